This design comes from an exercise in tuning for small area and a short achievable clock period on the open sky130 flow, not from production work.
At most, simulation tests tie the RTL to the original design; equivalence was not proved.
Runs are listed by start time; runs that overlapped did not see each other's results, and the first one shown may already differ from the original design.
The series may have gaps, and a smaller design here may also do less where the tests do not look.
Only the layout flow was run in runs 5 to 7, 9, 10, 18 and 31; the RTL was not checked for function there.

<file path="constraint.sdc">
create_clock -name core_clock -period 21.0 [get_ports {clk}]
set_input_delay 4.2000 -clock core_clock [delete_from_list [all_inputs] [get_ports {clk}]]
set_output_delay 4.2000 -clock core_clock [all_outputs]
set_load 0.01 [all_outputs]
</file>
<file path="run.sh">
#!/bin/bash
# synth_recipe.tcl (not shown) runs the flow's synth.tcl, then flattens the netlist and writes it again
# the make line also repeats each setting of config.mk as NAME=value (left out here)
make -C /OpenROAD-flow-scripts/flow DESIGN_CONFIG=/design/flow/config.mk WORK_HOME=/design/flow/orfs CLKGATE_MAP_FILE= SYNTH_SCRIPT=/design/flow/synth_recipe.tcl finish
</file>
<file path="config.mk">
export PLATFORM = sky130hd
export DESIGN_NAME = izhneuron_verilog
export DESIGN_NICKNAME = izhneuron_verilog
export VERILOG_FILES = /design/flow/design.v
export SDC_FILE = /design/flow/constraint.sdc
export NUM_CORES = 4
export LEC_CHECK = 0
export CAP_MARGIN = 20
export CORE_MARGIN = 2
export CORE_UTILIZATION = 40
export SLEW_MARGIN = 20
</file>
<file path="design.v">
module RAM(clk, rst, we, syn_addr, AER_bus, syn_weight, weight_out);
	parameter N_NEURONS=4;				 
	input we, rst, clk;					 
	input [3:0] AER_bus, syn_addr;	 
	input [10:0] syn_weight;			 
	output reg [10:0] weight_out;			 
	reg [10:0] memory [N_NEURONS-1:0];
	integer i;
	always @ (posedge clk) begin
					if (rst) begin
							weight_out <= 11'b00000000000;
							for (i=0; i<N_NEURONS; i= i+1)begin				 
								memory[i] <= 11'b00000000000;
							end
					end
					else begin
						if(we) begin
							if(syn_addr < N_NEURONS)				 
								memory[syn_addr] <= syn_weight;
						end
						else
							weight_out <= (AER_bus < N_NEURONS) ? memory[AER_bus] : 11'b00000000000;	 
					end
	end
endmodule 
module input_align(clk, rst, en, synaptic_in, out, out_next);
input en, rst, clk;
input [10:0] synaptic_in;
output reg [10:0] out;
output reg [10:0] out_next;			 
reg [10:0] intermediate;
reg [10:0] sum;
always @(*) begin
	sum = intermediate + synaptic_in;
	if(rst)
		out_next = 11'b00000000000;
	else if(en)
		out_next = sum;  
	else
		out_next = out;
end
always @ (posedge clk) begin
	out <= out_next;
	if(rst || en)
		intermediate <= 11'b00000000000;
	else
		intermediate <= sum;
end
endmodule 
module store(clk, rst, in, out);
input clk, rst;
input [31:0] in;
output integer out;
always @ (posedge clk) begin
	out <= in;
end
endmodule
module neg_store(clk, rst, in, out);
input clk, rst;
input [31:0] in;
output integer out;
always @ (posedge clk) begin
	out <= in;
end
endmodule
module u_equation(rst, clk, v, u, spike, u_out);  
parameter d = 80;
input clk, rst;
input signed [31:0] v, u;
input wire spike;
output integer u_out;
integer intermediate;
always@(*) begin
	intermediate = (((v>>>2) - u)>>>6) + u;
	if(rst)
		u_out = d;
	else begin
		if(spike) 
			u_out = intermediate+d;
		else 
			u_out = intermediate;
	end
end
endmodule
module v_equation(clk, rst, v, u, I, u_next, I_next, v_out, spike);
parameter threshold = 300;
parameter c = -650;
input signed [31:0] v, u, u_next;
input signed [10:0] I, I_next;
input rst, clk;
output integer v_out;
output reg spike;
integer base;
integer intermediate;
integer intermediate_next;
always@(*) begin
	base = ((v*v)>>>8) + (v<<<1) + (v<<<2) + 1400;
	intermediate = base - u + I;
	if(rst)
		spike = 1'b0;
	else if(intermediate > threshold) 
		spike = 1'b1;
	else 
		spike = 1'b0;
	intermediate_next = base - u_next + I_next;
	if(rst)
		v_out = c;
	else if(intermediate_next > threshold)
		v_out = c;
	else
		v_out = intermediate_next;
end
endmodule
module izhneuron_verilog(
	clk,
	rst,
	en,
	WE,
	Addr,
	AER_BUS,
	Weight,
	spike_out
);
input wire	clk;
input wire	rst;
input wire	en;
input wire	WE;
input wire	[3:0] Addr;
input wire	[3:0] AER_BUS;
input wire	[10:0] Weight;
output wire	spike_out;
wire	SYNTHESIZED_WIRE_0;
wire	[31:0] SYNTHESIZED_WIRE_9;
wire	[31:0] SYNTHESIZED_WIRE_10;
wire	[31:0] SYNTHESIZED_WIRE_3;
wire	[31:0] SYNTHESIZED_WIRE_4;
wire	[10:0] SYNTHESIZED_WIRE_5;
wire	[10:0] SYNTHESIZED_WIRE_6;
wire	[10:0] SYNTHESIZED_WIRE_7;
assign	spike_out = SYNTHESIZED_WIRE_0;
u_equation	b2v_inst(
	.rst(rst),
	.clk(clk),
	.spike(SYNTHESIZED_WIRE_0),
	.u(SYNTHESIZED_WIRE_9),
	.v(SYNTHESIZED_WIRE_10),
	.u_out(SYNTHESIZED_WIRE_3));
	defparam	b2v_inst.d = 80;
store	b2v_inst2(
	.rst(rst),
	.clk(clk),
	.in(SYNTHESIZED_WIRE_3),
	.out(SYNTHESIZED_WIRE_9));
neg_store	b2v_inst3(
	.rst(rst),
	.clk(clk),
	.in(SYNTHESIZED_WIRE_4),
	.out(SYNTHESIZED_WIRE_10));
input_align	b2v_inst4(
	.clk(clk),
	.rst(rst),
	.en(en),
	.synaptic_in(SYNTHESIZED_WIRE_5),
	.out(SYNTHESIZED_WIRE_6),
	.out_next(SYNTHESIZED_WIRE_7));
RAM	b2v_inst5(
	.clk(clk),
	.rst(rst),
	.we(WE),
	.AER_bus(AER_BUS),
	.syn_addr(Addr),
	.syn_weight(Weight),
	.weight_out(SYNTHESIZED_WIRE_5));
	defparam	b2v_inst5.N_NEURONS = 4;
v_equation	b2v_inst6(
	.clk(clk),
	.rst(rst),
	.I(SYNTHESIZED_WIRE_6),
	.u(SYNTHESIZED_WIRE_9),
	.v(SYNTHESIZED_WIRE_10),
	.u_next(SYNTHESIZED_WIRE_3),
	.I_next(SYNTHESIZED_WIRE_7),
	.spike(SYNTHESIZED_WIRE_0),
	.v_out(SYNTHESIZED_WIRE_4));
	defparam	b2v_inst6.c = -650;
	defparam	b2v_inst6.threshold = 300;
endmodule
</file>
==> impl_metrics.env, run 1 <==
export IMPL_hold_path_class="flip-flop to flip-flop"
export IMPL_cts_resized=0
export IMPL_cts_tree="yes"
export IMPL_drc_errors=0
export IMPL_critical_path_required_ns=16.80
export IMPL_cts_clk_slew_worst_paths_ns=0.08
export IMPL_outcome="finished clean"
export IMPL_layout_drive_gt1_share_pct=5.74
export IMPL_ys_top_cells_by_count="inv_1 (638), fa_1 (451), ha_1 (363)"
export IMPL_vias=21700
export IMPL_ys_ff_latch=141
export IMPL_initial_utilization_pct=40.5
export IMPL_setup_tns_ns=0
export IMPL_port_buffers=23
export IMPL_maxCapViolCount=0
export IMPL_clock_skew_ns=0.0104
export IMPL_cts_setup_buffers=0
export IMPL_syn_area_um2=29600
export IMPL_dieArea_um2=76100
export IMPL_area_growth_pct=6.71
export IMPL_synth_top_area_cell="fa_1"
export IMPL_path_common_cell="fa_1"
export IMPL_setup_viol=0
export IMPL_startpoint="b2v_inst3.out[2]$_SDFF_PP1_"
export IMPL_synth_most_common_cell="inv_1"
export IMPL_min_period_over_period_pct=96.0
export IMPL_endpoint_kind="output port"
export IMPL_antenna_found_initial=0
export IMPL_grt_max_degree=57
export IMPL_final_area_um2=31600
export IMPL_worstPathMaxFanout=12
export IMPL_grtUsageTotal_pct=20.8
export IMPL_die_w_um=276
export IMPL_dp_cells=4148
export IMPL_worst_path_buf_inv=6
export IMPL_drt_antenna_violating_nets=0
export IMPL_root_buffer="clkbuf_16"
export IMPL_num_nets_final=4045
export IMPL_grt_pass1_vias=22800
export IMPL_cts_htree_levels=4
export IMPL_cp_start_kind="flip-flop"
export IMPL_netlist_instances=3210
export IMPL_async_flop_share_pct=0
export IMPL_cp_slowest_cell="a211oi_1"
export IMPL_n_antenna_cell=0
export IMPL_rsz0062_at_grt="false"
export IMPL_cts_sinks=141
export IMPL_routed_wl_um=76000
export IMPL_yosysWarnings=6
export IMPL_seq_area_frac_synth_pct=11.0
export IMPL_ios=24
export IMPL_gp_congestion=0.906
export IMPL_finalHoldViolCount=0
export IMPL_fin_hold_ws_ns=0.530
export IMPL_firstDrtPassIters=5
export IMPL_arrival_ns=15.96
export IMPL_seqCellArea_um2=3260
export IMPL_hold_buffers=0
export IMPL_timing_worst_setup_path_type="flip-flop to output port"
export IMPL_instances_no_fill=4180
export IMPL_clkLatencyLatePin_ns=0.46
export IMPL_core_area_um2=73100
export IMPL_cp_depth=53
export IMPL_dpl_cell_area_um2=30900
export IMPL_syn_area_per_cell_um2=9.21
export IMPL_worstMarginPinSlew_ns=0.948
export IMPL_synth_nets=4047
export IMPL_r2r_start="b2v_inst3.out[2]$_SDFF_PP1_"
export IMPL_fill_cells=7285
export IMPL_slew_headroom_pct=36.7
export IMPL_reg2reg_depth=69
export IMPL_first_iter_violations=1143
export IMPL_grt_pass1_wl_um=124000
export IMPL_yosysUniqueCellTypes=105
export IMPL_viasPerCell=5.19
export IMPL_synth_edf_count=44
export IMPL_hold_start="b2v_inst5.weight_out[9]$_SDFFE_PP0N_"
export IMPL_synth_top_cells_by_area="fa_1 (31%), ha_1 (15%), inv_1 (8.1%), dfxtp_1 (6.6%), edfxtp_1 (4.5%)"
export IMPL_die_height_um=276
export IMPL_critPathMaxStageDelay_ns=0.61
export IMPL_yosysTopAreaCellShare_pct=30.5
export IMPL_wl_per_cell_um=18.2
export IMPL_fmax_mhz=49.6
export IMPL_num_rows=99
export IMPL_holdPathStages=2
export IMPL_period_minus_slack_ns=20.16
export IMPL_cts_buffers=17
export IMPL_critical_path_top_delay_family="adder cells"
export IMPL_multi_input_area_um2=23600
export IMPL_finalMaxSlewViolations=0
export IMPL_hpwl_um=64000
export IMPL_grt_ovfl_total=0
export IMPL_clockBufferDepth=2
export IMPL_ys_flop_type="dfxtp_1"
-- path summary, 6_finish.rpt --
kind / to / slack (ns)
max reg2reg: b2v_inst3.out[4]$_SDFF_PP1_ / 1.30
min reg2reg: b2v_inst5.weight_out[9]$_SDFFE_PP0N_ / 0.53
max: spike_out / 0.84
min: b2v_inst5.weight_out[9]$_SDFFE_PP0N_ / 0.53
-- layout make-up --
| class | instances | area share (%) |
|---|---|---|
| timing repair buffer | 56 | 1.50 |
| multi-input combinational | 2342 | 74.7 |
| clock inverter | 15 | 0.607 |
| inverter | 650 | 7.73 |
| sequential | 141 | 10.3 |
| tap | 959 | 3.80 |
| clock buffer | 17 | 1.35 |
-- sequential cells by signal, indices dropped and copies added (netlist names) --
name and count:
b2v_inst2.out 32, b2v_inst4.out 11, b2v_inst5.weight_out 11, b2v_inst5.memory 44, b2v_inst3.out 32, b2v_inst4.intermediate 11
-- per-stage QoR --
step           setup slack [ns]  util (%)
2_1_floorplan              3.73         -
3_3_place_gp               1.59      42.3
3_5_place_dp               1.38      42.3
4_1_cts                   0.820      43.2
5_1_grt                  0.0865      43.2
6_report                  0.839      43.2
-- cells in the final DEF, fill, tap and decap left out, drive strengths merged, types with 14 or more instances in the layout --
master         synthesis  layout
nand2b                18      18
buf                   20      34
and2                  94      94
dfxtp                 97      97
or2                   24      24
nand2                172     172
ha                   363     363
and3                  24      24
a21oi                145     145
edfxtp                44      44
a21o                  71      71
clkdlybuf4s50          0      22
inv                  643     655
xor2                  72      72
nor2b                 29      29
o211ai                34      34
o21ai                 82      82
nor3                  47      47
fa                   451     451
mux2i                 14      14
nand3                 29      29
xnor2                125     125
a211oi                23      23
nand4                 32      32
a31oi                 22      22
o21bai                21      21
nor2                 225     225
o21a                  33      33
clkbuf                57      17
-- worst reg2reg max path: cells and delay by family, from the launching register on --
| family | cells | cell delay [ns] |
|---|---|---|
| DFF | 1 | 0.33 |
| AOI/OAI and AO/OA | 24 | 6.77 |
| adders and majority gates | 16 | 6.57 |
| xor gates and xnor gates | 3 | 0.76 |
| and+or+nand+nor | 20 | 4.52 |
| buffers and inverters | 6 | 0.63 |
-- cell families (layout without fill, tap and decap cells) --
family                   Yosys count  after routing  share of synthesized area, %
other                              1              1                        0.0127
buffers and inverters            727            738                          9.36
multiplexers                      27             27                          1.39
XOR/XNOR                         202            202                          6.31
AO/OA/AOI/OAI                    537            537                          13.1
flip-flops                       141            141                          11.0
AND/OR/NAND/NOR                  761            761                          13.0
adder cells (fa/ha/maj)          814            814                          45.9
-- routing by layer --
layer | global-route usage, % | wire length (µm) | up-vias
met2 | 35.9 | 36600 | 412
met4 | 3.10 | 767 | 0
met3 | 1.84 | 3120 | 49
li1 | - | - | 10500
met5 | 0 | 0 | -
met1 | 29.0 | 35600 | 10800
Power of run 1 is left out: the tool's default activity adds up to more than one toggle a clock period on the data nets, which glitch-free logic cannot reach.
==> run 2: changes to the inputs <==
==> design.v (replaced) <==
module izhneuron_verilog(clk, rst, en, WE, Addr, AER_BUS, Weight, spike_out);
input wire clk;
input wire rst;
input wire en;
input wire WE;
input wire [3:0] Addr;
input wire [3:0] AER_BUS;
input wire [10:0] Weight;
output wire spike_out;
reg [10:0] mem0, mem1, mem2, mem3;
reg [10:0] wout, acc, I;
reg signed [13:0] u, v;
wire [10:0] sum = acc + wout;
wire [10:0] I_next = en ? sum : I;
reg [10:0] rd;
always @(*) begin
	case (AER_BUS[1:0])
		2'd0: rd = mem0;
		2'd1: rd = mem1;
		2'd2: rd = mem2;
		default: rd = mem3;
	endcase
end
wire signed [27:0] sq = v * v;
wire signed [17:0] sqh = sq[25:8];
wire signed [17:0] B = sqh + 18'sd6 * v + 18'sd1400;
wire signed [10:0] Is = I;
wire signed [10:0] Ins = I_next;
wire signed [17:0] W = B - u + Is;
wire spk = W > 18'sd300;
assign spike_out = !rst && spk;
wire signed [13:0] u0 = u + (((v >>> 2) - u) >>> 6);
wire signed [13:0] u_next = spk ? u0 + 14'sd80 : u0;
wire signed [17:0] Wn = B - u_next + Ins;
wire signed [13:0] v_next = (Wn > 18'sd300) ? -14'sd650 : Wn[13:0];
always @(posedge clk) begin
	if (rst) begin
		mem0 <= 0; mem1 <= 0; mem2 <= 0; mem3 <= 0;
		wout <= 0; acc <= 0; I <= 0;
		u <= 14'sd80; v <= -14'sd650;
	end else begin
		if (WE && Addr[3:2] == 2'b00) begin
			case (Addr[1:0])
				2'd0: mem0 <= Weight;
				2'd1: mem1 <= Weight;
				2'd2: mem2 <= Weight;
				default: mem3 <= Weight;
			endcase
		end
		if (!WE) wout <= (AER_BUS[3:2] == 2'b00) ? rd : 11'd0;
		acc <= en ? 11'd0 : sum;
		I <= I_next;
		u <= u_next;
		v <= v_next;
	end
end
endmodule
==> impl_metrics.env, run 2 <==
export IMPL_outcome="finished clean"
export IMPL_cts_clk_slew_worst_paths_ns=0.08
export IMPL_synth_nets=2126
export IMPL_critPathMaxStageDelay_ns=0.72
export IMPL_n_antenna_cell=0
export IMPL_area_growth_pct=6.97
export IMPL_final_cell_mix="inv_1 (294), fa_1 (202), ha_1 (194)"
export IMPL_setup_viol=0
export IMPL_grt_ovfl_total=0
export IMPL_num_nets_final=2129
export IMPL_setup_tns_ns=0
export IMPL_finalMaxSlewViolations=0
export IMPL_antenna_found_initial=0
export IMPL_netlist_instances=1707
export IMPL_clockBufferDepth=2
export IMPL_clkLatencyLatePin_ns=0.37
export IMPL_grtUsageMet1_pct=26.0
export IMPL_cp_slowest_cell="dfxtp_1"
export IMPL_cts_resized=0
export IMPL_synth_edf_count=0
export IMPL_clock_skew_ns=0.0132
export IMPL_num_rows=72
export IMPL_wl_per_cell_um=15.8
export IMPL_multi_input_area_um2=12300
export IMPL_root_buffer="clkbuf_16"
export IMPL_initial_utilization_pct=40.4
export IMPL_fmax_mhz=61.3
export IMPL_cts_sinks=105
export IMPL_synth_top_area_cell="fa_1"
export IMPL_rsz0062_at_grt="false"
export IMPL_ys_top_cells_by_count="inv_1 (294), fa_1 (202), ha_1 (194)"
export IMPL_ys_ff_latch=105
export IMPL_die_w_um=202
export IMPL_die_height_um=202
export IMPL_ios=24
export IMPL_routed_wl_um=35300
export IMPL_worstPathMaxFanout=17
export IMPL_layout_drive_gt1_share_pct=4.90
export IMPL_drt_antenna_violating_nets=0
export IMPL_final_common_cell="inv_1"
export IMPL_cp_start_kind="flip-flop"
export IMPL_first_iter_violations=619
export IMPL_yosysUniqueCellTypes=77
export IMPL_grt_pass1_wl_um=59500
export IMPL_hold_buffers=0
export IMPL_slew_headroom_pct=40.3
export IMPL_seqCellArea_um2=2100
export IMPL_syn_area_um2=15600
export IMPL_holdPathStages=2
export IMPL_hold_path_class="flip-flop to flip-flop"
export IMPL_endpoint_kind="output port"
export IMPL_grtUsageTotal_pct=18.1
export IMPL_critical_path_required_ns=16.80
export IMPL_cts_tree="yes"
export IMPL_fill_cells=3738
export IMPL_core_area_um2=38600
export IMPL_cp_depth=43
export IMPL_reg2reg_depth=53
export IMPL_grt_pass1_vias=11700
export IMPL_path_common_cell="inv_1"
export IMPL_hpwl_um=29500
export IMPL_period_minus_slack_ns=16.30
export IMPL_synth_most_common_cell="inv_1"
export IMPL_yosysTopAreaCellShare_pct=25.9
export IMPL_maxCapViolCount=0
export IMPL_critical_path_top_delay_family="adder cells"
export IMPL_drc_errors=0
export IMPL_vias=11400
export IMPL_arrival_ns=12.10
export IMPL_yosysWarnings=1
export IMPL_viasPerCell=5.12
export IMPL_rrSetupSlack_ns=5.58
export IMPL_timing_worst_setup_path_type="flip-flop to output port"
export IMPL_met3_usage_pct=1.90
export IMPL_seq_area_frac_synth_pct=13.4
export IMPL_min_period_over_period_pct=77.6
export IMPL_grt_max_degree=81
export IMPL_cts_setup_buffers=0
export IMPL_busiest_layer="met2"
export IMPL_largestRegisters="u: 14 flops, v: 14 flops"
export IMPL_grtUsageMet2_pct=29.8
export IMPL_firstDrtPassIters=5
export IMPL_ys_flop_type="dfxtp_1"
export IMPL_dieArea_um2=40700
export IMPL_cts_buffers=9
export IMPL_worst_path_buf_inv=9
export IMPL_cts_htree_levels=3
export IMPL_port_buffers=23
export IMPL_gp_congestion=0.887
export IMPL_synth_top_cells_by_area="fa_1 (26%), ha_1 (16%), dfxtp_1 (13%), inv_1 (7.1%), xnor2_1 (4.2%)"
export IMPL_syn_area_per_cell_um2=9.16
export IMPL_worstMarginPinSlew_ns=0.895
export IMPL_finalHoldViolCount=0
export IMPL_async_flop_share_pct=0
## run 2: through the flow
step | area (µm²) | utilization, % | setup slack, ns | instances | hold slack, ns
4_1_cts | 16700 | 43.3 | 4.71 | 2233 | 0.501
6_report | 16700 | 43.3 | 4.70 | 2233 | 0.495
3_3_place_gp | 16400 | 42.4 | 5.34 | 2216 | 0.468
2_1_floorplan | 15600 | - | 6.70 | 1707 | 0.455
3_5_place_dp | 16400 | 42.5 | 5.13 | 2217 | 0.482
5_1_grt | 16700 | 43.3 | 4.01 | 2233 | 0.526
## run 2: kinds of logic (layout without fill, tap and decap cells)
logic type / Yosys count / count (layout) / share of synthesized area, %
buf+inv: 335 / 343 / 8.20
flops: 105 / 105 / 13.4
mux: 74 / 74 / 5.75
other cells: 1 / 1 / 0.0240
simple gates: 407 / 407 / 12.4
xor+xnor: 109 / 109 / 6.38
fa+ha+maj: 396 / 396 / 41.4
compound gates: 280 / 280 / 12.4
## run 2: layout make-up
cell class,count,area share [%]
clock inverters,7,0.546
repair buffers,33,1.78
multi-input cells,1267,73.3
flip-flops and latches,105,12.6
clock buffers,9,1.35
well taps,518,3.88
inverters,294,6.60
## run 2: worst paths after layout
kind,end,start
setup / recovery,spike_out,v[4]$_SDFF_PP1_
hold / removal,mem0[10]$_SDFFE_PP0P_,mem0[10]$_SDFFE_PP0P_
setup reg to reg,v[2]$_SDFF_PP1_,v[4]$_SDFF_PP1_
hold reg to reg,mem0[10]$_SDFFE_PP0P_,mem0[10]$_SDFFE_PP0P_
## run 2: routing by layer
layer	vias to the layer above	part of all wire [%]
met5	-	0
met4	0	1.4
met3	27	4.2
met2	235	46
met1	5570	48
li1	5609	-
## run 2: worst register-to-register path, delay by kind of cell, from the launching register on
kind / cells / cell delay (ns)
DFF: 1 / 0.72
adders and majority gates: 14 / 5.93
buffers and inverters: 8 / 0.45
and+or+nand+nor: 10 / 3.64
AOI/OAI and AO/OA: 19 / 3.89
xor gates and xnor gates: 2 / 0.62
Power of run 2 is left out for the same reason.
==> run 3: changes to the inputs <==
==> design.v (replaced) <==
module izhneuron_verilog(clk, rst, en, WE, Addr, AER_BUS, Weight, spike_out);
input wire clk;
input wire rst;
input wire en;
input wire WE;
input wire [3:0] Addr;
input wire [3:0] AER_BUS;
input wire [10:0] Weight;
output wire spike_out;
reg [10:0] mem0, mem1, mem2, mem3;
reg [3:0] valid;                  
reg [10:0] wout, acc, I;
reg [13:0] u, t;
reg [10:0] rd;
reg rv;
always @(*) begin
	case (AER_BUS[1:0])
		2'd0: begin rd = mem0; rv = valid[0]; end
		2'd1: begin rd = mem1; rv = valid[1]; end
		2'd2: begin rd = mem2; rv = valid[2]; end
		default: begin rd = mem3; rv = valid[3]; end
	endcase
end
wire rsel = rv && (AER_BUS[3:2] == 2'b00);
wire [10:0] sum = acc + wout;
wire [10:0] I_next = en ? sum : I;
wire [13:0] dv = {{2{t[13]}}, t[13:2]} - 14'd192 - u;      
wire [13:0] u0 = u + {{6{dv[13]}}, dv[13:6]};
wire [13:0] G = {{3{I[10]}}, I} - u - 14'd1205;
wire [13:0] H = 14'd0 - 14'd136 - 14'd1024 - u0;
wire [10:0] In = {~I_next[10], I_next[9:0]};               
wire c0 = t[0] ^ t[13];
wire c1 = t[1] ^ t[13];
wire c2 = t[2] ^ t[13];
wire c3 = t[3] ^ t[13];
wire c4 = t[4] ^ t[13];
wire c5 = t[5] ^ t[13];
wire c6 = t[6] ^ t[13];
wire c7 = t[7] ^ t[13];
wire c8 = t[8] ^ t[13];
wire c9 = t[9] ^ t[13];
wire c10 = t[10] ^ t[13];
wire nq = t[13] & ~t[0];
wire m1 = t[13] & c1;
wire m2 = t[13] & c2;
wire m3 = t[13] & c3;
wire m4 = t[13] & c4;
wire m5 = t[13] & c5;
wire m6 = t[13] & c6;
wire m7 = t[13] & c7;
wire m8 = t[13] & c8;
wire m9 = t[13] & c9;
wire m10 = t[13] & c10;
wire p0_1 = c0 & c1;
wire p0_2 = c0 & c2;
wire p0_3 = c0 & c3;
wire p0_4 = c0 & c4;
wire p0_5 = c0 & c5;
wire p0_6 = c0 & c6;
wire p0_7 = c0 & c7;
wire p0_8 = c0 & c8;
wire p0_9 = c0 & c9;
wire p0_10 = c0 & c10;
wire p1_2 = c1 & c2;
wire p1_3 = c1 & c3;
wire p1_4 = c1 & c4;
wire p1_5 = c1 & c5;
wire p1_6 = c1 & c6;
wire p1_7 = c1 & c7;
wire p1_8 = c1 & c8;
wire p1_9 = c1 & c9;
wire p1_10 = c1 & c10;
wire p2_3 = c2 & c3;
wire p2_4 = c2 & c4;
wire p2_5 = c2 & c5;
wire p2_6 = c2 & c6;
wire p2_7 = c2 & c7;
wire p2_8 = c2 & c8;
wire p2_9 = c2 & c9;
wire p2_10 = c2 & c10;
wire p3_4 = c3 & c4;
wire p3_5 = c3 & c5;
wire p3_6 = c3 & c6;
wire p3_7 = c3 & c7;
wire p3_8 = c3 & c8;
wire p3_9 = c3 & c9;
wire p3_10 = c3 & c10;
wire p4_5 = c4 & c5;
wire p4_6 = c4 & c6;
wire p4_7 = c4 & c7;
wire p4_8 = c4 & c8;
wire p4_9 = c4 & c9;
wire p4_10 = c4 & c10;
wire p5_6 = c5 & c6;
wire p5_7 = c5 & c7;
wire p5_8 = c5 & c8;
wire p5_9 = c5 & c9;
wire p5_10 = c5 & c10;
wire p6_7 = c6 & c7;
wire p6_8 = c6 & c8;
wire p6_9 = c6 & c9;
wire p6_10 = c6 & c10;
wire p7_8 = c7 & c8;
wire p7_9 = c7 & c9;
wire p7_10 = c7 & c10;
wire p8_9 = c8 & c9;
wire p8_10 = c8 & c10;
wire p9_10 = c9 & c10;
wire qs0 = c1 ^ m1 ^ nq;
wire qc0 = (c1 & m1) | (c1 & nq) | (m1 & nq);
wire qs1 = m2 ^ p0_2 ^ qc0;
wire qc1 = (m2 & p0_2) | (m2 & qc0) | (p0_2 & qc0);
wire qs2 = c2 ^ m3 ^ p0_3;
wire qc2 = (c2 & m3) | (c2 & p0_3) | (m3 & p0_3);
wire qs3 = p1_2 ^ qs2 ^ qc1;
wire qc3 = (p1_2 & qs2) | (p1_2 & qc1) | (qs2 & qc1);
wire qs4 = m4 ^ p0_4 ^ p1_3;
wire qc4 = (m4 & p0_4) | (m4 & p1_3) | (p0_4 & p1_3);
wire qs5 = qc2 ^ qs4 ^ qc3;
wire qc5 = (qc2 & qs4) | (qc2 & qc3) | (qs4 & qc3);
wire qs6 = c3 ^ m5 ^ p0_5;
wire qc6 = (c3 & m5) | (c3 & p0_5) | (m5 & p0_5);
wire qs7 = p1_4 ^ p2_3 ^ qc4;
wire qc7 = (p1_4 & p2_3) | (p1_4 & qc4) | (p2_3 & qc4);
wire qs8 = qs6 ^ qs7 ^ qc5;
wire qc8 = (qs6 & qs7) | (qs6 & qc5) | (qs7 & qc5);
wire qs9 = m6 ^ p0_6 ^ p1_5;
wire qc9 = (m6 & p0_6) | (m6 & p1_5) | (p0_6 & p1_5);
wire qs10 = p2_4 ^ qc6 ^ qs9;
wire qc10 = (p2_4 & qc6) | (p2_4 & qs9) | (qc6 & qs9);
wire qs11 = qc7 ^ qs10 ^ qc8;
wire qc11 = (qc7 & qs10) | (qc7 & qc8) | (qs10 & qc8);
wire qs12 = c4 ^ m7 ^ p0_7;
wire qc12 = (c4 & m7) | (c4 & p0_7) | (m7 & p0_7);
wire qs13 = p1_6 ^ p2_5 ^ p3_4;
wire qc13 = (p1_6 & p2_5) | (p1_6 & p3_4) | (p2_5 & p3_4);
wire qs14 = qc9 ^ qs12 ^ qs13;
wire qc14 = (qc9 & qs12) | (qc9 & qs13) | (qs12 & qs13);
wire qs15 = qc10 ^ qs14 ^ qc11;
wire qc15 = (qc10 & qs14) | (qc10 & qc11) | (qs14 & qc11);
wire qs16 = m8 ^ p0_8 ^ p1_7;
wire qc16 = (m8 & p0_8) | (m8 & p1_7) | (p0_8 & p1_7);
wire qs17 = p2_6 ^ p3_5 ^ qc12;
wire qc17 = (p2_6 & p3_5) | (p2_6 & qc12) | (p3_5 & qc12);
wire qs18 = qc13 ^ qs16 ^ qc14;
wire qc18 = (qc13 & qs16) | (qc13 & qc14) | (qs16 & qc14);
wire qs19 = qs17 ^ qs18 ^ qc15;
wire qc19 = (qs17 & qs18) | (qs17 & qc15) | (qs18 & qc15);
wire qs20 = c5 ^ m9 ^ p0_9;
wire qc20 = (c5 & m9) | (c5 & p0_9) | (m9 & p0_9);
wire qs21 = p1_8 ^ p2_7 ^ p3_6;
wire qc21 = (p1_8 & p2_7) | (p1_8 & p3_6) | (p2_7 & p3_6);
wire qs22 = p4_5 ^ qc16 ^ qs20;
wire qc22 = (p4_5 & qc16) | (p4_5 & qs20) | (qc16 & qs20);
wire qs23 = qs21 ^ qc17 ^ qs22;
wire qc23 = (qs21 & qc17) | (qs21 & qs22) | (qc17 & qs22);
wire qs24 = qc18 ^ qs23 ^ qc19;
wire qc24 = (qc18 & qs23) | (qc18 & qc19) | (qs23 & qc19);
wire qs25 = m10 ^ p0_10 ^ p1_9;
wire qc25 = (m10 & p0_10) | (m10 & p1_9) | (p0_10 & p1_9);
wire qs26 = p2_8 ^ p3_7 ^ p4_6;
wire qc26 = (p2_8 & p3_7) | (p2_8 & p4_6) | (p3_7 & p4_6);
wire qs27 = qc20 ^ qc21 ^ qs25;
wire qc27 = (qc20 & qc21) | (qc20 & qs25) | (qc21 & qs25);
wire qs28 = qs26 ^ qc22 ^ qs27;
wire qc28 = (qs26 & qc22) | (qs26 & qs27) | (qc22 & qs27);
wire qs29 = qc23 ^ qs28 ^ qc24;
wire qc29 = (qc23 & qs28) | (qc23 & qc24) | (qs28 & qc24);
wire qs30 = c6 ^ p1_10 ^ p2_9;
wire qc30 = (c6 & p1_10) | (c6 & p2_9) | (p1_10 & p2_9);
wire qs31 = p3_8 ^ p4_7 ^ p5_6;
wire qc31 = (p3_8 & p4_7) | (p3_8 & p5_6) | (p4_7 & p5_6);
wire qs32 = qc25 ^ qc26 ^ qs30;
wire qc32 = (qc25 & qc26) | (qc25 & qs30) | (qc26 & qs30);
wire qs33 = qs31 ^ qc27 ^ qs32;
wire qc33 = (qs31 & qc27) | (qs31 & qs32) | (qc27 & qs32);
wire qs34 = qc28 ^ qs33 ^ qc29;
wire qc34 = (qc28 & qs33) | (qc28 & qc29) | (qs33 & qc29);
wire qs35 = p2_10 ^ p3_9 ^ p4_8;
wire qc35 = (p2_10 & p3_9) | (p2_10 & p4_8) | (p3_9 & p4_8);
wire qs36 = p5_7 ^ qc30 ^ qc31;
wire qc36 = (p5_7 & qc30) | (p5_7 & qc31) | (qc30 & qc31);
wire qs37 = qs35 ^ qc32 ^ qs36;
wire qc37 = (qs35 & qc32) | (qs35 & qs36) | (qc32 & qs36);
wire qs38 = qc33 ^ qs37 ^ qc34;
wire qc38 = (qc33 & qs37) | (qc33 & qc34) | (qs37 & qc34);
wire qs39 = c7 ^ p3_10 ^ p4_9;
wire qc39 = (c7 & p3_10) | (c7 & p4_9) | (p3_10 & p4_9);
wire qs40 = p5_8 ^ p6_7 ^ qc35;
wire qc40 = (p5_8 & p6_7) | (p5_8 & qc35) | (p6_7 & qc35);
wire qs41 = qs39 ^ qc36 ^ qs40;
wire qc41 = (qs39 & qc36) | (qs39 & qs40) | (qc36 & qs40);
wire qs42 = qc37 ^ qs41 ^ qc38;
wire qc42 = (qc37 & qs41) | (qc37 & qc38) | (qs41 & qc38);
wire qs43 = p4_10 ^ p5_9 ^ p6_8;
wire qc43 = (p4_10 & p5_9) | (p4_10 & p6_8) | (p5_9 & p6_8);
wire qs44 = qc39 ^ qs43 ^ qc40;
wire qc44 = (qc39 & qs43) | (qc39 & qc40) | (qs43 & qc40);
wire qs45 = qs44 ^ qc41 ^ qc42;
wire qc45 = (qs44 & qc41) | (qs44 & qc42) | (qc41 & qc42);
wire qs46 = c8 ^ p5_10 ^ p6_9;
wire qc46 = (c8 & p5_10) | (c8 & p6_9) | (p5_10 & p6_9);
wire qs47 = p7_8 ^ qc43 ^ qs46;
wire qc47 = (p7_8 & qc43) | (p7_8 & qs46) | (qc43 & qs46);
wire qs48 = qs47 ^ qc44 ^ qc45;
wire qc48 = (qs47 & qc44) | (qs47 & qc45) | (qc44 & qc45);
wire qs49 = p6_10 ^ p7_9 ^ qc46;
wire qc49 = (p6_10 & p7_9) | (p6_10 & qc46) | (p7_9 & qc46);
wire qs50 = qc47 ^ qs49 ^ qc48;
wire qc50 = (qc47 & qs49) | (qc47 & qc48) | (qs49 & qc48);
wire qs51 = c9 ^ p7_10 ^ p8_9;
wire qc51 = (c9 & p7_10) | (c9 & p8_9) | (p7_10 & p8_9);
wire qs52 = qs51 ^ qc49 ^ qc50;
wire qc52 = (qs51 & qc49) | (qs51 & qc50) | (qc49 & qc50);
wire qs53 = p8_10 ^ qc51 ^ qc52;
wire qc53 = (p8_10 & qc51) | (p8_10 & qc52) | (qc51 & qc52);
wire qs54 = c10 ^ p9_10 ^ qc53;
wire qc54 = (c10 & p9_10) | (c10 & qc53) | (p9_10 & qc53);
wire [21:0] sqa = {qc54, qs54, qs53, qs52, qs50, qs48, qs45, qs42, qs38, qs34, qs29, qs24, qs19, qs15, qs11, qs8, qs5, qs3, qs1, p0_1, 1'b0, t[0]};
wire [21:0] sqb = {1'b0, 1'b0, 1'b0, 1'b0, 1'b0, 1'b0, 1'b0, 1'b0, 1'b0, 1'b0, 1'b0, 1'b0, 1'b0, 1'b0, 1'b0, 1'b0, 1'b0, 1'b0, 1'b0, qs0, 1'b0, 1'b0};
wire [8:0] sqlo = sqa[7:0] + sqb[7:0];
wire lc8 = sqlo[8];
wire gs55 = G[0] ^ lc8 ^ qs15;
wire gc55 = (G[0] & lc8) | (G[0] & qs15) | (lc8 & qs15);
wire gs56 = G[1] ^ gc55 ^ qs19;
wire gc56 = (G[1] & gc55) | (G[1] & qs19) | (gc55 & qs19);
wire gs57 = G[2] ^ gc56 ^ qs24;
wire gc57 = (G[2] & gc56) | (G[2] & qs24) | (gc56 & qs24);
wire gs58 = G[3] ^ gc57 ^ qs29;
wire gc58 = (G[3] & gc57) | (G[3] & qs29) | (gc57 & qs29);
wire gs59 = G[4] ^ gc58 ^ qs34;
wire gc59 = (G[4] & gc58) | (G[4] & qs34) | (gc58 & qs34);
wire gs60 = G[5] ^ gc59 ^ qs38;
wire gc60 = (G[5] & gc59) | (G[5] & qs38) | (gc59 & qs38);
wire gs61 = G[6] ^ gc60 ^ qs42;
wire gc61 = (G[6] & gc60) | (G[6] & qs42) | (gc60 & qs42);
wire gs62 = G[7] ^ gc61 ^ qs45;
wire gc62 = (G[7] & gc61) | (G[7] & qs45) | (gc61 & qs45);
wire gs63 = G[8] ^ gc62 ^ qs48;
wire gc63 = (G[8] & gc62) | (G[8] & qs48) | (gc62 & qs48);
wire gs64 = G[9] ^ gc63 ^ qs50;
wire gc64 = (G[9] & gc63) | (G[9] & qs50) | (gc63 & qs50);
wire gs65 = G[10] ^ gc64 ^ qs52;
wire gc65 = (G[10] & gc64) | (G[10] & qs52) | (gc64 & qs52);
wire gs66 = G[11] ^ gc65 ^ qs53;
wire gc66 = (G[11] & gc65) | (G[11] & qs53) | (gc65 & qs53);
wire gs67 = G[12] ^ gc66 ^ qs54;
wire gc67 = (G[12] & gc66) | (G[12] & qs54) | (gc66 & qs54);
wire gs68 = G[13] ^ qc54 ^ gc67;
wire gc68 = (G[13] & qc54) | (G[13] & gc67) | (qc54 & gc67);
wire [13:0] wsa = {gs68, gs67, gs66, gs65, gs64, gs63, gs62, gs61, gs60, gs59, gs58, gs57, gs56, gs55};
wire [13:0] wsb = {1'b0, 1'b0, 1'b0, 1'b0, 1'b0, 1'b0, 1'b0, 1'b0, 1'b0, 1'b0, 1'b0, 1'b0, 1'b0, 1'b0};
wire hs69 = H[0] ^ lc8 ^ qs15;
wire hc69 = (H[0] & lc8) | (H[0] & qs15) | (lc8 & qs15);
wire hs70 = H[1] ^ hc69 ^ qs19;
wire hc70 = (H[1] & hc69) | (H[1] & qs19) | (hc69 & qs19);
wire hs71 = H[2] ^ In[2] ^ hc70;
wire hc71 = (H[2] & In[2]) | (H[2] & hc70) | (In[2] & hc70);
wire hs72 = H[3] ^ In[3] ^ hc71;
wire hc72 = (H[3] & In[3]) | (H[3] & hc71) | (In[3] & hc71);
wire hs73 = H[4] ^ In[4] ^ hc72;
wire hc73 = (H[4] & In[4]) | (H[4] & hc72) | (In[4] & hc72);
wire hs74 = H[5] ^ In[5] ^ hc73;
wire hc74 = (H[5] & In[5]) | (H[5] & hc73) | (In[5] & hc73);
wire hs75 = H[6] ^ In[6] ^ hc74;
wire hc75 = (H[6] & In[6]) | (H[6] & hc74) | (In[6] & hc74);
wire hs76 = H[7] ^ In[7] ^ hc75;
wire hc76 = (H[7] & In[7]) | (H[7] & hc75) | (In[7] & hc75);
wire hs77 = H[8] ^ In[8] ^ hc76;
wire hc77 = (H[8] & In[8]) | (H[8] & hc76) | (In[8] & hc76);
wire hs78 = H[9] ^ In[9] ^ hc77;
wire hc78 = (H[9] & In[9]) | (H[9] & hc77) | (In[9] & hc77);
wire hs79 = H[10] ^ In[10] ^ hc78;
wire hc79 = (H[10] & In[10]) | (H[10] & hc78) | (In[10] & hc78);
wire hs80 = H[11] ^ hc79 ^ qs53;
wire hc80 = (H[11] & hc79) | (H[11] & qs53) | (hc79 & qs53);
wire hs81 = H[12] ^ hc80 ^ qs54;
wire hc81 = (H[12] & hc80) | (H[12] & qs54) | (hc80 & qs54);
wire hs82 = H[13] ^ qc54 ^ hc81;
wire hc82 = (H[13] & qc54) | (H[13] & hc81) | (qc54 & hc81);
wire [13:0] wya = {hs82, hs81, hs80, qs52, qs50, qs48, qs45, qs42, qs38, qs34, qs29, qs24, In[1], hs69};
wire [13:0] wyb = {1'b0, 1'b0, 1'b0, hs79, hs78, hs77, hs76, hs75, hs74, hs73, hs72, hs71, hs70, In[0]};
wire [13:0] ws = wsa + wsb;            
wire [13:0] y0 = wya + wyb;            
wire signed [13:0] ts = t;
wire f = ts < -14'sd1285;               
wire spk = f | ~ws[13];
assign spike_out = ~rst & spk;
wire [13:0] y1 = y0 - 14'd80;
wire g0 = ~y0[13] & (y0[12:0] > 13'd1068);
wire g1 = ~y0[13] & (y0[12:0] > 13'd1148);
wire [13:0] u_next = spk ? u0 + 14'd80 : u0;
wire [13:0] t_next = (f | (spk ? g1 : g0)) ? 14'd118 : (spk ? y1 : y0);
always @(posedge clk) begin
	if (WE && Addr[3:2] == 2'b00) begin
		case (Addr[1:0])
			2'd0: mem0 <= Weight;
			2'd1: mem1 <= Weight;
			2'd2: mem2 <= Weight;
			default: mem3 <= Weight;
		endcase
	end
	if (rst) begin
		valid <= 4'b0000;
		wout <= 11'd0; acc <= 11'd0; I <= 11'd0;
		u <= 14'd80; t <= 14'd118;
	end else begin
		if (WE && Addr[3:2] == 2'b00) valid[Addr[1:0]] <= 1'b1;
		if (!WE) wout <= rsel ? rd : 11'd0;
		acc <= en ? 11'd0 : sum;
		I <= I_next;
		u <= u_next;
		t <= t_next;
	end
end
endmodule
==> impl_metrics.env, run 3 <==
export IMPL_outcome="finished clean"
export IMPL_setup_tns_ns=0
export IMPL_first_iter_violations=548
export IMPL_root_buffer="clkbuf_16"
export IMPL_setup_viol=0
export IMPL_slew_headroom_pct=40.3
export IMPL_cts_clk_slew_worst_paths_ns=0.09
export IMPL_ys_top_cells_by_count="inv_1 (143), nor2_1 (101), ha_1 (90)"
export IMPL_holdPathStages=2
export IMPL_fin_util_pct=44.1
export IMPL_cts_htree_levels=3
export IMPL_hpwl_um=18000
export IMPL_firstDrtPassIters=5
export IMPL_core_area_um2=24200
export IMPL_fill_cells=2334
export IMPL_seq_area_frac_synth_pct=26.7
export IMPL_clkLatencyLatePin_ns=0.36
export IMPL_cts_sinks=109
export IMPL_synth_most_common_cell="inv_1"
export IMPL_reg2reg_depth=37
export IMPL_gp_congestion=0.863
export IMPL_cts_buffers=9
export IMPL_num_rows=57
export IMPL_num_nets_final=1222
export IMPL_ios=24
export IMPL_synth_edf_count=44
export IMPL_clock_skew_ns=0.0198
export IMPL_finalHoldViolCount=0
export IMPL_n_antenna_cell=0
export IMPL_path_common_cell="fa_1"
export IMPL_grt_pass1_vias=7151
export IMPL_seqCellArea_um2=2620
export IMPL_min_period_over_period_pct=67.4
export IMPL_grt_max_degree=48
export IMPL_vias=7143
export IMPL_yosysTopAreaCellShare_pct=14.1
export IMPL_timing_worst_setup_path_type="flip-flop to output port"
export IMPL_die_height_um=161
export IMPL_largestRegisters="t: 14 flops, u: 14 flops"
export IMPL_port_buffers=23
export IMPL_drt_antenna_violating_nets=0
export IMPL_routed_wl_um=22400
export IMPL_worstPathMaxFanout=17
export IMPL_ys_flop_type="dfxtp_1"
export IMPL_area_growth_pct=8.70
export IMPL_final_common_cell="inv_1"
export IMPL_synth_top_area_cell="fa_1"
export IMPL_endpoint_kind="output port"
export IMPL_ys_ff_latch=109
export IMPL_yosysUniqueCellTypes=86
export IMPL_hold_start="valid[1]$_SDFFE_PP0P_"
export IMPL_maxCapViolCount=0
export IMPL_synth_top_cells_by_area="fa_1 (14%), edfxtp_1 (13%), dfxtp_1 (13%), ha_1 (11%), inv_1 (5.5%)"
export IMPL_startpoint="t[13]$_SDFF_PP0_"
export IMPL_critical_path_required_ns=16.80
export IMPL_r2r_start="t[13]$_SDFF_PP0_"
export IMPL_die_w_um=161
export IMPL_antenna_found_initial=0
export IMPL_cts_resized=0
export IMPL_grtUsageTotal_pct=18.4
export IMPL_final_cell_mix="inv_1 (143), nor2_1 (101), ha_1 (90)"
export IMPL_hold_path_class="flip-flop to flip-flop"
export IMPL_drc_errors=0
export IMPL_period_minus_slack_ns=14.14
export IMPL_arrival_ns=9.94
export IMPL_async_flop_share_pct=0
export IMPL_netlist_instances=1031
export IMPL_worstMarginPinSlew_ns=0.892
export IMPL_dieArea_um2=25800
export IMPL_syn_area_per_cell_um2=9.52
export IMPL_finalMaxSlewViolations=0
export IMPL_grt_pass1_wl_um=37600
export IMPL_clockBufferDepth=2
export IMPL_grt_ovfl_total=0
export IMPL_cp_slowest_cell="dfxtp_1"
export IMPL_viasPerCell=5.22
export IMPL_cts_setup_buffers=0
export IMPL_synth_nets=1213
export IMPL_multi_input_area_um2=6550
export IMPL_cp_start_kind="flip-flop"
export IMPL_hold_buffers=0
export IMPL_syn_area_um2=9810
export IMPL_wl_per_cell_um=16.4
export IMPL_initial_utilization_pct=40.6
export IMPL_fmax_mhz=70.7
export IMPL_yosysWarnings=1
export IMPL_critPathMaxStageDelay_ns=0.78
export IMPL_cts_tree="yes"
export IMPL_rsz0062_at_grt="false"
export IMPL_layout_drive_gt1_share_pct=8.80
==> run 3: cells by family (layout without fill, tap and decap cells) <==
kind of cell,count (synthesis),in the layout,synth area share [%]
AND/OR/NAND/NOR,308,308,16.4
AO/OA/AOI/OAI,190,190,13.7
buffers and inverters,170,184,6.99
adder cells (fa/ha/maj),161,161,25.8
multiplexers,26,26,4.25
XOR/XNOR,67,67,6.12
flip-flops,109,109,26.7
==> run 3: path summary, 6_finish.rpt <==
path	slack [ns]	to
worst min-delay path	0.48	valid[1]$_SDFFE_PP0P_
worst max register to register	10.73	t[5]$_SDFF_PP1_
worst min register to register	0.48	valid[1]$_SDFFE_PP0P_
worst max-delay path	6.86	spike_out
==> run 3: cell type report <==
cell class,count,share of cell area [%]
multi-input combinational,752,61.4
timing repair buffer,25,2.25
tap,324,3.80
clock buffer,9,2.11
clock inverter,7,0.809
inverter,143,5.03
sequential,109,24.6
==> run 3: routing by layer <==
metal | track usage, % | vias up | wire length (µm)
li1 | - | 3567 | -
met1 | 26.0 | 3426 | 10800
met2 | 29.9 | 129 | 10200
met3 | 2.27 | 21 | 872
met4 | 5.20 | 0 | 429
met5 | 0 | - | 0
==> run 3: critical path, delay by kind of cell (launching register included) <==
family	cells	cell delay [ns]
simple gates	3	0.93
buf+inv	6	0.88
fa+ha+maj	18	6.16
flops	1	0.78
compound gates	4	0.83
==> run 3: stage by stage <==
step	cells	cell area, µm²	hold WS [ns]	worst slack (ns)
2_1_floorplan	1031	9810	0.435	8.40
3_3_place_gp	1353	10300	0.453	7.47
3_5_place_dp	1353	10300	0.464	7.20
4_1_cts	1369	10700	0.483	6.81
5_1_grt	1369	10700	0.507	6.38
6_report	1369	10700	0.480	6.86
Power of run 3 is left out for the same reason.
==> run 4: changes to the inputs <==
==> design.v (replaced) <==
module izhneuron_verilog(clk, rst, en, WE, Addr, AER_BUS, Weight, spike_out);
input wire clk;
input wire rst;
input wire en;
input wire WE;
input wire [3:0] Addr;
input wire [3:0] AER_BUS;
input wire [10:0] Weight;
output wire spike_out;
reg [10:0] mem0, mem1, mem2, mem3;
reg [3:0] valid;                  
reg [10:0] wout, acc, I;
reg [13:0] u, t;
reg [10:0] rd;
reg rv;
always @(*) begin
	case (AER_BUS[1:0])
		2'd0: begin rd = mem0; rv = valid[0]; end
		2'd1: begin rd = mem1; rv = valid[1]; end
		2'd2: begin rd = mem2; rv = valid[2]; end
		default: begin rd = mem3; rv = valid[3]; end
	endcase
end
wire rsel = rv && (AER_BUS[3:2] == 2'b00);
wire [10:0] sum = acc + wout;
wire [10:0] I_next = en ? sum : I;
wire [13:0] dv = {{2{t[13]}}, t[13:2]} - 14'd192 - u;      
wire [13:0] u0 = u + {{6{dv[13]}}, dv[13:6]};
wire [13:0] G = {{3{I[10]}}, I} - u - 14'd1205;
wire [13:0] H = 14'd0 - 14'd136 - 14'd1024 - u0;
wire [10:0] In = {~I_next[10], I_next[9:0]};               
wire c0 = t[0] ^ t[13];
wire c1 = t[1] ^ t[13];
wire c2 = t[2] ^ t[13];
wire c3 = t[3] ^ t[13];
wire c4 = t[4] ^ t[13];
wire c5 = t[5] ^ t[13];
wire c6 = t[6] ^ t[13];
wire c7 = t[7] ^ t[13];
wire c8 = t[8] ^ t[13];
wire c9 = t[9] ^ t[13];
wire c10 = t[10] ^ t[13];
wire nq = t[13] & ~t[0];
wire m1 = t[13] & c1;
wire m2 = t[13] & c2;
wire m3 = t[13] & c3;
wire m4 = t[13] & c4;
wire m5 = t[13] & c5;
wire m6 = t[13] & c6;
wire m7 = t[13] & c7;
wire m8 = t[13] & c8;
wire m9 = t[13] & c9;
wire m10 = t[13] & c10;
wire p0_1 = c0 & c1;
wire p0_2 = c0 & c2;
wire p0_3 = c0 & c3;
wire p0_4 = c0 & c4;
wire p0_5 = c0 & c5;
wire p0_6 = c0 & c6;
wire p0_7 = c0 & c7;
wire p0_8 = c0 & c8;
wire p0_9 = c0 & c9;
wire p0_10 = c0 & c10;
wire p1_2 = c1 & c2;
wire p1_3 = c1 & c3;
wire p1_4 = c1 & c4;
wire p1_5 = c1 & c5;
wire p1_6 = c1 & c6;
wire p1_7 = c1 & c7;
wire p1_8 = c1 & c8;
wire p1_9 = c1 & c9;
wire p1_10 = c1 & c10;
wire p2_3 = c2 & c3;
wire p2_4 = c2 & c4;
wire p2_5 = c2 & c5;
wire p2_6 = c2 & c6;
wire p2_7 = c2 & c7;
wire p2_8 = c2 & c8;
wire p2_9 = c2 & c9;
wire p2_10 = c2 & c10;
wire p3_4 = c3 & c4;
wire p3_5 = c3 & c5;
wire p3_6 = c3 & c6;
wire p3_7 = c3 & c7;
wire p3_8 = c3 & c8;
wire p3_9 = c3 & c9;
wire p3_10 = c3 & c10;
wire p4_5 = c4 & c5;
wire p4_6 = c4 & c6;
wire p4_7 = c4 & c7;
wire p4_8 = c4 & c8;
wire p4_9 = c4 & c9;
wire p4_10 = c4 & c10;
wire p5_6 = c5 & c6;
wire p5_7 = c5 & c7;
wire p5_8 = c5 & c8;
wire p5_9 = c5 & c9;
wire p5_10 = c5 & c10;
wire p6_7 = c6 & c7;
wire p6_8 = c6 & c8;
wire p6_9 = c6 & c9;
wire p6_10 = c6 & c10;
wire p7_8 = c7 & c8;
wire p7_9 = c7 & c9;
wire p7_10 = c7 & c10;
wire p8_9 = c8 & c9;
wire p8_10 = c8 & c10;
wire p9_10 = c9 & c10;
wire s1 = c5 ^ m9;
wire k2 = c5 & m9;
wire s3 = m10 ^ p0_10;
wire k4 = m10 & p0_10;
wire s5 = c6 ^ p1_10;
wire k6 = c6 & p1_10;
wire s7 = c3 ^ m5;
wire k8 = c3 & m5;
wire s9 = m6 ^ p0_6;
wire k10 = m6 & p0_6;
wire s11 = c4 ^ m7 ^ p0_7;
wire k12 = (c4 & m7) | (c4 & p0_7) | (m7 & p0_7);
wire s13 = p1_6 ^ p2_5;
wire k14 = p1_6 & p2_5;
wire s15 = m8 ^ p0_8 ^ p1_7;
wire k16 = (m8 & p0_8) | (m8 & p1_7) | (p0_8 & p1_7);
wire s17 = p2_6 ^ p3_5;
wire k18 = p2_6 & p3_5;
wire s19 = p0_9 ^ p1_8 ^ p2_7;
wire k20 = (p0_9 & p1_8) | (p0_9 & p2_7) | (p1_8 & p2_7);
wire s21 = p3_6 ^ p4_5 ^ s1;
wire k22 = (p3_6 & p4_5) | (p3_6 & s1) | (p4_5 & s1);
wire s23 = p1_9 ^ p2_8 ^ p3_7;
wire k24 = (p1_9 & p2_8) | (p1_9 & p3_7) | (p2_8 & p3_7);
wire s25 = p4_6 ^ k2 ^ s3;
wire k26 = (p4_6 & k2) | (p4_6 & s3) | (k2 & s3);
wire s27 = p2_9 ^ p3_8 ^ p4_7;
wire k28 = (p2_9 & p3_8) | (p2_9 & p4_7) | (p3_8 & p4_7);
wire s29 = p5_6 ^ k4 ^ s5;
wire k30 = (p5_6 & k4) | (p5_6 & s5) | (k4 & s5);
wire s31 = p2_10 ^ p3_9 ^ p4_8;
wire k32 = (p2_10 & p3_9) | (p2_10 & p4_8) | (p3_9 & p4_8);
wire s33 = p5_7 ^ k6;
wire k34 = p5_7 & k6;
wire s35 = c7 ^ p3_10 ^ p4_9;
wire k36 = (c7 & p3_10) | (c7 & p4_9) | (p3_10 & p4_9);
wire s37 = p5_8 ^ p6_7;
wire k38 = p5_8 & p6_7;
wire s39 = p4_10 ^ p5_9;
wire k40 = p4_10 & p5_9;
wire s41 = c8 ^ p5_10;
wire k42 = c8 & p5_10;
wire s43 = c1 ^ m1;
wire k44 = c1 & m1;
wire s45 = c2 ^ m3;
wire k46 = c2 & m3;
wire s47 = m4 ^ p0_4;
wire k48 = m4 & p0_4;
wire s49 = p0_5 ^ p1_4 ^ p2_3;
wire k50 = (p0_5 & p1_4) | (p0_5 & p2_3) | (p1_4 & p2_3);
wire s51 = p1_5 ^ p2_4 ^ k8;
wire k52 = (p1_5 & p2_4) | (p1_5 & k8) | (p2_4 & k8);
wire s53 = p3_4 ^ k10 ^ s13;
wire k54 = (p3_4 & k10) | (p3_4 & s13) | (k10 & s13);
wire s55 = k14 ^ s17 ^ k12;
wire k56 = (k14 & s17) | (k14 & k12) | (s17 & k12);
wire s57 = k18 ^ k16 ^ s19;
wire k58 = (k18 & k16) | (k18 & s19) | (k16 & s19);
wire s59 = k20 ^ s23 ^ k22;
wire k60 = (k20 & s23) | (k20 & k22) | (s23 & k22);
wire s61 = k24 ^ s27 ^ k26;
wire k62 = (k24 & s27) | (k24 & k26) | (s27 & k26);
wire s63 = k28 ^ s31 ^ s33;
wire k64 = (k28 & s31) | (k28 & s33) | (s31 & s33);
wire s65 = s37 ^ k32 ^ s35;
wire k66 = (s37 & k32) | (s37 & s35) | (k32 & s35);
wire s67 = p6_8 ^ k38 ^ s39;
wire k68 = (p6_8 & k38) | (p6_8 & s39) | (k38 & s39);
wire s69 = p6_9 ^ p7_8 ^ k40;
wire k70 = (p6_9 & p7_8) | (p6_9 & k40) | (p7_8 & k40);
wire s71 = p6_10 ^ p7_9;
wire k72 = p6_10 & p7_9;
wire s73 = c9 ^ p7_10;
wire k74 = c9 & p7_10;
wire s75 = nq ^ p0_1;
wire k76 = nq & p0_1;
wire s77 = m2 ^ p0_2 ^ k44;
wire k78 = (m2 & p0_2) | (m2 & k44) | (p0_2 & k44);
wire s79 = p0_3 ^ p1_2 ^ s45;
wire k80 = (p0_3 & p1_2) | (p0_3 & s45) | (p1_2 & s45);
wire s81 = p1_3 ^ k46 ^ s47;
wire k82 = (p1_3 & k46) | (p1_3 & s47) | (k46 & s47);
wire s83 = k48 ^ s7 ^ s49;
wire k84 = (k48 & s7) | (k48 & s49) | (s7 & s49);
wire s85 = s9 ^ k50 ^ s51;
wire k86 = (s9 & k50) | (s9 & s51) | (k50 & s51);
wire s87 = s11 ^ k52 ^ s53;
wire k88 = (s11 & k52) | (s11 & s53) | (k52 & s53);
wire s89 = s15 ^ k54 ^ s55;
wire k90 = (s15 & k54) | (s15 & s55) | (k54 & s55);
wire s91 = s21 ^ k56 ^ s57;
wire k92 = (s21 & k56) | (s21 & s57) | (k56 & s57);
wire s93 = s25 ^ k58 ^ s59;
wire k94 = (s25 & k58) | (s25 & s59) | (k58 & s59);
wire s95 = s29 ^ k60 ^ s61;
wire k96 = (s29 & k60) | (s29 & s61) | (k60 & s61);
wire s97 = k30 ^ s63 ^ k62;
wire k98 = (k30 & s63) | (k30 & k62) | (s63 & k62);
wire s99 = k34 ^ s65 ^ k64;
wire k100 = (k34 & s65) | (k34 & k64) | (s65 & k64);
wire s101 = k36 ^ s67 ^ k66;
wire k102 = (k36 & s67) | (k36 & k66) | (s67 & k66);
wire s103 = s41 ^ k68 ^ s69;
wire k104 = (s41 & k68) | (s41 & s69) | (k68 & s69);
wire s105 = k42 ^ s71 ^ k70;
wire k106 = (k42 & s71) | (k42 & k70) | (s71 & k70);
wire s107 = p8_9 ^ k72 ^ s73;
wire k108 = (p8_9 & k72) | (p8_9 & s73) | (k72 & s73);
wire s109 = p8_10 ^ k74;
wire k110 = p8_10 & k74;
wire s111 = c10 ^ p9_10;
wire k112 = c10 & p9_10;
wire g113 = t[0] & 1'b0;
wire p114 = t[0] | 1'b0;
wire g115 = 1'b0 & 1'b0;
wire p116 = 1'b0 | 1'b0;
wire g117 = s43 & s75;
wire p118 = s43 | s75;
wire g119 = k76 & s77;
wire p120 = k76 | s77;
wire g121 = k78 & s79;
wire p122 = k78 | s79;
wire g123 = k80 & s81;
wire p124 = k80 | s81;
wire g125 = k82 & s83;
wire p126 = k82 | s83;
wire g127 = k84 & s85;
wire p128 = k84 | s85;
wire G129 = g115 | (p116 & g113);
wire P130 = p116 & p114;
wire G131 = g119 | (p120 & g117);
wire P132 = p120 & p118;
wire G133 = g123 | (p124 & g121);
wire P134 = p124 & p122;
wire G135 = g127 | (p128 & g125);
wire P136 = p128 & p126;
wire G137 = g117 | (p118 & G129);
wire P138 = p118 & P130;
wire G139 = G131 | (P132 & G129);
wire P140 = P132 & P130;
wire G141 = g125 | (p126 & G133);
wire P142 = p126 & P134;
wire G143 = G135 | (P136 & G133);
wire P144 = P136 & P134;
wire G145 = g121 | (p122 & G139);
wire P146 = p122 & P140;
wire G147 = G133 | (P134 & G139);
wire P148 = P134 & P140;
wire G149 = G141 | (P142 & G139);
wire P150 = P142 & P140;
wire G151 = G143 | (P144 & G139);
wire P152 = P144 & P140;
wire lc8 = G151;
wire s153 = G[0] ^ k86;
wire k154 = G[0] & k86;
wire s155 = G[1] ^ k88;
wire k156 = G[1] & k88;
wire s157 = G[2] ^ k90;
wire k158 = G[2] & k90;
wire s159 = G[3] ^ k92;
wire k160 = G[3] & k92;
wire s161 = G[4] ^ k94;
wire k162 = G[4] & k94;
wire s163 = G[5] ^ k96;
wire k164 = G[5] & k96;
wire s165 = G[6] ^ s99;
wire k166 = G[6] & s99;
wire s167 = G[7] ^ s101;
wire k168 = G[7] & s101;
wire s169 = G[8] ^ s103;
wire k170 = G[8] & s103;
wire s171 = G[9] ^ k104;
wire k172 = G[9] & k104;
wire s173 = s107 ^ G[10];
wire k174 = s107 & G[10];
wire s175 = s109 ^ k108;
wire k176 = s109 & k108;
wire s177 = s111 ^ k110;
wire k178 = s111 & k110;
wire s179 = s87 ^ s153;
wire k180 = s87 & s153;
wire s181 = s89 ^ k154 ^ s155;
wire k182 = (s89 & k154) | (s89 & s155) | (k154 & s155);
wire s183 = s91 ^ k156 ^ s157;
wire k184 = (s91 & k156) | (s91 & s157) | (k156 & s157);
wire s185 = k158 ^ s159 ^ s93;
wire k186 = (k158 & s159) | (k158 & s93) | (s159 & s93);
wire s187 = k160 ^ s95 ^ s161;
wire k188 = (k160 & s95) | (k160 & s161) | (s95 & s161);
wire s189 = s97 ^ k162 ^ s163;
wire k190 = (s97 & k162) | (s97 & s163) | (k162 & s163);
wire s191 = k98 ^ s165 ^ k164;
wire k192 = (k98 & s165) | (k98 & k164) | (s165 & k164);
wire s193 = k100 ^ s167 ^ k166;
wire k194 = (k100 & s167) | (k100 & k166) | (s167 & k166);
wire s195 = k102 ^ s169 ^ k168;
wire k196 = (k102 & s169) | (k102 & k168) | (s169 & k168);
wire s197 = s105 ^ s171 ^ k170;
wire k198 = (s105 & s171) | (s105 & k170) | (s171 & k170);
wire s199 = k106 ^ s173 ^ k172;
wire k200 = (k106 & s173) | (k106 & k172) | (s173 & k172);
wire s201 = G[11] ^ s175 ^ k174;
wire k202 = (G[11] & s175) | (G[11] & k174) | (s175 & k174);
wire s203 = G[12] ^ s177 ^ k176;
wire k204 = (G[12] & s177) | (G[12] & k176) | (s177 & k176);
wire s205 = k112 ^ G[13] ^ k178;
wire k206 = (k112 & G[13]) | (k112 & k178) | (G[13] & k178);
wire g207 = s179 & lc8;
wire x209 = s179 ^ lc8;
wire g210 = k180 & s181;
wire x212 = k180 ^ s181;
wire g213 = k182 & s183;
wire x215 = k182 ^ s183;
wire g216 = k184 & s185;
wire x218 = k184 ^ s185;
wire g219 = k186 & s187;
wire x221 = k186 ^ s187;
wire g222 = k188 & s189;
wire x224 = k188 ^ s189;
wire g225 = k190 & s191;
wire x227 = k190 ^ s191;
wire g228 = s193 & k192;
wire x230 = s193 ^ k192;
wire g231 = s195 & k194;
wire x233 = s195 ^ k194;
wire g234 = s197 & k196;
wire x236 = s197 ^ k196;
wire g237 = k198 & s199;
wire x239 = k198 ^ s199;
wire g240 = s201 & k200;
wire x242 = s201 ^ k200;
wire g243 = s203 & k202;
wire x245 = s203 ^ k202;
wire g246 = s205 & k204;
wire x248 = s205 ^ k204;
wire G249 = g210 | (x212 & g207);
wire P250 = x212 & x209;
wire G251 = g216 | (x218 & g213);
wire P252 = x218 & x215;
wire G253 = g222 | (x224 & g219);
wire P254 = x224 & x221;
wire G255 = g228 | (x230 & g225);
wire P256 = x230 & x227;
wire G257 = g234 | (x236 & g231);
wire P258 = x236 & x233;
wire G259 = g240 | (x242 & g237);
wire P260 = x242 & x239;
wire G261 = g213 | (x215 & G249);
wire P262 = x215 & P250;
wire G263 = G251 | (P252 & G249);
wire P264 = P252 & P250;
wire G265 = g225 | (x227 & G253);
wire P266 = x227 & P254;
wire G267 = G255 | (P256 & G253);
wire P268 = P256 & P254;
wire G269 = g237 | (x239 & G257);
wire P270 = x239 & P258;
wire G271 = G259 | (P260 & G257);
wire P272 = P260 & P258;
wire G273 = g219 | (x221 & G263);
wire P274 = x221 & P264;
wire G275 = G253 | (P254 & G263);
wire P276 = P254 & P264;
wire G277 = G265 | (P266 & G263);
wire P278 = P266 & P264;
wire G279 = G267 | (P268 & G263);
wire P280 = P268 & P264;
wire G281 = g243 | (x245 & G271);
wire P282 = x245 & P272;
wire G283 = g231 | (x233 & G279);
wire P284 = x233 & P280;
wire G285 = G257 | (P258 & G279);
wire P286 = P258 & P280;
wire G287 = G269 | (P270 & G279);
wire P288 = P270 & P280;
wire G289 = G271 | (P272 & G279);
wire P290 = P272 & P280;
wire G291 = G281 | (P282 & G279);
wire P292 = P282 & P280;
wire wsn = x248 ^ G291;
wire s293 = k86 ^ s87;
wire k294 = k86 & s87;
wire s295 = k88 ^ s89;
wire k296 = k88 & s89;
wire s297 = k90 ^ s91;
wire k298 = k90 & s91;
wire s299 = k92 ^ s93;
wire k300 = k92 & s93;
wire s301 = k94 ^ s95;
wire k302 = k94 & s95;
wire s303 = k96 ^ s97;
wire k304 = k96 & s97;
wire s305 = s99 ^ k98;
wire k306 = s99 & k98;
wire s307 = s101 ^ k100;
wire k308 = s101 & k100;
wire s309 = s103 ^ k102;
wire k310 = s103 & k102;
wire s311 = k104 ^ s105;
wire k312 = k104 & s105;
wire s313 = s107 ^ k106;
wire k314 = s107 & k106;
wire s315 = s293 ^ H[0];
wire k316 = s293 & H[0];
wire s317 = k294 ^ s295 ^ H[1];
wire k318 = (k294 & s295) | (k294 & H[1]) | (s295 & H[1]);
wire s319 = k296 ^ s297 ^ H[2];
wire k320 = (k296 & s297) | (k296 & H[2]) | (s297 & H[2]);
wire s321 = k298 ^ H[3] ^ s299;
wire k322 = (k298 & H[3]) | (k298 & s299) | (H[3] & s299);
wire s323 = H[4] ^ k300 ^ s301;
wire k324 = (H[4] & k300) | (H[4] & s301) | (k300 & s301);
wire s325 = H[5] ^ s303 ^ k302;
wire k326 = (H[5] & s303) | (H[5] & k302) | (s303 & k302);
wire s327 = H[6] ^ s305 ^ k304;
wire k328 = (H[6] & s305) | (H[6] & k304) | (s305 & k304);
wire s329 = s307 ^ H[7] ^ k306;
wire k330 = (s307 & H[7]) | (s307 & k306) | (H[7] & k306);
wire s331 = s309 ^ k308 ^ H[8];
wire k332 = (s309 & k308) | (s309 & H[8]) | (k308 & H[8]);
wire s333 = s311 ^ k310 ^ H[9];
wire k334 = (s311 & k310) | (s311 & H[9]) | (k310 & H[9]);
wire s335 = s313 ^ k312 ^ H[10];
wire k336 = (s313 & k312) | (s313 & H[10]) | (k312 & H[10]);
wire s337 = s109 ^ k108 ^ k314;
wire k338 = (s109 & k108) | (s109 & k314) | (k108 & k314);
wire s339 = s111 ^ k110;
wire k340 = s111 & k110;
wire s341 = s315 ^ lc8;
wire k342 = s315 & lc8;
wire s343 = k316 ^ s317 ^ In[1];
wire k344 = (k316 & s317) | (k316 & In[1]) | (s317 & In[1]);
wire s345 = k318 ^ s319 ^ In[2];
wire k346 = (k318 & s319) | (k318 & In[2]) | (s319 & In[2]);
wire s347 = k320 ^ s321 ^ In[3];
wire k348 = (k320 & s321) | (k320 & In[3]) | (s321 & In[3]);
wire s349 = k322 ^ s323 ^ In[4];
wire k350 = (k322 & s323) | (k322 & In[4]) | (s323 & In[4]);
wire s351 = k324 ^ s325 ^ In[5];
wire k352 = (k324 & s325) | (k324 & In[5]) | (s325 & In[5]);
wire s353 = s327 ^ k326 ^ In[6];
wire k354 = (s327 & k326) | (s327 & In[6]) | (k326 & In[6]);
wire s355 = k328 ^ s329 ^ In[7];
wire k356 = (k328 & s329) | (k328 & In[7]) | (s329 & In[7]);
wire s357 = k330 ^ s331 ^ In[8];
wire k358 = (k330 & s331) | (k330 & In[8]) | (s331 & In[8]);
wire s359 = k332 ^ s333 ^ In[9];
wire k360 = (k332 & s333) | (k332 & In[9]) | (s333 & In[9]);
wire s361 = k334 ^ s335 ^ In[10];
wire k362 = (k334 & s335) | (k334 & In[10]) | (s335 & In[10]);
wire s363 = H[11] ^ s337 ^ k336;
wire k364 = (H[11] & s337) | (H[11] & k336) | (s337 & k336);
wire s365 = s339 ^ H[12] ^ k338;
wire k366 = (s339 & H[12]) | (s339 & k338) | (H[12] & k338);
wire s367 = k112 ^ k340 ^ H[13];
wire k368 = (k112 & k340) | (k112 & H[13]) | (k340 & H[13]);
wire g369 = s341 & In[0];
wire x371 = s341 ^ In[0];
wire g372 = k342 & s343;
wire x374 = k342 ^ s343;
wire g375 = k344 & s345;
wire x377 = k344 ^ s345;
wire g378 = k346 & s347;
wire x380 = k346 ^ s347;
wire g381 = k348 & s349;
wire x383 = k348 ^ s349;
wire g384 = k350 & s351;
wire x386 = k350 ^ s351;
wire g387 = k352 & s353;
wire x389 = k352 ^ s353;
wire g390 = k354 & s355;
wire x392 = k354 ^ s355;
wire g393 = k356 & s357;
wire x395 = k356 ^ s357;
wire g396 = k358 & s359;
wire x398 = k358 ^ s359;
wire g399 = k360 & s361;
wire x401 = k360 ^ s361;
wire g402 = s363 & k362;
wire x404 = s363 ^ k362;
wire g405 = s365 & k364;
wire x407 = s365 ^ k364;
wire g408 = k366 & s367;
wire x410 = k366 ^ s367;
wire G411 = g372 | (x374 & g369);
wire P412 = x374 & x371;
wire G413 = g378 | (x380 & g375);
wire P414 = x380 & x377;
wire G415 = g384 | (x386 & g381);
wire P416 = x386 & x383;
wire G417 = g390 | (x392 & g387);
wire P418 = x392 & x389;
wire G419 = g396 | (x398 & g393);
wire P420 = x398 & x395;
wire G421 = g402 | (x404 & g399);
wire P422 = x404 & x401;
wire G423 = g408 | (x410 & g405);
wire P424 = x410 & x407;
wire G425 = g375 | (x377 & G411);
wire P426 = x377 & P412;
wire G427 = G413 | (P414 & G411);
wire P428 = P414 & P412;
wire G429 = g387 | (x389 & G415);
wire P430 = x389 & P416;
wire G431 = G417 | (P418 & G415);
wire P432 = P418 & P416;
wire G433 = g399 | (x401 & G419);
wire P434 = x401 & P420;
wire G435 = G421 | (P422 & G419);
wire P436 = P422 & P420;
wire G437 = g381 | (x383 & G427);
wire P438 = x383 & P428;
wire G439 = G415 | (P416 & G427);
wire P440 = P416 & P428;
wire G441 = G429 | (P430 & G427);
wire P442 = P430 & P428;
wire G443 = G431 | (P432 & G427);
wire P444 = P432 & P428;
wire G445 = g405 | (x407 & G435);
wire P446 = x407 & P436;
wire G447 = G423 | (P424 & G435);
wire P448 = P424 & P436;
wire G449 = g393 | (x395 & G443);
wire P450 = x395 & P444;
wire G451 = G419 | (P420 & G443);
wire P452 = P420 & P444;
wire G453 = G433 | (P434 & G443);
wire P454 = P434 & P444;
wire G455 = G435 | (P436 & G443);
wire P456 = P436 & P444;
wire G457 = G445 | (P446 & G443);
wire P458 = P446 & P444;
wire G459 = G447 | (P448 & G443);
wire P460 = P448 & P444;
wire [13:0] y0;
assign y0[0] = x371 ^ 1'b0;
assign y0[1] = x374 ^ g369;
assign y0[2] = x377 ^ G411;
assign y0[3] = x380 ^ G425;
assign y0[4] = x383 ^ G427;
assign y0[5] = x386 ^ G437;
assign y0[6] = x389 ^ G439;
assign y0[7] = x392 ^ G441;
assign y0[8] = x395 ^ G443;
assign y0[9] = x398 ^ G449;
assign y0[10] = x401 ^ G451;
assign y0[11] = x404 ^ G453;
assign y0[12] = x407 ^ G455;
assign y0[13] = x410 ^ G457;
wire signed [13:0] ts = t;
wire f = ts < -14'sd1285;               
wire spk = f | ~wsn;
assign spike_out = ~rst & spk;
wire [13:0] y1 = y0 - 14'd80;
wire g0 = ~y0[13] & (y0[12:0] > 13'd1068);
wire g1 = ~y0[13] & (y0[12:0] > 13'd1148);
wire [13:0] u_next = spk ? u0 + 14'd80 : u0;
wire [13:0] t_next = (f | (spk ? g1 : g0)) ? 14'd118 : (spk ? y1 : y0);
always @(posedge clk) begin
	if (WE && Addr[3:2] == 2'b00) begin
		case (Addr[1:0])
			2'd0: mem0 <= Weight;
			2'd1: mem1 <= Weight;
			2'd2: mem2 <= Weight;
			default: mem3 <= Weight;
		endcase
	end
	if (rst) begin
		valid <= 4'b0000;
		wout <= 11'd0; acc <= 11'd0; I <= 11'd0;
		u <= 14'd80; t <= 14'd118;
	end else begin
		if (WE && Addr[3:2] == 2'b00) valid[Addr[1:0]] <= 1'b1;
		if (!WE) wout <= rsel ? rd : 11'd0;
		acc <= en ? 11'd0 : sum;
		I <= I_next;
		u <= u_next;
		t <= t_next;
	end
end
endmodule
==> impl_metrics.env, run 4 <==
export IMPL_outcome="finished clean"
export IMPL_cts_htree_levels=3
export IMPL_port_buffers=23
export IMPL_core_area_um2=25900
export IMPL_seqCellArea_um2=2620
export IMPL_final_common_cell="inv_1"
export IMPL_hold_buffers=0
export IMPL_cts_setup_buffers=0
export IMPL_hpwl_um=19900
export IMPL_die_height_um=166
export IMPL_synth_edf_count=44
export IMPL_num_rows=59
export IMPL_antenna_found_initial=0
export IMPL_slew_headroom_pct=32.7
export IMPL_cts_sinks=109
export IMPL_fmax_mhz=93.3
export IMPL_cts_clk_slew_worst_paths_ns=0.07
export IMPL_min_period_over_period_pct=51.1
export IMPL_hold_path_class="flip-flop to flip-flop"
export IMPL_n_antenna_cell=0
export IMPL_gp_congestion=0.877
export IMPL_vias=7363
export IMPL_synth_top_area_cell="ha_1"
export IMPL_drt_antenna_violating_nets=0
export IMPL_fin_ws_ns=10.28
export IMPL_dieArea_um2=27500
export IMPL_arrival_ns=6.52
export IMPL_period_minus_slack_ns=10.72
export IMPL_fill_cells=2430
export IMPL_ys_top_cells_by_count="inv_1 (163), ha_1 (149), nor2_1 (133)"
export IMPL_num_nets_final=1340
export IMPL_grt_max_degree=45
export IMPL_layout_drive_gt1_share_pct=5.94
export IMPL_clkLatencyLatePin_ns=0.36
export IMPL_maxCapViolCount=0
export IMPL_yosysTopAreaCellShare_pct=17.8
export IMPL_synth_nets=1328
export IMPL_dp_slack_ns=10.74
export IMPL_viasPerCell=5.15
export IMPL_timing_worst_setup_path_type="flip-flop to output port"
export IMPL_rsz0062_at_grt="false"
export IMPL_critical_path_required_ns=16.80
export IMPL_area_growth_pct=8.52
export IMPL_routed_wl_um=23500
export IMPL_synth_top_cells_by_area="ha_1 (18%), fa_1 (15%), edfxtp_1 (13%), dfxtp_1 (12%), inv_1 (5.8%)"
export IMPL_syn_area_per_cell_um2=9.73
export IMPL_firstDrtPassIters=5
export IMPL_syn_area_um2=10500
export IMPL_root_buffer="clkbuf_16"
export IMPL_endpoint_kind="output port"
export IMPL_cts_tree="yes"
export IMPL_async_flop_share_pct=0
export IMPL_worstMarginPinSlew_ns=1.01
export IMPL_setup_tns_ns=0
export IMPL_finalMaxSlewViolations=0
export IMPL_ys_flop_type="dfxtp_1"
export IMPL_netlist_instances=1077
export IMPL_grtUsageTotal_pct=18.0
export IMPL_cp_start_kind="flip-flop"
export IMPL_finalHoldViolCount=0
export IMPL_first_iter_violations=395
export IMPL_fin_hold_ws_ns=0.473
export IMPL_synth_most_common_cell="inv_1"
export IMPL_grt_pass1_wl_um=39500
export IMPL_ios=24
export IMPL_cts_resized=0
export IMPL_grt_pass1_vias=7521
export IMPL_ys_ff_latch=109
export IMPL_final_cell_mix="inv_1 (163), ha_1 (149), nor2_1 (133)"
export IMPL_multi_input_area_um2=7170
export IMPL_clockBufferDepth=2
export IMPL_clock_skew_ns=0.0105
export IMPL_cts_buffers=9
export IMPL_initial_utilization_pct=40.5
export IMPL_largestRegisters="t: 14 flops, u: 14 flops"
export IMPL_seq_area_frac_synth_pct=25.0
export IMPL_drc_errors=0
export IMPL_grt_ovfl_total=0
export IMPL_worstPathMaxFanout=19
export IMPL_yosysUniqueCellTypes=75
export IMPL_wl_per_cell_um=16.4
export IMPL_yosysWarnings=1
export IMPL_fin_util_pct=43.9
export IMPL_die_w_um=166
export IMPL_setup_viol=0
## run 4: cell types whose count changed after synthesis, sizes merged, moves of 9 or more
cell,previous run,this run
inv,143,163
a21oi,49,40
fa,69,79
or2,32,8
and3,15,4
nor2,102,133
ha,90,149
xnor2,39,48
## run 4: kinds of logic after synthesis
kind of cell,synth area share [%]
adders and majority gates,32.9
buffers and inverters,6.88
and+or+nand+nor,13.7
DFF,25.0
AOI/OAI and AO/OA,10.5
muxes,3.96
xor gates and xnor gates,7.15
## run 4: layout make-up
class                   count  area share [%]
clock inverters             7           0.583
repair buffers             27            2.24
multi-input cells         779            63.1
inverters                 163            5.38
flip-flops and latches    109            23.1
well taps                 335            3.68
clock buffers               9            1.98
## run 4: worst max-delay path, stage by stage (launching register included)
cell and delay (ns):
dfxtp_1 0.68, ha_1 0.45, or2_2 0.35, fa_1 0.52, fa_1 0.52, inv_1 0.05, fa_1 0.39, ha_1 0.32
fa_1 0.38, ha_1 0.32, a21oi_1 0.13, o21ai_0 0.11, a41o_1 0.26, o31a_1 0.24, a211oi_1 0.33, mux2i_2 0.24
buf_4 0.28, nor2_1 0.07, clkdlybuf4s50_1 0.51
## run 4: final timing paths
kind / end / cells after the start / from / slack [ns]
hold reg to reg: valid[1]$_SDFFE_PP0P_ / 2 / valid[1]$_SDFFE_PP0P_ / 0.47
setup reg to reg: t[5]$_SDFF_PP1_ / 34 / u[6]$_SDFF_PP1_ / 12.32
hold / removal: valid[1]$_SDFFE_PP0P_ / 2 / valid[1]$_SDFFE_PP0P_ / 0.47
setup / recovery: spike_out / 18 / t[13]$_SDFF_PP0_ / 10.28
## run 4: through the flow
step                      cell area (µm²)  cells
after floorplan                     10500   1077
after global placement              11100   1413
after detailed placement            11100   1413
after CTS                           11400   1429
after global routing                11400   1429
final                               11400   1429
## run 4: per-layer routing
metal | global-route usage, % | part of all wire, % | vias to the layer above | wire length (µm)
li1 | - | - | 3654 | -
met1 | 25.1 | 48 | 3580 | 11300
met2 | 29.9 | 47 | 105 | 11100
met3 | 1.91 | 2.6 | 24 | 616
met4 | 4.91 | 2.1 | 0 | 483
met5 | 0 | 0 | - | 0
Power of run 4 is left out for the same reason.
==> run 5: changes to the inputs <==
--- a/design.v
+++ b/design.v
@@ -560,9 +560,8 @@
 wire spk = f | ~wsn;
 assign spike_out = ~rst & spk;
-wire [13:0] y1 = y0 - 14'd80;
-wire g0 = ~y0[13] & (y0[12:0] > 13'd1068);
-wire g1 = ~y0[13] & (y0[12:0] > 13'd1148);
-wire [13:0] u_next = spk ? u0 + 14'd80 : u0;
-wire [13:0] t_next = (f | (spk ? g1 : g0)) ? 14'd118 : (spk ? y1 : y0);
+wire [13:0] y = y0 + {spk, spk, spk, spk, spk, spk, spk, 1'b0, spk, spk, 4'b0000};    
+wire g = ~y[13] & (y[12:0] > 13'd1068);
+wire [13:0] u_next = u0 + {7'b0, spk, 1'b0, spk, 4'b0000};                           
+wire [13:0] t_next = (f | g) ? 14'd118 : y;
 always @(posedge clk) begin
 	if (WE && Addr[3:2] == 2'b00) begin
==> flow/run.sh (new file) <==
#!/bin/bash
cp standard.sh standard.sh.log
export SETUP_SLACK_MARGIN=${FLOW_SETUP_MARGIN:-11}
export BUFFER_PORTS_ARGS="-buffer_cell sky130_fd_sc_hd__buf_2"
bash standard.sh > standard.log 2>&1
==> standard.sh (new file) <==
#!/bin/bash
# synth_recipe.tcl (not shown) runs the flow's synth.tcl, then flattens the netlist and writes it again
# the make line also repeats each setting of config.mk as NAME=value (left out here)
make -C /OpenROAD-flow-scripts/flow DESIGN_CONFIG=/design/flow/config.mk WORK_HOME=/design/flow/orfs CLKGATE_MAP_FILE= SYNTH_SCRIPT=/design/flow/synth_recipe.tcl "${@:-finish}"
removed: run.sh
==> impl_metrics.env, run 5 <==
export IMPL_die_height_um=165
export IMPL_clockBufferDepth=2
export IMPL_root_buffer="clkbuf_16"
export IMPL_reg2reg_depth=37
export IMPL_final_common_cell="inv_1"
export IMPL_worstMarginPinSlew_ns=1.00
export IMPL_port_buffers=23
export IMPL_clock_skew_ns=0.0140
export IMPL_netlist_instances=1063
export IMPL_yosysWarnings=1
export IMPL_core_area_um2=25800
export IMPL_firstDrtPassIters=5
export IMPL_ys_top_cells_by_count="inv_1 (155), ha_1 (154), nor2_1 (120)"
export IMPL_finalMaxSlewViolations=0
export IMPL_drt_antenna_violating_nets=0
export IMPL_ys_ff_latch=109
export IMPL_endpoint_kind="output port"
export IMPL_final_cell_mix="inv_1 (153), ha_1 (140), nor2_1 (119)"
export IMPL_vias=7447
export IMPL_grt_pass1_wl_um=39800
export IMPL_maxCapViolCount=0
export IMPL_synth_top_area_cell="ha_1"
export IMPL_yosysTopAreaCellShare_pct=18.5
export IMPL_fill_cells=2459
export IMPL_async_flop_share_pct=0
export IMPL_rrSetupSlack_ns=11.56
export IMPL_num_rows=59
export IMPL_worstReg2RegEnd="t[1]$_SDFF_PP1_"
export IMPL_r2r_start="t[8]$_SDFF_PP0_"
export IMPL_rsz0062_at_grt="true"
export IMPL_finalHoldViolCount=0
export IMPL_hold_buffers=0
export IMPL_viasPerCell=5.23
export IMPL_period_minus_slack_ns=9.82
export IMPL_ios=24
export IMPL_seq_area_frac_synth_pct=25.2
export IMPL_timing_worst_setup_path_type="flip-flop to output port"
export IMPL_multi_input_area_um2=7340
export IMPL_yosysUniqueCellTypes=68
export IMPL_syn_area_um2=10400
export IMPL_critical_path_required_ns=16.80
export IMPL_grt_max_degree=46
export IMPL_routed_wl_um=24600
export IMPL_hold_path_class="flip-flop to flip-flop"
export IMPL_gp_congestion=0.916
export IMPL_min_period_over_period_pct=46.8
export IMPL_layout_drive_gt1_share_pct=11.7
export IMPL_wl_per_cell_um=17.2
export IMPL_fmax_mhz=102
export IMPL_holdPathStages=2
export IMPL_area_growth_pct=10.6
export IMPL_synth_edf_count=44
export IMPL_ys_flop_type="dfxtp_1"
export IMPL_slew_headroom_pct=33.1
export IMPL_n_antenna_cell=0
export IMPL_clkLatencyLatePin_ns=0.37
export IMPL_outcome="finished clean"
export IMPL_initial_utilization_pct=40.3
export IMPL_setup_tns_ns=0
export IMPL_largestRegisters="t: 14 flops, u: 14 flops"
export IMPL_die_w_um=165
export IMPL_startpoint="t[13]$_SDFF_PP0_"
export IMPL_cts_tree="yes"
export IMPL_num_nets_final=1342
export IMPL_first_iter_violations=430
export IMPL_synth_most_common_cell="inv_1"
export IMPL_drc_errors=0
export IMPL_cp_endpoint="spike_out"
export IMPL_cts_clk_slew_worst_paths_ns=0.08
export IMPL_cts_buffers=9
export IMPL_cts_htree_levels=3
export IMPL_arrival_ns=5.62
export IMPL_synth_top_cells_by_area="ha_1 (19%), fa_1 (15%), edfxtp_1 (13%), dfxtp_1 (12%), inv_1 (5.6%)"
export IMPL_syn_area_per_cell_um2=9.80
export IMPL_worstPathMaxFanout=9
export IMPL_grt_pass1_vias=7672
export IMPL_cp_start_kind="flip-flop"
export IMPL_setup_viol=0
export IMPL_hpwl_um=20200
export IMPL_antenna_found_initial=0
export IMPL_grt_ovfl_total=0
export IMPL_synth_nets=1320
export IMPL_cts_sinks=109
export IMPL_dieArea_um2=27300
export IMPL_grtUsageTotal_pct=18.9
export IMPL_seqCellArea_um2=2640
run 5: cell count changes after synthesis, moves of 7 or more:
cell     delta
nor2_1     -13
inv_1       -8
or2_2       +7
nor3_1      -8
a21oi_1    +10
xnor2_1    +12
run 5: timing repair:
item	CTS	global route
pin swaps	1	3
setup buffers	3	6
endpoints found under the setup margin	1	11
gates resized for setup	24	29
run 5: how the worst min path moves through the flow:
stage / from / slack [ns] / endpoint
after floorplan: valid[1]$_SDFFE_PP0P_ / 0.43 / valid[1]$_SDFFE_PP0P_
after global placement: valid[1]$_SDFFE_PP0P_ / 0.45 / valid[1]$_SDFFE_PP0P_
after detailed placement: valid[1]$_SDFFE_PP0P_ / 0.46 / valid[1]$_SDFFE_PP0P_
after CTS: valid[1]$_SDFFE_PP0P_ / 0.48 / valid[1]$_SDFFE_PP0P_
after global routing: valid[1]$_SDFFE_PP0P_ / 0.51 / valid[1]$_SDFFE_PP0P_
final: valid[0]$_SDFFE_PP0P_ / 0.49 / valid[0]$_SDFFE_PP0P_
run 5: logic make-up (layout without fill, tap and decap cells):
| logic type | Yosys count | in the layout | share of synthesized area [%] |
|---|---|---|---|
| AND/OR/NAND/NOR | 273 | 273 | 12.7 |
| adder cells (fa/ha/maj) | 235 | 235 | 34.0 |
| buffers and inverters | 180 | 207 | 6.50 |
| AO/OA/AOI/OAI | 161 | 161 | 10.7 |
| flip-flops | 109 | 109 | 25.2 |
| XOR/XNOR | 81 | 81 | 7.09 |
| multiplexers | 24 | 24 | 3.82 |
run 5: through the flow:
step / area [µm²] / hold WS (ns) / worst slack, ns / instances / util (%)
after detailed placement: 10900 / 0.461 / 10.87 / 1400 / 42.2
after global routing: 11500 / 0.512 / 10.95 / 1425 / 44.6
after global placement: 10900 / 0.448 / 10.97 / 1400 / 42.2
after floorplan: 10400 / 0.435 / 11.18 / 1063 / -
after CTS: 11300 / 0.480 / 11.02 / 1419 / 43.8
final: 11500 / 0.488 / 11.18 / 1425 / 44.6
run 5: worst max-delay path, stage by stage, from the launching register on:
cell and delay [ns]:
dfxtp_4 0.39, buf_8 0.16, ha_4 0.32, inv_1 0.10, fa_1 0.50, fa_1 0.39
fa_2 0.58, ha_1 0.26, fa_1 0.50, ha_1 0.34, nand4_1 0.14, nor2_1 0.07
a211o_1 0.27, a211o_1 0.26, or3_1 0.39, a21o_1 0.21, nand3_4 0.08, inv_1 0.07
nor2_1 0.08, buf_2 0.13
run 5: routing by layer:
| metal | up-vias | wire length [µm] | global-route usage [%] |
|---|---|---|---|
| met3 | 33 | 560 | 2.37 |
| li1 | 3662 | - | - |
| met4 | 0 | 567 | 5.21 |
| met2 | 101 | 12200 | 33.4 |
| met1 | 3651 | 11200 | 24.3 |
| met5 | - | 0 | 0 |
run 5: final cells by class:
type / instances / area share (%)
clock buffer: 9 / 1.96
clock inverter: 7 / 0.750
inverter: 155 / 5.05
multi-input combinational: 774 / 63.8
sequential: 109 / 22.9
tap: 335 / 3.64
timing repair buffer: 36 / 1.93
Power of run 5 is left out for the same reason.
==> run 6: changes to the inputs <==
==> flow/run.sh (replaced) <==
#!/bin/bash
cp standard.sh standard.sh.log
export SETUP_SLACK_MARGIN=${FLOW_SETUP_MARGIN:-13}
export BUFFER_PORTS_ARGS="-buffer_cell sky130_fd_sc_hd__buf_2"
bash standard.sh > standard.log 2>&1
==> impl_metrics.env, run 6 <==
export IMPL_grt_ovfl_total=0
export IMPL_ys_flop_type="dfxtp_1"
export IMPL_area_growth_pct=22.0
export IMPL_cp_endpoint="spike_out"
export IMPL_grtUsageMet1_pct=24.3
export IMPL_gp_congestion=0.905
export IMPL_ys_top_cells_by_count="inv_1 (155), ha_1 (154), nor2_1 (120)"
export IMPL_cts_clk_slew_worst_paths_ns=0.08
export IMPL_holdPathStages=2
export IMPL_final_cell_mix="inv_1 (145), ha_1 (124), nor2_1 (113)"
export IMPL_die_w_um=165
export IMPL_timing_worst_setup_path_type="flip-flop to output port"
export IMPL_firstDrtPassIters=5
export IMPL_r2r_start="t[8]$_SDFF_PP0_"
export IMPL_die_height_um=165
export IMPL_synth_top_cells_by_area="ha_1 (19%), fa_1 (15%), edfxtp_1 (13%), dfxtp_1 (12%), inv_1 (5.6%)"
export IMPL_cts_sinks=109
export IMPL_startpoint="t[13]$_SDFF_PP0_"
export IMPL_port_buffers=23
export IMPL_netlist_instances=1063
export IMPL_setup_tns_ns=0
export IMPL_syn_area_um2=10400
export IMPL_yosysTopAreaCellShare_pct=18.5
export IMPL_core_area_um2=25800
export IMPL_rsz0062_at_grt="true"
export IMPL_yosysWarnings=1
export IMPL_worstReg2RegEnd="t[4]$_SDFF_PP1_"
export IMPL_root_buffer="clkbuf_16"
export IMPL_seq_area_frac_synth_pct=25.2
export IMPL_n_antenna_cell=0
export IMPL_syn_area_per_cell_um2=9.80
export IMPL_cp_start_kind="flip-flop"
export IMPL_antenna_found_initial=0
export IMPL_initial_utilization_pct=40.3
export IMPL_viasPerCell=5.23
export IMPL_hpwl_um=20000
export IMPL_num_rows=59
export IMPL_async_flop_share_pct=0
export IMPL_layout_drive_gt1_share_pct=24.9
export IMPL_clock_skew_ns=0.0175
export IMPL_min_period_over_period_pct=46.4
export IMPL_hold_path_class="flip-flop to flip-flop"
export IMPL_yosysUniqueCellTypes=68
export IMPL_first_iter_violations=333
export IMPL_outcome="finished clean"
export IMPL_wl_per_cell_um=17.6
export IMPL_busiest_layer="met2"
export IMPL_vias=7777
export IMPL_ys_ff_latch=109
export IMPL_drt_antenna_violating_nets=0
export IMPL_finalHoldViolCount=0
export IMPL_maxCapViolCount=0
export IMPL_hold_buffers=0
export IMPL_setup_viol=0
export IMPL_cts_htree_levels=3
export IMPL_clockBufferDepth=2
export IMPL_fin_hold_ws_ns=0.480
export IMPL_cts_buffers=9
export IMPL_routed_wl_um=26100
export IMPL_cts_tree="yes"
export IMPL_clkLatencyLatePin_ns=0.37
export IMPL_num_nets_final=1404
export IMPL_synth_nets=1320
export IMPL_finalMaxSlewViolations=0
export IMPL_ios=24
export IMPL_worstMarginPinSlew_ns=1.11
export IMPL_reg2reg_depth=38
export IMPL_fmax_mhz=103
export IMPL_grt_pass1_wl_um=40600
export IMPL_period_minus_slack_ns=9.74
export IMPL_synth_most_common_cell="inv_1"
export IMPL_drc_errors=0
export IMPL_grtUsageMet2_pct=34.8
export IMPL_slew_headroom_pct=25.8
export IMPL_grt_max_degree=46
export IMPL_largestRegisters="t: 14 flops, u: 14 flops"
export IMPL_arrival_ns=5.54
export IMPL_endpoint_kind="output port"
export IMPL_met3_usage_pct=2.00
export IMPL_synth_top_area_cell="ha_1"
export IMPL_final_common_cell="inv_1"
export IMPL_critical_path_required_ns=16.80
export IMPL_synth_edf_count=44
export IMPL_grt_pass1_vias=7849
export IMPL_worstPathMaxFanout=8
export IMPL_dieArea_um2=27300
export IMPL_grtUsageTotal_pct=19.5
export IMPL_rrSetupSlack_ns=12.45
-- run 6: final cells by class --
type                            count  area, µm²
Multi-Input combinational cell    774       7990
Sequential cell                   109       2630
Clock buffer                        9        225
Timing Repair Buffer               98        752
Inverter                          155        587
Tap cell                          335        419
Clock inverter                      7       98.8
Fill cell                        2343      13100
-- run 6: how the worst min path moves through the flow --
stage | start | endpoint | slack (ns)
after detailed placement | valid[2]$_SDFFE_PP0P_ | valid[2]$_SDFFE_PP0P_ | 0.47
after global placement | valid[3]$_SDFFE_PP0P_ | valid[3]$_SDFFE_PP0P_ | 0.45
after CTS | valid[2]$_SDFFE_PP0P_ | valid[2]$_SDFFE_PP0P_ | 0.48
final | valid[2]$_SDFFE_PP0P_ | valid[2]$_SDFFE_PP0P_ | 0.48
after global routing | valid[3]$_SDFFE_PP0P_ | valid[3]$_SDFFE_PP0P_ | 0.51
after floorplan | valid[1]$_SDFFE_PP0P_ | valid[1]$_SDFFE_PP0P_ | 0.43
-- run 6: logic make-up after synthesis --
group	count (synthesis)	share of synthesized area, %
buffers and inverters	180	6.50
adders and majority gates	235	34.0
AOI/OAI and AO/OA	161	10.7
xor gates and xnor gates	81	7.09
DFF	109	25.2
and+or+nand+nor	273	12.7
muxes	24	3.82
-- run 6: per-layer routing --
layer,routed length [µm],up-vias
li1,-,3769
met1,11200,3815
met2,13300,149
met3,871,44
met4,751,0
met5,0,-
-- run 6: timing repair --
item                       CTS  global route
setup buffers               41            30
pin swaps                   53            64
resized for setup           78            89
setup endpoints to repair   15            15
-- run 6: worst max-delay path: stages (launching register included) --
cell	delay (ns)
dfxtp_4	0.40
buf_8	0.15
ha_4	0.36
nor2_4	0.05
fa_1	0.48
fa_1	0.57
fa_1	0.46
ha_1	0.31
fa_1	0.53
ha_4	0.22
nand4_1	0.11
nor2_1	0.06
a211o_1	0.26
a211o_1	0.31
or3_4	0.37
a21o_1	0.19
nand3_4	0.12
inv_4	0.05
nor2_4	0.07
buf_6	0.10
-- run 6: per-stage QoR --
step	cell area [µm²]	instances	worst slack (ns)	util [%]
6_report	12700	1487	11.26	49.2
5_1_grt	12700	1487	11.11	49.2
4_1_cts	12000	1457	11.23	46.6
3_5_place_dp	11000	1400	11.32	42.7
3_3_place_gp	11000	1400	11.37	42.7
2_1_floorplan	10600	1063	11.77	-
Power of run 6 is left out for the same reason.
==> run 7: changes to the inputs <==
==> flow/run.sh (replaced) <==
#!/bin/bash
cp standard.sh standard.sh.log
export SETUP_SLACK_MARGIN=${FLOW_SETUP_MARGIN:-12}
export BUFFER_PORTS_ARGS="-buffer_cell sky130_fd_sc_hd__buf_2"
bash standard.sh > standard.log 2>&1
==> impl_metrics.env, run 7 <==
export IMPL_endpoint_kind="output port"
export IMPL_cts_tree="yes"
export IMPL_syn_area_per_cell_um2=9.80
export IMPL_hold_path_class="flip-flop to flip-flop"
export IMPL_timing_worst_setup_path_type="flip-flop to output port"
export IMPL_vias=7670
export IMPL_final_cell_mix="inv_1 (145), ha_1 (129), nor2_1 (115)"
export IMPL_dieArea_um2=27300
export IMPL_final_common_cell="inv_1"
export IMPL_critical_path_top_delay_family="adder cells"
export IMPL_root_buffer="clkbuf_16"
export IMPL_worstPathMaxFanout=8
export IMPL_critPathMaxStageDelay_ns=0.53
export IMPL_min_period_over_period_pct=46.3
export IMPL_netlist_instances=1063
export IMPL_die_w_um=165
export IMPL_grtUsageTotal_pct=18.9
export IMPL_hpwl_um=19600
export IMPL_grt_max_degree=46
export IMPL_n_antenna_cell=0
export IMPL_ys_ff_latch=109
export IMPL_drt_antenna_violating_nets=0
export IMPL_rrSetupSlack_ns=12.24
export IMPL_outcome="finished clean"
export IMPL_rsz0062_at_grt="true"
export IMPL_drc_errors=0
export IMPL_finalHoldViolCount=0
export IMPL_grt_pass1_vias=7681
export IMPL_setup_tns_ns=0
export IMPL_grt_ovfl_total=0
export IMPL_clockBufferDepth=2
export IMPL_seq_area_frac_synth_pct=25.2
export IMPL_die_height_um=165
export IMPL_yosysTopAreaCellShare_pct=18.5
export IMPL_antenna_found_initial=0
export IMPL_cts_buffers=9
export IMPL_clock_skew_ns=0.0177
export IMPL_synth_nets=1320
export IMPL_wl_per_cell_um=17.0
export IMPL_hold_start="valid[1]$_SDFFE_PP0P_"
export IMPL_fmax_mhz=103
export IMPL_cp_slowest_cell="fa_1"
export IMPL_critical_path_required_ns=16.80
export IMPL_firstDrtPassIters=5
export IMPL_cts_htree_levels=3
export IMPL_synth_top_cells_by_area="ha_1 (19%), fa_1 (15%), edfxtp_1 (13%), dfxtp_1 (12%), inv_1 (5.6%)"
export IMPL_largestRegisters="t: 14 flops, u: 14 flops"
export IMPL_r2r_start="t[8]$_SDFF_PP0_"
export IMPL_reg2reg_depth=38
export IMPL_yosysUniqueCellTypes=68
export IMPL_cp_start_kind="flip-flop"
export IMPL_num_rows=59
export IMPL_worst_path_buf_inv=3
export IMPL_area_growth_pct=19.5
export IMPL_layout_drive_gt1_share_pct=22.3
export IMPL_crit_chain="buf_12, ha_4, nor2_2, fa_1, fa_1, fa_1, ha_1, fa_1, ha_4, a21oi_1, nand2_1, a211o_1, a211o_1, or3_4, a21o_1, nand3_4, inv_4, nor2_4, buf_6"
export IMPL_cts_clk_slew_worst_paths_ns=0.08
export IMPL_grt_pass1_wl_um=39800
export IMPL_synth_top_area_cell="ha_1"
export IMPL_ios=24
export IMPL_first_iter_violations=375
export IMPL_viasPerCell=5.21
export IMPL_worstReg2RegEnd="t[4]$_SDFF_PP1_"
export IMPL_ys_top_cells_by_count="inv_1 (155), ha_1 (154), nor2_1 (120)"
export IMPL_gp_congestion=0.906
export IMPL_arrival_ns=5.52
export IMPL_syn_area_um2=10400
export IMPL_finalMaxSlewViolations=0
export IMPL_core_area_um2=25800
export IMPL_holdPathStages=2
export IMPL_routed_wl_um=25100
export IMPL_slew_headroom_pct=47.0
export IMPL_maxCapViolCount=0
export IMPL_async_flop_share_pct=0
export IMPL_synth_most_common_cell="inv_1"
export IMPL_cts_sinks=109
export IMPL_path_common_cell="fa_1"
export IMPL_hold_end="valid[1]$_SDFFE_PP0P_"
export IMPL_setup_viol=0
export IMPL_initial_utilization_pct=40.3
export IMPL_worstMarginPinSlew_ns=0.788
export IMPL_clkLatencyLatePin_ns=0.37
export IMPL_num_nets_final=1389
export IMPL_port_buffers=23
export IMPL_synth_edf_count=44
export IMPL_ys_flop_type="dfxtp_1"
export IMPL_period_minus_slack_ns=9.72
export IMPL_yosysWarnings=1
-- run 7: cell counts after synthesis --
No cell type changed its count.
-- run 7: tightest hold or removal path, cell delays in order (launching register included) --
cell	delay [ns]
dfxtp_1	0.33
nor2_1	0.05
nor2_1	0.07
-- run 7: area by class of cell --
cell class / count / area [µm²]
Fill cell: 2374 / 13400
Clock buffer: 9 / 225
Inverter: 155 / 592
Clock inverter: 7 / 93.8
Tap cell: 335 / 419
Sequential cell: 109 / 2630
Timing Repair Buffer: 83 / 606
Multi-Input combinational cell: 774 / 7880
-- run 7: timing repair --
item | 4_1_cts | 5_1_grt
hold buffers | 0 | 0
gates resized for setup | 53 | 97
buffers inserted | 29 | 27
setup endpoints to repair | 15 | 15
pin swaps | 33 | 46
endpoints found under the hold margin | 0 | 0
-- run 7: how the worst max path moves through the flow --
| stage | from | end | slack, ns | cells after the start |
|---|---|---|---|---|
| 2_1_floorplan | t[8]$_SDFF_PP0_ | spike_out | 11.77 | 19 |
| 3_3_place_gp | t[8]$_SDFF_PP0_ | spike_out | 11.20 | 20 |
| 3_5_place_dp | t[8]$_SDFF_PP0_ | spike_out | 11.16 | 20 |
| 4_1_cts | t[13]$_SDFF_PP0_ | spike_out | 11.27 | 20 |
| 5_1_grt | t[13]$_SDFF_PP0_ | spike_out | 11.13 | 19 |
| 6_report | t[13]$_SDFF_PP0_ | spike_out | 11.28 | 19 |
-- run 7: per-stage QoR --
| step | area, µm² | utilization, % | hold slack, ns | setup slack [ns] | instances |
|---|---|---|---|---|---|
| 2_1_floorplan | 10600 | - | 0.435 | 11.77 | 1063 |
| 6_report | 12400 | 48.2 | 0.478 | 11.28 | 1472 |
| 4_1_cts | 11800 | 45.6 | 0.485 | 11.27 | 1445 |
| 3_3_place_gp | 11000 | 42.6 | 0.445 | 11.20 | 1400 |
| 5_1_grt | 12400 | 48.2 | 0.511 | 11.13 | 1472 |
| 3_5_place_dp | 11000 | 42.6 | 0.466 | 11.16 | 1400 |
-- run 7: layer usage --
metal	vias up	routed length [µm]	track usage, %
met3	36	539	1.70
met1	3777	11500	24.9
met5	-	0	0
li1	3752	-	-
met4	0	573	5.76
met2	105	12400	32.9
-- run 7: logic make-up after synthesis --
logic type,share of synthesized area (%)
AO/OA/AOI/OAI,10.7
XOR/XNOR,7.09
adder cells (fa/ha/maj),34.0
buffers and inverters,6.50
flip-flops,25.2
multiplexers,3.82
AND/OR/NAND/NOR,12.7
Power of run 7 is left out for the same reason.
==> run 8: changes to the inputs <==
==> design.v (replaced) <==
module izhneuron_verilog(clk, rst, en, WE, Addr, AER_BUS, Weight, spike_out);
input wire clk;
input wire rst;
input wire en;
input wire WE;
input wire [3:0] Addr;
input wire [3:0] AER_BUS;
input wire [10:0] Weight;
output wire spike_out;
reg [10:0] mem0, mem1, mem2, mem3;
reg [3:0] valid;                  
reg [10:0] wout, acc, I;
reg [13:0] U, t;              
reg [10:0] rd;
reg rv;
always @(*) begin
	case (AER_BUS[1:0])
		2'd0: begin rd = mem0; rv = valid[0]; end
		2'd1: begin rd = mem1; rv = valid[1]; end
		2'd2: begin rd = mem2; rv = valid[2]; end
		default: begin rd = mem3; rv = valid[3]; end
	endcase
end
wire rsel = rv && (AER_BUS[3:2] == 2'b00);
wire [10:0] sum = acc + wout;
wire [10:0] I_next = en ? sum : I;
wire [13:0] dv = {t[13], t[13], t[13:2]} + 14'd2036 - U;      
wire [13:0] U0 = U + {{6{dv[13]}}, dv[13:6]};
wire [10:0] In = {~I[10], I[9:0]};                              
wire [10:0] Inn = {~I_next[10], I_next[9:0]};
wire c0 = t[0] ^ t[13];
wire c1 = t[1] ^ t[13];
wire c2 = t[2] ^ t[13];
wire c3 = t[3] ^ t[13];
wire c4 = t[4] ^ t[13];
wire c5 = t[5] ^ t[13];
wire c6 = t[6] ^ t[13];
wire c7 = t[7] ^ t[13];
wire c8 = t[8] ^ t[13];
wire c9 = t[9] ^ t[13];
wire c10 = t[10] ^ t[13];
wire nq = t[13] & ~t[0];
wire m1 = t[13] & c1;
wire m2 = t[13] & c2;
wire m3 = t[13] & c3;
wire m4 = t[13] & c4;
wire m5 = t[13] & c5;
wire m6 = t[13] & c6;
wire m7 = t[13] & c7;
wire m8 = t[13] & c8;
wire m9 = t[13] & c9;
wire m10 = t[13] & c10;
wire p0_1 = c0 & c1;
wire p0_2 = c0 & c2;
wire p0_3 = c0 & c3;
wire p0_4 = c0 & c4;
wire p0_5 = c0 & c5;
wire p0_6 = c0 & c6;
wire p0_7 = c0 & c7;
wire p0_8 = c0 & c8;
wire p0_9 = c0 & c9;
wire p0_10 = c0 & c10;
wire p1_2 = c1 & c2;
wire p1_3 = c1 & c3;
wire p1_4 = c1 & c4;
wire p1_5 = c1 & c5;
wire p1_6 = c1 & c6;
wire p1_7 = c1 & c7;
wire p1_8 = c1 & c8;
wire p1_9 = c1 & c9;
wire p1_10 = c1 & c10;
wire p2_3 = c2 & c3;
wire p2_4 = c2 & c4;
wire p2_5 = c2 & c5;
wire p2_6 = c2 & c6;
wire p2_7 = c2 & c7;
wire p2_8 = c2 & c8;
wire p2_9 = c2 & c9;
wire p2_10 = c2 & c10;
wire p3_4 = c3 & c4;
wire p3_5 = c3 & c5;
wire p3_6 = c3 & c6;
wire p3_7 = c3 & c7;
wire p3_8 = c3 & c8;
wire p3_9 = c3 & c9;
wire p3_10 = c3 & c10;
wire p4_5 = c4 & c5;
wire p4_6 = c4 & c6;
wire p4_7 = c4 & c7;
wire p4_8 = c4 & c8;
wire p4_9 = c4 & c9;
wire p4_10 = c4 & c10;
wire p5_6 = c5 & c6;
wire p5_7 = c5 & c7;
wire p5_8 = c5 & c8;
wire p5_9 = c5 & c9;
wire p5_10 = c5 & c10;
wire p6_7 = c6 & c7;
wire p6_8 = c6 & c8;
wire p6_9 = c6 & c9;
wire p6_10 = c6 & c10;
wire p7_8 = c7 & c8;
wire p7_9 = c7 & c9;
wire p7_10 = c7 & c10;
wire p8_9 = c8 & c9;
wire p8_10 = c8 & c10;
wire p9_10 = c9 & c10;
wire s1 = c4 ^ ~U[0];
wire k2 = c4 & ~U[0];
wire s3 = ~U[1] ^ m8;
wire k4 = ~U[1] & m8;
wire s5 = c5 ^ ~U[2] ^ m9;
wire k6 = (c5 & ~U[2]) | (c5 & m9) | (~U[2] & m9);
wire s7 = p0_9 ^ p1_8;
wire k8 = p0_9 & p1_8;
wire s9 = ~U[3] ^ m10 ^ p0_10;
wire k10 = (~U[3] & m10) | (~U[3] & p0_10) | (m10 & p0_10);
wire s11 = p1_9 ^ p2_8;
wire k12 = p1_9 & p2_8;
wire s13 = c6 ^ ~U[4] ^ p1_10;
wire k14 = (c6 & ~U[4]) | (c6 & p1_10) | (~U[4] & p1_10);
wire s15 = p2_9 ^ p3_8;
wire k16 = p2_9 & p3_8;
wire s17 = ~U[5] ^ p2_10;
wire k18 = ~U[5] & p2_10;
wire s19 = c7 ^ ~U[6];
wire k20 = c7 & ~U[6];
wire s21 = c3 ^ m5;
wire k22 = c3 & m5;
wire s23 = m6 ^ p0_6;
wire k24 = m6 & p0_6;
wire s25 = m7 ^ p0_7 ^ p1_6;
wire k26 = (m7 & p0_7) | (m7 & p1_6) | (p0_7 & p1_6);
wire s27 = p2_5 ^ p3_4;
wire k28 = p2_5 & p3_4;
wire s29 = p0_8 ^ p1_7 ^ p2_6;
wire k30 = (p0_8 & p1_7) | (p0_8 & p2_6) | (p1_7 & p2_6);
wire s31 = p3_5 ^ k2 ^ s3;
wire k32 = (p3_5 & k2) | (p3_5 & s3) | (k2 & s3);
wire s33 = p2_7 ^ p3_6 ^ p4_5;
wire k34 = (p2_7 & p3_6) | (p2_7 & p4_5) | (p3_6 & p4_5);
wire s35 = k4 ^ s7 ^ s5;
wire k36 = (k4 & s7) | (k4 & s5) | (s7 & s5);
wire s37 = p3_7 ^ p4_6 ^ k8;
wire k38 = (p3_7 & p4_6) | (p3_7 & k8) | (p4_6 & k8);
wire s39 = s11 ^ k6 ^ s9;
wire k40 = (s11 & k6) | (s11 & s9) | (k6 & s9);
wire s41 = p4_7 ^ p5_6 ^ k12;
wire k42 = (p4_7 & p5_6) | (p4_7 & k12) | (p5_6 & k12);
wire s43 = s15 ^ k10 ^ s13;
wire k44 = (s15 & k10) | (s15 & s13) | (k10 & s13);
wire s45 = p3_9 ^ p4_8 ^ p5_7;
wire k46 = (p3_9 & p4_8) | (p3_9 & p5_7) | (p4_8 & p5_7);
wire s47 = k16 ^ s17 ^ k14;
wire k48 = (k16 & s17) | (k16 & k14) | (s17 & k14);
wire s49 = p3_10 ^ p4_9 ^ p5_8;
wire k50 = (p3_10 & p4_9) | (p3_10 & p5_8) | (p4_9 & p5_8);
wire s51 = p6_7 ^ s19 ^ k18;
wire k52 = (p6_7 & s19) | (p6_7 & k18) | (s19 & k18);
wire s53 = ~U[7] ^ p4_10 ^ p5_9;
wire k54 = (~U[7] & p4_10) | (~U[7] & p5_9) | (p4_10 & p5_9);
wire s55 = p6_8 ^ k20;
wire k56 = p6_8 & k20;
wire s57 = c8 ^ ~U[8] ^ p5_10;
wire k58 = (c8 & ~U[8]) | (c8 & p5_10) | (~U[8] & p5_10);
wire s59 = p6_9 ^ p7_8;
wire k60 = p6_9 & p7_8;
wire s61 = ~U[9] ^ p6_10;
wire k62 = ~U[9] & p6_10;
wire s63 = c9 ^ ~U[10];
wire k64 = c9 & ~U[10];
wire s65 = c1 ^ m1;
wire k66 = c1 & m1;
wire s67 = c2 ^ m3;
wire k68 = c2 & m3;
wire s69 = m4 ^ p0_4;
wire k70 = m4 & p0_4;
wire s71 = p0_5 ^ p1_4 ^ p2_3;
wire k72 = (p0_5 & p1_4) | (p0_5 & p2_3) | (p1_4 & p2_3);
wire s73 = p1_5 ^ p2_4 ^ k22;
wire k74 = (p1_5 & p2_4) | (p1_5 & k22) | (p2_4 & k22);
wire s75 = s1 ^ k24 ^ s27;
wire k76 = (s1 & k24) | (s1 & s27) | (k24 & s27);
wire s77 = k28 ^ k26 ^ s29;
wire k78 = (k28 & k26) | (k28 & s29) | (k26 & s29);
wire s79 = k30 ^ s33 ^ k32;
wire k80 = (k30 & s33) | (k30 & k32) | (s33 & k32);
wire s81 = k34 ^ s37 ^ k36;
wire k82 = (k34 & s37) | (k34 & k36) | (s37 & k36);
wire s83 = k38 ^ s41 ^ k40;
wire k84 = (k38 & s41) | (k38 & k40) | (s41 & k40);
wire s85 = s45 ^ k42 ^ k44;
wire k86 = (s45 & k42) | (s45 & k44) | (k42 & k44);
wire s87 = k46 ^ s49 ^ s51;
wire k88 = (k46 & s49) | (k46 & s51) | (s49 & s51);
wire s89 = s55 ^ k50 ^ s53;
wire k90 = (s55 & k50) | (s55 & s53) | (k50 & s53);
wire s91 = s59 ^ k56 ^ k54;
wire k92 = (s59 & k56) | (s59 & k54) | (k56 & k54);
wire s93 = p7_9 ^ k60 ^ s61;
wire k94 = (p7_9 & k60) | (p7_9 & s61) | (k60 & s61);
wire s95 = p7_10 ^ p8_9 ^ s63;
wire k96 = (p7_10 & p8_9) | (p7_10 & s63) | (p8_9 & s63);
wire s97 = ~U[11] ^ p8_10;
wire k98 = ~U[11] & p8_10;
wire s99 = c10 ^ ~U[12];
wire k100 = c10 & ~U[12];
wire s101 = nq ^ p0_1;
wire k102 = nq & p0_1;
wire s103 = m2 ^ p0_2 ^ k66;
wire k104 = (m2 & p0_2) | (m2 & k66) | (p0_2 & k66);
wire s105 = p0_3 ^ p1_2 ^ s67;
wire k106 = (p0_3 & p1_2) | (p0_3 & s67) | (p1_2 & s67);
wire s107 = p1_3 ^ k68 ^ s69;
wire k108 = (p1_3 & k68) | (p1_3 & s69) | (k68 & s69);
wire s109 = k70 ^ s21 ^ s71;
wire k110 = (k70 & s21) | (k70 & s71) | (s21 & s71);
wire s111 = s23 ^ k72 ^ s73;
wire k112 = (s23 & k72) | (s23 & s73) | (k72 & s73);
wire s113 = s25 ^ k74 ^ s75;
wire k114 = (s25 & k74) | (s25 & s75) | (k74 & s75);
wire s115 = k76 ^ s31 ^ s77;
wire k116 = (k76 & s31) | (k76 & s77) | (s31 & s77);
wire s117 = k78 ^ s35 ^ s79;
wire k118 = (k78 & s35) | (k78 & s79) | (s35 & s79);
wire s119 = s39 ^ k80 ^ s81;
wire k120 = (s39 & k80) | (s39 & s81) | (k80 & s81);
wire s121 = s43 ^ k82 ^ s83;
wire k122 = (s43 & k82) | (s43 & s83) | (k82 & s83);
wire s123 = s47 ^ k84 ^ s85;
wire k124 = (s47 & k84) | (s47 & s85) | (k84 & s85);
wire s125 = k48 ^ s87 ^ k86;
wire k126 = (k48 & s87) | (k48 & k86) | (s87 & k86);
wire s127 = k52 ^ s89 ^ k88;
wire k128 = (k52 & s89) | (k52 & k88) | (s89 & k88);
wire s129 = s57 ^ k90 ^ s91;
wire k130 = (s57 & k90) | (s57 & s91) | (k90 & s91);
wire s131 = k58 ^ s93 ^ k92;
wire k132 = (k58 & s93) | (k58 & k92) | (s93 & k92);
wire s133 = k62 ^ s95 ^ k94;
wire k134 = (k62 & s95) | (k62 & k94) | (s95 & k94);
wire s135 = k64 ^ s97 ^ k96;
wire k136 = (k64 & s97) | (k64 & k96) | (s97 & k96);
wire s137 = p9_10 ^ s99 ^ k98;
wire k138 = (p9_10 & s99) | (p9_10 & k98) | (s99 & k98);
wire s139 = ~U[13] ^ k100;
wire k140 = ~U[13] & k100;
wire g141 = t[0] & 1'b0;
wire p142 = t[0] | 1'b0;
wire g143 = 1'b0 & 1'b0;
wire p144 = 1'b0 | 1'b0;
wire g145 = s101 & s65;
wire p146 = s101 | s65;
wire g147 = k102 & s103;
wire p148 = k102 | s103;
wire g149 = k104 & s105;
wire p150 = k104 | s105;
wire g151 = k106 & s107;
wire p152 = k106 | s107;
wire g153 = k108 & s109;
wire p154 = k108 | s109;
wire g155 = k110 & s111;
wire p156 = k110 | s111;
wire G157 = g143 | (p144 & g141);
wire P158 = p144 & p142;
wire G159 = g147 | (p148 & g145);
wire P160 = p148 & p146;
wire G161 = g151 | (p152 & g149);
wire P162 = p152 & p150;
wire G163 = g155 | (p156 & g153);
wire P164 = p156 & p154;
wire G165 = g145 | (p146 & G157);
wire P166 = p146 & P158;
wire G167 = G159 | (P160 & G157);
wire P168 = P160 & P158;
wire G169 = g153 | (p154 & G161);
wire P170 = p154 & P162;
wire G171 = G163 | (P164 & G161);
wire P172 = P164 & P162;
wire G173 = g149 | (p150 & G167);
wire P174 = p150 & P168;
wire G175 = G161 | (P162 & G167);
wire P176 = P162 & P168;
wire G177 = G169 | (P170 & G167);
wire P178 = P170 & P168;
wire G179 = G171 | (P172 & G167);
wire P180 = P172 & P168;
wire lc8 = G179;
wire s181 = In[0] ^ k112;
wire k182 = In[0] & k112;
wire s183 = In[1] ^ k114;
wire k184 = In[1] & k114;
wire s185 = In[2] ^ k116;
wire k186 = In[2] & k116;
wire s187 = In[3] ^ k118;
wire k188 = In[3] & k118;
wire s189 = In[4] ^ k120;
wire k190 = In[4] & k120;
wire s191 = In[5] ^ k122;
wire k192 = In[5] & k122;
wire s193 = In[6] ^ k124;
wire k194 = In[6] & k124;
wire s195 = In[7] ^ s127;
wire k196 = In[7] & s127;
wire s197 = In[8] ^ s129;
wire k198 = In[8] & s129;
wire s199 = In[9] ^ s131;
wire k200 = In[9] & s131;
wire s201 = In[10] ^ s133;
wire k202 = In[10] & s133;
wire s203 = s113 ^ s181;
wire k204 = s113 & s181;
wire s205 = s115 ^ k182 ^ s183;
wire k206 = (s115 & k182) | (s115 & s183) | (k182 & s183);
wire s207 = k184 ^ s185 ^ s117;
wire k208 = (k184 & s185) | (k184 & s117) | (s185 & s117);
wire s209 = k186 ^ s119 ^ s187;
wire k210 = (k186 & s119) | (k186 & s187) | (s119 & s187);
wire s211 = s121 ^ k188 ^ s189;
wire k212 = (s121 & k188) | (s121 & s189) | (k188 & s189);
wire s213 = s123 ^ k190 ^ s191;
wire k214 = (s123 & k190) | (s123 & s191) | (k190 & s191);
wire s215 = s125 ^ k192 ^ s193;
wire k216 = (s125 & k192) | (s125 & s193) | (k192 & s193);
wire s217 = k126 ^ s195 ^ k194;
wire k218 = (k126 & s195) | (k126 & k194) | (s195 & k194);
wire s219 = k128 ^ s197 ^ k196;
wire k220 = (k128 & s197) | (k128 & k196) | (s197 & k196);
wire s221 = k130 ^ s199 ^ k198;
wire k222 = (k130 & s199) | (k130 & k198) | (s199 & k198);
wire s223 = k132 ^ s201 ^ k200;
wire k224 = (k132 & s201) | (k132 & k200) | (s201 & k200);
wire s225 = s135 ^ k134 ^ k202;
wire k226 = (s135 & k134) | (s135 & k202) | (k134 & k202);
wire s227 = s137 ^ k136;
wire k228 = s137 & k136;
wire s229 = s139 ^ k138;
wire k230 = s139 & k138;
wire g231 = s203 & lc8;
wire x233 = s203 ^ lc8;
wire g234 = k204 & s205;
wire x236 = k204 ^ s205;
wire g237 = k206 & s207;
wire x239 = k206 ^ s207;
wire g240 = k208 & s209;
wire x242 = k208 ^ s209;
wire g243 = k210 & s211;
wire x245 = k210 ^ s211;
wire g246 = k212 & s213;
wire x248 = k212 ^ s213;
wire g249 = k214 & s215;
wire x251 = k214 ^ s215;
wire g252 = k216 & s217;
wire x254 = k216 ^ s217;
wire g255 = s219 & k218;
wire x257 = s219 ^ k218;
wire g258 = s221 & k220;
wire x260 = s221 ^ k220;
wire g261 = s223 & k222;
wire x263 = s223 ^ k222;
wire g264 = s225 & k224;
wire x266 = s225 ^ k224;
wire g267 = s227 & k226;
wire x269 = s227 ^ k226;
wire g270 = s229 & k228;
wire x272 = s229 ^ k228;
wire G273 = g234 | (x236 & g231);
wire P274 = x236 & x233;
wire G275 = g240 | (x242 & g237);
wire P276 = x242 & x239;
wire G277 = g246 | (x248 & g243);
wire P278 = x248 & x245;
wire G279 = g252 | (x254 & g249);
wire P280 = x254 & x251;
wire G281 = g258 | (x260 & g255);
wire P282 = x260 & x257;
wire G283 = g264 | (x266 & g261);
wire P284 = x266 & x263;
wire G285 = g237 | (x239 & G273);
wire P286 = x239 & P274;
wire G287 = G275 | (P276 & G273);
wire P288 = P276 & P274;
wire G289 = g249 | (x251 & G277);
wire P290 = x251 & P278;
wire G291 = G279 | (P280 & G277);
wire P292 = P280 & P278;
wire G293 = g261 | (x263 & G281);
wire P294 = x263 & P282;
wire G295 = G283 | (P284 & G281);
wire P296 = P284 & P282;
wire G297 = g243 | (x245 & G287);
wire P298 = x245 & P288;
wire G299 = G277 | (P278 & G287);
wire P300 = P278 & P288;
wire G301 = G289 | (P290 & G287);
wire P302 = P290 & P288;
wire G303 = G291 | (P292 & G287);
wire P304 = P292 & P288;
wire G305 = g267 | (x269 & G295);
wire P306 = x269 & P296;
wire G307 = g255 | (x257 & G303);
wire P308 = x257 & P304;
wire G309 = G281 | (P282 & G303);
wire P310 = P282 & P304;
wire G311 = G293 | (P294 & G303);
wire P312 = P294 & P304;
wire G313 = G295 | (P296 & G303);
wire P314 = P296 & P304;
wire G315 = G305 | (P306 & G303);
wire P316 = P306 & P304;
wire wsn = x272 ^ G315;
wire s317 = k112 ^ s113;
wire k318 = k112 & s113;
wire s319 = 1'b1 ^ k114 ^ s115;
wire k320 = (1'b1 & k114) | (1'b1 & s115) | (k114 & s115);
wire s321 = 1'b1 ^ k116 ^ s117;
wire k322 = (1'b1 & k116) | (1'b1 & s117) | (k116 & s117);
wire s323 = 1'b1 ^ k118 ^ ~dv[9];
wire k324 = (1'b1 & k118) | (1'b1 & ~dv[9]) | (k118 & ~dv[9]);
wire s325 = 1'b1 ^ ~dv[10] ^ k120;
wire k326 = (1'b1 & ~dv[10]) | (1'b1 & k120) | (~dv[10] & k120);
wire s327 = s121 ^ Inn[4];
wire k328 = s121 & Inn[4];
wire s329 = ~dv[11] ^ k122 ^ s123;
wire k330 = (~dv[11] & k122) | (~dv[11] & s123) | (k122 & s123);
wire s331 = 1'b1 ^ ~dv[12] ^ k124;
wire k332 = (1'b1 & ~dv[12]) | (1'b1 & k124) | (~dv[12] & k124);
wire s333 = s125 ^ Inn[6];
wire k334 = s125 & Inn[6];
wire s335 = s127 ^ dv[13] ^ k126;
wire k336 = (s127 & dv[13]) | (s127 & k126) | (dv[13] & k126);
wire s337 = 1'b1 ^ s129;
wire k338 = 1'b1 & s129;
wire s339 = 1'b1 ^ s131;
wire k340 = 1'b1 & s131;
wire s341 = s317 ^ ~dv[6];
wire k342 = s317 & ~dv[6];
wire s343 = k318 ^ ~dv[7] ^ s319;
wire k344 = (k318 & ~dv[7]) | (k318 & s319) | (~dv[7] & s319);
wire s345 = ~dv[8] ^ k320 ^ s321;
wire k346 = (~dv[8] & k320) | (~dv[8] & s321) | (k320 & s321);
wire s347 = s119 ^ k322 ^ s323;
wire k348 = (s119 & k322) | (s119 & s323) | (k322 & s323);
wire s349 = k324 ^ s325 ^ ~spk;
wire k350 = (k324 & s325) | (k324 & ~spk) | (s325 & ~spk);
wire s351 = k326 ^ s329 ^ Inn[5];
wire k352 = (k326 & s329) | (k326 & Inn[5]) | (s329 & Inn[5]);
wire s353 = k330 ^ s331 ^ ~spk;
wire k354 = (k330 & s331) | (k330 & ~spk) | (s331 & ~spk);
wire s355 = k332 ^ s335 ^ Inn[7];
wire k356 = (k332 & s335) | (k332 & Inn[7]) | (s335 & Inn[7]);
wire s357 = k128 ^ s337 ^ k336;
wire k358 = (k128 & s337) | (k128 & k336) | (s337 & k336);
wire s359 = k130 ^ s339 ^ k338;
wire k360 = (k130 & s339) | (k130 & k338) | (s339 & k338);
wire s361 = s133 ^ k132 ^ k340;
wire k362 = (s133 & k132) | (s133 & k340) | (k132 & k340);
wire s363 = s341 ^ lc8;
wire k364 = s341 & lc8;
wire s365 = k342 ^ s343 ^ Inn[1];
wire k366 = (k342 & s343) | (k342 & Inn[1]) | (s343 & Inn[1]);
wire s367 = k344 ^ s345 ^ Inn[2];
wire k368 = (k344 & s345) | (k344 & Inn[2]) | (s345 & Inn[2]);
wire s369 = k346 ^ s347 ^ Inn[3];
wire k370 = (k346 & s347) | (k346 & Inn[3]) | (s347 & Inn[3]);
wire s371 = k348 ^ s327 ^ s349;
wire k372 = (k348 & s327) | (k348 & s349) | (s327 & s349);
wire s373 = k328 ^ s351 ^ k350;
wire k374 = (k328 & s351) | (k328 & k350) | (s351 & k350);
wire s375 = s333 ^ k352 ^ s353;
wire k376 = (s333 & k352) | (s333 & s353) | (k352 & s353);
wire s377 = k334 ^ s355 ^ k354;
wire k378 = (k334 & s355) | (k334 & k354) | (s355 & k354);
wire s379 = s357 ^ Inn[8] ^ k356;
wire k380 = (s357 & Inn[8]) | (s357 & k356) | (Inn[8] & k356);
wire s381 = s359 ^ k358 ^ Inn[9];
wire k382 = (s359 & k358) | (s359 & Inn[9]) | (k358 & Inn[9]);
wire s383 = s361 ^ k360 ^ Inn[10];
wire k384 = (s361 & k360) | (s361 & Inn[10]) | (k360 & Inn[10]);
wire s385 = s135 ^ k134 ^ k362;
wire k386 = (s135 & k134) | (s135 & k362) | (k134 & k362);
wire s387 = s137 ^ k136;
wire k388 = s137 & k136;
wire s389 = s139 ^ k138;
wire k390 = s139 & k138;
wire g391 = s363 & Inn[0];
wire x393 = s363 ^ Inn[0];
wire g394 = k364 & s365;
wire x396 = k364 ^ s365;
wire g397 = k366 & s367;
wire x399 = k366 ^ s367;
wire g400 = k368 & s369;
wire x402 = k368 ^ s369;
wire g403 = k370 & s371;
wire x405 = k370 ^ s371;
wire g406 = k372 & s373;
wire x408 = k372 ^ s373;
wire g409 = k374 & s375;
wire x411 = k374 ^ s375;
wire g412 = k376 & s377;
wire x414 = k376 ^ s377;
wire g415 = s379 & k378;
wire x417 = s379 ^ k378;
wire g418 = s381 & k380;
wire x420 = s381 ^ k380;
wire g421 = k382 & s383;
wire x423 = k382 ^ s383;
wire g424 = s385 & k384;
wire x426 = s385 ^ k384;
wire g427 = s387 & k386;
wire x429 = s387 ^ k386;
wire g430 = s389 & k388;
wire x432 = s389 ^ k388;
wire G433 = g394 | (x396 & g391);
wire P434 = x396 & x393;
wire G435 = g400 | (x402 & g397);
wire P436 = x402 & x399;
wire G437 = g406 | (x408 & g403);
wire P438 = x408 & x405;
wire G439 = g412 | (x414 & g409);
wire P440 = x414 & x411;
wire G441 = g418 | (x420 & g415);
wire P442 = x420 & x417;
wire G443 = g424 | (x426 & g421);
wire P444 = x426 & x423;
wire G445 = g430 | (x432 & g427);
wire P446 = x432 & x429;
wire G447 = g397 | (x399 & G433);
wire P448 = x399 & P434;
wire G449 = G435 | (P436 & G433);
wire P450 = P436 & P434;
wire G451 = g409 | (x411 & G437);
wire P452 = x411 & P438;
wire G453 = G439 | (P440 & G437);
wire P454 = P440 & P438;
wire G455 = g421 | (x423 & G441);
wire P456 = x423 & P442;
wire G457 = G443 | (P444 & G441);
wire P458 = P444 & P442;
wire G459 = g403 | (x405 & G449);
wire P460 = x405 & P450;
wire G461 = G437 | (P438 & G449);
wire P462 = P438 & P450;
wire G463 = G451 | (P452 & G449);
wire P464 = P452 & P450;
wire G465 = G453 | (P454 & G449);
wire P466 = P454 & P450;
wire G467 = g427 | (x429 & G457);
wire P468 = x429 & P458;
wire G469 = G445 | (P446 & G457);
wire P470 = P446 & P458;
wire G471 = g415 | (x417 & G465);
wire P472 = x417 & P466;
wire G473 = G441 | (P442 & G465);
wire P474 = P442 & P466;
wire G475 = G455 | (P456 & G465);
wire P476 = P456 & P466;
wire G477 = G457 | (P458 & G465);
wire P478 = P458 & P466;
wire G479 = G467 | (P468 & G465);
wire P480 = P468 & P466;
wire G481 = G469 | (P470 & G465);
wire P482 = P470 & P466;
wire [13:0] y;
assign y[0] = x393 ^ 1'b0;
assign y[1] = x396 ^ g391;
assign y[2] = x399 ^ G433;
assign y[3] = x402 ^ G447;
assign y[4] = x405 ^ G449;
assign y[5] = x408 ^ G459;
assign y[6] = x411 ^ G461;
assign y[7] = x414 ^ G463;
assign y[8] = x417 ^ G465;
assign y[9] = x420 ^ G471;
assign y[10] = x423 ^ G473;
assign y[11] = x426 ^ G475;
assign y[12] = x429 ^ G477;
assign y[13] = x432 ^ G479;
wire signed [13:0] ts = t;
wire f = ts < -14'sd1285;               
wire spk = f | ~wsn;
assign spike_out = ~rst & spk;
wire g = ~y[13] & (y[12:0] > 13'd1068);
wire [13:0] U_next = U0 + {7'b0, spk, 1'b0, spk, 4'b0000};    
wire [13:0] t_next = (f | g) ? 14'd118 : y;
always @(posedge clk) begin
	if (WE && Addr[3:2] == 2'b00) begin
		case (Addr[1:0])
			2'd0: mem0 <= Weight;
			2'd1: mem1 <= Weight;
			2'd2: mem2 <= Weight;
			default: mem3 <= Weight;
		endcase
	end
	if (rst) begin
		valid <= 4'b0000;
		wout <= 11'd0; acc <= 11'd0; I <= 11'd0;
		U <= 14'd2308; t <= 14'd118;
	end else begin
		if (WE && Addr[3:2] == 2'b00) valid[Addr[1:0]] <= 1'b1;
		if (!WE) wout <= rsel ? rd : 11'd0;
		acc <= en ? 11'd0 : sum;
		I <= I_next;
		U <= U_next;
		t <= t_next;
	end
end
endmodule
==> flow/run.sh (replaced) <==
#!/bin/bash
cp standard.sh standard.sh.log
export SETUP_SLACK_MARGIN=${FLOW_SETUP_MARGIN:-11}
export BUFFER_PORTS_ARGS="-buffer_cell sky130_fd_sc_hd__buf_2"
bash standard.sh > standard.log 2>&1
==> impl_metrics.env, run 8 <==
export IMPL_fin_util_pct=44.1
export IMPL_routed_wl_um=18600
export IMPL_rrSetupSlack_ns=12.17
export IMPL_reg2reg_depth=31
export IMPL_holdPathStages=2
export IMPL_multi_input_area_um2=6170
export IMPL_rsz0062_at_grt="false"
export IMPL_r2r_start="t[13]$_SDFF_PP0_"
export IMPL_grt_pass1_vias=6145
export IMPL_timing_worst_setup_path_type="flip-flop to output port"
export IMPL_hold_path_class="flip-flop to flip-flop"
export IMPL_clockBufferDepth=2
export IMPL_final_cell_mix="inv_1 (164), ha_1 (116), nor2_1 (112)"
export IMPL_startpoint="t[13]$_SDFF_PP0_"
export IMPL_firstDrtPassIters=5
export IMPL_drc_errors=0
export IMPL_grtUsageTotal_pct=16.2
export IMPL_final_common_cell="inv_1"
export IMPL_synth_top_cells_by_area="fa_1 (19%), ha_1 (17%), edfxtp_1 (14%), dfxtp_1 (14%), inv_1 (6.6%)"
export IMPL_arrival_ns=5.48
export IMPL_synth_top_area_cell="fa_1"
export IMPL_core_area_um2=23300
export IMPL_hold_buffers=0
export IMPL_worstPathMaxFanout=14
export IMPL_cts_tree="yes"
export IMPL_viasPerCell=4.88
export IMPL_grt_pass1_wl_um=30900
export IMPL_netlist_instances=920
export IMPL_worstReg2RegEnd="t[6]$_SDFF_PP1_"
export IMPL_die_height_um=157
export IMPL_port_buffers=23
export IMPL_dpl_cell_area_um2=9860
export IMPL_cts_htree_levels=3
export IMPL_critical_path_required_ns=16.80
export IMPL_yosysTopAreaCellShare_pct=19.4
export IMPL_synth_edf_count=44
export IMPL_synth_most_common_cell="inv_1"
export IMPL_vias=6130
export IMPL_grt_max_degree=48
export IMPL_setup_viol=0
export IMPL_setup_tns_ns=0
export IMPL_fmax_mhz=103
export IMPL_slew_headroom_pct=38.5
export IMPL_dieArea_um2=24700
export IMPL_ys_flop_type="dfxtp_1"
export IMPL_hpwl_um=15400
export IMPL_period_minus_slack_ns=9.68
export IMPL_syn_area_per_cell_um2=10.2
export IMPL_maxCapViolCount=0
export IMPL_synth_nets=1158
export IMPL_n_antenna_cell=0
export IMPL_ios=24
export IMPL_cp_start_kind="flip-flop"
export IMPL_seqCellArea_um2=2630
export IMPL_largestRegisters="U: 14 flops, t: 14 flops"
export IMPL_seq_area_frac_synth_pct=27.9
export IMPL_initial_utilization_pct=40.4
export IMPL_syn_area_um2=9400
export IMPL_cp_endpoint="spike_out"
export IMPL_area_growth_pct=9.16
export IMPL_cts_clk_slew_worst_paths_ns=0.09
export IMPL_antenna_found_initial=0
export IMPL_gp_congestion=0.843
export IMPL_wl_per_cell_um=14.8
export IMPL_num_nets_final=1169
export IMPL_ys_top_cells_by_count="inv_1 (164), ha_1 (124), nor2_1 (112)"
export IMPL_grt_ovfl_total=0
export IMPL_num_rows=56
export IMPL_layout_drive_gt1_share_pct=9.94
export IMPL_clock_skew_ns=0.0126
export IMPL_first_iter_violations=272
export IMPL_cts_sinks=109
export IMPL_outcome="finished clean"
export IMPL_clkLatencyLatePin_ns=0.37
export IMPL_final_area_um2=10300
export IMPL_cts_buffers=9
export IMPL_yosysWarnings=1
export IMPL_endpoint_kind="output port"
export IMPL_dp_slack_ns=11.37
export IMPL_ys_ff_latch=109
export IMPL_async_flop_share_pct=0
export IMPL_root_buffer="clkbuf_16"
export IMPL_finalMaxSlewViolations=0
export IMPL_worstMarginPinSlew_ns=0.918
export IMPL_drt_antenna_violating_nets=0
export IMPL_min_period_over_period_pct=46.1
export IMPL_fin_ws_ns=11.32
export IMPL_yosysUniqueCellTypes=57
export IMPL_finalHoldViolCount=0
export IMPL_fill_cells=2251
export IMPL_die_w_um=157
-- run 8: cell types whose count changed after synthesis, sizes merged, moves of 8 or more --
| cell | change |
|---|---|
| nor2b | -8 |
| xnor2 | -28 |
| fa | +11 |
| nand3 | -9 |
| a21oi | -19 |
| nor3 | -10 |
| nor2 | -8 |
| o21bai | -8 |
| inv | +9 |
| ha | -30 |
-- run 8: how the worst min path moves through the flow --
stage / from / end / slack [ns]
after floorplan: valid[2]$_SDFFE_PP0P_ / valid[2]$_SDFFE_PP0P_ / 0.43
after detailed placement: valid[2]$_SDFFE_PP0P_ / valid[2]$_SDFFE_PP0P_ / 0.46
after CTS: valid[2]$_SDFFE_PP0P_ / valid[2]$_SDFFE_PP0P_ / 0.48
after global placement: valid[1]$_SDFFE_PP0P_ / valid[1]$_SDFFE_PP0P_ / 0.45
final: valid[2]$_SDFFE_PP0P_ / valid[2]$_SDFFE_PP0P_ / 0.47
after global routing: valid[0]$_SDFFE_PP0P_ / valid[0]$_SDFFE_PP0P_ / 0.52
-- run 8: repair_timing --
| item | in CTS | in global routing |
|---|---|---|
| setup endpoints to repair | 1 | 1 |
| resized for setup | 1 | 15 |
| buffers inserted | 0 | 0 |
| hold endpoints to repair | 0 | 0 |
-- run 8: kinds of logic (layout without fill, tap and decap cells) --
family,after synthesis,in the layout,synth area share (%)
adders and majority gates,216,216,36.0
and+or+nand+nor,213,213,10.6
buffers and inverters,188,204,7.59
AOI/OAI and AO/OA,121,121,9.03
DFF,109,109,27.9
xor gates and xnor gates,51,51,4.83
muxes,22,22,4.06
-- run 8: per-layer routing --
| metal | part of all wire (%) | GRT usage (%) | up-vias |
|---|---|---|---|
| li1 | - | - | 3058 |
| met1 | 49 | 22.8 | 2977 |
| met2 | 47 | 26.9 | 81 |
| met3 | 2.7 | 1.62 | 14 |
| met4 | 1.1 | 4.03 | 0 |
| met5 | 0 | 0 | - |
-- run 8: layout make-up --
| class | count | area share (%) |
|---|---|---|
| Timing Repair Buffer | 24 | 1.20 |
| Multi-Input combinational cell | 623 | 60.2 |
| Inverter | 164 | 6.00 |
| Sequential cell | 109 | 25.6 |
| Clock buffer | 9 | 2.20 |
| Clock inverter | 7 | 0.891 |
| Tap cell | 319 | 3.89 |
-- run 8: stage by stage --
stage | hold WS (ns) | std cells
after global placement | 0.450 | 1239
final | 0.474 | 1255
after CTS | 0.478 | 1255
after global routing | 0.518 | 1255
after floorplan | 0.435 | 920
after detailed placement | 0.458 | 1239
-- run 8: critical path: stages (launching register included) --
cell and delay, ns:
dfxtp_4 0.44, ha_4 0.37, inv_1 0.09, fa_1 0.50, inv_1 0.05, fa_1 0.36, inv_1 0.08, fa_1 0.43
fa_1 0.56, inv_1 0.07, fa_1 0.50, inv_1 0.04, ha_1 0.30, a21oi_1 0.15, a21oi_1 0.08, nor3_1 0.18
o31ai_1 0.09, a31oi_1 0.19, xor2_1 0.34, o21ba_1 0.16, buf_2 0.12
Power of run 8 is left out for the same reason.
==> run 9: changes to the inputs <==
==> design.v (replaced) <==
module izhneuron_verilog(clk, rst, en, WE, Addr, AER_BUS, Weight, spike_out);
input wire clk;
input wire rst;
input wire en;
input wire WE;
input wire [3:0] Addr;
input wire [3:0] AER_BUS;
input wire [10:0] Weight;
output wire spike_out;
reg [10:0] mem0, mem1, mem2, mem3;
reg [3:0] valid;                  
reg [10:0] wout, acc, I;
reg [13:0] N, t;              
wire sel0 = valid[0] & (AER_BUS == 4'd0);
wire sel1 = valid[1] & (AER_BUS == 4'd1);
wire sel2 = valid[2] & (AER_BUS == 4'd2);
wire sel3 = valid[3] & (AER_BUS == 4'd3);
wire [10:0] rdg = ({11{sel0}} & mem0) | ({11{sel1}} & mem1) | ({11{sel2}} & mem2) | ({11{sel3}} & mem3);
wire sm0 = acc[0] ^ wout[0];
wire sc0 = acc[0] & wout[0];
wire sm1 = acc[1] ^ wout[1] ^ sc0;
wire sc1 = (acc[1] & wout[1]) | (acc[1] & sc0) | (wout[1] & sc0);
wire sm2 = acc[2] ^ wout[2] ^ sc1;
wire sc2 = (acc[2] & wout[2]) | (acc[2] & sc1) | (wout[2] & sc1);
wire sm3 = acc[3] ^ wout[3] ^ sc2;
wire sc3 = (acc[3] & wout[3]) | (acc[3] & sc2) | (wout[3] & sc2);
wire sm4 = acc[4] ^ wout[4] ^ sc3;
wire sc4 = (acc[4] & wout[4]) | (acc[4] & sc3) | (wout[4] & sc3);
wire sm5 = acc[5] ^ wout[5] ^ sc4;
wire sc5 = (acc[5] & wout[5]) | (acc[5] & sc4) | (wout[5] & sc4);
wire sm6 = acc[6] ^ wout[6] ^ sc5;
wire sc6 = (acc[6] & wout[6]) | (acc[6] & sc5) | (wout[6] & sc5);
wire sm7 = acc[7] ^ wout[7] ^ sc6;
wire sc7 = (acc[7] & wout[7]) | (acc[7] & sc6) | (wout[7] & sc6);
wire sm8 = acc[8] ^ wout[8] ^ sc7;
wire sc8 = (acc[8] & wout[8]) | (acc[8] & sc7) | (wout[8] & sc7);
wire sm9 = acc[9] ^ wout[9] ^ sc8;
wire sc9 = (acc[9] & wout[9]) | (acc[9] & sc8) | (wout[9] & sc8);
wire sm10 = acc[10] ^ wout[10] ^ sc9;
wire sc10 = (acc[10] & wout[10]) | (acc[10] & sc9) | (wout[10] & sc9);
wire [10:0] sum = {sm10, sm9, sm8, sm7, sm6, sm5, sm4, sm3, sm2, sm1, sm0};
wire [10:0] I_next = en ? sum : I;
wire [13:0] dv = {t[13], t[13], t[13:2]} + N + 14'd2021;      
wire [7:0] d = dv[13:6];                                        
wire [10:0] In = {~I[10], I[9:0]};                              
wire [10:0] Inn = {~I_next[10], I_next[9:0]};
wire p0_1 = t[0] & t[1];
wire p0_2 = t[0] & t[2];
wire p0_3 = t[0] & t[3];
wire p0_4 = t[0] & t[4];
wire p0_5 = t[0] & t[5];
wire p0_6 = t[0] & t[6];
wire p0_7 = t[0] & t[7];
wire p0_8 = t[0] & t[8];
wire p0_9 = t[0] & t[9];
wire p0_10 = t[0] & t[10];
wire p1_2 = t[1] & t[2];
wire p1_3 = t[1] & t[3];
wire p1_4 = t[1] & t[4];
wire p1_5 = t[1] & t[5];
wire p1_6 = t[1] & t[6];
wire p1_7 = t[1] & t[7];
wire p1_8 = t[1] & t[8];
wire p1_9 = t[1] & t[9];
wire p1_10 = t[1] & t[10];
wire p2_3 = t[2] & t[3];
wire p2_4 = t[2] & t[4];
wire p2_5 = t[2] & t[5];
wire p2_6 = t[2] & t[6];
wire p2_7 = t[2] & t[7];
wire p2_8 = t[2] & t[8];
wire p2_9 = t[2] & t[9];
wire p2_10 = t[2] & t[10];
wire p3_4 = t[3] & t[4];
wire p3_5 = t[3] & t[5];
wire p3_6 = t[3] & t[6];
wire p3_7 = t[3] & t[7];
wire p3_8 = t[3] & t[8];
wire p3_9 = t[3] & t[9];
wire p3_10 = t[3] & t[10];
wire p4_5 = t[4] & t[5];
wire p4_6 = t[4] & t[6];
wire p4_7 = t[4] & t[7];
wire p4_8 = t[4] & t[8];
wire p4_9 = t[4] & t[9];
wire p4_10 = t[4] & t[10];
wire p5_6 = t[5] & t[6];
wire p5_7 = t[5] & t[7];
wire p5_8 = t[5] & t[8];
wire p5_9 = t[5] & t[9];
wire p5_10 = t[5] & t[10];
wire p6_7 = t[6] & t[7];
wire p6_8 = t[6] & t[8];
wire p6_9 = t[6] & t[9];
wire p6_10 = t[6] & t[10];
wire p7_8 = t[7] & t[8];
wire p7_9 = t[7] & t[9];
wire p7_10 = t[7] & t[10];
wire p8_9 = t[8] & t[9];
wire p8_10 = t[8] & t[10];
wire p9_10 = t[9] & t[10];
wire n0 = ~(t[11] & t[0]);
wire n1 = ~(t[11] & t[1]);
wire n2 = ~(t[11] & t[2]);
wire n3 = ~(t[11] & t[3]);
wire n4 = ~(t[11] & t[4]);
wire n5 = ~(t[11] & t[5]);
wire n6 = ~(t[11] & t[6]);
wire n7 = ~(t[11] & t[7]);
wire n8 = ~(t[11] & t[8]);
wire n9 = ~(t[11] & t[9]);
wire s1 = In[0] ^ N[0];
wire k2 = In[0] & N[0];
wire s3 = In[1] ^ N[1];
wire k4 = In[1] & N[1];
wire s5 = In[2] ^ N[2] ^ t[5];
wire k6 = (In[2] & N[2]) | (In[2] & t[5]) | (N[2] & t[5]);
wire s7 = p0_9 ^ p1_8;
wire k8 = p0_9 & p1_8;
wire s9 = In[3] ^ N[3] ^ p0_10;
wire k10 = (In[3] & N[3]) | (In[3] & p0_10) | (N[3] & p0_10);
wire s11 = p1_9 ^ p2_8;
wire k12 = p1_9 & p2_8;
wire s13 = In[4] ^ N[4] ^ t[6];
wire k14 = (In[4] & N[4]) | (In[4] & t[6]) | (N[4] & t[6]);
wire s15 = n0 ^ p1_10 ^ p2_9;
wire k16 = (n0 & p1_10) | (n0 & p2_9) | (p1_10 & p2_9);
wire s17 = p3_8 ^ p4_7;
wire k18 = p3_8 & p4_7;
wire s19 = In[5] ^ N[5] ^ n1;
wire k20 = (In[5] & N[5]) | (In[5] & n1) | (N[5] & n1);
wire s21 = p2_10 ^ p3_9 ^ p4_8;
wire k22 = (p2_10 & p3_9) | (p2_10 & p4_8) | (p3_9 & p4_8);
wire s23 = In[6] ^ N[6] ^ t[7];
wire k24 = (In[6] & N[6]) | (In[6] & t[7]) | (N[6] & t[7]);
wire s25 = n2 ^ p3_10 ^ p4_9;
wire k26 = (n2 & p3_10) | (n2 & p4_9) | (p3_10 & p4_9);
wire s27 = In[7] ^ N[7] ^ n3;
wire k28 = (In[7] & N[7]) | (In[7] & n3) | (N[7] & n3);
wire s29 = In[8] ^ N[8] ^ t[8];
wire k30 = (In[8] & N[8]) | (In[8] & t[8]) | (N[8] & t[8]);
wire s31 = t[4] ^ p0_7 ^ p1_6;
wire k32 = (t[4] & p0_7) | (t[4] & p1_6) | (p0_7 & p1_6);
wire s33 = p0_8 ^ p1_7 ^ p2_6;
wire k34 = (p0_8 & p1_7) | (p0_8 & p2_6) | (p1_7 & p2_6);
wire s35 = p3_5 ^ k2;
wire k36 = p3_5 & k2;
wire s37 = p2_7 ^ p3_6 ^ p4_5;
wire k38 = (p2_7 & p3_6) | (p2_7 & p4_5) | (p3_6 & p4_5);
wire s39 = k4 ^ s5 ^ s7;
wire k40 = (k4 & s5) | (k4 & s7) | (s5 & s7);
wire s41 = p3_7 ^ p4_6 ^ k6;
wire k42 = (p3_7 & p4_6) | (p3_7 & k6) | (p4_6 & k6);
wire s43 = k8 ^ s11 ^ s9;
wire k44 = (k8 & s11) | (k8 & s9) | (s11 & s9);
wire s45 = p5_6 ^ k12 ^ s13;
wire k46 = (p5_6 & k12) | (p5_6 & s13) | (k12 & s13);
wire s47 = s17 ^ k10 ^ s15;
wire k48 = (s17 & k10) | (s17 & s15) | (k10 & s15);
wire s49 = p5_7 ^ k14 ^ k18;
wire k50 = (p5_7 & k14) | (p5_7 & k18) | (k14 & k18);
wire s51 = k16 ^ s19 ^ s21;
wire k52 = (k16 & s19) | (k16 & s21) | (s19 & s21);
wire s53 = p5_8 ^ p6_7 ^ s23;
wire k54 = (p5_8 & p6_7) | (p5_8 & s23) | (p6_7 & s23);
wire s55 = k20 ^ k22 ^ s25;
wire k56 = (k20 & k22) | (k20 & s25) | (k22 & s25);
wire s57 = p4_10 ^ p5_9 ^ p6_8;
wire k58 = (p4_10 & p5_9) | (p4_10 & p6_8) | (p5_9 & p6_8);
wire s59 = k24 ^ k26 ^ s27;
wire k60 = (k24 & k26) | (k24 & s27) | (k26 & s27);
wire s61 = n4 ^ p5_10 ^ p6_9;
wire k62 = (n4 & p5_10) | (n4 & p6_9) | (p5_10 & p6_9);
wire s63 = p7_8 ^ s29 ^ k28;
wire k64 = (p7_8 & s29) | (p7_8 & k28) | (s29 & k28);
wire s65 = In[9] ^ N[9] ^ n5;
wire k66 = (In[9] & N[9]) | (In[9] & n5) | (N[9] & n5);
wire s67 = p6_10 ^ p7_9 ^ k30;
wire k68 = (p6_10 & p7_9) | (p6_10 & k30) | (p7_9 & k30);
wire s69 = In[10] ^ N[10] ^ t[9];
wire k70 = (In[10] & N[10]) | (In[10] & t[9]) | (N[10] & t[9]);
wire s71 = n6 ^ p7_10 ^ p8_9;
wire k72 = (n6 & p7_10) | (n6 & p8_9) | (p7_10 & p8_9);
wire s73 = N[11] ^ n7;
wire k74 = N[11] & n7;
wire s75 = N[12] ^ t[10];
wire k76 = N[12] & t[10];
wire s77 = t[3] ^ p0_5;
wire k78 = t[3] & p0_5;
wire s79 = p0_6 ^ p1_5;
wire k80 = p0_6 & p1_5;
wire s81 = p2_5 ^ p3_4 ^ s1;
wire k82 = (p2_5 & p3_4) | (p2_5 & s1) | (p3_4 & s1);
wire s83 = s3 ^ s35 ^ k32;
wire k84 = (s3 & s35) | (s3 & k32) | (s35 & k32);
wire s85 = k36 ^ k34 ^ s37;
wire k86 = (k36 & k34) | (k36 & s37) | (k34 & s37);
wire s87 = k38 ^ k40 ^ s41;
wire k88 = (k38 & k40) | (k38 & s41) | (k40 & s41);
wire s89 = k42 ^ s45 ^ k44;
wire k90 = (k42 & s45) | (k42 & k44) | (s45 & k44);
wire s91 = k46 ^ s49 ^ k48;
wire k92 = (k46 & s49) | (k46 & k48) | (s49 & k48);
wire s93 = k50 ^ s53 ^ k52;
wire k94 = (k50 & s53) | (k50 & k52) | (s53 & k52);
wire s95 = s57 ^ k54 ^ k56;
wire k96 = (s57 & k54) | (s57 & k56) | (k54 & k56);
wire s97 = k58 ^ s61 ^ k60;
wire k98 = (k58 & s61) | (k58 & k60) | (s61 & k60);
wire s99 = k62 ^ s65 ^ s67;
wire k100 = (k62 & s65) | (k62 & s67) | (s65 & s67);
wire s101 = s69 ^ k66 ^ s71;
wire k102 = (s69 & k66) | (s69 & s71) | (k66 & s71);
wire s103 = p8_10 ^ k70 ^ s73;
wire k104 = (p8_10 & k70) | (p8_10 & s73) | (k70 & s73);
wire s105 = n8 ^ p9_10 ^ s75;
wire k106 = (n8 & p9_10) | (n8 & s75) | (p9_10 & s75);
wire s107 = N[13] ^ n9;
wire k108 = N[13] & n9;
wire s109 = t[2] ^ p0_3;
wire k110 = t[2] & p0_3;
wire s111 = p0_4 ^ p1_3;
wire k112 = p0_4 & p1_3;
wire s113 = p1_4 ^ p2_3 ^ s77;
wire k114 = (p1_4 & p2_3) | (p1_4 & s77) | (p2_3 & s77);
wire s115 = p2_4 ^ k78 ^ s79;
wire k116 = (p2_4 & k78) | (p2_4 & s79) | (k78 & s79);
wire s117 = k80 ^ s31 ^ s81;
wire k118 = (k80 & s31) | (k80 & s81) | (s31 & s81);
wire s119 = s33 ^ k82 ^ s83;
wire k120 = (s33 & k82) | (s33 & s83) | (k82 & s83);
wire s121 = s39 ^ k84 ^ s85;
wire k122 = (s39 & k84) | (s39 & s85) | (k84 & s85);
wire s123 = k86 ^ s43 ^ s87;
wire k124 = (k86 & s43) | (k86 & s87) | (s43 & s87);
wire s125 = s47 ^ k88 ^ s89;
wire k126 = (s47 & k88) | (s47 & s89) | (k88 & s89);
wire s127 = s51 ^ k90 ^ s91;
wire k128 = (s51 & k90) | (s51 & s91) | (k90 & s91);
wire s129 = s55 ^ k92 ^ s93;
wire k130 = (s55 & k92) | (s55 & s93) | (k92 & s93);
wire s131 = s59 ^ k94 ^ s95;
wire k132 = (s59 & k94) | (s59 & s95) | (k94 & s95);
wire s133 = s63 ^ k96 ^ s97;
wire k134 = (s63 & k96) | (s63 & s97) | (k96 & s97);
wire s135 = k64 ^ s99 ^ k98;
wire k136 = (k64 & s99) | (k64 & k98) | (s99 & k98);
wire s137 = k68 ^ s101 ^ k100;
wire k138 = (k68 & s101) | (k68 & k100) | (s101 & k100);
wire s139 = k72 ^ s103 ^ k102;
wire k140 = (k72 & s103) | (k72 & k102) | (s103 & k102);
wire s141 = k74 ^ s105 ^ k104;
wire k142 = (k74 & s105) | (k74 & k104) | (s105 & k104);
wire s143 = k76 ^ s107 ^ k106;
wire k144 = (k76 & s107) | (k76 & k106) | (s107 & k106);
wire g145 = t[0] & 1'b0;
wire p146 = t[0] | 1'b0;
wire g147 = 1'b0 & 1'b0;
wire p148 = 1'b0 | 1'b0;
wire g149 = t[1] & p0_1;
wire p150 = t[1] | p0_1;
wire g151 = p0_2 & 1'b0;
wire p152 = p0_2 | 1'b0;
wire g153 = p1_2 & s109;
wire p154 = p1_2 | s109;
wire g155 = k110 & s111;
wire p156 = k110 | s111;
wire g157 = k112 & s113;
wire p158 = k112 | s113;
wire g159 = k114 & s115;
wire p160 = k114 | s115;
wire G161 = g147 | (p148 & g145);
wire P162 = p148 & p146;
wire G163 = g151 | (p152 & g149);
wire P164 = p152 & p150;
wire G165 = g155 | (p156 & g153);
wire P166 = p156 & p154;
wire G167 = g159 | (p160 & g157);
wire P168 = p160 & p158;
wire G169 = g149 | (p150 & G161);
wire P170 = p150 & P162;
wire G171 = G163 | (P164 & G161);
wire P172 = P164 & P162;
wire G173 = g157 | (p158 & G165);
wire P174 = p158 & P166;
wire G175 = G167 | (P168 & G165);
wire P176 = P168 & P166;
wire G177 = g153 | (p154 & G171);
wire P178 = p154 & P172;
wire G179 = G165 | (P166 & G171);
wire P180 = P166 & P172;
wire G181 = G173 | (P174 & G171);
wire P182 = P174 & P172;
wire G183 = G175 | (P176 & G171);
wire P184 = P176 & P172;
wire lc8 = G183;
wire s185 = k116 ^ s117;
wire k186 = k116 & s117;
wire s187 = k118 ^ s119;
wire k188 = k118 & s119;
wire s189 = k120 ^ s121;
wire k190 = k120 & s121;
wire s191 = k122 ^ s123;
wire k192 = k122 & s123;
wire s193 = k124 ^ s125;
wire k194 = k124 & s125;
wire s195 = k126 ^ s127;
wire k196 = k126 & s127;
wire s197 = k128 ^ s129;
wire k198 = k128 & s129;
wire s199 = k130 ^ s131;
wire k200 = k130 & s131;
wire s201 = k132 ^ s133;
wire k202 = k132 & s133;
wire s203 = k134 ^ s135;
wire k204 = k134 & s135;
wire s205 = s137 ^ k136;
wire k206 = s137 & k136;
wire s207 = s139 ^ k138;
wire k208 = s139 & k138;
wire s209 = s141 ^ k140;
wire k210 = s141 & k140;
wire s211 = s143 ^ k142;
wire k212 = s143 & k142;
wire g213 = s185 & lc8;
wire x215 = s185 ^ lc8;
wire g216 = k186 & s187;
wire x218 = k186 ^ s187;
wire g219 = k188 & s189;
wire x221 = k188 ^ s189;
wire g222 = k190 & s191;
wire x224 = k190 ^ s191;
wire g225 = k192 & s193;
wire x227 = k192 ^ s193;
wire g228 = k194 & s195;
wire x230 = k194 ^ s195;
wire g231 = k196 & s197;
wire x233 = k196 ^ s197;
wire g234 = k198 & s199;
wire x236 = k198 ^ s199;
wire g237 = k200 & s201;
wire x239 = k200 ^ s201;
wire g240 = s203 & k202;
wire x242 = s203 ^ k202;
wire g243 = s205 & k204;
wire x245 = s205 ^ k204;
wire g246 = s207 & k206;
wire x248 = s207 ^ k206;
wire g249 = s209 & k208;
wire x251 = s209 ^ k208;
wire g252 = s211 & k210;
wire x254 = s211 ^ k210;
wire G255 = g216 | (x218 & g213);
wire P256 = x218 & x215;
wire G257 = g222 | (x224 & g219);
wire P258 = x224 & x221;
wire G259 = g228 | (x230 & g225);
wire P260 = x230 & x227;
wire G261 = g234 | (x236 & g231);
wire P262 = x236 & x233;
wire G263 = g240 | (x242 & g237);
wire P264 = x242 & x239;
wire G265 = g246 | (x248 & g243);
wire P266 = x248 & x245;
wire G267 = g219 | (x221 & G255);
wire P268 = x221 & P256;
wire G269 = G257 | (P258 & G255);
wire P270 = P258 & P256;
wire G271 = g231 | (x233 & G259);
wire P272 = x233 & P260;
wire G273 = G261 | (P262 & G259);
wire P274 = P262 & P260;
wire G275 = g243 | (x245 & G263);
wire P276 = x245 & P264;
wire G277 = G265 | (P266 & G263);
wire P278 = P266 & P264;
wire G279 = g225 | (x227 & G269);
wire P280 = x227 & P270;
wire G281 = G259 | (P260 & G269);
wire P282 = P260 & P270;
wire G283 = G271 | (P272 & G269);
wire P284 = P272 & P270;
wire G285 = G273 | (P274 & G269);
wire P286 = P274 & P270;
wire G287 = g249 | (x251 & G277);
wire P288 = x251 & P278;
wire G289 = g237 | (x239 & G285);
wire P290 = x239 & P286;
wire G291 = G263 | (P264 & G285);
wire P292 = P264 & P286;
wire G293 = G275 | (P276 & G285);
wire P294 = P276 & P286;
wire G295 = G277 | (P278 & G285);
wire P296 = P278 & P286;
wire G297 = G287 | (P288 & G285);
wire P298 = P288 & P286;
wire wsn = x254 ^ G297;
wire s299 = 1'b1 ^ ~In[0] ^ k116;
wire k300 = (1'b1 & ~In[0]) | (1'b1 & k116) | (~In[0] & k116);
wire s301 = 1'b1 ^ ~In[1] ^ k118;
wire k302 = (1'b1 & ~In[1]) | (1'b1 & k118) | (~In[1] & k118);
wire s303 = 1'b1 ^ ~In[2] ^ k120;
wire k304 = (1'b1 & ~In[2]) | (1'b1 & k120) | (~In[2] & k120);
wire s305 = 1'b1 ^ ~In[3] ^ k122;
wire k306 = (1'b1 & ~In[3]) | (1'b1 & k122) | (~In[3] & k122);
wire s307 = 1'b1 ^ ~In[4] ^ k124;
wire k308 = (1'b1 & ~In[4]) | (1'b1 & k124) | (~In[4] & k124);
wire s309 = ~In[5] ^ k126;
wire k310 = ~In[5] & k126;
wire s311 = 1'b1 ^ ~In[6] ^ k128;
wire k312 = (1'b1 & ~In[6]) | (1'b1 & k128) | (~In[6] & k128);
wire s313 = ~In[7] ^ k130;
wire k314 = ~In[7] & k130;
wire s315 = 1'b1 ^ ~In[8];
wire k316 = 1'b1 & ~In[8];
wire s317 = 1'b1 ^ ~In[9];
wire k318 = 1'b1 & ~In[9];
wire s319 = s117 ^ s299;
wire k320 = s117 & s299;
wire s321 = k300 ^ s119 ^ s301;
wire k322 = (k300 & s119) | (k300 & s301) | (s119 & s301);
wire s323 = k302 ^ s121 ^ s303;
wire k324 = (k302 & s121) | (k302 & s303) | (s121 & s303);
wire s325 = s123 ^ k304 ^ s305;
wire k326 = (s123 & k304) | (s123 & s305) | (k304 & s305);
wire s327 = k306 ^ s125 ^ ~dv[10];
wire k328 = (k306 & s125) | (k306 & ~dv[10]) | (s125 & ~dv[10]);
wire s329 = s127 ^ ~dv[11] ^ k308;
wire k330 = (s127 & ~dv[11]) | (s127 & k308) | (~dv[11] & k308);
wire s331 = s129 ^ ~dv[12] ^ k310;
wire k332 = (s129 & ~dv[12]) | (s129 & k310) | (~dv[12] & k310);
wire s333 = s131 ^ dv[13] ^ s313;
wire k334 = (s131 & dv[13]) | (s131 & s313) | (dv[13] & s313);
wire s335 = s315 ^ k132 ^ s133;
wire k336 = (s315 & k132) | (s315 & s133) | (k132 & s133);
wire s337 = k316 ^ s317 ^ k134;
wire k338 = (k316 & s317) | (k316 & k134) | (s317 & k134);
wire s339 = ~In[10] ^ k318 ^ s137;
wire k340 = (~In[10] & k318) | (~In[10] & s137) | (k318 & s137);
wire s341 = 1'b1 ^ s139;
wire k342 = 1'b1 & s139;
wire s343 = 1'b1 ^ s141;
wire k344 = 1'b1 & s141;
wire s345 = 1'b1 ^ s143;
wire k346 = 1'b1 & s143;
wire s347 = s319 ^ ~dv[6];
wire k348 = s319 & ~dv[6];
wire s349 = k320 ^ ~dv[7] ^ s321;
wire k350 = (k320 & ~dv[7]) | (k320 & s321) | (~dv[7] & s321);
wire s351 = k322 ^ ~dv[8] ^ s323;
wire k352 = (k322 & ~dv[8]) | (k322 & s323) | (~dv[8] & s323);
wire s353 = ~dv[9] ^ k324 ^ s325;
wire k354 = (~dv[9] & k324) | (~dv[9] & s325) | (k324 & s325);
wire s355 = s307 ^ k326 ^ s327;
wire k356 = (s307 & k326) | (s307 & s327) | (k326 & s327);
wire s357 = s309 ^ k328 ^ s329;
wire k358 = (s309 & k328) | (s309 & s329) | (k328 & s329);
wire s359 = s311 ^ k330 ^ s331;
wire k360 = (s311 & k330) | (s311 & s331) | (k330 & s331);
wire s361 = k312 ^ k332 ^ s333;
wire k362 = (k312 & k332) | (k312 & s333) | (k332 & s333);
wire s363 = k314 ^ s335 ^ k334;
wire k364 = (k314 & s335) | (k314 & k334) | (s335 & k334);
wire s365 = s135 ^ s337 ^ k336;
wire k366 = (s135 & s337) | (s135 & k336) | (s337 & k336);
wire s367 = k136 ^ s339 ^ k338;
wire k368 = (k136 & s339) | (k136 & k338) | (s339 & k338);
wire s369 = k138 ^ s341 ^ k340;
wire k370 = (k138 & s341) | (k138 & k340) | (s341 & k340);
wire s371 = k140 ^ s343 ^ k342;
wire k372 = (k140 & s343) | (k140 & k342) | (s343 & k342);
wire s373 = k142 ^ s345 ^ k344;
wire k374 = (k142 & s345) | (k142 & k344) | (s345 & k344);
wire s375 = k354 ^ s355;
wire k376 = k354 & s355;
wire s377 = k356 ^ s357;
wire k378 = k356 & s357;
wire s379 = k358 ^ s359 ^ Inn[6];
wire k380 = (k358 & s359) | (k358 & Inn[6]) | (s359 & Inn[6]);
wire s381 = k360 ^ s361;
wire k382 = k360 & s361;
wire s383 = k362 ^ s363;
wire k384 = k362 & s363;
wire s385 = s365 ^ k364;
wire k386 = s365 & k364;
wire s387 = s367 ^ k366;
wire k388 = s367 & k366;
wire s389 = s347 ^ lc8;
wire k390 = s347 & lc8;
wire s391 = k348 ^ s349 ^ Inn[1];
wire k392 = (k348 & s349) | (k348 & Inn[1]) | (s349 & Inn[1]);
wire s393 = k350 ^ s351 ^ Inn[2];
wire k394 = (k350 & s351) | (k350 & Inn[2]) | (s351 & Inn[2]);
wire s395 = k352 ^ s353 ^ Inn[3];
wire k396 = (k352 & s353) | (k352 & Inn[3]) | (s353 & Inn[3]);
wire s397 = s375 ^ Inn[4] ^ ~spk;
wire k398 = (s375 & Inn[4]) | (s375 & ~spk) | (Inn[4] & ~spk);
wire s399 = k376 ^ s377 ^ Inn[5];
wire k400 = (k376 & s377) | (k376 & Inn[5]) | (s377 & Inn[5]);
wire s401 = k378 ^ ~spk ^ s379;
wire k402 = (k378 & ~spk) | (k378 & s379) | (~spk & s379);
wire s403 = s381 ^ Inn[7] ^ k380;
wire k404 = (s381 & Inn[7]) | (s381 & k380) | (Inn[7] & k380);
wire s405 = s383 ^ k382 ^ Inn[8];
wire k406 = (s383 & k382) | (s383 & Inn[8]) | (k382 & Inn[8]);
wire s407 = s385 ^ k384 ^ Inn[9];
wire k408 = (s385 & k384) | (s385 & Inn[9]) | (k384 & Inn[9]);
wire s409 = s387 ^ k386 ^ Inn[10];
wire k410 = (s387 & k386) | (s387 & Inn[10]) | (k386 & Inn[10]);
wire s411 = s369 ^ k368 ^ k388;
wire k412 = (s369 & k368) | (s369 & k388) | (k368 & k388);
wire s413 = s371 ^ k370;
wire k414 = s371 & k370;
wire s415 = s373 ^ k372;
wire k416 = s373 & k372;
wire g417 = s389 & Inn[0];
wire x419 = s389 ^ Inn[0];
wire g420 = k390 & s391;
wire x422 = k390 ^ s391;
wire g423 = k392 & s393;
wire x425 = k392 ^ s393;
wire g426 = k394 & s395;
wire x428 = k394 ^ s395;
wire g429 = k396 & s397;
wire x431 = k396 ^ s397;
wire g432 = s399 & k398;
wire x434 = s399 ^ k398;
wire g435 = k400 & s401;
wire x437 = k400 ^ s401;
wire g438 = k402 & s403;
wire x440 = k402 ^ s403;
wire g441 = s405 & k404;
wire x443 = s405 ^ k404;
wire g444 = k406 & s407;
wire x446 = k406 ^ s407;
wire g447 = k408 & s409;
wire x449 = k408 ^ s409;
wire g450 = s411 & k410;
wire x452 = s411 ^ k410;
wire g453 = s413 & k412;
wire x455 = s413 ^ k412;
wire g456 = s415 & k414;
wire x458 = s415 ^ k414;
wire G459 = g420 | (x422 & g417);
wire P460 = x422 & x419;
wire G461 = g426 | (x428 & g423);
wire P462 = x428 & x425;
wire G463 = g432 | (x434 & g429);
wire P464 = x434 & x431;
wire G465 = g438 | (x440 & g435);
wire P466 = x440 & x437;
wire G467 = g444 | (x446 & g441);
wire P468 = x446 & x443;
wire G469 = g450 | (x452 & g447);
wire P470 = x452 & x449;
wire G471 = g456 | (x458 & g453);
wire P472 = x458 & x455;
wire G473 = g423 | (x425 & G459);
wire P474 = x425 & P460;
wire G475 = G461 | (P462 & G459);
wire P476 = P462 & P460;
wire G477 = g435 | (x437 & G463);
wire P478 = x437 & P464;
wire G479 = G465 | (P466 & G463);
wire P480 = P466 & P464;
wire G481 = g447 | (x449 & G467);
wire P482 = x449 & P468;
wire G483 = G469 | (P470 & G467);
wire P484 = P470 & P468;
wire G485 = g429 | (x431 & G475);
wire P486 = x431 & P476;
wire G487 = G463 | (P464 & G475);
wire P488 = P464 & P476;
wire G489 = G477 | (P478 & G475);
wire P490 = P478 & P476;
wire G491 = G479 | (P480 & G475);
wire P492 = P480 & P476;
wire G493 = g453 | (x455 & G483);
wire P494 = x455 & P484;
wire G495 = G471 | (P472 & G483);
wire P496 = P472 & P484;
wire G497 = g441 | (x443 & G491);
wire P498 = x443 & P492;
wire G499 = G467 | (P468 & G491);
wire P500 = P468 & P492;
wire G501 = G481 | (P482 & G491);
wire P502 = P482 & P492;
wire G503 = G483 | (P484 & G491);
wire P504 = P484 & P492;
wire G505 = G493 | (P494 & G491);
wire P506 = P494 & P492;
wire G507 = G495 | (P496 & G491);
wire P508 = P496 & P492;
wire [13:0] y;
assign y[0] = x419 ^ 1'b0;
assign y[1] = x422 ^ g417;
assign y[2] = x425 ^ G459;
assign y[3] = x428 ^ G473;
assign y[4] = x431 ^ G475;
assign y[5] = x434 ^ G485;
assign y[6] = x437 ^ G487;
assign y[7] = x440 ^ G489;
assign y[8] = x443 ^ G491;
assign y[9] = x446 ^ G497;
assign y[10] = x449 ^ G499;
assign y[11] = x452 ^ G501;
assign y[12] = x455 ^ G503;
assign y[13] = x458 ^ G505;
wire signed [13:0] ts = t;
wire f = ts < -14'sd1285;               
wire spk = f | ~wsn;
assign spike_out = ~rst & spk;
wire g = ~y[13] & (y[12:0] > 13'd1068);
wire [13:0] N_next = N - {{6{d[7]}}, d} - {7'b0, spk, 1'b0, spk, 4'b0000};    
wire [13:0] t_next = (f | g) ? 14'd118 : y;
always @(posedge clk) begin
	if (WE && Addr[3:2] == 2'b00) begin
		case (Addr[1:0])
			2'd0: mem0 <= Weight;
			2'd1: mem1 <= Weight;
			2'd2: mem2 <= Weight;
			default: mem3 <= Weight;
		endcase
	end
	if (rst) begin
		valid <= 4'b0000;
		wout <= 11'd0; acc <= 11'd0; I <= 11'd0;
		N <= 14'd14091; t <= 14'd118;
	end else begin
		if (WE && Addr[3:2] == 2'b00) valid[Addr[1:0]] <= 1'b1;
		if (!WE) wout <= rdg;
		acc <= en ? 11'd0 : sum;
		I <= I_next;
		N <= N_next;
		t <= t_next;
	end
end
endmodule
==> flow/run.sh (replaced) <==
#!/bin/bash
set -e
cp standard.sh standard.sh.log
export SETUP_SLACK_MARGIN=${FLOW_SETUP_MARGIN:-11.5}
export BUFFER_PORTS_ARGS="-buffer_cell sky130_fd_sc_hd__buf_2"
bash standard.sh synth > synth.log 2>&1
R=orfs/results/sky130hd/izhneuron_verilog/base
cp $R/1_2_yosys.v yosys_netlist_before_polar.v.log
python3 flow/polar.py $R/1_2_yosys.v $R/1_2_yosys.polar.v > polar.log 2>&1
mv $R/1_2_yosys.polar.v $R/1_2_yosys.v
rm -f $R/1_synth.odb
bash standard.sh > standard.log 2>&1
==> flow/polar.py (new file) <==
#!/usr/bin/env python3
"""Re-polarise full adders in a mapped sky130hd netlist to remove inverters.

A full adder is self-dual: FA(~a, ~b, ~c) = (~sum, ~cout). Flipping an adder
complements what its inputs must carry and what its outputs carry, so the
inverters around it can move or vanish. The netlist's function is unchanged.
usage: polar.py in.v out.v
"""
import re
import sys
import random
from collections import defaultdict

src = open(sys.argv[1]).read()
cell_re = re.compile(r'^(\s*)(sky130_fd_sc_hd__\w+)\s+(\\\S+\s|\S+)\s*\((.*?)\);\n', re.S | re.M)
pin_re = re.compile(r'\.(\w+)\(\s*([^()]*?)\s*\)')
OUTPINS = {'X', 'Y', 'SUM', 'COUT', 'Q', 'Q_N', 'HI', 'LO'}

cells = []
for m in cell_re.finditer(src):
    pins = [(p, n) for p, n in pin_re.findall(m.group(4))]
    cells.append({'span': m.span(), 'ind': m.group(1), 'type': m.group(2), 'name': m.group(3), 'pins': pins})

outports = set()
for m in re.finditer(r'^\s*output\s+(\[[^\]]*\]\s*)?([^;]+);', src, re.M):
    rng, names = m.group(1), m.group(2)
    for nm in names.split(','):
        nm = nm.strip()
        if rng:
            hi, lo = map(int, re.findall(r'-?\d+', rng))
            for i in range(min(hi, lo), max(hi, lo) + 1):
                outports.add(f"{nm}[{i}]")
        else:
            outports.add(nm)

def is_inv(c):
    return re.match(r'sky130_fd_sc_hd__(inv|clkinv)_\d+$', c['type']) is not None

def is_fa(c):
    return re.match(r'sky130_fd_sc_hd__fa_\d+$', c['type']) is not None

# inverters that can be dissolved: input and output both internal nets
inv_of = {}   # output net -> input net
dissolve = set()
for i, c in enumerate(cells):
    if is_inv(c):
        d = dict(c['pins'])
        if d['Y'] not in outports:
            inv_of[d['Y']] = d['A']
            dissolve.add(i)

def root(net):
    p = 0
    while net in inv_of:
        net = inv_of[net]
        p ^= 1
    return net, p

driver_fa = {}  # net -> fa index
for i, c in enumerate(cells):
    if is_fa(c):
        for p, n in c['pins']:
            if p in ('SUM', 'COUT'):
                driver_fa[n] = i

# consumers: (cell index, pin, root, parity wanted in original terms)
cons = []
for i, c in enumerate(cells):
    if i in dissolve:
        continue
    for p, n in c['pins']:
        if p in OUTPINS:
            continue
        r, par = root(n)
        cons.append((i, p, r, par))
# output ports driven through dissolved inverters need the driving literal too:
# none, since inverters on output ports are kept.

fas = [i for i, c in enumerate(cells) if is_fa(c)]
flip = {i: 0 for i in fas}

def phys(r):
    i = driver_fa.get(r)
    return flip[i] if i is not None else 0

def need(con):
    i, p, r, par = con
    want = par ^ (flip[i] if i in flip else 0)
    return r, want ^ phys(r)    # 1: consumer needs the complement of the physical net

def cost():
    s = set()
    for con in cons:
        r, w = need(con)
        if w:
            s.add(r)
    return len(s)

by_root = defaultdict(list)
for k, con in enumerate(cons):
    by_root[con[2]].append(k)
fa_roots = defaultdict(set)
for k, con in enumerate(cons):
    if con[0] in flip:
        fa_roots[con[0]].add(con[2])
for i in fas:
    for p, n in cells[i]['pins']:
        if p in ('SUM', 'COUT'):
            fa_roots[i].add(n)

def local(rs):
    t = 0
    for r in rs:
        if any(need(cons[k])[1] for k in by_root[r]):
            t += 1
    return t

best = cost()
start = best
random.seed(1)
for it in range(50):
    improved = False
    order = fas[:]
    random.shuffle(order)
    for i in order:
        rs = fa_roots[i]
        before = local(rs)
        flip[i] ^= 1
        after = local(rs)
        if after < before or (after == before and random.random() < 0.0):
            improved = True
        elif after > before or after == before:
            flip[i] ^= 1
    if not improved:
        break
final = cost()

# rewrite
inv_net = {}
new_cells = []
k = 0
def esc(n):
    return n + " " if n.startswith("\\") else n


def inverted(r):
    global k
    if r not in inv_net:
        k += 1
        inv_net[r] = f"_pol{k}_"
        new_cells.append(f"  sky130_fd_sc_hd__inv_1 _polinv{k}_ (\n    .A({esc(r)}),\n    .Y(_pol{k}_)\n  );\n")
    return inv_net[r]

newpins = defaultdict(dict)
for con in cons:
    i, p, r, par = con
    rr, w = need(con)
    newpins[i][p] = inverted(rr) if w else rr

out = []
pos = 0
for i, c in enumerate(cells):
    a, b = c['span']
    out.append(src[pos:a])
    pos = b
    if i in dissolve:
        continue
    pins = []
    for p, n in c['pins']:
        pins.append((p, newpins[i].get(p, n)))
    body = ",\n".join(f"    .{p}({esc(n)})" for p, n in pins)
    out.append(f"{c['ind']}{c['type']} {c['name']}{'' if c['name'].endswith(' ') else ' '}(\n{body}\n  );\n")
tail = src[pos:]
ei = tail.rindex('endmodule')
out.append(tail[:ei])
out.extend(new_cells)
out.append(tail[ei:])
res = "".join(out)
# declare the new nets after the module header's last wire declaration
decl = "".join(f"  wire _pol{j}_;\n" for j in range(1, k + 1))
m = list(re.finditer(r'^\s*wire [^;]*;\n', res, re.M))
p = m[-1].end()
res = res[:p] + decl + res[p:]
open(sys.argv[2], 'w').write(res)
sys.stderr.write(f"polar: {len(fas)} adders, {sum(flip.values())} flipped, "
                 f"{len(dissolve)} inverters removed, {k} added (cost {start} -> {final})\n")
==> impl_metrics.env, run 9 <==
export IMPL_worstPathMaxFanout=40
export IMPL_min_period_over_period_pct=44.3
export IMPL_hpwl_um=15800
export IMPL_hold_buffers=0
export IMPL_initial_utilization_pct=40.7
export IMPL_grt_pass1_wl_um=33300
export IMPL_vias=6002
export IMPL_grt_pass1_vias=6297
export IMPL_die_w_um=156
export IMPL_final_common_cell="inv_1"
export IMPL_syn_area_um2=9220
export IMPL_cts_sinks=109
export IMPL_endpoint_kind="output port"
export IMPL_yosysWarnings=1
export IMPL_ios=24
export IMPL_routed_wl_um=19600
export IMPL_timing_worst_setup_path_type="input pin to output port"
export IMPL_finalMaxSlewViolations=0
export IMPL_hold_path_class="flip-flop to flip-flop"
export IMPL_core_area_um2=22600
export IMPL_syn_area_per_cell_um2=10.5
export IMPL_grtUsageTotal_pct=17.6
export IMPL_cp_start_kind="input pin"
export IMPL_slew_headroom_pct=45.4
export IMPL_setup_viol=0
export IMPL_synth_nets=1128
export IMPL_final_cell_mix="inv_1 (121), ha_1 (115), fa_1 (108)"
export IMPL_finalHoldViolCount=0
export IMPL_firstDrtPassIters=4
export IMPL_num_rows=55
export IMPL_wl_per_cell_um=16.6
export IMPL_gp_congestion=0.837
export IMPL_outcome="finished clean"
export IMPL_cts_setup_buffers=0
export IMPL_clkLatencyLatePin_ns=0.36
export IMPL_n_antenna_cell=0
export IMPL_grt_max_degree=41
export IMPL_fmax_mhz=107
export IMPL_viasPerCell=5.07
export IMPL_cts_clk_slew_worst_paths_ns=0.08
export IMPL_area_growth_pct=8.20
export IMPL_layout_drive_gt1_share_pct=7.68
export IMPL_root_buffer="clkbuf_16"
export IMPL_antenna_found_initial=0
export IMPL_dieArea_um2=24300
export IMPL_rsz0062_at_grt="false"
export IMPL_maxCapViolCount=0
export IMPL_rrSetupSlack_ns=12.99
export IMPL_grt_ovfl_total=0
export IMPL_port_buffers=23
export IMPL_cts_htree_levels=3
export IMPL_period_minus_slack_ns=9.30
export IMPL_cts_tree="yes"
export IMPL_num_nets_final=1139
export IMPL_clock_skew_ns=0.0106
export IMPL_drt_antenna_violating_nets=0
export IMPL_worstMarginPinSlew_ns=0.819
export IMPL_first_iter_violations=315
export IMPL_netlist_instances=882
export IMPL_setup_tns_ns=0
export IMPL_arrival_ns=5.10
export IMPL_critical_path_required_ns=16.80
export IMPL_largestRegisters="N: 14 flops, t: 14 flops"
export IMPL_drc_errors=0
export IMPL_die_height_um=156
export IMPL_cts_buffers=9
export IMPL_clockBufferDepth=2
run 9: final timing paths:
check	depth (start not counted)	from	to
min reg2reg	2	valid[0]$_SDFFE_PP0P_	valid[0]$_SDFFE_PP0P_
max reg2reg	26	t[0]$_SDFF_PP0_	t[4]$_SDFF_PP1_
max	3	rst	spike_out
min	2	valid[0]$_SDFFE_PP0P_	valid[0]$_SDFFE_PP0P_
run 9: timing repair:
| action | 4_1_cts | 5_1_grt |
|---|---|---|
| setup endpoints to repair | 1 | 1 |
| pin swaps | 0 | 2 |
| resized for setup | 10 | 8 |
| endpoints found under the hold margin | 0 | 0 |
run 9: final cells by class:
type | count | area (µm²)
Fill cell | 2129 | 12700
Multi-Input combinational cell | 626 | 6090
Sequential cell | 109 | 2640
Inverter | 121 | 454
Tap cell | 285 | 357
Clock buffer | 9 | 225
Timing Repair Buffer | 26 | 138
Clock inverter | 7 | 73.8
run 9: through the flow:
stage / instances / setup WS (ns) / utilization (%) / hold WS, ns / instance area [µm²]
after floorplan: 882 / 11.97 / - / 0.431 / 9220
after global placement: 1167 / 11.63 / 42.5 / 0.450 / 9630
after detailed placement: 1167 / 11.67 / 42.5 / 0.458 / 9630
after CTS: 1183 / 11.52 / 43.9 / 0.477 / 9940
after global routing: 1183 / 11.48 / 44.1 / 0.490 / 9980
final: 1183 / 11.70 / 44.1 / 0.473 / 9980
run 9: worst max-delay path, cell delays in order:
cell and delay [ns]:
buf_2 0.62, a21oi_1 0.09, buf_2 0.18
run 9: routing by layer:
metal  wire (µm)  GRT usage [%]
met1        9710           25.7
met2        9160           28.0
met3         490           2.31
met4         255           3.67
met5           0              0
Power of run 9 is left out for the same reason.
==> run 10: changes to the inputs <==
--- a/flow/run.sh
+++ b/flow/run.sh
@@ -2,5 +2,5 @@
 set -e
 cp standard.sh standard.sh.log
-export SETUP_SLACK_MARGIN=${FLOW_SETUP_MARGIN:-11.5}
+export SETUP_SLACK_MARGIN=${FLOW_SETUP_MARGIN:-12}
 export BUFFER_PORTS_ARGS="-buffer_cell sky130_fd_sc_hd__buf_2"
 bash standard.sh synth > synth.log 2>&1
==> impl_metrics.env, run 10 <==
export IMPL_cts_htree_levels=3
export IMPL_worstPathMaxFanout=40
export IMPL_arrival_ns=4.78
export IMPL_firstDrtPassIters=4
export IMPL_num_rows=55
export IMPL_hold_path_class="flip-flop to flip-flop"
export IMPL_yosysWarnings=1
export IMPL_routed_wl_um=19600
export IMPL_cts_tree="yes"
export IMPL_endpoint_kind="output port"
export IMPL_hold_buffers=0
export IMPL_final_common_cell="inv_1"
export IMPL_area_growth_pct=11.4
export IMPL_dp_cells=1170
export IMPL_grt_ovfl_total=0
export IMPL_final_cell_mix="inv_1 (118), ha_1 (111), fa_1 (102)"
export IMPL_num_nets_final=1160
export IMPL_wl_per_cell_um=16.2
export IMPL_cts_clk_slew_worst_paths_ns=0.07
export IMPL_syn_area_per_cell_um2=10.5
export IMPL_grt_max_degree=41
export IMPL_outcome="finished clean"
export IMPL_path_common_cell="buf_2"
export IMPL_viasPerCell=5.07
export IMPL_antenna_found_initial=0
export IMPL_critical_path_top_delay_family="buffers and inverters"
export IMPL_first_iter_violations=319
export IMPL_n_antenna_cell=0
export IMPL_rsz0062_at_grt="true"
export IMPL_setup_viol=0
export IMPL_critical_path_required_ns=16.80
export IMPL_cp_slowest_cell="buf_8"
export IMPL_dieArea_um2=24300
export IMPL_finalHoldViolCount=0
export IMPL_instances_no_fill=1204
export IMPL_worstMarginPinSlew_ns=0.820
export IMPL_cp_start_kind="input pin"
export IMPL_largestRegisters="N: 14 flops, t: 14 flops"
export IMPL_fin_util_pct=45.4
export IMPL_period_minus_slack_ns=8.98
export IMPL_critPathMaxStageDelay_ns=0.18
export IMPL_ios=24
export IMPL_die_w_um=156
export IMPL_port_buffers=23
export IMPL_cts_sinks=109
export IMPL_gp_congestion=0.836
export IMPL_drt_antenna_violating_nets=0
export IMPL_cts_buffers=9
export IMPL_timing_worst_setup_path_type="input pin to output port"
export IMPL_fmax_mhz=111
export IMPL_grtUsageTotal_pct=17.5
export IMPL_slew_headroom_pct=44.5
export IMPL_syn_area_um2=9220
export IMPL_hpwl_um=15600
export IMPL_drc_errors=0
export IMPL_core_area_um2=22600
export IMPL_crit_chain="buf_2, buf_8, a21oi_2, buf_2"
export IMPL_clock_skew_ns=0.0114
export IMPL_finalMaxSlewViolations=0
export IMPL_die_height_um=156
export IMPL_grt_pass1_wl_um=32900
export IMPL_root_buffer="clkbuf_16"
export IMPL_grt_pass1_vias=6326
export IMPL_worst_path_buf_inv=3
export IMPL_initial_utilization_pct=40.7
export IMPL_min_period_over_period_pct=42.8
export IMPL_clkLatencyLatePin_ns=0.37
export IMPL_maxCapViolCount=0
export IMPL_synth_nets=1128
export IMPL_setup_tns_ns=0
export IMPL_clockBufferDepth=2
export IMPL_layout_drive_gt1_share_pct=12.1
export IMPL_vias=6102
export IMPL_netlist_instances=882
run 10: timing repair:
| action | in CTS | in global routing |
|---|---|---|
| buffers inserted | 16 | 2 |
| gates cloned | 0 | 0 |
| pin swaps | 12 | 14 |
| setup endpoints to repair | 1 | 1 |
| gates resized for setup | 37 | 18 |
run 10: worst paths after layout:
path | cells after the start | slack [ns] | from | endpoint
max | 4 | 12.02 | rst | spike_out
min | 2 | 0.47 | valid[1]$_SDFFE_PP0P_ | valid[1]$_SDFFE_PP0P_
max reg2reg | 26 | 13.17 | t[8]$_SDFF_PP0_ | t[4]$_SDFF_PP1_
min reg2reg | 2 | 0.47 | valid[1]$_SDFFE_PP0P_ | valid[1]$_SDFFE_PP0P_
run 10: layout make-up:
type | instances | area (µm²)
multi-input combinational | 626 | 6170
sequential | 109 | 2670
clock inverter | 7 | 91.3
clock buffer | 9 | 225
inverter | 121 | 454
tap | 285 | 357
fill | 2126 | 12400
timing repair buffer | 47 | 307
run 10: worst reg2reg max path, delay by kind of cell (launching register included):
family                   cells  cell delay (ns)
XOR/XNOR                     1             0.22
flip-flops                   1             0.35
buffers and inverters        3             0.47
adder cells (fa/ha/maj)      9             3.87
AO/OA/AOI/OAI                8             1.95
AND/OR/NAND/NOR              5             0.86
run 10: per-layer routing:
| layer | wire length (µm) | track usage [%] | part of all wire, % | vias to the layer above |
|---|---|---|---|---|
| met2 | 9090 | 28.3 | 46 | 74 |
| li1 | - | - | - | 3038 |
| met4 | 251 | 4.85 | 1.3 | 0 |
| met3 | 493 | 1.75 | 2.5 | 12 |
| met1 | 9720 | 25.1 | 50 | 2978 |
| met5 | 0 | 0 | 0 | - |
run 10: metrics by stage:
stage / setup WS [ns] / hold WS [ns] / instance area [µm²]
3_3_place_gp: 11.83 / 0.453 / 9650
3_5_place_dp: 11.83 / 0.456 / 9650
6_report: 12.02 / 0.468 / 10300
4_1_cts: 11.99 / 0.474 / 10200
2_1_floorplan: 12.04 / 0.431 / 9220
5_1_grt: 11.90 / 0.499 / 10300
Power of run 10 is left out for the same reason.
==> run 11: changes to the inputs <==
==> design.v (replaced) <==
module izhneuron_verilog(clk, rst, en, WE, Addr, AER_BUS, Weight, spike_out);
input wire clk;
input wire rst;
input wire en;
input wire WE;
input wire [3:0] Addr;
input wire [3:0] AER_BUS;
input wire [10:0] Weight;
output wire spike_out;
reg [10:0] mem0, mem1, mem2, mem3;
reg [3:0] valid;                  
reg [10:0] wout, acc, I;
reg [13:0] N, t;              
wire sel0 = valid[0] & (AER_BUS == 4'd0);
wire sel1 = valid[1] & (AER_BUS == 4'd1);
wire sel2 = valid[2] & (AER_BUS == 4'd2);
wire sel3 = valid[3] & (AER_BUS == 4'd3);
wire [10:0] rdg = ({11{sel0}} & mem0) | ({11{sel1}} & mem1) | ({11{sel2}} & mem2) | ({11{sel3}} & mem3);
wire sm0 = acc[0] ^ wout[0];
wire sc0 = acc[0] & wout[0];
wire sm1 = acc[1] ^ wout[1] ^ sc0;
wire sc1 = (acc[1] & wout[1]) | (acc[1] & sc0) | (wout[1] & sc0);
wire sm2 = acc[2] ^ wout[2] ^ sc1;
wire sc2 = (acc[2] & wout[2]) | (acc[2] & sc1) | (wout[2] & sc1);
wire sm3 = acc[3] ^ wout[3] ^ sc2;
wire sc3 = (acc[3] & wout[3]) | (acc[3] & sc2) | (wout[3] & sc2);
wire sm4 = acc[4] ^ wout[4] ^ sc3;
wire sc4 = (acc[4] & wout[4]) | (acc[4] & sc3) | (wout[4] & sc3);
wire sm5 = acc[5] ^ wout[5] ^ sc4;
wire sc5 = (acc[5] & wout[5]) | (acc[5] & sc4) | (wout[5] & sc4);
wire sm6 = acc[6] ^ wout[6] ^ sc5;
wire sc6 = (acc[6] & wout[6]) | (acc[6] & sc5) | (wout[6] & sc5);
wire sm7 = acc[7] ^ wout[7] ^ sc6;
wire sc7 = (acc[7] & wout[7]) | (acc[7] & sc6) | (wout[7] & sc6);
wire sm8 = acc[8] ^ wout[8] ^ sc7;
wire sc8 = (acc[8] & wout[8]) | (acc[8] & sc7) | (wout[8] & sc7);
wire sm9 = acc[9] ^ wout[9] ^ sc8;
wire sc9 = (acc[9] & wout[9]) | (acc[9] & sc8) | (wout[9] & sc8);
wire sm10 = acc[10] ^ wout[10] ^ sc9;
wire sc10 = (acc[10] & wout[10]) | (acc[10] & sc9) | (wout[10] & sc9);
wire [10:0] sum = {sm10, sm9, sm8, sm7, sm6, sm5, sm4, sm3, sm2, sm1, sm0};
wire [10:0] I_next = en ? sum : I;
wire [10:0] In = {~I[10], I[9:0]};                              
wire [10:0] Inn = {~I_next[10], I_next[9:0]};
wire g1 = N[0] & t[2];
wire p2 = N[0] | t[2];
wire g3 = N[1] & t[3];
wire p4 = N[1] | t[3];
wire g5 = N[2] & t[4];
wire p6 = N[2] | t[4];
wire g7 = N[3] & t[5];
wire p8 = N[3] | t[5];
wire g9 = N[4] & t[6];
wire p10 = N[4] | t[6];
wire g11 = N[5] & t[7];
wire p12 = N[5] | t[7];
wire G13 = g3 | (p4 & g1);
wire P14 = p4 & p2;
wire G15 = g7 | (p8 & g5);
wire P16 = p8 & p6;
wire G17 = g11 | (p12 & g9);
wire P18 = p12 & p10;
wire G19 = g5 | (p6 & G13);
wire P20 = p6 & P14;
wire G21 = G15 | (P16 & G13);
wire P22 = P16 & P14;
wire G23 = g9 | (p10 & G21);
wire P24 = p10 & P22;
wire G25 = G17 | (P18 & G21);
wire P26 = P18 & P22;
wire cdv6 = G25;
wire dvs0 = t[8] ^ N[6] ^ cdv6;
wire dvc0 = (t[8] & N[6]) | (t[8] & cdv6) | (N[6] & cdv6);
wire dvs1 = t[9] ^ N[7] ^ dvc0;
wire dvc1 = (t[9] & N[7]) | (t[9] & dvc0) | (N[7] & dvc0);
wire dvs2 = t[10] ^ N[8] ^ dvc1;
wire dvc2 = (t[10] & N[8]) | (t[10] & dvc1) | (N[8] & dvc1);
wire dvs3 = t[11] ^ N[9] ^ dvc2;
wire dvc3 = (t[11] & N[9]) | (t[11] & dvc2) | (N[9] & dvc2);
wire dvs4 = t[12] ^ N[10] ^ dvc3;
wire dvc4 = (t[12] & N[10]) | (t[12] & dvc3) | (N[10] & dvc3);
wire dvs5 = t[13] ^ N[11] ^ dvc4;
wire dvc5 = (t[13] & N[11]) | (t[13] & dvc4) | (N[11] & dvc4);
wire dvs6 = t[13] ^ N[12] ^ dvc5;
wire dvc6 = (t[13] & N[12]) | (t[13] & dvc5) | (N[12] & dvc5);
wire dvs7 = t[13] ^ N[13] ^ dvc6;
wire [7:0] d = {dvs7, dvs6, dvs5, dvs4, dvs3, dvs2, dvs1, dvs0};
wire nas0 = N[0] ^ ~d[0] ^ 1'b1;
wire nac0 = (N[0] & ~d[0]) | (N[0] & 1'b1) | (~d[0] & 1'b1);
wire nas1 = N[1] ^ ~d[1] ^ nac0;
wire nac1 = (N[1] & ~d[1]) | (N[1] & nac0) | (~d[1] & nac0);
wire nas2 = N[2] ^ ~d[2] ^ nac1;
wire nac2 = (N[2] & ~d[2]) | (N[2] & nac1) | (~d[2] & nac1);
wire nas3 = N[3] ^ ~d[3] ^ nac2;
wire nac3 = (N[3] & ~d[3]) | (N[3] & nac2) | (~d[3] & nac2);
wire nas4 = N[4] ^ ~d[4] ^ nac3;
wire nac4 = (N[4] & ~d[4]) | (N[4] & nac3) | (~d[4] & nac3);
wire nas5 = N[5] ^ ~d[5] ^ nac4;
wire nac5 = (N[5] & ~d[5]) | (N[5] & nac4) | (~d[5] & nac4);
wire nas6 = N[6] ^ ~d[6] ^ nac5;
wire nac6 = (N[6] & ~d[6]) | (N[6] & nac5) | (~d[6] & nac5);
wire nas7 = N[7] ^ ~d[7] ^ nac6;
wire nac7 = (N[7] & ~d[7]) | (N[7] & nac6) | (~d[7] & nac6);
wire nas8 = N[8] ^ ~d[7] ^ nac7;
wire nac8 = (N[8] & ~d[7]) | (N[8] & nac7) | (~d[7] & nac7);
wire nas9 = N[9] ^ ~d[7] ^ nac8;
wire nac9 = (N[9] & ~d[7]) | (N[9] & nac8) | (~d[7] & nac8);
wire nas10 = N[10] ^ ~d[7] ^ nac9;
wire nac10 = (N[10] & ~d[7]) | (N[10] & nac9) | (~d[7] & nac9);
wire nas11 = N[11] ^ ~d[7] ^ nac10;
wire nac11 = (N[11] & ~d[7]) | (N[11] & nac10) | (~d[7] & nac10);
wire nas12 = N[12] ^ ~d[7] ^ nac11;
wire nac12 = (N[12] & ~d[7]) | (N[12] & nac11) | (~d[7] & nac11);
wire nas13 = N[13] ^ ~d[7] ^ nac12;
wire nms0 = N[0] ^ 1'b1 ^ 1'b0;
wire nmc0 = (N[0] & 1'b1) | (N[0] & 1'b0) | (1'b1 & 1'b0);
wire nms1 = N[1] ^ 1'b0 ^ nmc0;
wire nmc1 = (N[1] & 1'b0) | (N[1] & nmc0) | (1'b0 & nmc0);
wire nms2 = N[2] ^ 1'b0 ^ nmc1;
wire nmc2 = (N[2] & 1'b0) | (N[2] & nmc1) | (1'b0 & nmc1);
wire nms3 = N[3] ^ 1'b0 ^ nmc2;
wire nmc3 = (N[3] & 1'b0) | (N[3] & nmc2) | (1'b0 & nmc2);
wire nms4 = N[4] ^ 1'b1 ^ nmc3;
wire nmc4 = (N[4] & 1'b1) | (N[4] & nmc3) | (1'b1 & nmc3);
wire nms5 = N[5] ^ 1'b1 ^ nmc4;
wire nmc5 = (N[5] & 1'b1) | (N[5] & nmc4) | (1'b1 & nmc4);
wire nms6 = N[6] ^ 1'b0 ^ nmc5;
wire nmc6 = (N[6] & 1'b0) | (N[6] & nmc5) | (1'b0 & nmc5);
wire nms7 = N[7] ^ 1'b1 ^ nmc6;
wire nmc7 = (N[7] & 1'b1) | (N[7] & nmc6) | (1'b1 & nmc6);
wire nms8 = N[8] ^ 1'b1 ^ nmc7;
wire nmc8 = (N[8] & 1'b1) | (N[8] & nmc7) | (1'b1 & nmc7);
wire nms9 = N[9] ^ 1'b1 ^ nmc8;
wire nmc9 = (N[9] & 1'b1) | (N[9] & nmc8) | (1'b1 & nmc8);
wire nms10 = N[10] ^ 1'b1 ^ nmc9;
wire nmc10 = (N[10] & 1'b1) | (N[10] & nmc9) | (1'b1 & nmc9);
wire nms11 = N[11] ^ 1'b1 ^ nmc10;
wire nmc11 = (N[11] & 1'b1) | (N[11] & nmc10) | (1'b1 & nmc10);
wire nms12 = N[12] ^ 1'b1 ^ nmc11;
wire nmc12 = (N[12] & 1'b1) | (N[12] & nmc11) | (1'b1 & nmc11);
wire nms13 = N[13] ^ 1'b1 ^ nmc12;
wire nbs0 = nms0 ^ ~d[0] ^ 1'b0;
wire nbc0 = (nms0 & ~d[0]) | (nms0 & 1'b0) | (~d[0] & 1'b0);
wire nbs1 = nms1 ^ ~d[1] ^ nbc0;
wire nbc1 = (nms1 & ~d[1]) | (nms1 & nbc0) | (~d[1] & nbc0);
wire nbs2 = nms2 ^ ~d[2] ^ nbc1;
wire nbc2 = (nms2 & ~d[2]) | (nms2 & nbc1) | (~d[2] & nbc1);
wire nbs3 = nms3 ^ ~d[3] ^ nbc2;
wire nbc3 = (nms3 & ~d[3]) | (nms3 & nbc2) | (~d[3] & nbc2);
wire nbs4 = nms4 ^ ~d[4] ^ nbc3;
wire nbc4 = (nms4 & ~d[4]) | (nms4 & nbc3) | (~d[4] & nbc3);
wire nbs5 = nms5 ^ ~d[5] ^ nbc4;
wire nbc5 = (nms5 & ~d[5]) | (nms5 & nbc4) | (~d[5] & nbc4);
wire nbs6 = nms6 ^ ~d[6] ^ nbc5;
wire nbc6 = (nms6 & ~d[6]) | (nms6 & nbc5) | (~d[6] & nbc5);
wire nbs7 = nms7 ^ ~d[7] ^ nbc6;
wire nbc7 = (nms7 & ~d[7]) | (nms7 & nbc6) | (~d[7] & nbc6);
wire nbs8 = nms8 ^ ~d[7] ^ nbc7;
wire nbc8 = (nms8 & ~d[7]) | (nms8 & nbc7) | (~d[7] & nbc7);
wire nbs9 = nms9 ^ ~d[7] ^ nbc8;
wire nbc9 = (nms9 & ~d[7]) | (nms9 & nbc8) | (~d[7] & nbc8);
wire nbs10 = nms10 ^ ~d[7] ^ nbc9;
wire nbc10 = (nms10 & ~d[7]) | (nms10 & nbc9) | (~d[7] & nbc9);
wire nbs11 = nms11 ^ ~d[7] ^ nbc10;
wire nbc11 = (nms11 & ~d[7]) | (nms11 & nbc10) | (~d[7] & nbc10);
wire nbs12 = nms12 ^ ~d[7] ^ nbc11;
wire nbc12 = (nms12 & ~d[7]) | (nms12 & nbc11) | (~d[7] & nbc11);
wire nbs13 = nms13 ^ ~d[7] ^ nbc12;
wire [13:0] N0a = {nas13, nas12, nas11, nas10, nas9, nas8, nas7, nas6, nas5, nas4, nas3, nas2, nas1, nas0};
wire [13:0] N0b = {nbs13, nbs12, nbs11, nbs10, nbs9, nbs8, nbs7, nbs6, nbs5, nbs4, nbs3, nbs2, nbs1, nbs0};
wire p0_1 = t[0] & t[1];
wire p0_2 = t[0] & t[2];
wire p0_3 = t[0] & t[3];
wire p0_4 = t[0] & t[4];
wire p0_5 = t[0] & t[5];
wire p0_6 = t[0] & t[6];
wire p0_7 = t[0] & t[7];
wire p0_8 = t[0] & t[8];
wire p0_9 = t[0] & t[9];
wire p0_10 = t[0] & t[10];
wire p1_2 = t[1] & t[2];
wire p1_3 = t[1] & t[3];
wire p1_4 = t[1] & t[4];
wire p1_5 = t[1] & t[5];
wire p1_6 = t[1] & t[6];
wire p1_7 = t[1] & t[7];
wire p1_8 = t[1] & t[8];
wire p1_9 = t[1] & t[9];
wire p1_10 = t[1] & t[10];
wire p2_3 = t[2] & t[3];
wire p2_4 = t[2] & t[4];
wire p2_5 = t[2] & t[5];
wire p2_6 = t[2] & t[6];
wire p2_7 = t[2] & t[7];
wire p2_8 = t[2] & t[8];
wire p2_9 = t[2] & t[9];
wire p2_10 = t[2] & t[10];
wire p3_4 = t[3] & t[4];
wire p3_5 = t[3] & t[5];
wire p3_6 = t[3] & t[6];
wire p3_7 = t[3] & t[7];
wire p3_8 = t[3] & t[8];
wire p3_9 = t[3] & t[9];
wire p3_10 = t[3] & t[10];
wire p4_5 = t[4] & t[5];
wire p4_6 = t[4] & t[6];
wire p4_7 = t[4] & t[7];
wire p4_8 = t[4] & t[8];
wire p4_9 = t[4] & t[9];
wire p4_10 = t[4] & t[10];
wire p5_6 = t[5] & t[6];
wire p5_7 = t[5] & t[7];
wire p5_8 = t[5] & t[8];
wire p5_9 = t[5] & t[9];
wire p5_10 = t[5] & t[10];
wire p6_7 = t[6] & t[7];
wire p6_8 = t[6] & t[8];
wire p6_9 = t[6] & t[9];
wire p6_10 = t[6] & t[10];
wire p7_8 = t[7] & t[8];
wire p7_9 = t[7] & t[9];
wire p7_10 = t[7] & t[10];
wire p8_9 = t[8] & t[9];
wire p8_10 = t[8] & t[10];
wire p9_10 = t[9] & t[10];
wire n0 = ~(t[11] & t[0]);
wire n1 = ~(t[11] & t[1]);
wire n2 = ~(t[11] & t[2]);
wire n3 = ~(t[11] & t[3]);
wire n4 = ~(t[11] & t[4]);
wire n5 = ~(t[11] & t[5]);
wire n6 = ~(t[11] & t[6]);
wire n7 = ~(t[11] & t[7]);
wire n8 = ~(t[11] & t[8]);
wire n9 = ~(t[11] & t[9]);
wire s27 = 1'b1 ^ In[4];
wire k28 = 1'b1 & In[4];
wire s29 = 1'b1 ^ In[0] ^ N[0];
wire k30 = (1'b1 & In[0]) | (1'b1 & N[0]) | (In[0] & N[0]);
wire s31 = 1'b1 ^ In[1] ^ N[1];
wire k32 = (1'b1 & In[1]) | (1'b1 & N[1]) | (In[1] & N[1]);
wire s33 = In[2] ^ N[2] ^ t[5];
wire k34 = (In[2] & N[2]) | (In[2] & t[5]) | (N[2] & t[5]);
wire s35 = p0_9 ^ p1_8;
wire k36 = p0_9 & p1_8;
wire s37 = 1'b1 ^ In[3] ^ N[3];
wire k38 = (1'b1 & In[3]) | (1'b1 & N[3]) | (In[3] & N[3]);
wire s39 = p0_10 ^ p1_9 ^ p2_8;
wire k40 = (p0_10 & p1_9) | (p0_10 & p2_8) | (p1_9 & p2_8);
wire s41 = N[4] ^ t[6] ^ n0;
wire k42 = (N[4] & t[6]) | (N[4] & n0) | (t[6] & n0);
wire s43 = p1_10 ^ p2_9 ^ p3_8;
wire k44 = (p1_10 & p2_9) | (p1_10 & p3_8) | (p2_9 & p3_8);
wire s45 = p4_7 ^ p5_6;
wire k46 = p4_7 & p5_6;
wire s47 = In[5] ^ N[5] ^ n1;
wire k48 = (In[5] & N[5]) | (In[5] & n1) | (N[5] & n1);
wire s49 = p2_10 ^ p3_9 ^ p4_8;
wire k50 = (p2_10 & p3_9) | (p2_10 & p4_8) | (p3_9 & p4_8);
wire s51 = p5_7 ^ k28;
wire k52 = p5_7 & k28;
wire s53 = In[6] ^ N[6] ^ t[7];
wire k54 = (In[6] & N[6]) | (In[6] & t[7]) | (N[6] & t[7]);
wire s55 = n2 ^ p3_10 ^ p4_9;
wire k56 = (n2 & p3_10) | (n2 & p4_9) | (p3_10 & p4_9);
wire s57 = p5_8 ^ p6_7;
wire k58 = p5_8 & p6_7;
wire s59 = In[7] ^ N[7] ^ n3;
wire k60 = (In[7] & N[7]) | (In[7] & n3) | (N[7] & n3);
wire s61 = p4_10 ^ p5_9;
wire k62 = p4_10 & p5_9;
wire s63 = In[8] ^ N[8] ^ t[8];
wire k64 = (In[8] & N[8]) | (In[8] & t[8]) | (N[8] & t[8]);
wire s65 = n4 ^ p5_10;
wire k66 = n4 & p5_10;
wire s67 = In[9] ^ N[9];
wire k68 = In[9] & N[9];
wire s69 = In[10] ^ N[10];
wire k70 = In[10] & N[10];
wire s71 = t[4] ^ p0_7 ^ p1_6;
wire k72 = (t[4] & p0_7) | (t[4] & p1_6) | (p0_7 & p1_6);
wire s73 = p0_8 ^ p1_7 ^ p2_6;
wire k74 = (p0_8 & p1_7) | (p0_8 & p2_6) | (p1_7 & p2_6);
wire s75 = p3_5 ^ k30;
wire k76 = p3_5 & k30;
wire s77 = p2_7 ^ p3_6 ^ p4_5;
wire k78 = (p2_7 & p3_6) | (p2_7 & p4_5) | (p3_6 & p4_5);
wire s79 = k32 ^ s33 ^ s35;
wire k80 = (k32 & s33) | (k32 & s35) | (s33 & s35);
wire s81 = p3_7 ^ p4_6 ^ k34;
wire k82 = (p3_7 & p4_6) | (p3_7 & k34) | (p4_6 & k34);
wire s83 = k36 ^ s37 ^ s39;
wire k84 = (k36 & s37) | (k36 & s39) | (s37 & s39);
wire s85 = s27 ^ k38 ^ s45;
wire k86 = (s27 & k38) | (s27 & s45) | (k38 & s45);
wire s87 = k40 ^ s41 ^ s43;
wire k88 = (k40 & s41) | (k40 & s43) | (s41 & s43);
wire s89 = k46 ^ s51 ^ k42;
wire k90 = (k46 & s51) | (k46 & k42) | (s51 & k42);
wire s91 = k44 ^ s47 ^ s49;
wire k92 = (k44 & s47) | (k44 & s49) | (s47 & s49);
wire s93 = s53 ^ s57 ^ k52;
wire k94 = (s53 & s57) | (s53 & k52) | (s57 & k52);
wire s95 = k48 ^ k50 ^ s55;
wire k96 = (k48 & k50) | (k48 & s55) | (k50 & s55);
wire s97 = p6_8 ^ k54 ^ k58;
wire k98 = (p6_8 & k54) | (p6_8 & k58) | (k54 & k58);
wire s99 = s61 ^ k56 ^ s59;
wire k100 = (s61 & k56) | (s61 & s59) | (k56 & s59);
wire s101 = p6_9 ^ p7_8 ^ k62;
wire k102 = (p6_9 & p7_8) | (p6_9 & k62) | (p7_8 & k62);
wire s103 = s63 ^ s65 ^ k60;
wire k104 = (s63 & s65) | (s63 & k60) | (s65 & k60);
wire s105 = n5 ^ p6_10 ^ p7_9;
wire k106 = (n5 & p6_10) | (n5 & p7_9) | (p6_10 & p7_9);
wire s107 = s67 ^ k64 ^ k66;
wire k108 = (s67 & k64) | (s67 & k66) | (k64 & k66);
wire s109 = t[9] ^ n6 ^ p7_10;
wire k110 = (t[9] & n6) | (t[9] & p7_10) | (n6 & p7_10);
wire s111 = p8_9 ^ k68 ^ s69;
wire k112 = (p8_9 & k68) | (p8_9 & s69) | (k68 & s69);
wire s113 = 1'b1 ^ N[11] ^ n7;
wire k114 = (1'b1 & N[11]) | (1'b1 & n7) | (N[11] & n7);
wire s115 = p8_10 ^ k70;
wire k116 = p8_10 & k70;
wire s117 = 1'b1 ^ N[12] ^ t[10];
wire k118 = (1'b1 & N[12]) | (1'b1 & t[10]) | (N[12] & t[10]);
wire s119 = n8 ^ p9_10;
wire k120 = n8 & p9_10;
wire s121 = 1'b1 ^ N[13];
wire k122 = 1'b1 & N[13];
wire s123 = t[3] ^ p0_5;
wire k124 = t[3] & p0_5;
wire s125 = p0_6 ^ p1_5;
wire k126 = p0_6 & p1_5;
wire s127 = p2_5 ^ p3_4 ^ s29;
wire k128 = (p2_5 & p3_4) | (p2_5 & s29) | (p3_4 & s29);
wire s129 = s31 ^ k72 ^ s73;
wire k130 = (s31 & k72) | (s31 & s73) | (k72 & s73);
wire s131 = k74 ^ s77 ^ k76;
wire k132 = (k74 & s77) | (k74 & k76) | (s77 & k76);
wire s133 = k78 ^ k80 ^ s81;
wire k134 = (k78 & k80) | (k78 & s81) | (k80 & s81);
wire s135 = k82 ^ s85 ^ k84;
wire k136 = (k82 & s85) | (k82 & k84) | (s85 & k84);
wire s137 = k86 ^ k88 ^ s89;
wire k138 = (k86 & k88) | (k86 & s89) | (k88 & s89);
wire s139 = k90 ^ s93 ^ k92;
wire k140 = (k90 & s93) | (k90 & k92) | (s93 & k92);
wire s141 = s97 ^ k94 ^ k96;
wire k142 = (s97 & k94) | (s97 & k96) | (k94 & k96);
wire s143 = k98 ^ s101 ^ k100;
wire k144 = (k98 & s101) | (k98 & k100) | (s101 & k100);
wire s145 = s105 ^ k102 ^ s107;
wire k146 = (s105 & k102) | (s105 & s107) | (k102 & s107);
wire s147 = k106 ^ s109 ^ s111;
wire k148 = (k106 & s109) | (k106 & s111) | (s109 & s111);
wire s149 = s115 ^ k110 ^ s113;
wire k150 = (s115 & k110) | (s115 & s113) | (k110 & s113);
wire s151 = s117 ^ s119 ^ k116;
wire k152 = (s117 & s119) | (s117 & k116) | (s119 & k116);
wire s153 = n9 ^ s121 ^ k118;
wire k154 = (n9 & s121) | (n9 & k118) | (s121 & k118);
wire s155 = t[2] ^ p0_3;
wire k156 = t[2] & p0_3;
wire s157 = p0_4 ^ p1_3;
wire k158 = p0_4 & p1_3;
wire s159 = p1_4 ^ p2_3 ^ s123;
wire k160 = (p1_4 & p2_3) | (p1_4 & s123) | (p2_3 & s123);
wire s161 = p2_4 ^ k124 ^ s125;
wire k162 = (p2_4 & k124) | (p2_4 & s125) | (k124 & s125);
wire s163 = k126 ^ s71 ^ s127;
wire k164 = (k126 & s71) | (k126 & s127) | (s71 & s127);
wire s165 = s75 ^ k128 ^ s129;
wire k166 = (s75 & k128) | (s75 & s129) | (k128 & s129);
wire s167 = s79 ^ k130 ^ s131;
wire k168 = (s79 & k130) | (s79 & s131) | (k130 & s131);
wire s169 = k132 ^ s83 ^ s133;
wire k170 = (k132 & s83) | (k132 & s133) | (s83 & s133);
wire s171 = s87 ^ k134 ^ s135;
wire k172 = (s87 & k134) | (s87 & s135) | (k134 & s135);
wire s173 = s91 ^ k136 ^ s137;
wire k174 = (s91 & k136) | (s91 & s137) | (k136 & s137);
wire s175 = s95 ^ k138 ^ s139;
wire k176 = (s95 & k138) | (s95 & s139) | (k138 & s139);
wire s177 = s99 ^ k140 ^ s141;
wire k178 = (s99 & k140) | (s99 & s141) | (k140 & s141);
wire s179 = s103 ^ k142 ^ s143;
wire k180 = (s103 & k142) | (s103 & s143) | (k142 & s143);
wire s181 = k104 ^ s145 ^ k144;
wire k182 = (k104 & s145) | (k104 & k144) | (s145 & k144);
wire s183 = k108 ^ s147 ^ k146;
wire k184 = (k108 & s147) | (k108 & k146) | (s147 & k146);
wire s185 = k112 ^ s149 ^ k148;
wire k186 = (k112 & s149) | (k112 & k148) | (s149 & k148);
wire s187 = k114 ^ s151 ^ k150;
wire k188 = (k114 & s151) | (k114 & k150) | (s151 & k150);
wire s189 = k120 ^ s153 ^ k152;
wire k190 = (k120 & s153) | (k120 & k152) | (s153 & k152);
wire g191 = t[0] & 1'b0;
wire p192 = t[0] | 1'b0;
wire g193 = 1'b0 & 1'b0;
wire p194 = 1'b0 | 1'b0;
wire g195 = t[1] & p0_1;
wire p196 = t[1] | p0_1;
wire g197 = p0_2 & 1'b0;
wire p198 = p0_2 | 1'b0;
wire g199 = p1_2 & s155;
wire p200 = p1_2 | s155;
wire g201 = k156 & s157;
wire p202 = k156 | s157;
wire g203 = k158 & s159;
wire p204 = k158 | s159;
wire g205 = k160 & s161;
wire p206 = k160 | s161;
wire G207 = g193 | (p194 & g191);
wire P208 = p194 & p192;
wire G209 = g197 | (p198 & g195);
wire P210 = p198 & p196;
wire G211 = g201 | (p202 & g199);
wire P212 = p202 & p200;
wire G213 = g205 | (p206 & g203);
wire P214 = p206 & p204;
wire G215 = g195 | (p196 & G207);
wire P216 = p196 & P208;
wire G217 = G209 | (P210 & G207);
wire P218 = P210 & P208;
wire G219 = g203 | (p204 & G211);
wire P220 = p204 & P212;
wire G221 = G213 | (P214 & G211);
wire P222 = P214 & P212;
wire G223 = g199 | (p200 & G217);
wire P224 = p200 & P218;
wire G225 = G211 | (P212 & G217);
wire P226 = P212 & P218;
wire G227 = G219 | (P220 & G217);
wire P228 = P220 & P218;
wire G229 = G221 | (P222 & G217);
wire P230 = P222 & P218;
wire lc8 = G229;
wire s231 = k162 ^ s163;
wire k232 = k162 & s163;
wire s233 = k164 ^ s165;
wire k234 = k164 & s165;
wire s235 = k166 ^ s167;
wire k236 = k166 & s167;
wire s237 = k168 ^ s169;
wire k238 = k168 & s169;
wire s239 = k170 ^ s171;
wire k240 = k170 & s171;
wire s241 = k172 ^ s173;
wire k242 = k172 & s173;
wire s243 = k174 ^ s175;
wire k244 = k174 & s175;
wire s245 = k176 ^ s177;
wire k246 = k176 & s177;
wire s247 = k178 ^ s179;
wire k248 = k178 & s179;
wire s249 = k180 ^ s181;
wire k250 = k180 & s181;
wire s251 = s183 ^ k182;
wire k252 = s183 & k182;
wire s253 = s185 ^ k184;
wire k254 = s185 & k184;
wire s255 = s187 ^ k186;
wire k256 = s187 & k186;
wire s257 = s189 ^ k188;
wire k258 = s189 & k188;
wire g259 = s231 & lc8;
wire x261 = s231 ^ lc8;
wire g262 = k232 & s233;
wire x264 = k232 ^ s233;
wire g265 = k234 & s235;
wire x267 = k234 ^ s235;
wire g268 = k236 & s237;
wire x270 = k236 ^ s237;
wire g271 = k238 & s239;
wire x273 = k238 ^ s239;
wire g274 = k240 & s241;
wire x276 = k240 ^ s241;
wire g277 = k242 & s243;
wire x279 = k242 ^ s243;
wire g280 = k244 & s245;
wire x282 = k244 ^ s245;
wire g283 = k246 & s247;
wire x285 = k246 ^ s247;
wire g286 = s249 & k248;
wire x288 = s249 ^ k248;
wire g289 = s251 & k250;
wire x291 = s251 ^ k250;
wire g292 = s253 & k252;
wire x294 = s253 ^ k252;
wire g295 = s255 & k254;
wire x297 = s255 ^ k254;
wire g298 = s257 & k256;
wire x300 = s257 ^ k256;
wire G301 = g262 | (x264 & g259);
wire P302 = x264 & x261;
wire G303 = g268 | (x270 & g265);
wire P304 = x270 & x267;
wire G305 = g274 | (x276 & g271);
wire P306 = x276 & x273;
wire G307 = g280 | (x282 & g277);
wire P308 = x282 & x279;
wire G309 = g286 | (x288 & g283);
wire P310 = x288 & x285;
wire G311 = g292 | (x294 & g289);
wire P312 = x294 & x291;
wire G313 = g265 | (x267 & G301);
wire P314 = x267 & P302;
wire G315 = G303 | (P304 & G301);
wire P316 = P304 & P302;
wire G317 = g277 | (x279 & G305);
wire P318 = x279 & P306;
wire G319 = G307 | (P308 & G305);
wire P320 = P308 & P306;
wire G321 = g289 | (x291 & G309);
wire P322 = x291 & P310;
wire G323 = G311 | (P312 & G309);
wire P324 = P312 & P310;
wire G325 = g271 | (x273 & G315);
wire P326 = x273 & P316;
wire G327 = G305 | (P306 & G315);
wire P328 = P306 & P316;
wire G329 = G317 | (P318 & G315);
wire P330 = P318 & P316;
wire G331 = G319 | (P320 & G315);
wire P332 = P320 & P316;
wire G333 = g295 | (x297 & G323);
wire P334 = x297 & P324;
wire G335 = g283 | (x285 & G331);
wire P336 = x285 & P332;
wire G337 = G309 | (P310 & G331);
wire P338 = P310 & P332;
wire G339 = G321 | (P322 & G331);
wire P340 = P322 & P332;
wire G341 = G323 | (P324 & G331);
wire P342 = P324 & P332;
wire G343 = G333 | (P334 & G331);
wire P344 = P334 & P332;
wire wsn = x300 ^ G343;
wire s345 = 1'b1 ^ ~In[0];
wire k346 = 1'b1 & ~In[0];
wire s347 = 1'b1 ^ ~In[1];
wire k348 = 1'b1 & ~In[1];
wire s349 = 1'b1 ^ ~In[2];
wire k350 = 1'b1 & ~In[2];
wire s351 = 1'b1 ^ ~In[3];
wire k352 = 1'b1 & ~In[3];
wire s353 = 1'b1 ^ ~In[4];
wire k354 = 1'b1 & ~In[4];
wire s355 = s345 ^ k162;
wire k356 = s345 & k162;
wire s357 = k346 ^ s347 ^ k164;
wire k358 = (k346 & s347) | (k346 & k164) | (s347 & k164);
wire s359 = k348 ^ s349 ^ k166;
wire k360 = (k348 & s349) | (k348 & k166) | (s349 & k166);
wire s361 = k350 ^ s351 ^ k168;
wire k362 = (k350 & s351) | (k350 & k168) | (s351 & k168);
wire s363 = k352 ^ s353 ^ k170;
wire k364 = (k352 & s353) | (k352 & k170) | (s353 & k170);
wire s365 = ~In[5] ^ k354 ^ k172;
wire k366 = (~In[5] & k354) | (~In[5] & k172) | (k354 & k172);
wire s367 = 1'b1 ^ ~In[6] ^ k174;
wire k368 = (1'b1 & ~In[6]) | (1'b1 & k174) | (~In[6] & k174);
wire s369 = ~In[7] ^ k176;
wire k370 = ~In[7] & k176;
wire s371 = 1'b1 ^ ~In[8] ^ k178;
wire k372 = (1'b1 & ~In[8]) | (1'b1 & k178) | (~In[8] & k178);
wire s373 = 1'b1 ^ ~In[9] ^ k180;
wire k374 = (1'b1 & ~In[9]) | (1'b1 & k180) | (~In[9] & k180);
wire s375 = ~In[10] ^ s183;
wire k376 = ~In[10] & s183;
wire s377 = 1'b1 ^ s185;
wire k378 = 1'b1 & s185;
wire s379 = 1'b1 ^ s187;
wire k380 = 1'b1 & s187;
wire s381 = 1'b1 ^ s189;
wire k382 = 1'b1 & s189;
wire s383 = s355 ^ s163;
wire k384 = s355 & s163;
wire s385 = k356 ^ s165 ^ s357;
wire k386 = (k356 & s165) | (k356 & s357) | (s165 & s357);
wire s387 = s167 ^ k358 ^ s359;
wire k388 = (s167 & k358) | (s167 & s359) | (k358 & s359);
wire s389 = s169 ^ k360 ^ s361;
wire k390 = (s169 & k360) | (s169 & s361) | (k360 & s361);
wire s391 = k362 ^ s171 ^ s363;
wire k392 = (k362 & s171) | (k362 & s363) | (s171 & s363);
wire s393 = s173 ^ k364 ^ s365;
wire k394 = (s173 & k364) | (s173 & s365) | (k364 & s365);
wire s395 = s175 ^ k366 ^ s367;
wire k396 = (s175 & k366) | (s175 & s367) | (k366 & s367);
wire s397 = s177 ^ s369 ^ k368;
wire k398 = (s177 & s369) | (s177 & k368) | (s369 & k368);
wire s399 = s179 ^ k370 ^ s371;
wire k400 = (s179 & k370) | (s179 & s371) | (k370 & s371);
wire s401 = s181 ^ k372 ^ s373;
wire k402 = (s181 & k372) | (s181 & s373) | (k372 & s373);
wire s403 = k182 ^ s375 ^ k374;
wire k404 = (k182 & s375) | (k182 & k374) | (s375 & k374);
wire s405 = k184 ^ s377 ^ k376;
wire k406 = (k184 & s377) | (k184 & k376) | (s377 & k376);
wire s407 = k186 ^ s379 ^ k378;
wire k408 = (k186 & s379) | (k186 & k378) | (s379 & k378);
wire s409 = k188 ^ s381 ^ k380;
wire k410 = (k188 & s381) | (k188 & k380) | (s381 & k380);
wire s411 = k390 ^ s391;
wire k412 = k390 & s391;
wire s413 = k392 ^ s393;
wire k414 = k392 & s393;
wire s415 = k394 ^ s395 ^ ~d[6];
wire k416 = (k394 & s395) | (k394 & ~d[6]) | (s395 & ~d[6]);
wire s417 = k396 ^ s397;
wire k418 = k396 & s397;
wire s419 = s383 ^ lc8;
wire k420 = s383 & lc8;
wire s421 = k384 ^ s385 ^ ~d[1];
wire k422 = (k384 & s385) | (k384 & ~d[1]) | (s385 & ~d[1]);
wire s423 = k386 ^ s387 ^ ~d[2];
wire k424 = (k386 & s387) | (k386 & ~d[2]) | (s387 & ~d[2]);
wire s425 = k388 ^ s389 ^ ~d[3];
wire k426 = (k388 & s389) | (k388 & ~d[3]) | (s389 & ~d[3]);
wire s427 = s411 ^ ~d[4] ^ Inn[4];
wire k428 = (s411 & ~d[4]) | (s411 & Inn[4]) | (~d[4] & Inn[4]);
wire s429 = k412 ^ s413 ^ ~d[5];
wire k430 = (k412 & s413) | (k412 & ~d[5]) | (s413 & ~d[5]);
wire s431 = k414 ^ Inn[6] ^ s415;
wire k432 = (k414 & Inn[6]) | (k414 & s415) | (Inn[6] & s415);
wire s433 = s417 ^ d[7] ^ Inn[7];
wire k434 = (s417 & d[7]) | (s417 & Inn[7]) | (d[7] & Inn[7]);
wire s435 = k398 ^ s399 ^ k418;
wire k436 = (k398 & s399) | (k398 & k418) | (s399 & k418);
wire s437 = k400 ^ s401;
wire k438 = k400 & s401;
wire s439 = k402 ^ s403;
wire k440 = k402 & s403;
wire s441 = s419 ^ ~d[0];
wire k442 = s419 & ~d[0];
wire s443 = k420 ^ Inn[1] ^ s421;
wire k444 = (k420 & Inn[1]) | (k420 & s421) | (Inn[1] & s421);
wire s445 = Inn[2] ^ k422 ^ s423;
wire k446 = (Inn[2] & k422) | (Inn[2] & s423) | (k422 & s423);
wire s447 = Inn[3] ^ k424 ^ s425;
wire k448 = (Inn[3] & k424) | (Inn[3] & s425) | (k424 & s425);
wire s449 = k426 ^ ~spk ^ s427;
wire k450 = (k426 & ~spk) | (k426 & s427) | (~spk & s427);
wire s451 = Inn[5] ^ s429 ^ k428;
wire k452 = (Inn[5] & s429) | (Inn[5] & k428) | (s429 & k428);
wire s453 = k430 ^ ~spk ^ s431;
wire k454 = (k430 & ~spk) | (k430 & s431) | (~spk & s431);
wire s455 = k416 ^ s433 ^ k432;
wire k456 = (k416 & s433) | (k416 & k432) | (s433 & k432);
wire s457 = s435 ^ Inn[8] ^ k434;
wire k458 = (s435 & Inn[8]) | (s435 & k434) | (Inn[8] & k434);
wire s459 = s437 ^ k436 ^ Inn[9];
wire k460 = (s437 & k436) | (s437 & Inn[9]) | (k436 & Inn[9]);
wire s461 = s439 ^ k438 ^ Inn[10];
wire k462 = (s439 & k438) | (s439 & Inn[10]) | (k438 & Inn[10]);
wire s463 = s405 ^ k404 ^ k440;
wire k464 = (s405 & k404) | (s405 & k440) | (k404 & k440);
wire s465 = s407 ^ k406;
wire k466 = s407 & k406;
wire s467 = s409 ^ k408;
wire k468 = s409 & k408;
wire g469 = Inn[0] & s441;
wire x471 = Inn[0] ^ s441;
wire g472 = k442 & s443;
wire x474 = k442 ^ s443;
wire g475 = k444 & s445;
wire x477 = k444 ^ s445;
wire g478 = k446 & s447;
wire x480 = k446 ^ s447;
wire g481 = k448 & s449;
wire x483 = k448 ^ s449;
wire g484 = k450 & s451;
wire x486 = k450 ^ s451;
wire g487 = k452 & s453;
wire x489 = k452 ^ s453;
wire g490 = k454 & s455;
wire x492 = k454 ^ s455;
wire g493 = s457 & k456;
wire x495 = s457 ^ k456;
wire g496 = s459 & k458;
wire x498 = s459 ^ k458;
wire g499 = k460 & s461;
wire x501 = k460 ^ s461;
wire g502 = s463 & k462;
wire x504 = s463 ^ k462;
wire g505 = s465 & k464;
wire x507 = s465 ^ k464;
wire g508 = s467 & k466;
wire x510 = s467 ^ k466;
wire G511 = g472 | (x474 & g469);
wire P512 = x474 & x471;
wire G513 = g478 | (x480 & g475);
wire P514 = x480 & x477;
wire G515 = g484 | (x486 & g481);
wire P516 = x486 & x483;
wire G517 = g490 | (x492 & g487);
wire P518 = x492 & x489;
wire G519 = g496 | (x498 & g493);
wire P520 = x498 & x495;
wire G521 = g502 | (x504 & g499);
wire P522 = x504 & x501;
wire G523 = g508 | (x510 & g505);
wire P524 = x510 & x507;
wire G525 = g475 | (x477 & G511);
wire P526 = x477 & P512;
wire G527 = G513 | (P514 & G511);
wire P528 = P514 & P512;
wire G529 = g487 | (x489 & G515);
wire P530 = x489 & P516;
wire G531 = G517 | (P518 & G515);
wire P532 = P518 & P516;
wire G533 = g499 | (x501 & G519);
wire P534 = x501 & P520;
wire G535 = G521 | (P522 & G519);
wire P536 = P522 & P520;
wire G537 = g481 | (x483 & G527);
wire P538 = x483 & P528;
wire G539 = G515 | (P516 & G527);
wire P540 = P516 & P528;
wire G541 = G529 | (P530 & G527);
wire P542 = P530 & P528;
wire G543 = G531 | (P532 & G527);
wire P544 = P532 & P528;
wire G545 = g505 | (x507 & G535);
wire P546 = x507 & P536;
wire G547 = G523 | (P524 & G535);
wire P548 = P524 & P536;
wire G549 = g493 | (x495 & G543);
wire P550 = x495 & P544;
wire G551 = G519 | (P520 & G543);
wire P552 = P520 & P544;
wire G553 = G533 | (P534 & G543);
wire P554 = P534 & P544;
wire G555 = G535 | (P536 & G543);
wire P556 = P536 & P544;
wire G557 = G545 | (P546 & G543);
wire P558 = P546 & P544;
wire G559 = G547 | (P548 & G543);
wire P560 = P548 & P544;
wire [13:0] y;
assign y[0] = x471 ^ 1'b0;
assign y[1] = x474 ^ g469;
assign y[2] = x477 ^ G511;
assign y[3] = x480 ^ G525;
assign y[4] = x483 ^ G527;
assign y[5] = x486 ^ G537;
assign y[6] = x489 ^ G539;
assign y[7] = x492 ^ G541;
assign y[8] = x495 ^ G543;
assign y[9] = x498 ^ G549;
assign y[10] = x501 ^ G551;
assign y[11] = x504 ^ G553;
assign y[12] = x507 ^ G555;
assign y[13] = x510 ^ G557;
wire signed [13:0] ts = t;
wire f = ts < -14'sd1285;               
wire spk = f | ~wsn;
assign spike_out = ~rst & spk;
wire g = ~y[13] & (y[12:0] > 13'd1068);
wire [13:0] N_next = spk ? N0b : N0a;    
wire [13:0] t_next = (f | g) ? 14'd118 : y;
always @(posedge clk) begin
	if (WE && Addr[3:2] == 2'b00) begin
		case (Addr[1:0])
			2'd0: mem0 <= Weight;
			2'd1: mem1 <= Weight;
			2'd2: mem2 <= Weight;
			default: mem3 <= Weight;
		endcase
	end
	if (rst) begin
		valid <= 4'b0000;
		wout <= 11'd0; acc <= 11'd0; I <= 11'd0;
		N <= 14'd16112; t <= 14'd118;
	end else begin
		if (WE && Addr[3:2] == 2'b00) valid[Addr[1:0]] <= 1'b1;
		if (!WE) wout <= rdg;
		acc <= en ? 11'd0 : sum;
		I <= I_next;
		N <= N_next;
		t <= t_next;
	end
end
endmodule
==> impl_metrics.env, run 11 <==
export IMPL_final_common_cell="fa_1"
export IMPL_viasPerCell=5.08
export IMPL_startpoint="rst"
export IMPL_grt_pass1_vias=6272
export IMPL_worstPathMaxFanout=34
export IMPL_initial_utilization_pct=40.5
export IMPL_drc_errors=0
export IMPL_die_w_um=155
export IMPL_crit_chain="buf_2, buf_8, nor2_2, buf_2"
export IMPL_die_height_um=155
export IMPL_period_minus_slack_ns=8.95
export IMPL_routed_wl_um=19600
export IMPL_largestRegisters="N: 14 flops, t: 14 flops"
export IMPL_seqCellArea_um2=2670
export IMPL_cp_slowest_cell="buf_8"
export IMPL_cp_depth=4
export IMPL_critPathMaxStageDelay_ns=0.25
export IMPL_cts_buffers=9
export IMPL_maxCapViolCount=0
export IMPL_port_buffers=23
export IMPL_finalMaxSlewViolations=0
export IMPL_area_growth_pct=12.5
export IMPL_cts_htree_levels=3
export IMPL_dieArea_um2=23900
export IMPL_fill_cells=2088
export IMPL_fmax_mhz=112
export IMPL_setup_tns_ns=0
export IMPL_first_iter_violations=314
export IMPL_core_area_um2=22400
export IMPL_root_buffer="clkbuf_16"
export IMPL_antenna_found_initial=0
export IMPL_hold_buffers=0
export IMPL_drt_antenna_violating_nets=0
export IMPL_clkLatencyLatePin_ns=0.36
export IMPL_endpoint_kind="output port"
export IMPL_hpwl_um=15100
export IMPL_critical_path_required_ns=16.80
export IMPL_num_rows=55
export IMPL_syn_area_per_cell_um2=11.4
export IMPL_cts_sinks=109
export IMPL_firstDrtPassIters=5
export IMPL_rsz0062_at_grt="true"
export IMPL_clock_skew_ns=0.0100
export IMPL_grt_ovfl_total=0
export IMPL_critical_path_top_delay_family="buffers and inverters"
export IMPL_reg2reg_depth=28
export IMPL_yosysWarnings=1
export IMPL_vias=5739
export IMPL_n_antenna_cell=0
export IMPL_path_common_cell="buf_2"
export IMPL_outcome="finished clean"
export IMPL_netlist_instances=798
export IMPL_synth_nets=1049
export IMPL_worstMarginPinSlew_ns=0.804
export IMPL_slew_headroom_pct=45.3
export IMPL_multi_input_area_um2=6150
export IMPL_hold_start="valid[0]$_SDFFE_PP0P_"
export IMPL_final_cell_mix="fa_1 (132), inv_1 (94), ha_1 (82)"
export IMPL_holdPathStages=2
export IMPL_min_period_over_period_pct=42.6
export IMPL_layout_drive_gt1_share_pct=14.9
export IMPL_finalHoldViolCount=0
export IMPL_grt_max_degree=35
export IMPL_clockBufferDepth=2
export IMPL_wl_per_cell_um=17.3
export IMPL_num_nets_final=1090
export IMPL_cp_start_kind="input pin"
export IMPL_gp_congestion=0.793
export IMPL_cts_tree="yes"
export IMPL_timing_worst_setup_path_type="input pin to output port"
export IMPL_grtUsageTotal_pct=17.9
export IMPL_arrival_ns=4.75
export IMPL_worst_path_buf_inv=3
export IMPL_grt_pass1_wl_um=33200
export IMPL_hold_path_class="flip-flop to flip-flop"
export IMPL_r2r_start="t[3]$_SDFF_PP0_"
export IMPL_syn_area_um2=9080
export IMPL_ios=24
export IMPL_cts_clk_slew_worst_paths_ns=0.08
export IMPL_setup_viol=0
## run 11: changes by cell type in the layout (fill, tap and decap cells not counted), moves of 9 or more
| cell | delta |
|---|---|
| fa_1 | +30 |
| ha_1 | -29 |
| inv_1 | -24 |
| nor2_1 | -21 |
| o211ai_1 | +13 |
| a21oi_1 | -9 |
| buf_4 | +9 |
| xnor2_1 | -9 |
## run 11: cell type report
type | instances | share of cell area, %
Clock buffer | 9 | 2.21
Sequential cell | 109 | 26.1
Multi-Input combinational cell | 566 | 60.2
Inverter | 96 | 3.56
Clock inverter | 7 | 0.649
Tap cell | 285 | 3.49
Timing Repair Buffer | 57 | 3.77
## run 11: final timing paths
check	endpoint	slack, ns
max reg2reg	t[4]$_SDFF_PP1_	12.61
min	valid[0]$_SDFFE_PP0P_	0.46
max	spike_out	12.05
min reg2reg	valid[0]$_SDFFE_PP0P_	0.46
## run 11: tightest hold or removal path, stage by stage (launching register included)
cell,delay (ns)
dfxtp_1,0.32
nor2_1,0.04
nor2_1,0.07
## run 11: timing repair
item                                    in CTS  in global routing
pin swaps                                   23                  2
gates cloned                                 1                  0
buffers inserted                            25                  4
gates resized for setup                     52                  3
endpoints found under the setup margin       1                  8
## run 11: routing by layer
| metal | up-vias | global-route usage [%] | wire length [µm] |
|---|---|---|---|
| li1 | 2747 | - | - |
| met1 | 2897 | 25.0 | 9030 |
| met2 | 74 | 29.7 | 9600 |
| met3 | 21 | 2.35 | 563 |
| met4 | 0 | 4.85 | 357 |
| met5 | - | 0 | 0 |
## run 11: through the flow
stage | cells | util, % | cell area (µm²) | hold WS [ns] | setup slack, ns
after floorplan | 798 | - | 9100 | 0.431 | 12.00
after global placement | 1083 | 42.4 | 9500 | 0.445 | 11.39
after detailed placement | 1083 | 42.4 | 9500 | 0.451 | 11.16
after CTS | 1125 | 45.3 | 10200 | 0.469 | 12.00
after global routing | 1129 | 45.5 | 10200 | 0.495 | 11.90
final | 1129 | 45.5 | 10200 | 0.463 | 12.05
Power of run 11 is left out for the same reason.
==> run 12: changes to the inputs <==
--- a/design.v
+++ b/design.v
@@ -113,60 +113,5 @@
 wire nac12 = (N[12] & ~d[7]) | (N[12] & nac11) | (~d[7] & nac11);
 wire nas13 = N[13] ^ ~d[7] ^ nac12;
-wire nms0 = N[0] ^ 1'b1 ^ 1'b0;
-wire nmc0 = (N[0] & 1'b1) | (N[0] & 1'b0) | (1'b1 & 1'b0);
-wire nms1 = N[1] ^ 1'b0 ^ nmc0;
-wire nmc1 = (N[1] & 1'b0) | (N[1] & nmc0) | (1'b0 & nmc0);
-wire nms2 = N[2] ^ 1'b0 ^ nmc1;
-wire nmc2 = (N[2] & 1'b0) | (N[2] & nmc1) | (1'b0 & nmc1);
-wire nms3 = N[3] ^ 1'b0 ^ nmc2;
-wire nmc3 = (N[3] & 1'b0) | (N[3] & nmc2) | (1'b0 & nmc2);
-wire nms4 = N[4] ^ 1'b1 ^ nmc3;
-wire nmc4 = (N[4] & 1'b1) | (N[4] & nmc3) | (1'b1 & nmc3);
-wire nms5 = N[5] ^ 1'b1 ^ nmc4;
-wire nmc5 = (N[5] & 1'b1) | (N[5] & nmc4) | (1'b1 & nmc4);
-wire nms6 = N[6] ^ 1'b0 ^ nmc5;
-wire nmc6 = (N[6] & 1'b0) | (N[6] & nmc5) | (1'b0 & nmc5);
-wire nms7 = N[7] ^ 1'b1 ^ nmc6;
-wire nmc7 = (N[7] & 1'b1) | (N[7] & nmc6) | (1'b1 & nmc6);
-wire nms8 = N[8] ^ 1'b1 ^ nmc7;
-wire nmc8 = (N[8] & 1'b1) | (N[8] & nmc7) | (1'b1 & nmc7);
-wire nms9 = N[9] ^ 1'b1 ^ nmc8;
-wire nmc9 = (N[9] & 1'b1) | (N[9] & nmc8) | (1'b1 & nmc8);
-wire nms10 = N[10] ^ 1'b1 ^ nmc9;
-wire nmc10 = (N[10] & 1'b1) | (N[10] & nmc9) | (1'b1 & nmc9);
-wire nms11 = N[11] ^ 1'b1 ^ nmc10;
-wire nmc11 = (N[11] & 1'b1) | (N[11] & nmc10) | (1'b1 & nmc10);
-wire nms12 = N[12] ^ 1'b1 ^ nmc11;
-wire nmc12 = (N[12] & 1'b1) | (N[12] & nmc11) | (1'b1 & nmc11);
-wire nms13 = N[13] ^ 1'b1 ^ nmc12;
-wire nbs0 = nms0 ^ ~d[0] ^ 1'b0;
-wire nbc0 = (nms0 & ~d[0]) | (nms0 & 1'b0) | (~d[0] & 1'b0);
-wire nbs1 = nms1 ^ ~d[1] ^ nbc0;
-wire nbc1 = (nms1 & ~d[1]) | (nms1 & nbc0) | (~d[1] & nbc0);
-wire nbs2 = nms2 ^ ~d[2] ^ nbc1;
-wire nbc2 = (nms2 & ~d[2]) | (nms2 & nbc1) | (~d[2] & nbc1);
-wire nbs3 = nms3 ^ ~d[3] ^ nbc2;
-wire nbc3 = (nms3 & ~d[3]) | (nms3 & nbc2) | (~d[3] & nbc2);
-wire nbs4 = nms4 ^ ~d[4] ^ nbc3;
-wire nbc4 = (nms4 & ~d[4]) | (nms4 & nbc3) | (~d[4] & nbc3);
-wire nbs5 = nms5 ^ ~d[5] ^ nbc4;
-wire nbc5 = (nms5 & ~d[5]) | (nms5 & nbc4) | (~d[5] & nbc4);
-wire nbs6 = nms6 ^ ~d[6] ^ nbc5;
-wire nbc6 = (nms6 & ~d[6]) | (nms6 & nbc5) | (~d[6] & nbc5);
-wire nbs7 = nms7 ^ ~d[7] ^ nbc6;
-wire nbc7 = (nms7 & ~d[7]) | (nms7 & nbc6) | (~d[7] & nbc6);
-wire nbs8 = nms8 ^ ~d[7] ^ nbc7;
-wire nbc8 = (nms8 & ~d[7]) | (nms8 & nbc7) | (~d[7] & nbc7);
-wire nbs9 = nms9 ^ ~d[7] ^ nbc8;
-wire nbc9 = (nms9 & ~d[7]) | (nms9 & nbc8) | (~d[7] & nbc8);
-wire nbs10 = nms10 ^ ~d[7] ^ nbc9;
-wire nbc10 = (nms10 & ~d[7]) | (nms10 & nbc9) | (~d[7] & nbc9);
-wire nbs11 = nms11 ^ ~d[7] ^ nbc10;
-wire nbc11 = (nms11 & ~d[7]) | (nms11 & nbc10) | (~d[7] & nbc10);
-wire nbs12 = nms12 ^ ~d[7] ^ nbc11;
-wire nbc12 = (nms12 & ~d[7]) | (nms12 & nbc11) | (~d[7] & nbc11);
-wire nbs13 = nms13 ^ ~d[7] ^ nbc12;
 wire [13:0] N0a = {nas13, nas12, nas11, nas10, nas9, nas8, nas7, nas6, nas5, nas4, nas3, nas2, nas1, nas0};
-wire [13:0] N0b = {nbs13, nbs12, nbs11, nbs10, nbs9, nbs8, nbs7, nbs6, nbs5, nbs4, nbs3, nbs2, nbs1, nbs0};
 wire p0_1 = t[0] & t[1];
 wire p0_2 = t[0] & t[2];
@@ -495,266 +440,299 @@
 wire g298 = s257 & k256;
 wire x300 = s257 ^ k256;
-wire G301 = g262 | (x264 & g259);
-wire P302 = x264 & x261;
-wire G303 = g268 | (x270 & g265);
-wire P304 = x270 & x267;
-wire G305 = g274 | (x276 & g271);
-wire P306 = x276 & x273;
-wire G307 = g280 | (x282 & g277);
-wire P308 = x282 & x279;
-wire G309 = g286 | (x288 & g283);
-wire P310 = x288 & x285;
-wire G311 = g292 | (x294 & g289);
-wire P312 = x294 & x291;
-wire G313 = g265 | (x267 & G301);
-wire P314 = x267 & P302;
-wire G315 = G303 | (P304 & G301);
-wire P316 = P304 & P302;
-wire G317 = g277 | (x279 & G305);
-wire P318 = x279 & P306;
-wire G319 = G307 | (P308 & G305);
-wire P320 = P308 & P306;
-wire G321 = g289 | (x291 & G309);
-wire P322 = x291 & P310;
-wire G323 = G311 | (P312 & G309);
-wire P324 = P312 & P310;
-wire G325 = g271 | (x273 & G315);
-wire P326 = x273 & P316;
-wire G327 = G305 | (P306 & G315);
-wire P328 = P306 & P316;
-wire G329 = G317 | (P318 & G315);
-wire P330 = P318 & P316;
-wire G331 = G319 | (P320 & G315);
-wire P332 = P320 & P316;
-wire G333 = g295 | (x297 & G323);
-wire P334 = x297 & P324;
-wire G335 = g283 | (x285 & G331);
-wire P336 = x285 & P332;
-wire G337 = G309 | (P310 & G331);
-wire P338 = P310 & P332;
-wire G339 = G321 | (P322 & G331);
-wire P340 = P322 & P332;
-wire G341 = G323 | (P324 & G331);
-wire P342 = P324 & P332;
-wire G343 = G333 | (P334 & G331);
-wire P344 = P334 & P332;
-wire wsn = x300 ^ G343;
-wire s345 = 1'b1 ^ ~In[0];
-wire k346 = 1'b1 & ~In[0];
-wire s347 = 1'b1 ^ ~In[1];
-wire k348 = 1'b1 & ~In[1];
-wire s349 = 1'b1 ^ ~In[2];
-wire k350 = 1'b1 & ~In[2];
-wire s351 = 1'b1 ^ ~In[3];
-wire k352 = 1'b1 & ~In[3];
-wire s353 = 1'b1 ^ ~In[4];
-wire k354 = 1'b1 & ~In[4];
-wire s355 = s345 ^ k162;
-wire k356 = s345 & k162;
-wire s357 = k346 ^ s347 ^ k164;
-wire k358 = (k346 & s347) | (k346 & k164) | (s347 & k164);
-wire s359 = k348 ^ s349 ^ k166;
-wire k360 = (k348 & s349) | (k348 & k166) | (s349 & k166);
-wire s361 = k350 ^ s351 ^ k168;
-wire k362 = (k350 & s351) | (k350 & k168) | (s351 & k168);
-wire s363 = k352 ^ s353 ^ k170;
-wire k364 = (k352 & s353) | (k352 & k170) | (s353 & k170);
-wire s365 = ~In[5] ^ k354 ^ k172;
-wire k366 = (~In[5] & k354) | (~In[5] & k172) | (k354 & k172);
-wire s367 = 1'b1 ^ ~In[6] ^ k174;
-wire k368 = (1'b1 & ~In[6]) | (1'b1 & k174) | (~In[6] & k174);
-wire s369 = ~In[7] ^ k176;
-wire k370 = ~In[7] & k176;
-wire s371 = 1'b1 ^ ~In[8] ^ k178;
-wire k372 = (1'b1 & ~In[8]) | (1'b1 & k178) | (~In[8] & k178);
-wire s373 = 1'b1 ^ ~In[9] ^ k180;
-wire k374 = (1'b1 & ~In[9]) | (1'b1 & k180) | (~In[9] & k180);
-wire s375 = ~In[10] ^ s183;
-wire k376 = ~In[10] & s183;
-wire s377 = 1'b1 ^ s185;
-wire k378 = 1'b1 & s185;
-wire s379 = 1'b1 ^ s187;
-wire k380 = 1'b1 & s187;
-wire s381 = 1'b1 ^ s189;
-wire k382 = 1'b1 & s189;
-wire s383 = s355 ^ s163;
-wire k384 = s355 & s163;
-wire s385 = k356 ^ s165 ^ s357;
-wire k386 = (k356 & s165) | (k356 & s357) | (s165 & s357);
-wire s387 = s167 ^ k358 ^ s359;
-wire k388 = (s167 & k358) | (s167 & s359) | (k358 & s359);
-wire s389 = s169 ^ k360 ^ s361;
-wire k390 = (s169 & k360) | (s169 & s361) | (k360 & s361);
-wire s391 = k362 ^ s171 ^ s363;
-wire k392 = (k362 & s171) | (k362 & s363) | (s171 & s363);
-wire s393 = s173 ^ k364 ^ s365;
-wire k394 = (s173 & k364) | (s173 & s365) | (k364 & s365);
-wire s395 = s175 ^ k366 ^ s367;
-wire k396 = (s175 & k366) | (s175 & s367) | (k366 & s367);
-wire s397 = s177 ^ s369 ^ k368;
-wire k398 = (s177 & s369) | (s177 & k368) | (s369 & k368);
-wire s399 = s179 ^ k370 ^ s371;
-wire k400 = (s179 & k370) | (s179 & s371) | (k370 & s371);
-wire s401 = s181 ^ k372 ^ s373;
-wire k402 = (s181 & k372) | (s181 & s373) | (k372 & s373);
-wire s403 = k182 ^ s375 ^ k374;
-wire k404 = (k182 & s375) | (k182 & k374) | (s375 & k374);
-wire s405 = k184 ^ s377 ^ k376;
-wire k406 = (k184 & s377) | (k184 & k376) | (s377 & k376);
-wire s407 = k186 ^ s379 ^ k378;
-wire k408 = (k186 & s379) | (k186 & k378) | (s379 & k378);
-wire s409 = k188 ^ s381 ^ k380;
-wire k410 = (k188 & s381) | (k188 & k380) | (s381 & k380);
-wire s411 = k390 ^ s391;
-wire k412 = k390 & s391;
-wire s413 = k392 ^ s393;
-wire k414 = k392 & s393;
-wire s415 = k394 ^ s395 ^ ~d[6];
-wire k416 = (k394 & s395) | (k394 & ~d[6]) | (s395 & ~d[6]);
-wire s417 = k396 ^ s397;
-wire k418 = k396 & s397;
-wire s419 = s383 ^ lc8;
-wire k420 = s383 & lc8;
-wire s421 = k384 ^ s385 ^ ~d[1];
-wire k422 = (k384 & s385) | (k384 & ~d[1]) | (s385 & ~d[1]);
-wire s423 = k386 ^ s387 ^ ~d[2];
-wire k424 = (k386 & s387) | (k386 & ~d[2]) | (s387 & ~d[2]);
-wire s425 = k388 ^ s389 ^ ~d[3];
-wire k426 = (k388 & s389) | (k388 & ~d[3]) | (s389 & ~d[3]);
-wire s427 = s411 ^ ~d[4] ^ Inn[4];
-wire k428 = (s411 & ~d[4]) | (s411 & Inn[4]) | (~d[4] & Inn[4]);
-wire s429 = k412 ^ s413 ^ ~d[5];
-wire k430 = (k412 & s413) | (k412 & ~d[5]) | (s413 & ~d[5]);
-wire s431 = k414 ^ Inn[6] ^ s415;
-wire k432 = (k414 & Inn[6]) | (k414 & s415) | (Inn[6] & s415);
-wire s433 = s417 ^ d[7] ^ Inn[7];
-wire k434 = (s417 & d[7]) | (s417 & Inn[7]) | (d[7] & Inn[7]);
-wire s435 = k398 ^ s399 ^ k418;
-wire k436 = (k398 & s399) | (k398 & k418) | (s399 & k418);
-wire s437 = k400 ^ s401;
-wire k438 = k400 & s401;
-wire s439 = k402 ^ s403;
-wire k440 = k402 & s403;
-wire s441 = s419 ^ ~d[0];
-wire k442 = s419 & ~d[0];
-wire s443 = k420 ^ Inn[1] ^ s421;
-wire k444 = (k420 & Inn[1]) | (k420 & s421) | (Inn[1] & s421);
-wire s445 = Inn[2] ^ k422 ^ s423;
-wire k446 = (Inn[2] & k422) | (Inn[2] & s423) | (k422 & s423);
-wire s447 = Inn[3] ^ k424 ^ s425;
-wire k448 = (Inn[3] & k424) | (Inn[3] & s425) | (k424 & s425);
-wire s449 = k426 ^ ~spk ^ s427;
-wire k450 = (k426 & ~spk) | (k426 & s427) | (~spk & s427);
-wire s451 = Inn[5] ^ s429 ^ k428;
-wire k452 = (Inn[5] & s429) | (Inn[5] & k428) | (s429 & k428);
-wire s453 = k430 ^ ~spk ^ s431;
-wire k454 = (k430 & ~spk) | (k430 & s431) | (~spk & s431);
-wire s455 = k416 ^ s433 ^ k432;
-wire k456 = (k416 & s433) | (k416 & k432) | (s433 & k432);
-wire s457 = s435 ^ Inn[8] ^ k434;
-wire k458 = (s435 & Inn[8]) | (s435 & k434) | (Inn[8] & k434);
-wire s459 = s437 ^ k436 ^ Inn[9];
-wire k460 = (s437 & k436) | (s437 & Inn[9]) | (k436 & Inn[9]);
-wire s461 = s439 ^ k438 ^ Inn[10];
-wire k462 = (s439 & k438) | (s439 & Inn[10]) | (k438 & Inn[10]);
-wire s463 = s405 ^ k404 ^ k440;
-wire k464 = (s405 & k404) | (s405 & k440) | (k404 & k440);
-wire s465 = s407 ^ k406;
-wire k466 = s407 & k406;
-wire s467 = s409 ^ k408;
-wire k468 = s409 & k408;
-wire g469 = Inn[0] & s441;
-wire x471 = Inn[0] ^ s441;
-wire g472 = k442 & s443;
-wire x474 = k442 ^ s443;
-wire g475 = k444 & s445;
-wire x477 = k444 ^ s445;
-wire g478 = k446 & s447;
-wire x480 = k446 ^ s447;
-wire g481 = k448 & s449;
-wire x483 = k448 ^ s449;
-wire g484 = k450 & s451;
-wire x486 = k450 ^ s451;
-wire g487 = k452 & s453;
-wire x489 = k452 ^ s453;
-wire g490 = k454 & s455;
-wire x492 = k454 ^ s455;
-wire g493 = s457 & k456;
-wire x495 = s457 ^ k456;
-wire g496 = s459 & k458;
-wire x498 = s459 ^ k458;
-wire g499 = k460 & s461;
-wire x501 = k460 ^ s461;
-wire g502 = s463 & k462;
-wire x504 = s463 ^ k462;
-wire g505 = s465 & k464;
-wire x507 = s465 ^ k464;
-wire g508 = s467 & k466;
-wire x510 = s467 ^ k466;
-wire G511 = g472 | (x474 & g469);
-wire P512 = x474 & x471;
-wire G513 = g478 | (x480 & g475);
-wire P514 = x480 & x477;
-wire G515 = g484 | (x486 & g481);
-wire P516 = x486 & x483;
-wire G517 = g490 | (x492 & g487);
-wire P518 = x492 & x489;
-wire G519 = g496 | (x498 & g493);
-wire P520 = x498 & x495;
-wire G521 = g502 | (x504 & g499);
-wire P522 = x504 & x501;
-wire G523 = g508 | (x510 & g505);
-wire P524 = x510 & x507;
-wire G525 = g475 | (x477 & G511);
-wire P526 = x477 & P512;
-wire G527 = G513 | (P514 & G511);
-wire P528 = P514 & P512;
-wire G529 = g487 | (x489 & G515);
-wire P530 = x489 & P516;
-wire G531 = G517 | (P518 & G515);
-wire P532 = P518 & P516;
-wire G533 = g499 | (x501 & G519);
-wire P534 = x501 & P520;
-wire G535 = G521 | (P522 & G519);
-wire P536 = P522 & P520;
-wire G537 = g481 | (x483 & G527);
-wire P538 = x483 & P528;
-wire G539 = G515 | (P516 & G527);
-wire P540 = P516 & P528;
-wire G541 = G529 | (P530 & G527);
-wire P542 = P530 & P528;
-wire G543 = G531 | (P532 & G527);
-wire P544 = P532 & P528;
-wire G545 = g505 | (x507 & G535);
-wire P546 = x507 & P536;
-wire G547 = G523 | (P524 & G535);
-wire P548 = P524 & P536;
-wire G549 = g493 | (x495 & G543);
-wire P550 = x495 & P544;
-wire G551 = G519 | (P520 & G543);
-wire P552 = P520 & P544;
-wire G553 = G533 | (P534 & G543);
-wire P554 = P534 & P544;
-wire G555 = G535 | (P536 & G543);
-wire P556 = P536 & P544;
-wire G557 = G545 | (P546 & G543);
-wire P558 = P546 & P544;
-wire G559 = G547 | (P548 & G543);
-wire P560 = P548 & P544;
+wire o301 = s231 | lc8;
+wire o302 = k232 | s233;
+wire o303 = k234 | s235;
+wire o304 = k236 | s237;
+wire o305 = k238 | s239;
+wire o306 = k240 | s241;
+wire o307 = k242 | s243;
+wire o308 = k244 | s245;
+wire o309 = k246 | s247;
+wire o310 = s249 | k248;
+wire o311 = s251 | k250;
+wire o312 = s253 | k252;
+wire o313 = s255 | k254;
+wire G314 = g262 | (o302 & g259);
+wire P315 = o302 & o301;
+wire G316 = g268 | (o304 & g265);
+wire P317 = o304 & o303;
+wire G318 = g274 | (o306 & g271);
+wire P319 = o306 & o305;
+wire G320 = g280 | (o308 & g277);
+wire P321 = o308 & o307;
+wire G322 = g286 | (o310 & g283);
+wire P323 = o310 & o309;
+wire G324 = g292 | (o312 & g289);
+wire P325 = o312 & o311;
+wire G326 = g265 | (o303 & G314);
+wire P327 = o303 & P315;
+wire G328 = G316 | (P317 & G314);
+wire P329 = P317 & P315;
+wire G330 = g277 | (o307 & G318);
+wire P331 = o307 & P319;
+wire G332 = G320 | (P321 & G318);
+wire P333 = P321 & P319;
+wire G334 = g289 | (o311 & G322);
+wire P335 = o311 & P323;
+wire G336 = G324 | (P325 & G322);
+wire P337 = P325 & P323;
+wire G338 = g271 | (o305 & G328);
+wire P339 = o305 & P329;
+wire G340 = G318 | (P319 & G328);
+wire P341 = P319 & P329;
+wire G342 = G330 | (P331 & G328);
+wire P343 = P331 & P329;
+wire G344 = G332 | (P333 & G328);
+wire P345 = P333 & P329;
+wire G346 = g295 | (o313 & G336);
+wire P347 = o313 & P337;
+wire G348 = g283 | (o309 & G344);
+wire P349 = o309 & P345;
+wire G350 = G322 | (P323 & G344);
+wire P351 = P323 & P345;
+wire G352 = G334 | (P335 & G344);
+wire P353 = P335 & P345;
+wire G354 = G336 | (P337 & G344);
+wire P355 = P337 & P345;
+wire G356 = G346 | (P347 & G344);
+wire P357 = P347 & P345;
+wire wsn = x300 ^ G356;
+wire s358 = 1'b1 ^ ~In[0];
+wire k359 = 1'b1 & ~In[0];
+wire s360 = 1'b1 ^ ~In[1];
+wire k361 = 1'b1 & ~In[1];
+wire s362 = 1'b1 ^ ~In[2];
+wire k363 = 1'b1 & ~In[2];
+wire s364 = 1'b1 ^ ~In[3];
+wire k365 = 1'b1 & ~In[3];
+wire s366 = 1'b1 ^ ~In[4];
+wire k367 = 1'b1 & ~In[4];
+wire s368 = s358 ^ k162;
+wire k369 = s358 & k162;
+wire s370 = k359 ^ s360 ^ k164;
+wire k371 = (k359 & s360) | (k359 & k164) | (s360 & k164);
+wire s372 = k361 ^ s362 ^ k166;
+wire k373 = (k361 & s362) | (k361 & k166) | (s362 & k166);
+wire s374 = k363 ^ s364 ^ k168;
+wire k375 = (k363 & s364) | (k363 & k168) | (s364 & k168);
+wire s376 = k365 ^ s366 ^ k170;
+wire k377 = (k365 & s366) | (k365 & k170) | (s366 & k170);
+wire s378 = ~In[5] ^ k367 ^ k172;
+wire k379 = (~In[5] & k367) | (~In[5] & k172) | (k367 & k172);
+wire s380 = 1'b1 ^ ~In[6] ^ k174;
+wire k381 = (1'b1 & ~In[6]) | (1'b1 & k174) | (~In[6] & k174);
+wire s382 = ~In[7] ^ k176;
+wire k383 = ~In[7] & k176;
+wire s384 = 1'b1 ^ ~In[8] ^ k178;
+wire k385 = (1'b1 & ~In[8]) | (1'b1 & k178) | (~In[8] & k178);
+wire s386 = 1'b1 ^ ~In[9] ^ k180;
+wire k387 = (1'b1 & ~In[9]) | (1'b1 & k180) | (~In[9] & k180);
+wire s388 = ~In[10] ^ s183;
+wire k389 = ~In[10] & s183;
+wire s390 = 1'b1 ^ s185;
+wire k391 = 1'b1 & s185;
+wire s392 = 1'b1 ^ s187;
+wire k393 = 1'b1 & s187;
+wire s394 = 1'b1 ^ s189;
+wire k395 = 1'b1 & s189;
+wire s396 = s368 ^ s163;
+wire k397 = s368 & s163;
+wire s398 = k369 ^ s165 ^ s370;
+wire k399 = (k369 & s165) | (k369 & s370) | (s165 & s370);
+wire s400 = s167 ^ k371 ^ s372;
+wire k401 = (s167 & k371) | (s167 & s372) | (k371 & s372);
+wire s402 = s169 ^ k373 ^ s374;
+wire k403 = (s169 & k373) | (s169 & s374) | (k373 & s374);
+wire s404 = k375 ^ s171 ^ s376;
+wire k405 = (k375 & s171) | (k375 & s376) | (s171 & s376);
+wire s406 = s173 ^ k377 ^ s378;
+wire k407 = (s173 & k377) | (s173 & s378) | (k377 & s378);
+wire s408 = s175 ^ k379 ^ s380;
+wire k409 = (s175 & k379) | (s175 & s380) | (k379 & s380);
+wire s410 = s177 ^ s382 ^ k381;
+wire k411 = (s177 & s382) | (s177 & k381) | (s382 & k381);
+wire s412 = s179 ^ k383 ^ s384;
+wire k413 = (s179 & k383) | (s179 & s384) | (k383 & s384);
+wire s414 = s181 ^ k385 ^ s386;
+wire k415 = (s181 & k385) | (s181 & s386) | (k385 & s386);
+wire s416 = k182 ^ s388 ^ k387;
+wire k417 = (k182 & s388) | (k182 & k387) | (s388 & k387);
+wire s418 = k184 ^ s390 ^ k389;
+wire k419 = (k184 & s390) | (k184 & k389) | (s390 & k389);
+wire s420 = k186 ^ s392 ^ k391;
+wire k421 = (k186 & s392) | (k186 & k391) | (s392 & k391);
+wire s422 = k188 ^ s394 ^ k393;
+wire k423 = (k188 & s394) | (k188 & k393) | (s394 & k393);
+wire s424 = k403 ^ s404;
+wire k425 = k403 & s404;
+wire s426 = k405 ^ s406;
+wire k427 = k405 & s406;
+wire s428 = k407 ^ s408 ^ ~d[6];
+wire k429 = (k407 & s408) | (k407 & ~d[6]) | (s408 & ~d[6]);
+wire s430 = k409 ^ s410;
+wire k431 = k409 & s410;
+wire s432 = s396 ^ lc8;
+wire k433 = s396 & lc8;
+wire s434 = k397 ^ s398 ^ ~d[1];
+wire k435 = (k397 & s398) | (k397 & ~d[1]) | (s398 & ~d[1]);
+wire s436 = k399 ^ s400 ^ ~d[2];
+wire k437 = (k399 & s400) | (k399 & ~d[2]) | (s400 & ~d[2]);
+wire s438 = k401 ^ s402 ^ ~d[3];
+wire k439 = (k401 & s402) | (k401 & ~d[3]) | (s402 & ~d[3]);
+wire s440 = s424 ^ ~d[4] ^ Inn[4];
+wire k441 = (s424 & ~d[4]) | (s424 & Inn[4]) | (~d[4] & Inn[4]);
+wire s442 = k425 ^ s426 ^ ~d[5];
+wire k443 = (k425 & s426) | (k425 & ~d[5]) | (s426 & ~d[5]);
+wire s444 = k427 ^ Inn[6] ^ s428;
+wire k445 = (k427 & Inn[6]) | (k427 & s428) | (Inn[6] & s428);
+wire s446 = s430 ^ d[7] ^ Inn[7];
+wire k447 = (s430 & d[7]) | (s430 & Inn[7]) | (d[7] & Inn[7]);
+wire s448 = k411 ^ s412 ^ k431;
+wire k449 = (k411 & s412) | (k411 & k431) | (s412 & k431);
+wire s450 = k413 ^ s414;
+wire k451 = k413 & s414;
+wire s452 = k415 ^ s416;
+wire k453 = k415 & s416;
+wire s454 = s432 ^ ~d[0];
+wire k455 = s432 & ~d[0];
+wire s456 = k433 ^ Inn[1] ^ s434;
+wire k457 = (k433 & Inn[1]) | (k433 & s434) | (Inn[1] & s434);
+wire s458 = Inn[2] ^ k435 ^ s436;
+wire k459 = (Inn[2] & k435) | (Inn[2] & s436) | (k435 & s436);
+wire s460 = Inn[3] ^ k437 ^ s438;
+wire k461 = (Inn[3] & k437) | (Inn[3] & s438) | (k437 & s438);
+wire s462 = k439 ^ ~spk ^ s440;
+wire k463 = (k439 & ~spk) | (k439 & s440) | (~spk & s440);
+wire s464 = Inn[5] ^ s442 ^ k441;
+wire k465 = (Inn[5] & s442) | (Inn[5] & k441) | (s442 & k441);
+wire s466 = k443 ^ ~spk ^ s444;
+wire k467 = (k443 & ~spk) | (k443 & s444) | (~spk & s444);
+wire s468 = k429 ^ s446 ^ k445;
+wire k469 = (k429 & s446) | (k429 & k445) | (s446 & k445);
+wire s470 = s448 ^ Inn[8] ^ k447;
+wire k471 = (s448 & Inn[8]) | (s448 & k447) | (Inn[8] & k447);
+wire s472 = s450 ^ k449 ^ Inn[9];
+wire k473 = (s450 & k449) | (s450 & Inn[9]) | (k449 & Inn[9]);
+wire s474 = s452 ^ k451 ^ Inn[10];
+wire k475 = (s452 & k451) | (s452 & Inn[10]) | (k451 & Inn[10]);
+wire s476 = s418 ^ k417 ^ k453;
+wire k477 = (s418 & k417) | (s418 & k453) | (k417 & k453);
+wire s478 = s420 ^ k419;
+wire k479 = s420 & k419;
+wire s480 = s422 ^ k421;
+wire k481 = s422 & k421;
+wire g482 = Inn[0] & s454;
+wire x484 = Inn[0] ^ s454;
+wire g485 = k455 & s456;
+wire x487 = k455 ^ s456;
+wire g488 = k457 & s458;
+wire x490 = k457 ^ s458;
+wire g491 = k459 & s460;
+wire x493 = k459 ^ s460;
+wire g494 = k461 & s462;
+wire x496 = k461 ^ s462;
+wire g497 = k463 & s464;
+wire x499 = k463 ^ s464;
+wire g500 = k465 & s466;
+wire x502 = k465 ^ s466;
+wire g503 = k467 & s468;
+wire x505 = k467 ^ s468;
+wire g506 = s470 & k469;
+wire x508 = s470 ^ k469;
+wire g509 = s472 & k471;
+wire x511 = s472 ^ k471;
+wire g512 = k473 & s474;
+wire x514 = k473 ^ s474;
+wire g515 = s476 & k475;
+wire x517 = s476 ^ k475;
+wire g518 = s478 & k477;
+wire x520 = s478 ^ k477;
+wire g521 = s480 & k479;
+wire x523 = s480 ^ k479;
+wire G524 = g485 | (x487 & g482);
+wire P525 = x487 & x484;
+wire G526 = g491 | (x493 & g488);
+wire P527 = x493 & x490;
+wire G528 = g497 | (x499 & g494);
+wire P529 = x499 & x496;
+wire G530 = g503 | (x505 & g500);
+wire P531 = x505 & x502;
+wire G532 = g509 | (x511 & g506);
+wire P533 = x511 & x508;
+wire G534 = g515 | (x517 & g512);
+wire P535 = x517 & x514;
+wire G536 = g521 | (x523 & g518);
+wire P537 = x523 & x520;
+wire G538 = g488 | (x490 & G524);
+wire P539 = x490 & P525;
+wire G540 = G526 | (P527 & G524);
+wire P541 = P527 & P525;
+wire G542 = g500 | (x502 & G528);
+wire P543 = x502 & P529;
+wire G544 = G530 | (P531 & G528);
+wire P545 = P531 & P529;
+wire G546 = g512 | (x514 & G532);
+wire P547 = x514 & P533;
+wire G548 = G534 | (P535 & G532);
+wire P549 = P535 & P533;
+wire G550 = g494 | (x496 & G540);
+wire P551 = x496 & P541;
+wire G552 = G528 | (P529 & G540);
+wire P553 = P529 & P541;
+wire G554 = G542 | (P543 & G540);
+wire P555 = P543 & P541;
+wire G556 = G544 | (P545 & G540);
+wire P557 = P545 & P541;
+wire G558 = g518 | (x520 & G548);
+wire P559 = x520 & P549;
+wire G560 = G536 | (P537 & G548);
+wire P561 = P537 & P549;
+wire G562 = g506 | (x508 & G556);
+wire P563 = x508 & P557;
+wire G564 = G532 | (P533 & G556);
+wire P565 = P533 & P557;
+wire G566 = G546 | (P547 & G556);
+wire P567 = P547 & P557;
+wire G568 = G548 | (P549 & G556);
+wire P569 = P549 & P557;
+wire G570 = G558 | (P559 & G556);
+wire P571 = P559 & P557;
+wire G572 = G560 | (P561 & G556);
+wire P573 = P561 & P557;
 wire [13:0] y;
-assign y[0] = x471 ^ 1'b0;
-assign y[1] = x474 ^ g469;
-assign y[2] = x477 ^ G511;
-assign y[3] = x480 ^ G525;
-assign y[4] = x483 ^ G527;
-assign y[5] = x486 ^ G537;
-assign y[6] = x489 ^ G539;
-assign y[7] = x492 ^ G541;
-assign y[8] = x495 ^ G543;
-assign y[9] = x498 ^ G549;
-assign y[10] = x501 ^ G551;
-assign y[11] = x504 ^ G553;
-assign y[12] = x507 ^ G555;
-assign y[13] = x510 ^ G557;
+assign y[0] = x484 ^ 1'b0;
+assign y[1] = x487 ^ g482;
+assign y[2] = x490 ^ G524;
+assign y[3] = x493 ^ G538;
+assign y[4] = x496 ^ G540;
+assign y[5] = x499 ^ G550;
+assign y[6] = x502 ^ G552;
+assign y[7] = x505 ^ G554;
+assign y[8] = x508 ^ G556;
+assign y[9] = x511 ^ G562;
+assign y[10] = x514 ^ G564;
+assign y[11] = x517 ^ G566;
+assign y[12] = x520 ^ G568;
+assign y[13] = x523 ^ G570;
+wire nns0 = N0a[4] ^ spk ^ 1'b0;
+wire nnc0 = (N0a[4] & spk) | (N0a[4] & 1'b0) | (spk & 1'b0);
+wire nns1 = N0a[5] ^ spk ^ nnc0;
+wire nnc1 = (N0a[5] & spk) | (N0a[5] & nnc0) | (spk & nnc0);
+wire nns2 = N0a[6] ^ 1'b0 ^ nnc1;
+wire nnc2 = (N0a[6] & 1'b0) | (N0a[6] & nnc1) | (1'b0 & nnc1);
+wire nns3 = N0a[7] ^ spk ^ nnc2;
+wire nnc3 = (N0a[7] & spk) | (N0a[7] & nnc2) | (spk & nnc2);
+wire nns4 = N0a[8] ^ spk ^ nnc3;
+wire nnc4 = (N0a[8] & spk) | (N0a[8] & nnc3) | (spk & nnc3);
+wire nns5 = N0a[9] ^ spk ^ nnc4;
+wire nnc5 = (N0a[9] & spk) | (N0a[9] & nnc4) | (spk & nnc4);
+wire nns6 = N0a[10] ^ spk ^ nnc5;
+wire nnc6 = (N0a[10] & spk) | (N0a[10] & nnc5) | (spk & nnc5);
+wire nns7 = N0a[11] ^ spk ^ nnc6;
+wire nnc7 = (N0a[11] & spk) | (N0a[11] & nnc6) | (spk & nnc6);
+wire nns8 = N0a[12] ^ spk ^ nnc7;
+wire nnc8 = (N0a[12] & spk) | (N0a[12] & nnc7) | (spk & nnc7);
+wire nns9 = N0a[13] ^ spk ^ nnc8;
+wire [13:0] N_next = {nns9, nns8, nns7, nns6, nns5, nns4, nns3, nns2, nns1, nns0, N0a[3:0]};
 wire signed [13:0] ts = t;
 wire f = ts < -14'sd1285;               
@@ -762,5 +740,4 @@
 assign spike_out = ~rst & spk;
 wire g = ~y[13] & (y[12:0] > 13'd1068);
-wire [13:0] N_next = spk ? N0b : N0a;    
 wire [13:0] t_next = (f | g) ? 14'd118 : y;
 always @(posedge clk) begin
==> impl_metrics.env, run 12 <==
export IMPL_cts_clk_slew_worst_paths_ns=0.07
export IMPL_drt_antenna_violating_nets=0
export IMPL_ios=24
export IMPL_maxCapViolCount=0
export IMPL_hold_start="valid[2]$_SDFFE_PP0P_"
export IMPL_num_nets_final=997
export IMPL_crit_chain="buf_2, buf_12, nor2_2, buf_2"
export IMPL_endpoint_kind="output port"
export IMPL_period_minus_slack_ns=8.96
export IMPL_layout_drive_gt1_share_pct=12.9
export IMPL_wl_per_cell_um=17.3
export IMPL_syn_area_per_cell_um2=11.4
export IMPL_core_area_um2=21100
export IMPL_r2r_start="t[2]$_SDFF_PP1_"
export IMPL_grt_ovfl_total=0
export IMPL_gp_congestion=0.834
export IMPL_die_w_um=151
export IMPL_outcome="finished clean"
export IMPL_arrival_ns=4.76
export IMPL_fmax_mhz=112
export IMPL_grt_pass1_vias=5701
export IMPL_cts_tree="yes"
export IMPL_rsz0062_at_grt="false"
export IMPL_firstDrtPassIters=4
export IMPL_cp_start_kind="input pin"
export IMPL_critPathMaxStageDelay_ns=0.18
export IMPL_fill_cells=1967
export IMPL_worstPathMaxFanout=46
export IMPL_cp_endpoint="spike_out"
export IMPL_largestRegisters="N: 14 flops, t: 14 flops"
export IMPL_syn_area_um2=8600
export IMPL_vias=5316
export IMPL_rrSetupSlack_ns=12.37
export IMPL_cp_slowest_cell="buf_12"
export IMPL_drc_errors=0
export IMPL_yosysWarnings=1
export IMPL_port_buffers=23
export IMPL_startpoint="rst"
export IMPL_grtUsageMet1_pct=25.2
export IMPL_num_rows=53
export IMPL_initial_utilization_pct=40.8
export IMPL_dieArea_um2=22700
export IMPL_root_buffer="clkbuf_16"
export IMPL_n_antenna_cell=0
export IMPL_clockBufferDepth=2
export IMPL_grt_pass1_wl_um=30500
export IMPL_final_cell_mix="fa_1 (129), inv_1 (89), ha_1 (65)"
export IMPL_netlist_instances=752
export IMPL_slew_headroom_pct=57.2
export IMPL_die_height_um=151
export IMPL_setup_tns_ns=0
export IMPL_worstReg2RegEnd="N[13]$_SDFF_PP1_"
export IMPL_cts_htree_levels=3
export IMPL_setup_viol=0
export IMPL_critical_path_required_ns=16.80
export IMPL_worstMarginPinSlew_ns=0.643
export IMPL_cts_buffers=9
export IMPL_finalHoldViolCount=0
export IMPL_clkLatencyLatePin_ns=0.36
export IMPL_viasPerCell=5.05
export IMPL_cts_sinks=109
export IMPL_min_period_over_period_pct=42.7
export IMPL_area_growth_pct=10.7
export IMPL_first_iter_violations=290
export IMPL_grtUsageMet2_pct=29.1
export IMPL_busiest_layer="met2"
export IMPL_antenna_found_initial=0
export IMPL_grtUsageTotal_pct=17.8
export IMPL_final_common_cell="fa_1"
export IMPL_met3_usage_pct=3.24
export IMPL_grt_max_degree=47
export IMPL_hold_path_class="flip-flop to flip-flop"
export IMPL_worst_path_buf_inv=3
export IMPL_critical_path_top_delay_family="buffers and inverters"
export IMPL_finalMaxSlewViolations=0
export IMPL_cp_depth=4
export IMPL_timing_worst_setup_path_type="input pin to output port"
export IMPL_hpwl_um=14700
export IMPL_routed_wl_um=18200
export IMPL_synth_nets=976
export IMPL_reg2reg_depth=28
export IMPL_path_common_cell="buf_2"
export IMPL_clock_skew_ns=0.00788
run 12: worst min path at each step:
stage,endpoint,slack [ns],cells after the start
2_1_floorplan,valid[0]$_SDFFE_PP0P_,0.43,2
3_3_place_gp,valid[0]$_SDFFE_PP0P_,0.45,2
3_5_place_dp,valid[2]$_SDFFE_PP0P_,0.46,2
4_1_cts,valid[2]$_SDFFE_PP0P_,0.48,2
5_1_grt,valid[0]$_SDFFE_PP0P_,0.51,2
6_report,valid[2]$_SDFFE_PP0P_,0.47,2
run 12: final cells by class:
type                    instances  area (µm²)  area share, %
clock inverters                 4        55.1          0.578
repair buffers                 34         210           2.21
multi-input cells             529        5670           59.6
clock buffers                  12         236           2.48
inverters                      90         338           3.55
flip-flops and latches        109        2670           28.0
well taps                     275         344           3.61
run 12: timing repair:
item / in CTS / in global routing
pin swaps: 1 / 7
resized for setup: 28 / 19
hold buffers: 0 / 0
setup endpoints to repair: 12 / 10
setup buffers: 1 / 5
run 12: tightest hold or removal path: stages, from the launching register on:
cell and delay [ns]:
dfxtp_1 0.32, nor2_1 0.04, nor2_1 0.07
run 12: stage by stage:
stage / util [%] / setup slack, ns / hold WS [ns] / instance area [µm²] / instances
floorplan: - / 12.04 / 0.431 / 8600 / 752
global placement: 42.8 / 11.12 / 0.453 / 9020 / 1031
detailed placement: 42.8 / 11.21 / 0.459 / 9020 / 1031
CTS: 44.6 / 12.03 / 0.477 / 9400 / 1048
global route: 45.2 / 11.99 / 0.511 / 9520 / 1053
finish: 45.2 / 12.04 / 0.473 / 9520 / 1053
run 12: routing by layer:
layer	vias up	wire length, µm
met5	-	0
met4	0	176
met3	10	585
met2	88	8860
met1	2686	8550
li1	2532	-
Power of run 12 is left out for the same reason.
==> run 13: changes to the inputs <==
--- a/config.mk
+++ b/config.mk
@@ -9,3 +9,5 @@
 export CORE_MARGIN = 2
 export CORE_UTILIZATION = 40
+export CTS_BUF_LIST = sky130_fd_sc_hd__clkbuf_8
+export CTS_CLUSTER_SIZE = 10
 export SLEW_MARGIN = 20
==> impl_metrics.env, run 13 <==
export IMPL_outcome="finished clean"
export IMPL_largestRegisters="N: 14 flops, t: 14 flops"
export IMPL_gp_congestion=0.834
export IMPL_setup_tns_ns=0
export IMPL_grt_ovfl_total=0
export IMPL_antenna_found_initial=0
export IMPL_critical_path_required_ns=16.80
export IMPL_core_area_um2=21100
export IMPL_drc_errors=0
export IMPL_clkLatencyLatePin_ns=0.39
export IMPL_n_antenna_cell=0
export IMPL_path_common_cell="buf_2"
export IMPL_netlist_instances=752
export IMPL_critPathMaxStageDelay_ns=0.18
export IMPL_clock_skew_ns=0.0158
export IMPL_ios=24
export IMPL_viasPerCell=5.02
export IMPL_wl_per_cell_um=17.3
export IMPL_firstDrtPassIters=5
export IMPL_clockBufferDepth=2
export IMPL_worstPathMaxFanout=46
export IMPL_cts_clk_slew_worst_paths_ns=0.10
export IMPL_rsz0062_at_grt="false"
export IMPL_cp_start_kind="input pin"
export IMPL_final_common_cell="fa_1"
export IMPL_routed_wl_um=18400
export IMPL_cts_buffers=9
export IMPL_slew_headroom_pct=56.3
export IMPL_holdPathStages=2
export IMPL_crit_chain="buf_2, buf_12, nor2_2, buf_2"
export IMPL_reg2reg_depth=30
export IMPL_critical_path_top_delay_family="buffers and inverters"
export IMPL_maxCapViolCount=0
export IMPL_initial_utilization_pct=40.8
export IMPL_num_rows=53
export IMPL_final_cell_mix="fa_1 (128), inv_1 (92), ha_1 (66)"
export IMPL_drt_antenna_violating_nets=0
export IMPL_cts_sinks=109
export IMPL_port_buffers=23
export IMPL_hpwl_um=14700
export IMPL_finalMaxSlewViolations=0
export IMPL_synth_nets=976
export IMPL_grt_max_degree=47
export IMPL_area_growth_pct=10.7
export IMPL_num_nets_final=1007
export IMPL_worstReg2RegEnd="N[13]$_SDFF_PP1_"
export IMPL_root_buffer="clkbuf_8"
export IMPL_worst_path_buf_inv=3
export IMPL_worstMarginPinSlew_ns=0.656
export IMPL_hold_buffers=0
export IMPL_die_height_um=151
export IMPL_arrival_ns=4.76
export IMPL_hold_path_class="flip-flop to flip-flop"
export IMPL_yosysWarnings=1
export IMPL_period_minus_slack_ns=8.96
export IMPL_die_w_um=151
export IMPL_rrSetupSlack_ns=12.36
export IMPL_finalHoldViolCount=0
export IMPL_grt_pass1_wl_um=30400
export IMPL_multi_input_area_um2=5690
export IMPL_syn_area_per_cell_um2=11.4
export IMPL_cts_tree="yes"
export IMPL_min_period_over_period_pct=42.7
export IMPL_cts_htree_levels=3
export IMPL_cp_depth=4
export IMPL_vias=5331
export IMPL_r2r_start="t[2]$_SDFF_PP1_"
export IMPL_syn_area_um2=8600
export IMPL_fill_cells=1972
export IMPL_grt_pass1_vias=5686
export IMPL_seqCellArea_um2=2670
export IMPL_dieArea_um2=22700
export IMPL_setup_viol=0
export IMPL_fmax_mhz=112
export IMPL_first_iter_violations=254
export IMPL_cp_slowest_cell="buf_12"
export IMPL_hold_end="valid[2]$_SDFFE_PP0P_"
export IMPL_endpoint_kind="output port"
export IMPL_grtUsageTotal_pct=17.7
export IMPL_hold_start="valid[2]$_SDFFE_PP0P_"
export IMPL_timing_worst_setup_path_type="input pin to output port"
export IMPL_layout_drive_gt1_share_pct=14.5
## run 13: per-layer routing
layer  track usage [%]  part of all wire, %  wire length, µm
met5                 0                    0                0
met4              4.21                  1.4              255
met3              2.67                  2.3              416
met2              29.0                   49             8900
met1              25.0                   48             8780
## run 13: final cells by class
cell class	count	share of cell area, %
multi-input combinational	529	59.8
sequential	109	28.0
clock buffer	9	1.30
timing repair buffer	44	3.00
tap	275	3.62
clock inverter	7	0.697
inverter	90	3.55
## run 13: how the worst max path moves through the flow
stage / from / end / slack (ns)
after floorplan: rst / spike_out / 12.04
after global placement: t[4]$_SDFF_PP1_ / spike_out / 11.12
after detailed placement: t[4]$_SDFF_PP1_ / spike_out / 11.21
after CTS: t[6]$_SDFF_PP1_ / spike_out / 12.01
after global routing: t[2]$_SDFF_PP1_ / N[13]$_SDFF_PP1_ / 11.99
final: rst / spike_out / 12.04
## run 13: timing repair
item                                    CTS  global route
buffers inserted                          3            13
endpoints found under the setup margin   12            10
pin swaps                                 3             8
resized for setup                        31            22
hold endpoints to repair                  0             0
## run 13: tightest hold or removal path, stage by stage, from the launching register on
cell and delay, ns:
dfxtp_1 0.33, nor2_1 0.04, nor2_1 0.07
## run 13: metrics by stage
| step | area (µm²) | setup slack, ns | hold WS [ns] | utilization [%] | cells |
|---|---|---|---|---|---|
| final | 9510 | 12.04 | 0.477 | 45.1 | 1063 |
| after global routing | 9510 | 11.99 | 0.519 | 45.1 | 1063 |
| after global placement | 9020 | 11.12 | 0.453 | 42.8 | 1031 |
| after detailed placement | 9020 | 11.21 | 0.459 | 42.8 | 1031 |
| after floorplan | 8600 | 12.04 | 0.431 | - | 752 |
| after CTS | 9330 | 12.01 | 0.484 | 44.2 | 1050 |
Power of run 13 is left out for the same reason.
## Run 14: large edit since run 13, in outline
design.v: 765 -> 733 lines; modules unchanged: 0
  izhneuron_verilog: edited, 765 -> 733 lines, shown in part
==> module izhneuron_verilog as of run 14, first 41 of 733 lines <==
module izhneuron_verilog(clk, rst, en, WE, Addr, AER_BUS, Weight, spike_out);
input wire clk;
input wire rst;
input wire en;
input wire WE;
input wire [3:0] Addr;
input wire [3:0] AER_BUS;
input wire [10:0] Weight;
output wire spike_out;
reg [10:0] mem0, mem1, mem2, mem3;
reg [3:0] valid;                  
reg [10:0] wout, acc, I;
reg [13:0] N, t;              
wire sel0 = valid[0] & (AER_BUS == 4'd0);
wire sel1 = valid[1] & (AER_BUS == 4'd1);
wire sel2 = valid[2] & (AER_BUS == 4'd2);
wire sel3 = valid[3] & (AER_BUS == 4'd3);
wire [10:0] rdg = ({11{sel0}} & mem0) | ({11{sel1}} & mem1) | ({11{sel2}} & mem2) | ({11{sel3}} & mem3);
wire sm0 = acc[0] ^ wout[0];
wire sc0 = acc[0] & wout[0];
wire sm1 = acc[1] ^ wout[1] ^ sc0;
wire sc1 = (acc[1] & wout[1]) | (acc[1] & sc0) | (wout[1] & sc0);
wire sm2 = acc[2] ^ wout[2] ^ sc1;
wire sc2 = (acc[2] & wout[2]) | (acc[2] & sc1) | (wout[2] & sc1);
wire sm3 = acc[3] ^ wout[3] ^ sc2;
wire sc3 = (acc[3] & wout[3]) | (acc[3] & sc2) | (wout[3] & sc2);
wire sm4 = acc[4] ^ wout[4] ^ sc3;
wire sc4 = (acc[4] & wout[4]) | (acc[4] & sc3) | (wout[4] & sc3);
wire sm5 = acc[5] ^ wout[5] ^ sc4;
wire sc5 = (acc[5] & wout[5]) | (acc[5] & sc4) | (wout[5] & sc4);
wire sm6 = acc[6] ^ wout[6] ^ sc5;
wire sc6 = (acc[6] & wout[6]) | (acc[6] & sc5) | (wout[6] & sc5);
wire sm7 = acc[7] ^ wout[7] ^ sc6;
wire sc7 = (acc[7] & wout[7]) | (acc[7] & sc6) | (wout[7] & sc6);
wire sm8 = acc[8] ^ wout[8] ^ sc7;
wire sc8 = (acc[8] & wout[8]) | (acc[8] & sc7) | (wout[8] & sc7);
wire sm9 = acc[9] ^ wout[9] ^ sc8;
wire sc9 = (acc[9] & wout[9]) | (acc[9] & sc8) | (wout[9] & sc8);
wire sm10 = acc[10] ^ wout[10] ^ sc9;
wire sc10 = (acc[10] & wout[10]) | (acc[10] & sc9) | (wout[10] & sc9);
wire [10:0] sum = {sm10, sm9, sm8, sm7, sm6, sm5, sm4, sm3, sm2, sm1, sm0};
--- a/flow/polar.py
+++ b/flow/polar.py
@@ -4,5 +4,8 @@
 A full adder is self-dual: FA(~a, ~b, ~c) = (~sum, ~cout). Flipping an adder
 complements what its inputs must carry and what its outputs carry, so the
-inverters around it can move or vanish. The netlist's function is unchanged.
+inverters around it can move or vanish. Likewise a gate with a complementary
+cell (and2/nand2, or2/nor2, xor2/xnor2, ...) can be swapped for it with its
+output's polarity flipped. A simulated-annealing search picks the flips that
+leave the least inverter and gate area. The netlist's function is unchanged.
 usage: polar.py in.v out.v
 """
@@ -57,9 +60,29 @@
     return net, p
 
-driver_fa = {}  # net -> fa index
+COMP = {}
+for a, b in [('and2', 'nand2'), ('or2', 'nor2'), ('and3', 'nand3'), ('or3', 'nor3'),
+             ('and4', 'nand4'), ('or4', 'nor4'), ('xor2', 'xnor2')]:
+    for d in ('0', '1', '2', '4'):
+        COMP[f'sky130_fd_sc_hd__{a}_{d}'] = f'sky130_fd_sc_hd__{b}_{d}'
+        COMP[f'sky130_fd_sc_hd__{b}_{d}'] = f'sky130_fd_sc_hd__{a}_{d}'
+libsrc = open('/OpenROAD-flow-scripts/flow/platforms/sky130hd/lib/sky130_fd_sc_hd__tt_025C_1v80.lib').read() if len(sys.argv) < 4 else open(sys.argv[3]).read()
+AREA = {m.group(1): float(m.group(2)) for m in re.finditer(r'cell \("(sky130_fd_sc_hd__\w+)"\)\s*\{.*?\barea\s*:\s*([\d.]+)', libsrc, re.S)}
+OUTMAP = {}   # pin names of the complementary cell
+for k in list(COMP):
+    if k not in AREA or COMP[k] not in AREA:
+        del COMP[k]
+
+def is_gate_flip(c):
+    return c['type'] in COMP and all(p in ('A', 'B', 'C', 'D', 'X', 'Y') for p, _ in c['pins'])
+
+driver_fa = {}  # net -> flippable cell index
 for i, c in enumerate(cells):
     if is_fa(c):
         for p, n in c['pins']:
             if p in ('SUM', 'COUT'):
+                driver_fa[n] = i
+    elif is_gate_flip(c):
+        for p, n in c['pins']:
+            if p in ('X', 'Y'):
                 driver_fa[n] = i
 
@@ -78,5 +101,7 @@
 
 fas = [i for i, c in enumerate(cells) if is_fa(c)]
-flip = {i: 0 for i in fas}
+gates = [i for i, c in enumerate(cells) if is_gate_flip(c)]
+flip = {i: 0 for i in fas + gates}
+fa_set = set(fas)
 
 def phys(r):
@@ -86,6 +111,12 @@
 def need(con):
     i, p, r, par = con
-    want = par ^ (flip[i] if i in flip else 0)
+    want = par ^ (flip[i] if i in fa_set else 0)
     return r, want ^ phys(r)    # 1: consumer needs the complement of the physical net
+
+INV = AREA['sky130_fd_sc_hd__inv_1']
+
+def garea(i):
+    c = cells[i]
+    return AREA[COMP[c['type']]] if flip[i] else AREA[c['type']]
 
 def cost():
@@ -95,5 +126,5 @@
         if w:
             s.add(r)
-    return len(s)
+    return INV * len(s) + sum(garea(i) for i in gates)
 
 by_root = defaultdict(list)
@@ -104,14 +135,16 @@
     if con[0] in flip:
         fa_roots[con[0]].add(con[2])
-for i in fas:
+for i in fas + gates:
     for p, n in cells[i]['pins']:
-        if p in ('SUM', 'COUT'):
+        if p in ('SUM', 'COUT', 'X', 'Y'):
             fa_roots[i].add(n)
 
-def local(rs):
+def local(rs, i):
     t = 0
     for r in rs:
         if any(need(cons[k])[1] for k in by_root[r]):
-            t += 1
+            t += INV
+    if i in flip and i not in fa_set:
+        t += garea(i)
     return t
 
@@ -119,16 +152,35 @@
 start = best
 random.seed(1)
-for it in range(50):
+import math
+order = fas + gates
+cur = best
+best_flip = dict(flip)
+T0, T1, steps = 4.0, 0.05, 60000
+for step in range(steps):
+    T = T0 * (T1 / T0) ** (step / steps)
+    i = order[random.randrange(len(order))]
+    rs = fa_roots[i]
+    before = local(rs, i)
+    flip[i] ^= 1
+    after = local(rs, i)
+    dlt = after - before
+    if dlt <= 0 or random.random() < math.exp(-dlt / T):
+        cur += dlt
+        if cur < best - 1e-9:
+            best = cur
+            best_flip = dict(flip)
+    else:
+        flip[i] ^= 1
+flip.update(best_flip)
+# greedy polish
+while True:
     improved = False
-    order = fas[:]
-    random.shuffle(order)
     for i in order:
         rs = fa_roots[i]
-        before = local(rs)
+        before = local(rs, i)
         flip[i] ^= 1
-        after = local(rs)
-        if after < before or (after == before and random.random() < 0.0):
+        if local(rs, i) < before - 1e-9:
             improved = True
-        elif after > before or after == before:
+        else:
             flip[i] ^= 1
     if not improved:
@@ -166,9 +218,17 @@
     if i in dissolve:
         continue
+    ctype = COMP[c['type']] if (i in flip and i not in fa_set and flip[i]) else c['type']
     pins = []
+    outpin = None
+    if ctype != c['type']:
+        outpin = 'Y' if re.search(r'__(nand|nor|xnor)', ctype) else 'X'
     for p, n in c['pins']:
-        pins.append((p, newpins[i].get(p, n)))
+        if outpin and p in ('X', 'Y'):
+            p2 = outpin
+        else:
+            p2 = p
+        pins.append((p2, newpins[i].get(p, n)))
     body = ",\n".join(f"    .{p}({esc(n)})" for p, n in pins)
-    out.append(f"{c['ind']}{c['type']} {c['name']}{'' if c['name'].endswith(' ') else ' '}(\n{body}\n  );\n")
+    out.append(f"{c['ind']}{ctype} {c['name']}{'' if c['name'].endswith(' ') else ' '}(\n{body}\n  );\n")
 tail = src[pos:]
 ei = tail.rindex('endmodule')
@@ -183,4 +243,4 @@
 res = res[:p] + decl + res[p:]
 open(sys.argv[2], 'w').write(res)
-sys.stderr.write(f"polar: {len(fas)} adders, {sum(flip.values())} flipped, "
-                 f"{len(dissolve)} inverters removed, {k} added (cost {start} -> {final})\n")
+sys.stderr.write(f"polar: {len(fas)} adders, {len(gates)} gates, {sum(flip.values())} flipped, "
+                 f"{len(dissolve)} inverters removed, {k} added (cost {start:.1f} -> {final:.1f})\n")
--- a/config.mk
+++ b/config.mk
@@ -9,5 +9,3 @@
 export CORE_MARGIN = 2
 export CORE_UTILIZATION = 40
-export CTS_BUF_LIST = sky130_fd_sc_hd__clkbuf_8
-export CTS_CLUSTER_SIZE = 10
 export SLEW_MARGIN = 20
==> impl_metrics.env, run 14 <==
export IMPL_clock_skew_ns=0.0116
export IMPL_hold_path_class="flip-flop to flip-flop"
export IMPL_grt_pass1_wl_um=30500
export IMPL_syn_area_um2=8450
export IMPL_gp_congestion=0.811
export IMPL_worst_path_buf_inv=2
export IMPL_fin_util_pct=44.6
export IMPL_finalMaxSlewViolations=0
export IMPL_fmax_mhz=113
export IMPL_setup_tns_ns=0
export IMPL_drc_errors=0
export IMPL_root_buffer="clkbuf_16"
export IMPL_die_height_um=149
export IMPL_grt_max_degree=44
export IMPL_syn_area_per_cell_um2=11.2
export IMPL_critical_path_required_ns=16.80
export IMPL_largestRegisters="N: 14 flops, t: 14 flops"
export IMPL_worstMarginPinSlew_ns=0.828
export IMPL_timing_worst_setup_path_type="input pin to output port"
export IMPL_path_common_cell="buf_2"
export IMPL_num_rows=53
export IMPL_initial_utilization_pct=40.4
export IMPL_hold_buffers=0
export IMPL_finalHoldViolCount=0
export IMPL_core_area_um2=20900
export IMPL_synth_nets=972
export IMPL_slew_headroom_pct=44.8
export IMPL_num_nets_final=996
export IMPL_routed_wl_um=18500
export IMPL_clockBufferDepth=2
export IMPL_dieArea_um2=22300
export IMPL_period_minus_slack_ns=8.82
export IMPL_viasPerCell=5.02
export IMPL_cts_tree="yes"
export IMPL_endpoint_kind="output port"
export IMPL_layout_drive_gt1_share_pct=12.6
export IMPL_cts_clk_slew_worst_paths_ns=0.08
export IMPL_die_w_um=149
export IMPL_cp_start_kind="input pin"
export IMPL_yosysWarnings=1
export IMPL_grt_pass1_vias=5749
export IMPL_area_growth_pct=10.4
export IMPL_grt_ovfl_total=0
export IMPL_first_iter_violations=340
export IMPL_n_antenna_cell=0
export IMPL_setup_viol=0
export IMPL_hpwl_um=14600
export IMPL_final_cell_mix="fa_1 (126), inv_1 (98), ha_1 (63)"
export IMPL_critical_path_top_delay_family="buffers and inverters"
export IMPL_firstDrtPassIters=5
export IMPL_min_period_over_period_pct=42.0
export IMPL_port_buffers=23
export IMPL_fill_cells=1978
export IMPL_ios=24
export IMPL_cts_sinks=109
export IMPL_maxCapViolCount=0
export IMPL_critPathMaxStageDelay_ns=0.15
export IMPL_netlist_instances=757
export IMPL_arrival_ns=4.62
export IMPL_cts_buffers=9
export IMPL_cp_slowest_cell="buf_2"
export IMPL_antenna_found_initial=0
export IMPL_cts_htree_levels=3
export IMPL_outcome="finished clean"
export IMPL_worstPathMaxFanout=2
export IMPL_rsz0062_at_grt="false"
export IMPL_wl_per_cell_um=17.4
export IMPL_final_common_cell="fa_1"
export IMPL_clkLatencyLatePin_ns=0.36
export IMPL_grtUsageTotal_pct=18.0
export IMPL_crit_chain="buf_2, nor2_1, buf_2"
export IMPL_drt_antenna_violating_nets=0
export IMPL_vias=5325
run 14: cell types whose count changed in the layout (fill, tap and decap cells not counted), moves of 3 or more:
| cell | delta |
|---|---|
| buf_4 | -4 |
| nor2_1 | +4 |
| inv_1 | +6 |
| a21oi_1 | +3 |
| nand2b_1 | -3 |
| clkbuf_8 | -9 |
| and2_1 | -18 |
| fa_2 | -3 |
| o211ai_1 | -3 |
| nand2_1 | +29 |
| clkbuf_16 | +9 |
| ha_1 | -3 |
| nand3_1 | -3 |
run 14: final timing paths:
kind / endpoint / depth (start not counted) / slack, ns / startpoint
max: spike_out / 3 / 12.18 / rst
min: valid[0]$_SDFFE_PP0P_ / 2 / 0.47 / valid[0]$_SDFFE_PP0P_
max reg2reg: N[13]$_SDFF_PP1_ / 30 / 12.49 / t[1]$_SDFF_PP1_
min reg2reg: valid[0]$_SDFFE_PP0P_ / 2 / 0.47 / valid[0]$_SDFFE_PP0P_
run 14: worst min-delay path, stage by stage, from the launching register on:
cell and delay (ns):
dfxtp_1 0.33, nor2_1 0.05, nor2_1 0.07
run 14: cell type report:
class,instances,area (µm²),share of cell area (%)
clock inverters,6,78.8,0.845
inverters,98,368,3.94
flip-flops and latches,109,2670,28.6
well taps,275,344,3.69
clock buffers,10,229,2.46
multi-input cells,524,5400,57.9
repair buffers,39,235,2.52
run 14: routing by layer:
metal / GRT usage (%) / vias to the layer above / wire [µm]
met4: 4.19 / 0 / 337
met5: 0 / - / 0
li1: - / 2527 / -
met1: 24.6 / 2702 / 8590
met3: 3.91 / 21 / 519
met2: 29.6 / 75 / 9050
run 14: per-stage QoR:
step / setup WS (ns) / instance area [µm²] / hold WS (ns) / std cells
after global routing: 11.99 / 9330 / 0.509 / 1061
after global placement: 12.08 / 8850 / 0.446 / 1034
final: 12.18 / 9330 / 0.471 / 1061
after floorplan: 12.09 / 8450 / 0.431 / 757
after CTS: 12.00 / 9200 / 0.478 / 1051
after detailed placement: 11.98 / 8850 / 0.459 / 1034
run 14: what timing repair did:
item / CTS / global route
pin swaps: 2 / 6
setup endpoints to repair: 1 / 2
gates resized for setup: 21 / 11
setup buffers: 1 / 10
Power of run 14 is left out for the same reason.
==> run 15: changes to the inputs <==
--- a/config.mk
+++ b/config.mk
@@ -9,3 +9,5 @@
 export CORE_MARGIN = 2
 export CORE_UTILIZATION = 40
+export CTS_CLUSTER_DIAMETER = 100
+export CTS_CLUSTER_SIZE = 30
 export SLEW_MARGIN = 20
==> impl_metrics.env, run 15 <==
export IMPL_grt_ovfl_total=0
export IMPL_routed_wl_um=18500
export IMPL_wl_per_cell_um=17.4
export IMPL_slew_headroom_pct=44.8
export IMPL_cts_sinks=109
export IMPL_syn_area_per_cell_um2=11.2
export IMPL_min_period_over_period_pct=42.0
export IMPL_dp_slack_ns=11.98
export IMPL_grt_max_degree=44
export IMPL_maxCapViolCount=0
export IMPL_netlist_instances=757
export IMPL_layout_drive_gt1_share_pct=12.6
export IMPL_drt_antenna_violating_nets=0
export IMPL_cp_start_kind="input pin"
export IMPL_cts_buffers=9
export IMPL_n_antenna_cell=0
export IMPL_outcome="finished clean"
export IMPL_critical_path_required_ns=16.80
export IMPL_crit_chain="buf_2, nor2_1, buf_2"
export IMPL_grtUsageTotal_pct=18.0
export IMPL_die_height_um=149
export IMPL_endpoint_kind="output port"
export IMPL_viasPerCell=5.02
export IMPL_clock_skew_ns=0.0116
export IMPL_die_w_um=149
export IMPL_cts_clk_slew_worst_paths_ns=0.08
export IMPL_vias=5325
export IMPL_cts_htree_levels=3
export IMPL_largestRegisters="N: 14 flops, t: 14 flops"
export IMPL_cp_slowest_cell="buf_2"
export IMPL_port_buffers=23
export IMPL_fmax_mhz=113
export IMPL_hold_path_class="flip-flop to flip-flop"
export IMPL_worstMarginPinSlew_ns=0.828
export IMPL_setup_viol=0
export IMPL_finalMaxSlewViolations=0
export IMPL_fin_ws_ns=12.18
export IMPL_timing_worst_setup_path_type="input pin to output port"
export IMPL_finalHoldViolCount=0
export IMPL_dieArea_um2=22300
export IMPL_cts_tree="yes"
export IMPL_critPathMaxStageDelay_ns=0.15
export IMPL_core_area_um2=20900
export IMPL_clockBufferDepth=2
export IMPL_final_common_cell="fa_1"
export IMPL_fill_cells=1978
export IMPL_area_growth_pct=10.4
export IMPL_firstDrtPassIters=5
export IMPL_antenna_found_initial=0
export IMPL_clkLatencyLatePin_ns=0.36
export IMPL_first_iter_violations=340
export IMPL_final_cell_mix="fa_1 (126), inv_1 (98), ha_1 (63)"
export IMPL_initial_utilization_pct=40.4
export IMPL_hpwl_um=14600
export IMPL_rsz0062_at_grt="false"
export IMPL_num_nets_final=996
export IMPL_ios=24
export IMPL_synth_nets=972
export IMPL_grt_pass1_vias=5749
export IMPL_drc_errors=0
export IMPL_grt_pass1_wl_um=30500
export IMPL_arrival_ns=4.62
export IMPL_syn_area_um2=8450
export IMPL_worstPathMaxFanout=2
export IMPL_gp_congestion=0.811
export IMPL_yosysWarnings=1
export IMPL_root_buffer="clkbuf_16"
export IMPL_num_rows=53
export IMPL_path_common_cell="buf_2"
export IMPL_period_minus_slack_ns=8.82
export IMPL_setup_tns_ns=0
## run 15: worst paths after layout
| kind | start | endpoint | slack (ns) | cells after the start |
|---|---|---|---|---|
| min reg2reg | valid[0]$_SDFFE_PP0P_ | valid[0]$_SDFFE_PP0P_ | 0.47 | 2 |
| max | rst | spike_out | 12.18 | 3 |
| max reg2reg | t[1]$_SDFF_PP1_ | N[13]$_SDFF_PP1_ | 12.49 | 30 |
| min | valid[0]$_SDFFE_PP0P_ | valid[0]$_SDFFE_PP0P_ | 0.47 | 2 |
## run 15: through the flow
| step | hold WS, ns | util (%) | std cells | cell area (µm²) |
|---|---|---|---|---|
| floorplan | 0.431 | - | 757 | 8450 |
| global placement | 0.446 | 42.4 | 1034 | 8850 |
| detailed placement | 0.459 | 42.4 | 1034 | 8850 |
| CTS | 0.478 | 44.1 | 1051 | 9200 |
| global route | 0.509 | 44.6 | 1061 | 9330 |
| finish | 0.471 | 44.6 | 1061 | 9330 |
## run 15: cell type report
type | count | area, µm² | share of cell area, %
Clock buffer | 10 | 229 | 2.46
Inverter | 98 | 368 | 3.94
Timing Repair Buffer | 39 | 235 | 2.52
Tap cell | 275 | 344 | 3.69
Multi-Input combinational cell | 524 | 5400 | 57.9
Clock inverter | 6 | 78.8 | 0.845
Sequential cell | 109 | 2670 | 28.6
## run 15: routing by layer
layer / wire length, µm / global-route usage, %
met1: 8590 / 24.6
met2: 9050 / 29.6
met3: 519 / 3.91
met4: 337 / 4.19
met5: 0 / 0
## run 15: worst max-delay path: cells and delay by family
family | cells | cell delay [ns]
buf+inv | 2 | 0.29
simple gates | 1 | 0.12
## run 15: timing repair
item                       in CTS  in global routing
setup buffers                   1                 10
hold buffers                    0                  0
pin swaps                       2                  6
resized for setup              21                 11
setup endpoints to repair       1                  2
Power of run 15 is left out for the same reason.
==> run 16: changes to the inputs <==
--- a/config.mk
+++ b/config.mk
@@ -8,6 +8,4 @@
 export CAP_MARGIN = 20
 export CORE_MARGIN = 2
-export CORE_UTILIZATION = 40
-export CTS_CLUSTER_DIAMETER = 100
-export CTS_CLUSTER_SIZE = 30
+export CORE_UTILIZATION = 60
 export SLEW_MARGIN = 20
==> impl_metrics.env, run 16 <==
export IMPL_area_growth_pct=10.7
export IMPL_rsz0062_at_grt="false"
export IMPL_layout_drive_gt1_share_pct=15.6
export IMPL_hpwl_um=14300
export IMPL_routed_wl_um=18000
export IMPL_setup_tns_ns=0
export IMPL_maxCapViolCount=0
export IMPL_period_minus_slack_ns=8.97
export IMPL_worstPathMaxFanout=44
export IMPL_multi_input_area_um2=5420
export IMPL_antenna_found_initial=0
export IMPL_gp_congestion=0.886
export IMPL_fmax_mhz=112
export IMPL_hold_path_class="flip-flop to flip-flop"
export IMPL_grt_pass1_wl_um=28900
export IMPL_worstMarginPinSlew_ns=0.798
export IMPL_root_buffer="clkbuf_16"
export IMPL_cts_clk_slew_worst_paths_ns=0.07
export IMPL_clock_skew_ns=0.00530
export IMPL_clockBufferDepth=2
export IMPL_endpoint_kind="output port"
export IMPL_viasPerCell=5.54
export IMPL_min_period_over_period_pct=42.7
export IMPL_netlist_instances=757
export IMPL_slew_headroom_pct=46.8
export IMPL_core_area_um2=13800
export IMPL_seqCellArea_um2=2670
export IMPL_grt_pass1_vias=5584
export IMPL_route_met2_wl_um=9040
export IMPL_syn_area_per_cell_um2=11.2
export IMPL_grt_max_degree=45
export IMPL_die_w_um=123
export IMPL_critical_path_required_ns=16.80
export IMPL_finalHoldViolCount=0
export IMPL_startpoint="rst"
export IMPL_highest_layer="met4"
export IMPL_finalMaxSlewViolations=0
export IMPL_synth_nets=972
export IMPL_vias=5441
export IMPL_worstReg2RegEnd="N[13]$_SDFF_PP1_"
export IMPL_die_height_um=123
export IMPL_rrSetupSlack_ns=12.58
export IMPL_yosysWarnings=1
export IMPL_drc_errors=0
export IMPL_ios=24
export IMPL_first_iter_violations=281
export IMPL_r2r_start="t[3]$_SDFF_PP0_"
export IMPL_reg2reg_depth=30
export IMPL_dieArea_um2=15000
export IMPL_clkLatencyLatePin_ns=0.34
export IMPL_largestRegisters="N: 14 flops, t: 14 flops"
export IMPL_final_common_cell="fa_1"
export IMPL_initial_utilization_pct=61.1
export IMPL_fin_util_pct=67.6
export IMPL_timing_worst_setup_path_type="input pin to output port"
export IMPL_cts_htree_levels=3
export IMPL_cp_start_kind="input pin"
export IMPL_wl_per_cell_um=18.3
export IMPL_grt_ovfl_total=0
export IMPL_num_rows=43
export IMPL_num_nets_final=1012
export IMPL_n_antenna_cell=0
export IMPL_port_buffers=23
export IMPL_fill_cells=1079
export IMPL_hold_buffers=0
export IMPL_final_cell_mix="fa_1 (119), inv_1 (97), ha_1 (63)"
export IMPL_outcome="finished clean"
export IMPL_met1_length_um=8140
export IMPL_cts_sinks=109
export IMPL_cts_buffers=9
export IMPL_grtUsageTotal_pct=25.3
export IMPL_syn_area_um2=8450
export IMPL_cp_endpoint="spike_out"
export IMPL_dr_wl_met3_um=545
export IMPL_setup_viol=0
export IMPL_drt_antenna_violating_nets=0
export IMPL_cts_tree="yes"
export IMPL_arrival_ns=4.77
export IMPL_firstDrtPassIters=4
run 16: how the worst min path moves through the flow:
| stage | from | cells after the start | endpoint | slack (ns) |
|---|---|---|---|---|
| final | valid[3]$_SDFFE_PP0P_ | 2 | valid[3]$_SDFFE_PP0P_ | 0.48 |
| after global routing | valid[2]$_SDFFE_PP0P_ | 2 | valid[2]$_SDFFE_PP0P_ | 0.50 |
| after floorplan | valid[0]$_SDFFE_PP0P_ | 2 | valid[0]$_SDFFE_PP0P_ | 0.43 |
| after detailed placement | valid[3]$_SDFFE_PP0P_ | 2 | valid[3]$_SDFFE_PP0P_ | 0.46 |
| after global placement | valid[3]$_SDFFE_PP0P_ | 2 | valid[3]$_SDFFE_PP0P_ | 0.45 |
| after CTS | valid[3]$_SDFFE_PP0P_ | 2 | valid[3]$_SDFFE_PP0P_ | 0.48 |
run 16: area by class of cell:
cell class | instances | share of cell area, %
timing repair buffer | 55 | 3.85
sequential | 109 | 28.5
multi-input combinational | 524 | 57.9
clock buffer | 11 | 2.82
inverter | 98 | 3.93
clock inverter | 5 | 0.508
tap | 180 | 2.41
run 16: through the flow:
stage,instances,hold WS [ns],instance area (µm²),setup WS (ns)
2_1_floorplan,757,0.431,8450,12.09
3_3_place_gp,938,0.450,8720,11.87
3_5_place_dp,938,0.460,8720,11.84
4_1_cts,956,0.478,9110,12.00
5_1_grt,982,0.502,9350,11.99
6_report,982,0.477,9350,12.03
run 16: routing by layer:
metal	track usage (%)	vias up
met5	0	-
met4	4.60	0
met1	36.6	2769
li1	-	2566
met2	41.9	84
met3	3.07	22
run 16: worst max-delay path: stages:
cell,delay [ns]
buf_2,0.11
buf_12,0.17
nor2_1,0.12
buf_2,0.14
run 16: timing repair:
action	CTS	global route
buffers inserted	2	26
pin swaps	4	7
gates resized for setup	25	19
endpoints found under the setup margin	2	2
Power of run 16 is left out for the same reason.
==> run 17: changes to the inputs <==
--- a/config.mk
+++ b/config.mk
@@ -8,4 +8,6 @@
 export CAP_MARGIN = 20
 export CORE_MARGIN = 2
-export CORE_UTILIZATION = 60
+export CORE_UTILIZATION = 40
+export CTS_BUF_LIST = sky130_fd_sc_hd__clkbuf_4 sky130_fd_sc_hd__clkbuf_8
+export CTS_CLUSTER_SIZE = 8
 export SLEW_MARGIN = 20
==> impl_metrics.env, run 17 <==
export IMPL_outcome="finished clean"
export IMPL_fmax_mhz=114
export IMPL_syn_area_um2=8450
export IMPL_yosysWarnings=1
export IMPL_cp_start_kind="input pin"
export IMPL_cts_tree="yes"
export IMPL_final_cell_mix="fa_1 (123), inv_1 (96), ha_1 (62)"
export IMPL_initial_utilization_pct=40.4
export IMPL_syn_area_per_cell_um2=11.2
export IMPL_finalHoldViolCount=0
export IMPL_setup_viol=0
export IMPL_grt_pass1_wl_um=30400
export IMPL_die_w_um=149
export IMPL_period_minus_slack_ns=8.81
export IMPL_port_buffers=23
export IMPL_cts_buffers=9
export IMPL_num_rows=53
export IMPL_wl_per_cell_um=17.3
export IMPL_maxCapViolCount=0
export IMPL_netlist_instances=757
export IMPL_first_iter_violations=326
export IMPL_num_nets_final=1011
export IMPL_finalMaxSlewViolations=0
export IMPL_gp_congestion=0.811
export IMPL_drc_errors=0
export IMPL_slew_headroom_pct=42.4
export IMPL_n_antenna_cell=0
export IMPL_die_height_um=149
export IMPL_viasPerCell=5.03
export IMPL_arrival_ns=4.61
export IMPL_routed_wl_um=18700
export IMPL_ios=24
export IMPL_hold_path_class="flip-flop to flip-flop"
export IMPL_grtUsageTotal_pct=18.0
export IMPL_fill_cells=1977
export IMPL_hpwl_um=14600
export IMPL_clock_skew_ns=0.0148
export IMPL_synth_nets=972
export IMPL_grt_ovfl_total=0
export IMPL_dieArea_um2=22300
export IMPL_drt_antenna_violating_nets=0
export IMPL_cts_htree_levels=3
export IMPL_worstMarginPinSlew_ns=0.865
export IMPL_setup_tns_ns=0
export IMPL_cts_clk_slew_worst_paths_ns=0.11
export IMPL_grt_pass1_vias=5716
export IMPL_root_buffer="clkbuf_8"
export IMPL_core_area_um2=20900
export IMPL_firstDrtPassIters=5
export IMPL_clkLatencyLatePin_ns=0.39
export IMPL_rsz0062_at_grt="true"
export IMPL_cts_sinks=109
export IMPL_seqCellArea_um2=2670
export IMPL_critical_path_required_ns=16.80
export IMPL_area_growth_pct=10.9
export IMPL_multi_input_area_um2=5440
export IMPL_clockBufferDepth=2
export IMPL_grt_max_degree=44
export IMPL_worstPathMaxFanout=2
export IMPL_layout_drive_gt1_share_pct=15.5
export IMPL_timing_worst_setup_path_type="input pin to output port"
export IMPL_min_period_over_period_pct=42.0
export IMPL_antenna_found_initial=0
export IMPL_endpoint_kind="output port"
export IMPL_largestRegisters="N: 14 flops, t: 14 flops"
export IMPL_final_common_cell="fa_1"
export IMPL_vias=5417
run 17: metal layers:
layer	GRT usage [%]	vias to the layer above	routed length (µm)
li1	-	2557	-
met1	24.8	2756	8640
met2	29.5	83	9110
met3	3.18	21	564
met4	4.62	0	345
met5	0	-	0
run 17: cell type report:
type                       instances  share of cell area, %
clock buffer                      10                   1.40
clock inverter                     6                  0.841
inverter                          98                   3.93
multi-input combinational        524                   58.0
sequential                       109                   28.5
tap                              275                   3.67
timing repair buffer              54                   3.63
run 17: critical path, cell delays in order:
cell and delay (ns):
buf_2 0.16, nor2_1 0.11, buf_2 0.14
run 17: repair_timing:
action / CTS / global route
gates resized for setup: 24 / 19
hold buffers: 0 / 0
pin swaps: 2 / 9
endpoints found under the hold margin: 0 / 0
setup endpoints to repair: 1 / 2
gates cloned: 0 / 0
buffers inserted: 6 / 20
run 17: final timing paths:
| kind | end | startpoint | slack (ns) | depth (start not counted) |
|---|---|---|---|---|
| hold / removal | valid[0]$_SDFFE_PP0P_ | valid[0]$_SDFFE_PP0P_ | 0.48 | 2 |
| setup / recovery | spike_out | rst | 12.19 | 3 |
| hold reg to reg | valid[0]$_SDFFE_PP0P_ | valid[0]$_SDFFE_PP0P_ | 0.48 | 2 |
| setup reg to reg | N[13]$_SDFF_PP1_ | t[2]$_SDFF_PP1_ | 12.47 | 28 |
run 17: through the flow:
stage	setup WS, ns	hold slack, ns	instances	utilization (%)	area (µm²)
global placement	12.08	0.446	1034	42.4	8850
detailed placement	11.98	0.459	1034	42.4	8850
finish	12.19	0.479	1076	44.9	9370
floorplan	12.09	0.431	757	-	8450
CTS	12.02	0.487	1056	43.8	9160
global route	11.96	0.519	1076	44.9	9370
Power of run 17 is left out for the same reason.
==> run 18: changes to the inputs <==
--- a/design.v
+++ b/design.v
@@ -478,209 +478,221 @@
 wire P337 = P327 & P325;
 wire wsn = x280 ^ G336;
-wire s338 = 1'b1 ^ ~In[0] ^ k150;
-wire k339 = (1'b1 & ~In[0]) | (1'b1 & k150) | (~In[0] & k150);
-wire s340 = 1'b1 ^ ~In[1] ^ s125;
-wire k341 = (1'b1 & ~In[1]) | (1'b1 & s125) | (~In[1] & s125);
-wire s342 = 1'b1 ^ ~In[2] ^ k152;
-wire k343 = (1'b1 & ~In[2]) | (1'b1 & k152) | (~In[2] & k152);
-wire s344 = 1'b1 ^ ~In[3] ^ k154;
-wire k345 = (1'b1 & ~In[3]) | (1'b1 & k154) | (~In[3] & k154);
-wire s346 = 1'b1 ^ ~In[4] ^ k156;
-wire k347 = (1'b1 & ~In[4]) | (1'b1 & k156) | (~In[4] & k156);
-wire s348 = ~In[5] ^ k158 ^ s159;
-wire k349 = (~In[5] & k158) | (~In[5] & s159) | (k158 & s159);
-wire s350 = 1'b1 ^ ~In[6] ^ k160;
-wire k351 = (1'b1 & ~In[6]) | (1'b1 & k160) | (~In[6] & k160);
-wire s352 = ~In[7] ^ k162 ^ s163;
-wire k353 = (~In[7] & k162) | (~In[7] & s163) | (k162 & s163);
-wire s354 = 1'b1 ^ ~In[8] ^ k164;
-wire k355 = (1'b1 & ~In[8]) | (1'b1 & k164) | (~In[8] & k164);
-wire s356 = 1'b1 ^ ~In[9] ^ k166;
-wire k357 = (1'b1 & ~In[9]) | (1'b1 & k166) | (~In[9] & k166);
-wire s358 = ~In[10] ^ s169 ^ k168;
-wire k359 = (~In[10] & s169) | (~In[10] & k168) | (s169 & k168);
-wire s360 = 1'b1 ^ s143 ^ k170;
-wire k361 = (1'b1 & s143) | (1'b1 & k170) | (s143 & k170);
-wire s362 = 1'b1 ^ k144 ^ s145;
-wire k363 = (1'b1 & k144) | (1'b1 & s145) | (k144 & s145);
-wire s364 = 1'b1 ^ s147 ^ k146;
-wire k365 = (1'b1 & s147) | (1'b1 & k146) | (s147 & k146);
-wire s366 = s123 ^ s338;
-wire k367 = s123 & s338;
-wire s368 = k339 ^ s151 ^ s340;
-wire k369 = (k339 & s151) | (k339 & s340) | (s151 & s340);
-wire s370 = k341 ^ s153 ^ s342;
-wire k371 = (k341 & s153) | (k341 & s342) | (s153 & s342);
-wire s372 = s155 ^ k343 ^ s344;
-wire k373 = (s155 & k343) | (s155 & s344) | (k343 & s344);
-wire s374 = s157 ^ k345 ^ s346;
-wire k375 = (s157 & k345) | (s157 & s346) | (k345 & s346);
-wire s376 = k347 ^ s348;
-wire k377 = k347 & s348;
-wire s378 = s161 ^ s350 ^ k349;
-wire k379 = (s161 & s350) | (s161 & k349) | (s350 & k349);
-wire s380 = k351 ^ s352;
-wire k381 = k351 & s352;
-wire s382 = s165 ^ s354 ^ k353;
-wire k383 = (s165 & s354) | (s165 & k353) | (s354 & k353);
-wire s384 = s167 ^ k355 ^ s356;
-wire k385 = (s167 & k355) | (s167 & s356) | (k355 & s356);
-wire s386 = k357 ^ s358;
-wire k387 = k357 & s358;
-wire s388 = s360 ^ k359;
-wire k389 = s360 & k359;
-wire s390 = s362 ^ k361;
-wire k391 = s362 & k361;
-wire s392 = s364 ^ k363;
-wire k393 = s364 & k363;
-wire s394 = s366 ^ lc8 ^ ~d[0];
-wire k395 = (s366 & lc8) | (s366 & ~d[0]) | (lc8 & ~d[0]);
-wire s396 = k367 ^ s368 ^ ~d[1];
-wire k397 = (k367 & s368) | (k367 & ~d[1]) | (s368 & ~d[1]);
-wire s398 = k369 ^ s370 ^ ~d[2];
-wire k399 = (k369 & s370) | (k369 & ~d[2]) | (s370 & ~d[2]);
-wire s400 = k371 ^ s372 ^ ~d[3];
-wire k401 = (k371 & s372) | (k371 & ~d[3]) | (s372 & ~d[3]);
-wire s402 = k373 ^ s374 ^ ~d[4];
-wire k403 = (k373 & s374) | (k373 & ~d[4]) | (s374 & ~d[4]);
-wire s404 = s376 ^ k375 ^ ~d[5];
-wire k405 = (s376 & k375) | (s376 & ~d[5]) | (k375 & ~d[5]);
-wire s406 = k377 ^ s378 ^ ~d[6];
-wire k407 = (k377 & s378) | (k377 & ~d[6]) | (s378 & ~d[6]);
-wire s408 = s380 ^ k379 ^ d[7];
-wire k409 = (s380 & k379) | (s380 & d[7]) | (k379 & d[7]);
-wire s410 = k381 ^ s382 ^ Inn[8];
-wire k411 = (k381 & s382) | (k381 & Inn[8]) | (s382 & Inn[8]);
-wire s412 = k383 ^ s384 ^ Inn[9];
-wire k413 = (k383 & s384) | (k383 & Inn[9]) | (s384 & Inn[9]);
-wire s414 = s386 ^ k385 ^ Inn[10];
-wire k415 = (s386 & k385) | (s386 & Inn[10]) | (k385 & Inn[10]);
-wire s416 = Inn[1] ^ k395 ^ s396;
-wire k417 = (Inn[1] & k395) | (Inn[1] & s396) | (k395 & s396);
-wire s418 = Inn[2] ^ k397 ^ s398;
-wire k419 = (Inn[2] & k397) | (Inn[2] & s398) | (k397 & s398);
-wire s420 = Inn[3] ^ k399 ^ s400;
-wire k421 = (Inn[3] & k399) | (Inn[3] & s400) | (k399 & s400);
-wire s422 = Inn[4] ^ k401 ^ s402;
-wire k423 = (Inn[4] & k401) | (Inn[4] & s402) | (k401 & s402);
-wire s424 = Inn[5] ^ k403 ^ s404;
-wire k425 = (Inn[5] & k403) | (Inn[5] & s404) | (k403 & s404);
-wire s426 = Inn[6] ^ k405 ^ s406;
-wire k427 = (Inn[6] & k405) | (Inn[6] & s406) | (k405 & s406);
-wire s428 = Inn[7] ^ k407 ^ s408;
-wire k429 = (Inn[7] & k407) | (Inn[7] & s408) | (k407 & s408);
-wire s430 = s388 ^ k387 ^ k415;
-wire k431 = (s388 & k387) | (s388 & k415) | (k387 & k415);
-wire s432 = ~spk ^ k421;
-wire k433 = ~spk & k421;
-wire s434 = k423 ^ s424;
-wire k435 = k423 & s424;
-wire s436 = ~spk ^ k425 ^ s426;
-wire k437 = (~spk & k425) | (~spk & s426) | (k425 & s426);
-wire s438 = k427 ^ s428;
-wire k439 = k427 & s428;
-wire s440 = k409 ^ s410 ^ k429;
-wire k441 = (k409 & s410) | (k409 & k429) | (s410 & k429);
-wire s442 = k411 ^ s412;
-wire k443 = k411 & s412;
-wire s444 = k413 ^ s414;
-wire k445 = k413 & s414;
-wire s446 = s390 ^ k389;
-wire k447 = s390 & k389;
-wire s448 = s392 ^ k391;
-wire k449 = s392 & k391;
-wire g450 = Inn[0] & s394;
-wire x452 = Inn[0] ^ s394;
-wire g453 = s416 & 1'b0;
-wire x455 = s416 ^ 1'b0;
-wire g456 = k417 & s418;
-wire x458 = k417 ^ s418;
-wire g459 = k419 & s420;
-wire x461 = k419 ^ s420;
-wire g462 = s422 & s432;
-wire x464 = s422 ^ s432;
-wire g465 = k433 & s434;
-wire x467 = k433 ^ s434;
-wire g468 = k435 & s436;
-wire x470 = k435 ^ s436;
-wire g471 = s438 & k437;
-wire x473 = s438 ^ k437;
-wire g474 = k439 & s440;
-wire x476 = k439 ^ s440;
-wire g477 = s442 & k441;
-wire x479 = s442 ^ k441;
-wire g480 = k443 & s444;
-wire x482 = k443 ^ s444;
-wire g483 = k445 & s430;
-wire x485 = k445 ^ s430;
-wire g486 = s446 & k431;
-wire x488 = s446 ^ k431;
-wire g489 = s448 & k447;
-wire x491 = s448 ^ k447;
-wire G492 = g453 | (x455 & g450);
-wire P493 = x455 & x452;
-wire G494 = g459 | (x461 & g456);
-wire P495 = x461 & x458;
-wire G496 = g465 | (x467 & g462);
-wire P497 = x467 & x464;
-wire G498 = g471 | (x473 & g468);
-wire P499 = x473 & x470;
-wire G500 = g477 | (x479 & g474);
-wire P501 = x479 & x476;
-wire G502 = g483 | (x485 & g480);
-wire P503 = x485 & x482;
-wire G504 = g489 | (x491 & g486);
-wire P505 = x491 & x488;
-wire G506 = g456 | (x458 & G492);
-wire P507 = x458 & P493;
-wire G508 = G494 | (P495 & G492);
-wire P509 = P495 & P493;
-wire G510 = g468 | (x470 & G496);
-wire P511 = x470 & P497;
-wire G512 = G498 | (P499 & G496);
-wire P513 = P499 & P497;
-wire G514 = g480 | (x482 & G500);
-wire P515 = x482 & P501;
-wire G516 = G502 | (P503 & G500);
-wire P517 = P503 & P501;
-wire G518 = g462 | (x464 & G508);
-wire P519 = x464 & P509;
-wire G520 = G496 | (P497 & G508);
-wire P521 = P497 & P509;
-wire G522 = G510 | (P511 & G508);
-wire P523 = P511 & P509;
-wire G524 = G512 | (P513 & G508);
-wire P525 = P513 & P509;
-wire G526 = g486 | (x488 & G516);
-wire P527 = x488 & P517;
-wire G528 = G504 | (P505 & G516);
-wire P529 = P505 & P517;
-wire G530 = g474 | (x476 & G524);
-wire P531 = x476 & P525;
-wire G532 = G500 | (P501 & G524);
-wire P533 = P501 & P525;
-wire G534 = G514 | (P515 & G524);
-wire P535 = P515 & P525;
-wire G536 = G516 | (P517 & G524);
-wire P537 = P517 & P525;
-wire G538 = G526 | (P527 & G524);
-wire P539 = P527 & P525;
-wire G540 = G528 | (P529 & G524);
-wire P541 = P529 & P525;
+wire s338 = 1'b1 ^ ~In[0];
+wire k339 = 1'b1 & ~In[0];
+wire s340 = 1'b1 ^ ~In[1];
+wire k341 = 1'b1 & ~In[1];
+wire s342 = 1'b1 ^ ~In[2];
+wire k343 = 1'b1 & ~In[2];
+wire s344 = 1'b1 ^ ~In[3];
+wire k345 = 1'b1 & ~In[3];
+wire s346 = 1'b1 ^ ~In[4];
+wire k347 = 1'b1 & ~In[4];
+wire s348 = s338 ^ k150;
+wire k349 = s338 & k150;
+wire s350 = k339 ^ s340 ^ s125;
+wire k351 = (k339 & s340) | (k339 & s125) | (s340 & s125);
+wire s352 = k341 ^ s342 ^ k152;
+wire k353 = (k341 & s342) | (k341 & k152) | (s342 & k152);
+wire s354 = k343 ^ s344 ^ k154;
+wire k355 = (k343 & s344) | (k343 & k154) | (s344 & k154);
+wire s356 = k345 ^ s346 ^ k156;
+wire k357 = (k345 & s346) | (k345 & k156) | (s346 & k156);
+wire s358 = ~In[5] ^ k347 ^ k158;
+wire k359 = (~In[5] & k347) | (~In[5] & k158) | (k347 & k158);
+wire s360 = 1'b1 ^ ~In[6] ^ k160;
+wire k361 = (1'b1 & ~In[6]) | (1'b1 & k160) | (~In[6] & k160);
+wire s362 = ~In[7] ^ k162;
+wire k363 = ~In[7] & k162;
+wire s364 = 1'b1 ^ ~In[8] ^ k164;
+wire k365 = (1'b1 & ~In[8]) | (1'b1 & k164) | (~In[8] & k164);
+wire s366 = 1'b1 ^ ~In[9] ^ k166;
+wire k367 = (1'b1 & ~In[9]) | (1'b1 & k166) | (~In[9] & k166);
+wire s368 = ~In[10] ^ s169;
+wire k369 = ~In[10] & s169;
+wire s370 = 1'b1 ^ s143;
+wire k371 = 1'b1 & s143;
+wire s372 = 1'b1 ^ k144;
+wire k373 = 1'b1 & k144;
+wire s374 = 1'b1 ^ s147;
+wire k375 = 1'b1 & s147;
+wire s376 = s348 ^ s123;
+wire k377 = s348 & s123;
+wire s378 = k349 ^ s151 ^ s350;
+wire k379 = (k349 & s151) | (k349 & s350) | (s151 & s350);
+wire s380 = k351 ^ s153 ^ s352;
+wire k381 = (k351 & s153) | (k351 & s352) | (s153 & s352);
+wire s382 = s155 ^ k353 ^ s354;
+wire k383 = (s155 & k353) | (s155 & s354) | (k353 & s354);
+wire s384 = s157 ^ k355 ^ s356;
+wire k385 = (s157 & k355) | (s157 & s356) | (k355 & s356);
+wire s386 = s159 ^ k357 ^ s358;
+wire k387 = (s159 & k357) | (s159 & s358) | (k357 & s358);
+wire s388 = s161 ^ k359 ^ s360;
+wire k389 = (s161 & k359) | (s161 & s360) | (k359 & s360);
+wire s390 = s163 ^ s362 ^ k361;
+wire k391 = (s163 & s362) | (s163 & k361) | (s362 & k361);
+wire s392 = s165 ^ k363 ^ s364;
+wire k393 = (s165 & k363) | (s165 & s364) | (k363 & s364);
+wire s394 = s167 ^ k365 ^ s366;
+wire k395 = (s167 & k365) | (s167 & s366) | (k365 & s366);
+wire s396 = k168 ^ s368 ^ k367;
+wire k397 = (k168 & s368) | (k168 & k367) | (s368 & k367);
+wire s398 = k170 ^ s370 ^ k369;
+wire k399 = (k170 & s370) | (k170 & k369) | (s370 & k369);
+wire s400 = s145 ^ s372 ^ k371;
+wire k401 = (s145 & s372) | (s145 & k371) | (s372 & k371);
+wire s402 = k146 ^ s374 ^ k373;
+wire k403 = (k146 & s374) | (k146 & k373) | (s374 & k373);
+wire s404 = k383 ^ s384;
+wire k405 = k383 & s384;
+wire s406 = k385 ^ s386;
+wire k407 = k385 & s386;
+wire s408 = k387 ^ s388 ^ ~d[6];
+wire k409 = (k387 & s388) | (k387 & ~d[6]) | (s388 & ~d[6]);
+wire s410 = k389 ^ s390;
+wire k411 = k389 & s390;
+wire s412 = s376 ^ lc8;
+wire k413 = s376 & lc8;
+wire s414 = k377 ^ s378 ^ ~d[1];
+wire k415 = (k377 & s378) | (k377 & ~d[1]) | (s378 & ~d[1]);
+wire s416 = k379 ^ s380 ^ ~d[2];
+wire k417 = (k379 & s380) | (k379 & ~d[2]) | (s380 & ~d[2]);
+wire s418 = k381 ^ s382 ^ ~d[3];
+wire k419 = (k381 & s382) | (k381 & ~d[3]) | (s382 & ~d[3]);
+wire s420 = s404 ^ ~d[4] ^ Inn[4];
+wire k421 = (s404 & ~d[4]) | (s404 & Inn[4]) | (~d[4] & Inn[4]);
+wire s422 = k405 ^ s406 ^ ~d[5];
+wire k423 = (k405 & s406) | (k405 & ~d[5]) | (s406 & ~d[5]);
+wire s424 = k407 ^ Inn[6] ^ s408;
+wire k425 = (k407 & Inn[6]) | (k407 & s408) | (Inn[6] & s408);
+wire s426 = s410 ^ d[7] ^ Inn[7];
+wire k427 = (s410 & d[7]) | (s410 & Inn[7]) | (d[7] & Inn[7]);
+wire s428 = k391 ^ s392 ^ k411;
+wire k429 = (k391 & s392) | (k391 & k411) | (s392 & k411);
+wire s430 = k393 ^ s394;
+wire k431 = k393 & s394;
+wire s432 = k395 ^ s396;
+wire k433 = k395 & s396;
+wire s434 = s412 ^ ~d[0];
+wire k435 = s412 & ~d[0];
+wire s436 = k413 ^ Inn[1] ^ s414;
+wire k437 = (k413 & Inn[1]) | (k413 & s414) | (Inn[1] & s414);
+wire s438 = Inn[2] ^ k415 ^ s416;
+wire k439 = (Inn[2] & k415) | (Inn[2] & s416) | (k415 & s416);
+wire s440 = Inn[3] ^ k417 ^ s418;
+wire k441 = (Inn[3] & k417) | (Inn[3] & s418) | (k417 & s418);
+wire s442 = k419 ^ ~spk ^ s420;
+wire k443 = (k419 & ~spk) | (k419 & s420) | (~spk & s420);
+wire s444 = Inn[5] ^ s422 ^ k421;
+wire k445 = (Inn[5] & s422) | (Inn[5] & k421) | (s422 & k421);
+wire s446 = k423 ^ ~spk ^ s424;
+wire k447 = (k423 & ~spk) | (k423 & s424) | (~spk & s424);
+wire s448 = k409 ^ s426 ^ k425;
+wire k449 = (k409 & s426) | (k409 & k425) | (s426 & k425);
+wire s450 = s428 ^ Inn[8] ^ k427;
+wire k451 = (s428 & Inn[8]) | (s428 & k427) | (Inn[8] & k427);
+wire s452 = s430 ^ k429 ^ Inn[9];
+wire k453 = (s430 & k429) | (s430 & Inn[9]) | (k429 & Inn[9]);
+wire s454 = s432 ^ k431 ^ Inn[10];
+wire k455 = (s432 & k431) | (s432 & Inn[10]) | (k431 & Inn[10]);
+wire s456 = s398 ^ k397 ^ k433;
+wire k457 = (s398 & k397) | (s398 & k433) | (k397 & k433);
+wire s458 = s400 ^ k399;
+wire k459 = s400 & k399;
+wire s460 = s402 ^ k401;
+wire k461 = s402 & k401;
+wire g462 = Inn[0] & s434;
+wire x464 = Inn[0] ^ s434;
+wire g465 = k435 & s436;
+wire x467 = k435 ^ s436;
+wire g468 = k437 & s438;
+wire x470 = k437 ^ s438;
+wire g471 = k439 & s440;
+wire x473 = k439 ^ s440;
+wire g474 = k441 & s442;
+wire x476 = k441 ^ s442;
+wire g477 = k443 & s444;
+wire x479 = k443 ^ s444;
+wire g480 = k445 & s446;
+wire x482 = k445 ^ s446;
+wire g483 = k447 & s448;
+wire x485 = k447 ^ s448;
+wire g486 = s450 & k449;
+wire x488 = s450 ^ k449;
+wire g489 = s452 & k451;
+wire x491 = s452 ^ k451;
+wire g492 = k453 & s454;
+wire x494 = k453 ^ s454;
+wire g495 = s456 & k455;
+wire x497 = s456 ^ k455;
+wire g498 = s458 & k457;
+wire x500 = s458 ^ k457;
+wire g501 = s460 & k459;
+wire x503 = s460 ^ k459;
+wire G504 = g465 | (x467 & g462);
+wire P505 = x467 & x464;
+wire G506 = g471 | (x473 & g468);
+wire P507 = x473 & x470;
+wire G508 = g477 | (x479 & g474);
+wire P509 = x479 & x476;
+wire G510 = g483 | (x485 & g480);
+wire P511 = x485 & x482;
+wire G512 = g489 | (x491 & g486);
+wire P513 = x491 & x488;
+wire G514 = g495 | (x497 & g492);
+wire P515 = x497 & x494;
+wire G516 = g501 | (x503 & g498);
+wire P517 = x503 & x500;
+wire G518 = g468 | (x470 & G504);
+wire P519 = x470 & P505;
+wire G520 = G506 | (P507 & G504);
+wire P521 = P507 & P505;
+wire G522 = g480 | (x482 & G508);
+wire P523 = x482 & P509;
+wire G524 = G510 | (P511 & G508);
+wire P525 = P511 & P509;
+wire G526 = g492 | (x494 & G512);
+wire P527 = x494 & P513;
+wire G528 = G514 | (P515 & G512);
+wire P529 = P515 & P513;
+wire G530 = g474 | (x476 & G520);
+wire P531 = x476 & P521;
+wire G532 = G508 | (P509 & G520);
+wire P533 = P509 & P521;
+wire G534 = G522 | (P523 & G520);
+wire P535 = P523 & P521;
+wire G536 = G524 | (P525 & G520);
+wire P537 = P525 & P521;
+wire G538 = g498 | (x500 & G528);
+wire P539 = x500 & P529;
+wire G540 = G516 | (P517 & G528);
+wire P541 = P517 & P529;
+wire G542 = g486 | (x488 & G536);
+wire P543 = x488 & P537;
+wire G544 = G512 | (P513 & G536);
+wire P545 = P513 & P537;
+wire G546 = G526 | (P527 & G536);
+wire P547 = P527 & P537;
+wire G548 = G528 | (P529 & G536);
+wire P549 = P529 & P537;
+wire G550 = G538 | (P539 & G536);
+wire P551 = P539 & P537;
+wire G552 = G540 | (P541 & G536);
+wire P553 = P541 & P537;
 wire [13:0] y;
-assign y[0] = x452 ^ 1'b0;
-assign y[1] = x455 ^ g450;
-assign y[2] = x458 ^ G492;
-assign y[3] = x461 ^ G506;
-assign y[4] = x464 ^ G508;
-assign y[5] = x467 ^ G518;
-assign y[6] = x470 ^ G520;
-assign y[7] = x473 ^ G522;
-assign y[8] = x476 ^ G524;
-assign y[9] = x479 ^ G530;
-assign y[10] = x482 ^ G532;
-assign y[11] = x485 ^ G534;
-assign y[12] = x488 ^ G536;
-assign y[13] = x491 ^ G538;
+assign y[0] = x464 ^ 1'b0;
+assign y[1] = x467 ^ g462;
+assign y[2] = x470 ^ G504;
+assign y[3] = x473 ^ G518;
+assign y[4] = x476 ^ G520;
+assign y[5] = x479 ^ G530;
+assign y[6] = x482 ^ G532;
+assign y[7] = x485 ^ G534;
+assign y[8] = x488 ^ G536;
+assign y[9] = x491 ^ G542;
+assign y[10] = x494 ^ G544;
+assign y[11] = x497 ^ G546;
+assign y[12] = x500 ^ G548;
+assign y[13] = x503 ^ G550;
 wire nns0 = N0a[4] ^ spk ^ 1'b0;
 wire nnc0 = (N0a[4] & spk) | (N0a[4] & 1'b0) | (spk & 1'b0);
--- a/config.mk
+++ b/config.mk
@@ -9,5 +9,3 @@
 export CORE_MARGIN = 2
 export CORE_UTILIZATION = 40
-export CTS_BUF_LIST = sky130_fd_sc_hd__clkbuf_4 sky130_fd_sc_hd__clkbuf_8
-export CTS_CLUSTER_SIZE = 8
 export SLEW_MARGIN = 20
==> impl_metrics.env, run 18 <==
export IMPL_outcome="finished clean"
export IMPL_final_cell_mix="fa_1 (130), inv_1 (73), ha_1 (54)"
export IMPL_syn_area_per_cell_um2=11.6
export IMPL_core_area_um2=20400
export IMPL_cts_buffers=9
export IMPL_netlist_instances=722
export IMPL_clockBufferDepth=2
export IMPL_fill_cells=1845
export IMPL_crit_chain="and2_1, fa_1, fa_2, fa_1, fa_1, ha_4, a222oi_1, and3_1, o31ai_2, a31oi_2, nor3_2, a211o_2, nor2_2, buf_2"
export IMPL_final_common_cell="fa_1"
export IMPL_maxCapViolCount=0
export IMPL_yosysWarnings=1
export IMPL_grt_ovfl_total=0
export IMPL_worst_path_buf_inv=1
export IMPL_routed_wl_um=18200
export IMPL_antenna_found_initial=0
export IMPL_min_period_over_period_pct=42.7
export IMPL_finalHoldViolCount=0
export IMPL_num_nets_final=981
export IMPL_first_iter_violations=286
export IMPL_fin_util_pct=46.4
export IMPL_die_w_um=149
export IMPL_syn_area_um2=8360
export IMPL_cts_clk_slew_worst_paths_ns=0.07
export IMPL_viasPerCell=5.13
export IMPL_cts_htree_levels=3
export IMPL_grt_pass1_wl_um=30300
export IMPL_hold_path_class="flip-flop to flip-flop"
export IMPL_root_buffer="clkbuf_16"
export IMPL_largestRegisters="N: 14 flops, t: 14 flops"
export IMPL_timing_worst_setup_path_type="flip-flop to output port"
export IMPL_gp_congestion=0.879
export IMPL_drt_antenna_violating_nets=0
export IMPL_synth_nets=936
export IMPL_num_rows=52
export IMPL_fin_hold_ws_ns=0.473
export IMPL_vias=5348
export IMPL_reg2reg_depth=28
export IMPL_critPathMaxStageDelay_ns=0.57
export IMPL_endpoint_kind="output port"
export IMPL_setup_viol=0
export IMPL_wl_per_cell_um=17.4
export IMPL_path_common_cell="fa_1"
export IMPL_layout_drive_gt1_share_pct=16.1
export IMPL_instances_no_fill=1042
export IMPL_rrSetupSlack_ns=12.58
export IMPL_dp_cells=992
export IMPL_cp_start_kind="flip-flop"
export IMPL_clkLatencyLatePin_ns=0.35
export IMPL_area_growth_pct=13.1
export IMPL_r2r_start="t[3]$_SDFF_PP0_"
export IMPL_firstDrtPassIters=7
export IMPL_cp_slowest_cell="fa_1"
export IMPL_ios=24
export IMPL_critical_path_required_ns=16.80
export IMPL_holdPathStages=2
export IMPL_clock_skew_ns=0.0100
export IMPL_hold_end="valid[3]$_SDFFE_PP0P_"
export IMPL_grtUsageTotal_pct=17.8
export IMPL_die_height_um=149
export IMPL_dieArea_um2=22100
export IMPL_setup_tns_ns=0
export IMPL_grt_pass1_vias=5881
export IMPL_worstPathMaxFanout=7
export IMPL_cts_tree="yes"
export IMPL_finalMaxSlewViolations=0
export IMPL_hpwl_um=14100
export IMPL_period_minus_slack_ns=8.97
export IMPL_critical_path_top_delay_family="adder cells"
export IMPL_slew_headroom_pct=38.0
export IMPL_grt_max_degree=48
export IMPL_initial_utilization_pct=41.1
export IMPL_drc_errors=0
export IMPL_hold_start="valid[3]$_SDFFE_PP0P_"
export IMPL_worstMarginPinSlew_ns=0.923
export IMPL_port_buffers=23
export IMPL_fmax_mhz=111
export IMPL_arrival_ns=4.77
export IMPL_cts_sinks=109
export IMPL_n_antenna_cell=0
export IMPL_hold_buffers=0
export IMPL_rsz0062_at_grt="true"
export IMPL_worstReg2RegEnd="N[13]$_SDFF_PP1_"
run 18: layout make-up:
cell class              instances  area [µm²]  share of cell area [%]
inverters                      75         282                    2.98
multi-input cells             512        5450                    57.6
clock buffers                   9         225                    2.38
well taps                     270         338                    3.57
clock inverters                 7        88.8                   0.939
flip-flops and latches        109        2670                    28.2
repair buffers                 60         407                    4.30
run 18: per-stage QoR:
step / setup WS (ns) / cell area (µm²)
5_1_grt: 11.85 / 9460
6_report: 12.03 / 9460
4_1_cts: 12.00 / 9280
3_3_place_gp: 11.66 / 8760
2_1_floorplan: 12.03 / 8360
3_5_place_dp: 11.64 / 8760
run 18: per-layer routing:
metal | part of all wire (%) | track usage (%)
met5 | 0 | 0
met4 | 2.8 | 6.14
met3 | 3.4 | 2.67
met2 | 51 | 29.9
met1 | 43 | 23.6
run 18: worst max path at each step:
stage	endpoint	slack [ns]	startpoint	cells after the start
6_report	spike_out	12.03	t[4]$_SDFF_PP1_	14
2_1_floorplan	spike_out	12.03	rst	3
4_1_cts	spike_out	12.00	t[2]$_SDFF_PP1_	14
3_3_place_gp	spike_out	11.66	rst	3
3_5_place_dp	spike_out	11.64	t[2]$_SDFF_PP1_	15
5_1_grt	spike_out	11.85	t[0]$_SDFF_PP0_	15
run 18: timing repair:
action	CTS	global route
buffers inserted	17	17
resized for setup	32	13
pin swaps	10	13
endpoints found under the setup margin	2	13
run 18: tightest hold or removal path, cell delays in order, from the launching register on:
cell	delay, ns
dfxtp_1	0.33
nor2_1	0.05
nor2_1	0.07
Power of run 18 is left out for the same reason.
==> run 19: changes to the inputs <==
==> design.v: back to that of run 14 <==
--- a/flow/run.sh
+++ b/flow/run.sh
@@ -2,5 +2,5 @@
 set -e
 cp standard.sh standard.sh.log
-export SETUP_SLACK_MARGIN=${FLOW_SETUP_MARGIN:-12}
+export SETUP_SLACK_MARGIN=${FLOW_SETUP_MARGIN:-12.3}
 export BUFFER_PORTS_ARGS="-buffer_cell sky130_fd_sc_hd__buf_2"
 bash standard.sh synth > synth.log 2>&1
==> impl_metrics.env, run 19 <==
export IMPL_vias=5334
export IMPL_final_common_cell="fa_1"
export IMPL_worstReg2RegEnd="N[13]$_SDFF_PP1_"
export IMPL_hpwl_um=13900
export IMPL_grt_pass1_wl_um=29500
export IMPL_fmax_mhz=113
export IMPL_hold_buffers=0
export IMPL_grt_ovfl_total=0
export IMPL_layout_drive_gt1_share_pct=16.4
export IMPL_netlist_instances=757
export IMPL_arrival_ns=4.68
export IMPL_cp_slowest_cell="fa_1"
export IMPL_outcome="finished clean"
export IMPL_setup_tns_ns=0
export IMPL_grt_max_degree=26
export IMPL_die_w_um=149
export IMPL_port_buffers=23
export IMPL_finalHoldViolCount=0
export IMPL_rrSetupSlack_ns=12.62
export IMPL_antenna_found_initial=0
export IMPL_syn_area_um2=8450
export IMPL_rsz0062_at_grt="true"
export IMPL_reg2reg_depth=29
export IMPL_worstMarginPinSlew_ns=0.735
export IMPL_drc_errors=0
export IMPL_cts_clk_slew_worst_paths_ns=0.07
export IMPL_synth_nets=972
export IMPL_cts_tree="yes"
export IMPL_slew_headroom_pct=50.3
export IMPL_period_minus_slack_ns=8.88
export IMPL_endpoint_kind="output port"
export IMPL_critPathMaxStageDelay_ns=0.56
export IMPL_finalMaxSlewViolations=0
export IMPL_cts_buffers=9
export IMPL_cp_endpoint="spike_out"
export IMPL_num_nets_final=1008
export IMPL_yosysWarnings=1
export IMPL_dieArea_um2=22300
export IMPL_clkLatencyLatePin_ns=0.35
export IMPL_wl_per_cell_um=17.0
export IMPL_cts_htree_levels=3
export IMPL_clock_skew_ns=0.0109
export IMPL_initial_utilization_pct=40.4
export IMPL_first_iter_violations=234
export IMPL_drt_antenna_violating_nets=0
export IMPL_maxCapViolCount=0
export IMPL_area_growth_pct=13.6
export IMPL_root_buffer="clkbuf_16"
export IMPL_firstDrtPassIters=5
export IMPL_r2r_start="t[0]$_SDFF_PP0_"
export IMPL_core_area_um2=20900
export IMPL_num_rows=53
export IMPL_critical_path_required_ns=16.80
export IMPL_largestRegisters="N: 14 flops, t: 14 flops"
export IMPL_die_height_um=149
export IMPL_syn_area_per_cell_um2=11.2
export IMPL_clockBufferDepth=2
export IMPL_worstPathMaxFanout=6
export IMPL_hold_path_class="flip-flop to flip-flop"
export IMPL_grt_pass1_vias=5485
export IMPL_ios=24
export IMPL_cts_sinks=109
export IMPL_timing_worst_setup_path_type="flip-flop to output port"
export IMPL_cp_start_kind="flip-flop"
export IMPL_viasPerCell=4.97
export IMPL_n_antenna_cell=0
export IMPL_routed_wl_um=18200
export IMPL_grtUsageTotal_pct=17.3
export IMPL_min_period_over_period_pct=42.3
export IMPL_setup_viol=0
export IMPL_gp_congestion=0.843
export IMPL_crit_chain="nand2_4, fa_1, fa_2, fa_1, fa_1, inv_2, ha_4, o22ai_2, or3_4, nor4_4, nor3_2, a211oi_2, o22ai_4, nor2_4, buf_6"
export IMPL_final_cell_mix="fa_1 (121), inv_1 (96), ha_1 (61)"
export IMPL_path_common_cell="fa_1"
export IMPL_startpoint="t[0]$_SDFF_PP0_"
==> run 19: metal layers <==
layer | global-route usage, % | wire length (µm) | up-vias
met4 | 2.67 | 78 | 0
met3 | 2.57 | 501 | 4
met5 | 0 | 0 | -
li1 | - | - | 2555
met1 | 24.6 | 8470 | 2698
met2 | 28.9 | 9180 | 77
==> run 19: repair_timing <==
action / 4_1_cts / 5_1_grt
setup buffers: 4 / 18
setup endpoints to repair: 3 / 13
gates resized for setup: 38 / 23
pin swaps: 6 / 14
cloned: 2 / 0
==> run 19: final cells by class <==
class	count	area (µm²)
fill	1952	11300
multi-input combinational	524	5510
sequential	109	2670
timing repair buffer	51	388
inverter	98	372
tap	275	344
clock buffer	9	225
clock inverter	7	90.1
==> run 19: worst max-delay path, delay by kind of cell, from the launching register on <==
family	cells	cell delay, ns
AO/OA/AOI/OAI	3	0.55
buffers and inverters	2	0.15
flip-flops	1	0.41
adder cells (fa/ha/maj)	5	2.21
AND/OR/NAND/NOR	5	0.98
==> run 19: worst min path at each step <==
stage	slack, ns	endpoint	cells past startpoint	from
after floorplan	0.43	valid[0]$_SDFFE_PP0P_	2	valid[0]$_SDFFE_PP0P_
after CTS	0.47	valid[1]$_SDFFE_PP0P_	2	valid[1]$_SDFFE_PP0P_
final	0.47	valid[3]$_SDFFE_PP0P_	2	valid[3]$_SDFFE_PP0P_
after detailed placement	0.46	valid[1]$_SDFFE_PP0P_	2	valid[1]$_SDFFE_PP0P_
after global routing	0.52	valid[2]$_SDFFE_PP0P_	2	valid[2]$_SDFFE_PP0P_
after global placement	0.45	valid[1]$_SDFFE_PP0P_	2	valid[1]$_SDFFE_PP0P_
==> run 19: stage by stage <==
step,utilization [%],instances,setup WS [ns],instance area (µm²),hold slack [ns]
floorplan,-,757,12.23,8480,0.431
global placement,42.4,1033,11.93,8850,0.452
detailed placement,42.4,1033,11.87,8850,0.459
CTS,44.9,1055,12.19,9380,0.475
global route,45.9,1073,11.99,9600,0.516
finish,45.9,1073,12.12,9600,0.468
Power of run 19 is left out for the same reason.
==> run 20: changes to the inputs <==
--- a/flow/run.sh
+++ b/flow/run.sh
@@ -2,5 +2,5 @@
 set -e
 cp standard.sh standard.sh.log
-export SETUP_SLACK_MARGIN=${FLOW_SETUP_MARGIN:-12.3}
+export SETUP_SLACK_MARGIN=${FLOW_SETUP_MARGIN:-11.8}
 export BUFFER_PORTS_ARGS="-buffer_cell sky130_fd_sc_hd__buf_2"
 bash standard.sh synth > synth.log 2>&1
==> impl_metrics.env, run 20 <==
export IMPL_cts_clk_slew_worst_paths_ns=0.07
export IMPL_syn_area_um2=8450
export IMPL_clkLatencyLatePin_ns=0.36
export IMPL_cts_buffers=9
export IMPL_grt_max_degree=45
export IMPL_crit_chain="buf_2, buf_6, nor2_1, buf_2"
export IMPL_fin_util_pct=44.4
export IMPL_netlist_instances=757
export IMPL_die_w_um=149
export IMPL_n_antenna_cell=0
export IMPL_critPathMaxStageDelay_ns=0.30
export IMPL_grt_ovfl_total=0
export IMPL_num_nets_final=989
export IMPL_rsz0062_at_grt="false"
export IMPL_grt_pass1_wl_um=29000
export IMPL_grtUsageTotal_pct=17.2
export IMPL_port_buffers=23
export IMPL_final_common_cell="fa_1"
export IMPL_reg2reg_depth=27
export IMPL_critical_path_required_ns=16.80
export IMPL_routed_wl_um=17400
export IMPL_viasPerCell=4.89
export IMPL_layout_drive_gt1_share_pct=11.8
export IMPL_startpoint="rst"
export IMPL_worstReg2RegEnd="N[13]$_SDFF_PP1_"
export IMPL_setup_tns_ns=0
export IMPL_syn_area_per_cell_um2=11.2
export IMPL_slew_headroom_pct=43.6
export IMPL_period_minus_slack_ns=9.04
export IMPL_hold_start="valid[0]$_SDFFE_PP0P_"
export IMPL_synth_nets=972
export IMPL_final_cell_mix="fa_1 (128), inv_1 (97), ha_1 (64)"
export IMPL_wl_per_cell_um=16.5
export IMPL_timing_worst_setup_path_type="input pin to output port"
export IMPL_setup_viol=0
export IMPL_critical_path_top_delay_family="buffers and inverters"
export IMPL_root_buffer="clkbuf_16"
export IMPL_hold_path_class="flip-flop to flip-flop"
export IMPL_maxCapViolCount=0
export IMPL_path_common_cell="buf_2"
export IMPL_hold_end="valid[0]$_SDFFE_PP0P_"
export IMPL_gp_congestion=0.866
export IMPL_clockBufferDepth=2
export IMPL_core_area_um2=20900
export IMPL_endpoint_kind="output port"
export IMPL_drc_errors=0
export IMPL_rrSetupSlack_ns=12.68
export IMPL_drt_antenna_violating_nets=0
export IMPL_clock_skew_ns=0.0111
export IMPL_fmax_mhz=111
export IMPL_antenna_found_initial=0
export IMPL_arrival_ns=4.84
export IMPL_cp_slowest_cell="buf_6"
export IMPL_worst_path_buf_inv=3
export IMPL_min_period_over_period_pct=43.1
export IMPL_worstMarginPinSlew_ns=0.846
export IMPL_finalMaxSlewViolations=0
export IMPL_largestRegisters="N: 14 flops, t: 14 flops"
export IMPL_fin_hold_ws_ns=0.467
export IMPL_holdPathStages=2
export IMPL_initial_utilization_pct=40.4
export IMPL_grt_pass1_vias=5443
export IMPL_hold_buffers=0
export IMPL_hpwl_um=14100
export IMPL_yosysWarnings=1
export IMPL_dieArea_um2=22300
export IMPL_cts_tree="yes"
export IMPL_vias=5155
export IMPL_finalHoldViolCount=0
export IMPL_firstDrtPassIters=5
export IMPL_fill_cells=1973
export IMPL_worstPathMaxFanout=44
export IMPL_outcome="finished clean"
export IMPL_first_iter_violations=248
export IMPL_r2r_start="t[0]$_SDFF_PP0_"
export IMPL_cp_start_kind="input pin"
export IMPL_cts_sinks=109
export IMPL_area_growth_pct=9.66
export IMPL_num_rows=53
export IMPL_ios=24
export IMPL_die_height_um=149
export IMPL_cts_htree_levels=3
==> run 20: cell type report <==
class / instances / area (µm²) / area share, %
multi-input combinational: 524 / 5410 / 58.3
clock inverter: 5 / 42.5 / 0.459
timing repair buffer: 32 / 186 / 2.01
tap: 275 / 344 / 3.71
inverter: 98 / 368 / 3.97
clock buffer: 11 / 253 / 2.73
sequential: 109 / 2670 / 28.8
==> run 20: repair_timing <==
| item | 4_1_cts | 5_1_grt |
|---|---|---|
| endpoints found under the setup margin | 1 | 1 |
| pin swaps | 0 | 3 |
| gates cloned | 0 | 0 |
| buffers inserted | 0 | 5 |
| gates resized for setup | 17 | 16 |
==> run 20: metal layers <==
layer  vias up  routed length [µm]  GRT usage [%]
met1      2586                8410           24.4
met3        11                 364           3.24
li1       2523                   -              -
met4         0                 182           3.67
met2        35                8400           27.7
met5         -                   0              0
==> run 20: stage by stage <==
| step | cells | worst slack (ns) | area, µm² |
|---|---|---|---|
| 2_1_floorplan | 757 | 11.99 | 8450 |
| 3_3_place_gp | 1033 | 11.86 | 8840 |
| 3_5_place_dp | 1033 | 11.85 | 8840 |
| 4_1_cts | 1049 | 11.84 | 9180 |
| 5_1_grt | 1054 | 11.81 | 9270 |
| 6_report | 1054 | 11.96 | 9270 |
==> run 20: worst reg2reg max path, cell delays in order (launching register included) <==
cell	delay (ns)
dfxtp_4	0.43
nand2_1	0.10
fa_1	0.56
fa_1	0.44
fa_1	0.40
fa_1	0.58
inv_1	0.06
ha_1	0.30
o22ai_1	0.09
or3_1	0.36
nor4_4	0.30
nor3_2	0.12
a2bb2oi_2	0.18
o22ai_4	0.27
inv_1	0.32
ha_1	0.33
a211o_1	0.31
ha_1	0.20
fa_1	0.38
fa_1	0.38
fa_1	0.38
fa_1	0.38
fa_1	0.39
fa_1	0.39
xnor2_1	0.19
xnor2_1	0.15
nor2b_1	0.15
mux2i_1	0.07
==> run 20: worst max-delay path by stage <==
stage	end	slack [ns]	cells past startpoint
after floorplan	spike_out	11.99	3
after global placement	spike_out	11.86	4
after detailed placement	spike_out	11.85	4
after CTS	spike_out	11.84	14
after global routing	spike_out	11.81	15
final	spike_out	11.96	4
Power of run 20 is left out for the same reason.
==> run 21: changes to the inputs <==
--- a/flow/run.sh
+++ b/flow/run.sh
@@ -2,5 +2,5 @@
 set -e
 cp standard.sh standard.sh.log
-export SETUP_SLACK_MARGIN=${FLOW_SETUP_MARGIN:-11.8}
+export SETUP_SLACK_MARGIN=${FLOW_SETUP_MARGIN:-11.9}
 export BUFFER_PORTS_ARGS="-buffer_cell sky130_fd_sc_hd__buf_2"
 bash standard.sh synth > synth.log 2>&1
==> impl_metrics.env, run 21 <==
export IMPL_outcome="finished clean"
export IMPL_path_common_cell="buf_2"
export IMPL_die_w_um=149
export IMPL_hold_buffers=0
export IMPL_final_cell_mix="fa_1 (128), inv_1 (96), ha_1 (63)"
export IMPL_setup_tns_ns=0
export IMPL_rrSetupSlack_ns=12.64
export IMPL_grt_pass1_vias=5443
export IMPL_antenna_found_initial=0
export IMPL_fill_cells=1976
export IMPL_vias=5255
export IMPL_die_height_um=149
export IMPL_rsz0062_at_grt="false"
export IMPL_finalHoldViolCount=0
export IMPL_final_common_cell="fa_1"
export IMPL_num_rows=53
export IMPL_grtUsageTotal_pct=17.2
export IMPL_yosysWarnings=1
export IMPL_clockBufferDepth=2
export IMPL_critPathMaxStageDelay_ns=0.30
export IMPL_holdPathStages=2
export IMPL_cts_htree_levels=3
export IMPL_syn_area_um2=8450
export IMPL_root_buffer="clkbuf_16"
export IMPL_grt_pass1_wl_um=29000
export IMPL_grt_max_degree=45
export IMPL_netlist_instances=757
export IMPL_reg2reg_depth=28
export IMPL_timing_worst_setup_path_type="input pin to output port"
export IMPL_critical_path_required_ns=16.80
export IMPL_port_buffers=23
export IMPL_crit_chain="buf_2, buf_6, nor2_1, buf_2"
export IMPL_routed_wl_um=17700
export IMPL_period_minus_slack_ns=9.04
export IMPL_cp_endpoint="spike_out"
export IMPL_core_area_um2=20900
export IMPL_largestRegisters="N: 14 flops, t: 14 flops"
export IMPL_critical_path_top_delay_family="buffers and inverters"
export IMPL_worst_path_buf_inv=3
export IMPL_hpwl_um=14100
export IMPL_drc_errors=0
export IMPL_r2r_start="t[2]$_SDFF_PP1_"
export IMPL_firstDrtPassIters=4
export IMPL_cp_start_kind="input pin"
export IMPL_endpoint_kind="output port"
export IMPL_slew_headroom_pct=41.7
export IMPL_cp_slowest_cell="buf_6"
export IMPL_grt_ovfl_total=0
export IMPL_finalMaxSlewViolations=0
export IMPL_layout_drive_gt1_share_pct=14.1
export IMPL_startpoint="rst"
export IMPL_syn_area_per_cell_um2=11.2
export IMPL_worstReg2RegEnd="N[13]$_SDFF_PP1_"
export IMPL_initial_utilization_pct=40.4
export IMPL_arrival_ns=4.84
export IMPL_n_antenna_cell=0
export IMPL_cts_buffers=9
export IMPL_setup_viol=0
export IMPL_wl_per_cell_um=16.5
export IMPL_clock_skew_ns=0.0102
export IMPL_first_iter_violations=235
export IMPL_num_nets_final=1005
export IMPL_min_period_over_period_pct=43.1
export IMPL_clkLatencyLatePin_ns=0.36
export IMPL_cts_tree="yes"
export IMPL_gp_congestion=0.866
export IMPL_cts_clk_slew_worst_paths_ns=0.07
export IMPL_worstMarginPinSlew_ns=0.874
export IMPL_viasPerCell=4.91
export IMPL_drt_antenna_violating_nets=0
export IMPL_maxCapViolCount=0
export IMPL_ios=24
export IMPL_cts_sinks=109
export IMPL_area_growth_pct=11.3
export IMPL_fmax_mhz=111
export IMPL_multi_input_area_um2=5420
export IMPL_worstPathMaxFanout=44
export IMPL_seqCellArea_um2=2670
export IMPL_cp_depth=4
export IMPL_hold_path_class="flip-flop to flip-flop"
export IMPL_dieArea_um2=22300
export IMPL_synth_nets=972
-- run 21: cell type report --
cell class	count	share of cell area, %
multi-input cells	524	57.7
flip-flops and latches	109	28.4
inverters	98	3.91
well taps	275	3.66
repair buffers	48	3.21
clock buffers	11	2.69
clock inverters	5	0.452
-- run 21: how the worst min path moves through the flow --
stage / startpoint / endpoint / slack (ns)
5_1_grt: valid[1]$_SDFFE_PP0P_ / valid[1]$_SDFFE_PP0P_ / 0.50
3_5_place_dp: valid[1]$_SDFFE_PP0P_ / valid[1]$_SDFFE_PP0P_ / 0.46
3_3_place_gp: valid[0]$_SDFFE_PP0P_ / valid[0]$_SDFFE_PP0P_ / 0.45
2_1_floorplan: valid[0]$_SDFFE_PP0P_ / valid[0]$_SDFFE_PP0P_ / 0.43
6_report: valid[0]$_SDFFE_PP0P_ / valid[0]$_SDFFE_PP0P_ / 0.47
4_1_cts: valid[1]$_SDFFE_PP0P_ / valid[1]$_SDFFE_PP0P_ / 0.48
-- run 21: routing by layer --
metal	up-vias	track usage (%)	routed length [µm]
li1	2552	-	-
met1	2635	24.4	8520
met2	57	27.7	8540
met3	11	3.24	449
met4	0	3.67	182
met5	-	0	0
-- run 21: per-stage QoR --
step	area (µm²)	instances	setup WS [ns]	util, %	hold WS (ns)
2_1_floorplan	8450	757	11.99	-	0.431
5_1_grt	9400	1070	11.90	45.0	0.502
3_5_place_dp	8840	1033	11.85	42.3	0.458
3_3_place_gp	8840	1033	11.86	42.3	0.451
6_report	9400	1070	11.96	45.0	0.467
4_1_cts	9200	1049	11.92	44.1	0.475
-- run 21: worst reg2reg max path: cells and delay by family, from the launching register on --
kind	cells	cell delay, ns
multiplexers	1	0.07
buffers and inverters	3	0.28
XOR/XNOR	2	0.34
AO/OA/AOI/OAI	4	0.60
AND/OR/NAND/NOR	2	0.25
flip-flops	1	0.39
adder cells (fa/ha/maj)	16	6.32
-- run 21: timing repair --
action,CTS,global route
gates resized for setup,26,13
pin swaps,1,5
setup buffers,0,21
setup endpoints to repair,1,1
Power of run 21 is left out for the same reason.
==> run 22: changes to the inputs <==
--- a/flow/run.sh
+++ b/flow/run.sh
@@ -2,5 +2,5 @@
 set -e
 cp standard.sh standard.sh.log
-export SETUP_SLACK_MARGIN=${FLOW_SETUP_MARGIN:-11.9}
+export SETUP_SLACK_MARGIN=${FLOW_SETUP_MARGIN:-12}
 export BUFFER_PORTS_ARGS="-buffer_cell sky130_fd_sc_hd__buf_2"
 bash standard.sh synth > synth.log 2>&1
--- a/config.mk
+++ b/config.mk
@@ -9,3 +9,4 @@
 export CORE_MARGIN = 2
 export CORE_UTILIZATION = 40
+export PLACE_DENSITY = 0.5
 export SLEW_MARGIN = 20
==> impl_metrics.env, run 22 <==
export IMPL_outcome="finished clean"
export IMPL_cts_buffers=9
export IMPL_worstMarginPinSlew_ns=0.917
export IMPL_holdPathStages=2
export IMPL_r2r_start="t[2]$_SDFF_PP1_"
export IMPL_wl_per_cell_um=17.6
export IMPL_clockBufferDepth=2
export IMPL_worstReg2RegEnd="t[1]$_SDFF_PP1_"
export IMPL_arrival_ns=4.74
export IMPL_hold_start="valid[0]$_SDFFE_PP0P_"
export IMPL_cts_sinks=109
export IMPL_vias=5334
export IMPL_grt_ovfl_total=0
export IMPL_grt_max_degree=45
export IMPL_slew_headroom_pct=38.4
export IMPL_first_iter_violations=156
export IMPL_maxCapViolCount=0
export IMPL_final_area_um2=9440
export IMPL_fin_ws_ns=12.06
export IMPL_finalMaxSlewViolations=0
export IMPL_routed_wl_um=18900
export IMPL_netlist_instances=757
export IMPL_final_common_cell="fa_1"
export IMPL_dieArea_um2=22300
export IMPL_largestRegisters="N: 14 flops, t: 14 flops"
export IMPL_endpoint_kind="output port"
export IMPL_cts_clk_slew_worst_paths_ns=0.07
export IMPL_min_period_over_period_pct=42.6
export IMPL_layout_drive_gt1_share_pct=15.0
export IMPL_fmax_mhz=112
export IMPL_final_cell_mix="fa_1 (120), inv_1 (96), ha_1 (62)"
export IMPL_port_buffers=23
export IMPL_firstDrtPassIters=4
export IMPL_cp_start_kind="input pin"
export IMPL_viasPerCell=4.99
export IMPL_num_nets_final=1006
export IMPL_gp_congestion=0.815
export IMPL_hold_buffers=0
export IMPL_initial_utilization_pct=40.4
export IMPL_grt_pass1_wl_um=31300
export IMPL_ios=24
export IMPL_rsz0062_at_grt="false"
export IMPL_worstPathMaxFanout=44
export IMPL_critPathMaxStageDelay_ns=0.22
export IMPL_num_rows=53
export IMPL_fill_cells=1958
export IMPL_reg2reg_depth=30
export IMPL_timing_worst_setup_path_type="input pin to output port"
export IMPL_n_antenna_cell=0
export IMPL_cts_htree_levels=3
export IMPL_synth_nets=972
export IMPL_dp_slack_ns=11.85
export IMPL_finalHoldViolCount=0
export IMPL_period_minus_slack_ns=8.94
export IMPL_hpwl_um=15300
export IMPL_rrSetupSlack_ns=12.43
export IMPL_clkLatencyLatePin_ns=0.35
export IMPL_die_w_um=149
export IMPL_grtUsageTotal_pct=18.5
export IMPL_drt_antenna_violating_nets=0
export IMPL_antenna_found_initial=0
export IMPL_grt_pass1_vias=5767
export IMPL_hold_path_class="flip-flop to flip-flop"
export IMPL_dpl_cell_area_um2=8840
export IMPL_syn_area_um2=8450
export IMPL_hold_end="valid[0]$_SDFFE_PP0P_"
export IMPL_cp_slowest_cell="buf_12"
export IMPL_area_growth_pct=11.7
export IMPL_root_buffer="clkbuf_16"
export IMPL_critical_path_required_ns=16.80
export IMPL_crit_chain="buf_2, buf_12, nor2_1, buf_2"
export IMPL_setup_viol=0
export IMPL_fin_hold_ws_ns=0.473
export IMPL_cts_tree="yes"
export IMPL_clock_skew_ns=0.00817
export IMPL_drc_errors=0
export IMPL_core_area_um2=20900
export IMPL_yosysWarnings=1
export IMPL_setup_tns_ns=0
export IMPL_die_height_um=149
export IMPL_path_common_cell="buf_2"
export IMPL_syn_area_per_cell_um2=11.2
## run 22: how the worst max path moves through the flow
stage,from,to,slack (ns),cells past startpoint
after floorplan,rst,spike_out,12.09,3
after global placement,rst,spike_out,11.85,4
after detailed placement,rst,spike_out,11.85,4
after CTS,rst,spike_out,12.00,4
after global routing,t[2]$_SDFF_PP1_,t[1]$_SDFF_PP1_,12.00,30
final,rst,spike_out,12.06,4
## run 22: critical path: cells and delay by family
family | cells | cell delay, ns
buffers and inverters | 3 | 0.46
and+or+nand+nor | 1 | 0.06
## run 22: routing by layer
layer	wire [µm]	global-route usage, %	vias up
li1	-	-	2547
met1	8850	26.1	2686
met2	9270	30.5	84
met3	525	2.81	17
met4	239	3.57	0
met5	0	0	-
## run 22: repair_timing
item                                    CTS  global route
pin swaps                                 4            10
setup buffers                             1            22
endpoints found under the setup margin    2             2
resized for setup                        25            23
## run 22: final cells by class
cell class,instances,area (µm²),area share [%]
multi-input cells,524,5440,57.7
well taps,275,344,3.64
flip-flops and latches,109,2670,28.3
inverters,98,372,3.94
clock buffers,10,229,2.43
clock inverters,5,60.1,0.636
repair buffers,49,320,3.39
## run 22: through the flow
step	instances	util (%)
2_1_floorplan	757	-
3_3_place_gp	1032	42.3
3_5_place_dp	1032	42.3
4_1_cts	1048	44.0
5_1_grt	1070	45.2
6_report	1070	45.2
Power of run 22 is left out for the same reason.
==> run 23: changes to the inputs <==
--- a/config.mk
+++ b/config.mk
@@ -9,4 +9,4 @@
 export CORE_MARGIN = 2
 export CORE_UTILIZATION = 40
-export PLACE_DENSITY = 0.5
+export PLACE_DENSITY = 0.75
 export SLEW_MARGIN = 20
==> impl_metrics.env, run 23 <==
export IMPL_startpoint="rst"
export IMPL_hpwl_um=14000
export IMPL_die_height_um=149
export IMPL_initial_utilization_pct=40.4
export IMPL_setup_viol=0
export IMPL_worstReg2RegEnd="t[1]$_SDFF_PP1_"
export IMPL_crit_chain="buf_2, buf_12, nor2_1, buf_2"
export IMPL_critPathMaxStageDelay_ns=0.17
export IMPL_fmax_mhz=112
export IMPL_critical_path_required_ns=16.80
export IMPL_cp_start_kind="input pin"
export IMPL_setup_tns_ns=0
export IMPL_cts_tree="yes"
export IMPL_num_rows=53
export IMPL_grt_ovfl_total=0
export IMPL_root_buffer="clkbuf_16"
export IMPL_syn_area_per_cell_um2=11.2
export IMPL_r2r_start="t[2]$_SDFF_PP1_"
export IMPL_cp_depth=4
export IMPL_drc_errors=0
export IMPL_min_period_over_period_pct=42.5
export IMPL_dieArea_um2=22300
export IMPL_slew_headroom_pct=39.6
export IMPL_worst_path_buf_inv=3
export IMPL_cts_sinks=109
export IMPL_arrival_ns=4.72
export IMPL_final_cell_mix="fa_1 (122), inv_1 (97), ha_1 (62)"
export IMPL_instances_no_fill=1064
export IMPL_die_w_um=149
export IMPL_n_antenna_cell=0
export IMPL_synth_nets=972
export IMPL_routed_wl_um=17800
export IMPL_dp_cells=1033
export IMPL_clockBufferDepth=2
export IMPL_yosysWarnings=1
export IMPL_antenna_found_initial=0
export IMPL_gp_congestion=0.857
export IMPL_grtUsageTotal_pct=17.2
export IMPL_cts_clk_slew_worst_paths_ns=0.08
export IMPL_firstDrtPassIters=4
export IMPL_drt_antenna_violating_nets=0
export IMPL_netlist_instances=757
export IMPL_critical_path_top_delay_family="buffers and inverters"
export IMPL_path_common_cell="buf_2"
export IMPL_maxCapViolCount=0
export IMPL_worstPathMaxFanout=44
export IMPL_clkLatencyLatePin_ns=0.36
export IMPL_final_common_cell="fa_1"
export IMPL_hold_path_class="flip-flop to flip-flop"
export IMPL_finalHoldViolCount=0
export IMPL_port_buffers=23
export IMPL_cts_buffers=9
export IMPL_viasPerCell=5.14
export IMPL_reg2reg_depth=30
export IMPL_rrSetupSlack_ns=12.48
export IMPL_vias=5465
export IMPL_num_nets_final=999
export IMPL_cp_endpoint="spike_out"
export IMPL_fill_cells=1843
export IMPL_timing_worst_setup_path_type="input pin to output port"
export IMPL_largestRegisters="N: 14 flops, t: 14 flops"
export IMPL_worstMarginPinSlew_ns=0.906
export IMPL_layout_drive_gt1_share_pct=14.2
export IMPL_area_growth_pct=11.3
export IMPL_rsz0062_at_grt="false"
export IMPL_first_iter_violations=447
export IMPL_grt_max_degree=45
export IMPL_grt_pass1_wl_um=29500
export IMPL_period_minus_slack_ns=8.92
export IMPL_syn_area_um2=8450
export IMPL_outcome="finished clean"
export IMPL_grt_pass1_vias=5861
export IMPL_finalMaxSlewViolations=0
export IMPL_wl_per_cell_um=16.7
export IMPL_endpoint_kind="output port"
export IMPL_ios=24
export IMPL_clock_skew_ns=0.00887
export IMPL_core_area_um2=20900
export IMPL_cts_htree_levels=3
export IMPL_cp_slowest_cell="buf_12"
## run 23: how the worst min path moves through the flow
stage | to | depth (start not counted) | startpoint
floorplan | valid[0]$_SDFFE_PP0P_ | 2 | valid[0]$_SDFFE_PP0P_
global placement | valid[2]$_SDFFE_PP0P_ | 2 | valid[2]$_SDFFE_PP0P_
detailed placement | valid[2]$_SDFFE_PP0P_ | 2 | valid[2]$_SDFFE_PP0P_
CTS | valid[2]$_SDFFE_PP0P_ | 2 | valid[2]$_SDFFE_PP0P_
global route | valid[0]$_SDFFE_PP0P_ | 2 | valid[0]$_SDFFE_PP0P_
finish | valid[2]$_SDFFE_PP0P_ | 2 | valid[2]$_SDFFE_PP0P_
## run 23: metrics by stage
step | cell area [µm²] | hold slack, ns | util (%) | worst slack, ns
floorplan | 8450 | 0.431 | - | 12.09
global placement | 8840 | 0.457 | 42.3 | 11.90
detailed placement | 8840 | 0.460 | 42.3 | 11.88
CTS | 9250 | 0.478 | 44.3 | 12.02
global route | 9400 | 0.510 | 45.0 | 11.98
finish | 9400 | 0.476 | 45.0 | 12.08
## run 23: area by class of cell
class	instances	area, µm²	area share [%]
clock inverters	7	73.8	0.785
repair buffers	42	270	2.87
clock buffers	9	225	2.40
multi-input cells	524	5450	58.0
well taps	275	344	3.66
flip-flops and latches	109	2670	28.4
inverters	98	368	3.91
## run 23: worst register-to-register path: cells and delay by family (launching register included)
kind | cells | cell delay [ns]
xor gates and xnor gates | 1 | 0.16
AOI/OAI and AO/OA | 10 | 2.39
DFF | 1 | 0.40
and+or+nand+nor | 4 | 0.62
adders and majority gates | 12 | 4.59
buffers and inverters | 3 | 0.28
## run 23: layer usage
layer  GRT usage (%)  vias to the layer above  share of wire, %
li1                -                     2540                 -
met1            22.2                     2741                42
met4            6.33                        0               3.4
met2            28.7                      139                50
met5               0                        -                 0
met3            3.70                       45               4.6
## run 23: repair_timing
action,4_1_cts,5_1_grt
setup buffers,5,10
pin swaps,3,5
gates resized for setup,28,19
endpoints found under the setup margin,2,1
hold buffers,0,0
Power of run 23 is left out for the same reason.
==> run 24: changes to the inputs <==
--- a/flow/run.sh
+++ b/flow/run.sh
@@ -4,4 +4,5 @@
 export SETUP_SLACK_MARGIN=${FLOW_SETUP_MARGIN:-12}
 export BUFFER_PORTS_ARGS="-buffer_cell sky130_fd_sc_hd__buf_2"
+export CTS_ARGS="-sink_clustering_enable -repair_clock_nets -sink_buffer_max_cap_derate 0.02"
 bash standard.sh synth > synth.log 2>&1
 R=orfs/results/sky130hd/izhneuron_verilog/base
--- a/config.mk
+++ b/config.mk
@@ -9,4 +9,3 @@
 export CORE_MARGIN = 2
 export CORE_UTILIZATION = 40
-export PLACE_DENSITY = 0.75
 export SLEW_MARGIN = 20
==> impl_metrics.env, run 24 <==
export IMPL_antenna_found_initial=0
export IMPL_area_growth_pct=10.9
export IMPL_grtUsageTotal_pct=18.0
export IMPL_core_area_um2=20900
export IMPL_cp_slowest_cell="buf_2"
export IMPL_finalMaxSlewViolations=0
export IMPL_fmax_mhz=114
export IMPL_path_common_cell="buf_2"
export IMPL_dieArea_um2=22300
export IMPL_cp_endpoint="spike_out"
export IMPL_crit_chain="buf_2, nor2_1, buf_2"
export IMPL_viasPerCell=5.05
export IMPL_timing_worst_setup_path_type="input pin to output port"
export IMPL_clkLatencyLatePin_ns=0.39
export IMPL_cp_start_kind="input pin"
export IMPL_largestRegisters="N: 14 flops, t: 14 flops"
export IMPL_worstMarginPinSlew_ns=0.854
export IMPL_layout_drive_gt1_share_pct=15.4
export IMPL_maxCapViolCount=0
export IMPL_routed_wl_um=18700
export IMPL_grt_ovfl_total=0
export IMPL_fin_util_pct=44.8
export IMPL_syn_area_per_cell_um2=11.2
export IMPL_wl_per_cell_um=17.4
export IMPL_reg2reg_depth=28
export IMPL_rsz0062_at_grt="true"
export IMPL_outcome="finished clean"
export IMPL_seqCellArea_um2=2670
export IMPL_num_nets_final=1011
export IMPL_yosysWarnings=1
export IMPL_die_height_um=149
export IMPL_worstPathMaxFanout=2
export IMPL_num_rows=53
export IMPL_grt_pass1_vias=5704
export IMPL_critPathMaxStageDelay_ns=0.15
export IMPL_grt_max_degree=44
export IMPL_syn_area_um2=8450
export IMPL_hold_buffers=0
export IMPL_period_minus_slack_ns=8.80
export IMPL_min_period_over_period_pct=41.9
export IMPL_slew_headroom_pct=43.1
export IMPL_port_buffers=23
export IMPL_gp_congestion=0.811
export IMPL_die_w_um=149
export IMPL_final_cell_mix="fa_1 (123), inv_1 (96), ha_1 (62)"
export IMPL_setup_viol=0
export IMPL_root_buffer="clkbuf_8"
export IMPL_critical_path_top_delay_family="buffers and inverters"
export IMPL_cts_tree="yes"
export IMPL_initial_utilization_pct=40.4
export IMPL_first_iter_violations=323
export IMPL_n_antenna_cell=0
export IMPL_startpoint="rst"
export IMPL_multi_input_area_um2=5440
export IMPL_rrSetupSlack_ns=12.48
export IMPL_cts_buffers=9
export IMPL_drc_errors=0
export IMPL_drt_antenna_violating_nets=0
export IMPL_r2r_start="t[2]$_SDFF_PP1_"
export IMPL_arrival_ns=4.60
export IMPL_finalHoldViolCount=0
export IMPL_synth_nets=972
export IMPL_cts_clk_slew_worst_paths_ns=0.11
export IMPL_netlist_instances=757
export IMPL_cp_depth=3
export IMPL_endpoint_kind="output port"
export IMPL_ios=24
export IMPL_clockBufferDepth=2
export IMPL_worst_path_buf_inv=2
export IMPL_worstReg2RegEnd="N[13]$_SDFF_PP1_"
export IMPL_cts_sinks=109
export IMPL_setup_tns_ns=0
export IMPL_hpwl_um=14600
export IMPL_grt_pass1_wl_um=30400
export IMPL_cts_htree_levels=3
export IMPL_firstDrtPassIters=5
export IMPL_critical_path_required_ns=16.80
export IMPL_fill_cells=1979
export IMPL_vias=5438
export IMPL_clock_skew_ns=0.0144
export IMPL_hold_path_class="flip-flop to flip-flop"
export IMPL_final_common_cell="fa_1"
run 24: cell types whose count changed in the layout (fill, tap and decap cells not counted), moves of 2 or more:
cell / before / now
buf_2: 23 / 25
buf_4: 18 / 28
nor3_2: 0 / 2
clkbuf_8: 0 / 9
clkbuf_16: 9 / 0
run 24: stage by stage:
stage | instance area [µm²] | std cells | hold WS, ns | worst slack [ns]
final | 9370 | 1076 | 0.482 | 12.20
after CTS | 9160 | 1056 | 0.487 | 12.02
after detailed placement | 8850 | 1034 | 0.459 | 11.98
after global placement | 8850 | 1034 | 0.446 | 12.08
after global routing | 9370 | 1076 | 0.519 | 11.96
after floorplan | 8450 | 757 | 0.431 | 12.09
run 24: how the worst min path moves through the flow:
stage / start / to / slack (ns) / cells after the start
floorplan: valid[0]$_SDFFE_PP0P_ / valid[0]$_SDFFE_PP0P_ / 0.43 / 2
global placement: valid[3]$_SDFFE_PP0P_ / valid[3]$_SDFFE_PP0P_ / 0.45 / 2
detailed placement: valid[0]$_SDFFE_PP0P_ / valid[0]$_SDFFE_PP0P_ / 0.46 / 2
CTS: valid[0]$_SDFFE_PP0P_ / valid[0]$_SDFFE_PP0P_ / 0.49 / 2
global route: valid[2]$_SDFFE_PP0P_ / valid[2]$_SDFFE_PP0P_ / 0.52 / 2
finish: valid[0]$_SDFFE_PP0P_ / valid[0]$_SDFFE_PP0P_ / 0.48 / 2
run 24: worst reg2reg max path, delay by kind of cell (launching register included):
family	cells	cell delay, ns
xor+xnor	2	0.30
compound gates	4	0.60
fa+ha+maj	16	6.44
mux	1	0.20
simple gates	2	0.23
buf+inv	3	0.27
flops	1	0.41
run 24: area by class of cell:
class                      count  share of cell area [%]
multi-input combinational    524                    58.0
sequential                   109                    28.5
inverter                      98                    3.93
tap                          275                    3.67
timing repair buffer          54                    3.63
clock buffer                  10                    1.36
clock inverter                 6                   0.841
run 24: repair_timing:
item,4_1_cts,5_1_grt
pin swaps,2,9
endpoints found under the setup margin,1,2
setup buffers,6,20
resized for setup,24,19
run 24: per-layer routing:
metal	GRT usage, %	wire, µm	up-vias
li1	-	-	2556
met5	0	0	-
met3	3.18	596	24
met4	4.62	357	0
met2	29.6	9180	97
met1	24.8	8550	2761
Power of run 24 is left out for the same reason.
==> run 25: changes to the inputs <==
--- a/design.v
+++ b/design.v
@@ -12,8 +12,8 @@
 reg [10:0] wout, acc, I;
 reg [13:0] N, t;              
-wire sel0 = valid[0] & (AER_BUS == 4'd0);
-wire sel1 = valid[1] & (AER_BUS == 4'd1);
-wire sel2 = valid[2] & (AER_BUS == 4'd2);
-wire sel3 = valid[3] & (AER_BUS == 4'd3);
+wire sel0 = ~rst & valid[0] & (AER_BUS == 4'd0);
+wire sel1 = ~rst & valid[1] & (AER_BUS == 4'd1);
+wire sel2 = ~rst & valid[2] & (AER_BUS == 4'd2);
+wire sel3 = ~rst & valid[3] & (AER_BUS == 4'd3);
 wire [10:0] rdg = ({11{sel0}} & mem0) | ({11{sel1}} & mem1) | ({11{sel2}} & mem2) | ({11{sel3}} & mem3);
 wire sm0 = acc[0] ^ wout[0];
@@ -718,11 +718,11 @@
 		endcase
 	end
+	if (rst || !WE) wout <= rdg;
 	if (rst) begin
 		valid <= 4'b0000;
-		wout <= 11'd0; acc <= 11'd0; I <= 11'd0;
+		acc <= 11'd0; I <= 11'd0;
 		N <= 14'd16112; t <= 14'd118;
 	end else begin
 		if (WE && Addr[3:2] == 2'b00) valid[Addr[1:0]] <= 1'b1;
-		if (!WE) wout <= rdg;
 		acc <= en ? 11'd0 : sum;
 		I <= I_next;
--- a/flow/run.sh
+++ b/flow/run.sh
@@ -4,5 +4,4 @@
 export SETUP_SLACK_MARGIN=${FLOW_SETUP_MARGIN:-12}
 export BUFFER_PORTS_ARGS="-buffer_cell sky130_fd_sc_hd__buf_2"
-export CTS_ARGS="-sink_clustering_enable -repair_clock_nets -sink_buffer_max_cap_derate 0.02"
 bash standard.sh synth > synth.log 2>&1
 R=orfs/results/sky130hd/izhneuron_verilog/base
--- a/flow/polar.py
+++ b/flow/polar.py
@@ -156,5 +156,5 @@
 cur = best
 best_flip = dict(flip)
-T0, T1, steps = 4.0, 0.05, 60000
+T0, T1, steps = 4.0, 0.05, 200000
 for step in range(steps):
     T = T0 * (T1 / T0) ** (step / steps)
==> impl_metrics.env, run 25 <==
export IMPL_area_growth_pct=14.6
export IMPL_cts_htree_levels=3
export IMPL_grtUsageTotal_pct=18.8
export IMPL_cp_start_kind="input pin"
export IMPL_grt_pass1_vias=5816
export IMPL_setup_viol=0
export IMPL_arrival_ns=4.76
export IMPL_period_minus_slack_ns=8.96
export IMPL_outcome="finished clean"
export IMPL_antenna_found_initial=0
export IMPL_clockBufferDepth=2
export IMPL_cts_sinks=109
export IMPL_drt_antenna_violating_nets=0
export IMPL_core_area_um2=21000
export IMPL_rsz0062_at_grt="true"
export IMPL_cts_buffers=9
export IMPL_grt_pass1_wl_um=31600
export IMPL_ios=24
export IMPL_min_period_over_period_pct=42.7
export IMPL_grt_ovfl_total=0
export IMPL_clkLatencyLatePin_ns=0.35
export IMPL_worstPathMaxFanout=36
export IMPL_wl_per_cell_um=18.1
export IMPL_num_rows=53
export IMPL_die_w_um=150
export IMPL_clock_skew_ns=0.00723
export IMPL_largestRegisters="N: 14 flops, t: 14 flops"
export IMPL_endpoint_kind="output port"
export IMPL_grt_max_degree=37
export IMPL_critical_path_required_ns=16.80
export IMPL_port_buffers=23
export IMPL_vias=5496
export IMPL_viasPerCell=5.10
export IMPL_maxCapViolCount=0
export IMPL_fill_cells=1968
export IMPL_seqCellArea_um2=2780
export IMPL_initial_utilization_pct=40.7
export IMPL_hold_buffers=0
export IMPL_crit_chain="buf_4, nor2_1, buf_2"
export IMPL_dieArea_um2=22500
export IMPL_gp_congestion=0.868
export IMPL_firstDrtPassIters=5
export IMPL_n_antenna_cell=0
export IMPL_synth_nets=958
export IMPL_routed_wl_um=19500
export IMPL_num_nets_final=1013
export IMPL_layout_drive_gt1_share_pct=19.6
export IMPL_multi_input_area_um2=5520
export IMPL_die_height_um=150
export IMPL_netlist_instances=743
export IMPL_hold_path_class="flip-flop to flip-flop"
export IMPL_cp_slowest_cell="buf_4"
export IMPL_syn_area_um2=8530
export IMPL_syn_area_per_cell_um2=11.5
export IMPL_cts_tree="yes"
export IMPL_cts_clk_slew_worst_paths_ns=0.07
export IMPL_finalHoldViolCount=0
export IMPL_finalMaxSlewViolations=0
export IMPL_timing_worst_setup_path_type="input pin to output port"
export IMPL_setup_tns_ns=0
export IMPL_critPathMaxStageDelay_ns=0.32
export IMPL_final_common_cell="fa_1"
export IMPL_first_iter_violations=409
export IMPL_hpwl_um=15400
export IMPL_root_buffer="clkbuf_16"
export IMPL_drc_errors=0
export IMPL_final_cell_mix="fa_1 (114), inv_1 (95), nand2_1 (70)"
export IMPL_fmax_mhz=112
export IMPL_worstMarginPinSlew_ns=1.07
export IMPL_slew_headroom_pct=28.0
export IMPL_yosysWarnings=1
## run 25: worst max-delay path: cells and delay by family
kind,cells,cell delay [ns]
AND/OR/NAND/NOR,1,0.08
buffers and inverters,2,0.47
## run 25: final timing paths
check | from | end | slack [ns] | depth (start not counted)
max | rst | spike_out | 12.04 | 3
min | valid[2]$_SDFFE_PP0P_ | valid[2]$_SDFFE_PP0P_ | 0.48 | 2
max reg2reg | t[2]$_SDFF_PP1_ | t[7]$_SDFF_PP0_ | 12.56 | 29
min reg2reg | valid[2]$_SDFFE_PP0P_ | valid[2]$_SDFFE_PP0P_ | 0.48 | 2
## run 25: cell type report
class	instances	share of cell area, %
Timing Repair Buffer	67	4.70
Multi-Input combinational cell	511	56.5
Clock buffer	10	2.34
Inverter	100	3.94
Tap cell	275	3.52
Clock inverter	6	0.614
Sequential cell	109	28.4
## run 25: metal layers
| metal | vias up | global-route usage (%) | part of all wire, % | routed length (µm) |
|---|---|---|---|---|
| met1 | 2789 | 25.4 | 44 | 8650 |
| met5 | - | 0 | 0 | 0 |
| met2 | 113 | 31.3 | 50 | 9750 |
| li1 | 2573 | - | - | - |
| met3 | 21 | 3.32 | 4.1 | 790 |
| met4 | 0 | 4.95 | 1.4 | 280 |
## run 25: repair_timing
item / CTS / global route
endpoints found under the setup margin: 10 / 16
cloned: 0 / 0
resized for setup: 38 / 28
setup buffers: 30 / 10
pin swaps: 9 / 25
## run 25: stage by stage
stage | hold WS (ns) | instances | instance area (µm²) | setup slack (ns) | utilization, %
3_3_place_gp | 0.449 | 1022 | 8960 | 11.33 | 42.8
3_5_place_dp | 0.463 | 1022 | 8960 | 11.32 | 42.8
2_1_floorplan | 0.432 | 743 | 8540 | 12.07 | -
4_1_cts | 0.482 | 1068 | 9570 | 11.89 | 45.7
6_report | 0.480 | 1078 | 9780 | 12.04 | 46.7
5_1_grt | 0.513 | 1078 | 9780 | 11.88 | 46.7
Power of run 25 is left out for the same reason.
==> run 26: changes to the inputs <==
--- a/design.v
+++ b/design.v
@@ -12,8 +12,8 @@
 reg [10:0] wout, acc, I;
 reg [13:0] N, t;              
-wire sel0 = ~rst & valid[0] & (AER_BUS == 4'd0);
-wire sel1 = ~rst & valid[1] & (AER_BUS == 4'd1);
-wire sel2 = ~rst & valid[2] & (AER_BUS == 4'd2);
-wire sel3 = ~rst & valid[3] & (AER_BUS == 4'd3);
+wire sel0 = valid[0] & (AER_BUS == 4'd0);
+wire sel1 = valid[1] & (AER_BUS == 4'd1);
+wire sel2 = valid[2] & (AER_BUS == 4'd2);
+wire sel3 = valid[3] & (AER_BUS == 4'd3);
 wire [10:0] rdg = ({11{sel0}} & mem0) | ({11{sel1}} & mem1) | ({11{sel2}} & mem2) | ({11{sel3}} & mem3);
 wire sm0 = acc[0] ^ wout[0];
@@ -683,24 +683,25 @@
 assign y[12] = x488 ^ G536;
 assign y[13] = x491 ^ G538;
-wire nns0 = N0a[4] ^ spk ^ 1'b0;
-wire nnc0 = (N0a[4] & spk) | (N0a[4] & 1'b0) | (spk & 1'b0);
-wire nns1 = N0a[5] ^ spk ^ nnc0;
-wire nnc1 = (N0a[5] & spk) | (N0a[5] & nnc0) | (spk & nnc0);
-wire nns2 = N0a[6] ^ 1'b0 ^ nnc1;
-wire nnc2 = (N0a[6] & 1'b0) | (N0a[6] & nnc1) | (1'b0 & nnc1);
-wire nns3 = N0a[7] ^ spk ^ nnc2;
-wire nnc3 = (N0a[7] & spk) | (N0a[7] & nnc2) | (spk & nnc2);
-wire nns4 = N0a[8] ^ spk ^ nnc3;
-wire nnc4 = (N0a[8] & spk) | (N0a[8] & nnc3) | (spk & nnc3);
-wire nns5 = N0a[9] ^ spk ^ nnc4;
-wire nnc5 = (N0a[9] & spk) | (N0a[9] & nnc4) | (spk & nnc4);
-wire nns6 = N0a[10] ^ spk ^ nnc5;
-wire nnc6 = (N0a[10] & spk) | (N0a[10] & nnc5) | (spk & nnc5);
-wire nns7 = N0a[11] ^ spk ^ nnc6;
-wire nnc7 = (N0a[11] & spk) | (N0a[11] & nnc6) | (spk & nnc6);
-wire nns8 = N0a[12] ^ spk ^ nnc7;
-wire nnc8 = (N0a[12] & spk) | (N0a[12] & nnc7) | (spk & nnc7);
-wire nns9 = N0a[13] ^ spk ^ nnc8;
-wire [13:0] N_next = {nns9, nns8, nns7, nns6, nns5, nns4, nns3, nns2, nns1, nns0, N0a[3:0]};
+wire nnd4 = N0a[4] ^ spk;
+wire nnb4 = ~N0a[4] & spk;
+wire nnd5 = N0a[5] ^ nnb4;
+wire nnb5 = ~N0a[5] & nnb4;
+wire nnd6 = N0a[6] ^ spk ^ nnb5;
+wire nnb6 = (~N0a[6] & spk) | (~N0a[6] & nnb5) | (spk & nnb5);
+wire nnd7 = N0a[7] ^ nnb6;
+wire nnb7 = ~N0a[7] & nnb6;
+wire nnd8 = N0a[8] ^ nnb7;
+wire nnb8 = ~N0a[8] & nnb7;
+wire nnd9 = N0a[9] ^ nnb8;
+wire nnb9 = ~N0a[9] & nnb8;
+wire nnd10 = N0a[10] ^ nnb9;
+wire nnb10 = ~N0a[10] & nnb9;
+wire nnd11 = N0a[11] ^ nnb10;
+wire nnb11 = ~N0a[11] & nnb10;
+wire nnd12 = N0a[12] ^ nnb11;
+wire nnb12 = ~N0a[12] & nnb11;
+wire nnd13 = N0a[13] ^ nnb12;
+wire nnb13 = ~N0a[13] & nnb12;
+wire [13:0] N_next = {nnd13, nnd12, nnd11, nnd10, nnd9, nnd8, nnd7, nnd6, nnd5, nnd4, N0a[3:0]};
 wire signed [13:0] ts = t;
 wire f = ts < -14'sd1285;               
@@ -718,11 +719,11 @@
 		endcase
 	end
-	if (rst || !WE) wout <= rdg;
 	if (rst) begin
 		valid <= 4'b0000;
-		acc <= 11'd0; I <= 11'd0;
+		wout <= 11'd0; acc <= 11'd0; I <= 11'd0;
 		N <= 14'd16112; t <= 14'd118;
 	end else begin
 		if (WE && Addr[3:2] == 2'b00) valid[Addr[1:0]] <= 1'b1;
+		if (!WE) wout <= rdg;
 		acc <= en ? 11'd0 : sum;
 		I <= I_next;
--- a/flow/polar.py
+++ b/flow/polar.py
@@ -156,5 +156,5 @@
 cur = best
 best_flip = dict(flip)
-T0, T1, steps = 4.0, 0.05, 200000
+T0, T1, steps = 4.0, 0.05, 60000
 for step in range(steps):
     T = T0 * (T1 / T0) ** (step / steps)
==> impl_metrics.env, run 26 <==
export IMPL_outcome="finished clean"
export IMPL_viasPerCell=5.04
export IMPL_yosysWarnings=1
export IMPL_setup_viol=0
export IMPL_grt_ovfl_total=0
export IMPL_holdPathStages=2
export IMPL_timing_worst_setup_path_type="input pin to output port"
export IMPL_core_area_um2=20900
export IMPL_drt_antenna_violating_nets=0
export IMPL_hold_path_class="flip-flop to flip-flop"
export IMPL_cts_buffers=9
export IMPL_clockBufferDepth=2
export IMPL_num_nets_final=991
export IMPL_endpoint_kind="output port"
export IMPL_setup_tns_ns=0
export IMPL_grtUsageMet2_pct=30.1
export IMPL_first_iter_violations=344
export IMPL_cts_tree="yes"
export IMPL_initial_utilization_pct=40.4
export IMPL_multi_input_area_um2=5390
export IMPL_grt_max_degree=26
export IMPL_wl_per_cell_um=17.6
export IMPL_arrival_ns=4.76
export IMPL_critical_path_required_ns=16.80
export IMPL_syn_area_um2=8440
export IMPL_cp_start_kind="input pin"
export IMPL_antenna_found_initial=0
export IMPL_num_rows=53
export IMPL_final_area_um2=9300
export IMPL_worstPathMaxFanout=3
export IMPL_cts_clk_slew_worst_paths_ns=0.07
export IMPL_min_period_over_period_pct=42.7
export IMPL_layout_drive_gt1_share_pct=10.2
export IMPL_final_common_cell="fa_1"
export IMPL_fill_cells=1972
export IMPL_drc_errors=0
export IMPL_area_growth_pct=10.1
export IMPL_die_w_um=149
export IMPL_finalMaxSlewViolations=0
export IMPL_grt_pass1_vias=5730
export IMPL_port_buffers=23
export IMPL_firstDrtPassIters=5
export IMPL_netlist_instances=759
export IMPL_gp_congestion=0.828
export IMPL_final_cell_mix="fa_1 (123), inv_1 (98), ha_1 (68)"
export IMPL_period_minus_slack_ns=8.96
export IMPL_cts_htree_levels=3
export IMPL_largestRegisters="N: 14 flops, t: 14 flops"
export IMPL_maxCapViolCount=0
export IMPL_dpl_cell_area_um2=8850
export IMPL_ios=24
export IMPL_synth_nets=973
export IMPL_worstMarginPinSlew_ns=0.844
export IMPL_cts_sinks=109
export IMPL_root_buffer="clkbuf_16"
export IMPL_die_height_um=149
export IMPL_vias=5329
export IMPL_clkLatencyLatePin_ns=0.36
export IMPL_rsz0062_at_grt="false"
export IMPL_busiest_layer="met2"
export IMPL_grtUsageTotal_pct=18.2
export IMPL_dieArea_um2=22300
export IMPL_routed_wl_um=18600
export IMPL_seqCellArea_um2=2650
export IMPL_fmax_mhz=112
export IMPL_grtUsageMet1_pct=25.0
export IMPL_finalHoldViolCount=0
export IMPL_hpwl_um=14400
export IMPL_grt_pass1_wl_um=30600
export IMPL_slew_headroom_pct=43.5
export IMPL_syn_area_per_cell_um2=11.1
export IMPL_clock_skew_ns=0.0129
export IMPL_reg2reg_depth=25
export IMPL_n_antenna_cell=0
export IMPL_met3_usage_pct=2.72
## run 26: layer usage
metal / share of wire (%) / wire [µm] / vias to the layer above
met1: 46 / 8630 / 2675
met4: 2.2 / 402 / 0
met2: 49 / 9030 / 64
met5: 0 / 0 / -
li1: - / - / 2569
met3: 2.7 / 499 / 21
## run 26: area by class of cell
type | count | area share (%)
multi-input combinational | 524 | 57.9
clock buffer | 10 | 2.46
tap | 275 | 3.70
timing repair buffer | 34 | 2.87
sequential | 109 | 28.5
inverter | 99 | 4.04
clock inverter | 6 | 0.471
## run 26: path summary, 6_finish.rpt
kind                               from                     to  slack, ns
setup / recovery                    rst              spike_out      12.04
hold / removal    valid[2]$_SDFFE_PP0P_  valid[2]$_SDFFE_PP0P_       0.48
setup reg to reg        t[3]$_SDFF_PP0_       N[13]$_SDFF_PP1_      12.97
hold reg to reg   valid[2]$_SDFFE_PP0P_  valid[2]$_SDFFE_PP0P_       0.48
## run 26: what timing repair did
action,4_1_cts,5_1_grt
resized for setup,13,18
pin swaps,0,2
setup buffers,1,3
hold buffers,0,0
setup endpoints to repair,1,1
cloned,2,0
## run 26: per-stage QoR
stage | instances | hold slack (ns) | util [%] | setup slack, ns
after global placement | 1035 | 0.445 | 42.4 | 11.71
final | 1057 | 0.479 | 44.5 | 12.04
after global routing | 1057 | 0.509 | 44.5 | 12.01
after floorplan | 759 | 0.431 | - | 12.20
after detailed placement | 1035 | 0.460 | 42.4 | 11.73
after CTS | 1054 | 0.475 | 44.2 | 12.00
## run 26: critical path: stages
cell,delay [ns]
buf_6,0.11
buf_12,0.12
and3b_1,0.19
buf_2,0.13
Power of run 26 is left out for the same reason.
==> run 27: changes to the inputs <==
--- a/flow/run.sh
+++ b/flow/run.sh
@@ -4,4 +4,7 @@
 export SETUP_SLACK_MARGIN=${FLOW_SETUP_MARGIN:-12}
 export BUFFER_PORTS_ARGS="-buffer_cell sky130_fd_sc_hd__buf_2"
+# after global routing: the reset input of spike_out's gate is fed straight from
+# the reset port's buffer (flow/post_grt.tcl)
+export POST_GLOBAL_ROUTE_TCL=$(pwd)/flow/post_grt.tcl
 bash standard.sh synth > synth.log 2>&1
 R=orfs/results/sky130hd/izhneuron_verilog/base
==> flow/post_grt.tcl (new file) <==
# Feed the reset input of the gate that drives spike_out straight from the reset
# port's input buffer, ahead of the buffers that spread the reset to the
# registers: spike_out is cleared by the reset in the same cycle, so that input
# is on the design's shortest input-to-output path.
proc my_driver_inst { net } {
  foreach it [$net getITerms] {
    if { [$it isOutputSignal] } { return [$it getInst] }
  }
  return ""
}
proc my_is_buf { inst } {
  set m [[$inst getMaster] getName]
  return [regexp {^sky130_fd_sc_hd__(buf|clkbuf)_\d+$} $m]
}
set block [ord::get_db_block]
set rstnet [$block findNet rst]
set ibuf ""
foreach it [$rstnet getITerms] {
  if { [$it isInputSignal] } { set ibuf [$it getInst] }
}
set sonet [$block findNet spike_out]
set obuf [my_driver_inst $sonet]
if { $ibuf ne "" && $obuf ne "" && [my_is_buf $ibuf] && [my_is_buf $obuf] } {
  set ibuf_net [[$ibuf findITerm X] getNet]
  set gate [my_driver_inst [[$obuf findITerm A] getNet]]
  foreach it [$gate getITerms] {
    if { ![$it isInputSignal] } { continue }
    set n [$it getNet]
    if { $n eq "NULL" || $n eq "" } { continue }
    if { [$n getName] eq [$ibuf_net getName] } { continue }
    # follow non-inverting buffers back towards the reset input buffer
    set cur $n
    set hops 0
    while { $hops < 8 } {
      set d [my_driver_inst $cur]
      if { $d eq "" || ![my_is_buf $d] } { break }
      set cur [[$d findITerm A] getNet]
      incr hops
      if { [$cur getName] eq [$ibuf_net getName] } { break }
    }
    if { $hops > 0 && [$cur getName] eq [$ibuf_net getName] } {
      puts "post_grt: [$gate getName]/[[$it getMTerm] getName] moved from [$n getName] to [$ibuf_net getName]"
      global_route -start_incremental
      $it disconnect
      $it connect $ibuf_net
      global_route -end_incremental
      write_guides $::env(RESULTS_DIR)/route.guide
    }
  }
}
==> impl_metrics.env, run 27 <==
export IMPL_cts_sinks=109
export IMPL_die_height_um=149
export IMPL_initial_utilization_pct=40.4
export IMPL_clock_skew_ns=0.0120
export IMPL_setup_viol=0
export IMPL_antenna_found_initial=0
export IMPL_netlist_instances=759
export IMPL_root_buffer="clkbuf_16"
export IMPL_num_rows=53
export IMPL_ios=24
export IMPL_maxCapViolCount=0
export IMPL_critical_path_required_ns=16.80
export IMPL_cts_tree="yes"
export IMPL_min_period_over_period_pct=42.1
export IMPL_layout_drive_gt1_share_pct=10.2
export IMPL_port_buffers=23
export IMPL_slew_headroom_pct=44.3
export IMPL_arrival_ns=4.65
export IMPL_final_common_cell="fa_1"
export IMPL_finalHoldViolCount=0
export IMPL_endpoint_kind="output port"
export IMPL_final_cell_mix="fa_1 (123), inv_1 (98), ha_1 (68)"
export IMPL_reg2reg_depth=25
export IMPL_syn_area_per_cell_um2=11.1
export IMPL_setup_tns_ns=0
export IMPL_clkLatencyLatePin_ns=0.36
export IMPL_timing_worst_setup_path_type="input pin to output port"
export IMPL_cts_clk_slew_worst_paths_ns=0.07
export IMPL_outcome="finished clean"
export IMPL_largestRegisters="N: 14 flops, t: 14 flops"
export IMPL_dieArea_um2=22300
export IMPL_hpwl_um=14400
export IMPL_syn_area_um2=8440
export IMPL_drc_errors=0
export IMPL_cp_start_kind="input pin"
export IMPL_wl_per_cell_um=17.5
export IMPL_cts_htree_levels=3
export IMPL_period_minus_slack_ns=8.85
export IMPL_yosysWarnings=1
export IMPL_cts_setup_buffers=1
export IMPL_num_nets_final=991
export IMPL_worstPathMaxFanout=4
export IMPL_clockBufferDepth=2
export IMPL_drt_antenna_violating_nets=0
export IMPL_cts_buffers=9
export IMPL_synth_nets=973
export IMPL_area_growth_pct=10.1
export IMPL_viasPerCell=5.04
export IMPL_holdPathStages=2
export IMPL_die_w_um=149
export IMPL_first_iter_violations=359
export IMPL_grtUsageTotal_pct=18.2
export IMPL_fmax_mhz=113
export IMPL_grt_pass1_vias=5730
export IMPL_cts_resized=13
export IMPL_hold_path_class="flip-flop to flip-flop"
export IMPL_vias=5329
export IMPL_grt_pass1_wl_um=30600
export IMPL_n_antenna_cell=0
export IMPL_hold_buffers=0
export IMPL_core_area_um2=20900
export IMPL_firstDrtPassIters=4
export IMPL_grt_ovfl_total=0
export IMPL_grt_max_degree=26
export IMPL_finalMaxSlewViolations=0
export IMPL_worstMarginPinSlew_ns=0.832
export IMPL_routed_wl_um=18500
export IMPL_gp_congestion=0.828
## run 27: worst paths after layout
check                        startpoint                     to  slack [ns]
setup reg to reg        t[3]$_SDFF_PP0_       N[13]$_SDFF_PP1_       12.98
setup / recovery                    rst              spike_out       12.15
hold / removal    valid[0]$_SDFFE_PP0P_  valid[0]$_SDFFE_PP0P_        0.48
hold reg to reg   valid[0]$_SDFFE_PP0P_  valid[0]$_SDFFE_PP0P_        0.48
## run 27: metal layers
layer | track usage [%] | up-vias | part of all wire (%)
met1 | 25.0 | 2692 | 47
met3 | 2.72 | 19 | 2.0
met4 | 5.38 | 0 | 1.8
met2 | 30.1 | 52 | 49
met5 | 0 | - | 0
li1 | - | 2566 | -
## run 27: stage by stage
step           hold slack (ns)  instance area [µm²]  cells  setup slack [ns]  utilization [%]
2_1_floorplan            0.431                 8440    759             12.20                -
3_3_place_gp             0.445                 8850   1035             11.71             42.4
3_5_place_dp             0.460                 8850   1035             11.73             42.4
4_1_cts                  0.475                 9230   1054             12.00             44.2
6_report                 0.477                 9300   1057             12.15             44.5
## run 27: critical path: stages
cell and delay, ns:
buf_6 0.12, and3b_1 0.20, buf_2 0.13
## run 27: final cells by class
class | instances | area (µm²)
clock inverter | 6 | 43.8
fill | 1972 | 11600
tap | 275 | 344
timing repair buffer | 34 | 267
sequential | 109 | 2650
multi-input combinational | 524 | 5390
clock buffer | 10 | 229
inverter | 99 | 375
Power of run 27 is left out for the same reason.
==> run 28: changes to the inputs <==
--- a/design.v
+++ b/design.v
@@ -709,6 +709,7 @@
 assign spike_out = ~rst & spk;
 wire g = ~y[13] & (y[12:0] > 13'd1068);
-wire [13:0] t_next = (f | g) ? 14'd118 : y;
+wire [13:0] t_next = (rst | f | g) ? 14'd118 : y;    
 always @(posedge clk) begin
+	t <= t_next;
 	if (WE && Addr[3:2] == 2'b00) begin
 		case (Addr[1:0])
@@ -722,5 +723,5 @@
 		valid <= 4'b0000;
 		wout <= 11'd0; acc <= 11'd0; I <= 11'd0;
-		N <= 14'd16112; t <= 14'd118;
+		N <= 14'd16112;
 	end else begin
 		if (WE && Addr[3:2] == 2'b00) valid[Addr[1:0]] <= 1'b1;
@@ -729,5 +730,4 @@
 		I <= I_next;
 		N <= N_next;
-		t <= t_next;
 	end
 end
--- a/flow/run.sh
+++ b/flow/run.sh
@@ -1,3 +1,8 @@
 #!/bin/bash
+# Standard ORFS layout of the standard synthesis, with these changes in how it is made:
+#  - after synthesis, flow/polar.py re-polarises full adders (FA(~a,~b,~c) =
+#    ~FA(a,b,c)) to drop inverters; the registers and the function are unchanged;
+#  - the gate driving spike_out takes the reset from the reset port's buffer
+#    directly, not through the reset's fan-out buffers (flow/post_grt.tcl);
 set -e
 cp standard.sh standard.sh.log
==> impl_metrics.env, run 28 <==
export IMPL_cts_resized=15
export IMPL_final_common_cell="fa_1"
export IMPL_hold_buffers=0
export IMPL_dieArea_um2=22200
export IMPL_layout_drive_gt1_share_pct=12.5
export IMPL_yosysWarnings=1
export IMPL_endpoint_kind="output port"
export IMPL_hold_start="valid[2]$_SDFFE_PP0P_"
export IMPL_gp_congestion=0.837
export IMPL_fmax_mhz=112
export IMPL_grtUsageTotal_pct=18.5
export IMPL_die_w_um=149
export IMPL_arrival_ns=4.69
export IMPL_worst_path_buf_inv=2
export IMPL_outcome="finished clean"
export IMPL_slew_headroom_pct=48.0
export IMPL_grt_pass1_wl_um=31000
export IMPL_syn_area_per_cell_um2=11.2
export IMPL_initial_utilization_pct=40.4
export IMPL_num_nets_final=998
export IMPL_setup_viol=0
export IMPL_cts_sinks=109
export IMPL_final_cell_mix="fa_1 (121), inv_1 (95), ha_1 (67)"
export IMPL_hpwl_um=14400
export IMPL_wl_per_cell_um=17.5
export IMPL_root_buffer="clkbuf_16"
export IMPL_syn_area_um2=8400
export IMPL_finalMaxSlewViolations=0
export IMPL_crit_chain="buf_12, nor3_4, buf_2"
export IMPL_port_buffers=23
export IMPL_cp_slowest_cell="nor3_4"
export IMPL_worstMarginPinSlew_ns=0.768
export IMPL_min_period_over_period_pct=42.3
export IMPL_routed_wl_um=18600
export IMPL_holdPathStages=2
export IMPL_cts_clk_slew_worst_paths_ns=0.07
export IMPL_r2r_start="N[1]$_SDFF_PP0_"
export IMPL_vias=5278
export IMPL_first_iter_violations=276
export IMPL_viasPerCell=4.96
export IMPL_critical_path_required_ns=16.80
export IMPL_cts_htree_levels=3
export IMPL_drc_errors=0
export IMPL_drt_antenna_violating_nets=0
export IMPL_hold_end="valid[2]$_SDFFE_PP0P_"
export IMPL_maxCapViolCount=0
export IMPL_cts_setup_buffers=1
export IMPL_cts_buffers=9
export IMPL_grt_ovfl_total=0
export IMPL_clockBufferDepth=2
export IMPL_core_area_um2=20800
export IMPL_fin_util_pct=45.2
export IMPL_reg2reg_depth=27
export IMPL_netlist_instances=752
export IMPL_cts_tree="yes"
export IMPL_worstReg2RegEnd="t[11]$_SDFF_PP0_"
export IMPL_clock_skew_ns=0.0109
export IMPL_finalHoldViolCount=0
export IMPL_clkLatencyLatePin_ns=0.36
export IMPL_antenna_found_initial=0
export IMPL_num_rows=53
export IMPL_area_growth_pct=12.0
export IMPL_setup_tns_ns=0
export IMPL_hold_path_class="flip-flop to flip-flop"
export IMPL_firstDrtPassIters=5
export IMPL_timing_worst_setup_path_type="input pin to output port"
export IMPL_die_height_um=149
export IMPL_ios=24
export IMPL_rrSetupSlack_ns=13.45
export IMPL_synth_nets=966
export IMPL_critical_path_top_delay_family="buffers and inverters"
export IMPL_grt_pass1_vias=5713
export IMPL_n_antenna_cell=0
export IMPL_largestRegisters="N: 14 flops, t: 14 flops"
export IMPL_grt_max_degree=26
export IMPL_period_minus_slack_ns=8.89
export IMPL_critPathMaxStageDelay_ns=0.21
export IMPL_cp_start_kind="input pin"
export IMPL_worstPathMaxFanout=3
## run 28: cell types whose count changed in the layout (fill, tap and decap cells not counted), moves of 3 or more
cell	change
a21oi_1	-8
a21boi_1	-3
buf_4	+12
a31oi_1	-3
nor2_1	+5
xor2_1	-3
nand2_1	-7
a211oi_1	+5
inv_1	-3
and2_1	+9
xnor2_1	+3
## run 28: how the worst max path moves through the flow
stage	start	end	slack [ns]	depth (start not counted)
CTS	t[3]$_SDFF_PP0_	spike_out	12.00	13
floorplan	rst	spike_out	12.03	3
global placement	rst	spike_out	11.73	4
finish	rst	spike_out	12.11	3
detailed placement	rst	spike_out	11.75	4
## run 28: routing by layer
metal | vias to the layer above | track usage [%] | wire (µm)
met2 | 66 | 30.7 | 9220
met5 | - | 0 | 0
met3 | 22 | 3.33 | 455
met1 | 2639 | 25.5 | 8670
met4 | 0 | 3.86 | 228
li1 | 2551 | - | -
## run 28: final cells by class
type	count	area [µm²]
clock buffer	10	229
timing repair buffer	47	370
fill	2014	11400
tap	275	344
clock inverter	6	58.8
multi-input combinational	520	5390
sequential	109	2660
inverter	97	364
## run 28: tightest hold or removal path, cell delays in order (launching register included)
cell     delay [ns]
dfxtp_1        0.34
nor2_1         0.05
nor2_1         0.07
## run 28: metrics by stage
step	hold slack, ns	setup slack (ns)	instances	instance area [µm²]
after CTS	0.481	12.00	1048	9230
after detailed placement	0.465	11.75	1029	8820
after floorplan	0.431	12.03	752	8410
final	0.485	12.11	1064	9420
after global placement	0.457	11.73	1029	8820
Power of run 28 is left out for the same reason.
==> run 29: changes to the inputs <==
--- a/design.v
+++ b/design.v
@@ -709,7 +709,6 @@
 assign spike_out = ~rst & spk;
 wire g = ~y[13] & (y[12:0] > 13'd1068);
-wire [13:0] t_next = (rst | f | g) ? 14'd118 : y;    
+wire [13:0] t_next = (f | g) ? 14'd118 : y;
 always @(posedge clk) begin
-	t <= t_next;
 	if (WE && Addr[3:2] == 2'b00) begin
 		case (Addr[1:0])
@@ -723,5 +722,5 @@
 		valid <= 4'b0000;
 		wout <= 11'd0; acc <= 11'd0; I <= 11'd0;
-		N <= 14'd16112;
+		N <= 14'd16112; t <= 14'd118;
 	end else begin
 		if (WE && Addr[3:2] == 2'b00) valid[Addr[1:0]] <= 1'b1;
@@ -730,4 +729,5 @@
 		I <= I_next;
 		N <= N_next;
+		t <= t_next;
 	end
 end
==> impl_metrics.env, run 29 <==
export IMPL_outcome="finished clean"
export IMPL_fin_util_pct=44.5
export IMPL_cts_tree="yes"
export IMPL_syn_area_um2=8440
export IMPL_slew_headroom_pct=44.3
export IMPL_critPathMaxStageDelay_ns=0.20
export IMPL_fmax_mhz=113
export IMPL_seqCellArea_um2=2650
export IMPL_cts_htree_levels=3
export IMPL_initial_utilization_pct=40.4
export IMPL_min_period_over_period_pct=42.1
export IMPL_final_common_cell="fa_1"
export IMPL_core_area_um2=20900
export IMPL_die_w_um=149
export IMPL_cp_start_kind="input pin"
export IMPL_antenna_found_initial=0
export IMPL_cts_setup_buffers=1
export IMPL_hpwl_um=14400
export IMPL_grt_pass1_vias=5730
export IMPL_setup_tns_ns=0
export IMPL_endpoint_kind="output port"
export IMPL_gp_congestion=0.828
export IMPL_drt_antenna_violating_nets=0
export IMPL_crit_chain="buf_6, and3b_1, buf_2"
export IMPL_cp_slowest_cell="and3b_1"
export IMPL_clock_skew_ns=0.0120
export IMPL_instances_no_fill=1057
export IMPL_drc_errors=0
export IMPL_cts_sinks=109
export IMPL_timing_worst_setup_path_type="input pin to output port"
export IMPL_fill_cells=1972
export IMPL_worstPathMaxFanout=4
export IMPL_fin_ws_ns=12.15
export IMPL_finalHoldViolCount=0
export IMPL_hold_path_class="flip-flop to flip-flop"
export IMPL_largestRegisters="N: 14 flops, t: 14 flops"
export IMPL_grtUsageTotal_pct=18.2
export IMPL_first_iter_violations=359
export IMPL_viasPerCell=5.04
export IMPL_firstDrtPassIters=4
export IMPL_maxCapViolCount=0
export IMPL_arrival_ns=4.65
export IMPL_area_growth_pct=10.1
export IMPL_grt_max_degree=26
export IMPL_port_buffers=23
export IMPL_clockBufferDepth=2
export IMPL_yosysWarnings=1
export IMPL_clkLatencyLatePin_ns=0.36
export IMPL_hold_buffers=0
export IMPL_cts_resized=13
export IMPL_num_rows=53
export IMPL_dieArea_um2=22300
export IMPL_root_buffer="clkbuf_16"
export IMPL_synth_nets=973
export IMPL_multi_input_area_um2=5390
export IMPL_critical_path_required_ns=16.80
export IMPL_n_antenna_cell=0
export IMPL_final_cell_mix="fa_1 (123), inv_1 (98), ha_1 (68)"
export IMPL_num_nets_final=991
export IMPL_wl_per_cell_um=17.5
export IMPL_cts_clk_slew_worst_paths_ns=0.07
export IMPL_ios=24
export IMPL_finalMaxSlewViolations=0
export IMPL_cts_buffers=9
export IMPL_grt_ovfl_total=0
export IMPL_routed_wl_um=18500
export IMPL_worstMarginPinSlew_ns=0.832
export IMPL_rrSetupSlack_ns=12.98
export IMPL_syn_area_per_cell_um2=11.1
export IMPL_period_minus_slack_ns=8.85
export IMPL_vias=5329
export IMPL_dp_slack_ns=11.73
export IMPL_die_height_um=149
export IMPL_layout_drive_gt1_share_pct=10.2
export IMPL_grt_pass1_wl_um=30600
export IMPL_dp_cells=1035
export IMPL_netlist_instances=759
export IMPL_setup_viol=0
## run 29: worst max-delay path: cells and delay by family
| kind | cells | cell delay [ns] |
|---|---|---|
| buffers and inverters | 2 | 0.25 |
| and+or+nand+nor | 1 | 0.20 |
## run 29: layer usage
metal  vias to the layer above  GRT usage, %  wire, µm
met2                        52          30.1      9070
li1                       2566             -         -
met1                      2692          25.0      8670
met3                        19          2.72       378
met4                         0          5.38       339
met5                         -             0         0
## run 29: worst paths after layout
kind,from,endpoint,cells after the start
min,valid[0]$_SDFFE_PP0P_,valid[0]$_SDFFE_PP0P_,2
max reg2reg,t[3]$_SDFF_PP0_,N[13]$_SDFF_PP1_,25
max,rst,spike_out,3
min reg2reg,valid[0]$_SDFFE_PP0P_,valid[0]$_SDFFE_PP0P_,2
## run 29: per-stage QoR
step / hold slack, ns / cell area (µm²)
floorplan: 0.431 / 8440
detailed placement: 0.460 / 8850
finish: 0.477 / 9300
global placement: 0.445 / 8850
CTS: 0.475 / 9230
## run 29: layout make-up
class	instances	area share, %
sequential	109	28.5
clock inverter	6	0.471
inverter	99	4.04
multi-input combinational	524	57.9
timing repair buffer	34	2.87
clock buffer	10	2.46
tap	275	3.70
Power of run 29 is left out for the same reason.
==> run 30: changes to the inputs <==
--- a/flow/run.sh
+++ b/flow/run.sh
@@ -7,5 +7,5 @@
 set -e
 cp standard.sh standard.sh.log
-export SETUP_SLACK_MARGIN=${FLOW_SETUP_MARGIN:-12}
+export SETUP_SLACK_MARGIN=${FLOW_SETUP_MARGIN:-12.15}
 export BUFFER_PORTS_ARGS="-buffer_cell sky130_fd_sc_hd__buf_2"
 # after global routing: the reset input of spike_out's gate is fed straight from
==> impl_metrics.env, run 30 <==
export IMPL_clock_skew_ns=0.0102
export IMPL_cts_buffers=9
export IMPL_synth_nets=973
export IMPL_cts_tree="yes"
export IMPL_slew_headroom_pct=43.7
export IMPL_routed_wl_um=18600
export IMPL_critical_path_required_ns=16.80
export IMPL_finalMaxSlewViolations=0
export IMPL_dpl_cell_area_um2=8850
export IMPL_wl_per_cell_um=17.5
export IMPL_port_buffers=23
export IMPL_setup_viol=0
export IMPL_grtUsageTotal_pct=18.3
export IMPL_cts_setup_buffers=3
export IMPL_endpoint_kind="output port"
export IMPL_netlist_instances=759
export IMPL_hpwl_um=14400
export IMPL_fin_hold_ws_ns=0.477
export IMPL_worstPathMaxFanout=3
export IMPL_timing_worst_setup_path_type="input pin to output port"
export IMPL_min_period_over_period_pct=42.1
export IMPL_core_area_um2=20900
export IMPL_initial_utilization_pct=40.4
export IMPL_period_minus_slack_ns=8.85
export IMPL_yosysWarnings=1
export IMPL_drc_errors=0
export IMPL_arrival_ns=4.65
export IMPL_root_buffer="clkbuf_16"
export IMPL_grt_pass1_wl_um=30700
export IMPL_r2r_start="t[2]$_SDFF_PP1_"
export IMPL_cts_clk_slew_worst_paths_ns=0.07
export IMPL_grt_pass1_vias=5742
export IMPL_final_common_cell="fa_1"
export IMPL_maxCapViolCount=0
export IMPL_busiest_layer="met2"
export IMPL_cts_sinks=109
export IMPL_hold_buffers=0
export IMPL_vias=5339
export IMPL_antenna_found_initial=0
export IMPL_rrSetupSlack_ns=12.94
export IMPL_gp_congestion=0.828
export IMPL_syn_area_per_cell_um2=11.1
export IMPL_firstDrtPassIters=4
export IMPL_grt_ovfl_total=0
export IMPL_n_antenna_cell=0
export IMPL_hold_path_class="flip-flop to flip-flop"
export IMPL_outcome="finished clean"
export IMPL_hold_start="valid[0]$_SDFFE_PP0P_"
export IMPL_first_iter_violations=354
export IMPL_startpoint="rst"
export IMPL_cts_resized=22
export IMPL_largestRegisters="N: 14 flops, t: 14 flops"
export IMPL_fin_util_pct=44.6
export IMPL_met3_usage_pct=2.72
export IMPL_worstMarginPinSlew_ns=0.842
export IMPL_viasPerCell=5.04
export IMPL_final_area_um2=9320
export IMPL_finalHoldViolCount=0
export IMPL_dieArea_um2=22300
export IMPL_ios=24
export IMPL_area_growth_pct=10.4
export IMPL_setup_tns_ns=0
export IMPL_drt_antenna_violating_nets=0
export IMPL_syn_area_um2=8440
export IMPL_cts_htree_levels=3
export IMPL_fill_cells=1967
export IMPL_final_cell_mix="fa_1 (123), inv_1 (98), ha_1 (68)"
export IMPL_grtUsageMet2_pct=30.2
export IMPL_num_rows=53
export IMPL_grtUsageMet1_pct=25.0
export IMPL_clockBufferDepth=2
export IMPL_die_height_um=149
export IMPL_die_w_um=149
export IMPL_fmax_mhz=113
export IMPL_clkLatencyLatePin_ns=0.35
export IMPL_num_nets_final=993
export IMPL_layout_drive_gt1_share_pct=10.7
export IMPL_cp_start_kind="input pin"
export IMPL_grt_max_degree=26
## run 30: metal layers
| layer | vias up | wire length, µm |
|---|---|---|
| met3 | 19 | 454 |
| met5 | - | 0 |
| met2 | 79 | 9080 |
| met4 | 0 | 346 |
| li1 | 2573 | - |
| met1 | 2668 | 8690 |
## run 30: final cells by class
class                      instances  area [µm²]  share of cell area (%)
inverter                          99         375                    4.03
tap                              275         344                    3.69
sequential                       109        2650                    28.5
multi-input combinational        524        5390                    57.8
clock inverter                     6        43.8                   0.470
clock buffer                      10         229                    2.46
timing repair buffer              36         285                    3.06
## run 30: final timing paths
path | end | cells after the start
worst max-delay path | spike_out | 3
worst min-delay path | valid[0]$_SDFFE_PP0P_ | 2
worst max register to register | N[13]$_SDFF_PP1_ | 25
worst min register to register | valid[0]$_SDFFE_PP0P_ | 2
## run 30: critical path, stage by stage
cell and delay, ns:
buf_8 0.12, and3b_1 0.20, buf_2 0.13
## run 30: through the flow
| step | std cells | setup slack (ns) |
|---|---|---|
| 2_1_floorplan | 759 | 12.20 |
| 3_3_place_gp | 1035 | 11.71 |
| 3_5_place_dp | 1035 | 11.73 |
| 4_1_cts | 1056 | 12.05 |
| 6_report | 1059 | 12.15 |
Power of run 30 is left out for the same reason.
==> run 31: changes to the inputs <==
--- a/design.v
+++ b/design.v
@@ -12,8 +12,8 @@
 reg [10:0] wout, acc, I;
 reg [13:0] N, t;              
-wire sel0 = valid[0] & (AER_BUS == 4'd0);
-wire sel1 = valid[1] & (AER_BUS == 4'd1);
-wire sel2 = valid[2] & (AER_BUS == 4'd2);
-wire sel3 = valid[3] & (AER_BUS == 4'd3);
+wire sel0 = ~rst & valid[0] & (AER_BUS == 4'd0);
+wire sel1 = ~rst & valid[1] & (AER_BUS == 4'd1);
+wire sel2 = ~rst & valid[2] & (AER_BUS == 4'd2);
+wire sel3 = ~rst & valid[3] & (AER_BUS == 4'd3);
 wire [10:0] rdg = ({11{sel0}} & mem0) | ({11{sel1}} & mem1) | ({11{sel2}} & mem2) | ({11{sel3}} & mem3);
 wire sm0 = acc[0] ^ wout[0];
@@ -683,25 +683,24 @@
 assign y[12] = x488 ^ G536;
 assign y[13] = x491 ^ G538;
-wire nnd4 = N0a[4] ^ spk;
-wire nnb4 = ~N0a[4] & spk;
-wire nnd5 = N0a[5] ^ nnb4;
-wire nnb5 = ~N0a[5] & nnb4;
-wire nnd6 = N0a[6] ^ spk ^ nnb5;
-wire nnb6 = (~N0a[6] & spk) | (~N0a[6] & nnb5) | (spk & nnb5);
-wire nnd7 = N0a[7] ^ nnb6;
-wire nnb7 = ~N0a[7] & nnb6;
-wire nnd8 = N0a[8] ^ nnb7;
-wire nnb8 = ~N0a[8] & nnb7;
-wire nnd9 = N0a[9] ^ nnb8;
-wire nnb9 = ~N0a[9] & nnb8;
-wire nnd10 = N0a[10] ^ nnb9;
-wire nnb10 = ~N0a[10] & nnb9;
-wire nnd11 = N0a[11] ^ nnb10;
-wire nnb11 = ~N0a[11] & nnb10;
-wire nnd12 = N0a[12] ^ nnb11;
-wire nnb12 = ~N0a[12] & nnb11;
-wire nnd13 = N0a[13] ^ nnb12;
-wire nnb13 = ~N0a[13] & nnb12;
-wire [13:0] N_next = {nnd13, nnd12, nnd11, nnd10, nnd9, nnd8, nnd7, nnd6, nnd5, nnd4, N0a[3:0]};
+wire nns0 = N0a[4] ^ spk ^ 1'b0;
+wire nnc0 = (N0a[4] & spk) | (N0a[4] & 1'b0) | (spk & 1'b0);
+wire nns1 = N0a[5] ^ spk ^ nnc0;
+wire nnc1 = (N0a[5] & spk) | (N0a[5] & nnc0) | (spk & nnc0);
+wire nns2 = N0a[6] ^ 1'b0 ^ nnc1;
+wire nnc2 = (N0a[6] & 1'b0) | (N0a[6] & nnc1) | (1'b0 & nnc1);
+wire nns3 = N0a[7] ^ spk ^ nnc2;
+wire nnc3 = (N0a[7] & spk) | (N0a[7] & nnc2) | (spk & nnc2);
+wire nns4 = N0a[8] ^ spk ^ nnc3;
+wire nnc4 = (N0a[8] & spk) | (N0a[8] & nnc3) | (spk & nnc3);
+wire nns5 = N0a[9] ^ spk ^ nnc4;
+wire nnc5 = (N0a[9] & spk) | (N0a[9] & nnc4) | (spk & nnc4);
+wire nns6 = N0a[10] ^ spk ^ nnc5;
+wire nnc6 = (N0a[10] & spk) | (N0a[10] & nnc5) | (spk & nnc5);
+wire nns7 = N0a[11] ^ spk ^ nnc6;
+wire nnc7 = (N0a[11] & spk) | (N0a[11] & nnc6) | (spk & nnc6);
+wire nns8 = N0a[12] ^ spk ^ nnc7;
+wire nnc8 = (N0a[12] & spk) | (N0a[12] & nnc7) | (spk & nnc7);
+wire nns9 = N0a[13] ^ spk ^ nnc8;
+wire [13:0] N_next = {nns9, nns8, nns7, nns6, nns5, nns4, nns3, nns2, nns1, nns0, N0a[3:0]};
 wire signed [13:0] ts = t;
 wire f = ts < -14'sd1285;               
@@ -709,5 +708,5 @@
 assign spike_out = ~rst & spk;
 wire g = ~y[13] & (y[12:0] > 13'd1068);
-wire [13:0] t_next = (f | g) ? 14'd118 : y;
+wire [13:0] t_next = (rst | f | g) ? 14'd118 : y;    
 always @(posedge clk) begin
 	if (WE && Addr[3:2] == 2'b00) begin
@@ -719,15 +718,15 @@
 		endcase
 	end
+	if (rst || !WE) wout <= rdg;
+	t <= t_next;
 	if (rst) begin
 		valid <= 4'b0000;
-		wout <= 11'd0; acc <= 11'd0; I <= 11'd0;
-		N <= 14'd16112; t <= 14'd118;
+		acc <= 11'd0; I <= 11'd0;
+		N <= 14'd16112;
 	end else begin
 		if (WE && Addr[3:2] == 2'b00) valid[Addr[1:0]] <= 1'b1;
-		if (!WE) wout <= rdg;
 		acc <= en ? 11'd0 : sum;
 		I <= I_next;
 		N <= N_next;
-		t <= t_next;
 	end
 end
--- a/flow/run.sh
+++ b/flow/run.sh
@@ -7,5 +7,5 @@
 set -e
 cp standard.sh standard.sh.log
-export SETUP_SLACK_MARGIN=${FLOW_SETUP_MARGIN:-12.15}
+export SETUP_SLACK_MARGIN=${FLOW_SETUP_MARGIN:-12}
 export BUFFER_PORTS_ARGS="-buffer_cell sky130_fd_sc_hd__buf_2"
 # after global routing: the reset input of spike_out's gate is fed straight from
==> impl_metrics.env, run 31 <==
export IMPL_n_antenna_cell=0
export IMPL_firstDrtPassIters=4
export IMPL_num_rows=52
export IMPL_syn_area_per_cell_um2=11.7
export IMPL_setup_tns_ns=0
export IMPL_die_w_um=148
export IMPL_min_period_over_period_pct=42.7
export IMPL_drc_errors=0
export IMPL_grt_max_degree=23
export IMPL_reg2reg_depth=30
export IMPL_wl_per_cell_um=17.9
export IMPL_hold_start="valid[2]$_SDFFE_PP0P_"
export IMPL_cts_sinks=109
export IMPL_final_common_cell="fa_1"
export IMPL_clockBufferDepth=2
export IMPL_hold_path_class="flip-flop to flip-flop"
export IMPL_fmax_mhz=112
export IMPL_largestRegisters="N: 14 flops, t: 14 flops"
export IMPL_timing_worst_setup_path_type="flip-flop to output port"
export IMPL_finalMaxSlewViolations=0
export IMPL_drt_antenna_violating_nets=0
export IMPL_maxCapViolCount=0
export IMPL_cp_start_kind="flip-flop"
export IMPL_hpwl_um=14500
export IMPL_yosysWarnings=1
export IMPL_fill_cells=1896
export IMPL_cts_htree_levels=3
export IMPL_cts_buffers=9
export IMPL_area_growth_pct=14.9
export IMPL_synth_nets=926
export IMPL_dieArea_um2=21900
export IMPL_viasPerCell=5.14
export IMPL_outcome="finished clean"
export IMPL_cts_clk_slew_worst_paths_ns=0.08
export IMPL_num_nets_final=975
export IMPL_cts_tree="yes"
export IMPL_core_area_um2=20300
export IMPL_netlist_instances=711
export IMPL_clkLatencyLatePin_ns=0.36
export IMPL_routed_wl_um=18500
export IMPL_rrSetupSlack_ns=12.42
export IMPL_antenna_found_initial=0
export IMPL_die_height_um=148
export IMPL_slew_headroom_pct=48.9
export IMPL_ios=24
export IMPL_vias=5315
export IMPL_critical_path_required_ns=16.80
export IMPL_holdPathStages=2
export IMPL_grt_ovfl_total=0
export IMPL_syn_area_um2=8310
export IMPL_clock_skew_ns=0.00919
export IMPL_grt_pass1_wl_um=30800
export IMPL_endpoint_kind="output port"
export IMPL_grt_pass1_vias=5835
export IMPL_cts_setup_buffers=30
export IMPL_grtUsageTotal_pct=18.3
export IMPL_setup_viol=0
export IMPL_worstPathMaxFanout=3
export IMPL_period_minus_slack_ns=8.96
export IMPL_hold_buffers=0
export IMPL_initial_utilization_pct=40.9
export IMPL_gp_congestion=0.881
export IMPL_worstReg2RegEnd="N[13]$_SDFF_PP1_"
export IMPL_first_iter_violations=292
export IMPL_r2r_start="t[8]$_SDFF_PP0_"
export IMPL_layout_drive_gt1_share_pct=18.2
export IMPL_port_buffers=23
export IMPL_hold_end="valid[2]$_SDFFE_PP0P_"
export IMPL_arrival_ns=4.76
export IMPL_finalHoldViolCount=0
export IMPL_root_buffer="clkbuf_16"
export IMPL_final_cell_mix="fa_1 (118), inv_1 (88), nand2_1 (64)"
export IMPL_worstMarginPinSlew_ns=0.766
export IMPL_cts_resized=60
run 31: metal layers:
metal,vias to the layer above,global-route usage [%],part of all wire [%]
met2,98,31.6,51
li1,2452,-,-
met5,-,0,0
met1,2737,23.9,42
met4,0,5.43,2.6
met3,28,2.98,4.3
run 31: worst max-delay path, cell delays in order (launching register included):
cell and delay, ns:
dfxtp_4 0.36, buf_4 0.15, buf_4 0.13, nand2_1 0.08
fa_1 0.43, fa_1 0.38, inv_1 0.09, fa_1 0.43
fa_1 0.60, ha_4 0.24, o22ai_4 0.15, nor3_1 0.08
o21a_1 0.19, a221o_1 0.32, or4b_4 0.50, and3_4 0.17
buf_6 0.11
run 31: worst max path at each step:
| stage | startpoint | end | slack, ns | cells after the start |
|---|---|---|---|---|
| floorplan | t[3]$_SDFF_PP0_ | spike_out | 12.33 | 13 |
| global placement | rst | spike_out | 11.58 | 4 |
| detailed placement | rst | spike_out | 11.53 | 4 |
| CTS | rst | spike_out | 12.02 | 4 |
| finish | t[8]$_SDFF_PP0_ | spike_out | 12.04 | 16 |
run 31: metrics by stage:
step | instances | util (%) | area (µm²) | hold WS (ns) | worst slack, ns
6_report | 1035 | 47.0 | 9550 | 0.475 | 12.04
4_1_cts | 1032 | 46.5 | 9450 | 0.483 | 12.02
3_5_place_dp | 986 | 42.9 | 8710 | 0.465 | 11.53
3_3_place_gp | 986 | 42.9 | 8710 | 0.461 | 11.58
2_1_floorplan | 711 | - | 8310 | 0.431 | 12.33
run 31: final cells by class:
class / count / area, µm² / area share [%]
clock buffers: 9 / 225 / 2.36
repair buffers: 59 / 409 / 4.28
well taps: 270 / 338 / 3.54
inverters: 95 / 364 / 3.81
multi-input cells: 486 / 5330 / 55.8
flip-flops and latches: 109 / 2780 / 29.1
clock inverters: 7 / 103 / 1.07
Power of run 31 is left out for the same reason.

## port drivers added, routing unchanged
No port has a modelled driver above. Below, the same layouts with a new extraction and two added sets of constraints. Step 1, drivers: a clkbuf_16 drives clk and a buf_2 each remaining input, both assumed. Step 2, shift: input delay + t, output delay - t, t = (earliest + latest rising clock arrival at the registers) / 2. This alone moves slack from input paths to output paths. Slacks: ideal ports / drivers / drivers and shift; pairs: ideal ports / drivers.
run	t, ns	slack for setup (ns)	latest minus earliest clock arrival (ns)	worst slew at a driven data input, ns	pins driven straight from the clock port
run 1	0.504	0.839 / 0.790 / 1.294	0.014 / 0.013	0.05	1
run 2	0.407	4.699 / 4.652 / 5.060	0.014 / 0.015	0.03	1
run 3	0.401	6.856 / 6.810 / 7.211	0.020 / 0.020	0.04	1
run 4	0.396	10.279 / 10.237 / 10.633	0.011 / 0.011	0.03	1
run 5	0.402	11.180 / 11.137 / 11.083	0.015 / 0.015	0.05	1
run 6	0.406	11.264 / 11.222 / 11.629	0.017 / 0.017	0.08	1
run 7	0.402	11.280 / 11.239 / 11.641	0.018 / 0.018	0.05	1
run 8	0.404	11.323 / 11.279 / 11.515	0.015 / 0.015	0.04	1
run 9	0.398	11.696 / 11.672 / 11.672	0.010 / 0.011	0.04	1
run 10	0.404	12.016 / 11.996 / 11.996	0.011 / 0.012	0.03	1
run 11	0.396	12.053 / 12.033 / 12.033	0.012 / 0.012	0.04	1
run 12	0.394	12.042 / 12.021 / 11.999	0.009 / 0.008	0.04	1
run 13	0.419	12.036 / 12.015 / 12.015	0.016 / 0.015	0.04	1
run 14	0.395	12.183 / 12.162 / 12.089	0.012 / 0.012	0.05	1
run 15	0.395	12.183 / 12.162 / 12.089	0.012 / 0.012	0.05	1
run 16	0.380	12.034 / 12.016 / 12.016	0.006 / 0.006	0.04	1
run 17	0.420	12.190 / 12.165 / 12.082	0.015 / 0.015	0.05	1
run 18	0.385	12.029 / 11.986 / 11.936	0.010 / 0.010	0.04	1
run 19	0.383	12.124 / 12.083 / 12.145	0.012 / 0.012	0.04	1
run 20	0.397	11.955 / 11.931 / 11.931	0.011 / 0.011	0.04	1
run 21	0.397	11.956 / 11.932 / 11.932	0.011 / 0.010	0.04	1
run 22	0.385	12.065 / 12.038 / 11.969	0.008 / 0.009	0.05	1
run 23	0.393	12.081 / 12.055 / 12.035	0.010 / 0.010	0.05	1
run 24	0.422	12.198 / 12.178 / 12.118	0.016 / 0.016	0.05	1
run 25	0.386	12.042 / 12.020 / 12.020	0.009 / 0.009	0.04	1
run 26	0.394	12.043 / 12.013 / 12.013	0.013 / 0.013	0.04	1
run 27	0.393	12.150 / 12.119 / 12.119	0.012 / 0.012	0.04	1
run 28	0.398	12.108 / 12.058 / 12.058	0.011 / 0.012	0.06	1
run 29	0.393	12.150 / 12.119 / 12.119	0.012 / 0.012	0.04	1
run 30	0.394	12.155 / 12.117 / 12.117	0.010 / 0.011	0.05	1
run 31	0.399	12.041 / 11.996 / 11.996	0.012 / 0.011	0.05	1
After both steps every run listed still meets setup and hold. For run 17, which loses most, drivers alone change the setup slack by -0.025 ns; drivers and shift together by -0.108 ns.
